Source: an optimization exercise on an open RTL-to-GDS flow (aim: small area and a short achievable clock period). Production flows keep margins and buffers that such runs may drop. At most, simulation tests tie the RTL to the original design; equivalence was not proved. Runs are listed by start time; runs that overlapped did not see each other's results, and the first one shown may already differ from the original design. The series may have gaps, and a smaller design here may also do less where the tests do not look. Function not checked in runs 2 to 8, 14, 15, 26 to 29, 32 and 34: the RTL went through the layout flow alone.

==> design/flow/design.v <==
module adaptive_filter(
    input wire clk,
    input wire rst_n,
    input wire [31:0] input_signal,
    input wire [31:0] desired_signal,
    output reg [31:0] filtered_signal  
);
integer i;
reg [15:0] filter_coefficients [0:7];  
reg [15:0] delay_line [0:7];           
reg [15:0] error_signal;
reg [15:0] update_value;
parameter LEARNING_RATE = 16'd10;  
always @(posedge clk or negedge rst_n)
begin
    if (!rst_n)
    begin
        for ( i = 0; i < 8; i = i + 1)  
        begin
            filter_coefficients[i] <= 16'b0;
            delay_line[i] <= 32'b0;
        end
        error_signal <= 32'b0;
        update_value <= 32'b0;
        filtered_signal <= 32'd0;  
    end
    else
    begin
        for (i = 7; i > 0; i = i - 1)  
        begin
            delay_line[i] <= delay_line[i - 1];
        end
        delay_line[0] <= input_signal;
        filtered_signal <= filter_coefficients[0] * delay_line[0];  
        for ( i = 1; i < 8; i = i + 1)
        begin
            filtered_signal <= filtered_signal + filter_coefficients[i] * delay_line[i];
        end
        error_signal <= desired_signal - filtered_signal;
        update_value <= LEARNING_RATE * error_signal * delay_line[0];
        filter_coefficients[0] <= filter_coefficients[0] + update_value;
        for (i = 1; i < 8; i = i + 1)  
        begin
            update_value <= LEARNING_RATE * error_signal * delay_line[i];
            filter_coefficients[i] <= filter_coefficients[i] + update_value;
        end
    end
end
endmodule
==> design/flow/run.sh <==
#!/bin/bash
# synth_recipe.tcl (not shown) runs the flow's synth.tcl, then flattens the netlist and writes it again
# the make line also repeats each setting of config.mk as NAME=value (left out here)
make -C /OpenROAD-flow-scripts/flow DESIGN_CONFIG=/design/flow/config.mk WORK_HOME=/design/flow/orfs CLKGATE_MAP_FILE= SYNTH_SCRIPT=/design/flow/synth_recipe.tcl finish
==> design/flow/config.mk <==
export PLATFORM = sky130hd
export DESIGN_NAME = adaptive_filter
export DESIGN_NICKNAME = adaptive_filter
export VERILOG_FILES = /design/flow/design.v
export SDC_FILE = /design/flow/constraint.sdc
export NUM_CORES = 4
export LEC_CHECK = 0
export CAP_MARGIN = 20
export CORE_MARGIN = 2
export CORE_UTILIZATION = 40
export SLEW_MARGIN = 20
==> design/flow/constraint.sdc <==
create_clock -name core_clock -period 7.5 [get_ports {clk}]
set_input_delay 1.5000 -clock core_clock [delete_from_list [all_inputs] [get_ports {clk}]]
set_output_delay 1.5000 -clock core_clock [all_outputs]
set_load 0.01 [all_outputs]
==> results of run 1 <==
## critical path: cells and delay by family (launching register included)
family / cells / cell delay (ns)
simple gates: 3 / 0.54
buf+inv: 7 / 0.36
flops: 1 / 0.40
xor+xnor: 3 / 0.80
fa+ha+maj: 10 / 4.16
compound gates: 4 / 0.65
## sequential cells by signal, summed over array words and instances, names as in the netlist
name                 count
delay_line             128
update_value            15
error_signal            15
filter_coefficients     15
filtered_signal         31
## final cells by class
type	count	area, um^2	area share
Multi-Input combinational cell	1203	12200	0.570
Sequential cell	204	5100	0.239
Inverter	448	1680	0.0787
Timing Repair Buffer	90	858	0.0402
Tap cell	615	769	0.0360
Clock buffer	28	624	0.0292
Clock inverter	11	138	0.00644
## worst paths after layout
check / start / endpoint / slack, ns / cells after the start
max: error_signal[3]$_DFF_PN0_ / update_value[15]$_DFF_PN0_ / 0.44 / 27
min: delay_line[4][6]$_DFF_PN0_ / delay_line[5][6]$_DFF_PN0_ / 0.34 / 0
max reg2reg: error_signal[3]$_DFF_PN0_ / update_value[15]$_DFF_PN0_ / 0.44 / 27
min reg2reg: delay_line[4][6]$_DFF_PN0_ / delay_line[5][6]$_DFF_PN0_ / 0.34 / 0
max in group asynchronous: rst_n / delay_line[4][15]$_DFF_PN0_ / 5.03 / 3
min in group asynchronous: rst_n / delay_line[0][0]$_DFF_PN0_ / 0.88 / 1
## cell usage after synthesis, drive strengths merged, types with 3 or more instances
cell,number,area share
o21ai,30,0.0078
a31oi,4,0.0013
xnor2,69,0.032
inv,448,0.088
or3,3,0.00098
nand3,13,0.0034
nand2,228,0.045
a211oi,4,0.0021
nor2b,16,0.0052
a21o,18,0.0070
o211ai,6,0.0023
o21bai,3,0.0012
o21a,5,0.0020
and2,148,0.049
dfrtp,204,0.27
a21boi,7,0.0027
and3,5,0.0016
fa,281,0.29
nor2,59,0.012
a21oi,40,0.011
clkbuf,52,0.010
xor2,18,0.0092
ha,190,0.12
nand2b,10,0.0033
nor3,11,0.0029
## metal layers
metal | up-vias | global-route usage
li1 | 5820 | -
met1 | 6356 | 0.230
met2 | 170 | 0.306
met3 | 53 | 0.0173
met4 | 0 | 0.0416
met5 | - | 0
## cells by family after synthesis
| logic type | after synthesis | share of synthesized area |
|---|---|---|
| other | 1 | 0.000196 |
| DFF | 204 | 0.266 |
| xor gates and xnor gates | 89 | 0.0439 |
| AOI/OAI and AO/OA | 135 | 0.0456 |
| and+or+nand+nor | 504 | 0.127 |
| muxes | 2 | 0.00111 |
| buffers and inverters | 502 | 0.0989 |
| adders and majority gates | 471 | 0.417 |
## repair_timing
item / CTS / global route
setup buffers: 0 / 1
setup endpoints to repair: 0 / 1
gates resized for setup: 0 / 1
## cells in the final DEF, fill, tap and decap left out, types with 23 or more instances in the layout
cell type / count
nor2_1: 58
clkbuf_16: 23
and2_1: 142
nand2_1: 227
a21oi_1: 39
ha_1: 190
dfrtp_1: 204
xnor2_1: 67
clkdlybuf4s50_1: 62
o21ai_0: 25
buf_4: 26
fa_1: 281
inv_1: 448
## per-stage QoR
stage | std cells | worst slack [ns] | hold slack [ns] | util
after global routing | 2599 | 0.0463 | 0.346 | 0.449
after global placement | 2558 | 0.477 | 0.333 | 0.432
final | 2599 | 0.442 | 0.342 | 0.449
after floorplan | 1909 | 0.776 | 0.331 | -
after CTS | 2597 | 0.374 | 0.339 | 0.448
after detailed placement | 2558 | 0.413 | 0.335 | 0.432
==> results.json, run 1 <==
{
  "outcome": "finished clean",
  "avgSynthCellArea_um2": 10.0,
  "cpMaxStageDelayCell": "fa_1",
  "first_global_vias": 13908,
  "numPortBuffers": 63,
  "cts_tree": "yes",
  "die_h_um": 223,
  "grt_start_max_net_pins": 144,
  "die_w_um": 223,
  "skew_ns": 0.0191,
  "setup_viol": 0,
  "start_util": 0.403,
  "post_drt_wl_per_cell_um": 15.3,
  "antenna_left": 0,
  "place_congestion": 0.810,
  "synth.distinct_cells": 61,
  "endpoint_kind": "register",
  "worst_slew_margin_rel": 0.312,
  "grt.overflow.total": 0,
  "cp.required_ns": 7.92,
  "met2_wirelength_um": 20100,
  "clock-sinks": 204,
  "tightestPinTransition_ns": 1.03,
  "postCtsHoldBufs": 0,
  "design_area_um2": 21400,
  "slowest_delay_ns": 0.53,
  "worst_setup_path_start_kind": "register",
  "ios": 98,
  "highest_layer": "met4",
  "path_class": "register to register",
  "core_area_um2": 47500,
  "fmax_mhz": 142,
  "place_hpwl_um": 31500,
  "dpl_cell_area_um2": 20600,
  "ys.warnings.count": 3,
  "rsz0062_at_grt": "no",
  "insertion_delay_ns": 0.55,
  "dr.pass1.iters": 5,
  "fillCellCount": 4475,
  "maxCapViolCount": 0,
  "nets": 2507,
  "drive_gt1_frac": 0.0428,
  "drtIter0Drc": 412,
  "routed_wl_um": 39800,
  "drc": 0,
  "wl_met1_um": 17500,
  "wl_met3_um": 1320,
  "cts_buffers": 23,
  "ys.flop_type": "dfrtp_1",
  "period_share": 0.941,
  "die_area_um2": 49700,
  "synth_edf_count": 0,
  "antenna_found_initial": 0,
  "async_reset_ff_frac": 1.00,
  "ys_seq_area_frac": 0.266,
  "viasPerCell": 4.77,
  "synth-seq-cells": 204,
  "area_growth_pct": 11.4,
  "arrival_ns": 7.48,
  "hold_viol_final": 0,
  "cts_max_level": 1,
  "grt_pass1_wl_um": 69600,
  "synth_area_um2": 19200,
  "cts_root_buf": "clkbuf_16",
  "antennaDiodeCount": 0,
  "ctsLongestPathBuffers": 3,
  "vias": 12399,
  "clk_pin_slew_ns": 0.06,
  "min-delay-path-class": "register to register",
  "min_period_ns": 7.06,
  "slew_violations": 0,
  "fin_setup_tns_ns": 0,
  "critPathMaxFanout": 10,
  "grt_use_total": 0.173,
  "syn_inst": 1908,
  "rows": 80
}
Power of run 1 is left out: the tool's default activity adds up to more than one toggle a clock period on the data nets, which glitch-free logic cannot reach.
==> inputs of run 2 (changes only) <==
==> design/flow/design.v (replaced) <==
module adaptive_filter(
    input wire clk,
    input wire rst_n,
    input wire [31:0] input_signal,
    input wire [31:0] desired_signal,
    output wire [31:0] filtered_signal
);
reg [15:0] d0, d1, d2, d3, d4, d5, d6, d7;
reg [14:0] e;        
reg [14:0] cn;       
reg [30:0] p;        
reg [30:0] fh;       
reg [3:0]  cnt;      
wire        dv  = cnt[3];
wire [14:0] d7m = dv ? d7[14:0] : 15'd0;
assign filtered_signal = {fh, 1'b0};
always @(posedge clk) begin
    d0 <= input_signal[15:0];
    d1 <= d0; d2 <= d1; d3 <= d2; d4 <= d3; d5 <= d4; d6 <= d5; d7 <= d6;
    e  <= desired_signal[14:0] - {fh[13:0], 1'b0};
end
always @(posedge clk or negedge rst_n) begin
    if (!rst_n) begin
        cnt <= 4'd0;
        cn  <= 15'd0;
        p   <= 31'd0;
        fh  <= 31'd0;
    end else begin
        if (!dv) cnt <= cnt + 4'd1;
        cn <= cn + 15'd5 * e * d7m;
        p  <= cn * d6;
        fh <= fh + p;
    end
end
endmodule
==> results.json, run 2 <==
{
  "viasPerCell": 4.96,
  "place_hpwl_um": 32400,
  "postCtsHoldBufs": 0,
  "grt.overflow.total": 0,
  "synth_edf_count": 0,
  "first_global_vias": 13733,
  "min-delay-path-class": "register to register",
  "place_congestion": 0.868,
  "ys.warnings.count": 1,
  "path_class": "register to register",
  "synth_area_leader_cell": "fa_1",
  "drtIter0Drc": 595,
  "start_util": 0.404,
  "cts_tree": "yes",
  "yosysMostFrequentCell": "inv_1",
  "multi_input_area_um2": 13000,
  "cts_buffers": 26,
  "grt_start_max_net_pins": 59,
  "vias": 13078,
  "cp.required_ns": 7.91,
  "avgSynthCellArea_um2": 9.96,
  "tightestPinTransition_ns": 0.898,
  "busiest_layer": "met2",
  "antenna_left": 0,
  "postLayoutCoreUtil": 0.456,
  "rsz0062_at_grt": "yes",
  "hold_depth": 0,
  "ys_seq_area_frac": 0.253,
  "use_met3": 0.0236,
  "skew_ns": 0.0142,
  "dr.pass1.iters": 5,
  "area_growth_pct": 12.8,
  "cpMaxStageDelayCell": "fa_1",
  "outcome": "finished clean",
  "setup_viol": 0,
  "synth_area_um2": 19300,
  "maxCapViolCount": 0,
  "critical_path.top_delay_family": "adder cells",
  "worst_setup_path_start_kind": "register",
  "routed_wl_um": 40200,
  "grt_use_met2": 0.286,
  "critPathMaxFanout": 2,
  "synth.distinct_cells": 68,
  "numPortBuffers": 63,
  "worst_slew_margin_rel": 0.395,
  "ios": 98,
  "drive_gt1_frac": 0.0568,
  "synth_top_area_frac": 0.273,
  "die_h_um": 223,
  "worstRegToRegCells": 27,
  "die_area_um2": 49900,
  "cts_max_level": 1,
  "regArea_um2": 4870,
  "mostFrequentLayoutCells": "345 x inv_1, 261 x fa_1, 206 x ha_1",
  "final_common_cell": "inv_1",
  "grt_use_total": 0.167,
  "nets": 2547,
  "fillCellCount": 4508,
  "ctsLongestPathBuffers": 3,
  "slew_violations": 0,
  "synth_common_cells": "345 x inv_1, 263 x fa_1, 211 x ha_1",
  "antenna_found_initial": 0,
  "core_area_um2": 47600,
  "rows": 80,
  "endpoint_kind": "register",
  "fmax_mhz": 136,
  "crit_buf_inv": 0,
  "cts_root_buf": "clkbuf_16",
  "async_reset_ff_frac": 0.363,
  "grtUsageMet1": 0.222,
  "antennaDiodeCount": 0,
  "hold_viol_final": 0,
  "slowest_delay_ns": 0.59,
  "grt_pass1_wl_um": 67700,
  "period_share": 0.978,
  "drc": 0,
  "biggestRegsByFlops": "fh x31, p x31",
  "arrival_ns": 7.74,
  "synth_area_leaders": "fa_1 27%, dfxtp_1 15%, ha_1 14%",
  "die_w_um": 223,
  "synth-seq-cells": 223,
  "insertion_delay_ns": 0.54,
  "min_period_ns": 7.33,
  "post_drt_wl_per_cell_um": 15.2,
  "syn_inst": 1934,
  "crit_top_cell": "xnor2_1",
  "ys.flop_type": "dfxtp_1",
  "clk_pin_slew_ns": 0.07,
  "clock-sinks": 223,
  "cp.depth": 27
}
-- run 2: cell count changes after synthesis, sizes merged, moves of 18 or more --
cell	change
a21oi	+21
and3	+35
dfrtp	-123
dfxtp	+142
fa	-18
ha	+21
inv	-103
nand2	-52
nand3	+30
nor2	+22
-- run 2: path summary, 6_finish.rpt --
check,start,to,slack [ns]
min reg2reg,d5[13]$_DFF_P_,d6[13]$_DFF_P_,0.31
max reg2reg,e[3]$_DFF_P_,cn[14]$_DFF_PN0_,0.17
max in group asynchronous,rst_n,cn[11]$_DFF_PN0_,5.52
min,d5[13]$_DFF_P_,d6[13]$_DFF_P_,0.31
max,e[3]$_DFF_P_,cn[14]$_DFF_PN0_,0.17
min in group asynchronous,rst_n,p[30]$_DFF_PN0_,0.86
-- run 2: cell families (layout without fill, tap and decap cells) --
group | count (synthesis) | count (layout) | synth area share
xor+xnor | 107 | 107 | 0.0529
simple gates | 527 | 527 | 0.135
compound gates | 202 | 202 | 0.0691
fa+ha+maj | 474 | 474 | 0.410
buf+inv | 398 | 488 | 0.0783
other cells | 1 | 1 | 0.000195
mux | 2 | 2 | 0.00110
flops | 223 | 223 | 0.253
-- run 2: area by class of cell --
type / count / area share
Tap cell: 615 / 0.0354
Multi-Input combinational cell: 1313 / 0.598
Sequential cell: 223 / 0.224
Clock inverter: 11 / 0.00605
Timing Repair Buffer: 98 / 0.0410
Inverter: 345 / 0.0596
Clock buffer: 34 / 0.0357
-- run 2: metal layers --
metal  part of all wire  vias to the layer above
met2               0.49                      271
met5                  0                        -
met1               0.44                     6545
met3              0.047                       58
met4              0.022                        0
li1                   -                     6204
-- run 2: stage by stage --
| stage | setup slack (ns) | hold WS [ns] | cell area, um^2 | instances | TNS, ns |
|---|---|---|---|---|---|
| final | 0.166 | 0.313 | 21700 | 2639 | 0 |
| after floorplan | 0.0578 | 0.310 | 19300 | 1934 | 0 |
| after CTS | 0.00160 | 0.315 | 21700 | 2639 | 0 |
| after global placement | -0.167 | 0.310 | 20700 | 2590 | -0.167 |
| after global routing | -0.213 | 0.318 | 21700 | 2639 | -0.213 |
| after detailed placement | -0.217 | 0.312 | 20700 | 2590 | -0.217 |
-- run 2: worst register-to-register path, stage by stage, from the launching register on --
cell and delay, ns:
dfxtp_2 0.34, ha_4 0.24, ha_4 0.16, fa_2 0.34, a21o_1 0.18, a2111o_1 0.37
a21o_1 0.18, a21oi_2 0.15, o21bai_1 0.09, a21oi_2 0.19, xnor2_2 0.14, nand3_1 0.12
fa_1 0.59, fa_1 0.45, fa_1 0.50, fa_1 0.56, fa_1 0.46, fa_2 0.37
xnor2_2 0.15, xnor2_1 0.17, xnor2_1 0.15, xnor2_1 0.15, xnor2_1 0.15, xnor2_1 0.16
xnor3_1 0.25, xor2_1 0.18, xnor2_1 0.18, xnor3_1 0.24
-- run 2: what timing repair did --
| action | in CTS | in global routing |
|---|---|---|
| pin swaps | 24 | 19 |
| gates resized for setup | 7 | 9 |
| endpoints found under the setup margin | 1 | 1 |
| hold endpoints to repair | 0 | 0 |
| setup buffers | 4 | 0 |
| gates cloned | 0 | 0 |
Power of run 2 is left out for the same reason.
==> inputs of run 3 (changes only) <==
--- a/design/flow/design.v
+++ b/design/flow/design.v
@@ -7,8 +7,8 @@
 );
 reg [15:0] d0, d1, d2, d3, d4, d5, d6, d7;
 reg [14:0] e;        
-reg [14:0] cn;       
-reg [30:0] p;        
+reg [14:0] uh;       
+reg [14:0] ch;       
 reg [30:0] fh;       
 reg [3:0]  cnt;      
 wire        dv  = cnt[3];
@@ -22,14 +22,14 @@
 always @(posedge clk or negedge rst_n) begin
     if (!rst_n) begin
         cnt <= 4'd0;
-        cn  <= 15'd0;
-        p   <= 31'd0;
+        uh  <= 15'd0;
+        ch  <= 15'd0;
         fh  <= 31'd0;
     end else begin
         if (!dv) cnt <= cnt + 4'd1;
-        cn <= cn + 15'd5 * e * d7m;
-        p  <= cn * d6;
-        fh <= fh + p;
+        uh <= 15'd5 * e * d7m;
+        ch <= ch + uh;
+        fh <= fh + ch * d7;
     end
 end
 endmodule
==> results.json, run 3 <==
{
  "outcome": "finished clean",
  "synth.distinct_cells": 63,
  "arrival_ns": 7.63,
  "cts_tree": "yes",
  "die_area_um2": 48000,
  "clock-sinks": 208,
  "synth-seq-cells": 208,
  "grt_start_max_net_pins": 66,
  "ctsLongestPathBuffers": 3,
  "instances_no_fill": 2572,
  "setup_viol": 0,
  "dpl_cell_area_um2": 20000,
  "ys.warnings.count": 1,
  "insertion_delay_ns": 0.55,
  "cp.required_ns": 7.94,
  "hold_viol_final": 0,
  "path_class": "register to register",
  "postCtsSetupBuffers": 0,
  "skew_ns": 0.0245,
  "cpMaxStageDelayCell": "fa_1",
  "ys_seq_area_frac": 0.243,
  "cts_root_buf": "clkbuf_16",
  "post_drt_wl_per_cell_um": 15.1,
  "top_register": "fh",
  "vias": 12337,
  "slew_violations": 0,
  "viasPerCell": 4.80,
  "final_common_cell": "inv_1",
  "die_w_um": 219,
  "area_growth_pct": 13.7,
  "antenna_found_initial": 0,
  "ys.flop_type": "dfxtp_1",
  "cts_buffers": 26,
  "ios": 98,
  "dp.cells": 2523,
  "postLayoutCoreUtil": 0.462,
  "worst_setup_path_start_kind": "register",
  "grt.overflow.total": 0,
  "routed_wl_um": 38800,
  "crit_buf_inv": 5,
  "mostFrequentLayoutCells": "407 x inv_1, 278 x fa_1, 181 x ha_1",
  "syn_inst": 1877,
  "rows": 78,
  "avgSynthCellArea_um2": 9.85,
  "grt_use_total": 0.173,
  "cts_max_level": 1,
  "maxCapViolCount": 0,
  "numPortBuffers": 63,
  "start_util": 0.407,
  "postCtsHoldBufs": 0,
  "place_congestion": 0.854,
  "slowest_delay_ns": 0.56,
  "drtIter0Drc": 443,
  "antenna_left": 0,
  "drive_gt1_frac": 0.0629,
  "place_hpwl_um": 30900,
  "worst_slew_margin_rel": 0.418,
  "synth_area_leader_cell": "fa_1",
  "period_share": 0.958,
  "tightestPinTransition_ns": 0.872,
  "synth_top_area_frac": 0.303,
  "yosysMostFrequentCell": "inv_1",
  "critical_path.top_delay_family": "adder cells",
  "whs_ns": 0.318,
  "min-delay-path-class": "register to register",
  "rsz0062_at_grt": "no",
  "antennaDiodeCount": 0,
  "async_reset_ff_frac": 0.313,
  "largest_register_ffs": 31,
  "critPathMaxFanout": 3,
  "design_area_um2": 21000,
  "synth_area_um2": 18500,
  "clk_pin_slew_ns": 0.06,
  "endpoint_kind": "register",
  "core_area_um2": 45500,
  "first_global_vias": 13390,
  "crit_top_cell": "fa_1",
  "nets": 2485,
  "grt_pass1_wl_um": 66400,
  "min_period_ns": 7.19,
  "synth_edf_count": 0,
  "synth_common_cells": "408 x inv_1, 280 x fa_1, 187 x ha_1",
  "die_h_um": 219,
  "fmax_mhz": 139,
  "synth_area_leaders": "fa_1 30%, dfxtp_1 15%, ha_1 13%",
  "dr.pass1.iters": 4,
  "drc": 0
}
[run 3: cell types whose count changed after synthesis, sizes merged, moves of 8 or more]
cell / previous run / this run
ha: 211 / 187
fa: 263 / 280
dfrtp: 81 / 65
o21ai: 36 / 28
inv: 345 / 408
a21o: 35 / 20
nor2: 81 / 72
a21oi: 61 / 39
and2: 132 / 120
nand3: 43 / 32
[run 3: repair_timing]
action,CTS,global route
resized for setup,4,17
pin swaps,5,18
setup endpoints to repair,1,1
[run 3: worst paths after layout]
| kind | start | to | slack (ns) | depth (start not counted) |
|---|---|---|---|---|
| hold reg to reg | d2[1]$_DFF_P_ | d3[1]$_DFF_P_ | 0.32 | 0 |
| hold / removal | d2[1]$_DFF_P_ | d3[1]$_DFF_P_ | 0.32 | 0 |
| setup reg to reg | e[1]$_DFF_P_ | uh[14]$_DFF_PN0_ | 0.31 | 27 |
| min in group asynchronous | rst_n | cnt[2]$_DFFE_PN0N_ | 0.88 | 1 |
| setup / recovery | e[1]$_DFF_P_ | uh[14]$_DFF_PN0_ | 0.31 | 27 |
| max in group asynchronous | rst_n | uh[14]$_DFF_PN0_ | 6.00 | 2 |
[run 3: per-layer routing]
metal  wire (um)  vias to the layer above  global-route usage
met3        1420                       72              0.0200
met4         970                        0              0.0509
li1            -                     5856                   -
met1       17500                     6211               0.229
met2       19000                      198               0.299
met5           0                        -                   0
[run 3: area by class of cell]
type / count / area, um^2
tap: 600 / 751
fill: 4389 / 24500
clock inverter: 14 / 143
multi-input combinational: 1204 / 12400
timing repair buffer: 104 / 948
inverter: 408 / 1530
clock buffer: 34 / 785
sequential: 208 / 4490
[run 3: through the flow]
| step | setup TNS [ns] | setup WS (ns) |
|---|---|---|
| floorplan | 0 | 0.108 |
| global placement | -0.0158 | -0.0158 |
| detailed placement | -0.115 | -0.115 |
| CTS | 0 | 0.00467 |
| global route | 0 | 0.000417 |
| finish | 0 | 0.312 |
[run 3: cells by family (layout without fill, tap and decap cells)]
family          after synthesis  in the layout  share of synthesized area
xor+xnor                     95             95                     0.0481
buf+inv                     465            560                     0.0947
simple gates                497            497                      0.133
compound gates              143            143                     0.0514
fa+ha+maj                   467            467                      0.430
flops                       208            208                      0.243
mux                           1              1                   0.000609
other cells                   1              1                   0.000203
Power of run 3 is left out for the same reason.
==> inputs of run 4 (changes only) <==
==> design/flow/design.v (replaced) <==
module adaptive_filter(
    input wire clk,
    input wire rst_n,
    input wire [31:0] input_signal,
    input wire [31:0] desired_signal,
    output wire [31:0] filtered_signal
);
reg [15:0] d0, d1, d2, d3, d4, d5, d6, d7;
reg [14:0] q7;       
reg [14:0] e;        
reg [14:0] uh;       
reg [14:0] ch;       
reg [30:0] fh;       
reg [3:0]  cnt;      
wire        dv = cnt[3];
wire [14:0] qm = q7 & {15{dv}};
assign filtered_signal = {fh, 1'b0};
wire tf_1 = fh[1] ^ (ch[0] & d7[1]) ^ (ch[1] & d7[0]);
wire tf_2 = (fh[1] & (ch[0] & d7[1])) | ((ch[1] & d7[0]) & (fh[1] ^ (ch[0] & d7[1])));
wire tf_3 = fh[2] ^ (ch[0] & d7[2]) ^ (ch[1] & d7[1]);
wire tf_4 = (fh[2] & (ch[0] & d7[2])) | ((ch[1] & d7[1]) & (fh[2] ^ (ch[0] & d7[2])));
wire tf_5 = (ch[2] & d7[0]) ^ tf_2 ^ tf_3;
wire tf_6 = ((ch[2] & d7[0]) & tf_2) | (tf_3 & ((ch[2] & d7[0]) ^ tf_2));
wire tf_7 = fh[3] ^ (ch[0] & d7[3]) ^ (ch[1] & d7[2]);
wire tf_8 = (fh[3] & (ch[0] & d7[3])) | ((ch[1] & d7[2]) & (fh[3] ^ (ch[0] & d7[3])));
wire tf_9 = (ch[2] & d7[1]) ^ (ch[3] & d7[0]) ^ tf_4;
wire tf_10 = ((ch[2] & d7[1]) & (ch[3] & d7[0])) | (tf_4 & ((ch[2] & d7[1]) ^ (ch[3] & d7[0])));
wire tf_11 = tf_7 ^ tf_6 ^ tf_9;
wire tf_12 = (tf_7 & tf_6) | (tf_9 & (tf_7 ^ tf_6));
wire tf_13 = fh[4] ^ (ch[0] & d7[4]) ^ (ch[1] & d7[3]);
wire tf_14 = (fh[4] & (ch[0] & d7[4])) | ((ch[1] & d7[3]) & (fh[4] ^ (ch[0] & d7[4])));
wire tf_15 = (ch[2] & d7[2]) ^ (ch[3] & d7[1]) ^ (ch[4] & d7[0]);
wire tf_16 = ((ch[2] & d7[2]) & (ch[3] & d7[1])) | ((ch[4] & d7[0]) & ((ch[2] & d7[2]) ^ (ch[3] & d7[1])));
wire tf_17 = tf_8 ^ tf_13 ^ tf_15;
wire tf_18 = (tf_8 & tf_13) | (tf_15 & (tf_8 ^ tf_13));
wire tf_19 = tf_10 ^ tf_17 ^ tf_12;
wire tf_20 = (tf_10 & tf_17) | (tf_12 & (tf_10 ^ tf_17));
wire tf_21 = fh[5] ^ (ch[0] & d7[5]) ^ (ch[1] & d7[4]);
wire tf_22 = (fh[5] & (ch[0] & d7[5])) | ((ch[1] & d7[4]) & (fh[5] ^ (ch[0] & d7[5])));
wire tf_23 = (ch[2] & d7[3]) ^ (ch[3] & d7[2]) ^ (ch[4] & d7[1]);
wire tf_24 = ((ch[2] & d7[3]) & (ch[3] & d7[2])) | ((ch[4] & d7[1]) & ((ch[2] & d7[3]) ^ (ch[3] & d7[2])));
wire tf_25 = (ch[5] & d7[0]) ^ tf_14 ^ tf_16;
wire tf_26 = ((ch[5] & d7[0]) & tf_14) | (tf_16 & ((ch[5] & d7[0]) ^ tf_14));
wire tf_27 = tf_21 ^ tf_23 ^ tf_18;
wire tf_28 = (tf_21 & tf_23) | (tf_18 & (tf_21 ^ tf_23));
wire tf_29 = tf_25 ^ tf_27 ^ tf_20;
wire tf_30 = (tf_25 & tf_27) | (tf_20 & (tf_25 ^ tf_27));
wire tf_31 = fh[6] ^ (ch[0] & d7[6]) ^ (ch[1] & d7[5]);
wire tf_32 = (fh[6] & (ch[0] & d7[6])) | ((ch[1] & d7[5]) & (fh[6] ^ (ch[0] & d7[6])));
wire tf_33 = (ch[2] & d7[4]) ^ (ch[3] & d7[3]) ^ (ch[4] & d7[2]);
wire tf_34 = ((ch[2] & d7[4]) & (ch[3] & d7[3])) | ((ch[4] & d7[2]) & ((ch[2] & d7[4]) ^ (ch[3] & d7[3])));
wire tf_35 = (ch[5] & d7[1]) ^ (ch[6] & d7[0]) ^ tf_22;
wire tf_36 = ((ch[5] & d7[1]) & (ch[6] & d7[0])) | (tf_22 & ((ch[5] & d7[1]) ^ (ch[6] & d7[0])));
wire tf_37 = tf_24 ^ tf_31 ^ tf_33;
wire tf_38 = (tf_24 & tf_31) | (tf_33 & (tf_24 ^ tf_31));
wire tf_39 = tf_26 ^ tf_35 ^ tf_37;
wire tf_40 = (tf_26 & tf_35) | (tf_37 & (tf_26 ^ tf_35));
wire tf_41 = tf_28 ^ tf_39 ^ tf_30;
wire tf_42 = (tf_28 & tf_39) | (tf_30 & (tf_28 ^ tf_39));
wire tf_43 = fh[7] ^ (ch[0] & d7[7]) ^ (ch[1] & d7[6]);
wire tf_44 = (fh[7] & (ch[0] & d7[7])) | ((ch[1] & d7[6]) & (fh[7] ^ (ch[0] & d7[7])));
wire tf_45 = (ch[2] & d7[5]) ^ (ch[3] & d7[4]) ^ (ch[4] & d7[3]);
wire tf_46 = ((ch[2] & d7[5]) & (ch[3] & d7[4])) | ((ch[4] & d7[3]) & ((ch[2] & d7[5]) ^ (ch[3] & d7[4])));
wire tf_47 = (ch[5] & d7[2]) ^ (ch[6] & d7[1]) ^ (ch[7] & d7[0]);
wire tf_48 = ((ch[5] & d7[2]) & (ch[6] & d7[1])) | ((ch[7] & d7[0]) & ((ch[5] & d7[2]) ^ (ch[6] & d7[1])));
wire tf_49 = tf_32 ^ tf_34 ^ tf_43;
wire tf_50 = (tf_32 & tf_34) | (tf_43 & (tf_32 ^ tf_34));
wire tf_51 = tf_45 ^ tf_47 ^ tf_36;
wire tf_52 = (tf_45 & tf_47) | (tf_36 & (tf_45 ^ tf_47));
wire tf_53 = tf_38 ^ tf_49 ^ tf_51;
wire tf_54 = (tf_38 & tf_49) | (tf_51 & (tf_38 ^ tf_49));
wire tf_55 = tf_40 ^ tf_53 ^ tf_42;
wire tf_56 = (tf_40 & tf_53) | (tf_42 & (tf_40 ^ tf_53));
wire tf_57 = fh[8] ^ (ch[0] & d7[8]) ^ (ch[1] & d7[7]);
wire tf_58 = (fh[8] & (ch[0] & d7[8])) | ((ch[1] & d7[7]) & (fh[8] ^ (ch[0] & d7[8])));
wire tf_59 = (ch[2] & d7[6]) ^ (ch[3] & d7[5]) ^ (ch[4] & d7[4]);
wire tf_60 = ((ch[2] & d7[6]) & (ch[3] & d7[5])) | ((ch[4] & d7[4]) & ((ch[2] & d7[6]) ^ (ch[3] & d7[5])));
wire tf_61 = (ch[5] & d7[3]) ^ (ch[6] & d7[2]) ^ (ch[7] & d7[1]);
wire tf_62 = ((ch[5] & d7[3]) & (ch[6] & d7[2])) | ((ch[7] & d7[1]) & ((ch[5] & d7[3]) ^ (ch[6] & d7[2])));
wire tf_63 = (ch[8] & d7[0]) ^ tf_44 ^ tf_46;
wire tf_64 = ((ch[8] & d7[0]) & tf_44) | (tf_46 & ((ch[8] & d7[0]) ^ tf_44));
wire tf_65 = tf_48 ^ tf_57 ^ tf_59;
wire tf_66 = (tf_48 & tf_57) | (tf_59 & (tf_48 ^ tf_57));
wire tf_67 = tf_61 ^ tf_50 ^ tf_63;
wire tf_68 = (tf_61 & tf_50) | (tf_63 & (tf_61 ^ tf_50));
wire tf_69 = tf_65 ^ tf_52 ^ tf_67;
wire tf_70 = (tf_65 & tf_52) | (tf_67 & (tf_65 ^ tf_52));
wire tf_71 = tf_54 ^ tf_69 ^ tf_56;
wire tf_72 = (tf_54 & tf_69) | (tf_56 & (tf_54 ^ tf_69));
wire tf_73 = fh[9] ^ (ch[0] & d7[9]) ^ (ch[1] & d7[8]);
wire tf_74 = (fh[9] & (ch[0] & d7[9])) | ((ch[1] & d7[8]) & (fh[9] ^ (ch[0] & d7[9])));
wire tf_75 = (ch[2] & d7[7]) ^ (ch[3] & d7[6]) ^ (ch[4] & d7[5]);
wire tf_76 = ((ch[2] & d7[7]) & (ch[3] & d7[6])) | ((ch[4] & d7[5]) & ((ch[2] & d7[7]) ^ (ch[3] & d7[6])));
wire tf_77 = (ch[5] & d7[4]) ^ (ch[6] & d7[3]) ^ (ch[7] & d7[2]);
wire tf_78 = ((ch[5] & d7[4]) & (ch[6] & d7[3])) | ((ch[7] & d7[2]) & ((ch[5] & d7[4]) ^ (ch[6] & d7[3])));
wire tf_79 = (ch[8] & d7[1]) ^ (ch[9] & d7[0]) ^ tf_58;
wire tf_80 = ((ch[8] & d7[1]) & (ch[9] & d7[0])) | (tf_58 & ((ch[8] & d7[1]) ^ (ch[9] & d7[0])));
wire tf_81 = tf_60 ^ tf_62 ^ tf_73;
wire tf_82 = (tf_60 & tf_62) | (tf_73 & (tf_60 ^ tf_62));
wire tf_83 = tf_75 ^ tf_77 ^ tf_64;
wire tf_84 = (tf_75 & tf_77) | (tf_64 & (tf_75 ^ tf_77));
wire tf_85 = tf_66 ^ tf_79 ^ tf_81;
wire tf_86 = (tf_66 & tf_79) | (tf_81 & (tf_66 ^ tf_79));
wire tf_87 = tf_83 ^ tf_68 ^ tf_85;
wire tf_88 = (tf_83 & tf_68) | (tf_85 & (tf_83 ^ tf_68));
wire tf_89 = tf_70 ^ tf_87 ^ tf_72;
wire tf_90 = (tf_70 & tf_87) | (tf_72 & (tf_70 ^ tf_87));
wire tf_91 = fh[10] ^ (ch[0] & d7[10]) ^ (ch[1] & d7[9]);
wire tf_92 = (fh[10] & (ch[0] & d7[10])) | ((ch[1] & d7[9]) & (fh[10] ^ (ch[0] & d7[10])));
wire tf_93 = (ch[2] & d7[8]) ^ (ch[3] & d7[7]) ^ (ch[4] & d7[6]);
wire tf_94 = ((ch[2] & d7[8]) & (ch[3] & d7[7])) | ((ch[4] & d7[6]) & ((ch[2] & d7[8]) ^ (ch[3] & d7[7])));
wire tf_95 = (ch[5] & d7[5]) ^ (ch[6] & d7[4]) ^ (ch[7] & d7[3]);
wire tf_96 = ((ch[5] & d7[5]) & (ch[6] & d7[4])) | ((ch[7] & d7[3]) & ((ch[5] & d7[5]) ^ (ch[6] & d7[4])));
wire tf_97 = (ch[8] & d7[2]) ^ (ch[9] & d7[1]) ^ (ch[10] & d7[0]);
wire tf_98 = ((ch[8] & d7[2]) & (ch[9] & d7[1])) | ((ch[10] & d7[0]) & ((ch[8] & d7[2]) ^ (ch[9] & d7[1])));
wire tf_99 = tf_74 ^ tf_76 ^ tf_78;
wire tf_100 = (tf_74 & tf_76) | (tf_78 & (tf_74 ^ tf_76));
wire tf_101 = tf_91 ^ tf_93 ^ tf_95;
wire tf_102 = (tf_91 & tf_93) | (tf_95 & (tf_91 ^ tf_93));
wire tf_103 = tf_97 ^ tf_80 ^ tf_82;
wire tf_104 = (tf_97 & tf_80) | (tf_82 & (tf_97 ^ tf_80));
wire tf_105 = tf_99 ^ tf_101 ^ tf_84;
wire tf_106 = (tf_99 & tf_101) | (tf_84 & (tf_99 ^ tf_101));
wire tf_107 = tf_86 ^ tf_103 ^ tf_105;
wire tf_108 = (tf_86 & tf_103) | (tf_105 & (tf_86 ^ tf_103));
wire tf_109 = tf_88 ^ tf_107 ^ tf_90;
wire tf_110 = (tf_88 & tf_107) | (tf_90 & (tf_88 ^ tf_107));
wire tf_111 = fh[11] ^ (ch[0] & d7[11]) ^ (ch[1] & d7[10]);
wire tf_112 = (fh[11] & (ch[0] & d7[11])) | ((ch[1] & d7[10]) & (fh[11] ^ (ch[0] & d7[11])));
wire tf_113 = (ch[2] & d7[9]) ^ (ch[3] & d7[8]) ^ (ch[4] & d7[7]);
wire tf_114 = ((ch[2] & d7[9]) & (ch[3] & d7[8])) | ((ch[4] & d7[7]) & ((ch[2] & d7[9]) ^ (ch[3] & d7[8])));
wire tf_115 = (ch[5] & d7[6]) ^ (ch[6] & d7[5]) ^ (ch[7] & d7[4]);
wire tf_116 = ((ch[5] & d7[6]) & (ch[6] & d7[5])) | ((ch[7] & d7[4]) & ((ch[5] & d7[6]) ^ (ch[6] & d7[5])));
wire tf_117 = (ch[8] & d7[3]) ^ (ch[9] & d7[2]) ^ (ch[10] & d7[1]);
wire tf_118 = ((ch[8] & d7[3]) & (ch[9] & d7[2])) | ((ch[10] & d7[1]) & ((ch[8] & d7[3]) ^ (ch[9] & d7[2])));
wire tf_119 = (ch[11] & d7[0]) ^ tf_92 ^ tf_94;
wire tf_120 = ((ch[11] & d7[0]) & tf_92) | (tf_94 & ((ch[11] & d7[0]) ^ tf_92));
wire tf_121 = tf_96 ^ tf_98 ^ tf_111;
wire tf_122 = (tf_96 & tf_98) | (tf_111 & (tf_96 ^ tf_98));
wire tf_123 = tf_113 ^ tf_115 ^ tf_117;
wire tf_124 = (tf_113 & tf_115) | (tf_117 & (tf_113 ^ tf_115));
wire tf_125 = tf_100 ^ tf_102 ^ tf_119;
wire tf_126 = (tf_100 & tf_102) | (tf_119 & (tf_100 ^ tf_102));
wire tf_127 = tf_121 ^ tf_123 ^ tf_104;
wire tf_128 = (tf_121 & tf_123) | (tf_104 & (tf_121 ^ tf_123));
wire tf_129 = tf_125 ^ tf_106 ^ tf_127;
wire tf_130 = (tf_125 & tf_106) | (tf_127 & (tf_125 ^ tf_106));
wire tf_131 = tf_108 ^ tf_129 ^ tf_110;
wire tf_132 = (tf_108 & tf_129) | (tf_110 & (tf_108 ^ tf_129));
wire tf_133 = fh[12] ^ (ch[0] & d7[12]) ^ (ch[1] & d7[11]);
wire tf_134 = (fh[12] & (ch[0] & d7[12])) | ((ch[1] & d7[11]) & (fh[12] ^ (ch[0] & d7[12])));
wire tf_135 = (ch[2] & d7[10]) ^ (ch[3] & d7[9]) ^ (ch[4] & d7[8]);
wire tf_136 = ((ch[2] & d7[10]) & (ch[3] & d7[9])) | ((ch[4] & d7[8]) & ((ch[2] & d7[10]) ^ (ch[3] & d7[9])));
wire tf_137 = (ch[5] & d7[7]) ^ (ch[6] & d7[6]) ^ (ch[7] & d7[5]);
wire tf_138 = ((ch[5] & d7[7]) & (ch[6] & d7[6])) | ((ch[7] & d7[5]) & ((ch[5] & d7[7]) ^ (ch[6] & d7[6])));
wire tf_139 = (ch[8] & d7[4]) ^ (ch[9] & d7[3]) ^ (ch[10] & d7[2]);
wire tf_140 = ((ch[8] & d7[4]) & (ch[9] & d7[3])) | ((ch[10] & d7[2]) & ((ch[8] & d7[4]) ^ (ch[9] & d7[3])));
wire tf_141 = (ch[11] & d7[1]) ^ (ch[12] & d7[0]) ^ tf_112;
wire tf_142 = ((ch[11] & d7[1]) & (ch[12] & d7[0])) | (tf_112 & ((ch[11] & d7[1]) ^ (ch[12] & d7[0])));
wire tf_143 = tf_114 ^ tf_116 ^ tf_118;
wire tf_144 = (tf_114 & tf_116) | (tf_118 & (tf_114 ^ tf_116));
wire tf_145 = tf_133 ^ tf_135 ^ tf_137;
wire tf_146 = (tf_133 & tf_135) | (tf_137 & (tf_133 ^ tf_135));
wire tf_147 = tf_139 ^ tf_120 ^ tf_122;
wire tf_148 = (tf_139 & tf_120) | (tf_122 & (tf_139 ^ tf_120));
wire tf_149 = tf_124 ^ tf_141 ^ tf_143;
wire tf_150 = (tf_124 & tf_141) | (tf_143 & (tf_124 ^ tf_141));
wire tf_151 = tf_145 ^ tf_126 ^ tf_147;
wire tf_152 = (tf_145 & tf_126) | (tf_147 & (tf_145 ^ tf_126));
wire tf_153 = tf_149 ^ tf_128 ^ tf_151;
wire tf_154 = (tf_149 & tf_128) | (tf_151 & (tf_149 ^ tf_128));
wire tf_155 = tf_130 ^ tf_153 ^ tf_132;
wire tf_156 = (tf_130 & tf_153) | (tf_132 & (tf_130 ^ tf_153));
wire tf_157 = fh[13] ^ (ch[0] & d7[13]) ^ (ch[1] & d7[12]);
wire tf_158 = (fh[13] & (ch[0] & d7[13])) | ((ch[1] & d7[12]) & (fh[13] ^ (ch[0] & d7[13])));
wire tf_159 = (ch[2] & d7[11]) ^ (ch[3] & d7[10]) ^ (ch[4] & d7[9]);
wire tf_160 = ((ch[2] & d7[11]) & (ch[3] & d7[10])) | ((ch[4] & d7[9]) & ((ch[2] & d7[11]) ^ (ch[3] & d7[10])));
wire tf_161 = (ch[5] & d7[8]) ^ (ch[6] & d7[7]) ^ (ch[7] & d7[6]);
wire tf_162 = ((ch[5] & d7[8]) & (ch[6] & d7[7])) | ((ch[7] & d7[6]) & ((ch[5] & d7[8]) ^ (ch[6] & d7[7])));
wire tf_163 = (ch[8] & d7[5]) ^ (ch[9] & d7[4]) ^ (ch[10] & d7[3]);
wire tf_164 = ((ch[8] & d7[5]) & (ch[9] & d7[4])) | ((ch[10] & d7[3]) & ((ch[8] & d7[5]) ^ (ch[9] & d7[4])));
wire tf_165 = (ch[11] & d7[2]) ^ (ch[12] & d7[1]) ^ (ch[13] & d7[0]);
wire tf_166 = ((ch[11] & d7[2]) & (ch[12] & d7[1])) | ((ch[13] & d7[0]) & ((ch[11] & d7[2]) ^ (ch[12] & d7[1])));
wire tf_167 = tf_134 ^ tf_136 ^ tf_138;
wire tf_168 = (tf_134 & tf_136) | (tf_138 & (tf_134 ^ tf_136));
wire tf_169 = tf_140 ^ tf_157 ^ tf_159;
wire tf_170 = (tf_140 & tf_157) | (tf_159 & (tf_140 ^ tf_157));
wire tf_171 = tf_161 ^ tf_163 ^ tf_165;
wire tf_172 = (tf_161 & tf_163) | (tf_165 & (tf_161 ^ tf_163));
wire tf_173 = tf_142 ^ tf_144 ^ tf_146;
wire tf_174 = (tf_142 & tf_144) | (tf_146 & (tf_142 ^ tf_144));
wire tf_175 = tf_167 ^ tf_169 ^ tf_171;
wire tf_176 = (tf_167 & tf_169) | (tf_171 & (tf_167 ^ tf_169));
wire tf_177 = tf_148 ^ tf_150 ^ tf_173;
wire tf_178 = (tf_148 & tf_150) | (tf_173 & (tf_148 ^ tf_150));
wire tf_179 = tf_175 ^ tf_152 ^ tf_177;
wire tf_180 = (tf_175 & tf_152) | (tf_177 & (tf_175 ^ tf_152));
wire tf_181 = tf_154 ^ tf_179 ^ tf_156;
wire tf_182 = (tf_154 & tf_179) | (tf_156 & (tf_154 ^ tf_179));
wire tf_183 = fh[14] ^ (ch[0] & d7[14]) ^ (ch[1] & d7[13]);
wire tf_184 = (fh[14] & (ch[0] & d7[14])) | ((ch[1] & d7[13]) & (fh[14] ^ (ch[0] & d7[14])));
wire tf_185 = (ch[2] & d7[12]) ^ (ch[3] & d7[11]) ^ (ch[4] & d7[10]);
wire tf_186 = ((ch[2] & d7[12]) & (ch[3] & d7[11])) | ((ch[4] & d7[10]) & ((ch[2] & d7[12]) ^ (ch[3] & d7[11])));
wire tf_187 = (ch[5] & d7[9]) ^ (ch[6] & d7[8]) ^ (ch[7] & d7[7]);
wire tf_188 = ((ch[5] & d7[9]) & (ch[6] & d7[8])) | ((ch[7] & d7[7]) & ((ch[5] & d7[9]) ^ (ch[6] & d7[8])));
wire tf_189 = (ch[8] & d7[6]) ^ (ch[9] & d7[5]) ^ (ch[10] & d7[4]);
wire tf_190 = ((ch[8] & d7[6]) & (ch[9] & d7[5])) | ((ch[10] & d7[4]) & ((ch[8] & d7[6]) ^ (ch[9] & d7[5])));
wire tf_191 = (ch[11] & d7[3]) ^ (ch[12] & d7[2]) ^ (ch[13] & d7[1]);
wire tf_192 = ((ch[11] & d7[3]) & (ch[12] & d7[2])) | ((ch[13] & d7[1]) & ((ch[11] & d7[3]) ^ (ch[12] & d7[2])));
wire tf_193 = (ch[14] & d7[0]) ^ tf_158 ^ tf_160;
wire tf_194 = ((ch[14] & d7[0]) & tf_158) | (tf_160 & ((ch[14] & d7[0]) ^ tf_158));
wire tf_195 = tf_162 ^ tf_164 ^ tf_166;
wire tf_196 = (tf_162 & tf_164) | (tf_166 & (tf_162 ^ tf_164));
wire tf_197 = tf_183 ^ tf_185 ^ tf_187;
wire tf_198 = (tf_183 & tf_185) | (tf_187 & (tf_183 ^ tf_185));
wire tf_199 = tf_189 ^ tf_191 ^ tf_168;
wire tf_200 = (tf_189 & tf_191) | (tf_168 & (tf_189 ^ tf_191));
wire tf_201 = tf_170 ^ tf_172 ^ tf_193;
wire tf_202 = (tf_170 & tf_172) | (tf_193 & (tf_170 ^ tf_172));
wire tf_203 = tf_195 ^ tf_197 ^ tf_199;
wire tf_204 = (tf_195 & tf_197) | (tf_199 & (tf_195 ^ tf_197));
wire tf_205 = tf_174 ^ tf_176 ^ tf_201;
wire tf_206 = (tf_174 & tf_176) | (tf_201 & (tf_174 ^ tf_176));
wire tf_207 = tf_178 ^ tf_203 ^ tf_205;
wire tf_208 = (tf_178 & tf_203) | (tf_205 & (tf_178 ^ tf_203));
wire tf_209 = tf_180 ^ tf_207 ^ tf_182;
wire tf_210 = (tf_180 & tf_207) | (tf_182 & (tf_180 ^ tf_207));
wire tf_211 = fh[15] ^ (ch[0] & d7[15]) ^ (ch[1] & d7[14]);
wire tf_212 = (fh[15] & (ch[0] & d7[15])) | ((ch[1] & d7[14]) & (fh[15] ^ (ch[0] & d7[15])));
wire tf_213 = (ch[2] & d7[13]) ^ (ch[3] & d7[12]) ^ (ch[4] & d7[11]);
wire tf_214 = ((ch[2] & d7[13]) & (ch[3] & d7[12])) | ((ch[4] & d7[11]) & ((ch[2] & d7[13]) ^ (ch[3] & d7[12])));
wire tf_215 = (ch[5] & d7[10]) ^ (ch[6] & d7[9]) ^ (ch[7] & d7[8]);
wire tf_216 = ((ch[5] & d7[10]) & (ch[6] & d7[9])) | ((ch[7] & d7[8]) & ((ch[5] & d7[10]) ^ (ch[6] & d7[9])));
wire tf_217 = (ch[8] & d7[7]) ^ (ch[9] & d7[6]) ^ (ch[10] & d7[5]);
wire tf_218 = ((ch[8] & d7[7]) & (ch[9] & d7[6])) | ((ch[10] & d7[5]) & ((ch[8] & d7[7]) ^ (ch[9] & d7[6])));
wire tf_219 = (ch[11] & d7[4]) ^ (ch[12] & d7[3]) ^ (ch[13] & d7[2]);
wire tf_220 = ((ch[11] & d7[4]) & (ch[12] & d7[3])) | ((ch[13] & d7[2]) & ((ch[11] & d7[4]) ^ (ch[12] & d7[3])));
wire tf_221 = (ch[14] & d7[1]) ^ tf_184 ^ tf_186;
wire tf_222 = ((ch[14] & d7[1]) & tf_184) | (tf_186 & ((ch[14] & d7[1]) ^ tf_184));
wire tf_223 = tf_188 ^ tf_190 ^ tf_192;
wire tf_224 = (tf_188 & tf_190) | (tf_192 & (tf_188 ^ tf_190));
wire tf_225 = tf_211 ^ tf_213 ^ tf_215;
wire tf_226 = (tf_211 & tf_213) | (tf_215 & (tf_211 ^ tf_213));
wire tf_227 = tf_217 ^ tf_219 ^ tf_194;
wire tf_228 = (tf_217 & tf_219) | (tf_194 & (tf_217 ^ tf_219));
wire tf_229 = tf_196 ^ tf_198 ^ tf_221;
wire tf_230 = (tf_196 & tf_198) | (tf_221 & (tf_196 ^ tf_198));
wire tf_231 = tf_223 ^ tf_225 ^ tf_200;
wire tf_232 = (tf_223 & tf_225) | (tf_200 & (tf_223 ^ tf_225));
wire tf_233 = tf_227 ^ tf_202 ^ tf_229;
wire tf_234 = (tf_227 & tf_202) | (tf_229 & (tf_227 ^ tf_202));
wire tf_235 = tf_204 ^ tf_231 ^ tf_206;
wire tf_236 = (tf_204 & tf_231) | (tf_206 & (tf_204 ^ tf_231));
wire tf_237 = tf_233 ^ tf_208 ^ tf_235;
wire tf_238 = (tf_233 & tf_208) | (tf_235 & (tf_233 ^ tf_208));
wire tf_239 = fh[16] ^ (ch[1] & d7[15]) ^ (ch[2] & d7[14]);
wire tf_240 = (fh[16] & (ch[1] & d7[15])) | ((ch[2] & d7[14]) & (fh[16] ^ (ch[1] & d7[15])));
wire tf_241 = (ch[3] & d7[13]) ^ (ch[4] & d7[12]) ^ (ch[5] & d7[11]);
wire tf_242 = ((ch[3] & d7[13]) & (ch[4] & d7[12])) | ((ch[5] & d7[11]) & ((ch[3] & d7[13]) ^ (ch[4] & d7[12])));
wire tf_243 = (ch[6] & d7[10]) ^ (ch[7] & d7[9]) ^ (ch[8] & d7[8]);
wire tf_244 = ((ch[6] & d7[10]) & (ch[7] & d7[9])) | ((ch[8] & d7[8]) & ((ch[6] & d7[10]) ^ (ch[7] & d7[9])));
wire tf_245 = (ch[9] & d7[7]) ^ (ch[10] & d7[6]) ^ (ch[11] & d7[5]);
wire tf_246 = ((ch[9] & d7[7]) & (ch[10] & d7[6])) | ((ch[11] & d7[5]) & ((ch[9] & d7[7]) ^ (ch[10] & d7[6])));
wire tf_247 = (ch[12] & d7[4]) ^ (ch[13] & d7[3]) ^ (ch[14] & d7[2]);
wire tf_248 = ((ch[12] & d7[4]) & (ch[13] & d7[3])) | ((ch[14] & d7[2]) & ((ch[12] & d7[4]) ^ (ch[13] & d7[3])));
wire tf_249 = tf_212 ^ tf_214 ^ tf_216;
wire tf_250 = (tf_212 & tf_214) | (tf_216 & (tf_212 ^ tf_214));
wire tf_251 = tf_218 ^ tf_220 ^ tf_239;
wire tf_252 = (tf_218 & tf_220) | (tf_239 & (tf_218 ^ tf_220));
wire tf_253 = tf_241 ^ tf_243 ^ tf_245;
wire tf_254 = (tf_241 & tf_243) | (tf_245 & (tf_241 ^ tf_243));
wire tf_255 = tf_247 ^ tf_222 ^ tf_224;
wire tf_256 = (tf_247 & tf_222) | (tf_224 & (tf_247 ^ tf_222));
wire tf_257 = tf_226 ^ tf_249 ^ tf_251;
wire tf_258 = (tf_226 & tf_249) | (tf_251 & (tf_226 ^ tf_249));
wire tf_259 = tf_253 ^ tf_228 ^ tf_255;
wire tf_260 = (tf_253 & tf_228) | (tf_255 & (tf_253 ^ tf_228));
wire tf_261 = tf_230 ^ tf_257 ^ tf_232;
wire tf_262 = (tf_230 & tf_257) | (tf_232 & (tf_230 ^ tf_257));
wire tf_263 = tf_234 ^ tf_259 ^ tf_261;
wire tf_264 = (tf_234 & tf_259) | (tf_261 & (tf_234 ^ tf_259));
wire tf_265 = tf_236 ^ tf_263 ^ tf_238;
wire tf_266 = (tf_236 & tf_263) | (tf_238 & (tf_236 ^ tf_263));
wire tf_267 = fh[17] ^ (ch[2] & d7[15]) ^ (ch[3] & d7[14]);
wire tf_268 = (fh[17] & (ch[2] & d7[15])) | ((ch[3] & d7[14]) & (fh[17] ^ (ch[2] & d7[15])));
wire tf_269 = (ch[4] & d7[13]) ^ (ch[5] & d7[12]) ^ (ch[6] & d7[11]);
wire tf_270 = ((ch[4] & d7[13]) & (ch[5] & d7[12])) | ((ch[6] & d7[11]) & ((ch[4] & d7[13]) ^ (ch[5] & d7[12])));
wire tf_271 = (ch[7] & d7[10]) ^ (ch[8] & d7[9]) ^ (ch[9] & d7[8]);
wire tf_272 = ((ch[7] & d7[10]) & (ch[8] & d7[9])) | ((ch[9] & d7[8]) & ((ch[7] & d7[10]) ^ (ch[8] & d7[9])));
wire tf_273 = (ch[10] & d7[7]) ^ (ch[11] & d7[6]) ^ (ch[12] & d7[5]);
wire tf_274 = ((ch[10] & d7[7]) & (ch[11] & d7[6])) | ((ch[12] & d7[5]) & ((ch[10] & d7[7]) ^ (ch[11] & d7[6])));
wire tf_275 = (ch[13] & d7[4]) ^ (ch[14] & d7[3]) ^ tf_240;
wire tf_276 = ((ch[13] & d7[4]) & (ch[14] & d7[3])) | (tf_240 & ((ch[13] & d7[4]) ^ (ch[14] & d7[3])));
wire tf_277 = tf_242 ^ tf_244 ^ tf_246;
wire tf_278 = (tf_242 & tf_244) | (tf_246 & (tf_242 ^ tf_244));
wire tf_279 = tf_248 ^ tf_267 ^ tf_269;
wire tf_280 = (tf_248 & tf_267) | (tf_269 & (tf_248 ^ tf_267));
wire tf_281 = tf_271 ^ tf_273 ^ tf_250;
wire tf_282 = (tf_271 & tf_273) | (tf_250 & (tf_271 ^ tf_273));
wire tf_283 = tf_252 ^ tf_254 ^ tf_275;
wire tf_284 = (tf_252 & tf_254) | (tf_275 & (tf_252 ^ tf_254));
wire tf_285 = tf_277 ^ tf_279 ^ tf_256;
wire tf_286 = (tf_277 & tf_279) | (tf_256 & (tf_277 ^ tf_279));
wire tf_287 = tf_281 ^ tf_258 ^ tf_283;
wire tf_288 = (tf_281 & tf_258) | (tf_283 & (tf_281 ^ tf_258));
wire tf_289 = tf_260 ^ tf_285 ^ tf_287;
wire tf_290 = (tf_260 & tf_285) | (tf_287 & (tf_260 ^ tf_285));
wire tf_291 = tf_262 ^ tf_289 ^ tf_264;
wire tf_292 = (tf_262 & tf_289) | (tf_264 & (tf_262 ^ tf_289));
wire tf_293 = fh[18] ^ (ch[3] & d7[15]) ^ (ch[4] & d7[14]);
wire tf_294 = (fh[18] & (ch[3] & d7[15])) | ((ch[4] & d7[14]) & (fh[18] ^ (ch[3] & d7[15])));
wire tf_295 = (ch[5] & d7[13]) ^ (ch[6] & d7[12]) ^ (ch[7] & d7[11]);
wire tf_296 = ((ch[5] & d7[13]) & (ch[6] & d7[12])) | ((ch[7] & d7[11]) & ((ch[5] & d7[13]) ^ (ch[6] & d7[12])));
wire tf_297 = (ch[8] & d7[10]) ^ (ch[9] & d7[9]) ^ (ch[10] & d7[8]);
wire tf_298 = ((ch[8] & d7[10]) & (ch[9] & d7[9])) | ((ch[10] & d7[8]) & ((ch[8] & d7[10]) ^ (ch[9] & d7[9])));
wire tf_299 = (ch[11] & d7[7]) ^ (ch[12] & d7[6]) ^ (ch[13] & d7[5]);
wire tf_300 = ((ch[11] & d7[7]) & (ch[12] & d7[6])) | ((ch[13] & d7[5]) & ((ch[11] & d7[7]) ^ (ch[12] & d7[6])));
wire tf_301 = (ch[14] & d7[4]) ^ tf_268 ^ tf_270;
wire tf_302 = ((ch[14] & d7[4]) & tf_268) | (tf_270 & ((ch[14] & d7[4]) ^ tf_268));
wire tf_303 = tf_272 ^ tf_274 ^ tf_293;
wire tf_304 = (tf_272 & tf_274) | (tf_293 & (tf_272 ^ tf_274));
wire tf_305 = tf_295 ^ tf_297 ^ tf_299;
wire tf_306 = (tf_295 & tf_297) | (tf_299 & (tf_295 ^ tf_297));
wire tf_307 = tf_276 ^ tf_278 ^ tf_280;
wire tf_308 = (tf_276 & tf_278) | (tf_280 & (tf_276 ^ tf_278));
wire tf_309 = tf_301 ^ tf_303 ^ tf_305;
wire tf_310 = (tf_301 & tf_303) | (tf_305 & (tf_301 ^ tf_303));
wire tf_311 = tf_282 ^ tf_284 ^ tf_307;
wire tf_312 = (tf_282 & tf_284) | (tf_307 & (tf_282 ^ tf_284));
wire tf_313 = tf_309 ^ tf_286 ^ tf_288;
wire tf_314 = (tf_309 & tf_286) | (tf_288 & (tf_309 ^ tf_286));
wire tf_315 = tf_311 ^ tf_290 ^ tf_313;
wire tf_316 = (tf_311 & tf_290) | (tf_313 & (tf_311 ^ tf_290));
wire tf_317 = fh[19] ^ (ch[4] & d7[15]) ^ (ch[5] & d7[14]);
wire tf_318 = (fh[19] & (ch[4] & d7[15])) | ((ch[5] & d7[14]) & (fh[19] ^ (ch[4] & d7[15])));
wire tf_319 = (ch[6] & d7[13]) ^ (ch[7] & d7[12]) ^ (ch[8] & d7[11]);
wire tf_320 = ((ch[6] & d7[13]) & (ch[7] & d7[12])) | ((ch[8] & d7[11]) & ((ch[6] & d7[13]) ^ (ch[7] & d7[12])));
wire tf_321 = (ch[9] & d7[10]) ^ (ch[10] & d7[9]) ^ (ch[11] & d7[8]);
wire tf_322 = ((ch[9] & d7[10]) & (ch[10] & d7[9])) | ((ch[11] & d7[8]) & ((ch[9] & d7[10]) ^ (ch[10] & d7[9])));
wire tf_323 = (ch[12] & d7[7]) ^ (ch[13] & d7[6]) ^ (ch[14] & d7[5]);
wire tf_324 = ((ch[12] & d7[7]) & (ch[13] & d7[6])) | ((ch[14] & d7[5]) & ((ch[12] & d7[7]) ^ (ch[13] & d7[6])));
wire tf_325 = tf_294 ^ tf_296 ^ tf_298;
wire tf_326 = (tf_294 & tf_296) | (tf_298 & (tf_294 ^ tf_296));
wire tf_327 = tf_300 ^ tf_317 ^ tf_319;
wire tf_328 = (tf_300 & tf_317) | (tf_319 & (tf_300 ^ tf_317));
wire tf_329 = tf_321 ^ tf_323 ^ tf_302;
wire tf_330 = (tf_321 & tf_323) | (tf_302 & (tf_321 ^ tf_323));
wire tf_331 = tf_304 ^ tf_306 ^ tf_325;
wire tf_332 = (tf_304 & tf_306) | (tf_325 & (tf_304 ^ tf_306));
wire tf_333 = tf_327 ^ tf_329 ^ tf_308;
wire tf_334 = (tf_327 & tf_329) | (tf_308 & (tf_327 ^ tf_329));
wire tf_335 = tf_310 ^ tf_331 ^ tf_312;
wire tf_336 = (tf_310 & tf_331) | (tf_312 & (tf_310 ^ tf_331));
wire tf_337 = tf_333 ^ tf_314 ^ tf_335;
wire tf_338 = (tf_333 & tf_314) | (tf_335 & (tf_333 ^ tf_314));
wire tf_339 = fh[20] ^ (ch[5] & d7[15]) ^ (ch[6] & d7[14]);
wire tf_340 = (fh[20] & (ch[5] & d7[15])) | ((ch[6] & d7[14]) & (fh[20] ^ (ch[5] & d7[15])));
wire tf_341 = (ch[7] & d7[13]) ^ (ch[8] & d7[12]) ^ (ch[9] & d7[11]);
wire tf_342 = ((ch[7] & d7[13]) & (ch[8] & d7[12])) | ((ch[9] & d7[11]) & ((ch[7] & d7[13]) ^ (ch[8] & d7[12])));
wire tf_343 = (ch[10] & d7[10]) ^ (ch[11] & d7[9]) ^ (ch[12] & d7[8]);
wire tf_344 = ((ch[10] & d7[10]) & (ch[11] & d7[9])) | ((ch[12] & d7[8]) & ((ch[10] & d7[10]) ^ (ch[11] & d7[9])));
wire tf_345 = (ch[13] & d7[7]) ^ (ch[14] & d7[6]) ^ tf_318;
wire tf_346 = ((ch[13] & d7[7]) & (ch[14] & d7[6])) | (tf_318 & ((ch[13] & d7[7]) ^ (ch[14] & d7[6])));
wire tf_347 = tf_320 ^ tf_322 ^ tf_324;
wire tf_348 = (tf_320 & tf_322) | (tf_324 & (tf_320 ^ tf_322));
wire tf_349 = tf_339 ^ tf_341 ^ tf_343;
wire tf_350 = (tf_339 & tf_341) | (tf_343 & (tf_339 ^ tf_341));
wire tf_351 = tf_326 ^ tf_328 ^ tf_345;
wire tf_352 = (tf_326 & tf_328) | (tf_345 & (tf_326 ^ tf_328));
wire tf_353 = tf_347 ^ tf_349 ^ tf_330;
wire tf_354 = (tf_347 & tf_349) | (tf_330 & (tf_347 ^ tf_349));
wire tf_355 = tf_332 ^ tf_351 ^ tf_334;
wire tf_356 = (tf_332 & tf_351) | (tf_334 & (tf_332 ^ tf_351));
wire tf_357 = tf_353 ^ tf_336 ^ tf_355;
wire tf_358 = (tf_353 & tf_336) | (tf_355 & (tf_353 ^ tf_336));
wire tf_359 = fh[21] ^ (ch[6] & d7[15]) ^ (ch[7] & d7[14]);
wire tf_360 = (fh[21] & (ch[6] & d7[15])) | ((ch[7] & d7[14]) & (fh[21] ^ (ch[6] & d7[15])));
wire tf_361 = (ch[8] & d7[13]) ^ (ch[9] & d7[12]) ^ (ch[10] & d7[11]);
wire tf_362 = ((ch[8] & d7[13]) & (ch[9] & d7[12])) | ((ch[10] & d7[11]) & ((ch[8] & d7[13]) ^ (ch[9] & d7[12])));
wire tf_363 = (ch[11] & d7[10]) ^ (ch[12] & d7[9]) ^ (ch[13] & d7[8]);
wire tf_364 = ((ch[11] & d7[10]) & (ch[12] & d7[9])) | ((ch[13] & d7[8]) & ((ch[11] & d7[10]) ^ (ch[12] & d7[9])));
wire tf_365 = (ch[14] & d7[7]) ^ tf_340 ^ tf_342;
wire tf_366 = ((ch[14] & d7[7]) & tf_340) | (tf_342 & ((ch[14] & d7[7]) ^ tf_340));
wire tf_367 = tf_344 ^ tf_359 ^ tf_361;
wire tf_368 = (tf_344 & tf_359) | (tf_361 & (tf_344 ^ tf_359));
wire tf_369 = tf_363 ^ tf_346 ^ tf_348;
wire tf_370 = (tf_363 & tf_346) | (tf_348 & (tf_363 ^ tf_346));
wire tf_371 = tf_350 ^ tf_365 ^ tf_367;
wire tf_372 = (tf_350 & tf_365) | (tf_367 & (tf_350 ^ tf_365));
wire tf_373 = tf_369 ^ tf_352 ^ tf_371;
wire tf_374 = (tf_369 & tf_352) | (tf_371 & (tf_369 ^ tf_352));
wire tf_375 = tf_354 ^ tf_373 ^ tf_356;
wire tf_376 = (tf_354 & tf_373) | (tf_356 & (tf_354 ^ tf_373));
wire tf_377 = fh[22] ^ (ch[7] & d7[15]) ^ (ch[8] & d7[14]);
wire tf_378 = (fh[22] & (ch[7] & d7[15])) | ((ch[8] & d7[14]) & (fh[22] ^ (ch[7] & d7[15])));
wire tf_379 = (ch[9] & d7[13]) ^ (ch[10] & d7[12]) ^ (ch[11] & d7[11]);
wire tf_380 = ((ch[9] & d7[13]) & (ch[10] & d7[12])) | ((ch[11] & d7[11]) & ((ch[9] & d7[13]) ^ (ch[10] & d7[12])));
wire tf_381 = (ch[12] & d7[10]) ^ (ch[13] & d7[9]) ^ (ch[14] & d7[8]);
wire tf_382 = ((ch[12] & d7[10]) & (ch[13] & d7[9])) | ((ch[14] & d7[8]) & ((ch[12] & d7[10]) ^ (ch[13] & d7[9])));
wire tf_383 = tf_360 ^ tf_362 ^ tf_364;
wire tf_384 = (tf_360 & tf_362) | (tf_364 & (tf_360 ^ tf_362));
wire tf_385 = tf_377 ^ tf_379 ^ tf_381;
wire tf_386 = (tf_377 & tf_379) | (tf_381 & (tf_377 ^ tf_379));
wire tf_387 = tf_366 ^ tf_368 ^ tf_383;
wire tf_388 = (tf_366 & tf_368) | (tf_383 & (tf_366 ^ tf_368));
wire tf_389 = tf_385 ^ tf_370 ^ tf_372;
wire tf_390 = (tf_385 & tf_370) | (tf_372 & (tf_385 ^ tf_370));
wire tf_391 = tf_387 ^ tf_374 ^ tf_389;
wire tf_392 = (tf_387 & tf_374) | (tf_389 & (tf_387 ^ tf_374));
wire tf_393 = fh[23] ^ (ch[8] & d7[15]) ^ (ch[9] & d7[14]);
wire tf_394 = (fh[23] & (ch[8] & d7[15])) | ((ch[9] & d7[14]) & (fh[23] ^ (ch[8] & d7[15])));
wire tf_395 = (ch[10] & d7[13]) ^ (ch[11] & d7[12]) ^ (ch[12] & d7[11]);
wire tf_396 = ((ch[10] & d7[13]) & (ch[11] & d7[12])) | ((ch[12] & d7[11]) & ((ch[10] & d7[13]) ^ (ch[11] & d7[12])));
wire tf_397 = (ch[13] & d7[10]) ^ (ch[14] & d7[9]) ^ tf_378;
wire tf_398 = ((ch[13] & d7[10]) & (ch[14] & d7[9])) | (tf_378 & ((ch[13] & d7[10]) ^ (ch[14] & d7[9])));
wire tf_399 = tf_380 ^ tf_382 ^ tf_393;
wire tf_400 = (tf_380 & tf_382) | (tf_393 & (tf_380 ^ tf_382));
wire tf_401 = tf_395 ^ tf_384 ^ tf_386;
wire tf_402 = (tf_395 & tf_384) | (tf_386 & (tf_395 ^ tf_384));
wire tf_403 = tf_397 ^ tf_399 ^ tf_388;
wire tf_404 = (tf_397 & tf_399) | (tf_388 & (tf_397 ^ tf_399));
wire tf_405 = tf_401 ^ tf_390 ^ tf_403;
wire tf_406 = (tf_401 & tf_390) | (tf_403 & (tf_401 ^ tf_390));
wire tf_407 = fh[24] ^ (ch[9] & d7[15]) ^ (ch[10] & d7[14]);
wire tf_408 = (fh[24] & (ch[9] & d7[15])) | ((ch[10] & d7[14]) & (fh[24] ^ (ch[9] & d7[15])));
wire tf_409 = (ch[11] & d7[13]) ^ (ch[12] & d7[12]) ^ (ch[13] & d7[11]);
wire tf_410 = ((ch[11] & d7[13]) & (ch[12] & d7[12])) | ((ch[13] & d7[11]) & ((ch[11] & d7[13]) ^ (ch[12] & d7[12])));
wire tf_411 = (ch[14] & d7[10]) ^ tf_394 ^ tf_396;
wire tf_412 = ((ch[14] & d7[10]) & tf_394) | (tf_396 & ((ch[14] & d7[10]) ^ tf_394));
wire tf_413 = tf_407 ^ tf_409 ^ tf_398;
wire tf_414 = (tf_407 & tf_409) | (tf_398 & (tf_407 ^ tf_409));
wire tf_415 = tf_400 ^ tf_411 ^ tf_413;
wire tf_416 = (tf_400 & tf_411) | (tf_413 & (tf_400 ^ tf_411));
wire tf_417 = tf_402 ^ tf_404 ^ tf_415;
wire tf_418 = (tf_402 & tf_404) | (tf_415 & (tf_402 ^ tf_404));
wire tf_419 = fh[25] ^ (ch[10] & d7[15]) ^ (ch[11] & d7[14]);
wire tf_420 = (fh[25] & (ch[10] & d7[15])) | ((ch[11] & d7[14]) & (fh[25] ^ (ch[10] & d7[15])));
wire tf_421 = (ch[12] & d7[13]) ^ (ch[13] & d7[12]) ^ (ch[14] & d7[11]);
wire tf_422 = ((ch[12] & d7[13]) & (ch[13] & d7[12])) | ((ch[14] & d7[11]) & ((ch[12] & d7[13]) ^ (ch[13] & d7[12])));
wire tf_423 = tf_408 ^ tf_410 ^ tf_419;
wire tf_424 = (tf_408 & tf_410) | (tf_419 & (tf_408 ^ tf_410));
wire tf_425 = tf_421 ^ tf_412 ^ tf_423;
wire tf_426 = (tf_421 & tf_412) | (tf_423 & (tf_421 ^ tf_412));
wire tf_427 = tf_414 ^ tf_425 ^ tf_416;
wire tf_428 = (tf_414 & tf_425) | (tf_416 & (tf_414 ^ tf_425));
wire tf_429 = fh[26] ^ (ch[11] & d7[15]) ^ (ch[12] & d7[14]);
wire tf_430 = (fh[26] & (ch[11] & d7[15])) | ((ch[12] & d7[14]) & (fh[26] ^ (ch[11] & d7[15])));
wire tf_431 = (ch[13] & d7[13]) ^ (ch[14] & d7[12]) ^ tf_420;
wire tf_432 = ((ch[13] & d7[13]) & (ch[14] & d7[12])) | (tf_420 & ((ch[13] & d7[13]) ^ (ch[14] & d7[12])));
wire tf_433 = tf_422 ^ tf_429 ^ tf_424;
wire tf_434 = (tf_422 & tf_429) | (tf_424 & (tf_422 ^ tf_429));
wire tf_435 = tf_431 ^ tf_426 ^ tf_433;
wire tf_436 = (tf_431 & tf_426) | (tf_433 & (tf_431 ^ tf_426));
wire tf_437 = fh[27] ^ (ch[12] & d7[15]) ^ (ch[13] & d7[14]);
wire tf_438 = (fh[27] & (ch[12] & d7[15])) | ((ch[13] & d7[14]) & (fh[27] ^ (ch[12] & d7[15])));
wire tf_439 = (ch[14] & d7[13]) ^ tf_430 ^ tf_437;
wire tf_440 = ((ch[14] & d7[13]) & tf_430) | (tf_437 & ((ch[14] & d7[13]) ^ tf_430));
wire tf_441 = tf_432 ^ tf_439 ^ tf_434;
wire tf_442 = (tf_432 & tf_439) | (tf_434 & (tf_432 ^ tf_439));
wire tf_443 = fh[28] ^ (ch[13] & d7[15]) ^ (ch[14] & d7[14]);
wire tf_444 = (fh[28] & (ch[13] & d7[15])) | ((ch[14] & d7[14]) & (fh[28] ^ (ch[13] & d7[15])));
wire tf_445 = tf_438 ^ tf_443 ^ tf_440;
wire tf_446 = (tf_438 & tf_443) | (tf_440 & (tf_438 ^ tf_443));
wire tf_447 = fh[29] ^ (ch[14] & d7[15]) ^ tf_444;
wire tf_448 = (fh[29] & (ch[14] & d7[15])) | (tf_444 & (fh[29] ^ (ch[14] & d7[15])));
wire [30:0] fsa = {fh[30], tf_447, tf_445, tf_436, tf_435, tf_418, tf_406, tf_392, tf_391, tf_358, tf_338, tf_316, tf_315, tf_291, tf_265, tf_237, tf_209, tf_181, tf_155, tf_131, tf_109, tf_89, tf_71, tf_55, tf_41, tf_29, tf_19, tf_11, tf_5, tf_1, fh[0]};
wire [30:0] fsb = {tf_448, tf_446, tf_442, tf_441, tf_428, tf_427, tf_417, tf_405, tf_376, tf_375, tf_357, tf_337, tf_292, tf_266, 1'b0, tf_210, 1'b0, 1'b0, 1'b0, 1'b0, 1'b0, 1'b0, 1'b0, 1'b0, 1'b0, 1'b0, 1'b0, 1'b0, 1'b0, 1'b0, (ch[0] & d7[0])};
wire tu_1 = (e[0] & qm[2]) ^ (e[1] & qm[1]) ^ (e[2] & qm[0]);
wire tu_2 = ((e[0] & qm[2]) & (e[1] & qm[1])) | ((e[2] & qm[0]) & ((e[0] & qm[2]) ^ (e[1] & qm[1])));
wire tu_3 = (e[0] & qm[3]) ^ (e[1] & qm[2]) ^ (e[2] & qm[1]);
wire tu_4 = ((e[0] & qm[3]) & (e[1] & qm[2])) | ((e[2] & qm[1]) & ((e[0] & qm[3]) ^ (e[1] & qm[2])));
wire tu_5 = (e[3] & qm[0]) ^ tu_2 ^ tu_3;
wire tu_6 = ((e[3] & qm[0]) & tu_2) | (tu_3 & ((e[3] & qm[0]) ^ tu_2));
wire tu_7 = (e[0] & qm[4]) ^ (e[1] & qm[3]) ^ (e[2] & qm[2]);
wire tu_8 = ((e[0] & qm[4]) & (e[1] & qm[3])) | ((e[2] & qm[2]) & ((e[0] & qm[4]) ^ (e[1] & qm[3])));
wire tu_9 = (e[3] & qm[1]) ^ (e[4] & qm[0]) ^ tu_4;
wire tu_10 = ((e[3] & qm[1]) & (e[4] & qm[0])) | (tu_4 & ((e[3] & qm[1]) ^ (e[4] & qm[0])));
wire tu_11 = tu_7 ^ tu_6 ^ tu_9;
wire tu_12 = (tu_7 & tu_6) | (tu_9 & (tu_7 ^ tu_6));
wire tu_13 = (e[0] & qm[5]) ^ (e[1] & qm[4]) ^ (e[2] & qm[3]);
wire tu_14 = ((e[0] & qm[5]) & (e[1] & qm[4])) | ((e[2] & qm[3]) & ((e[0] & qm[5]) ^ (e[1] & qm[4])));
wire tu_15 = (e[3] & qm[2]) ^ (e[4] & qm[1]) ^ (e[5] & qm[0]);
wire tu_16 = ((e[3] & qm[2]) & (e[4] & qm[1])) | ((e[5] & qm[0]) & ((e[3] & qm[2]) ^ (e[4] & qm[1])));
wire tu_17 = tu_8 ^ tu_13 ^ tu_15;
wire tu_18 = (tu_8 & tu_13) | (tu_15 & (tu_8 ^ tu_13));
wire tu_19 = tu_10 ^ tu_17 ^ tu_12;
wire tu_20 = (tu_10 & tu_17) | (tu_12 & (tu_10 ^ tu_17));
wire tu_21 = (e[0] & qm[6]) ^ (e[1] & qm[5]) ^ (e[2] & qm[4]);
wire tu_22 = ((e[0] & qm[6]) & (e[1] & qm[5])) | ((e[2] & qm[4]) & ((e[0] & qm[6]) ^ (e[1] & qm[5])));
wire tu_23 = (e[3] & qm[3]) ^ (e[4] & qm[2]) ^ (e[5] & qm[1]);
wire tu_24 = ((e[3] & qm[3]) & (e[4] & qm[2])) | ((e[5] & qm[1]) & ((e[3] & qm[3]) ^ (e[4] & qm[2])));
wire tu_25 = (e[6] & qm[0]) ^ tu_14 ^ tu_16;
wire tu_26 = ((e[6] & qm[0]) & tu_14) | (tu_16 & ((e[6] & qm[0]) ^ tu_14));
wire tu_27 = tu_21 ^ tu_23 ^ tu_18;
wire tu_28 = (tu_21 & tu_23) | (tu_18 & (tu_21 ^ tu_23));
wire tu_29 = tu_25 ^ tu_27 ^ tu_20;
wire tu_30 = (tu_25 & tu_27) | (tu_20 & (tu_25 ^ tu_27));
wire tu_31 = (e[0] & qm[7]) ^ (e[1] & qm[6]) ^ (e[2] & qm[5]);
wire tu_32 = ((e[0] & qm[7]) & (e[1] & qm[6])) | ((e[2] & qm[5]) & ((e[0] & qm[7]) ^ (e[1] & qm[6])));
wire tu_33 = (e[3] & qm[4]) ^ (e[4] & qm[3]) ^ (e[5] & qm[2]);
wire tu_34 = ((e[3] & qm[4]) & (e[4] & qm[3])) | ((e[5] & qm[2]) & ((e[3] & qm[4]) ^ (e[4] & qm[3])));
wire tu_35 = (e[6] & qm[1]) ^ (e[7] & qm[0]) ^ tu_22;
wire tu_36 = ((e[6] & qm[1]) & (e[7] & qm[0])) | (tu_22 & ((e[6] & qm[1]) ^ (e[7] & qm[0])));
wire tu_37 = tu_24 ^ tu_31 ^ tu_33;
wire tu_38 = (tu_24 & tu_31) | (tu_33 & (tu_24 ^ tu_31));
wire tu_39 = tu_26 ^ tu_35 ^ tu_37;
wire tu_40 = (tu_26 & tu_35) | (tu_37 & (tu_26 ^ tu_35));
wire tu_41 = tu_28 ^ tu_39 ^ tu_30;
wire tu_42 = (tu_28 & tu_39) | (tu_30 & (tu_28 ^ tu_39));
wire tu_43 = (e[0] & qm[8]) ^ (e[1] & qm[7]) ^ (e[2] & qm[6]);
wire tu_44 = ((e[0] & qm[8]) & (e[1] & qm[7])) | ((e[2] & qm[6]) & ((e[0] & qm[8]) ^ (e[1] & qm[7])));
wire tu_45 = (e[3] & qm[5]) ^ (e[4] & qm[4]) ^ (e[5] & qm[3]);
wire tu_46 = ((e[3] & qm[5]) & (e[4] & qm[4])) | ((e[5] & qm[3]) & ((e[3] & qm[5]) ^ (e[4] & qm[4])));
wire tu_47 = (e[6] & qm[2]) ^ (e[7] & qm[1]) ^ (e[8] & qm[0]);
wire tu_48 = ((e[6] & qm[2]) & (e[7] & qm[1])) | ((e[8] & qm[0]) & ((e[6] & qm[2]) ^ (e[7] & qm[1])));
wire tu_49 = tu_32 ^ tu_34 ^ tu_43;
wire tu_50 = (tu_32 & tu_34) | (tu_43 & (tu_32 ^ tu_34));
wire tu_51 = tu_45 ^ tu_47 ^ tu_36;
wire tu_52 = (tu_45 & tu_47) | (tu_36 & (tu_45 ^ tu_47));
wire tu_53 = tu_38 ^ tu_49 ^ tu_51;
wire tu_54 = (tu_38 & tu_49) | (tu_51 & (tu_38 ^ tu_49));
wire tu_55 = tu_40 ^ tu_53 ^ tu_42;
wire tu_56 = (tu_40 & tu_53) | (tu_42 & (tu_40 ^ tu_53));
wire tu_57 = (e[0] & qm[9]) ^ (e[1] & qm[8]) ^ (e[2] & qm[7]);
wire tu_58 = ((e[0] & qm[9]) & (e[1] & qm[8])) | ((e[2] & qm[7]) & ((e[0] & qm[9]) ^ (e[1] & qm[8])));
wire tu_59 = (e[3] & qm[6]) ^ (e[4] & qm[5]) ^ (e[5] & qm[4]);
wire tu_60 = ((e[3] & qm[6]) & (e[4] & qm[5])) | ((e[5] & qm[4]) & ((e[3] & qm[6]) ^ (e[4] & qm[5])));
wire tu_61 = (e[6] & qm[3]) ^ (e[7] & qm[2]) ^ (e[8] & qm[1]);
wire tu_62 = ((e[6] & qm[3]) & (e[7] & qm[2])) | ((e[8] & qm[1]) & ((e[6] & qm[3]) ^ (e[7] & qm[2])));
wire tu_63 = (e[9] & qm[0]) ^ tu_44 ^ tu_46;
wire tu_64 = ((e[9] & qm[0]) & tu_44) | (tu_46 & ((e[9] & qm[0]) ^ tu_44));
wire tu_65 = tu_48 ^ tu_57 ^ tu_59;
wire tu_66 = (tu_48 & tu_57) | (tu_59 & (tu_48 ^ tu_57));
wire tu_67 = tu_61 ^ tu_50 ^ tu_63;
wire tu_68 = (tu_61 & tu_50) | (tu_63 & (tu_61 ^ tu_50));
wire tu_69 = tu_65 ^ tu_52 ^ tu_67;
wire tu_70 = (tu_65 & tu_52) | (tu_67 & (tu_65 ^ tu_52));
wire tu_71 = tu_54 ^ tu_69 ^ tu_56;
wire tu_72 = (tu_54 & tu_69) | (tu_56 & (tu_54 ^ tu_69));
wire tu_73 = (e[0] & qm[10]) ^ (e[1] & qm[9]) ^ (e[2] & qm[8]);
wire tu_74 = ((e[0] & qm[10]) & (e[1] & qm[9])) | ((e[2] & qm[8]) & ((e[0] & qm[10]) ^ (e[1] & qm[9])));
wire tu_75 = (e[3] & qm[7]) ^ (e[4] & qm[6]) ^ (e[5] & qm[5]);
wire tu_76 = ((e[3] & qm[7]) & (e[4] & qm[6])) | ((e[5] & qm[5]) & ((e[3] & qm[7]) ^ (e[4] & qm[6])));
wire tu_77 = (e[6] & qm[4]) ^ (e[7] & qm[3]) ^ (e[8] & qm[2]);
wire tu_78 = ((e[6] & qm[4]) & (e[7] & qm[3])) | ((e[8] & qm[2]) & ((e[6] & qm[4]) ^ (e[7] & qm[3])));
wire tu_79 = (e[9] & qm[1]) ^ (e[10] & qm[0]) ^ tu_58;
wire tu_80 = ((e[9] & qm[1]) & (e[10] & qm[0])) | (tu_58 & ((e[9] & qm[1]) ^ (e[10] & qm[0])));
wire tu_81 = tu_60 ^ tu_62 ^ tu_73;
wire tu_82 = (tu_60 & tu_62) | (tu_73 & (tu_60 ^ tu_62));
wire tu_83 = tu_75 ^ tu_77 ^ tu_64;
wire tu_84 = (tu_75 & tu_77) | (tu_64 & (tu_75 ^ tu_77));
wire tu_85 = tu_66 ^ tu_79 ^ tu_81;
wire tu_86 = (tu_66 & tu_79) | (tu_81 & (tu_66 ^ tu_79));
wire tu_87 = tu_83 ^ tu_68 ^ tu_85;
wire tu_88 = (tu_83 & tu_68) | (tu_85 & (tu_83 ^ tu_68));
wire tu_89 = tu_70 ^ tu_87 ^ tu_72;
wire tu_90 = (tu_70 & tu_87) | (tu_72 & (tu_70 ^ tu_87));
wire tu_91 = (e[0] & qm[11]) ^ (e[1] & qm[10]) ^ (e[2] & qm[9]);
wire tu_92 = ((e[0] & qm[11]) & (e[1] & qm[10])) | ((e[2] & qm[9]) & ((e[0] & qm[11]) ^ (e[1] & qm[10])));
wire tu_93 = (e[3] & qm[8]) ^ (e[4] & qm[7]) ^ (e[5] & qm[6]);
wire tu_94 = ((e[3] & qm[8]) & (e[4] & qm[7])) | ((e[5] & qm[6]) & ((e[3] & qm[8]) ^ (e[4] & qm[7])));
wire tu_95 = (e[6] & qm[5]) ^ (e[7] & qm[4]) ^ (e[8] & qm[3]);
wire tu_96 = ((e[6] & qm[5]) & (e[7] & qm[4])) | ((e[8] & qm[3]) & ((e[6] & qm[5]) ^ (e[7] & qm[4])));
wire tu_97 = (e[9] & qm[2]) ^ (e[10] & qm[1]) ^ (e[11] & qm[0]);
wire tu_98 = ((e[9] & qm[2]) & (e[10] & qm[1])) | ((e[11] & qm[0]) & ((e[9] & qm[2]) ^ (e[10] & qm[1])));
wire tu_99 = tu_74 ^ tu_76 ^ tu_78;
wire tu_100 = (tu_74 & tu_76) | (tu_78 & (tu_74 ^ tu_76));
wire tu_101 = tu_91 ^ tu_93 ^ tu_95;
wire tu_102 = (tu_91 & tu_93) | (tu_95 & (tu_91 ^ tu_93));
wire tu_103 = tu_97 ^ tu_80 ^ tu_82;
wire tu_104 = (tu_97 & tu_80) | (tu_82 & (tu_97 ^ tu_80));
wire tu_105 = tu_99 ^ tu_101 ^ tu_84;
wire tu_106 = (tu_99 & tu_101) | (tu_84 & (tu_99 ^ tu_101));
wire tu_107 = tu_103 ^ tu_86 ^ tu_105;
wire tu_108 = (tu_103 & tu_86) | (tu_105 & (tu_103 ^ tu_86));
wire tu_109 = tu_88 ^ tu_107 ^ tu_90;
wire tu_110 = (tu_88 & tu_107) | (tu_90 & (tu_88 ^ tu_107));
wire tu_111 = (e[0] & qm[12]) ^ (e[1] & qm[11]) ^ (e[2] & qm[10]);
wire tu_112 = ((e[0] & qm[12]) & (e[1] & qm[11])) | ((e[2] & qm[10]) & ((e[0] & qm[12]) ^ (e[1] & qm[11])));
wire tu_113 = (e[3] & qm[9]) ^ (e[4] & qm[8]) ^ (e[5] & qm[7]);
wire tu_114 = ((e[3] & qm[9]) & (e[4] & qm[8])) | ((e[5] & qm[7]) & ((e[3] & qm[9]) ^ (e[4] & qm[8])));
wire tu_115 = (e[6] & qm[6]) ^ (e[7] & qm[5]) ^ (e[8] & qm[4]);
wire tu_116 = ((e[6] & qm[6]) & (e[7] & qm[5])) | ((e[8] & qm[4]) & ((e[6] & qm[6]) ^ (e[7] & qm[5])));
wire tu_117 = (e[9] & qm[3]) ^ (e[10] & qm[2]) ^ (e[11] & qm[1]);
wire tu_118 = ((e[9] & qm[3]) & (e[10] & qm[2])) | ((e[11] & qm[1]) & ((e[9] & qm[3]) ^ (e[10] & qm[2])));
wire tu_119 = (e[12] & qm[0]) ^ tu_92 ^ tu_94;
wire tu_120 = ((e[12] & qm[0]) & tu_92) | (tu_94 & ((e[12] & qm[0]) ^ tu_92));
wire tu_121 = tu_96 ^ tu_98 ^ tu_111;
wire tu_122 = (tu_96 & tu_98) | (tu_111 & (tu_96 ^ tu_98));
wire tu_123 = tu_113 ^ tu_115 ^ tu_117;
wire tu_124 = (tu_113 & tu_115) | (tu_117 & (tu_113 ^ tu_115));
wire tu_125 = tu_100 ^ tu_102 ^ tu_119;
wire tu_126 = (tu_100 & tu_102) | (tu_119 & (tu_100 ^ tu_102));
wire tu_127 = tu_121 ^ tu_123 ^ tu_104;
wire tu_128 = (tu_121 & tu_123) | (tu_104 & (tu_121 ^ tu_123));
wire tu_129 = tu_125 ^ tu_106 ^ tu_127;
wire tu_130 = (tu_125 & tu_106) | (tu_127 & (tu_125 ^ tu_106));
wire tu_131 = tu_108 ^ tu_129 ^ tu_110;
wire tu_132 = (tu_108 & tu_129) | (tu_110 & (tu_108 ^ tu_129));
wire tu_133 = (e[0] & qm[13]) ^ (e[1] & qm[12]) ^ (e[2] & qm[11]);
wire tu_134 = ((e[0] & qm[13]) & (e[1] & qm[12])) | ((e[2] & qm[11]) & ((e[0] & qm[13]) ^ (e[1] & qm[12])));
wire tu_135 = (e[3] & qm[10]) ^ (e[4] & qm[9]) ^ (e[5] & qm[8]);
wire tu_136 = ((e[3] & qm[10]) & (e[4] & qm[9])) | ((e[5] & qm[8]) & ((e[3] & qm[10]) ^ (e[4] & qm[9])));
wire tu_137 = (e[6] & qm[7]) ^ (e[7] & qm[6]) ^ (e[8] & qm[5]);
wire tu_138 = ((e[6] & qm[7]) & (e[7] & qm[6])) | ((e[8] & qm[5]) & ((e[6] & qm[7]) ^ (e[7] & qm[6])));
wire tu_139 = (e[9] & qm[4]) ^ (e[10] & qm[3]) ^ (e[11] & qm[2]);
wire tu_140 = ((e[9] & qm[4]) & (e[10] & qm[3])) | ((e[11] & qm[2]) & ((e[9] & qm[4]) ^ (e[10] & qm[3])));
wire tu_141 = (e[12] & qm[1]) ^ (e[13] & qm[0]) ^ tu_112;
wire tu_142 = ((e[12] & qm[1]) & (e[13] & qm[0])) | (tu_112 & ((e[12] & qm[1]) ^ (e[13] & qm[0])));
wire tu_143 = tu_114 ^ tu_116 ^ tu_118;
wire tu_144 = (tu_114 & tu_116) | (tu_118 & (tu_114 ^ tu_116));
wire tu_145 = tu_133 ^ tu_135 ^ tu_137;
wire tu_146 = (tu_133 & tu_135) | (tu_137 & (tu_133 ^ tu_135));
wire tu_147 = tu_139 ^ tu_120 ^ tu_122;
wire tu_148 = (tu_139 & tu_120) | (tu_122 & (tu_139 ^ tu_120));
wire tu_149 = tu_124 ^ tu_141 ^ tu_143;
wire tu_150 = (tu_124 & tu_141) | (tu_143 & (tu_124 ^ tu_141));
wire tu_151 = tu_145 ^ tu_126 ^ tu_147;
wire tu_152 = (tu_145 & tu_126) | (tu_147 & (tu_145 ^ tu_126));
wire tu_153 = tu_149 ^ tu_128 ^ tu_151;
wire tu_154 = (tu_149 & tu_128) | (tu_151 & (tu_149 ^ tu_128));
wire tu_155 = tu_130 ^ tu_153 ^ tu_132;
wire tu_156 = (tu_130 & tu_153) | (tu_132 & (tu_130 ^ tu_153));
wire tu_157 = (e[0] & qm[14]) ^ (e[1] & qm[13]) ^ (e[2] & qm[12]);
wire tu_158 = ((e[0] & qm[14]) & (e[1] & qm[13])) | ((e[2] & qm[12]) & ((e[0] & qm[14]) ^ (e[1] & qm[13])));
wire tu_159 = (e[3] & qm[11]) ^ (e[4] & qm[10]) ^ (e[5] & qm[9]);
wire tu_160 = ((e[3] & qm[11]) & (e[4] & qm[10])) | ((e[5] & qm[9]) & ((e[3] & qm[11]) ^ (e[4] & qm[10])));
wire tu_161 = (e[6] & qm[8]) ^ (e[7] & qm[7]) ^ (e[8] & qm[6]);
wire tu_162 = ((e[6] & qm[8]) & (e[7] & qm[7])) | ((e[8] & qm[6]) & ((e[6] & qm[8]) ^ (e[7] & qm[7])));
wire tu_163 = (e[9] & qm[5]) ^ (e[10] & qm[4]) ^ (e[11] & qm[3]);
wire tu_164 = ((e[9] & qm[5]) & (e[10] & qm[4])) | ((e[11] & qm[3]) & ((e[9] & qm[5]) ^ (e[10] & qm[4])));
wire tu_165 = (e[12] & qm[2]) ^ (e[13] & qm[1]) ^ (e[14] & qm[0]);
wire tu_166 = ((e[12] & qm[2]) & (e[13] & qm[1])) | ((e[14] & qm[0]) & ((e[12] & qm[2]) ^ (e[13] & qm[1])));
wire tu_167 = tu_134 ^ tu_136 ^ tu_138;
wire tu_168 = (tu_134 & tu_136) | (tu_138 & (tu_134 ^ tu_136));
wire tu_169 = tu_140 ^ tu_157 ^ tu_159;
wire tu_170 = (tu_140 & tu_157) | (tu_159 & (tu_140 ^ tu_157));
wire tu_171 = tu_161 ^ tu_163 ^ tu_165;
wire tu_172 = (tu_161 & tu_163) | (tu_165 & (tu_161 ^ tu_163));
wire tu_173 = tu_142 ^ tu_144 ^ tu_146;
wire tu_174 = (tu_142 & tu_144) | (tu_146 & (tu_142 ^ tu_144));
wire tu_175 = tu_167 ^ tu_169 ^ tu_171;
wire tu_176 = (tu_167 & tu_169) | (tu_171 & (tu_167 ^ tu_169));
wire tu_177 = tu_148 ^ tu_150 ^ tu_173;
wire tu_178 = (tu_148 & tu_150) | (tu_173 & (tu_148 ^ tu_150));
wire tu_179 = tu_175 ^ tu_152 ^ tu_177;
wire tu_180 = (tu_175 & tu_152) | (tu_177 & (tu_175 ^ tu_152));
wire tu_181 = tu_154 ^ tu_179 ^ tu_156;
wire tu_182 = (tu_154 & tu_179) | (tu_156 & (tu_154 ^ tu_179));
wire [14:0] usa = {tu_181, tu_155, tu_131, tu_109, tu_89, tu_71, tu_55, tu_41, tu_29, tu_19, tu_11, tu_5, tu_1, (e[0] & qm[1]), (e[0] & qm[0])};
wire [14:0] usb = {1'b0, 1'b0, 1'b0, 1'b0, 1'b0, 1'b0, 1'b0, 1'b0, 1'b0, 1'b0, 1'b0, 1'b0, 1'b0, (e[1] & qm[0]), 1'b0};
always @(posedge clk) begin
    d0 <= input_signal[15:0];
    d1 <= d0; d2 <= d1; d3 <= d2; d4 <= d3; d5 <= d4; d6 <= d5; d7 <= d6;
    q7 <= d6[14:0] + {d6[12:0], 2'b00};
    e  <= desired_signal[14:0] - {fh[13:0], 1'b0};
end
always @(posedge clk or negedge rst_n) begin
    if (!rst_n) begin
        cnt <= 4'd0;
        uh  <= 15'd0;
        ch  <= 15'd0;
        fh  <= 31'd0;
    end else begin
        if (!dv) cnt <= cnt + 4'd1;
        uh <= usa + usb;
        ch <= ch + uh;
        fh <= fsa + fsb;
    end
end
endmodule
==> results.json, run 4 <==
{
  "endpoint_kind": "register",
  "ys.flop_type": "dfxtp_1",
  "synth-seq-cells": 221,
  "insertion_delay_ns": 0.56,
  "area_growth_pct": 15.2,
  "min-delay-path-class": "register to register",
  "grt_pass1_wl_um": 64900,
  "worst_slew_margin_rel": 0.392,
  "place_congestion": 0.869,
  "instances_no_fill": 2269,
  "slowest_delay_ns": 0.52,
  "largest_register_ffs": 31,
  "clk_pin_slew_ns": 0.06,
  "pre_cts_ws_ns": -0.273,
  "ys_seq_area_frac": 0.280,
  "yosys.area_share.simple": 0.149,
  "numPortBuffers": 63,
  "synth_top_area_frac": 0.360,
  "synth_edf_count": 0,
  "dp.cells": 2221,
  "top_register": "fh",
  "whs_ns": 0.312,
  "antenna_left": 0,
  "cts_tree": "yes",
  "grt_start_max_net_pins": 66,
  "avgSynthCellArea_um2": 10.5,
  "synth_top_family_by_area": "adder cells",
  "grt.overflow.total": 0,
  "async_reset_ff_frac": 0.294,
  "synth_area_um2": 17000,
  "ys.warnings.count": 1,
  "slew_violations": 0,
  "critPathMaxFanout": 3,
  "min_period_ns": 7.42,
  "synth.area.mux_share": 0.000664,
  "routed_wl_um": 39500,
  "start_util": 0.405,
  "yosysMostFrequentCell": "fa_1",
  "crit_top_cell": "fa_2",
  "ctsLongestPathBuffers": 3,
  "grt_use_total": 0.190,
  "clock-sinks": 221,
  "cpMaxStageDelayCell": "fa_1",
  "rows": 75,
  "path_class": "register to register",
  "nets": 2142,
  "first_global_vias": 12010,
  "place_hpwl_um": 30100,
  "mostFrequentLayoutCells": "289 x fa_1, 241 x inv_1, 210 x nand2_1",
  "syn_inst": 1616,
  "antennaDiodeCount": 0,
  "die_h_um": 210,
  "synth_common_cells": "305 x fa_1, 248 x inv_1, 210 x nand2_1",
  "cp.required_ns": 7.96,
  "core_area_um2": 41900,
  "cts_buffers": 25,
  "viasPerCell": 4.91,
  "setup_viol": 0,
  "drc": 0,
  "maxCapViolCount": 0,
  "fin_setup_tns_ns": 0,
  "dr.pass1.iters": 5,
  "vias": 11130,
  "post_drt_wl_per_cell_um": 17.4,
  "ios": 98,
  "synth_fa_ha_area_frac": 0.404,
  "outcome": "finished clean",
  "cts_max_level": 1,
  "die_w_um": 210,
  "tightestPinTransition_ns": 0.912,
  "antenna_found_initial": 0,
  "hold_viol_final": 0,
  "final_common_cell": "fa_1",
  "arrival_ns": 7.88,
  "synth.distinct_cells": 58,
  "drtIter0Drc": 556,
  "rsz0062_at_grt": "yes",
  "fmax_mhz": 135,
  "drive_gt1_frac": 0.0919,
  "synth_area_leaders": "fa_1 36%, dfxtp_1 18%, dfrtp_1 9.6%",
  "period_share": 0.990,
  "synth_compound_gate_area_share": 0.0472,
  "skew_ns": 0.0310,
  "synth_area_leader_cell": "fa_1",
  "synth-xor-area-share": 0.0511,
  "cts_root_buf": "clkbuf_16",
  "worst_setup_path_start_kind": "register",
  "setup_ws_ns": 0.0767,
  "die_area_um2": 44000
}
## run 4: cell count changes after synthesis, moves of 8 or more
cell	previous run	this run
nor2_1	70	44
xnor2_1	63	74
dfxtp_1	143	156
and3_1	41	56
fa_1	280	305
ha_1	187	59
inv_1	408	248
a21oi_1	38	20
o21ai_1	9	1
nand2_1	174	210
## run 4: cell type report
| class | count | area (um^2) |
|---|---|---|
| timing repair buffer | 127 | 1120 |
| clock buffer | 30 | 674 |
| sequential | 221 | 4750 |
| fill | 3849 | 22300 |
| clock inverter | 15 | 199 |
| multi-input combinational | 1089 | 11200 |
| inverter | 248 | 931 |
| tap | 539 | 674 |
## run 4: worst paths after layout
kind                          startpoint          endpoint  slack, ns  depth (start not counted)
min in group asynchronous          rst_n   fh[9]$_DFF_PN0_       1.14                          2
max                        d7[2]$_DFF_P_  fh[29]$_DFF_PN0_       0.08                         27
max in group asynchronous          rst_n  fh[27]$_DFF_PN0_       5.72                          2
min reg2reg                d5[6]$_DFF_P_     d6[6]$_DFF_P_       0.31                          0
min                        d5[6]$_DFF_P_     d6[6]$_DFF_P_       0.31                          0
max reg2reg                d7[2]$_DFF_P_  fh[29]$_DFF_PN0_       0.08                         27
## run 4: timing repair
item                       in CTS  in global routing
resized for setup               8                 39
setup buffers                   0                  3
pin swaps                       3                 30
hold buffers                    0                  0
setup endpoints to repair      10                 11
## run 4: stage by stage
step	utilization	instance area (um^2)
global route	0.467	19500
global placement	0.442	18500
finish	0.467	19500
CTS	0.463	19400
detailed placement	0.442	18500
floorplan	-	17000
## run 4: critical path: cells and delay by family (launching register included)
family	cells	cell delay [ns]
flip-flops	1	0.33
AO/OA/AOI/OAI	6	1.26
buffers and inverters	5	0.40
adder cells (fa/ha/maj)	14	5.06
XOR/XNOR	1	0.14
AND/OR/NAND/NOR	1	0.14
## run 4: metal layers
| layer | vias to the layer above | track usage | wire (um) |
|---|---|---|---|
| met2 | 343 | 0.323 | 19300 |
| met1 | 5561 | 0.253 | 16600 |
| met3 | 84 | 0.0281 | 2390 |
| li1 | 5142 | - | - |
| met4 | 0 | 0.0543 | 1190 |
| met5 | - | 0 | 0 |
## run 4: logic make-up after synthesis
kind of cell    after synthesis
mux                           1
fa+ha+maj                   364
other cells                   1
compound gates              115
buf+inv                     306
simple gates                509
flops                       221
xor+xnor                     99
Power of run 4 is left out for the same reason.
--- run 5: outline of the changes from run 4 ---
design/flow/design.v: 671 -> 671 lines; modules unchanged: 0
  adaptive_filter: edited, 671 -> 671 lines, shown in part
==> module adaptive_filter as of run 5, first 36 of 671 lines <==
module adaptive_filter(
    input wire clk,
    input wire rst_n,
    input wire [31:0] input_signal,
    input wire [31:0] desired_signal,
    output wire [31:0] filtered_signal
);
reg [15:0] d0, d1, d2, d3, d4, d5, d6, d7;
reg [14:0] q7;       
reg [14:0] e;        
reg [14:0] uh;       
reg [14:0] ch;       
reg [30:0] fh;       
reg [3:0]  cnt;      
wire        dv = cnt[3];
wire [14:0] qm = q7 & {15{dv}};
assign filtered_signal = {fh, 1'b0};
wire tf_1 = fh[12] ^ (ch[0] & d7[12]);
wire tf_2 = fh[12] & (ch[0] & d7[12]);
wire tf_3 = fh[13] ^ (ch[0] & d7[13]) ^ (ch[1] & d7[12]);
wire tf_4 = (fh[13] & (ch[0] & d7[13])) | ((ch[1] & d7[12]) & (fh[13] ^ (ch[0] & d7[13])));
wire tf_5 = (ch[2] & d7[11]) ^ (ch[3] & d7[10]);
wire tf_6 = (ch[2] & d7[11]) & (ch[3] & d7[10]);
wire tf_7 = fh[14] ^ (ch[0] & d7[14]) ^ (ch[1] & d7[13]);
wire tf_8 = (fh[14] & (ch[0] & d7[14])) | ((ch[1] & d7[13]) & (fh[14] ^ (ch[0] & d7[14])));
wire tf_9 = (ch[2] & d7[12]) ^ (ch[3] & d7[11]) ^ (ch[4] & d7[10]);
wire tf_10 = ((ch[2] & d7[12]) & (ch[3] & d7[11])) | ((ch[4] & d7[10]) & ((ch[2] & d7[12]) ^ (ch[3] & d7[11])));
wire tf_11 = (ch[5] & d7[9]) ^ (ch[6] & d7[8]);
wire tf_12 = (ch[5] & d7[9]) & (ch[6] & d7[8]);
wire tf_13 = fh[15] ^ (ch[0] & d7[15]) ^ (ch[1] & d7[14]);
wire tf_14 = (fh[15] & (ch[0] & d7[15])) | ((ch[1] & d7[14]) & (fh[15] ^ (ch[0] & d7[15])));
wire tf_15 = (ch[2] & d7[13]) ^ (ch[3] & d7[12]) ^ (ch[4] & d7[11]);
wire tf_16 = ((ch[2] & d7[13]) & (ch[3] & d7[12])) | ((ch[4] & d7[11]) & ((ch[2] & d7[13]) ^ (ch[3] & d7[12])));
wire tf_17 = (ch[5] & d7[10]) ^ (ch[6] & d7[9]) ^ (ch[7] & d7[8]);
wire tf_18 = ((ch[5] & d7[10]) & (ch[6] & d7[9])) | ((ch[7] & d7[8]) & ((ch[5] & d7[10]) ^ (ch[6] & d7[9])));
wire tf_19 = fh[16] ^ (ch[1] & d7[15]) ^ (ch[2] & d7[14]);
==> results.json, run 5 <==
{
  "core_area_um2": 43200,
  "path_cells": "and2_1, fa_1, fa_1, inv_1, fa_1, inv_1, fa_1, inv_1, fa_1, fa_1, inv_1, ha_1, a21oi_1, o21ba_2, nand3b_1, a311oi_1, nor3_1, o21ai_0, nand2b_1, a21oi_1, xnor2_1",
  "avgSynthCellArea_um2": 10.1,
  "ys_seq_area_frac": 0.271,
  "die_area_um2": 45600,
  "outcome": "finished clean",
  "cts_resized": 0,
  "largest_register_ffs": 31,
  "routed_wl_um": 39100,
  "cts_buffers": 27,
  "hp-start": "d3[7]$_DFF_P_",
  "grt_use_total": 0.186,
  "synth_compound_gate_area_share": 0.0551,
  "synth_area_leaders": "fa_1 32%, dfxtp_1 18%, dfrtp_1 9.3%",
  "synth_area_um2": 17600,
  "maxCapViolCount": 0,
  "post_drt_wl_per_cell_um": 16.4,
  "synth-xor-area-share": 0.0514,
  "synth.area.mux_share": 0.000642,
  "synth.distinct_cells": 54,
  "cpMaxStageDelayCell": "a311oi_1",
  "cp.required_ns": 7.94,
  "synth_top_area_frac": 0.319,
  "min-delay-path-class": "register to register",
  "fillCellCount": 4160,
  "vias": 11557,
  "postLayoutCoreUtil": 0.454,
  "fin_setup_tns_ns": 0,
  "slew_violations": 0,
  "regArea_um2": 4750,
  "ios": 98,
  "start_util": 0.407,
  "ys.flop_type": "dfxtp_1",
  "grt.overflow.total": 0,
  "cts_tree": "yes",
  "grt_pass1_wl_um": 65700,
  "worst_setup_path_start_kind": "register",
  "cts_root_buf": "clkbuf_16",
  "ys.warnings.count": 1,
  "rsz0062_at_grt": "no",
  "insertion_delay_ns": 0.56,
  "drtIter0Drc": 582,
  "area_growth_pct": 11.7,
  "nets": 2241,
  "min_period_ns": 6.42,
  "synth_fa_ha_area_frac": 0.398,
  "syn_inst": 1743,
  "dr.pass1.iters": 4,
  "r2r_start": "ch[4]$_DFF_PN0_",
  "clock-sinks": 221,
  "antenna_found_initial": 0,
  "tightestPinTransition_ns": 0.912,
  "antennaDiodeCount": 0,
  "die_w_um": 213,
  "ctsLongestPathBuffers": 3,
  "drc": 0,
  "synth_common_cells": "312 x inv_1, 280 x fa_1, 196 x nand2_1",
  "synth-seq-cells": 221,
  "mostFrequentLayoutCells": "312 x inv_1, 280 x fa_1, 196 x nand2_1",
  "yosysMostFrequentCell": "inv_1",
  "numPortBuffers": 63,
  "setup_viol": 0,
  "final_common_cell": "inv_1",
  "viasPerCell": 4.84,
  "critPathMaxFanout": 17,
  "die_h_um": 213,
  "multi_input_area_um2": 11400,
  "place_congestion": 0.865,
  "arrival_ns": 6.86,
  "grt_start_max_net_pins": 93,
  "yosys.area_share.simple": 0.144,
  "skew_ns": 0.0265,
  "synth_top_family_by_area": "adder cells",
  "async_reset_ff_frac": 0.294,
  "clk_pin_slew_ns": 0.06,
  "crit_top_cell": "fa_1",
  "startpoint": "ch[4]$_DFF_PN0_",
  "fmax_mhz": 156,
  "hold_viol_final": 0,
  "period_share": 0.856,
  "path_class": "register to register",
  "rows": 76,
  "worst_slew_margin_rel": 0.392,
  "cts_max_level": 1,
  "postCtsHoldBufs": 0,
  "top_register": "fh",
  "synth_edf_count": 0,
  "antenna_left": 0,
  "synth_area_leader_cell": "fa_1",
  "endpoint_kind": "register",
  "regToRegSetupSlack_ns": 1.08,
  "postCtsSetupBuffers": 0,
  "drive_gt1_frac": 0.0383,
  "place_hpwl_um": 29900,
  "first_global_vias": 12638,
  "slowest_delay_ns": 0.69
}
run 5: worst paths after layout:
check	to	depth (start not counted)
hold reg to reg	d4[7]$_DFF_P_	0
min in group asynchronous	fh[4]$_DFF_PN0_	2
setup / recovery	fh[26]$_DFF_PN0_	21
hold / removal	d4[7]$_DFF_P_	0
max in group asynchronous	cnt[3]$_DFF_PN0_	2
setup reg to reg	fh[26]$_DFF_PN0_	21
run 5: worst max-delay path, delay by kind of cell, from the launching register on:
family          cells  cell delay [ns]
fa+ha+maj           7             3.00
compound gates      5             1.59
xor+xnor            1             0.18
buf+inv             4             0.23
flops               1             0.64
simple gates        4             0.67
run 5: cell families (layout without fill, tap and decap cells):
group	count (synthesis)	in the layout
and+or+nand+nor	507	507
adders and majority gates	390	390
buffers and inverters	370	429
DFF	221	221
AOI/OAI and AO/OA	150	150
xor gates and xnor gates	103	103
other	1	1
muxes	1	1
run 5: stage by stage:
step	hold WS [ns]	setup slack [ns]	instance area [um^2]	cells
final	0.324	1.08	19600	2387
after global routing	0.328	0.729	19600	2387
after CTS	0.323	1.08	19600	2387
after detailed placement	0.312	1.12	18700	2341
after global placement	0.311	1.14	18700	2341
after floorplan	0.310	1.97	17600	1743
run 5: final cells by class:
type,instances,area share
multi-input cells,1152,0.581
flip-flops and latches,221,0.242
repair buffers,71,0.0350
clock inverters,13,0.00670
inverters,312,0.0597
well taps,585,0.0373
clock buffers,33,0.0377
run 5: metal layers:
metal | wire (um) | global-route usage | vias to the layer above
met5 | 0 | 0 | -
met4 | 1310 | 0.0608 | 0
met3 | 1790 | 0.0264 | 75
met2 | 19100 | 0.321 | 252
li1 | - | - | 5442
met1 | 16900 | 0.240 | 5788
Power of run 5 is left out for the same reason.
--- run 6: outline of the changes from run 5 ---
design/flow/design.v: 671 -> 644 lines; modules unchanged: 0
  adaptive_filter: edited, 671 -> 644 lines, shown in part
==> module adaptive_filter, changes in run 6, first 36 of 1288 lines <==
@@ -6,666 +6,639 @@
     output wire [31:0] filtered_signal
 );
 reg [15:0] d0, d1, d2, d3, d4, d5, d6, d7;
-reg [14:0] q7;       
-reg [14:0] e;        
-reg [14:0] uh;       
-reg [14:0] ch;       
+reg [14:0] e5;       
+reg [14:0] cn;       
+reg [30:0] ps, pb;   
 reg [30:0] fh;       
 reg [3:0]  cnt;      
-wire        dv = cnt[3];
-wire [14:0] qm = q7 & {15{dv}};
+reg        st;       
 assign filtered_signal = {fh, 1'b0};
-wire tf_1 = fh[12] ^ (ch[0] & d7[12]);
-wire tf_2 = fh[12] & (ch[0] & d7[12]);
-wire tf_3 = fh[13] ^ (ch[0] & d7[13]) ^ (ch[1] & d7[12]);
-wire tf_4 = (fh[13] & (ch[0] & d7[13])) | ((ch[1] & d7[12]) & (fh[13] ^ (ch[0] & d7[13])));
-wire tf_5 = (ch[2] & d7[11]) ^ (ch[3] & d7[10]);
-wire tf_6 = (ch[2] & d7[11]) & (ch[3] & d7[10]);
-wire tf_7 = fh[14] ^ (ch[0] & d7[14]) ^ (ch[1] & d7[13]);
-wire tf_8 = (fh[14] & (ch[0] & d7[14])) | ((ch[1] & d7[13]) & (fh[14] ^ (ch[0] & d7[14])));
-wire tf_9 = (ch[2] & d7[12]) ^ (ch[3] & d7[11]) ^ (ch[4] & d7[10]);
-wire tf_10 = ((ch[2] & d7[12]) & (ch[3] & d7[11])) | ((ch[4] & d7[10]) & ((ch[2] & d7[12]) ^ (ch[3] & d7[11])));
-wire tf_11 = (ch[5] & d7[9]) ^ (ch[6] & d7[8]);
-wire tf_12 = (ch[5] & d7[9]) & (ch[6] & d7[8]);
-wire tf_13 = fh[15] ^ (ch[0] & d7[15]) ^ (ch[1] & d7[14]);
-wire tf_14 = (fh[15] & (ch[0] & d7[15])) | ((ch[1] & d7[14]) & (fh[15] ^ (ch[0] & d7[15])));
-wire tf_15 = (ch[2] & d7[13]) ^ (ch[3] & d7[12]) ^ (ch[4] & d7[11]);
-wire tf_16 = ((ch[2] & d7[13]) & (ch[3] & d7[12])) | ((ch[4] & d7[11]) & ((ch[2] & d7[13]) ^ (ch[3] & d7[12])));
-wire tf_17 = (ch[5] & d7[10]) ^ (ch[6] & d7[9]) ^ (ch[7] & d7[8]);
-wire tf_18 = ((ch[5] & d7[10]) & (ch[6] & d7[9])) | ((ch[7] & d7[8]) & ((ch[5] & d7[10]) ^ (ch[6] & d7[9])));
-wire tf_19 = fh[16] ^ (ch[1] & d7[15]) ^ (ch[2] & d7[14]);
==> results.json, run 6 <==
{
  "first_global_vias": 12793,
  "grt_start_max_net_pins": 67,
  "min_period_ns": 5.13,
  "outcome": "finished clean",
  "start_util": 0.407,
  "avgSynthCellArea_um2": 10.3,
  "nets": 2296,
  "grt_use_total": 0.183,
  "rsz0062_at_grt": "no",
  "ys.flop_type": "dfxtp_1",
  "slowest_delay_ns": 0.77,
  "top_register": "fh",
  "final_common_cell": "inv_1",
  "antennaDiodeCount": 0,
  "drive_gt1_frac": 0.0371,
  "grt_pass1_wl_um": 68500,
  "cts_max_level": 1,
  "ys.warnings.count": 1,
  "ys_seq_area_frac": 0.290,
  "synth_common_cells": "351 x inv_1, 292 x fa_1, 272 x and2_1",
  "largest_register_ffs": 31,
  "dpl_cell_area_um2": 19800,
  "synth_edf_count": 0,
  "cts_root_buf": "clkbuf_16",
  "design_area_um2": 20700,
  "clock-sinks": 252,
  "tightestPinTransition_ns": 1.03,
  "setup_viol": 0,
  "clk_pin_slew_ns": 0.06,
  "die_w_um": 219,
  "fin_setup_tns_ns": 0,
  "startpoint": "cn[9]$_DFF_PN0_",
  "vias": 11777,
  "core_area_um2": 45600,
  "post_drt_wl_per_cell_um": 16.7,
  "synth_area_um2": 18600,
  "crit_top_cell": "fa_1",
  "instances_no_fill": 2461,
  "yosysMostFrequentCell": "inv_1",
  "dr.pass1.iters": 5,
  "endpoint_kind": "register",
  "hold_viol_final": 0,
  "mostFrequentLayoutCells": "351 x inv_1, 292 x fa_1, 272 x and2_1",
  "insertion_delay_ns": 0.57,
  "slew_violations": 0,
  "period_share": 0.684,
  "ctsLongestPathBuffers": 3,
  "critPathMaxFanout": 17,
  "worst_setup_path_start_kind": "register",
  "postCtsHoldBufs": 0,
  "synth_area_leader_cell": "fa_1",
  "syn_inst": 1796,
  "antenna_left": 0,
  "dp.cells": 2409,
  "ios": 98,
  "routed_wl_um": 41200,
  "arrival_ns": 5.56,
  "maxCapViolCount": 0,
  "path_class": "register to register",
  "rows": 78,
  "biggestRegsByFlops": "fh x31, ps x30, pb x29",
  "synth_top_area_frac": 0.315,
  "drc": 0,
  "die_area_um2": 48100,
  "grt.overflow.total": 0,
  "r2r_start": "cn[9]$_DFF_PN0_",
  "drtIter0Drc": 653,
  "synth_area_leaders": "fa_1 31%, dfxtp_1 20%, and2_1 9.2%",
  "numPortBuffers": 63,
  "viasPerCell": 4.79,
  "area_growth_pct": 11.6,
  "path_cells": "inv_1, fa_1, fa_1, fa_1, fa_1, fa_1, inv_1, ha_1, or2_2, a21oi_1, a31oi_1, a31oi_1, xnor2_1",
  "hp-start": "d4[10]$_DFF_P_",
  "async_reset_ff_frac": 0.262,
  "worst_slew_margin_rel": 0.312,
  "skew_ns": 0.0232,
  "die_h_um": 219,
  "postCtsSetupBuffers": 0,
  "place_hpwl_um": 29900,
  "fmax_mhz": 195,
  "min-delay-path-class": "register to register",
  "place_congestion": 0.847,
  "synth.distinct_cells": 63,
  "postLayoutCoreUtil": 0.455,
  "synth-seq-cells": 252,
  "cp.required_ns": 7.93,
  "cpMaxStageDelayCell": "dfrtp_1",
  "cts_buffers": 28,
  "antenna_found_initial": 0,
  "cts_resized": 0,
  "cts_tree": "yes"
}
-- run 6: final cells by class --
class                           count  area (um^2)
Timing Repair Buffer               65          663
Multi-Input combinational cell   1142        11700
Clock buffer                       37          785
Tap cell                          600          751
Inverter                          351         1320
Fill cell                        4248        24900
Clock inverter                     14          154
Sequential cell                   252         5380
-- run 6: per-layer routing --
| layer | wire [um] | vias to the layer above | track usage |
|---|---|---|---|
| li1 | - | 5510 | - |
| met1 | 18400 | 5980 | 0.247 |
| met2 | 20000 | 221 | 0.310 |
| met3 | 1720 | 66 | 0.0231 |
| met4 | 1070 | 0 | 0.0514 |
| met5 | 0 | - | 0 |
-- run 6: per-stage QoR --
| stage | hold slack [ns] | setup slack (ns) |
|---|---|---|
| 6_report | 0.323 | 2.37 |
| 5_1_grt | 0.331 | 2.08 |
| 4_1_cts | 0.324 | 2.33 |
| 3_5_place_dp | 0.312 | 2.14 |
| 3_3_place_gp | 0.312 | 2.11 |
| 2_1_floorplan | 0.310 | 2.86 |
-- run 6: worst max-delay path, delay by kind of cell, from the launching register on --
kind | cells | cell delay [ns]
adders and majority gates | 6 | 2.95
and+or+nand+nor | 1 | 0.32
buffers and inverters | 2 | 0.24
xor gates and xnor gates | 1 | 0.13
AOI/OAI and AO/OA | 3 | 0.59
DFF | 1 | 0.77
-- run 6: worst paths after layout --
kind | endpoint | slack [ns] | cells after the start
setup / recovery | cn[14]$_DFF_PN0_ | 2.37 | 13
hold / removal | d5[10]$_DFF_P_ | 0.32 | 0
max in group asynchronous | fh[14]$_DFF_PN0_ | 6.05 | 2
setup reg to reg | cn[14]$_DFF_PN0_ | 2.37 | 13
min in group asynchronous | cn[13]$_DFF_PN0_ | 0.89 | 1
hold reg to reg | d5[10]$_DFF_P_ | 0.32 | 0
-- run 6: cells by family after synthesis --
group,count (synthesis),share of synthesized area
AO/OA/AOI/OAI,149,0.0560
XOR/XNOR,78,0.0368
adder cells (fa/ha/maj),390,0.381
buffers and inverters,402,0.0816
flip-flops,252,0.290
multiplexers,5,0.00283
other,2,0.000405
AND/OR/NAND/NOR,518,0.152
Power of run 6 is left out for the same reason.
==> inputs of run 7 (changes only) <==
--- a/design/flow/config.mk
+++ b/design/flow/config.mk
@@ -8,4 +8,5 @@
 export CAP_MARGIN = 20
 export CORE_MARGIN = 2
 export CORE_UTILIZATION = 40
+export SETUP_SLACK_MARGIN = 4
 export SLEW_MARGIN = 20
==> results.json, run 7 <==
{
  "postCtsHoldBufs": 0,
  "cp-endpoint": "e5[14]$_DFF_PN0_",
  "synth_top_area_frac": 0.315,
  "post_drt_wl_per_cell_um": 17.3,
  "tightestPinTransition_ns": 1.14,
  "ctsLongestPathBuffers": 3,
  "final_common_cell": "inv_1",
  "outcome": "finished clean",
  "cp.required_ns": 8.01,
  "grtUsageMet1": 0.257,
  "setup_viol": 0,
  "whs_ns": 0.312,
  "yosysMostFrequentCell": "inv_1",
  "cts_buffers": 28,
  "grt_use_met2": 0.311,
  "dr.pass1.iters": 5,
  "ys_seq_area_frac": 0.290,
  "hold_viol_final": 0,
  "regToRegSetupSlack_ns": 3.33,
  "rsz0062_at_grt": "yes",
  "core_area_um2": 45600,
  "insertion_delay_ns": 0.58,
  "endpoint_kind": "register",
  "grt_pass1_wl_um": 71000,
  "worstRegToRegCells": 14,
  "ys.warnings.count": 1,
  "numPortBuffers": 63,
  "antenna_found_initial": 0,
  "place_congestion": 0.852,
  "skew_ns": 0.0213,
  "startpoint": "desired_signal[6]",
  "synth-seq-cells": 252,
  "path_class": "primary input to register",
  "die_h_um": 219,
  "die_w_um": 219,
  "area_growth_pct": 21.2,
  "die_area_um2": 48100,
  "grt_use_total": 0.189,
  "min_period_ns": 4.20,
  "top_register": "fh",
  "rows": 78,
  "grt.overflow.total": 0,
  "synth.distinct_cells": 63,
  "ios": 98,
  "min-delay-path-class": "register to register",
  "antennaDiodeCount": 0,
  "start_util": 0.407,
  "cts_root_buf": "clkbuf_16",
  "mostFrequentLayoutCells": "306 x inv_1, 255 x and2_1, 243 x fa_1",
  "period_share": 0.560,
  "worst_slew_margin_rel": 0.236,
  "nets": 2387,
  "cts_max_level": 1,
  "routed_wl_um": 44000,
  "async_reset_ff_frac": 0.262,
  "busiest_layer": "met2",
  "synth_common_cells": "351 x inv_1, 292 x fa_1, 272 x and2_1",
  "fin_setup_tns_ns": 0,
  "use_met3": 0.0270,
  "postLayoutCoreUtil": 0.493,
  "synth_area_leaders": "fa_1 31%, dfxtp_1 20%, and2_1 9.2%",
  "fmax_mhz": 238,
  "worst_setup_path_start_kind": "primary input",
  "r2r-end": "cn[14]$_DFF_PN0_",
  "clk_pin_slew_ns": 0.06,
  "drc": 0,
  "maxCapViolCount": 0,
  "first_global_vias": 13190,
  "grt_start_max_net_pins": 67,
  "syn_inst": 1796,
  "ys.flop_type": "dfxtp_1",
  "r2r_start": "e5[1]$_DFF_PN0_",
  "critPathMaxFanout": 4,
  "clock-sinks": 252,
  "synth_edf_count": 0,
  "vias": 12190,
  "arrival_ns": 4.71,
  "drive_gt1_frac": 0.203,
  "slew_violations": 0,
  "viasPerCell": 4.78,
  "avgSynthCellArea_um2": 10.3,
  "synth_area_leader_cell": "fa_1",
  "largest_register_ffs": 31,
  "drtIter0Drc": 627,
  "place_hpwl_um": 30500,
  "cts_tree": "yes",
  "antenna_left": 0,
  "synth_area_um2": 18600,
  "biggestRegsByFlops": "fh x31, ps x30, pb x29"
}
[run 7: cell counts after synthesis]
No cell type changed its count.
[run 7: stage by stage]
stage,area [um^2],setup WS [ns],std cells
after global placement,19900,2.23,2409
final,22500,3.30,2552
after floorplan,18900,3.09,1796
after detailed placement,19900,2.16,2409
after CTS,21800,3.31,2516
after global routing,22500,3.16,2552
[run 7: cell type report]
class | count | area, um^2
Inverter | 351 | 1330
Clock inverter | 11 | 90.1
Sequential cell | 252 | 5490
Timing Repair Buffer | 156 | 1510
Clock buffer | 40 | 837
Multi-Input combinational cell | 1142 | 12500
Fill cell | 4087 | 23100
Tap cell | 600 | 751
[run 7: worst max-delay path: stages]
cell and delay, ns:
clkdlybuf4s50_1 0.41, ha_2 0.22, or3_1 0.39, o211ai_1 0.27
nand3b_1 0.19, xor2_2 0.23, ha_2 0.38, a21o_1 0.15
and2_2 0.21, nor4_4 0.06, or3_1 0.33, a211o_1 0.30
nand2_1 0.05
[run 7: layer usage]
metal / wire length [um] / up-vias
met2: 20900 / 265
met1: 20000 / 6172
met4: 1220 / 0
met3: 1890 / 67
met5: 0 / -
li1: - / 5686
[run 7: cell families after synthesis]
kind of cell             synth area share
AO/OA/AOI/OAI                      0.0560
XOR/XNOR                           0.0368
adder cells (fa/ha/maj)             0.381
buffers and inverters              0.0816
flip-flops                          0.290
multiplexers                      0.00283
other                            0.000405
AND/OR/NAND/NOR                     0.152
[run 7: what timing repair did]
action,CTS,global route
endpoints found under the setup margin,36,38
gates resized for setup,141,161
buffers inserted,56,36
pin swaps,58,81
[run 7: worst min-delay path by stage]
stage	slack, ns	from	to	cells past startpoint
global route	0.32	d4[3]$_DFF_P_	d5[3]$_DFF_P_	0
floorplan	0.31	d0[0]$_DFF_P_	d1[0]$_DFF_P_	0
detailed placement	0.31	d3[11]$_DFF_P_	d4[11]$_DFF_P_	0
global placement	0.31	d1[15]$_DFF_P_	d2[15]$_DFF_P_	0
finish	0.31	d4[3]$_DFF_P_	d5[3]$_DFF_P_	0
CTS	0.31	d5[5]$_DFF_P_	d6[5]$_DFF_P_	0
Power of run 7 is left out for the same reason.
==> inputs of run 8 (changes only) <==
--- a/design/flow/config.mk
+++ b/design/flow/config.mk
@@ -8,5 +8,5 @@
 export CAP_MARGIN = 20
 export CORE_MARGIN = 2
 export CORE_UTILIZATION = 40
-export SETUP_SLACK_MARGIN = 4
+export SETUP_SLACK_MARGIN = 3
 export SLEW_MARGIN = 20
==> results.json, run 8 <==
{
  "crit_top_cell": "fa_1",
  "start_util": 0.407,
  "setup_viol": 0,
  "min-delay-path-class": "register to register",
  "core_area_um2": 45600,
  "synth_area_leader_cell": "fa_1",
  "grt.overflow.total": 0,
  "grt_pass1_wl_um": 68700,
  "grt_use_total": 0.185,
  "async_reset_ff_frac": 0.262,
  "worst_setup_path_start_kind": "register",
  "ios": 98,
  "critPathMaxFanout": 6,
  "nets": 2321,
  "ctsLongestPathBuffers": 3,
  "antenna_left": 0,
  "fin_setup_tns_ns": 0,
  "endpoint_kind": "register",
  "synth.distinct_cells": 63,
  "area_growth_pct": 13.6,
  "ys.flop_type": "dfxtp_1",
  "top_register": "fh",
  "viasPerCell": 4.82,
  "numPortBuffers": 63,
  "avgSynthCellArea_um2": 10.3,
  "mostFrequentLayoutCells": "350 x inv_1, 289 x fa_1, 271 x and2_1",
  "cts_max_level": 1,
  "drtIter0Drc": 668,
  "ys_seq_area_frac": 0.290,
  "cp.required_ns": 8.00,
  "rows": 78,
  "min_period_ns": 4.35,
  "vias": 11999,
  "place_hpwl_um": 29900,
  "drc": 0,
  "arrival_ns": 4.85,
  "biggestRegsByFlops": "fh x31, ps x30, pb x29",
  "place_congestion": 0.857,
  "clock-sinks": 252,
  "syn_inst": 1796,
  "cts_root_buf": "clkbuf_16",
  "routed_wl_um": 41800,
  "dr.pass1.iters": 5,
  "ys.warnings.count": 1,
  "die_area_um2": 48100,
  "path_cells": "buf_2, nand2_1, fa_1, inv_1, fa_1, fa_1, fa_1, fa_1, xnor2_2, xnor2_2, xnor2_1, xnor2_1, xnor2_2, xnor2_1",
  "rsz0062_at_grt": "yes",
  "fmax_mhz": 230,
  "die_w_um": 219,
  "antenna_found_initial": 0,
  "final_common_cell": "inv_1",
  "synth_common_cells": "351 x inv_1, 292 x fa_1, 272 x and2_1",
  "synth_area_um2": 18600,
  "period_share": 0.580,
  "worst_slew_margin_rel": 0.339,
  "post_drt_wl_per_cell_um": 16.8,
  "grt_start_max_net_pins": 67,
  "yosysMostFrequentCell": "inv_1",
  "skew_ns": 0.0122,
  "cpMaxStageDelayCell": "fa_1",
  "outcome": "finished clean",
  "slew_violations": 0,
  "synth_top_area_frac": 0.315,
  "die_h_um": 219,
  "insertion_delay_ns": 0.58,
  "cts_tree": "yes",
  "clk_pin_slew_ns": 0.06,
  "synth_area_leaders": "fa_1 31%, dfxtp_1 20%, and2_1 9.2%",
  "antennaDiodeCount": 0,
  "hold_viol_final": 0,
  "slowest_delay_ns": 0.50,
  "drive_gt1_frac": 0.0757,
  "synth-seq-cells": 252,
  "largest_register_ffs": 31,
  "first_global_vias": 12875,
  "synth_edf_count": 0,
  "path_class": "register to register",
  "maxCapViolCount": 0,
  "cts_buffers": 29,
  "tightestPinTransition_ns": 0.992
}
run 8: critical path, delay by kind of cell (launching register included):
| family | cells | cell delay (ns) |
|---|---|---|
| xor gates and xnor gates | 6 | 1.06 |
| adders and majority gates | 5 | 2.35 |
| buffers and inverters | 2 | 0.29 |
| DFF | 1 | 0.46 |
| and+or+nand+nor | 1 | 0.10 |
run 8: path summary, 6_finish.rpt:
| kind | start | endpoint | slack [ns] | cells after the start |
|---|---|---|---|---|
| max | e5[3]$_DFF_PN0_ | cn[14]$_DFF_PN0_ | 3.15 | 14 |
| min | d4[0]$_DFF_P_ | d5[0]$_DFF_P_ | 0.32 | 0 |
| max reg2reg | e5[3]$_DFF_PN0_ | cn[14]$_DFF_PN0_ | 3.15 | 14 |
| min reg2reg | d4[0]$_DFF_P_ | d5[0]$_DFF_P_ | 0.32 | 0 |
| max in group asynchronous | rst_n | cn[8]$_DFF_PN0_ | 5.74 | 1 |
| min in group asynchronous | rst_n | cn[11]$_DFF_PN0_ | 1.07 | 1 |
run 8: layout make-up:
type,count,area [um^2]
fill,4174,24500
multi-input combinational,1142,11800
tap,600,751
sequential,252,5420
clock inverter,17,186
timing repair buffer,89,833
clock buffer,37,776
inverter,351,1320
run 8: repair_timing:
action                     in CTS  in global routing
hold buffers                    0                  0
setup endpoints to repair       6                  4
buffers inserted                5                 18
pin swaps                       3                 25
resized for setup              26                 34
run 8: routing by layer:
layer,wire length [um],GRT usage
met3,1840,0.0261
met4,1280,0.0592
met2,20000,0.309
met1,18700,0.247
met5,0,0
run 8: per-stage QoR:
step	worst slack (ns)	std cells	hold slack [ns]	utilization	instance area [um^2]
after floorplan	2.98	1796	0.310	-	18600
after global placement	2.27	2411	0.310	0.434	19800
after detailed placement	2.30	2411	0.312	0.434	19800
after CTS	3.00	2470	0.324	0.457	20800
after global routing	2.95	2488	0.328	0.463	21100
final	3.15	2488	0.322	0.463	21100
run 8: logic make-up after synthesis:
kind of cell | count (synthesis) | synth area share
mux | 5 | 0.00283
other cells | 2 | 0.000405
simple gates | 518 | 0.152
compound gates | 149 | 0.0560
fa+ha+maj | 390 | 0.381
buf+inv | 402 | 0.0816
xor+xnor | 78 | 0.0368
flops | 252 | 0.290
Power of run 8 is left out for the same reason.
## Run 9: large edit since run 8, in outline
design/flow/design.v: 644 -> 379 lines; modules unchanged: 0
  adaptive_filter: edited, 644 -> 379 lines, shown in part
==> module adaptive_filter, changes in run 9, first 39 of 993 lines <==
@@ -5,624 +5,359 @@
     input wire [31:0] desired_signal,
     output wire [31:0] filtered_signal
 );
-reg [15:0] d0, d1, d2, d3, d4, d5, d6, d7;
-reg [14:0] e5;       
-reg [14:0] cn;       
+reg [15:0] d0, d1, d2, d3, d4, d5, d6;
+reg [17:0] t6;       
+reg [14:0] q7, t7;   
+reg [14:0] e;        
+reg [14:0] cnh;      
 reg [30:0] ps, pb;   
 reg [30:0] fh;       
 reg [3:0]  cnt;      
 reg        st;       
 assign filtered_signal = {fh, 1'b0};
-wire [14:0] e  = desired_signal[14:0] - {fh[13:0], 1'b0};
-wire [14:0] e5n = e + {e[12:0], 2'b00};
-wire        ev = cnt[3] | (cnt[2:0] == 3'd7);
-wire tu_1 = cn[12] ^ (e5[0] & d7[12]);
-wire tu_2 = cn[12] & (e5[0] & d7[12]);
-wire tu_3 = cn[13] ^ (e5[0] & d7[13]) ^ (e5[1] & d7[12]);
-wire tu_4 = (cn[13] & (e5[0] & d7[13])) | ((e5[1] & d7[12]) & (cn[13] ^ (e5[0] & d7[13])));
-wire tu_5 = (e5[2] & d7[11]) ^ (e5[3] & d7[10]);
-wire tu_6 = (e5[2] & d7[11]) & (e5[3] & d7[10]);
-wire tu_7 = cn[14] ^ (e5[0] & d7[14]) ^ (e5[1] & d7[13]);
-wire tu_8 = (cn[14] & (e5[0] & d7[14])) | ((e5[1] & d7[13]) & (cn[14] ^ (e5[0] & d7[14])));
-wire tu_9 = (e5[2] & d7[12]) ^ (e5[3] & d7[11]) ^ (e5[4] & d7[10]);
-wire tu_10 = ((e5[2] & d7[12]) & (e5[3] & d7[11])) | ((e5[4] & d7[10]) & ((e5[2] & d7[12]) ^ (e5[3] & d7[11])));
-wire tu_11 = (e5[5] & d7[9]) ^ (e5[6] & d7[8]);
-wire tu_12 = (e5[5] & d7[9]) & (e5[6] & d7[8]);
-wire tu_13 = cn[8] ^ (e5[0] & d7[8]);
-wire tu_14 = cn[8] & (e5[0] & d7[8]);
-wire tu_15 = cn[9] ^ (e5[0] & d7[9]) ^ (e5[1] & d7[8]);
-wire tu_16 = (cn[9] & (e5[0] & d7[9])) | ((e5[1] & d7[8]) & (cn[9] ^ (e5[0] & d7[9])));
-wire tu_17 = (e5[2] & d7[7]) ^ (e5[3] & d7[6]);
-wire tu_18 = (e5[2] & d7[7]) & (e5[3] & d7[6]);
-wire tu_19 = cn[10] ^ (e5[0] & d7[10]) ^ (e5[1] & d7[9]);
==> results.json, run 9 <==
{
  "min_period_ns": 4.27,
  "insertion_delay_ns": 0.59,
  "outcome": "finished clean",
  "worst_slew_margin_rel": 0.220,
  "synth_area_leader_cell": "dfxtp_1",
  "synth-seq-cells": 283,
  "antennaDiodeCount": 0,
  "ys_seq_area_frac": 0.332,
  "grt.overflow.total": 0,
  "cts_buffers": 31,
  "ctsLongestPathBuffers": 3,
  "routed_wl_um": 44000,
  "fmax_mhz": 234,
  "fin_setup_tns_ns": 0,
  "arrival_ns": 4.73,
  "post_drt_wl_per_cell_um": 18.0,
  "dr.pass1.iters": 6,
  "yosysMostFrequentCell": "dfxtp_1",
  "postCtsHoldBufs": 0,
  "drtIter0Drc": 990,
  "grt_use_total": 0.192,
  "drive_gt1_frac": 0.0909,
  "ys.warnings.count": 1,
  "syn_inst": 1811,
  "cts_root_buf": "clkbuf_16",
  "grt_start_max_net_pins": 67,
  "antenna_left": 0,
  "clock-sinks": 283,
  "avgSynthCellArea_um2": 9.98,
  "clk_pin_slew_ns": 0.06,
  "mostFrequentLayoutCells": "217 x dfxtp_1, 200 x inv_1, 152 x fa_1",
  "worst_setup_path_start_kind": "register",
  "synth_area_um2": 18100,
  "critPathMaxFanout": 21,
  "numPortBuffers": 63,
  "place_congestion": 0.892,
  "ys.flop_type": "dfxtp_1",
  "final_common_cell": "dfxtp_1",
  "start_util": 0.407,
  "postCtsSetupBuffers": 0,
  "period_share": 0.570,
  "drc": 0,
  "antenna_found_initial": 0,
  "setup_viol": 0,
  "synth_edf_count": 0,
  "hold_viol_final": 0,
  "synth.distinct_cells": 61,
  "synth_common_cells": "217 x dfxtp_1, 200 x inv_1, 152 x fa_1",
  "core_area_um2": 44400,
  "rsz0062_at_grt": "no",
  "place_hpwl_um": 32300,
  "grt_pass1_wl_um": 71600,
  "min-delay-path-class": "register to register",
  "async_reset_ff_frac": 0.233,
  "cp.required_ns": 7.96,
  "ios": 98,
  "endpoint_kind": "register",
  "slew_violations": 0,
  "tightestPinTransition_ns": 1.17,
  "biggestRegsByFlops": "fh x31, ps x31, pb x28",
  "die_h_um": 217,
  "viasPerCell": 5.33,
  "path_class": "register to register",
  "maxCapViolCount": 0,
  "synth_top_area_frac": 0.240,
  "die_w_um": 217,
  "nets": 2171,
  "rows": 77,
  "area_growth_pct": 12.7,
  "cts_max_level": 1,
  "skew_ns": 0.0135,
  "vias": 13069,
  "cts_tree": "yes",
  "first_global_vias": 13189,
  "synth_area_leaders": "dfxtp_1 24%, fa_1 17%, dfrtp_1 9.1%",
  "die_area_um2": 46900
}
## run 9: changes by cell type after synthesis, sizes merged, moves of 21 or more
cell,change
fa,-140
a22o,+69
o21ai,+83
inv,-151
and2,-237
a22oi,+47
nor2,+34
mux2i,+43
ha,+21
dfxtp,+31
mux2,+71
a21oi,+37
clkbuf,+31
## run 9: logic make-up (layout without fill, tap and decap cells)
family | after synthesis | count (layout) | synth area share
AO/OA/AOI/OAI | 389 | 389 | 0.143
AND/OR/NAND/NOR | 362 | 362 | 0.0961
buffers and inverters | 291 | 339 | 0.0607
flip-flops | 283 | 283 | 0.332
adder cells (fa/ha/maj) | 271 | 271 | 0.251
multiplexers | 119 | 119 | 0.0710
XOR/XNOR | 94 | 94 | 0.0456
other | 2 | 2 | 0.000416
## run 9: routing by layer
layer | GRT usage | share of wire
met1 | 0.260 | 0.44
met3 | 0.0281 | 0.063
met5 | 0 | 0
met2 | 0.313 | 0.46
met4 | 0.0692 | 0.036
## run 9: repair_timing
item / in CTS / in global routing
endpoints found under the setup margin: 4 / 2
resized for setup: 9 / 6
cloned: 0 / 0
## run 9: area by class of cell
type                            count  area [um^2]
Sequential cell                   283         6000
Timing Repair Buffer               79          746
Clock buffer                       37          848
Inverter                          202          758
Tap cell                          592          741
Fill cell                        4120        24100
Multi-Input combinational cell   1237        11000
Clock inverter                     21          249
## run 9: stage by stage
| stage | utilization | instance area (um^2) | setup WS (ns) | cells | hold slack, ns |
|---|---|---|---|---|---|
| 6_report | 0.458 | 20400 | 3.23 | 2451 | 0.322 |
| 5_1_grt | 0.458 | 20400 | 3.05 | 2451 | 0.331 |
| 4_1_cts | 0.458 | 20300 | 3.03 | 2451 | 0.323 |
| 3_5_place_dp | 0.433 | 19200 | 2.44 | 2393 | 0.312 |
| 3_3_place_gp | 0.433 | 19200 | 2.51 | 2393 | 0.310 |
| 2_1_floorplan | - | 18100 | 3.22 | 1811 | 0.310 |
## run 9: path summary, 6_finish.rpt
check,startpoint,to,slack [ns],depth (start not counted)
worst max register to register,cnh[7]$_DFF_PN0_,cnh[14]$_DFF_PN0_,3.23,14
max in group asynchronous,rst_n,cnh[9]$_DFF_PN0_,5.71,2
min in group asynchronous,rst_n,st$_DFF_PN0_,1.10,2
worst min register to register,d4[12]$_DFF_P_,d5[12]$_DFF_P_,0.32,0
worst max-delay path,cnh[7]$_DFF_PN0_,cnh[14]$_DFF_PN0_,3.23,14
worst min-delay path,d4[12]$_DFF_P_,d5[12]$_DFF_P_,0.32,0
## run 9: critical path: stages (launching register included)
cell,delay [ns]
dfrtp_1,0.46
inv_1,0.66
fa_1,0.31
inv_1,0.06
fa_1,0.53
inv_1,0.06
fa_1,0.55
inv_1,0.05
ha_1,0.35
and2_1,0.17
o21ai_0,0.13
o21ai_0,0.17
o41ai_2,0.34
o21ai_0,0.18
xnor2_1,0.15
Power of run 9 is left out for the same reason.
==> inputs of run 10 (changes only) <==
--- a/design/flow/config.mk
+++ b/design/flow/config.mk
@@ -8,5 +8,5 @@
 export CAP_MARGIN = 20
 export CORE_MARGIN = 2
 export CORE_UTILIZATION = 40
-export SETUP_SLACK_MARGIN = 3
+export SETUP_SLACK_MARGIN = 3.5
 export SLEW_MARGIN = 20
==> results.json, run 10 <==
{
  "design_area_um2": 20700,
  "ys_seq_area_frac": 0.332,
  "path_class": "register to register",
  "fin_setup_tns_ns": 0,
  "path_cells": "buf_6, nor2b_4, buf_6, a22o_1, ha_1, fa_1, inv_1, fa_1, inv_1, ha_4, and2_1, a31oi_1, nand3_1, a31o_2, a21oi_2, xnor2_1",
  "worst_slew_margin_rel": 0.251,
  "critical_path.top_delay_family": "adder cells",
  "final_common_cell": "dfxtp_1",
  "synth-seq-cells": 283,
  "grt.overflow.total": 0,
  "setup_viol": 0,
  "endpoint_kind": "register",
  "worst_setup_path_start_kind": "register",
  "routed_wl_um": 45000,
  "place_congestion": 0.888,
  "antenna_found_initial": 0,
  "cts_max_level": 1,
  "nets": 2196,
  "synth_top_area_frac": 0.240,
  "syn_inst": 1811,
  "first_global_vias": 13196,
  "skew_ns": 0.0154,
  "yosysMostFrequentCell": "dfxtp_1",
  "drtIter0Drc": 1036,
  "die_w_um": 217,
  "ctsLongestPathBuffers": 3,
  "met2_wirelength_um": 20500,
  "worstRegToRegCells": 16,
  "hold_depth": 0,
  "start_util": 0.407,
  "area_growth_pct": 14.4,
  "hold_viol_final": 0,
  "ys.flop_type": "dfxtp_1",
  "fmax_mhz": 256,
  "dpl_cell_area_um2": 19200,
  "place_hpwl_um": 32400,
  "cp.required_ns": 8.00,
  "arrival_ns": 4.41,
  "clk_pin_slew_ns": 0.06,
  "slew_violations": 0,
  "post_drt_wl_per_cell_um": 18.2,
  "highest_layer": "met4",
  "synth_common_cells": "217 x dfxtp_1, 200 x inv_1, 152 x fa_1",
  "period_share": 0.522,
  "grt_pass1_wl_um": 72300,
  "ios": 98,
  "wl_met1_um": 20300,
  "antennaDiodeCount": 0,
  "drc": 0,
  "avgSynthCellArea_um2": 9.98,
  "insertion_delay_ns": 0.59,
  "numPortBuffers": 63,
  "antenna_left": 0,
  "drive_gt1_frac": 0.118,
  "cp.depth": 16,
  "vias": 13066,
  "die_h_um": 217,
  "crit_buf_inv": 4,
  "maxCapViolCount": 0,
  "biggestRegsByFlops": "fh x31, ps x31, pb x28",
  "synth_area_um2": 18100,
  "die_area_um2": 46900,
  "dr.pass1.iters": 5,
  "synth_edf_count": 0,
  "wl_met3_um": 2660,
  "synth_area_leader_cell": "dfxtp_1",
  "min-delay-path-class": "register to register",
  "cpMaxStageDelayCell": "fa_1",
  "synth_area_leaders": "dfxtp_1 24%, fa_1 17%, dfrtp_1 9.1%",
  "slowest_delay_ns": 0.57,
  "rows": 77,
  "outcome": "finished clean",
  "core_area_um2": 44400,
  "cts_root_buf": "clkbuf_16",
  "fillCellCount": 4114,
  "cts_tree": "yes",
  "min_period_ns": 3.91,
  "mostFrequentLayoutCells": "216 x dfxtp_1, 196 x inv_1, 150 x fa_1",
  "synth.distinct_cells": 61,
  "cts_buffers": 31,
  "ys.warnings.count": 1,
  "viasPerCell": 5.29,
  "tightestPinTransition_ns": 1.12,
  "grt_start_max_net_pins": 67,
  "grt_use_total": 0.193,
  "rsz0062_at_grt": "yes",
  "async_reset_ff_frac": 0.233,
  "clock-sinks": 283,
  "critPathMaxFanout": 8
}
## run 10: cell counts after synthesis
Identical to the previous run, type by type.
## run 10: per-stage QoR
stage	hold WS, ns	utilization	cells	setup WS [ns]
floorplan	0.310	-	1811	3.51
global placement	0.310	0.433	2392	2.71
detailed placement	0.312	0.433	2392	2.63
CTS	0.325	0.460	2460	3.50
global route	0.328	0.466	2472	3.49
finish	0.324	0.466	2472	3.59
## run 10: layer usage
layer	vias to the layer above	track usage
met5	-	0
met1	6340	0.260
met2	416	0.317
li1	6218	-
met4	0	0.0623
met3	92	0.0335
## run 10: final timing paths
check	start	slack, ns	endpoint
max in group asynchronous	rst_n	5.70	cnh[9]$_DFF_PN0_
max reg2reg	e[0]$_DFF_PN0_	3.59	cnh[13]$_DFF_PN0_
min	d1[3]$_DFF_P_	0.32	d2[3]$_DFF_P_
min in group asynchronous	rst_n	1.09	fh[20]$_DFF_PN0_
min reg2reg	d1[3]$_DFF_P_	0.32	d2[3]$_DFF_P_
max	e[0]$_DFF_PN0_	3.59	cnh[13]$_DFF_PN0_
## run 10: final cells by class
class | instances | area, um^2 | area share
clock buffers | 35 | 821 | 0.0397
multi-input cells | 1237 | 11200 | 0.541
repair inverters | 2 | 10.0 | 0.000484
well taps | 592 | 741 | 0.0358
flip-flops and latches | 283 | 6010 | 0.291
inverters | 202 | 766 | 0.0370
repair buffers | 102 | 945 | 0.0457
clock inverters | 19 | 204 | 0.00986
## run 10: logic make-up after synthesis
group / synth area share
flip-flops: 0.332
AO/OA/AOI/OAI: 0.143
adder cells (fa/ha/maj): 0.251
AND/OR/NAND/NOR: 0.0961
XOR/XNOR: 0.0456
other: 0.000416
multiplexers: 0.0710
buffers and inverters: 0.0607
## run 10: repair_timing
action | 4_1_cts | 5_1_grt
pin swaps | 2 | 22
gates resized for setup | 26 | 33
setup buffers | 12 | 12
hold buffers | 0 | 0
cloned | 2 | 0
endpoints found under the setup margin | 7 | 6
## run 10: worst reg2reg max path, stage by stage, from the launching register on
cell and delay, ns:
dfrtp_2 0.49, buf_6 0.15, nor2b_4 0.15, buf_6 0.16, a22o_1 0.22, ha_1 0.20, fa_1 0.55, inv_1 0.06
fa_1 0.57, inv_1 0.08, ha_4 0.17, and2_1 0.17, a31oi_1 0.21, nand3_1 0.14, a31o_2 0.24, a21oi_2 0.14
xnor2_1 0.12
Power of run 10 is left out for the same reason.
==> inputs of run 11 (changes only) <==
--- a/design/flow/config.mk
+++ b/design/flow/config.mk
@@ -8,5 +8,5 @@
 export CAP_MARGIN = 20
 export CORE_MARGIN = 2
 export CORE_UTILIZATION = 40
-export SETUP_SLACK_MARGIN = 3.5
+export SETUP_SLACK_MARGIN = 4
 export SLEW_MARGIN = 20
==> results.json, run 11 <==
{
  "outcome": "finished clean",
  "grt_pass1_wl_um": 74200,
  "tightestPinTransition_ns": 0.985,
  "nets": 2234,
  "worst_setup_path_start_kind": "register",
  "start_util": 0.407,
  "setup_ws_ns": 3.67,
  "cts_buffers": 31,
  "fmax_mhz": 261,
  "skew_ns": 0.00867,
  "insertion_delay_ns": 0.58,
  "antenna_found_initial": 0,
  "slowest_delay_ns": 0.50,
  "die_area_um2": 46900,
  "place_hpwl_um": 32500,
  "dr.pass1.iters": 6,
  "ctsLongestPathBuffers": 3,
  "period_share": 0.511,
  "cp.required_ns": 8.00,
  "worst_slew_margin_rel": 0.344,
  "setup_viol": 0,
  "drtIter0Drc": 921,
  "rsz0062_at_grt": "yes",
  "numPortBuffers": 63,
  "cts_root_buf": "clkbuf_16",
  "ys_seq_area_frac": 0.332,
  "cp.depth": 15,
  "drive_gt1_frac": 0.167,
  "min-delay-path-class": "register to register",
  "vias": 13395,
  "critPathMaxFanout": 6,
  "die_h_um": 217,
  "area_growth_pct": 18.2,
  "synth_top_area_frac": 0.240,
  "grt.overflow.total": 0,
  "clock-sinks": 283,
  "synth_common_cells": "217 x dfxtp_1, 200 x inv_1, 152 x fa_1",
  "drc": 0,
  "biggestRegsByFlops": "fh x31, ps x31, pb x28",
  "synth.distinct_cells": 61,
  "path_cells": "buf_6, buf_4, mux2_2, a22o_1, fa_1, fa_1, inv_1, fa_1, inv_2, ha_4, nor3_2, nand3_1, a31o_2, a21oi_2, xnor2_1",
  "syn_inst": 1811,
  "async_reset_ff_frac": 0.233,
  "synth_area_leaders": "dfxtp_1 24%, fa_1 17%, dfrtp_1 9.1%",
  "hold_viol_final": 0,
  "antenna_left": 0,
  "cpMaxStageDelayCell": "fa_1",
  "ys.flop_type": "dfxtp_1",
  "clk_pin_slew_ns": 0.06,
  "yosysMostFrequentCell": "dfxtp_1",
  "post_drt_wl_per_cell_um": 18.3,
  "min_period_ns": 3.83,
  "mostFrequentLayoutCells": "207 x dfxtp_1, 189 x inv_1, 144 x fa_1",
  "place_congestion": 0.881,
  "maxCapViolCount": 0,
  "first_global_vias": 13634,
  "synth-seq-cells": 283,
  "critical_path.top_delay_family": "adder cells",
  "ios": 98,
  "die_w_um": 217,
  "r2r_start": "e[7]$_DFF_PN0_",
  "viasPerCell": 5.33,
  "cts_tree": "yes",
  "path_class": "register to register",
  "grt_start_max_net_pins": 67,
  "synth_area_um2": 18100,
  "slew_violations": 0,
  "rows": 77,
  "pre_cts_ws_ns": 3.01,
  "grt_use_total": 0.199,
  "endpoint_kind": "register",
  "synth_area_leader_cell": "dfxtp_1",
  "avgSynthCellArea_um2": 9.98,
  "cp-endpoint": "cnh[13]$_DFF_PN0_",
  "regToRegSetupSlack_ns": 3.67,
  "routed_wl_um": 45900,
  "core_area_um2": 44400,
  "arrival_ns": 4.33,
  "fillCellCount": 4048,
  "antennaDiodeCount": 0,
  "crit_buf_inv": 4,
  "synth_edf_count": 0,
  "ys.warnings.count": 1,
  "crit_top_cell": "fa_1",
  "cts_max_level": 1,
  "startpoint": "e[7]$_DFF_PN0_",
  "fin_setup_tns_ns": 0,
  "final_common_cell": "dfxtp_1",
  "worstRegToRegCells": 15,
  "r2r-end": "cnh[13]$_DFF_PN0_"
}
## run 11: cell count changes in the layout (fill, tap and decap cells not counted), sizes merged
cell,previous run,this run
buf,40,77
bufinv,3,5
clkbuf,35,34
clkdlybuf4s50,62,61
clkinvlp,9,8
dlymetal6s2s,0,1
inv,200,204
nor2b,25,26
## run 11: cell families (layout without fill, tap and decap cells)
logic type / after synthesis / after routing / share of synthesized area
buf+inv: 291 / 401 / 0.0607
flops: 283 / 283 / 0.332
xor+xnor: 94 / 94 / 0.0456
compound gates: 389 / 389 / 0.143
fa+ha+maj: 271 / 271 / 0.251
mux: 119 / 119 / 0.0710
simple gates: 362 / 363 / 0.0961
other cells: 2 / 2 / 0.000416
## run 11: worst min path at each step
stage                   start              to  slack, ns  depth (start not counted)
3_3_place_gp   d0[13]$_DFF_P_  d1[13]$_DFF_P_       0.31                          0
3_5_place_dp   d0[10]$_DFF_P_  d1[10]$_DFF_P_       0.31                          0
2_1_floorplan   d0[0]$_DFF_P_   d1[0]$_DFF_P_       0.31                          0
5_1_grt        d3[12]$_DFF_P_  d4[12]$_DFF_P_       0.33                          0
6_report       d4[13]$_DFF_P_  d5[13]$_DFF_P_       0.32                          0
4_1_cts         d1[4]$_DFF_P_   d2[4]$_DFF_P_       0.32                          0
## run 11: worst reg2reg max path: stages (launching register included)
cell	delay (ns)
dfrtp_2	0.46
buf_6	0.14
buf_4	0.10
mux2_2	0.32
a22o_1	0.22
fa_1	0.49
fa_1	0.50
inv_1	0.06
fa_1	0.49
inv_2	0.05
ha_4	0.18
nor3_2	0.11
nand3_1	0.11
a31o_2	0.26
a21oi_2	0.14
xnor2_1	0.13
## run 11: metal layers
metal	routed length (um)	GRT usage	up-vias
met5	0	0	-
met4	1610	0.0737	0
met3	2920	0.0305	87
met2	21000	0.323	456
met1	20400	0.268	6529
li1	-	-	6323
## run 11: repair_timing
item | CTS | global route
pin swaps | 17 | 44
hold buffers | 0 | 0
buffers inserted | 40 | 20
gates resized for setup | 42 | 54
cloned | 3 | 0
setup endpoints to repair | 30 | 28
endpoints found under the hold margin | 0 | 0
## run 11: cell type report
class	instances	area, um^2	share of cell area
Timing Repair Buffer	139	1220	0.0572
Sequential cell	283	6040	0.283
Tap cell	592	741	0.0347
Clock inverter	24	302	0.0141
Clock buffer	34	787	0.0368
Timing Repair inverter	2	10.0	0.000469
Inverter	202	767	0.0359
Multi-Input combinational cell	1238	11500	0.538
## run 11: per-stage QoR
stage           util  hold WS [ns]  area, um^2  instances
6_report       0.481         0.321       21400       2514
5_1_grt        0.481         0.328       21400       2514
4_1_cts        0.473         0.324       21000       2494
3_5_place_dp   0.437         0.312       19400       2393
3_3_place_gp   0.437         0.310       19400       2393
2_1_floorplan      -         0.310       18300       1811
Power of run 11 is left out for the same reason.
==> inputs of run 12 (changes only) <==
--- a/design/flow/config.mk
+++ b/design/flow/config.mk
@@ -7,6 +7,6 @@
 export LEC_CHECK = 0
 export CAP_MARGIN = 20
 export CORE_MARGIN = 2
-export CORE_UTILIZATION = 40
-export SETUP_SLACK_MARGIN = 4
+export CORE_UTILIZATION = 55
+export SETUP_SLACK_MARGIN = 3.5
 export SLEW_MARGIN = 20
==> results.json, run 12 <==
{
  "endpoint_kind": "register",
  "synth_area_leaders": "dfxtp_1 24%, fa_1 17%, dfrtp_1 9.1%",
  "cts_tree": "yes",
  "dr.pass1.iters": 5,
  "syn_inst": 1811,
  "startpoint": "e[0]$_DFF_PN0_",
  "start_util": 0.557,
  "path_cells": "buf_12, buf_6, mux2_2, a22o_1, fa_1, fa_2, inv_2, fa_1, inv_1, fa_2, xnor2_2, xnor2_1, xnor2_1, xnor2_1, xnor2_1, xnor2_1",
  "tightestPinTransition_ns": 1.04,
  "synth_area_um2": 18100,
  "design_area_um2": 20400,
  "grt_pass1_wl_um": 70600,
  "viasPerCell": 5.67,
  "met2_wirelength_um": 19500,
  "min-delay-path-class": "register to register",
  "antennaDiodeCount": 0,
  "drive_gt1_frac": 0.121,
  "ctsLongestPathBuffers": 3,
  "grt_start_max_net_pins": 67,
  "rsz0062_at_grt": "yes",
  "cpMaxStageDelayCell": "fa_1",
  "avgSynthCellArea_um2": 9.98,
  "wl_met3_um": 2800,
  "clk_pin_slew_ns": 0.07,
  "cts_buffers": 29,
  "instances_no_fill": 2330,
  "grt_use_total": 0.264,
  "drc": 0,
  "synth_common_cells": "217 x dfxtp_1, 200 x inv_1, 152 x fa_1",
  "multi_input_area_um2": 11100,
  "hold_viol_final": 0,
  "setup_viol": 0,
  "nets": 2203,
  "synth_area_leader_cell": "dfxtp_1",
  "insertion_delay_ns": 0.56,
  "place_congestion": 0.893,
  "worstRegToRegCells": 16,
  "antenna_left": 0,
  "async_reset_ff_frac": 0.233,
  "crit_top_cell": "xnor2_1",
  "cts_root_buf": "clkbuf_16",
  "drtIter0Drc": 988,
  "biggestRegsByFlops": "fh x31, ps x31, pb x28",
  "r2r_start": "e[0]$_DFF_PN0_",
  "first_global_vias": 13260,
  "synth-seq-cells": 283,
  "ys.warnings.count": 1,
  "skew_ns": 0.0167,
  "vias": 13220,
  "cp-endpoint": "cnh[14]$_DFF_PN0_",
  "routed_wl_um": 44200,
  "regToRegSetupSlack_ns": 3.58,
  "area_growth_pct": 13.2,
  "fmax_mhz": 255,
  "path_class": "register to register",
  "cp.required_ns": 7.99,
  "synth.distinct_cells": 61,
  "clock-sinks": 283,
  "regArea_um2": 6010,
  "dp.cells": 2250,
  "worst_slew_margin_rel": 0.303,
  "ys_seq_area_frac": 0.332,
  "synth_edf_count": 0,
  "yosysMostFrequentCell": "dfxtp_1",
  "slowest_delay_ns": 0.53,
  "die_area_um2": 34300,
  "antenna_found_initial": 0,
  "die_h_um": 185,
  "fin_setup_tns_ns": 0,
  "core_area_um2": 32500,
  "place_hpwl_um": 32300,
  "numPortBuffers": 63,
  "ios": 98,
  "critPathMaxFanout": 7,
  "slew_violations": 0,
  "rows": 66,
  "cts_max_level": 1,
  "dpl_cell_area_um2": 19100,
  "fillCellCount": 2757,
  "maxCapViolCount": 0,
  "r2r-end": "cnh[14]$_DFF_PN0_",
  "postCtsHoldBufs": 0,
  "final_common_cell": "dfxtp_1",
  "mostFrequentLayoutCells": "217 x dfxtp_1, 194 x inv_1, 148 x fa_1",
  "arrival_ns": 4.41,
  "post_drt_wl_per_cell_um": 19.0,
  "grt.overflow.total": 0,
  "outcome": "finished clean",
  "period_share": 0.523,
  "ys.flop_type": "dfxtp_1",
  "min_period_ns": 3.92,
  "wl_met1_um": 20300,
  "die_w_um": 185,
  "synth_top_area_frac": 0.240,
  "highest_layer": "met4",
  "worst_setup_path_start_kind": "register",
  "whs_ns": 0.317
}
-- run 12: cell counts after synthesis --
Identical to the previous run, type by type.
-- run 12: repair_timing --
| item | 4_1_cts | 5_1_grt |
|---|---|---|
| setup endpoints to repair | 7 | 8 |
| resized for setup | 27 | 26 |
| buffers inserted | 16 | 8 |
| pin swaps | 10 | 24 |
| gates cloned | 1 | 2 |
-- run 12: how the worst min path moves through the flow --
stage                   start        endpoint  slack (ns)  depth (start not counted)
4_1_cts         d3[1]$_DFF_P_   d4[1]$_DFF_P_        0.32                          0
6_report        d3[1]$_DFF_P_   d4[1]$_DFF_P_        0.32                          0
3_3_place_gp   d4[12]$_DFF_P_  d5[12]$_DFF_P_        0.31                          0
3_5_place_dp   d3[14]$_DFF_P_  d4[14]$_DFF_P_        0.31                          0
5_1_grt         d3[2]$_DFF_P_   d4[2]$_DFF_P_        0.33                          0
2_1_floorplan   d0[0]$_DFF_P_   d1[0]$_DFF_P_        0.31                          0
-- run 12: layout make-up --
cell class | count | share of cell area
Timing Repair inverter | 2 | 0.000489
Timing Repair Buffer | 110 | 0.0490
Inverter | 202 | 0.0374
Clock inverter | 10 | 0.00349
Tap cell | 442 | 0.0270
Sequential cell | 283 | 0.294
Clock buffer | 43 | 0.0435
Multi-Input combinational cell | 1238 | 0.545
-- run 12: critical path: cells and delay by family, from the launching register on --
kind                     cells  cell delay (ns)
adder cells (fa/ha/maj)      4             1.55
XOR/XNOR                     6             1.00
flip-flops                   1             0.50
buffers and inverters        4             0.35
multiplexers                 1             0.26
AO/OA/AOI/OAI                1             0.21
-- run 12: cell families (layout without fill, tap and decap cells) --
group                      count (synthesis)  in the layout  share of synthesized area
and+or+nand+nor                          362            363                     0.0961
adders and majority gates                271            271                      0.251
DFF                                      283            283                      0.332
xor gates and xnor gates                  94             94                     0.0456
AOI/OAI and AO/OA                        389            389                      0.143
other                                      2              2                   0.000416
muxes                                    119            119                     0.0710
buffers and inverters                    291            367                     0.0607
-- run 12: through the flow --
step                      setup slack (ns)   util
final                                 3.58  0.630
after global routing                  3.45  0.630
after CTS                             3.48  0.625
after detailed placement              2.54  0.588
after global placement                2.57  0.588
after floorplan                       3.51      -
-- run 12: layer usage --
metal | up-vias | GRT usage
met3 | 97 | 0.0403
met2 | 425 | 0.413
met5 | - | 0
met1 | 6465 | 0.374
met4 | 0 | 0.0933
li1 | 6233 | -
Power of run 12 is left out for the same reason.
==> inputs of run 13 (changes only) <==
--- a/design/flow/config.mk
+++ b/design/flow/config.mk
@@ -8,5 +8,6 @@
 export CAP_MARGIN = 20
 export CORE_MARGIN = 2
 export CORE_UTILIZATION = 55
+export CTS_BUF_LIST = sky130_fd_sc_hd__clkbuf_4 sky130_fd_sc_hd__clkbuf_8
 export SETUP_SLACK_MARGIN = 3.5
 export SLEW_MARGIN = 20
==> results.json, run 13 <==
{
  "maxCapViolCount": 0,
  "die_h_um": 185,
  "synth_top_family_by_area": "adder cells",
  "synth_edf_count": 0,
  "r2r-end": "cnh[13]$_DFF_PN0_",
  "ctsLongestPathBuffers": 3,
  "synth.area.mux_share": 0.0710,
  "cts_root_buf": "clkbuf_8",
  "drive_gt1_frac": 0.135,
  "grt_use_total": 0.267,
  "routed_wl_um": 44400,
  "start_util": 0.557,
  "antenna_found_initial": 0,
  "post_drt_wl_per_cell_um": 18.8,
  "hold_depth": 0,
  "nets": 2217,
  "setup_viol": 0,
  "wl_met1_um": 20600,
  "regToRegSetupSlack_ns": 3.58,
  "fmax_mhz": 255,
  "area_growth_pct": 13.4,
  "wl_met3_um": 2800,
  "hold_viol_final": 0,
  "cts_buffers": 47,
  "place_hpwl_um": 32300,
  "endpoint_kind": "register",
  "critPathMaxFanout": 8,
  "ys_seq_area_frac": 0.332,
  "synth-xor-area-share": 0.0456,
  "antenna_left": 0,
  "synth_top_area_frac": 0.240,
  "design_area_um2": 20500,
  "period_share": 0.522,
  "rsz0062_at_grt": "yes",
  "clk_pin_slew_ns": 0.06,
  "first_global_vias": 13327,
  "fin_setup_tns_ns": 0,
  "drc": 0,
  "cts_max_level": 2,
  "worst_setup_path_start_kind": "register",
  "path_class": "register to register",
  "rows": 66,
  "clock-sinks": 283,
  "dr.pass1.iters": 5,
  "dp.cells": 2250,
  "synth_area_leaders": "dfxtp_1 24%, fa_1 17%, dfrtp_1 9.1%",
  "mostFrequentLayoutCells": "217 x dfxtp_1, 198 x inv_1, 149 x fa_1",
  "slew_violations": 0,
  "syn_inst": 1811,
  "cp.required_ns": 8.00,
  "synth_common_cells": "217 x dfxtp_1, 200 x inv_1, 152 x fa_1",
  "synth_area_um2": 18100,
  "core_area_um2": 32500,
  "die_w_um": 185,
  "postCtsHoldBufs": 0,
  "antennaDiodeCount": 0,
  "biggestRegsByFlops": "fh x31, ps x31, pb x28",
  "async_reset_ff_frac": 0.233,
  "grt.overflow.total": 0,
  "worst_slew_margin_rel": 0.298,
  "worstRegToRegCells": 14,
  "min-delay-path-class": "register to register",
  "skew_ns": 0.0392,
  "vias": 13318,
  "arrival_ns": 4.41,
  "min_period_ns": 3.92,
  "startpoint": "e[3]$_DFF_PN0_",
  "synth_fa_ha_area_frac": 0.251,
  "synth_compound_gate_area_share": 0.143,
  "synth_area_leader_cell": "dfxtp_1",
  "ys.flop_type": "dfxtp_1",
  "numPortBuffers": 63,
  "final_common_cell": "dfxtp_1",
  "yosys.area_share.simple": 0.0961,
  "die_area_um2": 34300,
  "ios": 98,
  "grt_start_max_net_pins": 67,
  "tightestPinTransition_ns": 1.05,
  "drtIter0Drc": 915,
  "dpl_cell_area_um2": 19100,
  "instances_no_fill": 2359,
  "outcome": "finished clean",
  "avgSynthCellArea_um2": 9.98,
  "synth.distinct_cells": 61,
  "met2_wirelength_um": 19500,
  "synth-seq-cells": 283,
  "grt_pass1_wl_um": 70800,
  "viasPerCell": 5.65,
  "insertion_delay_ns": 0.58,
  "cts_tree": "yes",
  "place_congestion": 0.893,
  "ys.warnings.count": 1,
  "yosysMostFrequentCell": "dfxtp_1",
  "cp-endpoint": "cnh[13]$_DFF_PN0_",
  "r2r_start": "e[3]$_DFF_PN0_",
  "highest_layer": "met4"
}
-- run 13: logic make-up after synthesis --
group                      count (synthesis)
AOI/OAI and AO/OA                        389
and+or+nand+nor                          362
buffers and inverters                    291
DFF                                      283
adders and majority gates                271
muxes                                    119
xor gates and xnor gates                  94
other                                      2
-- run 13: worst max-delay path, cell delays in order (launching register included) --
cell	delay (ns)
dfrtp_2	0.48
buf_6	0.13
mux2_2	0.32
a22o_1	0.20
fa_1	0.50
fa_1	0.54
inv_1	0.06
fa_1	0.55
inv_1	0.07
ha_4	0.18
nor3_2	0.18
nand3_1	0.12
a31o_2	0.23
a21oi_2	0.14
xnor2_1	0.13
-- run 13: final cells by class --
type | count | area, um^2
clock buffers | 66 | 833
clock inverters | 20 | 143
fillers | 2765 | 12000
inverters | 202 | 766
multi-input cells | 1238 | 11200
flip-flops and latches | 283 | 6010
well taps | 442 | 553
repair buffers | 106 | 985
repair inverters | 2 | 10.0
-- run 13: through the flow --
stage	hold slack, ns	setup slack (ns)	util
2_1_floorplan	0.310	3.51	-
3_3_place_gp	0.311	2.57	0.588
3_5_place_dp	0.313	2.54	0.588
4_1_cts	0.326	3.49	0.626
5_1_grt	0.328	3.43	0.631
6_report	0.324	3.58	0.631
-- run 13: how the worst min path moves through the flow --
stage                         from             end  slack, ns
floorplan            d0[0]$_DFF_P_   d1[0]$_DFF_P_       0.31
global placement    d4[12]$_DFF_P_  d5[12]$_DFF_P_       0.31
detailed placement  d3[14]$_DFF_P_  d4[14]$_DFF_P_       0.31
CTS                  d4[1]$_DFF_P_   d5[1]$_DFF_P_       0.33
global route        d1[12]$_DFF_P_  d2[12]$_DFF_P_       0.33
finish               d4[1]$_DFF_P_   d5[1]$_DFF_P_       0.32
-- run 13: layer usage --
metal  GRT usage  vias to the layer above
met1       0.376                     6498
met2       0.413                      445
met3      0.0438                      105
met5           0                        -
li1            -                     6270
met4       0.103                        0
-- run 13: what timing repair did --
| item | CTS | global route |
|---|---|---|
| setup endpoints to repair | 7 | 9 |
| gates resized for setup | 29 | 22 |
| buffers inserted | 15 | 5 |
| gates cloned | 1 | 2 |
| pin swaps | 11 | 18 |
Power of run 13 is left out for the same reason.
==> inputs of run 14 (changes only) <==
--- a/design/flow/design.v
+++ b/design/flow/design.v
@@ -9,6 +9,7 @@
 reg [17:0] t6;       
 reg [14:0] q7, t7;   
 reg [14:0] e;        
+reg [6:0]  es1_, es2_, es3_;  
 reg [14:0] cnh;      
 reg [30:0] ps, pb;   
 reg [30:0] fh;       
@@ -16,87 +17,69 @@
 reg        st;       
 assign filtered_signal = {fh, 1'b0};
 wire ev = cnt[3] | (cnt[2:0] == 3'd7);
-wire es1_0 = e[0] & ~e[1];
-wire es2_0 = ~e[0] & e[1];
-wire es3_0 = e[0] & e[1];
-wire es1_1 = e[2] & ~e[3];
-wire es2_1 = ~e[2] & e[3];
-wire es3_1 = e[2] & e[3];
-wire es1_2 = e[4] & ~e[5];
-wire es2_2 = ~e[4] & e[5];
-wire es3_2 = e[4] & e[5];
-wire es1_3 = e[6] & ~e[7];
-wire es2_3 = ~e[6] & e[7];
-wire es3_3 = e[6] & e[7];
-wire es1_4 = e[8] & ~e[9];
-wire es2_4 = ~e[8] & e[9];
-wire es3_4 = e[8] & e[9];
-wire es1_5 = e[10] & ~e[11];
-wire es2_5 = ~e[10] & e[11];
-wire es3_5 = e[10] & e[11];
-wire es1_6 = e[12] & ~e[13];
-wire es2_6 = ~e[12] & e[13];
-wire es3_6 = e[12] & e[13];
-wire tu_1 = cnh[10] ^ ((es1_0 & q7[10]) | (es2_0 & q7[9]) | (es3_0 & t7[10]));
-wire tu_2 = cnh[10] & ((es1_0 & q7[10]) | (es2_0 & q7[9]) | (es3_0 & t7[10]));
-wire tu_3 = cnh[11] ^ ((es1_0 & q7[11]) | (es2_0 & q7[10]) | (es3_0 & t7[11])) ^ ((es1_1 & q7[9]) | (es2_1 & q7[8]) | (es3_1 & t7[9]));
-wire tu_4 = (cnh[11] & ((es1_0 & q7[11]) | (es2_0 & q7[10]) | (es3_0 & t7[11]))) | (((es1_1 & q7[9]) | (es2_1 & q7[8]) | (es3_1 & t7[9])) & (cnh[11] ^ ((es1_0 & q7[11]) | (es2_0 & q7[10]) | (es3_0 & t7[11]))));
-wire tu_5 = cnh[12] ^ ((es1_0 & q7[12]) | (es2_0 & q7[11]) | (es3_0 & t7[12])) ^ ((es1_1 & q7[10]) | (es2_1 & q7[9]) | (es3_1 & t7[10]));
-wire tu_6 = (cnh[12] & ((es1_0 & q7[12]) | (es2_0 & q7[11]) | (es3_0 & t7[12]))) | (((es1_1 & q7[10]) | (es2_1 & q7[9]) | (es3_1 & t7[10])) & (cnh[12] ^ ((es1_0 & q7[12]) | (es2_0 & q7[11]) | (es3_0 & t7[12]))));
-wire tu_7 = ((es1_2 & q7[8]) | (es2_2 & q7[7]) | (es3_2 & t7[8])) ^ ((es1_3 & q7[6]) | (es2_3 & q7[5]) | (es3_3 & t7[6]));
-wire tu_8 = ((es1_2 & q7[8]) | (es2_2 & q7[7]) | (es3_2 & t7[8])) & ((es1_3 & q7[6]) | (es2_3 & q7[5]) | (es3_3 & t7[6]));
-wire tu_9 = cnh[13] ^ ((es1_0 & q7[13]) | (es2_0 & q7[12]) | (es3_0 & t7[13])) ^ ((es1_1 & q7[11]) | (es2_1 & q7[10]) | (es3_1 & t7[11]));
-wire tu_10 = (cnh[13] & ((es1_0 & q7[13]) | (es2_0 & q7[12]) | (es3_0 & t7[13]))) | (((es1_1 & q7[11]) | (es2_1 & q7[10]) | (es3_1 & t7[11])) & (cnh[13] ^ ((es1_0 & q7[13]) | (es2_0 & q7[12]) | (es3_0 & t7[13]))));
-wire tu_11 = ((es1_2 & q7[9]) | (es2_2 & q7[8]) | (es3_2 & t7[9])) ^ ((es1_3 & q7[7]) | (es2_3 & q7[6]) | (es3_3 & t7[7])) ^ ((es1_4 & q7[5]) | (es2_4 & q7[4]) | (es3_4 & t7[5]));
-wire tu_12 = (((es1_2 & q7[9]) | (es2_2 & q7[8]) | (es3_2 & t7[9])) & ((es1_3 & q7[7]) | (es2_3 & q7[6]) | (es3_3 & t7[7]))) | (((es1_4 & q7[5]) | (es2_4 & q7[4]) | (es3_4 & t7[5])) & (((es1_2 & q7[9]) | (es2_2 & q7[8]) | (es3_2 & t7[9])) ^ ((es1_3 & q7[7]) | (es2_3 & q7[6]) | (es3_3 & t7[7]))));
-wire tu_13 = cnh[14] ^ ((es1_0 & q7[14]) | (es2_0 & q7[13]) | (es3_0 & t7[14])) ^ ((es1_1 & q7[12]) | (es2_1 & q7[11]) | (es3_1 & t7[12]));
-wire tu_14 = (cnh[14] & ((es1_0 & q7[14]) | (es2_0 & q7[13]) | (es3_0 & t7[14]))) | (((es1_1 & q7[12]) | (es2_1 & q7[11]) | (es3_1 & t7[12])) & (cnh[14] ^ ((es1_0 & q7[14]) | (es2_0 & q7[13]) | (es3_0 & t7[14]))));
-wire tu_15 = ((es1_2 & q7[10]) | (es2_2 & q7[9]) | (es3_2 & t7[10])) ^ ((es1_3 & q7[8]) | (es2_3 & q7[7]) | (es3_3 & t7[8])) ^ ((es1_4 & q7[6]) | (es2_4 & q7[5]) | (es3_4 & t7[6]));
-wire tu_16 = (((es1_2 & q7[10]) | (es2_2 & q7[9]) | (es3_2 & t7[10])) & ((es1_3 & q7[8]) | (es2_3 & q7[7]) | (es3_3 & t7[8]))) | (((es1_4 & q7[6]) | (es2_4 & q7[5]) | (es3_4 & t7[6])) & (((es1_2 & q7[10]) | (es2_2 & q7[9]) | (es3_2 & t7[10])) ^ ((es1_3 & q7[8]) | (es2_3 & q7[7]) | (es3_3 & t7[8]))));
-wire tu_17 = ((es1_5 & q7[4]) | (es2_5 & q7[3]) | (es3_5 & t7[4])) ^ ((es1_6 & q7[2]) | (es2_6 & q7[1]) | (es3_6 & t7[2]));
-wire tu_18 = ((es1_5 & q7[4]) | (es2_5 & q7[3]) | (es3_5 & t7[4])) & ((es1_6 & q7[2]) | (es2_6 & q7[1]) | (es3_6 & t7[2]));
-wire tu_19 = cnh[6] ^ ((es1_0 & q7[6]) | (es2_0 & q7[5]) | (es3_0 & t7[6]));
-wire tu_20 = cnh[6] & ((es1_0 & q7[6]) | (es2_0 & q7[5]) | (es3_0 & t7[6]));
-wire tu_21 = cnh[7] ^ ((es1_0 & q7[7]) | (es2_0 & q7[6]) | (es3_0 & t7[7])) ^ ((es1_1 & q7[5]) | (es2_1 & q7[4]) | (es3_1 & t7[5]));
-wire tu_22 = (cnh[7] & ((es1_0 & q7[7]) | (es2_0 & q7[6]) | (es3_0 & t7[7]))) | (((es1_1 & q7[5]) | (es2_1 & q7[4]) | (es3_1 & t7[5])) & (cnh[7] ^ ((es1_0 & q7[7]) | (es2_0 & q7[6]) | (es3_0 & t7[7]))));
-wire tu_23 = cnh[8] ^ ((es1_0 & q7[8]) | (es2_0 & q7[7]) | (es3_0 & t7[8])) ^ ((es1_1 & q7[6]) | (es2_1 & q7[5]) | (es3_1 & t7[6]));
-wire tu_24 = (cnh[8] & ((es1_0 & q7[8]) | (es2_0 & q7[7]) | (es3_0 & t7[8]))) | (((es1_1 & q7[6]) | (es2_1 & q7[5]) | (es3_1 & t7[6])) & (cnh[8] ^ ((es1_0 & q7[8]) | (es2_0 & q7[7]) | (es3_0 & t7[8]))));
-wire tu_25 = ((es1_2 & q7[4]) | (es2_2 & q7[3]) | (es3_2 & t7[4])) ^ ((es1_3 & q7[2]) | (es2_3 & q7[1]) | (es3_3 & t7[2]));
-wire tu_26 = ((es1_2 & q7[4]) | (es2_2 & q7[3]) | (es3_2 & t7[4])) & ((es1_3 & q7[2]) | (es2_3 & q7[1]) | (es3_3 & t7[2]));
-wire tu_27 = cnh[9] ^ ((es1_0 & q7[9]) | (es2_0 & q7[8]) | (es3_0 & t7[9])) ^ ((es1_1 & q7[7]) | (es2_1 & q7[6]) | (es3_1 & t7[7]));
-wire tu_28 = (cnh[9] & ((es1_0 & q7[9]) | (es2_0 & q7[8]) | (es3_0 & t7[9]))) | (((es1_1 & q7[7]) | (es2_1 & q7[6]) | (es3_1 & t7[7])) & (cnh[9] ^ ((es1_0 & q7[9]) | (es2_0 & q7[8]) | (es3_0 & t7[9]))));
-wire tu_29 = ((es1_2 & q7[5]) | (es2_2 & q7[4]) | (es3_2 & t7[5])) ^ ((es1_3 & q7[3]) | (es2_3 & q7[2]) | (es3_3 & t7[3])) ^ ((es1_4 & q7[1]) | (es2_4 & q7[0]) | (es3_4 & t7[1]));
-wire tu_30 = (((es1_2 & q7[5]) | (es2_2 & q7[4]) | (es3_2 & t7[5])) & ((es1_3 & q7[3]) | (es2_3 & q7[2]) | (es3_3 & t7[3]))) | (((es1_4 & q7[1]) | (es2_4 & q7[0]) | (es3_4 & t7[1])) & (((es1_2 & q7[5]) | (es2_2 & q7[4]) | (es3_2 & t7[5])) ^ ((es1_3 & q7[3]) | (es2_3 & q7[2]) | (es3_3 & t7[3]))));
-wire tu_31 = ((es1_1 & q7[8]) | (es2_1 & q7[7]) | (es3_1 & t7[8])) ^ ((es1_2 & q7[6]) | (es2_2 & q7[5]) | (es3_2 & t7[6])) ^ ((es1_3 & q7[4]) | (es2_3 & q7[3]) | (es3_3 & t7[4]));
-wire tu_32 = (((es1_1 & q7[8]) | (es2_1 & q7[7]) | (es3_1 & t7[8])) & ((es1_2 & q7[6]) | (es2_2 & q7[5]) | (es3_2 & t7[6]))) | (((es1_3 & q7[4]) | (es2_3 & q7[3]) | (es3_3 & t7[4])) & (((es1_1 & q7[8]) | (es2_1 & q7[7]) | (es3_1 & t7[8])) ^ ((es1_2 & q7[6]) | (es2_2 & q7[5]) | (es3_2 & t7[6]))));
-wire tu_33 = ((es1_4 & q7[2]) | (es2_4 & q7[1]) | (es3_4 & t7[2])) ^ ((es1_5 & q7[0]) | (es3_5 & t7[0])) ^ tu_1;
-wire tu_34 = (((es1_4 & q7[2]) | (es2_4 & q7[1]) | (es3_4 & t7[2])) & ((es1_5 & q7[0]) | (es3_5 & t7[0]))) | (tu_1 & (((es1_4 & q7[2]) | (es2_4 & q7[1]) | (es3_4 & t7[2])) ^ ((es1_5 & q7[0]) | (es3_5 & t7[0]))));
-wire tu_35 = ((es1_2 & q7[7]) | (es2_2 & q7[6]) | (es3_2 & t7[7])) ^ ((es1_3 & q7[5]) | (es2_3 & q7[4]) | (es3_3 & t7[5])) ^ ((es1_4 & q7[3]) | (es2_4 & q7[2]) | (es3_4 & t7[3]));
-wire tu_36 = (((es1_2 & q7[7]) | (es2_2 & q7[6]) | (es3_2 & t7[7])) & ((es1_3 & q7[5]) | (es2_3 & q7[4]) | (es3_3 & t7[5]))) | (((es1_4 & q7[3]) | (es2_4 & q7[2]) | (es3_4 & t7[3])) & (((es1_2 & q7[7]) | (es2_2 & q7[6]) | (es3_2 & t7[7])) ^ ((es1_3 & q7[5]) | (es2_3 & q7[4]) | (es3_3 & t7[5]))));
-wire tu_37 = ((es1_5 & q7[1]) | (es2_5 & q7[0]) | (es3_5 & t7[1])) ^ tu_2 ^ tu_3;
-wire tu_38 = (((es1_5 & q7[1]) | (es2_5 & q7[0]) | (es3_5 & t7[1])) & tu_2) | (tu_3 & (((es1_5 & q7[1]) | (es2_5 & q7[0]) | (es3_5 & t7[1])) ^ tu_2));
-wire tu_39 = ((es1_4 & q7[4]) | (es2_4 & q7[3]) | (es3_4 & t7[4])) ^ ((es1_5 & q7[2]) | (es2_5 & q7[1]) | (es3_5 & t7[2])) ^ ((es1_6 & q7[0]) | (es3_6 & t7[0]));
-wire tu_40 = (((es1_4 & q7[4]) | (es2_4 & q7[3]) | (es3_4 & t7[4])) & ((es1_5 & q7[2]) | (es2_5 & q7[1]) | (es3_5 & t7[2]))) | (((es1_6 & q7[0]) | (es3_6 & t7[0])) & (((es1_4 & q7[4]) | (es2_4 & q7[3]) | (es3_4 & t7[4])) ^ ((es1_5 & q7[2]) | (es2_5 & q7[1]) | (es3_5 & t7[2]))));
+wire [14:0] en = ev ? desired_signal[14:0] - {fh[13:0], 1'b0} : 15'd0;
+wire [6:0] en0 = {en[12], en[10], en[8], en[6], en[4], en[2], en[0]};
+wire [6:0] en1 = {en[13], en[11], en[9], en[7], en[5], en[3], en[1]};
+wire tu_1 = cnh[10] ^ ((es1_[0] & q7[10]) | (es2_[0] & q7[9]) | (es3_[0] & t7[10]));
+wire tu_2 = cnh[10] & ((es1_[0] & q7[10]) | (es2_[0] & q7[9]) | (es3_[0] & t7[10]));
+wire tu_3 = cnh[11] ^ ((es1_[0] & q7[11]) | (es2_[0] & q7[10]) | (es3_[0] & t7[11])) ^ ((es1_[1] & q7[9]) | (es2_[1] & q7[8]) | (es3_[1] & t7[9]));
+wire tu_4 = (cnh[11] & ((es1_[0] & q7[11]) | (es2_[0] & q7[10]) | (es3_[0] & t7[11]))) | (((es1_[1] & q7[9]) | (es2_[1] & q7[8]) | (es3_[1] & t7[9])) & (cnh[11] ^ ((es1_[0] & q7[11]) | (es2_[0] & q7[10]) | (es3_[0] & t7[11]))));
+wire tu_5 = cnh[12] ^ ((es1_[0] & q7[12]) | (es2_[0] & q7[11]) | (es3_[0] & t7[12])) ^ ((es1_[1] & q7[10]) | (es2_[1] & q7[9]) | (es3_[1] & t7[10]));
+wire tu_6 = (cnh[12] & ((es1_[0] & q7[12]) | (es2_[0] & q7[11]) | (es3_[0] & t7[12]))) | (((es1_[1] & q7[10]) | (es2_[1] & q7[9]) | (es3_[1] & t7[10])) & (cnh[12] ^ ((es1_[0] & q7[12]) | (es2_[0] & q7[11]) | (es3_[0] & t7[12]))));
+wire tu_7 = ((es1_[2] & q7[8]) | (es2_[2] & q7[7]) | (es3_[2] & t7[8])) ^ ((es1_[3] & q7[6]) | (es2_[3] & q7[5]) | (es3_[3] & t7[6]));
+wire tu_8 = ((es1_[2] & q7[8]) | (es2_[2] & q7[7]) | (es3_[2] & t7[8])) & ((es1_[3] & q7[6]) | (es2_[3] & q7[5]) | (es3_[3] & t7[6]));
+wire tu_9 = cnh[13] ^ ((es1_[0] & q7[13]) | (es2_[0] & q7[12]) | (es3_[0] & t7[13])) ^ ((es1_[1] & q7[11]) | (es2_[1] & q7[10]) | (es3_[1] & t7[11]));
+wire tu_10 = (cnh[13] & ((es1_[0] & q7[13]) | (es2_[0] & q7[12]) | (es3_[0] & t7[13]))) | (((es1_[1] & q7[11]) | (es2_[1] & q7[10]) | (es3_[1] & t7[11])) & (cnh[13] ^ ((es1_[0] & q7[13]) | (es2_[0] & q7[12]) | (es3_[0] & t7[13]))));
+wire tu_11 = ((es1_[2] & q7[9]) | (es2_[2] & q7[8]) | (es3_[2] & t7[9])) ^ ((es1_[3] & q7[7]) | (es2_[3] & q7[6]) | (es3_[3] & t7[7])) ^ ((es1_[4] & q7[5]) | (es2_[4] & q7[4]) | (es3_[4] & t7[5]));
+wire tu_12 = (((es1_[2] & q7[9]) | (es2_[2] & q7[8]) | (es3_[2] & t7[9])) & ((es1_[3] & q7[7]) | (es2_[3] & q7[6]) | (es3_[3] & t7[7]))) | (((es1_[4] & q7[5]) | (es2_[4] & q7[4]) | (es3_[4] & t7[5])) & (((es1_[2] & q7[9]) | (es2_[2] & q7[8]) | (es3_[2] & t7[9])) ^ ((es1_[3] & q7[7]) | (es2_[3] & q7[6]) | (es3_[3] & t7[7]))));
+wire tu_13 = cnh[14] ^ ((es1_[0] & q7[14]) | (es2_[0] & q7[13]) | (es3_[0] & t7[14])) ^ ((es1_[1] & q7[12]) | (es2_[1] & q7[11]) | (es3_[1] & t7[12]));
+wire tu_14 = (cnh[14] & ((es1_[0] & q7[14]) | (es2_[0] & q7[13]) | (es3_[0] & t7[14]))) | (((es1_[1] & q7[12]) | (es2_[1] & q7[11]) | (es3_[1] & t7[12])) & (cnh[14] ^ ((es1_[0] & q7[14]) | (es2_[0] & q7[13]) | (es3_[0] & t7[14]))));
+wire tu_15 = ((es1_[2] & q7[10]) | (es2_[2] & q7[9]) | (es3_[2] & t7[10])) ^ ((es1_[3] & q7[8]) | (es2_[3] & q7[7]) | (es3_[3] & t7[8])) ^ ((es1_[4] & q7[6]) | (es2_[4] & q7[5]) | (es3_[4] & t7[6]));
+wire tu_16 = (((es1_[2] & q7[10]) | (es2_[2] & q7[9]) | (es3_[2] & t7[10])) & ((es1_[3] & q7[8]) | (es2_[3] & q7[7]) | (es3_[3] & t7[8]))) | (((es1_[4] & q7[6]) | (es2_[4] & q7[5]) | (es3_[4] & t7[6])) & (((es1_[2] & q7[10]) | (es2_[2] & q7[9]) | (es3_[2] & t7[10])) ^ ((es1_[3] & q7[8]) | (es2_[3] & q7[7]) | (es3_[3] & t7[8]))));
+wire tu_17 = ((es1_[5] & q7[4]) | (es2_[5] & q7[3]) | (es3_[5] & t7[4])) ^ ((es1_[6] & q7[2]) | (es2_[6] & q7[1]) | (es3_[6] & t7[2]));
+wire tu_18 = ((es1_[5] & q7[4]) | (es2_[5] & q7[3]) | (es3_[5] & t7[4])) & ((es1_[6] & q7[2]) | (es2_[6] & q7[1]) | (es3_[6] & t7[2]));
+wire tu_19 = cnh[6] ^ ((es1_[0] & q7[6]) | (es2_[0] & q7[5]) | (es3_[0] & t7[6]));
+wire tu_20 = cnh[6] & ((es1_[0] & q7[6]) | (es2_[0] & q7[5]) | (es3_[0] & t7[6]));
+wire tu_21 = cnh[7] ^ ((es1_[0] & q7[7]) | (es2_[0] & q7[6]) | (es3_[0] & t7[7])) ^ ((es1_[1] & q7[5]) | (es2_[1] & q7[4]) | (es3_[1] & t7[5]));
+wire tu_22 = (cnh[7] & ((es1_[0] & q7[7]) | (es2_[0] & q7[6]) | (es3_[0] & t7[7]))) | (((es1_[1] & q7[5]) | (es2_[1] & q7[4]) | (es3_[1] & t7[5])) & (cnh[7] ^ ((es1_[0] & q7[7]) | (es2_[0] & q7[6]) | (es3_[0] & t7[7]))));
+wire tu_23 = cnh[8] ^ ((es1_[0] & q7[8]) | (es2_[0] & q7[7]) | (es3_[0] & t7[8])) ^ ((es1_[1] & q7[6]) | (es2_[1] & q7[5]) | (es3_[1] & t7[6]));
+wire tu_24 = (cnh[8] & ((es1_[0] & q7[8]) | (es2_[0] & q7[7]) | (es3_[0] & t7[8]))) | (((es1_[1] & q7[6]) | (es2_[1] & q7[5]) | (es3_[1] & t7[6])) & (cnh[8] ^ ((es1_[0] & q7[8]) | (es2_[0] & q7[7]) | (es3_[0] & t7[8]))));
+wire tu_25 = ((es1_[2] & q7[4]) | (es2_[2] & q7[3]) | (es3_[2] & t7[4])) ^ ((es1_[3] & q7[2]) | (es2_[3] & q7[1]) | (es3_[3] & t7[2]));
+wire tu_26 = ((es1_[2] & q7[4]) | (es2_[2] & q7[3]) | (es3_[2] & t7[4])) & ((es1_[3] & q7[2]) | (es2_[3] & q7[1]) | (es3_[3] & t7[2]));
+wire tu_27 = cnh[9] ^ ((es1_[0] & q7[9]) | (es2_[0] & q7[8]) | (es3_[0] & t7[9])) ^ ((es1_[1] & q7[7]) | (es2_[1] & q7[6]) | (es3_[1] & t7[7]));
+wire tu_28 = (cnh[9] & ((es1_[0] & q7[9]) | (es2_[0] & q7[8]) | (es3_[0] & t7[9]))) | (((es1_[1] & q7[7]) | (es2_[1] & q7[6]) | (es3_[1] & t7[7])) & (cnh[9] ^ ((es1_[0] & q7[9]) | (es2_[0] & q7[8]) | (es3_[0] & t7[9]))));
+wire tu_29 = ((es1_[2] & q7[5]) | (es2_[2] & q7[4]) | (es3_[2] & t7[5])) ^ ((es1_[3] & q7[3]) | (es2_[3] & q7[2]) | (es3_[3] & t7[3])) ^ ((es1_[4] & q7[1]) | (es2_[4] & q7[0]) | (es3_[4] & t7[1]));
+wire tu_30 = (((es1_[2] & q7[5]) | (es2_[2] & q7[4]) | (es3_[2] & t7[5])) & ((es1_[3] & q7[3]) | (es2_[3] & q7[2]) | (es3_[3] & t7[3]))) | (((es1_[4] & q7[1]) | (es2_[4] & q7[0]) | (es3_[4] & t7[1])) & (((es1_[2] & q7[5]) | (es2_[2] & q7[4]) | (es3_[2] & t7[5])) ^ ((es1_[3] & q7[3]) | (es2_[3] & q7[2]) | (es3_[3] & t7[3]))));
+wire tu_31 = ((es1_[1] & q7[8]) | (es2_[1] & q7[7]) | (es3_[1] & t7[8])) ^ ((es1_[2] & q7[6]) | (es2_[2] & q7[5]) | (es3_[2] & t7[6])) ^ ((es1_[3] & q7[4]) | (es2_[3] & q7[3]) | (es3_[3] & t7[4]));
+wire tu_32 = (((es1_[1] & q7[8]) | (es2_[1] & q7[7]) | (es3_[1] & t7[8])) & ((es1_[2] & q7[6]) | (es2_[2] & q7[5]) | (es3_[2] & t7[6]))) | (((es1_[3] & q7[4]) | (es2_[3] & q7[3]) | (es3_[3] & t7[4])) & (((es1_[1] & q7[8]) | (es2_[1] & q7[7]) | (es3_[1] & t7[8])) ^ ((es1_[2] & q7[6]) | (es2_[2] & q7[5]) | (es3_[2] & t7[6]))));
+wire tu_33 = ((es1_[4] & q7[2]) | (es2_[4] & q7[1]) | (es3_[4] & t7[2])) ^ ((es1_[5] & q7[0]) | (es3_[5] & t7[0])) ^ tu_1;
+wire tu_34 = (((es1_[4] & q7[2]) | (es2_[4] & q7[1]) | (es3_[4] & t7[2])) & ((es1_[5] & q7[0]) | (es3_[5] & t7[0]))) | (tu_1 & (((es1_[4] & q7[2]) | (es2_[4] & q7[1]) | (es3_[4] & t7[2])) ^ ((es1_[5] & q7[0]) | (es3_[5] & t7[0]))));
+wire tu_35 = ((es1_[2] & q7[7]) | (es2_[2] & q7[6]) | (es3_[2] & t7[7])) ^ ((es1_[3] & q7[5]) | (es2_[3] & q7[4]) | (es3_[3] & t7[5])) ^ ((es1_[4] & q7[3]) | (es2_[4] & q7[2]) | (es3_[4] & t7[3]));
+wire tu_36 = (((es1_[2] & q7[7]) | (es2_[2] & q7[6]) | (es3_[2] & t7[7])) & ((es1_[3] & q7[5]) | (es2_[3] & q7[4]) | (es3_[3] & t7[5]))) | (((es1_[4] & q7[3]) | (es2_[4] & q7[2]) | (es3_[4] & t7[3])) & (((es1_[2] & q7[7]) | (es2_[2] & q7[6]) | (es3_[2] & t7[7])) ^ ((es1_[3] & q7[5]) | (es2_[3] & q7[4]) | (es3_[3] & t7[5]))));
+wire tu_37 = ((es1_[5] & q7[1]) | (es2_[5] & q7[0]) | (es3_[5] & t7[1])) ^ tu_2 ^ tu_3;
+wire tu_38 = (((es1_[5] & q7[1]) | (es2_[5] & q7[0]) | (es3_[5] & t7[1])) & tu_2) | (tu_3 & (((es1_[5] & q7[1]) | (es2_[5] & q7[0]) | (es3_[5] & t7[1])) ^ tu_2));
+wire tu_39 = ((es1_[4] & q7[4]) | (es2_[4] & q7[3]) | (es3_[4] & t7[4])) ^ ((es1_[5] & q7[2]) | (es2_[5] & q7[1]) | (es3_[5] & t7[2])) ^ ((es1_[6] & q7[0]) | (es3_[6] & t7[0]));
+wire tu_40 = (((es1_[4] & q7[4]) | (es2_[4] & q7[3]) | (es3_[4] & t7[4])) & ((es1_[5] & q7[2]) | (es2_[5] & q7[1]) | (es3_[5] & t7[2]))) | (((es1_[6] & q7[0]) | (es3_[6] & t7[0])) & (((es1_[4] & q7[4]) | (es2_[4] & q7[3]) | (es3_[4] & t7[4])) ^ ((es1_[5] & q7[2]) | (es2_[5] & q7[1]) | (es3_[5] & t7[2]))));
 wire tu_41 = tu_7 ^ tu_4 ^ tu_5;
 wire tu_42 = (tu_7 & tu_4) | (tu_5 & (tu_7 ^ tu_4));
-wire tu_43 = ((es1_5 & q7[3]) | (es2_5 & q7[2]) | (es3_5 & t7[3])) ^ ((es1_6 & q7[1]) | (es2_6 & q7[0]) | (es3_6 & t7[1])) ^ tu_8;
-wire tu_44 = (((es1_5 & q7[3]) | (es2_5 & q7[2]) | (es3_5 & t7[3])) & ((es1_6 & q7[1]) | (es2_6 & q7[0]) | (es3_6 & t7[1]))) | (tu_8 & (((es1_5 & q7[3]) | (es2_5 & q7[2]) | (es3_5 & t7[3])) ^ ((es1_6 & q7[1]) | (es2_6 & q7[0]) | (es3_6 & t7[1]))));
+wire tu_43 = ((es1_[5] & q7[3]) | (es2_[5] & q7[2]) | (es3_[5] & t7[3])) ^ ((es1_[6] & q7[1]) | (es2_[6] & q7[0]) | (es3_[6] & t7[1])) ^ tu_8;
+wire tu_44 = (((es1_[5] & q7[3]) | (es2_[5] & q7[2]) | (es3_[5] & t7[3])) & ((es1_[6] & q7[1]) | (es2_[6] & q7[0]) | (es3_[6] & t7[1]))) | (tu_8 & (((es1_[5] & q7[3]) | (es2_[5] & q7[2]) | (es3_[5] & t7[3])) ^ ((es1_[6] & q7[1]) | (es2_[6] & q7[0]) | (es3_[6] & t7[1]))));
 wire tu_45 = tu_6 ^ tu_9 ^ tu_11;
 wire tu_46 = (tu_6 & tu_9) | (tu_11 & (tu_6 ^ tu_9));
 wire tu_47 = ((e[14] & q7[0])) ^ tu_17 ^ tu_10;
 wire tu_48 = (((e[14] & q7[0])) & tu_17) | (tu_10 & (((e[14] & q7[0])) ^ tu_17));
 wire tu_49 = tu_12 ^ tu_13 ^ tu_15;
 wire tu_50 = (tu_12 & tu_13) | (tu_15 & (tu_12 ^ tu_13));
-wire tu_51 = cnh[4] ^ ((es1_0 & q7[4]) | (es2_0 & q7[3]) | (es3_0 & t7[4]));
-wire tu_52 = cnh[4] & ((es1_0 & q7[4]) | (es2_0 & q7[3]) | (es3_0 & t7[4]));
-wire tu_53 = cnh[5] ^ ((es1_0 & q7[5]) | (es2_0 & q7[4]) | (es3_0 & t7[5])) ^ ((es1_1 & q7[3]) | (es2_1 & q7[2]) | (es3_1 & t7[3]));
-wire tu_54 = (cnh[5] & ((es1_0 & q7[5]) | (es2_0 & q7[4]) | (es3_0 & t7[5]))) | (((es1_1 & q7[3]) | (es2_1 & q7[2]) | (es3_1 & t7[3])) & (cnh[5] ^ ((es1_0 & q7[5]) | (es2_0 & q7[4]) | (es3_0 & t7[5]))));
-wire tu_55 = ((es1_1 & q7[4]) | (es2_1 & q7[3]) | (es3_1 & t7[4])) ^ ((es1_2 & q7[2]) | (es2_2 & q7[1]) | (es3_2 & t7[2])) ^ ((es1_3 & q7[0]) | (es3_3 & t7[0]));
-wire tu_56 = (((es1_1 & q7[4]) | (es2_1 & q7[3]) | (es3_1 & t7[4])) & ((es1_2 & q7[2]) | (es2_2 & q7[1]) | (es3_2 & t7[2]))) | (((es1_3 & q7[0]) | (es3_3 & t7[0])) & (((es1_1 & q7[4]) | (es2_1 & q7[3]) | (es3_1 & t7[4])) ^ ((es1_2 & q7[2]) | (es2_2 & q7[1]) | (es3_2 & t7[2]))));
-wire tu_57 = ((es1_2 & q7[3]) | (es2_2 & q7[2]) | (es3_2 & t7[3])) ^ ((es1_3 & q7[1]) | (es2_3 & q7[0]) | (es3_3 & t7[1])) ^ tu_20;
-wire tu_58 = (((es1_2 & q7[3]) | (es2_2 & q7[2]) | (es3_2 & t7[3])) & ((es1_3 & q7[1]) | (es2_3 & q7[0]) | (es3_3 & t7[1]))) | (tu_20 & (((es1_2 & q7[3]) | (es2_2 & q7[2]) | (es3_2 & t7[3])) ^ ((es1_3 & q7[1]) | (es2_3 & q7[0]) | (es3_3 & t7[1]))));
-wire tu_59 = ((es1_4 & q7[0]) | (es3_4 & t7[0])) ^ tu_25 ^ tu_22;
-wire tu_60 = (((es1_4 & q7[0]) | (es3_4 & t7[0])) & tu_25) | (tu_22 & (((es1_4 & q7[0]) | (es3_4 & t7[0])) ^ tu_25));
+wire tu_51 = cnh[4] ^ ((es1_[0] & q7[4]) | (es2_[0] & q7[3]) | (es3_[0] & t7[4]));
+wire tu_52 = cnh[4] & ((es1_[0] & q7[4]) | (es2_[0] & q7[3]) | (es3_[0] & t7[4]));
+wire tu_53 = cnh[5] ^ ((es1_[0] & q7[5]) | (es2_[0] & q7[4]) | (es3_[0] & t7[5])) ^ ((es1_[1] & q7[3]) | (es2_[1] & q7[2]) | (es3_[1] & t7[3]));
+wire tu_54 = (cnh[5] & ((es1_[0] & q7[5]) | (es2_[0] & q7[4]) | (es3_[0] & t7[5]))) | (((es1_[1] & q7[3]) | (es2_[1] & q7[2]) | (es3_[1] & t7[3])) & (cnh[5] ^ ((es1_[0] & q7[5]) | (es2_[0] & q7[4]) | (es3_[0] & t7[5]))));
+wire tu_55 = ((es1_[1] & q7[4]) | (es2_[1] & q7[3]) | (es3_[1] & t7[4])) ^ ((es1_[2] & q7[2]) | (es2_[2] & q7[1]) | (es3_[2] & t7[2])) ^ ((es1_[3] & q7[0]) | (es3_[3] & t7[0]));
+wire tu_56 = (((es1_[1] & q7[4]) | (es2_[1] & q7[3]) | (es3_[1] & t7[4])) & ((es1_[2] & q7[2]) | (es2_[2] & q7[1]) | (es3_[2] & t7[2]))) | (((es1_[3] & q7[0]) | (es3_[3] & t7[0])) & (((es1_[1] & q7[4]) | (es2_[1] & q7[3]) | (es3_[1] & t7[4])) ^ ((es1_[2] & q7[2]) | (es2_[2] & q7[1]) | (es3_[2] & t7[2]))));
+wire tu_57 = ((es1_[2] & q7[3]) | (es2_[2] & q7[2]) | (es3_[2] & t7[3])) ^ ((es1_[3] & q7[1]) | (es2_[3] & q7[0]) | (es3_[3] & t7[1])) ^ tu_20;
+wire tu_58 = (((es1_[2] & q7[3]) | (es2_[2] & q7[2]) | (es3_[2] & t7[3])) & ((es1_[3] & q7[1]) | (es2_[3] & q7[0]) | (es3_[3] & t7[1]))) | (tu_20 & (((es1_[2] & q7[3]) | (es2_[2] & q7[2]) | (es3_[2] & t7[3])) ^ ((es1_[3] & q7[1]) | (es2_[3] & q7[0]) | (es3_[3] & t7[1]))));
+wire tu_59 = ((es1_[4] & q7[0]) | (es3_[4] & t7[0])) ^ tu_25 ^ tu_22;
+wire tu_60 = (((es1_[4] & q7[0]) | (es3_[4] & t7[0])) & tu_25) | (tu_22 & (((es1_[4] & q7[0]) | (es3_[4] & t7[0])) ^ tu_25));
 wire tu_61 = tu_26 ^ tu_24 ^ tu_27;
 wire tu_62 = (tu_26 & tu_24) | (tu_27 & (tu_26 ^ tu_24));
 wire tu_63 = tu_28 ^ tu_30 ^ tu_31;
@@ -109,14 +92,14 @@
 wire tu_70 = (tu_40 & tu_43) | (tu_42 & (tu_40 ^ tu_43));
 wire tu_71 = tu_44 ^ tu_46 ^ tu_47;
 wire tu_72 = (tu_44 & tu_46) | (tu_47 & (tu_44 ^ tu_46));
-wire tu_73 = cnh[2] ^ ((es1_0 & q7[2]) | (es2_0 & q7[1]) | (es3_0 & t7[2]));
-wire tu_74 = cnh[2] & ((es1_0 & q7[2]) | (es2_0 & q7[1]) | (es3_0 & t7[2]));
-wire tu_75 = cnh[3] ^ ((es1_0 & q7[3]) | (es2_0 & q7[2]) | (es3_0 & t7[3])) ^ ((es1_1 & q7[1]) | (es2_1 & q7[0]) | (es3_1 & t7[1]));
-wire tu_76 = (cnh[3] & ((es1_0 & q7[3]) | (es2_0 & q7[2]) | (es3_0 & t7[3]))) | (((es1_1 & q7[1]) | (es2_1 & q7[0]) | (es3_1 & t7[1])) & (cnh[3] ^ ((es1_0 & q7[3]) | (es2_0 & q7[2]) | (es3_0 & t7[3]))));
-wire tu_77 = ((es1_1 & q7[2]) | (es2_1 & q7[1]) | (es3_1 & t7[2])) ^ ((es1_2 & q7[0]) | (es3_2 & t7[0])) ^ tu_51;
-wire tu_78 = (((es1_1 & q7[2]) | (es2_1 & q7[1]) | (es3_1 & t7[2])) & ((es1_2 & q7[0]) | (es3_2 & t7[0]))) | (tu_51 & (((es1_1 & q7[2]) | (es2_1 & q7[1]) | (es3_1 & t7[2])) ^ ((es1_2 & q7[0]) | (es3_2 & t7[0]))));
-wire tu_79 = ((es1_2 & q7[1]) | (es2_2 & q7[0]) | (es3_2 & t7[1])) ^ tu_52 ^ tu_53;
-wire tu_80 = (((es1_2 & q7[1]) | (es2_2 & q7[0]) | (es3_2 & t7[1])) & tu_52) | (tu_53 & (((es1_2 & q7[1]) | (es2_2 & q7[0]) | (es3_2 & t7[1])) ^ tu_52));
+wire tu_73 = cnh[2] ^ ((es1_[0] & q7[2]) | (es2_[0] & q7[1]) | (es3_[0] & t7[2]));
+wire tu_74 = cnh[2] & ((es1_[0] & q7[2]) | (es2_[0] & q7[1]) | (es3_[0] & t7[2]));
+wire tu_75 = cnh[3] ^ ((es1_[0] & q7[3]) | (es2_[0] & q7[2]) | (es3_[0] & t7[3])) ^ ((es1_[1] & q7[1]) | (es2_[1] & q7[0]) | (es3_[1] & t7[1]));
+wire tu_76 = (cnh[3] & ((es1_[0] & q7[3]) | (es2_[0] & q7[2]) | (es3_[0] & t7[3]))) | (((es1_[1] & q7[1]) | (es2_[1] & q7[0]) | (es3_[1] & t7[1])) & (cnh[3] ^ ((es1_[0] & q7[3]) | (es2_[0] & q7[2]) | (es3_[0] & t7[3]))));
+wire tu_77 = ((es1_[1] & q7[2]) | (es2_[1] & q7[1]) | (es3_[1] & t7[2])) ^ ((es1_[2] & q7[0]) | (es3_[2] & t7[0])) ^ tu_51;
+wire tu_78 = (((es1_[1] & q7[2]) | (es2_[1] & q7[1]) | (es3_[1] & t7[2])) & ((es1_[2] & q7[0]) | (es3_[2] & t7[0]))) | (tu_51 & (((es1_[1] & q7[2]) | (es2_[1] & q7[1]) | (es3_[1] & t7[2])) ^ ((es1_[2] & q7[0]) | (es3_[2] & t7[0]))));
+wire tu_79 = ((es1_[2] & q7[1]) | (es2_[2] & q7[0]) | (es3_[2] & t7[1])) ^ tu_52 ^ tu_53;
+wire tu_80 = (((es1_[2] & q7[1]) | (es2_[2] & q7[0]) | (es3_[2] & t7[1])) & tu_52) | (tu_53 & (((es1_[2] & q7[1]) | (es2_[2] & q7[0]) | (es3_[2] & t7[1])) ^ tu_52));
 wire tu_81 = tu_19 ^ tu_54 ^ tu_55;
 wire tu_82 = (tu_19 & tu_54) | (tu_55 & (tu_19 ^ tu_54));
 wire tu_83 = tu_56 ^ tu_21 ^ tu_57;
@@ -135,8 +118,8 @@
 wire tu_96 = (tu_45 & tu_68) | (tu_69 & (tu_45 ^ tu_68));
 wire tu_97 = tu_49 ^ tu_70 ^ tu_71;
 wire tu_98 = (tu_49 & tu_70) | (tu_71 & (tu_49 ^ tu_70));
-wire [14:0] usa = {tu_96, tu_94, tu_92, tu_90, tu_88, tu_86, tu_84, tu_82, tu_80, tu_78, tu_76, tu_74, ((es1_1 & q7[0]) | (es3_1 & t7[0])), cnh[1], cnh[0]};
-wire [14:0] usb = {tu_97, tu_95, tu_93, tu_91, tu_89, tu_87, tu_85, tu_83, tu_81, tu_79, tu_77, tu_75, tu_73, ((es1_0 & q7[1]) | (es2_0 & q7[0]) | (es3_0 & t7[1])), ((es1_0 & q7[0]) | (es3_0 & t7[0]))};
+wire [14:0] usa = {tu_96, tu_94, tu_92, tu_90, tu_88, tu_86, tu_84, tu_82, tu_80, tu_78, tu_76, tu_74, ((es1_[1] & q7[0]) | (es3_[1] & t7[0])), cnh[1], cnh[0]};
+wire [14:0] usb = {tu_97, tu_95, tu_93, tu_91, tu_89, tu_87, tu_85, tu_83, tu_81, tu_79, tu_77, tu_75, tu_73, ((es1_[0] & q7[1]) | (es2_[0] & q7[0]) | (es3_[0] & t7[1])), ((es1_[0] & q7[0]) | (es3_[0] & t7[0]))};
 wire cs1_0 = cnh[0] & ~cnh[1];
 wire cs2_0 = ~cnh[0] & cnh[1];
 wire cs3_0 = cnh[0] & cnh[1];
@@ -366,12 +349,18 @@
         cnt <= 4'd0;
         st  <= 1'b0;
         e   <= 15'd0;
+        es1_ <= 7'd0;
+        es2_ <= 7'd0;
+        es3_ <= 7'd0;
         cnh <= 15'd0;
         fh  <= 31'd0;
     end else begin
         if (!cnt[3]) cnt <= cnt + 4'd1;
         st  <= 1'b1;
-        e   <= ev ? desired_signal[14:0] - {fh[13:0], 1'b0} : 15'd0;
+        e   <= en;
+        es1_ <= en0 & ~en1;
+        es2_ <= ~en0 & en1;
+        es3_ <= en0 & en1;
         cnh <= usa + usb;
         fh  <= st ? fh + ps + pb : 31'd0;
     end
--- a/design/flow/config.mk
+++ b/design/flow/config.mk
@@ -8,6 +8,5 @@
 export CAP_MARGIN = 20
 export CORE_MARGIN = 2
 export CORE_UTILIZATION = 55
-export CTS_BUF_LIST = sky130_fd_sc_hd__clkbuf_4 sky130_fd_sc_hd__clkbuf_8
 export SETUP_SLACK_MARGIN = 3.5
 export SLEW_MARGIN = 20
==> results.json, run 14 <==
{
  "outcome": "finished clean",
  "synth.distinct_cells": 75,
  "drive_gt1_frac": 0.0776,
  "arrival_ns": 4.46,
  "grt.overflow.total": 0,
  "rows": 66,
  "die_h_um": 186,
  "synth_edf_count": 0,
  "grt_use_met2": 0.441,
  "place_hpwl_um": 34200,
  "maxCapViolCount": 0,
  "start_util": 0.559,
  "drc": 0,
  "core_area_um2": 32500,
  "hp-start": "d4[7]$_DFF_P_",
  "busiest_layer": "met2",
  "min_period_ns": 3.93,
  "rsz0062_at_grt": "yes",
  "viasPerCell": 5.88,
  "setup_viol": 0,
  "clk_pin_slew_ns": 0.07,
  "antenna_found_initial": 0,
  "ctsLongestPathBuffers": 3,
  "yosysMostFrequentCell": "inv_1",
  "regToRegSetupSlack_ns": 3.57,
  "min-delay-path-class": "register to register",
  "synth_common_cells": "225 x inv_1, 217 x dfxtp_1, 152 x fa_1",
  "syn_inst": 1842,
  "synth_top_area_frac": 0.239,
  "first_global_vias": 13670,
  "area_growth_pct": 12.8,
  "routed_wl_um": 47800,
  "post_drt_wl_per_cell_um": 20.3,
  "insertion_delay_ns": 0.60,
  "period_share": 0.524,
  "die_w_um": 186,
  "antennaDiodeCount": 0,
  "skew_ns": 0.0420,
  "hold_depth": 0,
  "antenna_left": 0,
  "place_congestion": 0.924,
  "async_reset_ff_frac": 0.252,
  "drtIter0Drc": 1427,
  "grt_pass1_wl_um": 76700,
  "synth-seq-cells": 290,
  "worst_setup_path_start_kind": "register",
  "synth_area_leaders": "dfxtp_1 24%, fa_1 17%, dfrtp_1 10%",
  "final_common_cell": "inv_1",
  "cts_root_buf": "clkbuf_16",
  "numPortBuffers": 63,
  "fillCellCount": 2735,
  "min_to": "d5[7]$_DFF_P_",
  "ys.warnings.count": 1,
  "ios": 98,
  "clock-sinks": 290,
  "fin_setup_tns_ns": 0,
  "critPathMaxFanout": 5,
  "ys.flop_type": "dfxtp_1",
  "r2r-end": "cnh[13]$_DFF_PN0_",
  "slew_violations": 0,
  "ys_seq_area_frac": 0.339,
  "path_class": "register to register",
  "tightestPinTransition_ns": 0.912,
  "synth_area_um2": 18200,
  "dr.pass1.iters": 13,
  "avgSynthCellArea_um2": 9.87,
  "r2r_start": "es2_[0]$_DFF_PN0_",
  "vias": 13810,
  "worstRegToRegCells": 11,
  "cts_max_level": 1,
  "worst_slew_margin_rel": 0.391,
  "cts_buffers": 30,
  "grtUsageMet1": 0.418,
  "fmax_mhz": 254,
  "mostFrequentLayoutCells": "223 x inv_1, 217 x dfxtp_1, 150 x fa_1",
  "die_area_um2": 34500,
  "nets": 2220,
  "grt_start_max_net_pins": 74,
  "hold_viol_final": 0,
  "use_met3": 0.0462,
  "endpoint_kind": "register",
  "cts_tree": "yes",
  "cp.required_ns": 8.03,
  "grt_use_total": 0.286,
  "biggestRegsByFlops": "fh x31, ps x31, pb x28",
  "synth_area_leader_cell": "dfxtp_1"
}
==> run 14: changes by cell type in the layout (fill, tap and decap cells not counted), sizes merged, moves of 13 or more <==
cell	before	now
a22o	69	33
clkbuf	66	39
a22oi	47	28
mux2	73	17
a222oi	0	56
nand2	107	120
inv	202	230
==> run 14: critical path, cell delays in order (launching register included) <==
cell,delay (ns)
dfrtp_2,0.45
buf_4,0.15
a222oi_1,0.34
fa_1,0.54
fa_2,0.39
fa_1,0.48
fa_1,0.50
inv_1,0.07
ha_4,0.18
or4_1,0.52
o311ai_1,0.10
a211o_1,0.15
==> run 14: logic make-up (layout without fill, tap and decap cells) <==
logic type | after synthesis | in the layout | share of synthesized area
AO/OA/AOI/OAI | 436 | 436 | 0.169
XOR/XNOR | 89 | 89 | 0.0429
adder cells (fa/ha/maj) | 271 | 271 | 0.249
buffers and inverters | 313 | 378 | 0.0649
flip-flops | 290 | 290 | 0.339
multiplexers | 67 | 67 | 0.0381
other | 2 | 2 | 0.000413
AND/OR/NAND/NOR | 374 | 374 | 0.0964
==> run 14: final cells by class <==
class | instances | area (um^2) | share of cell area
Multi-Input combinational cell | 1239 | 11000 | 0.535
Sequential cell | 290 | 6180 | 0.301
Timing Repair Buffer | 95 | 876 | 0.0427
Inverter | 227 | 855 | 0.0417
Clock buffer | 39 | 836 | 0.0408
Tap cell | 442 | 553 | 0.0270
Clock inverter | 17 | 239 | 0.0117
==> run 14: how the worst max path moves through the flow <==
| stage | start | to | slack, ns | depth (start not counted) |
|---|---|---|---|---|
| 2_1_floorplan | es2_[0]$_DFF_PN0_ | cnh[13]$_DFF_PN0_ | 3.50 | 12 |
| 5_1_grt | es3_[0]$_DFF_PN0_ | cnh[13]$_DFF_PN0_ | 3.37 | 13 |
| 3_3_place_gp | es3_[0]$_DFF_PN0_ | cnh[13]$_DFF_PN0_ | 3.10 | 13 |
| 3_5_place_dp | cnh[7]$_DFF_PN0_ | cnh[14]$_DFF_PN0_ | 3.10 | 13 |
| 4_1_cts | es2_[0]$_DFF_PN0_ | cnh[14]$_DFF_PN0_ | 3.46 | 15 |
| 6_report | es2_[0]$_DFF_PN0_ | cnh[13]$_DFF_PN0_ | 3.57 | 11 |
==> run 14: timing repair <==
action / in CTS / in global routing
pin swaps: 15 / 20
hold buffers: 0 / 0
setup buffers: 13 / 1
gates resized for setup: 18 / 14
endpoints found under the setup margin: 8 / 10
==> run 14: per-layer routing <==
layer,vias to the layer above,wire length (um)
li1,6429,-
met1,6657,21500
met2,624,21000
met3,100,4030
met4,0,1210
met5,-,0
==> run 14: through the flow <==
stage | hold slack (ns) | setup slack, ns | instances | util | instance area, um^2
global placement | 0.309 | 3.10 | 2279 | 0.589 | 19200
CTS | 0.327 | 3.46 | 2348 | 0.628 | 20400
global route | 0.327 | 3.37 | 2349 | 0.630 | 20500
floorplan | 0.310 | 3.50 | 1842 | - | 18200
detailed placement | 0.312 | 3.10 | 2279 | 0.589 | 19200
finish | 0.324 | 3.57 | 2349 | 0.630 | 20500
Power of run 14 is left out for the same reason.
==> inputs of run 15 (changes only) <==
==> design/flow/flow/run.sh (new file) <==
#!/bin/bash
# Own layout flow: the standard flow (standard.sh) unchanged, except that
# the synthesis skips the generic 'abc -fast' pass that Yosys's synth runs
# before ORFS extracts full/half adders. Without it, the adder trees written
# in the RTL reach extract_fa as written, and ABC maps the remaining logic
# once, at the end, as in the standard flow. Registers, names and every
# later step are the standard ones.
set -euo pipefail
cd "$(dirname "$0")/.."
sed '1s/.*/proc synth {args} { if {[lsearch -exact $args fine:] >= 0} { yosys synth -nofsm -noshare -noabc {*}$args } else { yosys synth -nofsm -noshare {*}$args } }/' \
  synth_recipe.tcl > own_synth.tcl
head -1 own_synth.tcl > own_synth.head.log
sed 's#synth_recipe\.tcl#own_synth.tcl#g' standard.sh > own_standard.sh
bash own_standard.sh finish > own_flow.log 2>&1
==> design/flow/standard.sh (new file) <==
#!/bin/bash
# synth_recipe.tcl (not shown) runs the flow's synth.tcl, then flattens the netlist and writes it again
# the make line also repeats each setting of config.mk as NAME=value (left out here)
make -C /OpenROAD-flow-scripts/flow DESIGN_CONFIG=/design/flow/config.mk WORK_HOME=/design/flow/orfs CLKGATE_MAP_FILE= SYNTH_SCRIPT=/design/flow/synth_recipe.tcl "${@:-finish}"
removed: design/flow/run.sh
==> results.json, run 15 <==
{
  "grt_start_max_net_pins": 74,
  "ys_seq_area_frac": 0.346,
  "viasPerCell": 6.12,
  "die_w_um": 184,
  "dr.pass1.iters": 12,
  "crit_buf_inv": 1,
  "skew_ns": 0.0133,
  "path_cells": "a222oi_1, inv_1, fa_1, fa_2, fa_1, fa_1, ha_4, nand2_1, o41ai_4, xnor2_1",
  "area_growth_pct": 12.7,
  "min_period_ns": 4.05,
  "mostFrequentLayoutCells": "217 x dfxtp_1, 149 x fa_1, 126 x nand2_1",
  "fmax_mhz": 247,
  "drtIter0Drc": 1490,
  "biggestRegsByFlops": "fh x31, ps x31, pb x28",
  "insertion_delay_ns": 0.59,
  "fin_setup_tns_ns": 0,
  "start_util": 0.562,
  "critical_path.top_delay_family": "adder cells",
  "period_share": 0.540,
  "async_reset_ff_frac": 0.252,
  "synth_area_um2": 17800,
  "fillCellCount": 2597,
  "die_area_um2": 33900,
  "ctsLongestPathBuffers": 3,
  "whs_ns": 0.319,
  "die_h_um": 184,
  "grt_pass1_wl_um": 71600,
  "setup_ws_ns": 3.45,
  "synth_area_leader_cell": "dfxtp_1",
  "maxCapViolCount": 0,
  "critPathMaxFanout": 8,
  "cpMaxStageDelayCell": "fa_1",
  "synth_area_leaders": "dfxtp_1 24%, fa_1 17%, dfrtp_1 10%",
  "ios": 98,
  "use_met3": 0.0434,
  "endpoint_kind": "register",
  "grt_use_met2": 0.408,
  "post_drt_wl_per_cell_um": 20.9,
  "cts_max_level": 1,
  "place_congestion": 0.915,
  "slowest_delay_ns": 0.54,
  "min-delay-path-class": "register to register",
  "avgSynthCellArea_um2": 10.5,
  "hold_depth": 0,
  "postCtsHoldBufs": 0,
  "crit_top_cell": "fa_1",
  "worstRegToRegCells": 10,
  "worst_slew_margin_rel": 0.350,
  "synth_common_cells": "217 x dfxtp_1, 152 x fa_1, 126 x nand2_1",
  "cts_root_buf": "clkbuf_16",
  "regArea_um2": 6180,
  "drive_gt1_frac": 0.0850,
  "synth.distinct_cells": 66,
  "ys.warnings.count": 1,
  "postLayoutCoreUtil": 0.634,
  "rows": 65,
  "slew_violations": 0,
  "grt.overflow.total": 0,
  "ys.flop_type": "dfxtp_1",
  "path_class": "register to register",
  "antenna_left": 0,
  "nets": 2064,
  "worst_setup_path_start_kind": "register",
  "cp.required_ns": 8.01,
  "final_common_cell": "dfxtp_1",
  "numPortBuffers": 63,
  "hold_viol_final": 0,
  "tightestPinTransition_ns": 0.976,
  "routed_wl_um": 45000,
  "outcome": "finished clean",
  "syn_inst": 1700,
  "grtUsageMet1": 0.402,
  "cts_buffers": 31,
  "rsz0062_at_grt": "yes",
  "cts_tree": "yes",
  "antennaDiodeCount": 0,
  "grt_use_total": 0.271,
  "drc": 0,
  "first_global_vias": 12927,
  "core_area_um2": 31700,
  "multi_input_area_um2": 11100,
  "synth-seq-cells": 290,
  "antenna_found_initial": 0,
  "busiest_layer": "met2",
  "pre_cts_ws_ns": 3.11,
  "synth_edf_count": 0,
  "vias": 13180,
  "synth_top_area_frac": 0.244,
  "clk_pin_slew_ns": 0.06,
  "setup_viol": 0,
  "place_hpwl_um": 32100,
  "arrival_ns": 4.56,
  "cp.depth": 10,
  "clock-sinks": 290,
  "yosysMostFrequentCell": "dfxtp_1"
}
==> run 15: changes by cell type after synthesis, sizes merged, moves of 13 or more <==
cell / previous run / this run
nor2: 101 / 43
mux2i: 50 / 14
and2: 24 / 41
a22oi: 28 / 0
inv: 225 / 90
a22o: 33 / 106
nand3: 29 / 16
nor2b: 18 / 31
==> run 15: layout make-up <==
| type | instances | share of cell area |
|---|---|---|
| multi-input cells | 1223 | 0.551 |
| well taps | 402 | 0.0250 |
| clock inverters | 17 | 0.0119 |
| flip-flops and latches | 290 | 0.307 |
| inverters | 90 | 0.0168 |
| clock buffers | 41 | 0.0450 |
| repair buffers | 91 | 0.0425 |
==> run 15: per-layer routing <==
metal,vias up,wire (um)
met5,-,0
met2,562,19400
li1,6128,-
met1,6401,20800
met4,0,1150
met3,89,3600
==> run 15: logic make-up (layout without fill, tap and decap cells) <==
kind of cell / Yosys count / in the layout / synth area share
mux: 43 / 43 / 0.0262
buf+inv: 187 / 239 / 0.0404
compound gates: 472 / 472 / 0.192
flops: 290 / 290 / 0.346
fa+ha+maj: 271 / 271 / 0.254
simple gates: 350 / 350 / 0.0986
xor+xnor: 85 / 85 / 0.0418
other cells: 2 / 2 / 0.000421
==> run 15: path summary, 6_finish.rpt <==
check / startpoint / to / slack (ns)
hold / removal: d2[0]$_DFF_P_ / d3[0]$_DFF_P_ / 0.32
setup reg to reg: es1_[1]$_DFF_PN0_ / cnh[14]$_DFF_PN0_ / 3.45
setup / recovery: es1_[1]$_DFF_PN0_ / cnh[14]$_DFF_PN0_ / 3.45
min in group asynchronous: rst_n / cnt[2]$_DFFE_PN0N_ / 0.95
max in group asynchronous: rst_n / cnh[5]$_DFF_PN0_ / 6.03
hold reg to reg: d2[0]$_DFF_P_ / d3[0]$_DFF_P_ / 0.32
==> run 15: through the flow <==
stage / cell area, um^2 / cells
finish: 20100 / 2154
global route: 20100 / 2154
CTS: 19900 / 2147
detailed placement: 18700 / 2087
global placement: 18700 / 2087
floorplan: 17800 / 1700
==> run 15: timing repair <==
action,CTS,global route
pin swaps,0,14
gates resized for setup,10,20
buffers inserted,2,7
setup endpoints to repair,3,3
==> run 15: worst register-to-register path, stage by stage (launching register included) <==
cell      delay, ns
dfrtp_2        0.47
a222oi_1       0.42
inv_1          0.12
fa_1           0.51
fa_2           0.38
fa_1           0.49
fa_1           0.54
ha_4           0.32
nand2_1        0.09
o41ai_4        0.47
xnor2_1        0.17
Power of run 15 is left out for the same reason.
==> inputs of run 16 (changes only) <==
==> design/flow/design.v: back to that of run 9 <==
==> design/flow/run.sh (new file) <==
#!/bin/bash
# synth_recipe.tcl (not shown) runs the flow's synth.tcl, then flattens the netlist and writes it again
# the make line also repeats each setting of config.mk as NAME=value (left out here)
make -C /OpenROAD-flow-scripts/flow DESIGN_CONFIG=/design/flow/config.mk WORK_HOME=/design/flow/orfs CLKGATE_MAP_FILE= SYNTH_SCRIPT=/design/flow/synth_recipe.tcl finish
--- a/design/flow/config.mk
+++ b/design/flow/config.mk
@@ -7,6 +7,6 @@
 export LEC_CHECK = 0
 export CAP_MARGIN = 20
 export CORE_MARGIN = 2
-export CORE_UTILIZATION = 55
+export CORE_UTILIZATION = 65
 export SETUP_SLACK_MARGIN = 3.5
 export SLEW_MARGIN = 20
removed: design/flow/flow/run.sh
removed: design/flow/standard.sh
==> results.json, run 16 <==
{
  "outcome": "finished clean",
  "grt_use_total": 0.314,
  "synth_compound_gate_area_share": 0.143,
  "grt_start_max_net_pins": 67,
  "min_period_ns": 4.02,
  "rows": 61,
  "ctsLongestPathBuffers": 3,
  "dr.pass1.iters": 5,
  "numPortBuffers": 63,
  "die_area_um2": 29100,
  "worst_slew_margin_rel": 0.278,
  "start_util": 0.656,
  "area_growth_pct": 13.1,
  "arrival_ns": 4.47,
  "cts_buffers": 30,
  "cp.required_ns": 7.96,
  "synth_top_area_frac": 0.240,
  "place_congestion": 0.939,
  "endpoint_kind": "register",
  "synth_area_um2": 18100,
  "tightestPinTransition_ns": 1.08,
  "post_drt_wl_per_cell_um": 19.8,
  "synth_top_family_by_area": "adder cells",
  "grt_pass1_wl_um": 71600,
  "antennaDiodeCount": 0,
  "die_w_um": 171,
  "synth.area.mux_share": 0.0710,
  "ys_seq_area_frac": 0.332,
  "min-delay-path-class": "register to register",
  "grt.overflow.total": 0,
  "cts_root_buf": "clkbuf_16",
  "period_share": 0.536,
  "insertion_delay_ns": 0.57,
  "synth_fa_ha_area_frac": 0.251,
  "synth-seq-cells": 283,
  "hold_viol_final": 0,
  "slowest_delay_ns": 0.56,
  "skew_ns": 0.0183,
  "viasPerCell": 5.95,
  "ys.warnings.count": 1,
  "core_area_um2": 27600,
  "die_h_um": 171,
  "synth.distinct_cells": 61,
  "drtIter0Drc": 1091,
  "biggestRegsByFlops": "fh x31, ps x31, pb x28",
  "drive_gt1_frac": 0.118,
  "vias": 13463,
  "crit_top_cell": "xnor2_1",
  "drc": 0,
  "path_class": "register to register",
  "critPathMaxFanout": 6,
  "synth_area_leaders": "dfxtp_1 24%, fa_1 17%, dfrtp_1 9.1%",
  "fin_setup_tns_ns": 0,
  "fmax_mhz": 249,
  "syn_inst": 1811,
  "cpMaxStageDelayCell": "fa_1",
  "cts_max_level": 1,
  "async_reset_ff_frac": 0.233,
  "cts_tree": "yes",
  "first_global_vias": 13457,
  "synth-xor-area-share": 0.0456,
  "antenna_found_initial": 0,
  "maxCapViolCount": 0,
  "ios": 98,
  "crit_buf_inv": 3,
  "place_hpwl_um": 31500,
  "clk_pin_slew_ns": 0.06,
  "routed_wl_um": 44700,
  "ys.flop_type": "dfxtp_1",
  "yosys.area_share.simple": 0.0961,
  "antenna_left": 0,
  "mostFrequentLayoutCells": "216 x dfxtp_1, 198 x inv_1, 149 x fa_1",
  "path_cells": "buf_6, mux2_2, a22o_1, fa_1, fa_2, inv_1, fa_1, inv_1, fa_2, xnor2_2, xnor2_1, xnor2_1, xnor2_1, xnor2_1, xnor2_1",
  "rsz0062_at_grt": "yes",
  "yosysMostFrequentCell": "dfxtp_1",
  "critical_path.top_delay_family": "adder cells",
  "worst_setup_path_start_kind": "register",
  "final_common_cell": "dfxtp_1",
  "synth_edf_count": 0,
  "synth_area_leader_cell": "dfxtp_1",
  "synth_common_cells": "217 x dfxtp_1, 200 x inv_1, 152 x fa_1",
  "clock-sinks": 283,
  "nets": 2198,
  "slew_violations": 0,
  "setup_viol": 0,
  "avgSynthCellArea_um2": 9.98
}
[run 16: changes by cell type after synthesis, moves of 13 or more]
cell	delta
mux2_2	+44
a22o_1	-37
nor2_1	+49
clkbuf_1	-13
nand2_1	-19
inv_1	+110
o21a_1	-16
a222oi_1	-56
mux2i_1	+32
a22oi_1	+47
[run 16: final timing paths]
path,to,from,depth (start not counted),slack (ns)
worst max register to register,cnh[14]$_DFF_PN0_,e[0]$_DFF_PN0_,15,3.48
worst min-delay path,d2[13]$_DFF_P_,d1[13]$_DFF_P_,0,0.33
worst max-delay path,cnh[14]$_DFF_PN0_,e[0]$_DFF_PN0_,15,3.48
max in group asynchronous,e[1]$_DFF_PN0_,rst_n,2,5.65
min in group asynchronous,cnt[1]$_DFFE_PN0N_,rst_n,2,1.16
worst min register to register,d2[13]$_DFF_P_,d1[13]$_DFF_P_,0,0.33
[run 16: cell families after synthesis]
family,Yosys count
compound gates,389
xor+xnor,94
fa+ha+maj,271
buf+inv,291
flops,283
mux,119
other cells,2
simple gates,362
[run 16: worst reg2reg max path, stage by stage (launching register included)]
cell and delay [ns]:
dfrtp_4 0.54, buf_6 0.15, mux2_2 0.26, a22o_1 0.22
fa_1 0.56, fa_2 0.21, inv_1 0.05, fa_1 0.53
inv_1 0.05, fa_2 0.35, xnor2_2 0.14, xnor2_1 0.22
xnor2_1 0.17, xnor2_1 0.17, xnor2_1 0.13, xnor2_1 0.15
[run 16: per-layer routing]
layer	vias up	part of all wire	wire, um	GRT usage
met4	0	0.039	1770	0.120
met2	568	0.45	20200	0.491
met1	6564	0.43	19400	0.441
li1	6215	-	-	-
met3	116	0.075	3360	0.0516
met5	-	0	0	0
[run 16: repair_timing]
action                                  CTS  global route
gates cloned                              2             0
hold buffers                              0             0
hold endpoints to repair                  0             0
gates resized for setup                  28            23
pin swaps                                 6            17
endpoints found under the setup margin    7             8
setup buffers                            13            13
[run 16: area by class of cell]
class	instances	area, um^2
inverter	202	766
clock buffer	38	862
timing repair buffer	105	965
tap	378	473
multi-input combinational	1237	11100
fill	1957	7120
clock inverter	18	196
timing repair inverter	2	10.0
sequential	283	6010
[run 16: through the flow]
step	worst slack (ns)	cells	hold WS [ns]	area (um^2)	util
after CTS	3.50	2250	0.327	20200	0.733
after detailed placement	2.57	2179	0.312	19000	0.688
after global placement	2.65	2179	0.311	19000	0.688
after floorplan	3.51	1811	0.310	18100	-
final	3.48	2263	0.326	20400	0.742
after global routing	3.33	2263	0.329	20400	0.742
Power of run 16 is left out for the same reason.
==> inputs of run 17 (changes only) <==
==> design/flow/flow/run.sh (new file) <==
#!/bin/bash
# Own layout flow: the standard flow (standard.sh, standard synthesis)
# unchanged, except that each input and output port gets a plain
# sky130_fd_sc_hd__buf_2 as its port buffer (the standard flow picks
# clkdlybuf4s50_1, a slower and larger delay cell). Every port is still
# buffered; the resizer may resize these buffers like any other.
set -euo pipefail
cd "$(dirname "$0")/.."
sed 's#^make \(.*\) "\${@:-finish}"$#make \1 "BUFFER_PORTS_ARGS=-buffer_cell sky130_fd_sc_hd__buf_2" "${@:-finish}"#' \
  standard.sh > own_standard.sh
grep -c BUFFER_PORTS_ARGS own_standard.sh > own_standard.check.log
bash own_standard.sh finish > own_flow.log 2>&1
==> design/flow/standard.sh (new file) <==
#!/bin/bash
# synth_recipe.tcl (not shown) runs the flow's synth.tcl, then flattens the netlist and writes it again
# the make line also repeats each setting of config.mk as NAME=value (left out here)
make -C /OpenROAD-flow-scripts/flow DESIGN_CONFIG=/design/flow/config.mk WORK_HOME=/design/flow/orfs CLKGATE_MAP_FILE= SYNTH_SCRIPT=/design/flow/synth_recipe.tcl "${@:-finish}"
--- a/design/flow/config.mk
+++ b/design/flow/config.mk
@@ -7,6 +7,6 @@
 export LEC_CHECK = 0
 export CAP_MARGIN = 20
 export CORE_MARGIN = 2
-export CORE_UTILIZATION = 65
+export CORE_UTILIZATION = 55
 export SETUP_SLACK_MARGIN = 3.5
 export SLEW_MARGIN = 20
removed: design/flow/run.sh
==> results.json, run 17 <==
{
  "outcome": "finished clean",
  "vias": 13163,
  "cts_root_buf": "clkbuf_16",
  "busiest_layer": "met2",
  "rsz0062_at_grt": "yes",
  "core_area_um2": 32500,
  "min_period_ns": 3.94,
  "dr.pass1.iters": 5,
  "worst_slew_margin_rel": 0.350,
  "fillCellCount": 2837,
  "first_global_vias": 13143,
  "yosys.area_share.simple": 0.0961,
  "synth.distinct_cells": 61,
  "final_common_cell": "dfxtp_1",
  "path_cells": "buf_4, mux2_2, a22oi_2, fa_1, fa_1, fa_1, fa_1, inv_1, ha_1, nand2_1, o21ai_1, xnor2_1",
  "drc": 0,
  "antennaDiodeCount": 0,
  "viasPerCell": 5.66,
  "grt_use_met2": 0.425,
  "synth_compound_gate_area_share": 0.143,
  "clock-sinks": 283,
  "async_reset_ff_frac": 0.233,
  "synth_area_leader_cell": "dfxtp_1",
  "yosysMostFrequentCell": "dfxtp_1",
  "grt_use_total": 0.266,
  "die_area_um2": 34300,
  "biggestRegsByFlops": "fh x31, ps x31, pb x28",
  "fmax_mhz": 254,
  "critical_path.top_delay_family": "adder cells",
  "period_share": 0.526,
  "insertion_delay_ns": 0.56,
  "endpoint_kind": "register",
  "arrival_ns": 4.41,
  "grt_start_max_net_pins": 67,
  "synth-seq-cells": 283,
  "postLayoutCoreUtil": 0.622,
  "cp.required_ns": 7.97,
  "synth.area.mux_share": 0.0710,
  "grt.overflow.total": 0,
  "synth-xor-area-share": 0.0456,
  "tightestPinTransition_ns": 0.974,
  "grtUsageMet1": 0.374,
  "synth_fa_ha_area_frac": 0.251,
  "cts_tree": "yes",
  "crit_top_cell": "fa_1",
  "ctsLongestPathBuffers": 3,
  "drive_gt1_frac": 0.151,
  "fin_setup_tns_ns": 0,
  "critPathMaxFanout": 7,
  "mostFrequentLayoutCells": "217 x dfxtp_1, 194 x inv_1, 150 x fa_1",
  "area_growth_pct": 11.7,
  "antenna_found_initial": 0,
  "ys.warnings.count": 1,
  "ys_seq_area_frac": 0.332,
  "crit_buf_inv": 2,
  "synth_area_um2": 18100,
  "ios": 98,
  "dpl_cell_area_um2": 18800,
  "start_util": 0.557,
  "rows": 66,
  "cpMaxStageDelayCell": "fa_1",
  "die_h_um": 185,
  "die_w_um": 185,
  "slowest_delay_ns": 0.56,
  "use_met3": 0.0350,
  "synth_top_area_frac": 0.240,
  "clk_pin_slew_ns": 0.06,
  "slew_violations": 0,
  "min-delay-path-class": "register to register",
  "worst_setup_path_start_kind": "register",
  "drtIter0Drc": 1029,
  "synth_area_leaders": "dfxtp_1 24%, fa_1 17%, dfrtp_1 9.1%",
  "postCtsHoldBufs": 0,
  "synth_top_family_by_area": "adder cells",
  "routed_wl_um": 44600,
  "post_drt_wl_per_cell_um": 19.2,
  "maxCapViolCount": 0,
  "hold_viol_final": 0,
  "syn_inst": 1811,
  "cts_buffers": 29,
  "nets": 2198,
  "skew_ns": 0.0169,
  "cts_max_level": 1,
  "avgSynthCellArea_um2": 9.98,
  "synth_common_cells": "217 x dfxtp_1, 200 x inv_1, 152 x fa_1",
  "design_area_um2": 20200,
  "antenna_left": 0,
  "grt_pass1_wl_um": 71000,
  "path_class": "register to register",
  "place_congestion": 0.902,
  "ys.flop_type": "dfxtp_1",
  "setup_viol": 0,
  "dp.cells": 2247,
  "place_hpwl_um": 32500,
  "numPortBuffers": 63,
  "instances_no_fill": 2326,
  "synth_edf_count": 0
}
## run 17: cell counts after synthesis
Identical to the previous run, type by type.
## run 17: final cells by class
| cell class | instances | area (um^2) | share of cell area |
|---|---|---|---|
| inverter | 202 | 766 | 0.0380 |
| clock buffer | 40 | 881 | 0.0437 |
| multi-input combinational | 1237 | 11100 | 0.552 |
| timing repair buffer | 106 | 653 | 0.0324 |
| clock inverter | 14 | 161 | 0.00800 |
| timing repair inverter | 2 | 10.0 | 0.000496 |
| sequential | 283 | 6010 | 0.298 |
| tap | 442 | 553 | 0.0274 |
## run 17: cell families (layout without fill, tap and decap cells)
kind of cell | after synthesis | after routing
multiplexers | 119 | 119
AO/OA/AOI/OAI | 389 | 389
AND/OR/NAND/NOR | 362 | 362
flip-flops | 283 | 283
buffers and inverters | 291 | 364
adder cells (fa/ha/maj) | 271 | 271
other | 2 | 2
XOR/XNOR | 94 | 94
## run 17: worst paths after layout
kind,startpoint,to,slack [ns],cells after the start
worst max-delay path,e[0]$_DFF_PN0_,cnh[14]$_DFF_PN0_,3.56,12
worst min register to register,d3[2]$_DFF_P_,d4[2]$_DFF_P_,0.32,0
worst min-delay path,d3[2]$_DFF_P_,d4[2]$_DFF_P_,0.32,0
worst max register to register,e[0]$_DFF_PN0_,cnh[14]$_DFF_PN0_,3.56,12
min in group asynchronous,rst_n,e[0]$_DFF_PN0_,1.16,2
max in group asynchronous,rst_n,e[1]$_DFF_PN0_,5.65,2
## run 17: layer usage
metal | up-vias | wire (um)
met5 | - | 0
met2 | 439 | 19900
met3 | 90 | 2700
met1 | 6397 | 20600
li1 | 6237 | -
met4 | 0 | 1400
## run 17: repair_timing
| action | CTS | global route |
|---|---|---|
| endpoints found under the setup margin | 8 | 8 |
| gates resized for setup | 26 | 26 |
| pin swaps | 6 | 20 |
| setup buffers | 14 | 9 |
| gates cloned | 0 | 2 |
## run 17: worst register-to-register path, cell delays in order (launching register included)
cell and delay, ns:
dfrtp_4 0.54, buf_4 0.18, mux2_2 0.28, a22oi_2 0.16, fa_1 0.48, fa_1 0.45, fa_1 0.51, fa_1 0.56
inv_1 0.04, ha_1 0.34, nand2_1 0.07, o21ai_1 0.14, xnor2_1 0.13
## run 17: metrics by stage
| step | worst slack (ns) | hold WS, ns |
|---|---|---|
| final | 3.56 | 0.324 |
| after CTS | 3.49 | 0.325 |
| after detailed placement | 2.44 | 0.312 |
| after global placement | 2.52 | 0.312 |
| after floorplan | 3.51 | 0.310 |
| after global routing | 3.37 | 0.327 |
Power of run 17 is left out for the same reason.
==> inputs of run 18 (changes only) <==
--- a/design/flow/config.mk
+++ b/design/flow/config.mk
@@ -8,5 +8,5 @@
 export CAP_MARGIN = 20
 export CORE_MARGIN = 2
 export CORE_UTILIZATION = 55
-export SETUP_SLACK_MARGIN = 3.5
+export SETUP_SLACK_MARGIN = 3.7
 export SLEW_MARGIN = 20
==> results.json, run 18 <==
{
  "rows": 66,
  "maxCapViolCount": 0,
  "wl_met3_um": 2690,
  "dr.pass1.iters": 7,
  "die_h_um": 185,
  "syn_inst": 1811,
  "clock-sinks": 283,
  "drive_gt1_frac": 0.164,
  "drtIter0Drc": 919,
  "grt_use_total": 0.269,
  "antenna_left": 0,
  "post_drt_wl_per_cell_um": 19.2,
  "synth_area_um2": 18100,
  "numPortBuffers": 63,
  "nets": 2203,
  "area_growth_pct": 13.0,
  "postLayoutCoreUtil": 0.629,
  "cts_buffers": 31,
  "fin_setup_tns_ns": 0,
  "ys.flop_type": "dfxtp_1",
  "hold_viol_final": 0,
  "postCtsHoldBufs": 0,
  "crit_top_cell": "fa_1",
  "synth_edf_count": 0,
  "routed_wl_um": 44800,
  "async_reset_ff_frac": 0.233,
  "arrival_ns": 4.33,
  "synth.distinct_cells": 61,
  "grt.overflow.total": 0,
  "grt_start_max_net_pins": 67,
  "fillCellCount": 2737,
  "ctsLongestPathBuffers": 3,
  "skew_ns": 0.0175,
  "cts_max_level": 1,
  "yosysMostFrequentCell": "dfxtp_1",
  "synth_area_leaders": "dfxtp_1 24%, fa_1 17%, dfrtp_1 9.1%",
  "cts_root_buf": "clkbuf_16",
  "cpMaxStageDelayCell": "dfrtp_4",
  "rsz0062_at_grt": "yes",
  "synth_common_cells": "217 x dfxtp_1, 200 x inv_1, 152 x fa_1",
  "tightestPinTransition_ns": 0.971,
  "viasPerCell": 5.63,
  "setup_viol": 0,
  "start_util": 0.557,
  "met2_wirelength_um": 20100,
  "biggestRegsByFlops": "fh x31, ps x31, pb x28",
  "synth_top_area_frac": 0.240,
  "first_global_vias": 13314,
  "ys.warnings.count": 1,
  "place_congestion": 0.903,
  "slew_violations": 0,
  "setup_ws_ns": 3.63,
  "antennaDiodeCount": 0,
  "clk_pin_slew_ns": 0.07,
  "critPathMaxFanout": 5,
  "outcome": "finished clean",
  "final_common_cell": "dfxtp_1",
  "cp.required_ns": 7.96,
  "worst_setup_path_start_kind": "register",
  "wl_met1_um": 20600,
  "slowest_delay_ns": 0.53,
  "fmax_mhz": 258,
  "min_period_ns": 3.87,
  "worst_slew_margin_rel": 0.352,
  "insertion_delay_ns": 0.58,
  "mostFrequentLayoutCells": "216 x dfxtp_1, 195 x inv_1, 146 x fa_1",
  "die_w_um": 185,
  "core_area_um2": 32500,
  "cts_tree": "yes",
  "path_class": "register to register",
  "path_cells": "buf_6, buf_8, mux2_2, a22o_1, fa_2, inv_1, fa_1, fa_1, inv_2, ha_4, nand3_2, o21ai_4, o41ai_4, buf_4, xnor2_1",
  "endpoint_kind": "register",
  "period_share": 0.516,
  "vias": 13129,
  "antenna_found_initial": 0,
  "synth-seq-cells": 283,
  "ios": 98,
  "drc": 0,
  "synth_area_leader_cell": "dfxtp_1",
  "highest_layer": "met4",
  "avgSynthCellArea_um2": 9.98,
  "min-delay-path-class": "register to register",
  "grt_pass1_wl_um": 71700,
  "ys_seq_area_frac": 0.332,
  "die_area_um2": 34300,
  "pre_cts_ws_ns": 2.63,
  "place_hpwl_um": 32500
}
## run 18: cell counts after synthesis
No cell type changed its count.
## run 18: cell families (layout without fill, tap and decap cells)
logic type,Yosys count,count (layout),synth area share
AOI/OAI and AO/OA,389,389,0.143
buffers and inverters,291,371,0.0607
and+or+nand+nor,362,362,0.0961
xor gates and xnor gates,94,94,0.0456
other,2,2,0.000416
DFF,283,283,0.332
muxes,119,119,0.0710
adders and majority gates,271,271,0.251
## run 18: path summary, 6_finish.rpt
path / start / endpoint / slack [ns] / cells past startpoint
worst max-delay path: e[0]$_DFF_PN0_ / cnh[12]$_DFF_PN0_ / 3.63 / 15
worst max register to register: e[0]$_DFF_PN0_ / cnh[12]$_DFF_PN0_ / 3.63 / 15
worst min-delay path: d0[0]$_DFF_P_ / d1[0]$_DFF_P_ / 0.32 / 0
worst min register to register: d0[0]$_DFF_P_ / d1[0]$_DFF_P_ / 0.32 / 0
max in group asynchronous: rst_n / e[1]$_DFF_PN0_ / 5.67 / 2
min in group asynchronous: rst_n / cnt[3]$_DFF_PN0_ / 1.14 / 2
## run 18: area by class of cell
cell class              instances  area (um^2)  area share
well taps                     442          553      0.0271
inverters                     202          766      0.0375
repair buffers                109          694      0.0340
flip-flops and latches        283         6020       0.295
multi-input cells            1237        11300       0.554
repair inverters                2         10.0    0.000490
clock inverters                13          145     0.00711
clock buffers                  45          920      0.0451
## run 18: critical path: cells and delay by family, from the launching register on
| kind | cells | cell delay (ns) |
|---|---|---|
| and+or+nand+nor | 1 | 0.09 |
| DFF | 1 | 0.53 |
| adders and majority gates | 4 | 1.78 |
| xor gates and xnor gates | 1 | 0.11 |
| AOI/OAI and AO/OA | 3 | 0.47 |
| muxes | 1 | 0.26 |
| buffers and inverters | 5 | 0.51 |
## run 18: per-layer routing
layer,GRT usage,vias to the layer above
li1,-,6233
met3,0.0397,92
met5,0,-
met2,0.423,437
met1,0.381,6367
met4,0.0889,0
## run 18: timing repair
action                                  4_1_cts  5_1_grt
endpoints found under the setup margin       13       14
pin swaps                                    19       26
gates cloned                                  2        0
setup buffers                                22        4
resized for setup                            51       36
## run 18: metrics by stage
| step | hold WS [ns] | instance area [um^2] | cells |
|---|---|---|---|
| 2_1_floorplan | 0.310 | 18100 | 1811 |
| 3_3_place_gp | 0.311 | 18800 | 2247 |
| 3_5_place_dp | 0.312 | 18800 | 2247 |
| 4_1_cts | 0.323 | 20200 | 2329 |
| 5_1_grt | 0.328 | 20400 | 2333 |
| 6_report | 0.318 | 20400 | 2333 |
Power of run 18 is left out for the same reason.
==> inputs of run 19 (changes only) <==
==> design/flow/flow/run.sh (replaced) <==
#!/bin/bash
# Own layout flow: the standard flow (standard.sh) with two changes:
# 1. The synthesis skips the generic 'abc -fast' pass that Yosys's synth runs
#    before ORFS extracts full/half adders, so the adder trees written in the
#    RTL reach extract_fa as written; ABC still maps all remaining logic at
#    the end, as in the standard flow. Registers and their names are the
#    standard synthesis's.
# 2. Each input and output port gets a plain sky130_fd_sc_hd__buf_2 as its
#    port buffer (the standard flow picks clkdlybuf4s50_1, a slower and
#    larger delay cell). Every port is still buffered.
set -euo pipefail
cd "$(dirname "$0")/.."
sed '1s/.*/proc synth {args} { if {[lsearch -exact $args fine:] >= 0} { yosys synth -nofsm -noshare -noabc {*}$args } else { yosys synth -nofsm -noshare {*}$args } }/' \
  synth_recipe.tcl > own_synth.tcl
sed -e 's#synth_recipe\.tcl#own_synth.tcl#g' \
    -e 's#^make \(.*\) "\${@:-finish}"$#make \1 "BUFFER_PORTS_ARGS=-buffer_cell sky130_fd_sc_hd__buf_2" "${@:-finish}"#' \
  standard.sh > own_standard.sh
bash own_standard.sh finish > own_flow.log 2>&1
--- a/design/flow/config.mk
+++ b/design/flow/config.mk
@@ -8,5 +8,5 @@
 export CAP_MARGIN = 20
 export CORE_MARGIN = 2
 export CORE_UTILIZATION = 55
-export SETUP_SLACK_MARGIN = 3.7
+export SETUP_SLACK_MARGIN = 3.5
 export SLEW_MARGIN = 20
==> results.json, run 19 <==
{
  "outcome": "finished clean",
  "use_met3": 0.0445,
  "post_drt_wl_per_cell_um": 20.5,
  "regToRegSetupSlack_ns": 3.57,
  "ys_seq_area_frac": 0.341,
  "ctsLongestPathBuffers": 3,
  "start_util": 0.557,
  "die_area_um2": 33400,
  "synth_area_leader_cell": "dfxtp_1",
  "rsz0062_at_grt": "no",
  "place_congestion": 0.909,
  "maxCapViolCount": 0,
  "antenna_found_initial": 0,
  "drc": 0,
  "fin_setup_tns_ns": 0,
  "vias": 12347,
  "synth_common_cells": "217 x dfxtp_1, 156 x a22o_1, 152 x fa_1",
  "area_growth_pct": 10.6,
  "synth_area_leaders": "dfxtp_1 25%, fa_1 17%, dfrtp_1 9.4%",
  "die_h_um": 183,
  "postCtsHoldBufs": 0,
  "pre_cts_ws_ns": 2.63,
  "ys.warnings.count": 1,
  "arrival_ns": 4.38,
  "dr.pass1.iters": 5,
  "whs_ns": 0.320,
  "r2r-end": "cnh[12]$_DFF_PN0_",
  "cp.required_ns": 7.95,
  "place_hpwl_um": 31400,
  "ys.flop_type": "dfxtp_1",
  "core_area_um2": 31600,
  "endpoint_kind": "register",
  "synth_top_area_frac": 0.247,
  "busiest_layer": "met2",
  "antenna_left": 0,
  "min-delay-path-class": "register to register",
  "grt.overflow.total": 0,
  "synth_area_um2": 17600,
  "path_class": "register to register",
  "ios": 98,
  "worst_slew_margin_rel": 0.318,
  "first_global_vias": 12546,
  "syn_inst": 1634,
  "clock-sinks": 283,
  "worstRegToRegCells": 12,
  "cts_root_buf": "clkbuf_16",
  "cts_buffers": 30,
  "cts_max_level": 1,
  "grt_pass1_wl_um": 69800,
  "grt_use_met2": 0.430,
  "instances_no_fill": 2095,
  "cts_tree": "yes",
  "grt_use_total": 0.268,
  "fillCellCount": 2609,
  "r2r_start": "e[1]$_DFF_PN0_",
  "die_w_um": 183,
  "dp.cells": 2032,
  "skew_ns": 0.0102,
  "async_reset_ff_frac": 0.233,
  "routed_wl_um": 43000,
  "final_common_cell": "dfxtp_1",
  "synth.distinct_cells": 64,
  "synth-seq-cells": 283,
  "grtUsageMet1": 0.378,
  "hp-start": "d4[4]$_DFF_P_",
  "biggestRegsByFlops": "fh x31, ps x31, pb x28",
  "hold_viol_final": 0,
  "hold_depth": 0,
  "antennaDiodeCount": 0,
  "grt_start_max_net_pins": 67,
  "mostFrequentLayoutCells": "217 x dfxtp_1, 156 x a22o_1, 150 x fa_1",
  "rows": 65,
  "avgSynthCellArea_um2": 10.8,
  "clk_pin_slew_ns": 0.06,
  "critPathMaxFanout": 5,
  "setup_viol": 0,
  "tightestPinTransition_ns": 1.02,
  "min_to": "d5[4]$_DFF_P_",
  "drive_gt1_frac": 0.159,
  "synth_edf_count": 0,
  "nets": 2008,
  "min_period_ns": 3.93,
  "viasPerCell": 5.89,
  "fmax_mhz": 254,
  "worst_setup_path_start_kind": "register",
  "yosysMostFrequentCell": "dfxtp_1",
  "slew_violations": 0,
  "setup_ws_ns": 3.57,
  "insertion_delay_ns": 0.57,
  "period_share": 0.525,
  "drtIter0Drc": 818,
  "numPortBuffers": 63
}
run 19: cell count changes in the layout (fill, tap and decap cells not counted), sizes merged, moves of 5 or more:
cell and change:
a22o +87, inv -151, a21oi -22, buf -14
clkbuf -8, mux2 +12, a22oi -39, o31ai +5
a31oi -10, nor2 -27, mux2i -37, a21o +8
nand4 -7, nand2b -6
run 19: cell type report:
class / count / area (um^2) / share of cell area
clock buffers: 37 / 818 / 0.0421
clock inverters: 17 / 203 / 0.0104
inverters: 48 / 180 / 0.00927
multi-input cells: 1213 / 11200 / 0.574
flip-flops and latches: 283 / 6010 / 0.309
well taps: 402 / 503 / 0.0259
repair buffers: 95 / 563 / 0.0290
run 19: cells by family (layout without fill, tap and decap cells):
family          after synthesis  in the layout  share of synthesized area
simple gates                323            323                     0.0882
flops                       283            283                      0.341
compound gates              426            426                      0.174
fa+ha+maj                   271            271                      0.258
mux                          94             94                     0.0596
other cells                   2              2                   0.000427
buf+inv                     138            197                     0.0307
xor+xnor                     97             97                     0.0483
run 19: how the worst max path moves through the flow:
stage,start,endpoint,slack [ns]
floorplan,e[1]$_DFF_PN0_,cnh[14]$_DFF_PN0_,3.53
global placement,e[1]$_DFF_PN0_,cnh[14]$_DFF_PN0_,2.65
detailed placement,e[1]$_DFF_PN0_,cnh[14]$_DFF_PN0_,2.63
CTS,e[1]$_DFF_PN0_,cnh[14]$_DFF_PN0_,3.51
global route,e[5]$_DFF_PN0_,cnh[12]$_DFF_PN0_,3.49
finish,e[1]$_DFF_PN0_,cnh[12]$_DFF_PN0_,3.57
run 19: worst max-delay path: stages, from the launching register on:
cell     delay [ns]
dfrtp_4        0.53
buf_4          0.18
mux2_2         0.27
a22o_1         0.19
fa_1           0.48
fa_2           0.62
ha_4           0.23
or2_2          0.29
a21oi_1        0.24
o31ai_2        0.12
o41a_1         0.36
buf_4          0.15
xor2_1         0.14
run 19: layer usage:
layer  part of all wire  vias up  wire (um)
met5                  0        -          0
met4              0.024        0       1030
met3              0.067       66       2890
met2               0.45      386      19400
met1               0.46     6017      19700
li1                   -     5878          -
run 19: what timing repair did:
| action | in CTS | in global routing |
|---|---|---|
| endpoints found under the setup margin | 8 | 3 |
| pin swaps | 3 | 4 |
| setup buffers | 6 | 3 |
| gates resized for setup | 19 | 12 |
run 19: per-stage QoR:
step | utilization | cell area, um^2
6_report | 0.616 | 19400
5_1_grt | 0.616 | 19400
4_1_cts | 0.613 | 19400
3_5_place_dp | 0.577 | 18200
3_3_place_gp | 0.577 | 18200
2_1_floorplan | - | 17600
Power of run 19 is left out for the same reason.
==> inputs of run 20 (changes only) <==
--- a/design/flow/config.mk
+++ b/design/flow/config.mk
@@ -8,5 +8,5 @@
 export CAP_MARGIN = 20
 export CORE_MARGIN = 2
 export CORE_UTILIZATION = 55
-export SETUP_SLACK_MARGIN = 3.5
+export SETUP_SLACK_MARGIN = 3.7
 export SLEW_MARGIN = 20
==> results.json, run 20 <==
{
  "synth_area_leader_cell": "dfxtp_1",
  "maxCapViolCount": 0,
  "synth_area_leaders": "dfxtp_1 25%, fa_1 17%, dfrtp_1 9.4%",
  "worst_slew_margin_rel": 0.426,
  "synth.distinct_cells": 64,
  "yosysMostFrequentCell": "dfxtp_1",
  "final_common_cell": "dfxtp_1",
  "drtIter0Drc": 826,
  "endpoint_kind": "register",
  "antennaDiodeCount": 0,
  "cts_max_level": 1,
  "biggestRegsByFlops": "fh x31, ps x31, pb x28",
  "postCtsHoldBufs": 0,
  "place_hpwl_um": 31600,
  "die_h_um": 183,
  "routed_wl_um": 43200,
  "ys_seq_area_frac": 0.341,
  "post_drt_wl_per_cell_um": 20.6,
  "cts_buffers": 29,
  "synth-seq-cells": 283,
  "core_area_um2": 31600,
  "worst_setup_path_start_kind": "register",
  "place_congestion": 0.911,
  "grt_use_total": 0.267,
  "period_share": 0.524,
  "min-delay-path-class": "register to register",
  "die_w_um": 183,
  "outcome": "finished clean",
  "critPathMaxFanout": 6,
  "dr.pass1.iters": 5,
  "numPortBuffers": 63,
  "skew_ns": 0.0159,
  "synth_edf_count": 0,
  "vias": 12554,
  "slew_violations": 0,
  "fin_setup_tns_ns": 0,
  "arrival_ns": 4.37,
  "grt.overflow.total": 0,
  "cp.required_ns": 7.94,
  "path_cells": "buf_12, mux2_2, a22o_1, fa_2, fa_1, fa_1, ha_4, and2_4, o21ai_4, o31ai_4, o41a_1, buf_4, xor2_1",
  "area_growth_pct": 11.0,
  "ios": 98,
  "start_util": 0.557,
  "hold_viol_final": 0,
  "setup_viol": 0,
  "nets": 2013,
  "regToRegSetupSlack_ns": 3.57,
  "slowest_delay_ns": 0.57,
  "ys.warnings.count": 1,
  "antenna_left": 0,
  "grt_start_max_net_pins": 53,
  "async_reset_ff_frac": 0.233,
  "synth_area_um2": 17600,
  "cts_tree": "yes",
  "clk_pin_slew_ns": 0.06,
  "clock-sinks": 283,
  "fmax_mhz": 254,
  "drc": 0,
  "viasPerCell": 5.98,
  "die_area_um2": 33400,
  "synth_common_cells": "217 x dfxtp_1, 156 x a22o_1, 152 x fa_1",
  "min_period_ns": 3.93,
  "antenna_found_initial": 0,
  "synth_top_area_frac": 0.247,
  "insertion_delay_ns": 0.57,
  "cts_root_buf": "clkbuf_16",
  "crit_top_cell": "fa_1",
  "cpMaxStageDelayCell": "fa_1",
  "rsz0062_at_grt": "yes",
  "path_class": "register to register",
  "ctsLongestPathBuffers": 3,
  "mostFrequentLayoutCells": "217 x dfxtp_1, 156 x a22o_1, 149 x fa_1",
  "ys.flop_type": "dfxtp_1",
  "grt_pass1_wl_um": 69400,
  "drive_gt1_frac": 0.165,
  "tightestPinTransition_ns": 0.856,
  "rows": 65,
  "first_global_vias": 12580,
  "syn_inst": 1634,
  "avgSynthCellArea_um2": 10.8
}
## run 20: cell types whose count changed in the layout (fill, tap and decap cells not counted), moves of 2 or more
| cell | before | now |
|---|---|---|
| a21oi_1 | 51 | 49 |
| buf_4 | 31 | 34 |
| inv_4 | 2 | 0 |
| clkinv_2 | 6 | 8 |
| bufinv_16 | 3 | 1 |
| clkbuf_8 | 2 | 6 |
| buf_12 | 0 | 3 |
## run 20: worst max-delay path, delay by kind of cell (launching register included)
family	cells	cell delay [ns]
adders and majority gates	4	1.59
DFF	1	0.52
AOI/OAI and AO/OA	4	0.82
and+or+nand+nor	1	0.15
xor gates and xnor gates	1	0.13
buffers and inverters	2	0.31
muxes	1	0.27
## run 20: logic make-up after synthesis
kind of cell	share of synthesized area
AO/OA/AOI/OAI	0.174
AND/OR/NAND/NOR	0.0882
flip-flops	0.341
adder cells (fa/ha/maj)	0.258
buffers and inverters	0.0307
XOR/XNOR	0.0483
multiplexers	0.0596
other	0.000427
## run 20: per-stage QoR
| stage | util | cells | cell area [um^2] | hold WS (ns) | setup WS (ns) |
|---|---|---|---|---|---|
| floorplan | - | 1634 | 17600 | 0.310 | 3.72 |
| finish | 0.618 | 2101 | 19500 | 0.324 | 3.57 |
| detailed placement | 0.579 | 2036 | 18300 | 0.312 | 2.67 |
| CTS | 0.615 | 2100 | 19400 | 0.326 | 3.50 |
| global placement | 0.579 | 2036 | 18300 | 0.310 | 2.81 |
| global route | 0.618 | 2101 | 19500 | 0.330 | 3.46 |
## run 20: final timing paths
| path | start | cells after the start | to |
|---|---|---|---|
| worst max-delay path | e[1]$_DFF_PN0_ | 13 | cnh[12]$_DFF_PN0_ |
| max in group asynchronous | rst_n | 2 | e[1]$_DFF_PN0_ |
| min in group asynchronous | rst_n | 1 | cnh[6]$_DFF_PN0_ |
| worst min register to register | d4[5]$_DFF_P_ | 0 | d5[5]$_DFF_P_ |
| worst max register to register | e[1]$_DFF_PN0_ | 13 | cnh[12]$_DFF_PN0_ |
| worst min-delay path | d4[5]$_DFF_P_ | 0 | d5[5]$_DFF_P_ |
## run 20: final cells by class
cell class | instances | area, um^2
Fill cell | 2673 | 12000
Multi-Input combinational cell | 1213 | 11200
Sequential cell | 283 | 6010
Clock buffer | 39 | 845
Timing Repair Buffer | 101 | 642
Tap cell | 402 | 503
Inverter | 48 | 180
Clock inverter | 15 | 130
## run 20: routing by layer
metal | wire length (um) | global-route usage | vias up | share of wire
li1 | - | - | 5857 | -
met1 | 19000 | 0.365 | 6192 | 0.44
met2 | 20200 | 0.441 | 419 | 0.47
met3 | 2620 | 0.0379 | 86 | 0.060
met4 | 1470 | 0.0877 | 0 | 0.034
met5 | 0 | 0.00889 | - | 0
## run 20: repair_timing
action                     in CTS  in global routing
pin swaps                      10                 10
buffers inserted               10                  1
gates resized for setup        19                 15
setup endpoints to repair       9                 11
Power of run 20 is left out for the same reason.
==> inputs of run 21 (changes only) <==
--- a/design/flow/config.mk
+++ b/design/flow/config.mk
@@ -8,5 +8,6 @@
 export CAP_MARGIN = 20
 export CORE_MARGIN = 2
 export CORE_UTILIZATION = 55
-export SETUP_SLACK_MARGIN = 3.7
+export PLACE_DENSITY = 0.75
+export SETUP_SLACK_MARGIN = 3.5
 export SLEW_MARGIN = 20
==> results.json, run 21 <==
{
  "viasPerCell": 6.12,
  "outcome": "finished clean",
  "drc": 0,
  "mostFrequentLayoutCells": "217 x dfxtp_1, 156 x a22o_1, 147 x fa_1",
  "fmax_mhz": 248,
  "post_drt_wl_per_cell_um": 20.4,
  "clk_pin_slew_ns": 0.06,
  "rsz0062_at_grt": "yes",
  "worstRegToRegCells": 12,
  "die_area_um2": 33400,
  "ctsLongestPathBuffers": 3,
  "vias": 12845,
  "cts_root_buf": "clkbuf_16",
  "die_w_um": 183,
  "cp.required_ns": 7.98,
  "arrival_ns": 4.52,
  "path_class": "register to register",
  "ys.flop_type": "dfxtp_1",
  "grt_start_max_net_pins": 63,
  "ios": 98,
  "tightestPinTransition_ns": 1.05,
  "yosysMostFrequentCell": "dfxtp_1",
  "cts_max_level": 1,
  "grt_use_total": 0.259,
  "slew_violations": 0,
  "multi_input_area_um2": 11200,
  "insertion_delay_ns": 0.56,
  "drtIter0Drc": 835,
  "r2r-end": "cnh[14]$_DFF_PN0_",
  "synth_area_leaders": "dfxtp_1 25%, fa_1 17%, dfrtp_1 9.4%",
  "skew_ns": 0.00895,
  "drive_gt1_frac": 0.167,
  "period_share": 0.538,
  "worst_slew_margin_rel": 0.302,
  "clock-sinks": 283,
  "regArea_um2": 6010,
  "ys_seq_area_frac": 0.341,
  "area_growth_pct": 11.3,
  "antenna_found_initial": 1,
  "crit_top_cell": "fa_1",
  "hp-start": "d1[3]$_DFF_P_",
  "path_cells": "buf_6, mux2_4, a22o_1, fa_1, fa_1, fa_1, ha_4, o21ai_4, o31ai_4, o41a_1, a31oi_2, xnor2_1",
  "synth_edf_count": 0,
  "place_congestion": 0.939,
  "cts_buffers": 29,
  "cpMaxStageDelayCell": "fa_1",
  "synth_area_leader_cell": "dfxtp_1",
  "biggestRegsByFlops": "fh x31, ps x31, pb x28",
  "nets": 2013,
  "syn_inst": 1634,
  "hold_viol_final": 0,
  "maxCapViolCount": 0,
  "first_global_vias": 13190,
  "dr.pass1.iters": 6,
  "regToRegSetupSlack_ns": 3.47,
  "min_period_ns": 4.03,
  "avgSynthCellArea_um2": 10.8,
  "synth_common_cells": "217 x dfxtp_1, 156 x a22o_1, 152 x fa_1",
  "ys.warnings.count": 1,
  "worst_setup_path_start_kind": "register",
  "cts_tree": "yes",
  "fillCellCount": 2501,
  "slowest_delay_ns": 0.55,
  "setup_viol": 0,
  "r2r_start": "e[1]$_DFF_PN0_",
  "endpoint_kind": "register",
  "numPortBuffers": 63,
  "grt_pass1_wl_um": 68500,
  "synth_area_um2": 17600,
  "place_hpwl_um": 30000,
  "core_area_um2": 31600,
  "rows": 65,
  "die_h_um": 183,
  "start_util": 0.557,
  "synth.distinct_cells": 64,
  "critPathMaxFanout": 8,
  "min_to": "d2[3]$_DFF_P_",
  "grt.overflow.total": 0,
  "routed_wl_um": 42900,
  "antenna_left": 0,
  "min-delay-path-class": "register to register",
  "synth-seq-cells": 283,
  "async_reset_ff_frac": 0.233,
  "synth_top_area_frac": 0.247,
  "hold_depth": 0,
  "final_common_cell": "dfxtp_1",
  "fin_setup_tns_ns": 0,
  "antennaDiodeCount": 0
}
run 21: cell counts after synthesis:
No cell type changed its count.
run 21: how the worst max path moves through the flow:
| stage | startpoint | endpoint | cells past startpoint |
|---|---|---|---|
| final | e[1]$_DFF_PN0_ | cnh[14]$_DFF_PN0_ | 12 |
| after global routing | e[1]$_DFF_PN0_ | cnh[14]$_DFF_PN0_ | 12 |
| after CTS | e[1]$_DFF_PN0_ | cnh[14]$_DFF_PN0_ | 12 |
| after detailed placement | e[3]$_DFF_PN0_ | cnh[14]$_DFF_PN0_ | 11 |
| after global placement | e[3]$_DFF_PN0_ | cnh[14]$_DFF_PN0_ | 11 |
| after floorplan | e[1]$_DFF_PN0_ | cnh[14]$_DFF_PN0_ | 14 |
run 21: area by class of cell:
class                      instances  area share
timing repair buffer             101      0.0323
multi-input combinational       1213       0.574
tap                              402      0.0257
inverter                          48     0.00920
clock buffer                      40      0.0440
sequential                       283       0.307
clock inverter                    13     0.00831
run 21: critical path, delay by kind of cell (launching register included):
kind                       cells  cell delay, ns
AOI/OAI and AO/OA              5            1.08
xor gates and xnor gates       1            0.14
adders and majority gates      4            1.77
buffers and inverters          1            0.15
DFF                            1            0.51
muxes                          1            0.29
run 21: per-layer routing:
metal,GRT usage,vias up,wire length (um)
met5,0,-,12
met4,0.131,2,2510
met3,0.0465,173,3450
met2,0.419,601,19300
met1,0.336,6203,17600
li1,-,5866,-
run 21: timing repair:
item                       CTS  global route
setup buffers               10            11
setup endpoints to repair   19             3
hold buffers                 0             0
pin swaps                    6            16
resized for setup           24            25
cloned                       0             0
run 21: logic make-up after synthesis:
group | Yosys count | synth area share
flip-flops | 283 | 0.341
AND/OR/NAND/NOR | 323 | 0.0882
AO/OA/AOI/OAI | 426 | 0.174
XOR/XNOR | 97 | 0.0483
multiplexers | 94 | 0.0596
adder cells (fa/ha/maj) | 271 | 0.258
other | 2 | 0.000427
buffers and inverters | 138 | 0.0307
run 21: per-stage QoR:
stage          hold WS [ns]  area, um^2  utilization  setup WS (ns)  cells
2_1_floorplan         0.310       17600            -           3.53   1634
3_3_place_gp          0.310       18200        0.576           2.96   2026
3_5_place_dp          0.312       18200        0.576           2.91   2026
4_1_cts               0.321       19400        0.614           3.48   2089
5_1_grt               0.330       19600        0.620           3.43   2100
6_report              0.319       19600        0.620           3.47   2100
Power of run 21 is left out for the same reason.
==> inputs of run 22 (changes only) <==
--- a/design/flow/config.mk
+++ b/design/flow/config.mk
@@ -7,7 +7,6 @@
 export LEC_CHECK = 0
 export CAP_MARGIN = 20
 export CORE_MARGIN = 2
-export CORE_UTILIZATION = 55
-export PLACE_DENSITY = 0.75
+export CORE_UTILIZATION = 45
 export SETUP_SLACK_MARGIN = 3.5
 export SLEW_MARGIN = 20
==> results.json, run 22 <==
{
  "outcome": "finished clean",
  "ys.warnings.count": 1,
  "skew_ns": 0.0174,
  "min-delay-path-class": "register to register",
  "grt_pass1_wl_um": 69000,
  "numPortBuffers": 63,
  "grt_use_met2": 0.342,
  "synth_area_leaders": "dfxtp_1 25%, fa_1 17%, dfrtp_1 9.4%",
  "avgSynthCellArea_um2": 10.8,
  "hold_viol_final": 0,
  "use_met3": 0.0298,
  "dr.pass1.iters": 5,
  "synth_area_leader_cell": "dfxtp_1",
  "min_period_ns": 3.92,
  "synth_area_um2": 17600,
  "fin_setup_tns_ns": 0,
  "worst_slew_margin_rel": 0.299,
  "mostFrequentLayoutCells": "217 x dfxtp_1, 156 x a22o_1, 149 x fa_1",
  "tightestPinTransition_ns": 1.05,
  "worst_setup_path_start_kind": "register",
  "antenna_found_initial": 0,
  "biggestRegsByFlops": "fh x31, ps x31, pb x28",
  "maxCapViolCount": 0,
  "grtUsageMet1": 0.294,
  "path_class": "register to register",
  "die_w_um": 202,
  "die_area_um2": 40700,
  "vias": 12407,
  "clk_pin_slew_ns": 0.06,
  "drtIter0Drc": 793,
  "cts_buffers": 30,
  "regArea_um2": 6010,
  "synth_top_area_frac": 0.247,
  "antennaDiodeCount": 0,
  "async_reset_ff_frac": 0.233,
  "grt.overflow.total": 0,
  "synth-seq-cells": 283,
  "ys_seq_area_frac": 0.341,
  "area_growth_pct": 11.8,
  "ys.flop_type": "dfxtp_1",
  "grt_start_max_net_pins": 67,
  "ios": 98,
  "postCtsHoldBufs": 0,
  "multi_input_area_um2": 11200,
  "start_util": 0.455,
  "yosysMostFrequentCell": "dfxtp_1",
  "fillCellCount": 3408,
  "place_congestion": 0.851,
  "first_global_vias": 12755,
  "nets": 2011,
  "rsz0062_at_grt": "yes",
  "setup_viol": 0,
  "drive_gt1_frac": 0.163,
  "rows": 72,
  "synth.distinct_cells": 64,
  "cts_root_buf": "clkbuf_16",
  "die_h_um": 202,
  "post_drt_wl_per_cell_um": 19.3,
  "cts_max_level": 1,
  "insertion_delay_ns": 0.59,
  "synth_edf_count": 0,
  "endpoint_kind": "register",
  "busiest_layer": "met2",
  "clock-sinks": 283,
  "antenna_left": 0,
  "critPathMaxFanout": 7,
  "period_share": 0.523,
  "core_area_um2": 38600,
  "place_hpwl_um": 31100,
  "grt_use_total": 0.214,
  "routed_wl_um": 42700,
  "final_common_cell": "dfxtp_1",
  "ctsLongestPathBuffers": 3,
  "syn_inst": 1634,
  "drc": 0,
  "cp.required_ns": 7.96,
  "synth_common_cells": "217 x dfxtp_1, 156 x a22o_1, 152 x fa_1",
  "fmax_mhz": 255,
  "slew_violations": 0,
  "cts_tree": "yes",
  "viasPerCell": 5.60,
  "arrival_ns": 4.38
}
==> run 22: cell types whose count changed in the layout (fill, tap and decap cells not counted), moves of 3 or more <==
cell,previous run,this run
clkinvlp_4,0,3
buf_6,5,1
clkinv_2,7,1
clkinv_4,0,3
dfrtp_1,56,59
dfrtp_2,10,6
inv_4,0,3
==> run 22: routing by layer <==
metal  part of all wire  vias up
li1                   -     5872
met1               0.45     6086
met2               0.46      355
met3              0.055       94
met4              0.038        0
met5                  0        -
==> run 22: cell type report <==
type | instances | share of cell area
multi-input cells | 1213 | 0.569
flip-flops and latches | 283 | 0.306
clock buffers | 38 | 0.0423
well taps | 518 | 0.0330
repair buffers | 98 | 0.0302
clock inverters | 18 | 0.0110
inverters | 48 | 0.00916
==> run 22: logic make-up (layout without fill, tap and decap cells) <==
group | after synthesis | count (layout) | synth area share
xor gates and xnor gates | 97 | 97 | 0.0483
DFF | 283 | 283 | 0.341
and+or+nand+nor | 323 | 323 | 0.0882
buffers and inverters | 138 | 202 | 0.0307
adders and majority gates | 271 | 271 | 0.258
AOI/OAI and AO/OA | 426 | 426 | 0.174
other | 2 | 2 | 0.000427
muxes | 94 | 94 | 0.0596
==> run 22: critical path: stages (launching register included) <==
cell	delay, ns
dfrtp_2	0.48
buf_6	0.15
mux2_2	0.33
a22o_1	0.19
fa_1	0.54
fa_1	0.44
fa_1	0.49
ha_4	0.32
nand3_2	0.10
o31ai_4	0.26
o41a_1	0.24
a31oi_2	0.13
xnor2_1	0.13
==> run 22: what timing repair did <==
item | 4_1_cts | 5_1_grt
buffers inserted | 8 | 3
cloned | 0 | 0
resized for setup | 18 | 17
pin swaps | 2 | 3
setup endpoints to repair | 8 | 3
==> run 22: path summary, 6_finish.rpt <==
check / start / end / slack, ns / cells after the start
min in group asynchronous: rst_n / st$_DFF_PN0_ / 1.10 / 2
setup / recovery: e[3]$_DFF_PN0_ / cnh[14]$_DFF_PN0_ / 3.58 / 12
hold reg to reg: d3[2]$_DFF_P_ / d4[2]$_DFF_P_ / 0.32 / 0
max in group asynchronous: rst_n / e[0]$_DFF_PN0_ / 5.71 / 2
hold / removal: d3[2]$_DFF_P_ / d4[2]$_DFF_P_ / 0.32 / 0
setup reg to reg: e[3]$_DFF_PN0_ / cnh[14]$_DFF_PN0_ / 3.58 / 12
==> run 22: through the flow <==
step	hold slack (ns)	instances	setup slack [ns]	util	cell area (um^2)
after floorplan	0.310	1634	3.53	-	17600
after global placement	0.310	2149	2.78	0.475	18400
after detailed placement	0.312	2149	2.72	0.475	18400
after CTS	0.318	2213	3.52	0.506	19600
after global routing	0.330	2216	3.46	0.509	19700
final	0.320	2216	3.58	0.509	19700
Power of run 22 is left out for the same reason.
==> inputs of run 23 (changes only) <==
==> design/flow/flow/run.sh (replaced) <==
#!/bin/bash
# Own layout flow: the standard flow (standard.sh) with three changes:
# 1. The synthesis skips the generic 'abc -fast' pass that Yosys's synth runs
#    before ORFS extracts full/half adders, so the adder trees written in the
#    RTL reach extract_fa as written; ABC still maps all remaining logic at
#    the end, as in the standard flow. Registers and their names are the
#    standard synthesis's.
# 2. Each input and output port gets a plain sky130_fd_sc_hd__buf_1 as its
#    port buffer (the standard flow picks clkdlybuf4s50_1, a slower and
#    larger delay cell). Every port is still buffered.
# 3. Clock tree synthesis runs with ORFS's usual arguments plus
#    -dont_use_dummy_load (no extra load cells hung on the clock tree),
#    and sink clusters of up to 20 registers within 60 um.
set -euo pipefail
cd "$(dirname "$0")/.."
sed '1s/.*/proc synth {args} { if {[lsearch -exact $args fine:] >= 0} { yosys synth -nofsm -noshare -noabc {*}$args } else { yosys synth -nofsm -noshare {*}$args } }/' \
  synth_recipe.tcl > own_synth.tcl
sed -e 's#synth_recipe\.tcl#own_synth.tcl#g' \
    -e 's#^make \(.*\) "\${@:-finish}"$#make \1 "BUFFER_PORTS_ARGS=-buffer_cell sky130_fd_sc_hd__buf_1" "CTS_ARGS=-sink_clustering_enable -repair_clock_nets -dont_use_dummy_load -sink_clustering_size 20 -sink_clustering_max_diameter 60" "${@:-finish}"#' \
  standard.sh > own_standard.sh
bash own_standard.sh finish > own_flow.log 2>&1
--- a/design/flow/config.mk
+++ b/design/flow/config.mk
@@ -7,6 +7,6 @@
 export LEC_CHECK = 0
 export CAP_MARGIN = 20
 export CORE_MARGIN = 2
-export CORE_UTILIZATION = 45
+export CORE_UTILIZATION = 55
 export SETUP_SLACK_MARGIN = 3.5
 export SLEW_MARGIN = 20
==> results.json, run 23 <==
{
  "rsz0062_at_grt": "yes",
  "hp-start": "d2[12]$_DFF_P_",
  "maxCapViolCount": 0,
  "drive_gt1_frac": 0.113,
  "worstRegToRegCells": 12,
  "cts_max_level": 1,
  "first_global_vias": 12426,
  "grt.overflow.total": 0,
  "skew_ns": 0.0727,
  "endpoint_kind": "register",
  "start_util": 0.557,
  "place_hpwl_um": 31300,
  "ctsLongestPathBuffers": 3,
  "synth_edf_count": 0,
  "ys.flop_type": "dfxtp_1",
  "path_class": "register to register",
  "antenna_left": 0,
  "mostFrequentLayoutCells": "217 x dfxtp_1, 156 x a22o_1, 149 x fa_1",
  "insertion_delay_ns": 0.56,
  "async_reset_ff_frac": 0.233,
  "tightestPinTransition_ns": 1.06,
  "die_h_um": 183,
  "core_area_um2": 31600,
  "r2r_start": "e[1]$_DFF_PN0_",
  "avgSynthCellArea_um2": 10.8,
  "min_to": "d3[12]$_DFF_P_",
  "arrival_ns": 4.49,
  "hold_depth": 0,
  "numPortBuffers": 63,
  "min_period_ns": 4.01,
  "cts_tree": "yes",
  "critPathMaxFanout": 6,
  "fillCellCount": 2698,
  "rows": 65,
  "antennaDiodeCount": 0,
  "final_common_cell": "dfxtp_1",
  "clock-sinks": 283,
  "fin_setup_tns_ns": 0,
  "yosysMostFrequentCell": "dfxtp_1",
  "drtIter0Drc": 735,
  "synth_area_leader_cell": "dfxtp_1",
  "worst_setup_path_start_kind": "register",
  "ios": 98,
  "synth-seq-cells": 283,
  "synth_common_cells": "217 x dfxtp_1, 156 x a22o_1, 152 x fa_1",
  "postCtsHoldBufs": 0,
  "syn_inst": 1634,
  "nets": 2006,
  "vias": 12247,
  "hold_viol_final": 0,
  "synth_area_um2": 17600,
  "cts_root_buf": "clkbuf_16",
  "biggestRegsByFlops": "fh x31, ps x31, pb x28",
  "slew_violations": 0,
  "cts_buffers": 24,
  "ys_seq_area_frac": 0.341,
  "antenna_found_initial": 0,
  "grt_use_total": 0.262,
  "outcome": "finished clean",
  "die_w_um": 183,
  "grt_start_max_net_pins": 67,
  "viasPerCell": 5.92,
  "drc": 0,
  "dr.pass1.iters": 5,
  "area_growth_pct": 7.94,
  "ys.warnings.count": 1,
  "synth.distinct_cells": 64,
  "synth_area_leaders": "dfxtp_1 25%, fa_1 17%, dfrtp_1 9.4%",
  "routed_wl_um": 42600,
  "r2r-end": "cnh[14]$_DFF_PN0_",
  "clk_pin_slew_ns": 0.08,
  "regToRegSetupSlack_ns": 3.49,
  "post_drt_wl_per_cell_um": 20.6,
  "fmax_mhz": 249,
  "period_share": 0.534,
  "worst_slew_margin_rel": 0.295,
  "cp.required_ns": 7.98,
  "min-delay-path-class": "register to register",
  "setup_viol": 0,
  "place_congestion": 0.886,
  "die_area_um2": 33400,
  "synth_top_area_frac": 0.247,
  "grt_pass1_wl_um": 68900
}
## run 23: worst max path at each step
| stage | to | from | depth (start not counted) |
|---|---|---|---|
| after floorplan | cnh[14]$_DFF_PN0_ | e[1]$_DFF_PN0_ | 14 |
| after global placement | cnh[14]$_DFF_PN0_ | e[3]$_DFF_PN0_ | 11 |
| after detailed placement | cnh[14]$_DFF_PN0_ | e[3]$_DFF_PN0_ | 11 |
| after CTS | cnh[14]$_DFF_PN0_ | e[1]$_DFF_PN0_ | 13 |
| after global routing | cnh[14]$_DFF_PN0_ | e[1]$_DFF_PN0_ | 13 |
| final | cnh[14]$_DFF_PN0_ | e[1]$_DFF_PN0_ | 12 |
## run 23: logic make-up after synthesis
logic type | after synthesis | synth area share
XOR/XNOR | 97 | 0.0483
buffers and inverters | 138 | 0.0307
AND/OR/NAND/NOR | 323 | 0.0882
other | 2 | 0.000427
flip-flops | 283 | 0.341
adder cells (fa/ha/maj) | 271 | 0.258
multiplexers | 94 | 0.0596
AO/OA/AOI/OAI | 426 | 0.174
## run 23: through the flow
step                utilization  hold WS (ns)  std cells  cell area, um^2  setup WS (ns)
floorplan                     -         0.310       1634            17600           3.53
global placement          0.575         0.310       2033            18100           2.95
detailed placement        0.575         0.312       2033            18100           2.93
CTS                       0.596         0.288       2059            18800           3.45
global route              0.601         0.297       2069            19000           3.39
finish                    0.601         0.293       2069            19000           3.49
## run 23: metal layers
layer	routed length [um]	global-route usage
met3	2270	0.0355
met1	19600	0.364
met4	1000	0.0755
met5	0	0
met2	19700	0.432
## run 23: critical path: stages, from the launching register on
cell and delay [ns]:
dfrtp_4 0.53, buf_8 0.15, mux2_2 0.26, a22o_1 0.19
fa_1 0.48, fa_1 0.58, fa_1 0.47, ha_4 0.29
o21ai_2 0.09, o31ai_4 0.11, o41a_1 0.41, a31oi_2 0.22
xnor2_1 0.13
## run 23: area by class of cell
class / count / area, um^2 / area share
multi-input cells: 1213 / 11200 / 0.589
flip-flops and latches: 283 / 6010 / 0.317
clock buffers: 24 / 601 / 0.0316
repair buffers: 99 / 517 / 0.0272
well taps: 402 / 503 / 0.0265
inverters: 48 / 180 / 0.00949
## run 23: what timing repair did
action	in CTS	in global routing
setup endpoints to repair	12	3
gates resized for setup	14	24
pin swaps	2	12
cloned	0	1
setup buffers	2	9
Power of run 23 is left out for the same reason.
==> inputs of run 24 (changes only) <==
--- a/design/flow/flow/run.sh
+++ b/design/flow/flow/run.sh
@@ -9,13 +9,12 @@
 #    port buffer (the standard flow picks clkdlybuf4s50_1, a slower and
 #    larger delay cell). Every port is still buffered.
 # 3. Clock tree synthesis runs with ORFS's usual arguments plus
-#    -dont_use_dummy_load (no extra load cells hung on the clock tree),
-#    and sink clusters of up to 20 registers within 60 um.
+#    -dont_use_dummy_load (no extra load cells hung on the clock tree).
 set -euo pipefail
 cd "$(dirname "$0")/.."
 sed '1s/.*/proc synth {args} { if {[lsearch -exact $args fine:] >= 0} { yosys synth -nofsm -noshare -noabc {*}$args } else { yosys synth -nofsm -noshare {*}$args } }/' \
   synth_recipe.tcl > own_synth.tcl
 sed -e 's#synth_recipe\.tcl#own_synth.tcl#g' \
-    -e 's#^make \(.*\) "\${@:-finish}"$#make \1 "BUFFER_PORTS_ARGS=-buffer_cell sky130_fd_sc_hd__buf_1" "CTS_ARGS=-sink_clustering_enable -repair_clock_nets -dont_use_dummy_load -sink_clustering_size 20 -sink_clustering_max_diameter 60" "${@:-finish}"#' \
+    -e 's#^make \(.*\) "\${@:-finish}"$#make \1 "BUFFER_PORTS_ARGS=-buffer_cell sky130_fd_sc_hd__buf_1" "CTS_ARGS=-sink_clustering_enable -repair_clock_nets -dont_use_dummy_load" "${@:-finish}"#' \
   standard.sh > own_standard.sh
 bash own_standard.sh finish > own_flow.log 2>&1
==> results.json, run 24 <==
{
  "outcome": "finished clean",
  "first_global_vias": 12546,
  "crit_buf_inv": 1,
  "grt_pass1_wl_um": 69500,
  "hold_viol_final": 0,
  "period_share": 0.525,
  "postCtsHoldBufs": 0,
  "synth_area_um2": 17600,
  "antenna_found_initial": 0,
  "synth-seq-cells": 283,
  "path_class": "register to register",
  "slew_violations": 0,
  "grt.overflow.total": 0,
  "synth_area_leaders": "dfxtp_1 25%, fa_1 17%, dfrtp_1 9.4%",
  "dr.pass1.iters": 5,
  "die_h_um": 183,
  "post_drt_wl_per_cell_um": 20.5,
  "maxCapViolCount": 0,
  "antenna_left": 0,
  "ios": 98,
  "path_cells": "nor2b_1, buf_6, a22o_1, fa_2, fa_1, fa_1, ha_4, and2_4, o21ai_4, o31ai_4, o41a_1, a31oi_2, xnor2_1",
  "cts_tree": "yes",
  "drc": 0,
  "cpMaxStageDelayCell": "fa_1",
  "ys_seq_area_frac": 0.341,
  "fmax_mhz": 254,
  "cp.required_ns": 7.97,
  "worst_setup_path_start_kind": "register",
  "synth.distinct_cells": 64,
  "ys.warnings.count": 1,
  "cts_root_buf": "clkbuf_16",
  "vias": 12306,
  "die_area_um2": 33400,
  "drive_gt1_frac": 0.120,
  "skew_ns": 0.0208,
  "design_area_um2": 19200,
  "synth_top_area_frac": 0.247,
  "fin_setup_tns_ns": 0,
  "fillCellCount": 2677,
  "insertion_delay_ns": 0.56,
  "nets": 2016,
  "antennaDiodeCount": 0,
  "grt_start_max_net_pins": 67,
  "synth_common_cells": "217 x dfxtp_1, 156 x a22o_1, 152 x fa_1",
  "min_period_ns": 3.94,
  "routed_wl_um": 42700,
  "critical_path.top_delay_family": "adder cells",
  "clock-sinks": 283,
  "ys.flop_type": "dfxtp_1",
  "worst_slew_margin_rel": 0.307,
  "area_growth_pct": 9.24,
  "async_reset_ff_frac": 0.233,
  "rows": 65,
  "die_w_um": 183,
  "syn_inst": 1634,
  "grt_use_total": 0.264,
  "pre_cts_ws_ns": 2.93,
  "synth_edf_count": 0,
  "numPortBuffers": 63,
  "setup_ws_ns": 3.56,
  "viasPerCell": 5.92,
  "drtIter0Drc": 734,
  "cts_buffers": 30,
  "biggestRegsByFlops": "fh x31, ps x31, pb x28",
  "setup_viol": 0,
  "avgSynthCellArea_um2": 10.8,
  "crit_top_cell": "fa_1",
  "synth_area_leader_cell": "dfxtp_1",
  "min-delay-path-class": "register to register",
  "final_common_cell": "dfxtp_1",
  "whs_ns": 0.316,
  "core_area_um2": 31600,
  "clk_pin_slew_ns": 0.06,
  "arrival_ns": 4.41,
  "yosysMostFrequentCell": "dfxtp_1",
  "mostFrequentLayoutCells": "217 x dfxtp_1, 156 x a22o_1, 149 x fa_1",
  "dpl_cell_area_um2": 18100,
  "slowest_delay_ns": 0.56,
  "critPathMaxFanout": 14,
  "regToRegSetupSlack_ns": 3.56,
  "cts_max_level": 1,
  "ctsLongestPathBuffers": 3,
  "tightestPinTransition_ns": 1.04,
  "rsz0062_at_grt": "yes",
  "place_hpwl_um": 31300,
  "start_util": 0.557,
  "place_congestion": 0.886,
  "endpoint_kind": "register"
}
[run 24: cell count changes in the layout (fill, tap and decap cells not counted), sizes merged]
cell and delta:
clkbuf +6, buf +4
[run 24: layout make-up]
cell class	count	area (um^2)	share of cell area
multi-input combinational	1213	11200	0.583
sequential	283	6010	0.313
clock buffer	30	751	0.0391
timing repair buffer	103	566	0.0294
tap	402	503	0.0262
inverter	48	180	0.00938
[run 24: worst reg2reg max path, cell delays in order, from the launching register on]
cell and delay, ns:
dfrtp_4 0.52, nor2b_1 0.16, buf_6 0.15, a22o_1 0.25, fa_2 0.36, fa_1 0.47
fa_1 0.56, ha_4 0.23, and2_4 0.16, o21ai_4 0.14, o31ai_4 0.10, o41a_1 0.41
a31oi_2 0.22, xnor2_1 0.13
[run 24: stage by stage]
step           std cells  utilization
6_report            2079        0.609
2_1_floorplan       1634            -
4_1_cts             2068        0.602
3_3_place_gp        2033        0.575
3_5_place_dp        2033        0.575
5_1_grt             2079        0.609
[run 24: logic make-up after synthesis]
group                    synth area share
other                            0.000427
adder cells (fa/ha/maj)             0.258
AND/OR/NAND/NOR                    0.0882
AO/OA/AOI/OAI                       0.174
multiplexers                       0.0596
flip-flops                          0.341
buffers and inverters              0.0307
XOR/XNOR                           0.0483
[run 24: timing repair]
action	CTS	global route
hold endpoints to repair	0	0
setup endpoints to repair	11	3
resized for setup	16	25
buffers inserted	5	11
pin swaps	2	7
[run 24: worst paths after layout]
kind                                startpoint            endpoint  depth (start not counted)
max in group asynchronous                rst_n      e[1]$_DFF_PN0_                          2
worst min register to register  d1[11]$_DFF_P_      d2[11]$_DFF_P_                          0
worst max-delay path            e[1]$_DFF_PN0_   cnh[14]$_DFF_PN0_                         13
min in group asynchronous                rst_n  cnt[0]$_DFFE_PN0N_                          2
worst min-delay path            d1[11]$_DFF_P_      d2[11]$_DFF_P_                          0
worst max register to register  e[1]$_DFF_PN0_   cnh[14]$_DFF_PN0_                         13
[run 24: routing by layer]
metal,part of all wire,GRT usage
met5,0,0
met4,0.026,0.0774
met3,0.061,0.0381
met2,0.46,0.434
met1,0.45,0.366
Power of run 24 is left out for the same reason.
==> inputs of run 25 (changes only) <==
==> design/flow/flow/run.sh (replaced) <==
#!/bin/bash
# Own layout flow: the standard flow (standard.sh) with three changes:
# 1. The synthesis skips the generic 'abc -fast' pass that Yosys's synth runs
#    before ORFS extracts full/half adders, so the adder trees written in the
#    RTL reach extract_fa as written; ABC still maps all remaining logic at
#    the end, as in the standard flow. Registers and their names are the
#    standard synthesis's.
# 2. Each input and output port gets a plain sky130_fd_sc_hd__buf_2 as its
#    port buffer (the standard flow picks clkdlybuf4s50_1, a slower and
#    larger delay cell). Every port is still buffered.
# 3. Clock tree synthesis runs with ORFS's usual arguments plus
#    -dont_use_dummy_load (no extra load cells hung on the clock tree).
set -euo pipefail
cd "$(dirname "$0")/.."
sed '1s/.*/proc synth {args} { if {[lsearch -exact $args fine:] >= 0} { yosys synth -nofsm -noshare -noabc {*}$args } else { yosys synth -nofsm -noshare {*}$args } }/' \
  synth_recipe.tcl > own_synth.tcl
sed -e 's#synth_recipe\.tcl#own_synth.tcl#g' \
    -e 's#^make \(.*\) "\${@:-finish}"$#make \1 "BUFFER_PORTS_ARGS=-buffer_cell sky130_fd_sc_hd__buf_2" "CTS_ARGS=-sink_clustering_enable -repair_clock_nets -dont_use_dummy_load" "${@:-finish}"#' \
  standard.sh > own_standard.sh
bash own_standard.sh finish > own_flow.log 2>&1
==> results.json, run 25 <==
{
  "antenna_found_initial": 0,
  "r2r-end": "cnh[14]$_DFF_PN0_",
  "nets": 2008,
  "synth-xor-area-share": 0.0483,
  "synth_top_family_by_area": "adder cells",
  "synth.distinct_cells": 64,
  "area_growth_pct": 9.00,
  "antennaDiodeCount": 0,
  "skew_ns": 0.0538,
  "clock-sinks": 283,
  "cts_max_level": 1,
  "fin_setup_tns_ns": 0,
  "cts_buffers": 30,
  "grt_use_total": 0.267,
  "numPortBuffers": 63,
  "yosys.area_share.simple": 0.0882,
  "grt_pass1_wl_um": 69600,
  "cts_root_buf": "clkbuf_16",
  "ctsLongestPathBuffers": 3,
  "die_w_um": 183,
  "synth.area.mux_share": 0.0596,
  "rsz0062_at_grt": "yes",
  "cpMaxStageDelayCell": "dfrtp_4",
  "hold_viol_final": 0,
  "ys_seq_area_frac": 0.341,
  "die_h_um": 183,
  "avgSynthCellArea_um2": 10.8,
  "core_area_um2": 31600,
  "worstRegToRegCells": 11,
  "biggestRegsByFlops": "fh x31, ps x31, pb x28",
  "die_area_um2": 33400,
  "endpoint_kind": "register",
  "grt_start_max_net_pins": 67,
  "first_global_vias": 12472,
  "min_to": "d4[15]$_DFF_P_",
  "worst_slew_margin_rel": 0.317,
  "ios": 98,
  "ys.flop_type": "dfxtp_1",
  "synth_fa_ha_area_frac": 0.258,
  "place_congestion": 0.909,
  "routed_wl_um": 42700,
  "cts_tree": "yes",
  "synth_area_um2": 17600,
  "outcome": "finished clean",
  "async_reset_ff_frac": 0.233,
  "insertion_delay_ns": 0.56,
  "worst_setup_path_start_kind": "register",
  "clk_pin_slew_ns": 0.06,
  "place_hpwl_um": 31400,
  "post_drt_wl_per_cell_um": 20.6,
  "setup_viol": 0,
  "min-delay-path-class": "register to register",
  "drc": 0,
  "viasPerCell": 5.95,
  "synth_top_area_frac": 0.247,
  "path_class": "register to register",
  "yosysMostFrequentCell": "dfxtp_1",
  "min_period_ns": 3.94,
  "cp.required_ns": 7.98,
  "tightestPinTransition_ns": 1.02,
  "antenna_left": 0,
  "fmax_mhz": 254,
  "hp-start": "d3[15]$_DFF_P_",
  "synth_area_leader_cell": "dfxtp_1",
  "postCtsHoldBufs": 0,
  "regToRegSetupSlack_ns": 3.56,
  "dr.pass1.iters": 5,
  "ys.warnings.count": 1,
  "path_cells": "buf_8, mux2_2, a22o_1, fa_1, fa_1, fa_1, fa_1, ha_1, a21o_1, a31oi_2, xnor2_1",
  "syn_inst": 1634,
  "crit_buf_inv": 1,
  "crit_top_cell": "fa_1",
  "hold_depth": 0,
  "vias": 12329,
  "drive_gt1_frac": 0.150,
  "start_util": 0.557,
  "synth_area_leaders": "dfxtp_1 25%, fa_1 17%, dfrtp_1 9.4%",
  "period_share": 0.525,
  "synth-seq-cells": 283,
  "synth_common_cells": "217 x dfxtp_1, 156 x a22o_1, 152 x fa_1",
  "drtIter0Drc": 805,
  "slowest_delay_ns": 0.53,
  "critPathMaxFanout": 7,
  "r2r_start": "e[1]$_DFF_PN0_",
  "synth_edf_count": 0,
  "arrival_ns": 4.42,
  "grt.overflow.total": 0,
  "slew_violations": 0,
  "maxCapViolCount": 0,
  "critical_path.top_delay_family": "adder cells",
  "final_common_cell": "dfxtp_1",
  "synth_compound_gate_area_share": 0.174,
  "rows": 65,
  "mostFrequentLayoutCells": "217 x dfxtp_1, 156 x a22o_1, 150 x fa_1"
}
## run 25: per-stage QoR
stage / hold WS, ns / utilization / worst slack, ns / instance area, um^2 / cells
floorplan: 0.310 / - / 3.53 / 17600 / 1634
global placement: 0.310 / 0.577 / 2.65 / 18200 / 2032
detailed placement: 0.312 / 0.577 / 2.63 / 18200 / 2032
CTS: 0.320 / 0.605 / 3.51 / 19100 / 2068
global route: 0.329 / 0.607 / 3.44 / 19200 / 2071
finish: 0.318 / 0.607 / 3.56 / 19200 / 2071
## run 25: worst max-delay path by stage
stage	start	endpoint	slack, ns	cells past startpoint
after global placement	e[1]$_DFF_PN0_	cnh[14]$_DFF_PN0_	2.65	11
after CTS	e[1]$_DFF_PN0_	cnh[14]$_DFF_PN0_	3.51	12
final	e[1]$_DFF_PN0_	cnh[14]$_DFF_PN0_	3.56	11
after detailed placement	e[1]$_DFF_PN0_	cnh[14]$_DFF_PN0_	2.63	10
after floorplan	e[1]$_DFF_PN0_	cnh[14]$_DFF_PN0_	3.53	14
after global routing	e[0]$_DFF_PN0_	cnh[14]$_DFF_PN0_	3.44	10
## run 25: layout make-up
| cell class | instances | area, um^2 |
|---|---|---|
| Timing Repair Buffer | 95 | 563 |
| Fill cell | 2623 | 12400 |
| Inverter | 48 | 180 |
| Clock buffer | 30 | 751 |
| Tap cell | 402 | 503 |
| Multi-Input combinational cell | 1213 | 11200 |
| Sequential cell | 283 | 6010 |
## run 25: logic make-up after synthesis
| kind of cell | count (synthesis) |
|---|---|
| adder cells (fa/ha/maj) | 271 |
| multiplexers | 94 |
| other | 2 |
| XOR/XNOR | 97 |
| AND/OR/NAND/NOR | 323 |
| AO/OA/AOI/OAI | 426 |
| buffers and inverters | 138 |
| flip-flops | 283 |
## run 25: metal layers
metal	vias up	track usage	wire, um	share of wire
li1	5845	-	-	-
met1	6039	0.381	19700	0.46
met2	381	0.427	19200	0.45
met3	64	0.0401	2790	0.065
met4	0	0.0714	1010	0.024
met5	-	0	0	0
## run 25: worst reg2reg max path: cells and delay by family, from the launching register on
family	cells	cell delay (ns)
adders and majority gates	5	2.21
buffers and inverters	1	0.16
DFF	1	0.53
xor gates and xnor gates	1	0.14
AOI/OAI and AO/OA	3	0.56
muxes	1	0.26
## run 25: what timing repair did
| item | 4_1_cts | 5_1_grt |
|---|---|---|
| endpoints found under the setup margin | 8 | 7 |
| pin swaps | 3 | 4 |
| setup buffers | 6 | 3 |
| resized for setup | 19 | 12 |
Power of run 25 is left out for the same reason.
==> inputs of run 26 (changes only) <==
--- a/design/flow/design.v
+++ b/design/flow/design.v
@@ -7,8 +7,8 @@
 );
 reg [15:0] d0, d1, d2, d3, d4, d5, d6;
 reg [17:0] t6;       
-reg [14:0] q7, t7;   
-reg [14:0] e;        
+reg [14:0] d7, t7;   
+reg [14:0] e5;       
 reg [14:0] cnh;      
 reg [30:0] ps, pb;   
 reg [30:0] fh;       
@@ -16,87 +16,88 @@
 reg        st;       
 assign filtered_signal = {fh, 1'b0};
 wire ev = cnt[3] | (cnt[2:0] == 3'd7);
-wire es1_0 = e[0] & ~e[1];
-wire es2_0 = ~e[0] & e[1];
-wire es3_0 = e[0] & e[1];
-wire es1_1 = e[2] & ~e[3];
-wire es2_1 = ~e[2] & e[3];
-wire es3_1 = e[2] & e[3];
-wire es1_2 = e[4] & ~e[5];
-wire es2_2 = ~e[4] & e[5];
-wire es3_2 = e[4] & e[5];
-wire es1_3 = e[6] & ~e[7];
-wire es2_3 = ~e[6] & e[7];
-wire es3_3 = e[6] & e[7];
-wire es1_4 = e[8] & ~e[9];
-wire es2_4 = ~e[8] & e[9];
-wire es3_4 = e[8] & e[9];
-wire es1_5 = e[10] & ~e[11];
-wire es2_5 = ~e[10] & e[11];
-wire es3_5 = e[10] & e[11];
-wire es1_6 = e[12] & ~e[13];
-wire es2_6 = ~e[12] & e[13];
-wire es3_6 = e[12] & e[13];
-wire tu_1 = cnh[10] ^ ((es1_0 & q7[10]) | (es2_0 & q7[9]) | (es3_0 & t7[10]));
-wire tu_2 = cnh[10] & ((es1_0 & q7[10]) | (es2_0 & q7[9]) | (es3_0 & t7[10]));
-wire tu_3 = cnh[11] ^ ((es1_0 & q7[11]) | (es2_0 & q7[10]) | (es3_0 & t7[11])) ^ ((es1_1 & q7[9]) | (es2_1 & q7[8]) | (es3_1 & t7[9]));
-wire tu_4 = (cnh[11] & ((es1_0 & q7[11]) | (es2_0 & q7[10]) | (es3_0 & t7[11]))) | (((es1_1 & q7[9]) | (es2_1 & q7[8]) | (es3_1 & t7[9])) & (cnh[11] ^ ((es1_0 & q7[11]) | (es2_0 & q7[10]) | (es3_0 & t7[11]))));
-wire tu_5 = cnh[12] ^ ((es1_0 & q7[12]) | (es2_0 & q7[11]) | (es3_0 & t7[12])) ^ ((es1_1 & q7[10]) | (es2_1 & q7[9]) | (es3_1 & t7[10]));
-wire tu_6 = (cnh[12] & ((es1_0 & q7[12]) | (es2_0 & q7[11]) | (es3_0 & t7[12]))) | (((es1_1 & q7[10]) | (es2_1 & q7[9]) | (es3_1 & t7[10])) & (cnh[12] ^ ((es1_0 & q7[12]) | (es2_0 & q7[11]) | (es3_0 & t7[12]))));
-wire tu_7 = ((es1_2 & q7[8]) | (es2_2 & q7[7]) | (es3_2 & t7[8])) ^ ((es1_3 & q7[6]) | (es2_3 & q7[5]) | (es3_3 & t7[6]));
-wire tu_8 = ((es1_2 & q7[8]) | (es2_2 & q7[7]) | (es3_2 & t7[8])) & ((es1_3 & q7[6]) | (es2_3 & q7[5]) | (es3_3 & t7[6]));
-wire tu_9 = cnh[13] ^ ((es1_0 & q7[13]) | (es2_0 & q7[12]) | (es3_0 & t7[13])) ^ ((es1_1 & q7[11]) | (es2_1 & q7[10]) | (es3_1 & t7[11]));
-wire tu_10 = (cnh[13] & ((es1_0 & q7[13]) | (es2_0 & q7[12]) | (es3_0 & t7[13]))) | (((es1_1 & q7[11]) | (es2_1 & q7[10]) | (es3_1 & t7[11])) & (cnh[13] ^ ((es1_0 & q7[13]) | (es2_0 & q7[12]) | (es3_0 & t7[13]))));
-wire tu_11 = ((es1_2 & q7[9]) | (es2_2 & q7[8]) | (es3_2 & t7[9])) ^ ((es1_3 & q7[7]) | (es2_3 & q7[6]) | (es3_3 & t7[7])) ^ ((es1_4 & q7[5]) | (es2_4 & q7[4]) | (es3_4 & t7[5]));
-wire tu_12 = (((es1_2 & q7[9]) | (es2_2 & q7[8]) | (es3_2 & t7[9])) & ((es1_3 & q7[7]) | (es2_3 & q7[6]) | (es3_3 & t7[7]))) | (((es1_4 & q7[5]) | (es2_4 & q7[4]) | (es3_4 & t7[5])) & (((es1_2 & q7[9]) | (es2_2 & q7[8]) | (es3_2 & t7[9])) ^ ((es1_3 & q7[7]) | (es2_3 & q7[6]) | (es3_3 & t7[7]))));
-wire tu_13 = cnh[14] ^ ((es1_0 & q7[14]) | (es2_0 & q7[13]) | (es3_0 & t7[14])) ^ ((es1_1 & q7[12]) | (es2_1 & q7[11]) | (es3_1 & t7[12]));
-wire tu_14 = (cnh[14] & ((es1_0 & q7[14]) | (es2_0 & q7[13]) | (es3_0 & t7[14]))) | (((es1_1 & q7[12]) | (es2_1 & q7[11]) | (es3_1 & t7[12])) & (cnh[14] ^ ((es1_0 & q7[14]) | (es2_0 & q7[13]) | (es3_0 & t7[14]))));
-wire tu_15 = ((es1_2 & q7[10]) | (es2_2 & q7[9]) | (es3_2 & t7[10])) ^ ((es1_3 & q7[8]) | (es2_3 & q7[7]) | (es3_3 & t7[8])) ^ ((es1_4 & q7[6]) | (es2_4 & q7[5]) | (es3_4 & t7[6]));
-wire tu_16 = (((es1_2 & q7[10]) | (es2_2 & q7[9]) | (es3_2 & t7[10])) & ((es1_3 & q7[8]) | (es2_3 & q7[7]) | (es3_3 & t7[8]))) | (((es1_4 & q7[6]) | (es2_4 & q7[5]) | (es3_4 & t7[6])) & (((es1_2 & q7[10]) | (es2_2 & q7[9]) | (es3_2 & t7[10])) ^ ((es1_3 & q7[8]) | (es2_3 & q7[7]) | (es3_3 & t7[8]))));
-wire tu_17 = ((es1_5 & q7[4]) | (es2_5 & q7[3]) | (es3_5 & t7[4])) ^ ((es1_6 & q7[2]) | (es2_6 & q7[1]) | (es3_6 & t7[2]));
-wire tu_18 = ((es1_5 & q7[4]) | (es2_5 & q7[3]) | (es3_5 & t7[4])) & ((es1_6 & q7[2]) | (es2_6 & q7[1]) | (es3_6 & t7[2]));
-wire tu_19 = cnh[6] ^ ((es1_0 & q7[6]) | (es2_0 & q7[5]) | (es3_0 & t7[6]));
-wire tu_20 = cnh[6] & ((es1_0 & q7[6]) | (es2_0 & q7[5]) | (es3_0 & t7[6]));
-wire tu_21 = cnh[7] ^ ((es1_0 & q7[7]) | (es2_0 & q7[6]) | (es3_0 & t7[7])) ^ ((es1_1 & q7[5]) | (es2_1 & q7[4]) | (es3_1 & t7[5]));
-wire tu_22 = (cnh[7] & ((es1_0 & q7[7]) | (es2_0 & q7[6]) | (es3_0 & t7[7]))) | (((es1_1 & q7[5]) | (es2_1 & q7[4]) | (es3_1 & t7[5])) & (cnh[7] ^ ((es1_0 & q7[7]) | (es2_0 & q7[6]) | (es3_0 & t7[7]))));
-wire tu_23 = cnh[8] ^ ((es1_0 & q7[8]) | (es2_0 & q7[7]) | (es3_0 & t7[8])) ^ ((es1_1 & q7[6]) | (es2_1 & q7[5]) | (es3_1 & t7[6]));
-wire tu_24 = (cnh[8] & ((es1_0 & q7[8]) | (es2_0 & q7[7]) | (es3_0 & t7[8]))) | (((es1_1 & q7[6]) | (es2_1 & q7[5]) | (es3_1 & t7[6])) & (cnh[8] ^ ((es1_0 & q7[8]) | (es2_0 & q7[7]) | (es3_0 & t7[8]))));
-wire tu_25 = ((es1_2 & q7[4]) | (es2_2 & q7[3]) | (es3_2 & t7[4])) ^ ((es1_3 & q7[2]) | (es2_3 & q7[1]) | (es3_3 & t7[2]));
-wire tu_26 = ((es1_2 & q7[4]) | (es2_2 & q7[3]) | (es3_2 & t7[4])) & ((es1_3 & q7[2]) | (es2_3 & q7[1]) | (es3_3 & t7[2]));
-wire tu_27 = cnh[9] ^ ((es1_0 & q7[9]) | (es2_0 & q7[8]) | (es3_0 & t7[9])) ^ ((es1_1 & q7[7]) | (es2_1 & q7[6]) | (es3_1 & t7[7]));
-wire tu_28 = (cnh[9] & ((es1_0 & q7[9]) | (es2_0 & q7[8]) | (es3_0 & t7[9]))) | (((es1_1 & q7[7]) | (es2_1 & q7[6]) | (es3_1 & t7[7])) & (cnh[9] ^ ((es1_0 & q7[9]) | (es2_0 & q7[8]) | (es3_0 & t7[9]))));
-wire tu_29 = ((es1_2 & q7[5]) | (es2_2 & q7[4]) | (es3_2 & t7[5])) ^ ((es1_3 & q7[3]) | (es2_3 & q7[2]) | (es3_3 & t7[3])) ^ ((es1_4 & q7[1]) | (es2_4 & q7[0]) | (es3_4 & t7[1]));
-wire tu_30 = (((es1_2 & q7[5]) | (es2_2 & q7[4]) | (es3_2 & t7[5])) & ((es1_3 & q7[3]) | (es2_3 & q7[2]) | (es3_3 & t7[3]))) | (((es1_4 & q7[1]) | (es2_4 & q7[0]) | (es3_4 & t7[1])) & (((es1_2 & q7[5]) | (es2_2 & q7[4]) | (es3_2 & t7[5])) ^ ((es1_3 & q7[3]) | (es2_3 & q7[2]) | (es3_3 & t7[3]))));
-wire tu_31 = ((es1_1 & q7[8]) | (es2_1 & q7[7]) | (es3_1 & t7[8])) ^ ((es1_2 & q7[6]) | (es2_2 & q7[5]) | (es3_2 & t7[6])) ^ ((es1_3 & q7[4]) | (es2_3 & q7[3]) | (es3_3 & t7[4]));
-wire tu_32 = (((es1_1 & q7[8]) | (es2_1 & q7[7]) | (es3_1 & t7[8])) & ((es1_2 & q7[6]) | (es2_2 & q7[5]) | (es3_2 & t7[6]))) | (((es1_3 & q7[4]) | (es2_3 & q7[3]) | (es3_3 & t7[4])) & (((es1_1 & q7[8]) | (es2_1 & q7[7]) | (es3_1 & t7[8])) ^ ((es1_2 & q7[6]) | (es2_2 & q7[5]) | (es3_2 & t7[6]))));
-wire tu_33 = ((es1_4 & q7[2]) | (es2_4 & q7[1]) | (es3_4 & t7[2])) ^ ((es1_5 & q7[0]) | (es3_5 & t7[0])) ^ tu_1;
-wire tu_34 = (((es1_4 & q7[2]) | (es2_4 & q7[1]) | (es3_4 & t7[2])) & ((es1_5 & q7[0]) | (es3_5 & t7[0]))) | (tu_1 & (((es1_4 & q7[2]) | (es2_4 & q7[1]) | (es3_4 & t7[2])) ^ ((es1_5 & q7[0]) | (es3_5 & t7[0]))));
-wire tu_35 = ((es1_2 & q7[7]) | (es2_2 & q7[6]) | (es3_2 & t7[7])) ^ ((es1_3 & q7[5]) | (es2_3 & q7[4]) | (es3_3 & t7[5])) ^ ((es1_4 & q7[3]) | (es2_4 & q7[2]) | (es3_4 & t7[3]));
-wire tu_36 = (((es1_2 & q7[7]) | (es2_2 & q7[6]) | (es3_2 & t7[7])) & ((es1_3 & q7[5]) | (es2_3 & q7[4]) | (es3_3 & t7[5]))) | (((es1_4 & q7[3]) | (es2_4 & q7[2]) | (es3_4 & t7[3])) & (((es1_2 & q7[7]) | (es2_2 & q7[6]) | (es3_2 & t7[7])) ^ ((es1_3 & q7[5]) | (es2_3 & q7[4]) | (es3_3 & t7[5]))));
-wire tu_37 = ((es1_5 & q7[1]) | (es2_5 & q7[0]) | (es3_5 & t7[1])) ^ tu_2 ^ tu_3;
-wire tu_38 = (((es1_5 & q7[1]) | (es2_5 & q7[0]) | (es3_5 & t7[1])) & tu_2) | (tu_3 & (((es1_5 & q7[1]) | (es2_5 & q7[0]) | (es3_5 & t7[1])) ^ tu_2));
-wire tu_39 = ((es1_4 & q7[4]) | (es2_4 & q7[3]) | (es3_4 & t7[4])) ^ ((es1_5 & q7[2]) | (es2_5 & q7[1]) | (es3_5 & t7[2])) ^ ((es1_6 & q7[0]) | (es3_6 & t7[0]));
-wire tu_40 = (((es1_4 & q7[4]) | (es2_4 & q7[3]) | (es3_4 & t7[4])) & ((es1_5 & q7[2]) | (es2_5 & q7[1]) | (es3_5 & t7[2]))) | (((es1_6 & q7[0]) | (es3_6 & t7[0])) & (((es1_4 & q7[4]) | (es2_4 & q7[3]) | (es3_4 & t7[4])) ^ ((es1_5 & q7[2]) | (es2_5 & q7[1]) | (es3_5 & t7[2]))));
+wire [14:0] e = desired_signal[14:0] - {fh[13:0], 1'b0};
+wire es1_0 = e5[0] & ~e5[1];
+wire es2_0 = ~e5[0] & e5[1];
+wire es3_0 = e5[0] & e5[1];
+wire es1_1 = e5[2] & ~e5[3];
+wire es2_1 = ~e5[2] & e5[3];
+wire es3_1 = e5[2] & e5[3];
+wire es1_2 = e5[4] & ~e5[5];
+wire es2_2 = ~e5[4] & e5[5];
+wire es3_2 = e5[4] & e5[5];
+wire es1_3 = e5[6] & ~e5[7];
+wire es2_3 = ~e5[6] & e5[7];
+wire es3_3 = e5[6] & e5[7];
+wire es1_4 = e5[8] & ~e5[9];
+wire es2_4 = ~e5[8] & e5[9];
+wire es3_4 = e5[8] & e5[9];
+wire es1_5 = e5[10] & ~e5[11];
+wire es2_5 = ~e5[10] & e5[11];
+wire es3_5 = e5[10] & e5[11];
+wire es1_6 = e5[12] & ~e5[13];
+wire es2_6 = ~e5[12] & e5[13];
+wire es3_6 = e5[12] & e5[13];
+wire tu_1 = cnh[10] ^ ((es1_0 & d7[10]) | (es2_0 & d7[9]) | (es3_0 & t7[10]));
+wire tu_2 = cnh[10] & ((es1_0 & d7[10]) | (es2_0 & d7[9]) | (es3_0 & t7[10]));
+wire tu_3 = cnh[11] ^ ((es1_0 & d7[11]) | (es2_0 & d7[10]) | (es3_0 & t7[11])) ^ ((es1_1 & d7[9]) | (es2_1 & d7[8]) | (es3_1 & t7[9]));
+wire tu_4 = (cnh[11] & ((es1_0 & d7[11]) | (es2_0 & d7[10]) | (es3_0 & t7[11]))) | (((es1_1 & d7[9]) | (es2_1 & d7[8]) | (es3_1 & t7[9])) & (cnh[11] ^ ((es1_0 & d7[11]) | (es2_0 & d7[10]) | (es3_0 & t7[11]))));
+wire tu_5 = cnh[12] ^ ((es1_0 & d7[12]) | (es2_0 & d7[11]) | (es3_0 & t7[12])) ^ ((es1_1 & d7[10]) | (es2_1 & d7[9]) | (es3_1 & t7[10]));
+wire tu_6 = (cnh[12] & ((es1_0 & d7[12]) | (es2_0 & d7[11]) | (es3_0 & t7[12]))) | (((es1_1 & d7[10]) | (es2_1 & d7[9]) | (es3_1 & t7[10])) & (cnh[12] ^ ((es1_0 & d7[12]) | (es2_0 & d7[11]) | (es3_0 & t7[12]))));
+wire tu_7 = ((es1_2 & d7[8]) | (es2_2 & d7[7]) | (es3_2 & t7[8])) ^ ((es1_3 & d7[6]) | (es2_3 & d7[5]) | (es3_3 & t7[6]));
+wire tu_8 = ((es1_2 & d7[8]) | (es2_2 & d7[7]) | (es3_2 & t7[8])) & ((es1_3 & d7[6]) | (es2_3 & d7[5]) | (es3_3 & t7[6]));
+wire tu_9 = cnh[13] ^ ((es1_0 & d7[13]) | (es2_0 & d7[12]) | (es3_0 & t7[13])) ^ ((es1_1 & d7[11]) | (es2_1 & d7[10]) | (es3_1 & t7[11]));
+wire tu_10 = (cnh[13] & ((es1_0 & d7[13]) | (es2_0 & d7[12]) | (es3_0 & t7[13]))) | (((es1_1 & d7[11]) | (es2_1 & d7[10]) | (es3_1 & t7[11])) & (cnh[13] ^ ((es1_0 & d7[13]) | (es2_0 & d7[12]) | (es3_0 & t7[13]))));
+wire tu_11 = ((es1_2 & d7[9]) | (es2_2 & d7[8]) | (es3_2 & t7[9])) ^ ((es1_3 & d7[7]) | (es2_3 & d7[6]) | (es3_3 & t7[7])) ^ ((es1_4 & d7[5]) | (es2_4 & d7[4]) | (es3_4 & t7[5]));
+wire tu_12 = (((es1_2 & d7[9]) | (es2_2 & d7[8]) | (es3_2 & t7[9])) & ((es1_3 & d7[7]) | (es2_3 & d7[6]) | (es3_3 & t7[7]))) | (((es1_4 & d7[5]) | (es2_4 & d7[4]) | (es3_4 & t7[5])) & (((es1_2 & d7[9]) | (es2_2 & d7[8]) | (es3_2 & t7[9])) ^ ((es1_3 & d7[7]) | (es2_3 & d7[6]) | (es3_3 & t7[7]))));
+wire tu_13 = cnh[14] ^ ((es1_0 & d7[14]) | (es2_0 & d7[13]) | (es3_0 & t7[14])) ^ ((es1_1 & d7[12]) | (es2_1 & d7[11]) | (es3_1 & t7[12]));
+wire tu_14 = (cnh[14] & ((es1_0 & d7[14]) | (es2_0 & d7[13]) | (es3_0 & t7[14]))) | (((es1_1 & d7[12]) | (es2_1 & d7[11]) | (es3_1 & t7[12])) & (cnh[14] ^ ((es1_0 & d7[14]) | (es2_0 & d7[13]) | (es3_0 & t7[14]))));
+wire tu_15 = ((es1_2 & d7[10]) | (es2_2 & d7[9]) | (es3_2 & t7[10])) ^ ((es1_3 & d7[8]) | (es2_3 & d7[7]) | (es3_3 & t7[8])) ^ ((es1_4 & d7[6]) | (es2_4 & d7[5]) | (es3_4 & t7[6]));
+wire tu_16 = (((es1_2 & d7[10]) | (es2_2 & d7[9]) | (es3_2 & t7[10])) & ((es1_3 & d7[8]) | (es2_3 & d7[7]) | (es3_3 & t7[8]))) | (((es1_4 & d7[6]) | (es2_4 & d7[5]) | (es3_4 & t7[6])) & (((es1_2 & d7[10]) | (es2_2 & d7[9]) | (es3_2 & t7[10])) ^ ((es1_3 & d7[8]) | (es2_3 & d7[7]) | (es3_3 & t7[8]))));
+wire tu_17 = ((es1_5 & d7[4]) | (es2_5 & d7[3]) | (es3_5 & t7[4])) ^ ((es1_6 & d7[2]) | (es2_6 & d7[1]) | (es3_6 & t7[2]));
+wire tu_18 = ((es1_5 & d7[4]) | (es2_5 & d7[3]) | (es3_5 & t7[4])) & ((es1_6 & d7[2]) | (es2_6 & d7[1]) | (es3_6 & t7[2]));
+wire tu_19 = cnh[6] ^ ((es1_0 & d7[6]) | (es2_0 & d7[5]) | (es3_0 & t7[6]));
+wire tu_20 = cnh[6] & ((es1_0 & d7[6]) | (es2_0 & d7[5]) | (es3_0 & t7[6]));
+wire tu_21 = cnh[7] ^ ((es1_0 & d7[7]) | (es2_0 & d7[6]) | (es3_0 & t7[7])) ^ ((es1_1 & d7[5]) | (es2_1 & d7[4]) | (es3_1 & t7[5]));
+wire tu_22 = (cnh[7] & ((es1_0 & d7[7]) | (es2_0 & d7[6]) | (es3_0 & t7[7]))) | (((es1_1 & d7[5]) | (es2_1 & d7[4]) | (es3_1 & t7[5])) & (cnh[7] ^ ((es1_0 & d7[7]) | (es2_0 & d7[6]) | (es3_0 & t7[7]))));
+wire tu_23 = cnh[8] ^ ((es1_0 & d7[8]) | (es2_0 & d7[7]) | (es3_0 & t7[8])) ^ ((es1_1 & d7[6]) | (es2_1 & d7[5]) | (es3_1 & t7[6]));
+wire tu_24 = (cnh[8] & ((es1_0 & d7[8]) | (es2_0 & d7[7]) | (es3_0 & t7[8]))) | (((es1_1 & d7[6]) | (es2_1 & d7[5]) | (es3_1 & t7[6])) & (cnh[8] ^ ((es1_0 & d7[8]) | (es2_0 & d7[7]) | (es3_0 & t7[8]))));
+wire tu_25 = ((es1_2 & d7[4]) | (es2_2 & d7[3]) | (es3_2 & t7[4])) ^ ((es1_3 & d7[2]) | (es2_3 & d7[1]) | (es3_3 & t7[2]));
+wire tu_26 = ((es1_2 & d7[4]) | (es2_2 & d7[3]) | (es3_2 & t7[4])) & ((es1_3 & d7[2]) | (es2_3 & d7[1]) | (es3_3 & t7[2]));
+wire tu_27 = cnh[9] ^ ((es1_0 & d7[9]) | (es2_0 & d7[8]) | (es3_0 & t7[9])) ^ ((es1_1 & d7[7]) | (es2_1 & d7[6]) | (es3_1 & t7[7]));
+wire tu_28 = (cnh[9] & ((es1_0 & d7[9]) | (es2_0 & d7[8]) | (es3_0 & t7[9]))) | (((es1_1 & d7[7]) | (es2_1 & d7[6]) | (es3_1 & t7[7])) & (cnh[9] ^ ((es1_0 & d7[9]) | (es2_0 & d7[8]) | (es3_0 & t7[9]))));
+wire tu_29 = ((es1_2 & d7[5]) | (es2_2 & d7[4]) | (es3_2 & t7[5])) ^ ((es1_3 & d7[3]) | (es2_3 & d7[2]) | (es3_3 & t7[3])) ^ ((es1_4 & d7[1]) | (es2_4 & d7[0]) | (es3_4 & t7[1]));
+wire tu_30 = (((es1_2 & d7[5]) | (es2_2 & d7[4]) | (es3_2 & t7[5])) & ((es1_3 & d7[3]) | (es2_3 & d7[2]) | (es3_3 & t7[3]))) | (((es1_4 & d7[1]) | (es2_4 & d7[0]) | (es3_4 & t7[1])) & (((es1_2 & d7[5]) | (es2_2 & d7[4]) | (es3_2 & t7[5])) ^ ((es1_3 & d7[3]) | (es2_3 & d7[2]) | (es3_3 & t7[3]))));
+wire tu_31 = ((es1_1 & d7[8]) | (es2_1 & d7[7]) | (es3_1 & t7[8])) ^ ((es1_2 & d7[6]) | (es2_2 & d7[5]) | (es3_2 & t7[6])) ^ ((es1_3 & d7[4]) | (es2_3 & d7[3]) | (es3_3 & t7[4]));
+wire tu_32 = (((es1_1 & d7[8]) | (es2_1 & d7[7]) | (es3_1 & t7[8])) & ((es1_2 & d7[6]) | (es2_2 & d7[5]) | (es3_2 & t7[6]))) | (((es1_3 & d7[4]) | (es2_3 & d7[3]) | (es3_3 & t7[4])) & (((es1_1 & d7[8]) | (es2_1 & d7[7]) | (es3_1 & t7[8])) ^ ((es1_2 & d7[6]) | (es2_2 & d7[5]) | (es3_2 & t7[6]))));
+wire tu_33 = ((es1_4 & d7[2]) | (es2_4 & d7[1]) | (es3_4 & t7[2])) ^ ((es1_5 & d7[0]) | (es3_5 & t7[0])) ^ tu_1;
+wire tu_34 = (((es1_4 & d7[2]) | (es2_4 & d7[1]) | (es3_4 & t7[2])) & ((es1_5 & d7[0]) | (es3_5 & t7[0]))) | (tu_1 & (((es1_4 & d7[2]) | (es2_4 & d7[1]) | (es3_4 & t7[2])) ^ ((es1_5 & d7[0]) | (es3_5 & t7[0]))));
+wire tu_35 = ((es1_2 & d7[7]) | (es2_2 & d7[6]) | (es3_2 & t7[7])) ^ ((es1_3 & d7[5]) | (es2_3 & d7[4]) | (es3_3 & t7[5])) ^ ((es1_4 & d7[3]) | (es2_4 & d7[2]) | (es3_4 & t7[3]));
+wire tu_36 = (((es1_2 & d7[7]) | (es2_2 & d7[6]) | (es3_2 & t7[7])) & ((es1_3 & d7[5]) | (es2_3 & d7[4]) | (es3_3 & t7[5]))) | (((es1_4 & d7[3]) | (es2_4 & d7[2]) | (es3_4 & t7[3])) & (((es1_2 & d7[7]) | (es2_2 & d7[6]) | (es3_2 & t7[7])) ^ ((es1_3 & d7[5]) | (es2_3 & d7[4]) | (es3_3 & t7[5]))));
+wire tu_37 = ((es1_5 & d7[1]) | (es2_5 & d7[0]) | (es3_5 & t7[1])) ^ tu_2 ^ tu_3;
+wire tu_38 = (((es1_5 & d7[1]) | (es2_5 & d7[0]) | (es3_5 & t7[1])) & tu_2) | (tu_3 & (((es1_5 & d7[1]) | (es2_5 & d7[0]) | (es3_5 & t7[1])) ^ tu_2));
+wire tu_39 = ((es1_4 & d7[4]) | (es2_4 & d7[3]) | (es3_4 & t7[4])) ^ ((es1_5 & d7[2]) | (es2_5 & d7[1]) | (es3_5 & t7[2])) ^ ((es1_6 & d7[0]) | (es3_6 & t7[0]));
+wire tu_40 = (((es1_4 & d7[4]) | (es2_4 & d7[3]) | (es3_4 & t7[4])) & ((es1_5 & d7[2]) | (es2_5 & d7[1]) | (es3_5 & t7[2]))) | (((es1_6 & d7[0]) | (es3_6 & t7[0])) & (((es1_4 & d7[4]) | (es2_4 & d7[3]) | (es3_4 & t7[4])) ^ ((es1_5 & d7[2]) | (es2_5 & d7[1]) | (es3_5 & t7[2]))));
 wire tu_41 = tu_7 ^ tu_4 ^ tu_5;
 wire tu_42 = (tu_7 & tu_4) | (tu_5 & (tu_7 ^ tu_4));
-wire tu_43 = ((es1_5 & q7[3]) | (es2_5 & q7[2]) | (es3_5 & t7[3])) ^ ((es1_6 & q7[1]) | (es2_6 & q7[0]) | (es3_6 & t7[1])) ^ tu_8;
-wire tu_44 = (((es1_5 & q7[3]) | (es2_5 & q7[2]) | (es3_5 & t7[3])) & ((es1_6 & q7[1]) | (es2_6 & q7[0]) | (es3_6 & t7[1]))) | (tu_8 & (((es1_5 & q7[3]) | (es2_5 & q7[2]) | (es3_5 & t7[3])) ^ ((es1_6 & q7[1]) | (es2_6 & q7[0]) | (es3_6 & t7[1]))));
+wire tu_43 = ((es1_5 & d7[3]) | (es2_5 & d7[2]) | (es3_5 & t7[3])) ^ ((es1_6 & d7[1]) | (es2_6 & d7[0]) | (es3_6 & t7[1])) ^ tu_8;
+wire tu_44 = (((es1_5 & d7[3]) | (es2_5 & d7[2]) | (es3_5 & t7[3])) & ((es1_6 & d7[1]) | (es2_6 & d7[0]) | (es3_6 & t7[1]))) | (tu_8 & (((es1_5 & d7[3]) | (es2_5 & d7[2]) | (es3_5 & t7[3])) ^ ((es1_6 & d7[1]) | (es2_6 & d7[0]) | (es3_6 & t7[1]))));
 wire tu_45 = tu_6 ^ tu_9 ^ tu_11;
 wire tu_46 = (tu_6 & tu_9) | (tu_11 & (tu_6 ^ tu_9));
-wire tu_47 = ((e[14] & q7[0])) ^ tu_17 ^ tu_10;
-wire tu_48 = (((e[14] & q7[0])) & tu_17) | (tu_10 & (((e[14] & q7[0])) ^ tu_17));
+wire tu_47 = ((e5[14] & d7[0])) ^ tu_17 ^ tu_10;
+wire tu_48 = (((e5[14] & d7[0])) & tu_17) | (tu_10 & (((e5[14] & d7[0])) ^ tu_17));
 wire tu_49 = tu_12 ^ tu_13 ^ tu_15;
 wire tu_50 = (tu_12 & tu_13) | (tu_15 & (tu_12 ^ tu_13));
-wire tu_51 = cnh[4] ^ ((es1_0 & q7[4]) | (es2_0 & q7[3]) | (es3_0 & t7[4]));
-wire tu_52 = cnh[4] & ((es1_0 & q7[4]) | (es2_0 & q7[3]) | (es3_0 & t7[4]));
-wire tu_53 = cnh[5] ^ ((es1_0 & q7[5]) | (es2_0 & q7[4]) | (es3_0 & t7[5])) ^ ((es1_1 & q7[3]) | (es2_1 & q7[2]) | (es3_1 & t7[3]));
-wire tu_54 = (cnh[5] & ((es1_0 & q7[5]) | (es2_0 & q7[4]) | (es3_0 & t7[5]))) | (((es1_1 & q7[3]) | (es2_1 & q7[2]) | (es3_1 & t7[3])) & (cnh[5] ^ ((es1_0 & q7[5]) | (es2_0 & q7[4]) | (es3_0 & t7[5]))));
-wire tu_55 = ((es1_1 & q7[4]) | (es2_1 & q7[3]) | (es3_1 & t7[4])) ^ ((es1_2 & q7[2]) | (es2_2 & q7[1]) | (es3_2 & t7[2])) ^ ((es1_3 & q7[0]) | (es3_3 & t7[0]));
-wire tu_56 = (((es1_1 & q7[4]) | (es2_1 & q7[3]) | (es3_1 & t7[4])) & ((es1_2 & q7[2]) | (es2_2 & q7[1]) | (es3_2 & t7[2]))) | (((es1_3 & q7[0]) | (es3_3 & t7[0])) & (((es1_1 & q7[4]) | (es2_1 & q7[3]) | (es3_1 & t7[4])) ^ ((es1_2 & q7[2]) | (es2_2 & q7[1]) | (es3_2 & t7[2]))));
-wire tu_57 = ((es1_2 & q7[3]) | (es2_2 & q7[2]) | (es3_2 & t7[3])) ^ ((es1_3 & q7[1]) | (es2_3 & q7[0]) | (es3_3 & t7[1])) ^ tu_20;
-wire tu_58 = (((es1_2 & q7[3]) | (es2_2 & q7[2]) | (es3_2 & t7[3])) & ((es1_3 & q7[1]) | (es2_3 & q7[0]) | (es3_3 & t7[1]))) | (tu_20 & (((es1_2 & q7[3]) | (es2_2 & q7[2]) | (es3_2 & t7[3])) ^ ((es1_3 & q7[1]) | (es2_3 & q7[0]) | (es3_3 & t7[1]))));
-wire tu_59 = ((es1_4 & q7[0]) | (es3_4 & t7[0])) ^ tu_25 ^ tu_22;
-wire tu_60 = (((es1_4 & q7[0]) | (es3_4 & t7[0])) & tu_25) | (tu_22 & (((es1_4 & q7[0]) | (es3_4 & t7[0])) ^ tu_25));
+wire tu_51 = cnh[4] ^ ((es1_0 & d7[4]) | (es2_0 & d7[3]) | (es3_0 & t7[4]));
+wire tu_52 = cnh[4] & ((es1_0 & d7[4]) | (es2_0 & d7[3]) | (es3_0 & t7[4]));
+wire tu_53 = cnh[5] ^ ((es1_0 & d7[5]) | (es2_0 & d7[4]) | (es3_0 & t7[5])) ^ ((es1_1 & d7[3]) | (es2_1 & d7[2]) | (es3_1 & t7[3]));
+wire tu_54 = (cnh[5] & ((es1_0 & d7[5]) | (es2_0 & d7[4]) | (es3_0 & t7[5]))) | (((es1_1 & d7[3]) | (es2_1 & d7[2]) | (es3_1 & t7[3])) & (cnh[5] ^ ((es1_0 & d7[5]) | (es2_0 & d7[4]) | (es3_0 & t7[5]))));
+wire tu_55 = ((es1_1 & d7[4]) | (es2_1 & d7[3]) | (es3_1 & t7[4])) ^ ((es1_2 & d7[2]) | (es2_2 & d7[1]) | (es3_2 & t7[2])) ^ ((es1_3 & d7[0]) | (es3_3 & t7[0]));
+wire tu_56 = (((es1_1 & d7[4]) | (es2_1 & d7[3]) | (es3_1 & t7[4])) & ((es1_2 & d7[2]) | (es2_2 & d7[1]) | (es3_2 & t7[2]))) | (((es1_3 & d7[0]) | (es3_3 & t7[0])) & (((es1_1 & d7[4]) | (es2_1 & d7[3]) | (es3_1 & t7[4])) ^ ((es1_2 & d7[2]) | (es2_2 & d7[1]) | (es3_2 & t7[2]))));
+wire tu_57 = ((es1_2 & d7[3]) | (es2_2 & d7[2]) | (es3_2 & t7[3])) ^ ((es1_3 & d7[1]) | (es2_3 & d7[0]) | (es3_3 & t7[1])) ^ tu_20;
+wire tu_58 = (((es1_2 & d7[3]) | (es2_2 & d7[2]) | (es3_2 & t7[3])) & ((es1_3 & d7[1]) | (es2_3 & d7[0]) | (es3_3 & t7[1]))) | (tu_20 & (((es1_2 & d7[3]) | (es2_2 & d7[2]) | (es3_2 & t7[3])) ^ ((es1_3 & d7[1]) | (es2_3 & d7[0]) | (es3_3 & t7[1]))));
+wire tu_59 = ((es1_4 & d7[0]) | (es3_4 & t7[0])) ^ tu_25 ^ tu_22;
+wire tu_60 = (((es1_4 & d7[0]) | (es3_4 & t7[0])) & tu_25) | (tu_22 & (((es1_4 & d7[0]) | (es3_4 & t7[0])) ^ tu_25));
 wire tu_61 = tu_26 ^ tu_24 ^ tu_27;
 wire tu_62 = (tu_26 & tu_24) | (tu_27 & (tu_26 ^ tu_24));
 wire tu_63 = tu_28 ^ tu_30 ^ tu_31;
@@ -109,14 +110,14 @@
 wire tu_70 = (tu_40 & tu_43) | (tu_42 & (tu_40 ^ tu_43));
 wire tu_71 = tu_44 ^ tu_46 ^ tu_47;
 wire tu_72 = (tu_44 & tu_46) | (tu_47 & (tu_44 ^ tu_46));
-wire tu_73 = cnh[2] ^ ((es1_0 & q7[2]) | (es2_0 & q7[1]) | (es3_0 & t7[2]));
-wire tu_74 = cnh[2] & ((es1_0 & q7[2]) | (es2_0 & q7[1]) | (es3_0 & t7[2]));
-wire tu_75 = cnh[3] ^ ((es1_0 & q7[3]) | (es2_0 & q7[2]) | (es3_0 & t7[3])) ^ ((es1_1 & q7[1]) | (es2_1 & q7[0]) | (es3_1 & t7[1]));
-wire tu_76 = (cnh[3] & ((es1_0 & q7[3]) | (es2_0 & q7[2]) | (es3_0 & t7[3]))) | (((es1_1 & q7[1]) | (es2_1 & q7[0]) | (es3_1 & t7[1])) & (cnh[3] ^ ((es1_0 & q7[3]) | (es2_0 & q7[2]) | (es3_0 & t7[3]))));
-wire tu_77 = ((es1_1 & q7[2]) | (es2_1 & q7[1]) | (es3_1 & t7[2])) ^ ((es1_2 & q7[0]) | (es3_2 & t7[0])) ^ tu_51;
-wire tu_78 = (((es1_1 & q7[2]) | (es2_1 & q7[1]) | (es3_1 & t7[2])) & ((es1_2 & q7[0]) | (es3_2 & t7[0]))) | (tu_51 & (((es1_1 & q7[2]) | (es2_1 & q7[1]) | (es3_1 & t7[2])) ^ ((es1_2 & q7[0]) | (es3_2 & t7[0]))));
-wire tu_79 = ((es1_2 & q7[1]) | (es2_2 & q7[0]) | (es3_2 & t7[1])) ^ tu_52 ^ tu_53;
-wire tu_80 = (((es1_2 & q7[1]) | (es2_2 & q7[0]) | (es3_2 & t7[1])) & tu_52) | (tu_53 & (((es1_2 & q7[1]) | (es2_2 & q7[0]) | (es3_2 & t7[1])) ^ tu_52));
+wire tu_73 = cnh[2] ^ ((es1_0 & d7[2]) | (es2_0 & d7[1]) | (es3_0 & t7[2]));
+wire tu_74 = cnh[2] & ((es1_0 & d7[2]) | (es2_0 & d7[1]) | (es3_0 & t7[2]));
+wire tu_75 = cnh[3] ^ ((es1_0 & d7[3]) | (es2_0 & d7[2]) | (es3_0 & t7[3])) ^ ((es1_1 & d7[1]) | (es2_1 & d7[0]) | (es3_1 & t7[1]));
+wire tu_76 = (cnh[3] & ((es1_0 & d7[3]) | (es2_0 & d7[2]) | (es3_0 & t7[3]))) | (((es1_1 & d7[1]) | (es2_1 & d7[0]) | (es3_1 & t7[1])) & (cnh[3] ^ ((es1_0 & d7[3]) | (es2_0 & d7[2]) | (es3_0 & t7[3]))));
+wire tu_77 = ((es1_1 & d7[2]) | (es2_1 & d7[1]) | (es3_1 & t7[2])) ^ ((es1_2 & d7[0]) | (es3_2 & t7[0])) ^ tu_51;
+wire tu_78 = (((es1_1 & d7[2]) | (es2_1 & d7[1]) | (es3_1 & t7[2])) & ((es1_2 & d7[0]) | (es3_2 & t7[0]))) | (tu_51 & (((es1_1 & d7[2]) | (es2_1 & d7[1]) | (es3_1 & t7[2])) ^ ((es1_2 & d7[0]) | (es3_2 & t7[0]))));
+wire tu_79 = ((es1_2 & d7[1]) | (es2_2 & d7[0]) | (es3_2 & t7[1])) ^ tu_52 ^ tu_53;
+wire tu_80 = (((es1_2 & d7[1]) | (es2_2 & d7[0]) | (es3_2 & t7[1])) & tu_52) | (tu_53 & (((es1_2 & d7[1]) | (es2_2 & d7[0]) | (es3_2 & t7[1])) ^ tu_52));
 wire tu_81 = tu_19 ^ tu_54 ^ tu_55;
 wire tu_82 = (tu_19 & tu_54) | (tu_55 & (tu_19 ^ tu_54));
 wire tu_83 = tu_56 ^ tu_21 ^ tu_57;
@@ -135,8 +136,8 @@
 wire tu_96 = (tu_45 & tu_68) | (tu_69 & (tu_45 ^ tu_68));
 wire tu_97 = tu_49 ^ tu_70 ^ tu_71;
 wire tu_98 = (tu_49 & tu_70) | (tu_71 & (tu_49 ^ tu_70));
-wire [14:0] usa = {tu_96, tu_94, tu_92, tu_90, tu_88, tu_86, tu_84, tu_82, tu_80, tu_78, tu_76, tu_74, ((es1_1 & q7[0]) | (es3_1 & t7[0])), cnh[1], cnh[0]};
-wire [14:0] usb = {tu_97, tu_95, tu_93, tu_91, tu_89, tu_87, tu_85, tu_83, tu_81, tu_79, tu_77, tu_75, tu_73, ((es1_0 & q7[1]) | (es2_0 & q7[0]) | (es3_0 & t7[1])), ((es1_0 & q7[0]) | (es3_0 & t7[0]))};
+wire [14:0] usa = {tu_96, tu_94, tu_92, tu_90, tu_88, tu_86, tu_84, tu_82, tu_80, tu_78, tu_76, tu_74, ((es1_1 & d7[0]) | (es3_1 & t7[0])), cnh[1], cnh[0]};
+wire [14:0] usb = {tu_97, tu_95, tu_93, tu_91, tu_89, tu_87, tu_85, tu_83, tu_81, tu_79, tu_77, tu_75, tu_73, ((es1_0 & d7[1]) | (es2_0 & d7[0]) | (es3_0 & t7[1])), ((es1_0 & d7[0]) | (es3_0 & t7[0]))};
 wire cs1_0 = cnh[0] & ~cnh[1];
 wire cs2_0 = ~cnh[0] & cnh[1];
 wire cs3_0 = cnh[0] & cnh[1];
@@ -356,8 +357,8 @@
     d0 <= input_signal[15:0];
     d1 <= d0; d2 <= d1; d3 <= d2; d4 <= d3; d5 <= d4; d6 <= d5;
     t6 <= {2'b00, d5} + {1'b0, d5, 1'b0};
-    q7 <= d6[14:0] + {d6[12:0], 2'b00};
-    t7 <= {d6[10:0], 4'b0000} - d6[14:0];
+    d7 <= d6[14:0];
+    t7 <= t6[14:0];
     ps <= psa;
     pb <= psb;
 end
@@ -365,13 +366,13 @@
     if (!rst_n) begin
         cnt <= 4'd0;
         st  <= 1'b0;
-        e   <= 15'd0;
+        e5  <= 15'd0;
         cnh <= 15'd0;
         fh  <= 31'd0;
     end else begin
         if (!cnt[3]) cnt <= cnt + 4'd1;
         st  <= 1'b1;
-        e   <= ev ? desired_signal[14:0] - {fh[13:0], 1'b0} : 15'd0;
+        e5  <= ev ? e + {e[12:0], 2'b00} : 15'd0;
         cnh <= usa + usb;
         fh  <= st ? fh + ps + pb : 31'd0;
     end
==> results.json, run 26 <==
{
  "outcome": "finished clean",
  "setup_viol": 0,
  "avgSynthCellArea_um2": 11.6,
  "arrival_ns": 4.68,
  "clk_pin_slew_ns": 0.07,
  "drive_gt1_frac": 0.241,
  "grt_start_max_net_pins": 67,
  "nets": 1903,
  "hold_viol_final": 0,
  "cts_tree": "yes",
  "grt_use_total": 0.265,
  "grt_use_met2": 0.457,
  "async_reset_ff_frac": 0.233,
  "biggestRegsByFlops": "fh x31, ps x31, pb x28",
  "grtUsageMet1": 0.341,
  "tightestPinTransition_ns": 1.03,
  "setup_ws_ns": 3.23,
  "ys_seq_area_frac": 0.345,
  "endpoint_kind": "register",
  "pre_cts_ws_ns": 2.31,
  "worst_slew_margin_rel": 0.313,
  "mostFrequentLayoutCells": "217 x dfxtp_1, 157 x mux2_2, 155 x a22o_1",
  "viasPerCell": 6.03,
  "syn_inst": 1499,
  "die_h_um": 182,
  "die_area_um2": 33000,
  "dr.pass1.iters": 5,
  "synth-seq-cells": 283,
  "drtIter0Drc": 738,
  "postLayoutCoreUtil": 0.621,
  "yosysMostFrequentCell": "dfxtp_1",
  "synth_area_leaders": "dfxtp_1 25%, fa_1 18%, mux2_2 10%",
  "period_share": 0.570,
  "cts_root_buf": "clkbuf_16",
  "maxCapViolCount": 0,
  "drc": 0,
  "synth_edf_count": 0,
  "ys.warnings.count": 1,
  "postCtsHoldBufs": 0,
  "ys.flop_type": "dfxtp_1",
  "area_growth_pct": 11.9,
  "busiest_layer": "met2",
  "min_period_ns": 4.27,
  "path_class": "primary input to register",
  "insertion_delay_ns": 0.59,
  "cp.required_ns": 7.91,
  "antennaDiodeCount": 0,
  "die_w_um": 182,
  "worst_setup_path_start_kind": "primary input",
  "synth_common_cells": "217 x dfxtp_1, 158 x mux2_2, 155 x a22o_1",
  "numPortBuffers": 63,
  "start_util": 0.555,
  "clock-sinks": 283,
  "cts_max_level": 1,
  "synth_top_area_frac": 0.250,
  "rsz0062_at_grt": "yes",
  "whs_ns": 0.318,
  "min-delay-path-class": "register to register",
  "synth.distinct_cells": 68,
  "fmax_mhz": 234,
  "routed_wl_um": 42600,
  "fin_setup_tns_ns": 0,
  "ctsLongestPathBuffers": 3,
  "place_hpwl_um": 30000,
  "rows": 65,
  "final_common_cell": "dfxtp_1",
  "synth_area_leader_cell": "dfxtp_1",
  "core_area_um2": 31300,
  "grt_pass1_wl_um": 68600,
  "cts_buffers": 31,
  "post_drt_wl_per_cell_um": 21.5,
  "antenna_left": 0,
  "critPathMaxFanout": 3,
  "use_met3": 0.0437,
  "grt.overflow.total": 0,
  "synth_area_um2": 17400,
  "slew_violations": 0,
  "place_congestion": 0.880,
  "first_global_vias": 12571,
  "ios": 98,
  "antenna_found_initial": 0,
  "vias": 11923,
  "skew_ns": 0.0696
}
-- run 26: through the flow --
step / instances / area, um^2
after CTS: 1960 / 19100
after floorplan: 1499 / 17400
after detailed placement: 1910 / 18100
after global routing: 1977 / 19500
final: 1977 / 19500
after global placement: 1910 / 18100
-- run 26: kinds of logic (layout without fill, tap and decap cells) --
group	count (synthesis)	count (layout)	share of synthesized area
adders and majority gates	260	260	0.253
AOI/OAI and AO/OA	329	329	0.149
DFF	283	283	0.345
muxes	177	177	0.114
buffers and inverters	119	195	0.0260
xor gates and xnor gates	76	76	0.0383
other	2	2	0.000432
and+or+nand+nor	253	253	0.0749
-- run 26: routing by layer --
layer / share of wire / wire length (um)
met5: 0 / 0
met4: 0.035 / 1480
met3: 0.051 / 2180
met2: 0.48 / 20600
met1: 0.43 / 18400
-- run 26: final cells by class --
type	count	area (um^2)
inverter	39	161
tap	402	503
clock buffer	31	776
multi-input combinational	1097	11200
fill	2551	11900
sequential	283	6000
timing repair buffer	125	823
-- run 26: path summary, 6_finish.rpt --
check	start	endpoint	slack, ns	depth (start not counted)
worst max-delay path	desired_signal[3]	e5[14]$_DFF_PN0_	3.23	18
worst max register to register	e5[1]$_DFF_PN0_	cnh[14]$_DFF_PN0_	3.56	12
worst min register to register	d1[4]$_DFF_P_	d2[4]$_DFF_P_	0.32	0
worst min-delay path	d1[4]$_DFF_P_	d2[4]$_DFF_P_	0.32	0
min in group asynchronous	rst_n	fh[0]$_DFF_PN0_	1.14	2
max in group asynchronous	rst_n	e5[5]$_DFF_PN0_	5.72	2
-- run 26: critical path, cell delays in order --
cell and delay [ns]:
buf_2 0.10, ha_1 0.34, nor2b_2 0.18, o21ai_2 0.15, a21boi_2 0.09, buf_4 0.13
buf_4 0.12, buf_4 0.12, buf_4 0.12, nor2_2 0.18, ha_1 0.29, or3_1 0.39
o21ai_2 0.11, a211oi_4 0.07, nor3_2 0.22, o21ai_0 0.13, and3b_1 0.19, mux2_4 0.25
-- run 26: timing repair --
action                     4_1_cts  5_1_grt
gates resized for setup         23       37
setup endpoints to repair       10        9
buffers inserted                19       17
pin swaps                       14       34
cloned                           0        0
Power of run 26 is left out for the same reason.
==> inputs of run 27 (changes only) <==
--- a/design/flow/design.v
+++ b/design/flow/design.v
@@ -16,7 +16,8 @@
 reg        st;       
 assign filtered_signal = {fh, 1'b0};
 wire ev = cnt[3] | (cnt[2:0] == 3'd7);
-wire [14:0] e = desired_signal[14:0] - {fh[13:0], 1'b0};
+wire [14:0] F = {fh[13:0], 1'b0};
+wire [14:0] H = ~F + ~{F[12:0], 2'b00} + 15'd2;
 wire es1_0 = e5[0] & ~e5[1];
 wire es2_0 = ~e5[0] & e5[1];
 wire es3_0 = e5[0] & e5[1];
@@ -353,6 +354,34 @@
 wire tp_192 = ((cs3_6 & t6[17])) & ((cnh[14] & d6[15]));
 wire [30:0] psa = {tp_192, tp_191, tp_189, tp_187, tp_184, tp_182, tp_181, tp_178, tp_176, tp_174, tp_172, tp_170, tp_168, tp_166, tp_164, tp_162, tp_160, tp_158, tp_156, tp_154, tp_152, tp_150, tp_148, tp_146, tp_144, tp_142, ((cs1_2 & d6[0]) | (cs3_2 & t6[0])), ((cs1_0 & d6[3]) | (cs2_0 & d6[2]) | (cs3_0 & t6[3])), ((cs1_0 & d6[2]) | (cs2_0 & d6[1]) | (cs3_0 & t6[2])), ((cs1_0 & d6[1]) | (cs2_0 & d6[0]) | (cs3_0 & t6[1])), ((cs1_0 & d6[0]) | (cs3_0 & t6[0]))};
 wire [30:0] psb = {1'b0, tp_190, tp_188, tp_186, tp_185, tp_183, tp_180, tp_179, tp_177, tp_175, tp_173, tp_171, tp_169, tp_167, tp_165, tp_163, tp_161, tp_159, tp_157, tp_155, tp_153, tp_151, tp_149, tp_147, tp_145, tp_143, tp_141, ((cs1_1 & d6[1]) | (cs2_1 & d6[0]) | (cs3_1 & t6[1])), ((cs1_1 & d6[0]) | (cs3_1 & t6[0])), 1'b0, 1'b0};
+wire te_1 = desired_signal[2] ^ desired_signal[0];
+wire te_2 = desired_signal[2] & desired_signal[0];
+wire te_3 = desired_signal[3] ^ desired_signal[1] ^ H[3];
+wire te_4 = (desired_signal[3] & desired_signal[1]) | (H[3] & (desired_signal[3] ^ desired_signal[1]));
+wire te_5 = desired_signal[4] ^ desired_signal[2] ^ H[4];
+wire te_6 = (desired_signal[4] & desired_signal[2]) | (H[4] & (desired_signal[4] ^ desired_signal[2]));
+wire te_7 = desired_signal[5] ^ desired_signal[3] ^ H[5];
+wire te_8 = (desired_signal[5] & desired_signal[3]) | (H[5] & (desired_signal[5] ^ desired_signal[3]));
+wire te_9 = desired_signal[6] ^ desired_signal[4] ^ H[6];
+wire te_10 = (desired_signal[6] & desired_signal[4]) | (H[6] & (desired_signal[6] ^ desired_signal[4]));
+wire te_11 = desired_signal[7] ^ desired_signal[5] ^ H[7];
+wire te_12 = (desired_signal[7] & desired_signal[5]) | (H[7] & (desired_signal[7] ^ desired_signal[5]));
+wire te_13 = desired_signal[8] ^ desired_signal[6] ^ H[8];
+wire te_14 = (desired_signal[8] & desired_signal[6]) | (H[8] & (desired_signal[8] ^ desired_signal[6]));
+wire te_15 = desired_signal[9] ^ desired_signal[7] ^ H[9];
+wire te_16 = (desired_signal[9] & desired_signal[7]) | (H[9] & (desired_signal[9] ^ desired_signal[7]));
+wire te_17 = desired_signal[10] ^ desired_signal[8] ^ H[10];
+wire te_18 = (desired_signal[10] & desired_signal[8]) | (H[10] & (desired_signal[10] ^ desired_signal[8]));
+wire te_19 = desired_signal[11] ^ desired_signal[9] ^ H[11];
+wire te_20 = (desired_signal[11] & desired_signal[9]) | (H[11] & (desired_signal[11] ^ desired_signal[9]));
+wire te_21 = desired_signal[12] ^ desired_signal[10] ^ H[12];
+wire te_22 = (desired_signal[12] & desired_signal[10]) | (H[12] & (desired_signal[12] ^ desired_signal[10]));
+wire te_23 = desired_signal[13] ^ desired_signal[11] ^ H[13];
+wire te_24 = (desired_signal[13] & desired_signal[11]) | (H[13] & (desired_signal[13] ^ desired_signal[11]));
+wire te_25 = desired_signal[14] ^ desired_signal[12] ^ H[14];
+wire te_26 = (desired_signal[14] & desired_signal[12]) | (H[14] & (desired_signal[14] ^ desired_signal[12]));
+wire [14:0] esa = {te_24, te_22, te_20, te_18, te_16, te_14, te_12, te_10, te_8, te_6, te_4, te_2, H[2], desired_signal[1], desired_signal[0]};
+wire [14:0] esb = {te_25, te_23, te_21, te_19, te_17, te_15, te_13, te_11, te_9, te_7, te_5, te_3, te_1, H[1], H[0]};
 always @(posedge clk) begin
     d0 <= input_signal[15:0];
     d1 <= d0; d2 <= d1; d3 <= d2; d4 <= d3; d5 <= d4; d6 <= d5;
@@ -372,7 +401,7 @@
     end else begin
         if (!cnt[3]) cnt <= cnt + 4'd1;
         st  <= 1'b1;
-        e5  <= ev ? e + {e[12:0], 2'b00} : 15'd0;
+        e5  <= ev ? esa + esb : 15'd0;
         cnh <= usa + usb;
         fh  <= st ? fh + ps + pb : 31'd0;
     end
==> results.json, run 27 <==
{
  "antenna_left": 0,
  "period_share": 0.523,
  "die_w_um": 183,
  "cp.required_ns": 7.95,
  "skew_ns": 0.0649,
  "ys.warnings.count": 1,
  "viasPerCell": 6.04,
  "postLayoutCoreUtil": 0.624,
  "grt_start_max_net_pins": 67,
  "start_util": 0.560,
  "mostFrequentLayoutCells": "217 x dfxtp_1, 160 x mux2_2, 159 x fa_1",
  "outcome": "finished clean",
  "async_reset_ff_frac": 0.233,
  "die_h_um": 183,
  "cts_max_level": 1,
  "r2r_start": "e5[3]$_DFF_PN0_",
  "path_cells": "buf_4, mux2_2, a22o_1, fa_1, fa_1, fa_1, ha_4, or2_2, o31ai_2, a21oi_2, a21o_1, a21oi_2, xnor2_1",
  "regToRegSetupSlack_ns": 3.58,
  "synth_area_leader_cell": "dfxtp_1",
  "regArea_um2": 6020,
  "rsz0062_at_grt": "yes",
  "yosysMostFrequentCell": "dfxtp_1",
  "cts_tree": "yes",
  "numPortBuffers": 63,
  "cpMaxStageDelayCell": "fa_1",
  "min-delay-path-class": "register to register",
  "place_hpwl_um": 30600,
  "place_congestion": 0.892,
  "antenna_found_initial": 1,
  "ys.flop_type": "dfxtp_1",
  "min_period_ns": 3.92,
  "rows": 65,
  "setup_viol": 0,
  "biggestRegsByFlops": "fh x31, ps x31, pb x28",
  "first_global_vias": 12494,
  "synth_area_um2": 17700,
  "hold_viol_final": 0,
  "startpoint": "e5[3]$_DFF_PN0_",
  "syn_inst": 1486,
  "postCtsHoldBufs": 0,
  "drtIter0Drc": 708,
  "cts_root_buf": "clkbuf_16",
  "fin_setup_tns_ns": 0,
  "clock-sinks": 283,
  "r2r-end": "cnh[13]$_DFF_PN0_",
  "dr.pass1.iters": 5,
  "synth_top_area_frac": 0.246,
  "fmax_mhz": 255,
  "vias": 11828,
  "synth_area_leaders": "dfxtp_1 25%, fa_1 18%, mux2_2 10%",
  "worstRegToRegCells": 13,
  "critical_path.top_delay_family": "adder cells",
  "avgSynthCellArea_um2": 11.9,
  "tightestPinTransition_ns": 1.05,
  "ctsLongestPathBuffers": 3,
  "grt.overflow.total": 0,
  "maxCapViolCount": 0,
  "insertion_delay_ns": 0.58,
  "grt_pass1_wl_um": 70100,
  "grt_use_total": 0.269,
  "post_drt_wl_per_cell_um": 22.5,
  "endpoint_kind": "register",
  "multi_input_area_um2": 11500,
  "synth_common_cells": "217 x dfxtp_1, 162 x fa_1, 160 x mux2_2",
  "drc": 0,
  "crit_buf_inv": 1,
  "path_class": "register to register",
  "core_area_um2": 31600,
  "area_growth_pct": 11.4,
  "final_common_cell": "dfxtp_1",
  "routed_wl_um": 43900,
  "synth-seq-cells": 283,
  "nets": 1905,
  "cts_buffers": 31,
  "whs_ns": 0.314,
  "synth_edf_count": 0,
  "arrival_ns": 4.37,
  "min_to": "d4[3]$_DFF_P_",
  "hp-start": "d3[3]$_DFF_P_",
  "fillCellCount": 2544,
  "crit_top_cell": "fa_1",
  "clk_pin_slew_ns": 0.06,
  "critPathMaxFanout": 5,
  "slew_violations": 0,
  "ios": 98,
  "slowest_delay_ns": 0.58,
  "die_area_um2": 33600,
  "hold_depth": 0,
  "instances_no_fill": 1957,
  "dp.cells": 1890,
  "worst_setup_path_start_kind": "register",
  "worst_slew_margin_rel": 0.303,
  "ys_seq_area_frac": 0.340,
  "synth.distinct_cells": 64,
  "drive_gt1_frac": 0.254
}
==> run 27: final cells by class <==
cell class                      instances  area share
Inverter                               36     0.00687
Antenna cell                            1    0.000127
Sequential cell                       283       0.306
Clock buffer                           31      0.0394
Multi-Input combinational cell       1086       0.585
Tap cell                              402      0.0256
Timing Repair Buffer                  118      0.0375
==> run 27: kinds of logic after synthesis <==
kind of cell,after synthesis,synth area share
XOR/XNOR,93,0.0461
AO/OA/AOI/OAI,317,0.142
buffers and inverters,117,0.0256
AND/OR/NAND/NOR,221,0.0686
multiplexers,170,0.108
adder cells (fa/ha/maj),283,0.269
other,2,0.000425
flip-flops,283,0.340
==> run 27: repair_timing <==
action,CTS,global route
endpoints found under the setup margin,11,6
gates resized for setup,21,47
pin swaps,8,28
cloned,0,0
setup buffers,9,26
==> run 27: metal layers <==
metal,up-vias,GRT usage,share of wire
met5,-,0,0
met4,0,0.0611,0.025
met3,87,0.0318,0.056
met2,388,0.452,0.47
met1,5960,0.375,0.45
li1,5393,-,-
==> run 27: through the flow <==
| stage | area, um^2 | worst slack [ns] |
|---|---|---|
| floorplan | 17700 | 3.50 |
| global placement | 18300 | 2.83 |
| detailed placement | 18300 | 2.80 |
| CTS | 19300 | 3.48 |
| global route | 19700 | 3.45 |
| finish | 19700 | 3.58 |
==> run 27: worst max path at each step <==
stage	endpoint	slack [ns]	depth (start not counted)
floorplan	cnh[14]$_DFF_PN0_	3.50	12
global placement	cnh[14]$_DFF_PN0_	2.83	11
detailed placement	cnh[14]$_DFF_PN0_	2.80	11
CTS	cnh[14]$_DFF_PN0_	3.48	8
global route	e5[13]$_DFF_PN0_	3.45	17
finish	cnh[13]$_DFF_PN0_	3.58	13
==> run 27: worst register-to-register path: cells and delay by family (launching register included) <==
family	cells	cell delay, ns
compound gates	5	0.71
xor+xnor	1	0.14
fa+ha+maj	4	1.78
buf+inv	1	0.14
flops	1	0.42
mux	1	0.32
simple gates	1	0.33
Power of run 27 is left out for the same reason.
==> inputs of run 28 (changes only) <==
--- a/design/flow/config.mk
+++ b/design/flow/config.mk
@@ -8,5 +8,5 @@
 export CAP_MARGIN = 20
 export CORE_MARGIN = 2
 export CORE_UTILIZATION = 55
-export SETUP_SLACK_MARGIN = 3.5
+export SETUP_SLACK_MARGIN = 3.3
 export SLEW_MARGIN = 20
==> results.json, run 28 <==
{
  "synth_area_leaders": "dfxtp_1 25%, fa_1 18%, mux2_2 10%",
  "tightestPinTransition_ns": 0.944,
  "maxCapViolCount": 0,
  "cp-endpoint": "cnh[14]$_DFF_PN0_",
  "fmax_mhz": 248,
  "die_area_um2": 33600,
  "numPortBuffers": 63,
  "slew_violations": 0,
  "core_area_um2": 31600,
  "ios": 98,
  "cts_max_level": 1,
  "post_drt_wl_per_cell_um": 22.5,
  "synth_area_um2": 17700,
  "worst_slew_margin_rel": 0.371,
  "clk_pin_slew_ns": 0.05,
  "antennaDiodeCount": 0,
  "ys_seq_area_frac": 0.340,
  "dpl_cell_area_um2": 18300,
  "period_share": 0.538,
  "place_hpwl_um": 30900,
  "clock-sinks": 283,
  "synth_top_area_frac": 0.246,
  "ctsLongestPathBuffers": 3,
  "synth_common_cells": "217 x dfxtp_1, 162 x fa_1, 160 x mux2_2",
  "design_area_um2": 19300,
  "yosys.area_share.simple": 0.0686,
  "yosysMostFrequentCell": "dfxtp_1",
  "synth_area_leader_cell": "dfxtp_1",
  "path_class": "register to register",
  "synth_compound_gate_area_share": 0.142,
  "start_util": 0.560,
  "syn_inst": 1486,
  "regToRegSetupSlack_ns": 3.47,
  "synth-seq-cells": 283,
  "rows": 65,
  "first_global_vias": 12463,
  "startpoint": "e5[3]$_DFF_PN0_",
  "grt_use_total": 0.268,
  "ys.warnings.count": 1,
  "outcome": "finished clean",
  "routed_wl_um": 43500,
  "async_reset_ff_frac": 0.233,
  "antenna_left": 0,
  "worst_setup_path_start_kind": "register",
  "postLayoutCoreUtil": 0.610,
  "die_w_um": 183,
  "grt_start_max_net_pins": 67,
  "ys.flop_type": "dfxtp_1",
  "avgSynthCellArea_um2": 11.9,
  "cts_buffers": 30,
  "cp.required_ns": 7.91,
  "worstRegToRegCells": 11,
  "hp-start": "d3[7]$_DFF_P_",
  "critPathMaxFanout": 11,
  "drtIter0Drc": 641,
  "arrival_ns": 4.45,
  "insertion_delay_ns": 0.59,
  "min-delay-path-class": "register to register",
  "whs_ns": 0.314,
  "synth_top_family_by_area": "adder cells",
  "grt_pass1_wl_um": 69100,
  "synth_fa_ha_area_frac": 0.269,
  "hold_viol_final": 0,
  "biggestRegsByFlops": "fh x31, ps x31, pb x28",
  "rsz0062_at_grt": "no",
  "vias": 11688,
  "min_period_ns": 4.03,
  "synth.distinct_cells": 64,
  "r2r-end": "cnh[14]$_DFF_PN0_",
  "cts_tree": "yes",
  "fin_setup_tns_ns": 0,
  "synth.area.mux_share": 0.108,
  "nets": 1884,
  "drive_gt1_frac": 0.217,
  "mostFrequentLayoutCells": "217 x dfxtp_1, 162 x fa_1, 160 x mux2_2",
  "dr.pass1.iters": 5,
  "cts_root_buf": "clkbuf_16",
  "die_h_um": 183,
  "fillCellCount": 2621,
  "place_congestion": 0.921,
  "endpoint_kind": "register",
  "drc": 0,
  "r2r_start": "e5[3]$_DFF_PN0_",
  "synth-xor-area-share": 0.0461,
  "setup_viol": 0,
  "synth_edf_count": 0,
  "final_common_cell": "dfxtp_1",
  "area_growth_pct": 9.03,
  "skew_ns": 0.0642,
  "grt.overflow.total": 0,
  "viasPerCell": 6.04,
  "antenna_found_initial": 1
}
[run 28: cell count changes in the layout (fill, tap and decap cells not counted), sizes merged]
cell | previous run | this run
buf | 116 | 98
diode | 1 | 0
clkbuf | 33 | 30
[run 28: through the flow]
step	worst slack (ns)	cells
after CTS	3.32	1923
final	3.47	1935
after global routing	3.29	1935
after detailed placement	2.79	1892
after global placement	2.87	1892
after floorplan	3.35	1486
[run 28: worst max-delay path, cell delays in order (launching register included)]
cell and delay, ns:
dfrtp_2 0.50, buf_4 0.17, mux2_2 0.32, a22o_1 0.19
fa_1 0.46, fa_1 0.45, fa_1 0.55, fa_1 0.44
ha_1 0.34, a21o_1 0.19, a31o_1 0.19, xnor2_1 0.12
[run 28: how the worst min path moves through the flow]
stage,cells after the start,to
floorplan,0,d1[0]$_DFF_P_
global placement,0,d2[0]$_DFF_P_
detailed placement,0,d4[2]$_DFF_P_
CTS,0,d4[7]$_DFF_P_
global route,0,d3[7]$_DFF_P_
finish,0,d4[7]$_DFF_P_
[run 28: cell families after synthesis]
group / Yosys count
buffers and inverters: 117
flip-flops: 283
adder cells (fa/ha/maj): 283
multiplexers: 170
other: 2
XOR/XNOR: 93
AO/OA/AOI/OAI: 317
AND/OR/NAND/NOR: 221
[run 28: layout make-up]
cell class / count / area [um^2] / share of cell area
repair buffers: 98 / 578 / 0.0300
multi-input cells: 1086 / 11300 / 0.586
inverters: 36 / 135 / 0.00702
clock buffers: 30 / 751 / 0.0390
well taps: 402 / 503 / 0.0261
flip-flops and latches: 283 / 6010 / 0.312
[run 28: layer usage]
layer,GRT usage,vias to the layer above,wire [um]
li1,-,5355,-
met1,0.361,5881,19400
met2,0.448,363,20400
met3,0.0381,89,2320
met4,0.0822,0,1310
met5,0,-,0
[run 28: what timing repair did]
item | 4_1_cts | 5_1_grt
pin swaps | 1 | 5
resized for setup | 10 | 13
setup buffers | 1 | 12
hold buffers | 0 | 0
setup endpoints to repair | 8 | 5
Power of run 28 is left out for the same reason.
==> inputs of run 29 (changes only) <==
--- a/design/flow/config.mk
+++ b/design/flow/config.mk
@@ -8,5 +8,5 @@
 export CAP_MARGIN = 20
 export CORE_MARGIN = 2
 export CORE_UTILIZATION = 55
-export SETUP_SLACK_MARGIN = 3.3
+export SETUP_SLACK_MARGIN = 3.7
 export SLEW_MARGIN = 20
==> results.json, run 29 <==
{
  "outcome": "finished clean",
  "syn_inst": 1486,
  "place_congestion": 0.891,
  "start_util": 0.560,
  "min-delay-path-class": "register to register",
  "dp.cells": 1890,
  "skew_ns": 0.0513,
  "synth_top_area_frac": 0.246,
  "synth_edf_count": 0,
  "cts_buffers": 30,
  "die_w_um": 183,
  "rows": 65,
  "avgSynthCellArea_um2": 11.9,
  "antenna_left": 0,
  "clk_pin_slew_ns": 0.06,
  "die_h_um": 183,
  "hold_depth": 0,
  "biggestRegsByFlops": "fh x31, ps x31, pb x28",
  "synth-seq-cells": 283,
  "worstRegToRegCells": 12,
  "nets": 1900,
  "insertion_delay_ns": 0.57,
  "area_growth_pct": 12.4,
  "routed_wl_um": 43800,
  "post_drt_wl_per_cell_um": 22.5,
  "hold_viol_final": 0,
  "synth.distinct_cells": 64,
  "critPathMaxFanout": 7,
  "ctsLongestPathBuffers": 3,
  "ys_seq_area_frac": 0.340,
  "synth_area_um2": 17700,
  "antenna_found_initial": 1,
  "min_period_ns": 3.89,
  "synth_common_cells": "217 x dfxtp_1, 162 x fa_1, 160 x mux2_2",
  "worst_slew_margin_rel": 0.277,
  "path_class": "register to register",
  "tightestPinTransition_ns": 1.08,
  "core_area_um2": 31600,
  "fin_setup_tns_ns": 0,
  "cts_root_buf": "clkbuf_16",
  "drtIter0Drc": 753,
  "slew_violations": 0,
  "regToRegSetupSlack_ns": 3.61,
  "ios": 98,
  "setup_viol": 0,
  "grt_pass1_wl_um": 69100,
  "arrival_ns": 4.30,
  "grt_use_total": 0.265,
  "drive_gt1_frac": 0.267,
  "ys.flop_type": "dfxtp_1",
  "endpoint_kind": "register",
  "period_share": 0.519,
  "first_global_vias": 12366,
  "synth_area_leaders": "dfxtp_1 25%, fa_1 18%, mux2_2 10%",
  "postCtsHoldBufs": 0,
  "antennaDiodeCount": 0,
  "die_area_um2": 33600,
  "dr.pass1.iters": 5,
  "viasPerCell": 6.06,
  "worst_setup_path_start_kind": "register",
  "instances_no_fill": 1951,
  "vias": 11818,
  "fmax_mhz": 257,
  "numPortBuffers": 63,
  "place_hpwl_um": 30400,
  "async_reset_ff_frac": 0.233,
  "cts_tree": "yes",
  "final_common_cell": "dfxtp_1",
  "rsz0062_at_grt": "yes",
  "synth_area_leader_cell": "dfxtp_1",
  "clock-sinks": 283,
  "grt_start_max_net_pins": 67,
  "drc": 0,
  "cts_max_level": 1,
  "mostFrequentLayoutCells": "217 x dfxtp_1, 159 x mux2_2, 159 x fa_1",
  "ys.warnings.count": 1,
  "yosysMostFrequentCell": "dfxtp_1",
  "grt.overflow.total": 0,
  "maxCapViolCount": 0,
  "cp.required_ns": 7.91
}
==> run 29: cell counts after synthesis <==
No cell type changed its count.
==> run 29: kinds of logic after synthesis <==
logic type,after synthesis,synth area share
AOI/OAI and AO/OA,317,0.142
xor gates and xnor gates,93,0.0461
adders and majority gates,283,0.269
buffers and inverters,117,0.0256
DFF,283,0.340
muxes,170,0.108
other,2,0.000425
and+or+nand+nor,221,0.0686
==> run 29: worst paths after layout <==
kind | start | endpoint
min in group asynchronous | rst_n | cnt[2]$_DFFE_PN0N_
setup reg to reg | e5[3]$_DFF_PN0_ | cnh[14]$_DFF_PN0_
hold / removal | d4[10]$_DFF_P_ | d5[10]$_DFF_P_
hold reg to reg | d4[10]$_DFF_P_ | d5[10]$_DFF_P_
max in group asynchronous | rst_n | st$_DFF_PN0_
setup / recovery | e5[3]$_DFF_PN0_ | cnh[14]$_DFF_PN0_
==> run 29: cell type report <==
type | instances | area (um^2)
Fill cell | 2537 | 11700
Multi-Input combinational cell | 1086 | 11700
Sequential cell | 283 | 6010
Clock buffer | 30 | 751
Timing Repair Buffer | 114 | 744
Tap cell | 402 | 503
Inverter | 36 | 135
==> run 29: stage by stage <==
step	hold WS [ns]	area [um^2]	setup WS (ns)	util
6_report	0.296	19800	3.61	0.629
4_1_cts	0.291	19500	3.62	0.618
3_5_place_dp	0.312	18300	2.78	0.581
3_3_place_gp	0.309	18300	2.83	0.581
2_1_floorplan	0.310	17700	3.68	-
5_1_grt	0.310	19800	3.46	0.629
==> run 29: timing repair <==
item,CTS,global route
gates cloned,0,1
setup endpoints to repair,13,8
resized for setup,46,49
pin swaps,16,27
setup buffers,23,7
==> run 29: critical path: stages, from the launching register on <==
cell and delay (ns):
dfrtp_2 0.45, buf_12 0.15, nor2b_4 0.15, buf_6 0.14
a22o_1 0.23, fa_1 0.45, fa_2 0.38, fa_1 0.47
fa_1 0.57, ha_4 0.22, a21o_1 0.19, a31o_1 0.20
xnor2_1 0.12
==> run 29: layer usage <==
layer  wire, um  track usage  part of all wire
met1      19900        0.366              0.45
met2      20700        0.445              0.47
met3       2350       0.0312             0.054
met4        966       0.0691             0.022
met5          0            0                 0
Power of run 29 is left out for the same reason.
==> inputs of run 30 (changes only) <==
==> design/flow/design.v: back to that of run 9 <==
--- a/design/flow/config.mk
+++ b/design/flow/config.mk
@@ -7,6 +7,6 @@
 export LEC_CHECK = 0
 export CAP_MARGIN = 20
 export CORE_MARGIN = 2
-export CORE_UTILIZATION = 55
-export SETUP_SLACK_MARGIN = 3.7
+export CORE_UTILIZATION = 50
+export SETUP_SLACK_MARGIN = 3.5
 export SLEW_MARGIN = 20
==> results.json, run 30 <==
{
  "first_global_vias": 12710,
  "mostFrequentLayoutCells": "214 x dfxtp_1, 156 x a22o_1, 150 x fa_1",
  "cts_max_level": 1,
  "ys.warnings.count": 1,
  "synth-seq-cells": 283,
  "start_util": 0.508,
  "rows": 68,
  "min_period_ns": 4.07,
  "setup_viol": 0,
  "arrival_ns": 4.47,
  "place_congestion": 0.894,
  "rsz0062_at_grt": "yes",
  "postCtsHoldBufs": 0,
  "biggestRegsByFlops": "fh x31, ps x31, pb x28",
  "worst_slew_margin_rel": 0.295,
  "clk_pin_slew_ns": 0.06,
  "maxCapViolCount": 0,
  "ys.flop_type": "dfxtp_1",
  "period_share": 0.542,
  "grt_start_max_net_pins": 67,
  "insertion_delay_ns": 0.55,
  "crit_buf_inv": 3,
  "min-delay-path-class": "register to register",
  "core_area_um2": 34600,
  "antenna_left": 0,
  "place_hpwl_um": 31500,
  "critPathMaxFanout": 5,
  "cp.required_ns": 7.91,
  "die_h_um": 192,
  "worst_setup_path_start_kind": "register",
  "ys_seq_area_frac": 0.341,
  "cts_root_buf": "clkbuf_16",
  "slew_violations": 0,
  "die_w_um": 192,
  "tightestPinTransition_ns": 1.06,
  "drc": 0,
  "final_common_cell": "dfxtp_1",
  "grt.overflow.total": 0,
  "post_drt_wl_per_cell_um": 20.5,
  "grt_pass1_wl_um": 69800,
  "numPortBuffers": 63,
  "cpMaxStageDelayCell": "fa_1",
  "path_class": "register to register",
  "dpl_cell_area_um2": 18300,
  "path_cells": "buf_6, mux2_4, a22o_1, fa_2, fa_1, fa_1, ha_4, and2_4, o21ai_4, o31ai_4, o41a_1, buf_6, buf_6, xor2_1",
  "area_growth_pct": 10.5,
  "ios": 98,
  "ctsLongestPathBuffers": 3,
  "avgSynthCellArea_um2": 10.8,
  "die_area_um2": 36700,
  "postLayoutCoreUtil": 0.561,
  "viasPerCell": 5.86,
  "drive_gt1_frac": 0.165,
  "synth_area_leaders": "dfxtp_1 25%, fa_1 17%, dfrtp_1 9.4%",
  "outcome": "finished clean",
  "pre_cts_ws_ns": 2.68,
  "synth_area_um2": 17600,
  "critical_path.top_delay_family": "adder cells",
  "nets": 2025,
  "skew_ns": 0.0384,
  "grt_use_total": 0.244,
  "clock-sinks": 283,
  "synth_top_area_frac": 0.247,
  "synth_edf_count": 0,
  "slowest_delay_ns": 0.56,
  "crit_top_cell": "buf_6",
  "dr.pass1.iters": 5,
  "async_reset_ff_frac": 0.233,
  "fillCellCount": 3000,
  "cts_buffers": 29,
  "synth_common_cells": "217 x dfxtp_1, 156 x a22o_1, 152 x fa_1",
  "antennaDiodeCount": 0,
  "hold_viol_final": 0,
  "antenna_found_initial": 0,
  "design_area_um2": 19400,
  "endpoint_kind": "register",
  "fmax_mhz": 246,
  "routed_wl_um": 43900,
  "setup_ws_ns": 3.43,
  "drtIter0Drc": 917,
  "synth.distinct_cells": 64,
  "cts_tree": "yes",
  "yosysMostFrequentCell": "dfxtp_1",
  "fin_setup_tns_ns": 0,
  "vias": 12541,
  "synth_area_leader_cell": "dfxtp_1",
  "syn_inst": 1634
}
## run 30: path summary, 6_finish.rpt
| kind | endpoint | start | cells after the start | slack [ns] |
|---|---|---|---|---|
| worst min-delay path | d5[11]$_DFF_P_ | d4[11]$_DFF_P_ | 0 | 0.32 |
| worst min register to register | d5[11]$_DFF_P_ | d4[11]$_DFF_P_ | 0 | 0.32 |
| worst max register to register | cnh[12]$_DFF_PN0_ | e[3]$_DFF_PN0_ | 14 | 3.43 |
| max in group asynchronous | e[1]$_DFF_PN0_ | rst_n | 2 | 5.67 |
| min in group asynchronous | cnh[9]$_DFF_PN0_ | rst_n | 2 | 1.17 |
| worst max-delay path | cnh[12]$_DFF_PN0_ | e[3]$_DFF_PN0_ | 14 | 3.43 |
## run 30: cell type report
class	count	area (um^2)	area share
Inverter	48	180	0.00928
Sequential cell	283	6010	0.310
Tap cell	455	569	0.0293
Clock buffer	29	726	0.0374
Timing Repair Buffer	113	709	0.0365
Multi-Input combinational cell	1213	11200	0.578
## run 30: stage by stage
| stage | hold WS (ns) | cells |
|---|---|---|
| final | 0.319 | 2141 |
| after CTS | 0.322 | 2124 |
| after global placement | 0.310 | 2085 |
| after detailed placement | 0.312 | 2085 |
| after floorplan | 0.310 | 1634 |
| after global routing | 0.328 | 2141 |
## run 30: kinds of logic (layout without fill, tap and decap cells)
family,count (synthesis),in the layout,share of synthesized area
AO/OA/AOI/OAI,426,426,0.174
XOR/XNOR,97,97,0.0483
adder cells (fa/ha/maj),271,271,0.258
buffers and inverters,138,190,0.0307
flip-flops,283,283,0.341
multiplexers,94,94,0.0596
other,2,2,0.000427
AND/OR/NAND/NOR,323,323,0.0882
## run 30: layer usage
layer | track usage | up-vias | wire length (um)
met2 | 0.391 | 402 | 19900
li1 | - | 5875 | -
met5 | 0 | - | 0
met4 | 0.0873 | 0 | 1590
met1 | 0.342 | 6157 | 20000
met3 | 0.0297 | 107 | 2390
## run 30: repair_timing
action / in CTS / in global routing
setup endpoints to repair: 7 / 7
resized for setup: 28 / 21
buffers inserted: 10 / 17
pin swaps: 4 / 15
Power of run 30 is left out for the same reason.
==> inputs of run 31 (changes only) <==
--- a/design/flow/config.mk
+++ b/design/flow/config.mk
@@ -7,6 +7,6 @@
 export LEC_CHECK = 0
 export CAP_MARGIN = 20
 export CORE_MARGIN = 2
-export CORE_UTILIZATION = 50
+export CORE_UTILIZATION = 60
 export SETUP_SLACK_MARGIN = 3.5
 export SLEW_MARGIN = 20
==> results.json, run 31 <==
{
  "outcome": "finished clean",
  "ys_seq_area_frac": 0.341,
  "clk_pin_slew_ns": 0.06,
  "cpMaxStageDelayCell": "fa_1",
  "final_common_cell": "dfxtp_1",
  "postCtsHoldBufs": 0,
  "clock-sinks": 283,
  "worst_setup_path_start_kind": "register",
  "slowest_delay_ns": 0.58,
  "rows": 62,
  "drive_gt1_frac": 0.154,
  "grt_use_total": 0.287,
  "min_period_ns": 4.01,
  "die_h_um": 175,
  "synth_top_area_frac": 0.247,
  "drc": 0,
  "setup_viol": 0,
  "r2r_start": "e[1]$_DFF_PN0_",
  "grt.overflow.total": 0,
  "routed_wl_um": 43000,
  "post_drt_wl_per_cell_um": 20.9,
  "synth_common_cells": "217 x dfxtp_1, 156 x a22o_1, 152 x fa_1",
  "use_met3": 0.0431,
  "grt_pass1_wl_um": 69300,
  "critPathMaxFanout": 5,
  "die_w_um": 175,
  "busiest_layer": "met2",
  "regToRegSetupSlack_ns": 3.49,
  "antenna_found_initial": 0,
  "cts_root_buf": "clkbuf_16",
  "antenna_left": 0,
  "synth_edf_count": 0,
  "maxCapViolCount": 0,
  "period_share": 0.535,
  "crit_buf_inv": 1,
  "fmax_mhz": 249,
  "path_cells": "buf_6, mux2_4, a22o_1, fa_1, fa_1, fa_1, ha_4, o21ai_4, o31ai_4, o41a_1, a31oi_2, xnor2_1",
  "place_hpwl_um": 31000,
  "dr.pass1.iters": 5,
  "tightestPinTransition_ns": 1.07,
  "viasPerCell": 6.10,
  "syn_inst": 1634,
  "rsz0062_at_grt": "yes",
  "vias": 12527,
  "synth.distinct_cells": 64,
  "worstRegToRegCells": 12,
  "synth-seq-cells": 283,
  "first_global_vias": 12797,
  "critical_path.top_delay_family": "adder cells",
  "grt_start_max_net_pins": 67,
  "skew_ns": 0.0312,
  "synth_area_um2": 17600,
  "cp.depth": 12,
  "fillCellCount": 2231,
  "path_class": "register to register",
  "die_area_um2": 30700,
  "start_util": 0.611,
  "cts_buffers": 30,
  "area_growth_pct": 9.37,
  "hold_viol_final": 0,
  "startpoint": "e[1]$_DFF_PN0_",
  "place_congestion": 0.907,
  "async_reset_ff_frac": 0.233,
  "cts_max_level": 1,
  "cts_tree": "yes",
  "core_area_um2": 28800,
  "slew_violations": 0,
  "ys.warnings.count": 1,
  "yosysMostFrequentCell": "dfxtp_1",
  "hp-start": "d4[2]$_DFF_P_",
  "antennaDiodeCount": 0,
  "fin_setup_tns_ns": 0,
  "mostFrequentLayoutCells": "217 x dfxtp_1, 155 x a22o_1, 150 x fa_1",
  "ctsLongestPathBuffers": 3,
  "grtUsageMet1": 0.405,
  "avgSynthCellArea_um2": 10.8,
  "endpoint_kind": "register",
  "grt_use_met2": 0.460,
  "drtIter0Drc": 862,
  "ios": 98,
  "crit_top_cell": "fa_1",
  "hold_depth": 0,
  "ys.flop_type": "dfxtp_1",
  "arrival_ns": 4.44,
  "min-delay-path-class": "register to register",
  "numPortBuffers": 63,
  "worst_slew_margin_rel": 0.289,
  "synth_area_leaders": "dfxtp_1 25%, fa_1 17%, dfrtp_1 9.4%",
  "cp.required_ns": 7.93,
  "insertion_delay_ns": 0.55,
  "synth_area_leader_cell": "dfxtp_1",
  "nets": 2010,
  "biggestRegsByFlops": "fh x31, ps x31, pb x28"
}
## run 31: cell counts after synthesis
Identical to the previous run, type by type.
## run 31: logic make-up (layout without fill, tap and decap cells)
| family | Yosys count | in the layout | synth area share |
|---|---|---|---|
| AO/OA/AOI/OAI | 426 | 426 | 0.174 |
| buffers and inverters | 138 | 175 | 0.0307 |
| XOR/XNOR | 97 | 97 | 0.0483 |
| other | 2 | 2 | 0.000427 |
| flip-flops | 283 | 283 | 0.341 |
| multiplexers | 94 | 94 | 0.0596 |
| AND/OR/NAND/NOR | 323 | 323 | 0.0882 |
| adder cells (fa/ha/maj) | 271 | 271 | 0.258 |
## run 31: layer usage
metal	wire length, um	up-vias
li1	-	5844
met1	19100	6131
met2	19900	456
met3	2860	96
met4	1100	0
met5	0	-
## run 31: final timing paths
check / end
worst max-delay path: cnh[14]$_DFF_PN0_
worst min-delay path: d5[2]$_DFF_P_
worst max register to register: cnh[14]$_DFF_PN0_
worst min register to register: d5[2]$_DFF_P_
max in group asynchronous: cnh[7]$_DFF_PN0_
min in group asynchronous: cnt[0]$_DFFE_PN0N_
## run 31: worst reg2reg max path: stages (launching register included)
cell,delay (ns)
dfrtp_2,0.46
buf_6,0.15
mux2_4,0.29
a22o_1,0.22
fa_1,0.58
fa_1,0.46
fa_1,0.54
ha_4,0.24
o21ai_4,0.07
o31ai_4,0.09
o41a_1,0.42
a31oi_2,0.26
xnor2_1,0.09
## run 31: layout make-up
class	instances	area (um^2)	area share
Tap cell	384	480	0.0250
Clock buffer	30	751	0.0390
Sequential cell	283	6010	0.312
Inverter	48	180	0.00937
Timing Repair Buffer	97	594	0.0309
Multi-Input combinational cell	1213	11200	0.583
## run 31: repair_timing
item | CTS | global route
pin swaps | 2 | 9
buffers inserted | 8 | 7
gates resized for setup | 23 | 20
setup endpoints to repair | 8 | 3
## run 31: stage by stage
step	hold WS (ns)	utilization	instances	instance area, um^2	setup WS, ns
floorplan	0.310	-	1634	17600	3.53
CTS	0.326	0.662	2048	19100	3.51
finish	0.322	0.668	2055	19200	3.49
detailed placement	0.312	0.631	2010	18200	2.69
global route	0.326	0.668	2055	19200	3.40
global placement	0.311	0.631	2010	18200	2.72
Power of run 31 is left out for the same reason.
==> inputs of run 32 (changes only) <==
==> design/flow/design.v: back to that of run 14 <==
==> design/flow/flow/run.sh (replaced) <==
#!/bin/bash
# Own layout flow: the standard flow (standard.sh, standard synthesis)
# with two changes:
# 1. Each input and output port gets a plain sky130_fd_sc_hd__buf_2 as its
#    port buffer (the standard flow picks clkdlybuf4s50_1, a slower and
#    larger delay cell). Every port is still buffered.
# 2. Clock tree synthesis runs with ORFS's usual arguments plus
#    -dont_use_dummy_load (no extra load cells hung on the clock tree).
set -euo pipefail
cd "$(dirname "$0")/.."
sed -e 's#^make \(.*\) "\${@:-finish}"$#make \1 "BUFFER_PORTS_ARGS=-buffer_cell sky130_fd_sc_hd__buf_2" "CTS_ARGS=-sink_clustering_enable -repair_clock_nets -dont_use_dummy_load" "${@:-finish}"#' \
  standard.sh > own_standard.sh
bash own_standard.sh finish > own_flow.log 2>&1
--- a/design/flow/config.mk
+++ b/design/flow/config.mk
@@ -7,6 +7,6 @@
 export LEC_CHECK = 0
 export CAP_MARGIN = 20
 export CORE_MARGIN = 2
-export CORE_UTILIZATION = 60
+export CORE_UTILIZATION = 55
 export SETUP_SLACK_MARGIN = 3.5
 export SLEW_MARGIN = 20
==> results.json, run 32 <==
{
  "drive_gt1_frac": 0.110,
  "ys.flop_type": "dfxtp_1",
  "nets": 2224,
  "async_reset_ff_frac": 0.252,
  "min_period_ns": 3.88,
  "worst_setup_path_start_kind": "register",
  "synth_edf_count": 0,
  "synth_area_leader_cell": "dfxtp_1",
  "die_h_um": 186,
  "synth_area_um2": 18200,
  "start_util": 0.559,
  "outcome": "finished clean",
  "ios": 98,
  "synth.distinct_cells": 75,
  "core_area_um2": 32500,
  "mostFrequentLayoutCells": "220 x inv_1, 214 x dfxtp_1, 148 x fa_1",
  "viasPerCell": 5.92,
  "antennaDiodeCount": 0,
  "synth_top_area_frac": 0.239,
  "cts_root_buf": "clkbuf_16",
  "tightestPinTransition_ns": 1.02,
  "slew_violations": 0,
  "grt_start_max_net_pins": 46,
  "synth_common_cells": "225 x inv_1, 217 x dfxtp_1, 152 x fa_1",
  "vias": 13782,
  "post_drt_wl_per_cell_um": 20.4,
  "fin_setup_tns_ns": 0,
  "cts_buffers": 31,
  "avgSynthCellArea_um2": 9.87,
  "yosysMostFrequentCell": "inv_1",
  "place_hpwl_um": 34100,
  "ctsLongestPathBuffers": 3,
  "die_w_um": 186,
  "antenna_left": 0,
  "antenna_found_initial": 0,
  "ys_seq_area_frac": 0.339,
  "die_area_um2": 34500,
  "cts_max_level": 1,
  "cts_tree": "yes",
  "critPathMaxFanout": 21,
  "dr.pass1.iters": 7,
  "drtIter0Drc": 1555,
  "synth_area_leaders": "dfxtp_1 24%, fa_1 17%, dfrtp_1 10%",
  "grt.overflow.total": 0,
  "ys.warnings.count": 1,
  "grt_use_total": 0.282,
  "maxCapViolCount": 0,
  "grt_pass1_wl_um": 75300,
  "rsz0062_at_grt": "yes",
  "worst_slew_margin_rel": 0.316,
  "drc": 0,
  "endpoint_kind": "register",
  "syn_inst": 1842,
  "place_congestion": 0.921,
  "clock-sinks": 290,
  "fmax_mhz": 258,
  "biggestRegsByFlops": "fh x31, ps x31, pb x28",
  "area_growth_pct": 9.70,
  "hold_viol_final": 0,
  "rows": 66,
  "routed_wl_um": 47400,
  "final_common_cell": "inv_1",
  "synth-seq-cells": 290,
  "cp.required_ns": 7.91,
  "min-delay-path-class": "register to register",
  "skew_ns": 0.0622,
  "insertion_delay_ns": 0.58,
  "first_global_vias": 13590,
  "period_share": 0.517,
  "clk_pin_slew_ns": 0.06,
  "fillCellCount": 2855,
  "numPortBuffers": 63,
  "arrival_ns": 4.29,
  "setup_viol": 0,
  "path_class": "register to register"
}
run 32: cell types whose count changed in the layout (fill, tap and decap cells not counted), sizes merged, moves of 22 or more:
cell,delta
a22o,-123
a21oi,+22
a222oi,+56
inv,+178
mux2,-68
mux2i,+41
nor2,+36
run 32: kinds of logic after synthesis:
family | Yosys count | share of synthesized area
compound gates | 436 | 0.169
flops | 290 | 0.339
mux | 67 | 0.0381
fa+ha+maj | 271 | 0.249
buf+inv | 313 | 0.0649
xor+xnor | 89 | 0.0429
simple gates | 374 | 0.0964
other cells | 2 | 0.000413
run 32: worst paths after layout:
| kind | from | slack (ns) | cells after the start | to |
|---|---|---|---|---|
| hold reg to reg | d4[0]$_DFF_P_ | 0.32 | 0 | d5[0]$_DFF_P_ |
| setup / recovery | cnh[6]$_DFF_PN0_ | 3.62 | 10 | pb[18]$_DFF_P_ |
| min in group asynchronous | rst_n | 0.90 | 1 | fh[5]$_DFF_PN0_ |
| hold / removal | d4[0]$_DFF_P_ | 0.32 | 0 | d5[0]$_DFF_P_ |
| max in group asynchronous | rst_n | 5.59 | 2 | es3_[0]$_DFF_PN0_ |
| setup reg to reg | cnh[6]$_DFF_PN0_ | 3.62 | 10 | pb[18]$_DFF_P_ |
run 32: cell type report:
type	count	area (um^2)	share of cell area
Sequential cell	290	6190	0.310
Tap cell	442	553	0.0277
Timing Repair Buffer	98	588	0.0295
Inverter	227	857	0.0430
Multi-Input combinational cell	1239	11000	0.551
Clock buffer	31	776	0.0389
run 32: layer usage:
metal,vias to the layer above,track usage,part of all wire
li1,6406,-,-
met1,6657,0.406,0.45
met2,601,0.434,0.43
met3,118,0.0491,0.084
met4,0,0.0894,0.032
met5,-,0,0
run 32: critical path, cell delays in order (launching register included):
cell,delay [ns]
dfrtp_1,0.37
buf_4,0.37
nor2b_2,0.72
a21oi_1,0.21
fa_1,0.62
inv_1,0.07
fa_1,0.37
inv_1,0.08
fa_1,0.40
inv_1,0.08
fa_1,0.41
run 32: stage by stage:
stage / hold slack (ns) / cell area, um^2 / util / cells / worst slack [ns]
CTS: 0.325 / 19800 / 0.607 / 2320 / 3.38
detailed placement: 0.312 / 18900 / 0.580 / 2279 / 3.06
global placement: 0.310 / 18900 / 0.580 / 2279 / 3.10
global route: 0.328 / 19900 / 0.613 / 2327 / 3.47
floorplan: 0.310 / 18200 / - / 1842 / 3.50
finish: 0.323 / 19900 / 0.613 / 2327 / 3.62
run 32: timing repair:
item	4_1_cts	5_1_grt
pin swaps	5	33
hold buffers	0	0
buffers inserted	10	7
endpoints found under the setup margin	15	6
resized for setup	15	38
Power of run 32 is left out for the same reason.
==> inputs of run 33 (changes only) <==
==> design/flow/design.v: back to that of run 9 <==
==> results.json, run 33 <==
{
  "cts_max_level": 1,
  "synth_common_cells": "217 x dfxtp_1, 200 x inv_1, 152 x fa_1",
  "synth_top_area_frac": 0.240,
  "die_h_um": 185,
  "start_util": 0.557,
  "synth_edf_count": 0,
  "tightestPinTransition_ns": 0.976,
  "drive_gt1_frac": 0.145,
  "vias": 13158,
  "path_class": "register to register",
  "arrival_ns": 4.37,
  "period_share": 0.520,
  "syn_inst": 1811,
  "antennaDiodeCount": 0,
  "final_common_cell": "dfxtp_1",
  "viasPerCell": 5.71,
  "worst_setup_path_start_kind": "register",
  "synth_area_leaders": "dfxtp_1 24%, fa_1 17%, dfrtp_1 9.1%",
  "die_area_um2": 34300,
  "ios": 98,
  "avgSynthCellArea_um2": 9.98,
  "dp.cells": 2247,
  "core_area_um2": 32500,
  "ys_seq_area_frac": 0.332,
  "maxCapViolCount": 0,
  "grt_use_total": 0.265,
  "routed_wl_um": 44400,
  "rows": 66,
  "r2r_start": "e[0]$_DFF_PN0_",
  "min_period_ns": 3.90,
  "hold_viol_final": 0,
  "critPathMaxFanout": 7,
  "skew_ns": 0.0134,
  "r2r-end": "cnh[13]$_DFF_PN0_",
  "instances_no_fill": 2306,
  "ys.warnings.count": 1,
  "endpoint_kind": "register",
  "slew_violations": 0,
  "min-delay-path-class": "register to register",
  "place_congestion": 0.902,
  "biggestRegsByFlops": "fh x31, ps x31, pb x28",
  "min_to": "d4[11]$_DFF_P_",
  "worst_slew_margin_rel": 0.349,
  "numPortBuffers": 63,
  "whs_ns": 0.325,
  "async_reset_ff_frac": 0.233,
  "fin_setup_tns_ns": 0,
  "area_growth_pct": 10.3,
  "regToRegSetupSlack_ns": 3.60,
  "first_global_vias": 13124,
  "clk_pin_slew_ns": 0.06,
  "grt.overflow.total": 0,
  "cp.required_ns": 7.97,
  "fmax_mhz": 256,
  "setup_viol": 0,
  "cts_buffers": 29,
  "synth_area_leader_cell": "dfxtp_1",
  "synth.distinct_cells": 61,
  "synth-seq-cells": 283,
  "hp-start": "d3[11]$_DFF_P_",
  "synth_area_um2": 18100,
  "dr.pass1.iters": 7,
  "mostFrequentLayoutCells": "217 x dfxtp_1, 194 x inv_1, 150 x fa_1",
  "nets": 2203,
  "rsz0062_at_grt": "yes",
  "drc": 0,
  "clock-sinks": 283,
  "die_w_um": 185,
  "ys.flop_type": "dfxtp_1",
  "worstRegToRegCells": 14,
  "post_drt_wl_per_cell_um": 19.3,
  "cts_tree": "yes",
  "grt_pass1_wl_um": 70800,
  "drtIter0Drc": 931,
  "ctsLongestPathBuffers": 3,
  "hold_depth": 0,
  "place_hpwl_um": 32500,
  "antenna_found_initial": 0,
  "grt_start_max_net_pins": 67,
  "insertion_delay_ns": 0.54,
  "outcome": "finished clean",
  "antenna_left": 0,
  "yosysMostFrequentCell": "dfxtp_1",
  "cts_root_buf": "clkbuf_16"
}
## run 33: changes by cell type after synthesis, moves of 7 or more
| cell | previous run | this run |
|---|---|---|
| a211oi_1 | 13 | 6 |
| a222oi_1 | 56 | 0 |
| a22o_1 | 33 | 69 |
| a22oi_1 | 28 | 47 |
| a31oi_1 | 10 | 18 |
| and2_1 | 24 | 35 |
| dfrtp_1 | 73 | 66 |
| inv_1 | 225 | 200 |
| mux2_2 | 17 | 73 |
| nand2_1 | 118 | 107 |
| nand3_1 | 29 | 20 |
| nor2_1 | 101 | 92 |
| nor2b_1 | 18 | 25 |
| o21a_1 | 22 | 10 |
## run 33: cell families after synthesis
kind of cell	count (synthesis)	share of synthesized area
other	2	0.000416
adder cells (fa/ha/maj)	271	0.251
buffers and inverters	291	0.0607
AND/OR/NAND/NOR	362	0.0961
flip-flops	283	0.332
XOR/XNOR	94	0.0456
multiplexers	119	0.0710
AO/OA/AOI/OAI	389	0.143
## run 33: repair_timing
item | 4_1_cts | 5_1_grt
endpoints found under the hold margin | 0 | 0
setup buffers | 14 | 14
cloned | 1 | 1
resized for setup | 26 | 30
pin swaps | 6 | 24
hold buffers | 0 | 0
endpoints found under the setup margin | 8 | 7
## run 33: routing by layer
| layer | up-vias | GRT usage | part of all wire |
|---|---|---|---|
| li1 | 6224 | - | - |
| met1 | 6415 | 0.375 | 0.46 |
| met2 | 435 | 0.422 | 0.45 |
| met3 | 84 | 0.0348 | 0.061 |
| met4 | 0 | 0.0870 | 0.029 |
| met5 | - | 0 | 0 |
## run 33: how the worst max path moves through the flow
| stage | slack, ns | endpoint | start |
|---|---|---|---|
| 2_1_floorplan | 3.51 | cnh[14]$_DFF_PN0_ | e[5]$_DFF_PN0_ |
| 3_3_place_gp | 2.52 | cnh[14]$_DFF_PN0_ | e[0]$_DFF_PN0_ |
| 3_5_place_dp | 2.44 | cnh[14]$_DFF_PN0_ | e[0]$_DFF_PN0_ |
| 4_1_cts | 3.49 | cnh[14]$_DFF_PN0_ | e[7]$_DFF_PN0_ |
| 5_1_grt | 3.42 | cnh[14]$_DFF_PN0_ | e[0]$_DFF_PN0_ |
| 6_report | 3.60 | cnh[13]$_DFF_PN0_ | e[0]$_DFF_PN0_ |
## run 33: final cells by class
cell class / instances / area, um^2
Timing Repair Buffer: 111 / 691
Timing Repair inverter: 2 / 10.0
Inverter: 202 / 766
Fill cell: 2850 / 12500
Clock buffer: 29 / 726
Sequential cell: 283 / 6010
Tap cell: 442 / 553
Multi-Input combinational cell: 1237 / 11200
## run 33: stage by stage
step / area [um^2] / worst slack (ns) / util
2_1_floorplan: 18100 / 3.51 / -
3_3_place_gp: 18800 / 2.52 / 0.578
3_5_place_dp: 18800 / 2.44 / 0.578
4_1_cts: 19700 / 3.49 / 0.607
5_1_grt: 19900 / 3.42 / 0.614
6_report: 19900 / 3.60 / 0.614
## run 33: worst max-delay path, stage by stage, from the launching register on
cell and delay, ns:
dfrtp_4 0.54, buf_4 0.17, mux2_2 0.26, a22o_1 0.20, fa_1 0.49, inv_1 0.05, fa_1 0.46, fa_1 0.54
inv_1 0.09, ha_4 0.26, nor3_1 0.16, nor2_1 0.08, a31o_2 0.25, a21oi_2 0.14, xnor2_1 0.13
Power of run 33 is left out for the same reason.
## Run 34: large edit since run 33, in outline
design/flow/design.v: 379 -> 389 lines; modules unchanged: 0
  adaptive_filter: edited, 379 -> 389 lines, shown in part
==> module adaptive_filter as of run 34, first 48 of 389 lines <==
module adaptive_filter(
    input wire clk,
    input wire rst_n,
    input wire [31:0] input_signal,
    input wire [31:0] desired_signal,
    output wire [31:0] filtered_signal
);
reg [15:0] d0, d1, d2, d3, d4, d5, d6;
reg [17:0] t6;       
reg [14:0] q7, t7;   
reg [14:0] e;        
reg [14:0] cnh;      
reg        kc;
reg [30:0] ps, pb;   
reg [30:0] fh;       
reg [3:0]  cnt;      
reg        st;       
assign filtered_signal = {fh, 1'b0};
wire ev = cnt[3] | (cnt[2:0] == 3'd7);
wire [14:0] ct = {cnh[14:8] + {6'd0, kc}, cnh[7:0]};
wire es1_0 = e[0] & ~e[1];
wire es2_0 = ~e[0] & e[1];
wire es3_0 = e[0] & e[1];
wire es1_1 = e[2] & ~e[3];
wire es2_1 = ~e[2] & e[3];
wire es3_1 = e[2] & e[3];
wire es1_2 = e[4] & ~e[5];
wire es2_2 = ~e[4] & e[5];
wire es3_2 = e[4] & e[5];
wire es1_3 = e[6] & ~e[7];
wire es2_3 = ~e[6] & e[7];
wire es3_3 = e[6] & e[7];
wire es1_4 = e[8] & ~e[9];
wire es2_4 = ~e[8] & e[9];
wire es3_4 = e[8] & e[9];
wire es1_5 = e[10] & ~e[11];
wire es2_5 = ~e[10] & e[11];
wire es3_5 = e[10] & e[11];
wire es1_6 = e[12] & ~e[13];
wire es2_6 = ~e[12] & e[13];
wire es3_6 = e[12] & e[13];
wire tu_1 = cnh[8] ^ kc;
wire tu_2 = cnh[8] & kc;
wire tu_3 = cnh[9] ^ ((es1_0 & q7[9]) | (es2_0 & q7[8]) | (es3_0 & t7[9]));
wire tu_4 = cnh[9] & ((es1_0 & q7[9]) | (es2_0 & q7[8]) | (es3_0 & t7[9]));
wire tu_5 = cnh[10] ^ ((es1_0 & q7[10]) | (es2_0 & q7[9]) | (es3_0 & t7[10])) ^ ((es1_1 & q7[8]) | (es2_1 & q7[7]) | (es3_1 & t7[8]));
wire tu_6 = (cnh[10] & ((es1_0 & q7[10]) | (es2_0 & q7[9]) | (es3_0 & t7[10]))) | (((es1_1 & q7[8]) | (es2_1 & q7[7]) | (es3_1 & t7[8])) & (cnh[10] ^ ((es1_0 & q7[10]) | (es2_0 & q7[9]) | (es3_0 & t7[10]))));
wire tu_7 = cnh[11] ^ ((es1_0 & q7[11]) | (es2_0 & q7[10]) | (es3_0 & t7[11])) ^ ((es1_1 & q7[9]) | (es2_1 & q7[8]) | (es3_1 & t7[9]));
==> design/flow/flow/run.sh (replaced) <==
#!/bin/bash
# Own layout flow: the standard flow (standard.sh) with three changes:
# 1. The synthesis skips the generic 'abc -fast' pass that Yosys's synth runs
#    before ORFS extracts full/half adders, so the adder trees written in the
#    RTL reach extract_fa as written; ABC still maps all remaining logic at
#    the end, as in the standard flow. Registers and their names are the
#    standard synthesis's.
# 2. Each input and output port gets a plain sky130_fd_sc_hd__buf_2 as its
#    port buffer (the standard flow picks clkdlybuf4s50_1, a slower and
#    larger delay cell). Every port is still buffered.
# 3. Clock tree synthesis runs with ORFS's usual arguments plus
#    -dont_use_dummy_load (no extra load cells hung on the clock tree).
set -euo pipefail
cd "$(dirname "$0")/.."
sed '1s/.*/proc synth {args} { if {[lsearch -exact $args fine:] >= 0} { yosys synth -nofsm -noshare -noabc {*}$args } else { yosys synth -nofsm -noshare {*}$args } }/' \
  synth_recipe.tcl > own_synth.tcl
sed -e 's#synth_recipe\.tcl#own_synth.tcl#g' \
    -e 's#^make \(.*\) "\${@:-finish}"$#make \1 "BUFFER_PORTS_ARGS=-buffer_cell sky130_fd_sc_hd__buf_2" "CTS_ARGS=-sink_clustering_enable -repair_clock_nets -dont_use_dummy_load" "${@:-finish}"#' \
  standard.sh > own_standard.sh
bash own_standard.sh finish > own_flow.log 2>&1
==> results.json, run 34 <==
{
  "endpoint_kind": "register",
  "rsz0062_at_grt": "yes",
  "highest_layer": "met4",
  "path_cells": "buf_6, mux2_2, a22o_1, fa_1, fa_2, fa_1, fa_1, ha_4, inv_1, o21bai_1, a21oi_2, xnor2_2, xnor2_1",
  "hold_viol_final": 0,
  "clk_pin_slew_ns": 0.07,
  "worstRegToRegCells": 13,
  "r2r_start": "e[1]$_DFF_PN0_",
  "slew_violations": 0,
  "rows": 65,
  "die_area_um2": 33500,
  "synth-seq-cells": 284,
  "cts_max_level": 1,
  "syn_inst": 1658,
  "insertion_delay_ns": 0.59,
  "fmax_mhz": 247,
  "maxCapViolCount": 0,
  "post_drt_wl_per_cell_um": 20.7,
  "met2_wirelength_um": 21100,
  "synth_top_area_frac": 0.247,
  "nets": 2055,
  "postLayoutCoreUtil": 0.616,
  "viasPerCell": 6.01,
  "start_util": 0.558,
  "async_reset_ff_frac": 0.236,
  "synth_area_leader_cell": "dfxtp_1",
  "cts_root_buf": "clkbuf_16",
  "yosysMostFrequentCell": "dfxtp_1",
  "tightestPinTransition_ns": 1.03,
  "ys.flop_type": "dfxtp_1",
  "r2r-end": "cnh[14]$_DFF_PN0_",
  "antenna_left": 0,
  "biggestRegsByFlops": "fh x31, ps x31, pb x28",
  "die_h_um": 183,
  "final_common_cell": "dfxtp_1",
  "min_to": "d4[2]$_DFF_P_",
  "hold_depth": 0,
  "place_congestion": 0.929,
  "die_w_um": 183,
  "wl_met1_um": 18700,
  "core_area_um2": 31600,
  "clock-sinks": 284,
  "regToRegSetupSlack_ns": 3.44,
  "first_global_vias": 12996,
  "slowest_delay_ns": 0.53,
  "cts_tree": "yes",
  "drtIter0Drc": 1025,
  "synth_edf_count": 0,
  "worst_slew_margin_rel": 0.314,
  "synth_area_um2": 17600,
  "setup_viol": 0,
  "ios": 98,
  "dr.pass1.iters": 5,
  "grt_start_max_net_pins": 59,
  "synth_common_cells": "217 x dfxtp_1, 154 x fa_1, 125 x a22o_1",
  "synth.distinct_cells": 75,
  "vias": 12709,
  "period_share": 0.541,
  "pre_cts_ws_ns": 2.54,
  "regArea_um2": 6030,
  "place_hpwl_um": 31600,
  "postCtsHoldBufs": 0,
  "multi_input_area_um2": 11300,
  "avgSynthCellArea_um2": 10.6,
  "ys_seq_area_frac": 0.342,
  "min-delay-path-class": "register to register",
  "fillCellCount": 2636,
  "cts_buffers": 30,
  "ys.warnings.count": 1,
  "ctsLongestPathBuffers": 3,
  "worst_setup_path_start_kind": "register",
  "numPortBuffers": 63,
  "synth_area_leaders": "dfxtp_1 25%, fa_1 17%, dfrtp_1 9.5%",
  "drc": 0,
  "crit_top_cell": "fa_1",
  "path_class": "register to register",
  "outcome": "finished clean",
  "hp-start": "d3[2]$_DFF_P_",
  "skew_ns": 0.0923,
  "arrival_ns": 4.44,
  "setup_ws_ns": 3.44,
  "antenna_found_initial": 0,
  "mostFrequentLayoutCells": "217 x dfxtp_1, 149 x fa_1, 125 x a22o_1",
  "drive_gt1_frac": 0.162,
  "area_growth_pct": 10.4,
  "grt_use_total": 0.270,
  "min_period_ns": 4.06,
  "routed_wl_um": 43800,
  "cpMaxStageDelayCell": "fa_1",
  "critPathMaxFanout": 7,
  "fin_setup_tns_ns": 0,
  "wl_met3_um": 2470,
  "cp.required_ns": 7.89,
  "grt.overflow.total": 0,
  "grt_pass1_wl_um": 70900
}
run 34: changes by cell type after synthesis, sizes merged, moves of 14 or more:
cell   delta
inv     -150
a22o     +56
a22oi    -40
mux2i    -19
nand2    +17
and2     -16
a31oi    -14
run 34: kinds of logic (layout without fill, tap and decap cells):
group           Yosys count  in the layout  synth area share
buf+inv                 138            192            0.0300
compound gates          407            407             0.163
flops                   284            284             0.342
mux                     104            104            0.0645
simple gates            354            354            0.0927
other cells               2              3          0.000426
xor+xnor                 94             94            0.0471
fa+ha+maj               275            275             0.261
run 34: worst max-delay path, delay by kind of cell, from the launching register on:
kind	cells	cell delay (ns)
adder cells (fa/ha/maj)	5	2.23
AO/OA/AOI/OAI	3	0.46
XOR/XNOR	2	0.27
flip-flops	1	0.49
buffers and inverters	2	0.16
multiplexers	1	0.33
run 34: layout make-up:
cell class,instances,share of cell area
multi-input cells,1236,0.579
flip-flops and latches,284,0.310
clock buffers,30,0.0386
repair buffers,112,0.0371
well taps,402,0.0259
inverters,50,0.00965
diodes,1,0.000129
run 34: how the worst max path moves through the flow:
| stage | from | to | slack (ns) |
|---|---|---|---|
| after floorplan | e[1]$_DFF_PN0_ | cnh[14]$_DFF_PN0_ | 3.50 |
| after global placement | e[1]$_DFF_PN0_ | cnh[14]$_DFF_PN0_ | 2.65 |
| after detailed placement | e[1]$_DFF_PN0_ | cnh[14]$_DFF_PN0_ | 2.54 |
| after CTS | e[1]$_DFF_PN0_ | cnh[14]$_DFF_PN0_ | 3.50 |
| after global routing | e[1]$_DFF_PN0_ | cnh[14]$_DFF_PN0_ | 3.36 |
| final | e[1]$_DFF_PN0_ | cnh[14]$_DFF_PN0_ | 3.44 |
run 34: stage by stage:
| stage | cells | area [um^2] | hold WS, ns |
|---|---|---|---|
| floorplan | 1658 | 17600 | 0.310 |
| global placement | 2060 | 18300 | 0.310 |
| detailed placement | 2060 | 18300 | 0.312 |
| CTS | 2108 | 19300 | 0.310 |
| global route | 2114 | 19400 | 0.313 |
| finish | 2115 | 19400 | 0.310 |
run 34: per-layer routing:
| layer | global-route usage | up-vias |
|---|---|---|
| li1 | - | 5888 |
| met1 | 0.353 | 6278 |
| met2 | 0.466 | 442 |
| met3 | 0.0336 | 101 |
| met4 | 0.0902 | 0 |
| met5 | 0 | - |
run 34: timing repair:
action / CTS / global route
gates resized for setup: 30 / 17
pin swaps: 19 / 20
buffers inserted: 18 / 6
setup endpoints to repair: 22 / 17
Power of run 34 is left out for the same reason.

-- afterwards: timing with drivers on the ports --
The flow's constraints put no driver on any port. The routed layouts listed below were extracted and timed again, unchanged, in two steps.
Step 1, drivers: a clkbuf_16 drives clk and a buf_2 each remaining input, both assumed.
Step 2 moves the port delays by t, midway between the first and last clock arrival at a register: inputs arrive t later, outputs are due t later. That takes back most of the time a late clock gives input paths.
a / b / c = ideal / step 1 / step 2; a / b = the first two.
| run | shift t [ns] | slack for setup (ns) | cell pins on the clock port's net |
|---|---|---|---|
| run 1 | 0.591 | 0.442 / 0.442 / 0.442 | 1 |
| run 2 | 0.584 | 0.166 / 0.166 / 0.166 | 1 |
| run 3 | 0.596 | 0.312 / 0.312 / 0.312 | 1 |
| run 4 | 0.597 | 0.077 / 0.077 / 0.077 | 1 |
| run 5 | 0.605 | 1.081 / 1.081 / 1.081 | 1 |
| run 6 | 0.614 | 2.371 / 2.371 / 2.068 | 1 |
| run 7 | 0.623 | 3.301 / 3.325 / 2.702 | 1 |
| run 8 | 0.633 | 3.149 / 3.149 / 2.559 | 1 |
| run 9 | 0.634 | 3.228 / 3.228 / 3.228 | 1 |
| run 10 | 0.633 | 3.588 / 3.588 / 3.163 | 1 |
| run 11 | 0.635 | 3.668 / 3.668 / 3.409 | 1 |
| run 12 | 0.610 | 3.575 / 3.575 / 3.338 | 1 |
| run 13 | 0.611 | 3.585 / 3.585 / 3.343 | 1 |
| run 14 | 0.629 | 3.568 / 3.568 / 3.136 | 1 |
| run 15 | 0.636 | 3.451 / 3.451 / 3.214 | 1 |
| run 16 | 0.618 | 3.481 / 3.481 / 3.261 | 1 |
| run 17 | 0.599 | 3.558 / 3.558 / 3.558 | 1 |
| run 18 | 0.619 | 3.629 / 3.629 / 3.629 | 1 |
| run 19 | 0.620 | 3.566 / 3.566 / 3.566 | 1 |
| run 20 | 0.617 | 3.567 / 3.567 / 3.506 | 1 |
| run 21 | 0.604 | 3.466 / 3.466 / 3.466 | 1 |
| run 22 | 0.634 | 3.577 / 3.577 / 3.577 | 1 |
| run 23 | 0.573 | 3.491 / 3.491 / 3.491 | 1 |
| run 24 | 0.598 | 3.562 / 3.562 / 3.562 | 1 |
| run 25 | 0.593 | 3.563 / 3.563 / 3.563 | 1 |
| run 26 | 0.606 | 3.228 / 3.252 / 2.646 | 1 |
| run 27 | 0.601 | 3.577 / 3.577 / 3.098 | 1 |
| run 28 | 0.614 | 3.466 / 3.466 / 3.173 | 1 |
| run 29 | 0.596 | 3.609 / 3.609 / 3.247 | 1 |
| run 30 | 0.589 | 3.434 / 3.434 / 3.434 | 1 |
| run 31 | 0.591 | 3.488 / 3.488 / 3.488 | 1 |
| run 32 | 0.604 | 3.620 / 3.620 / 3.455 | 1 |
| run 33 | 0.591 | 3.598 / 3.598 / 3.598 | 1 |
| run 34 | 0.599 | 3.444 / 3.444 / 3.444 | 1 |
After both steps every run listed still meets setup and hold. The setup slack of run 7, which loses most, moves by +0.024 ns with the drivers and by -0.599 ns with both steps.
